This is an optimization exercise on Yosys and OpenROAD, whose aim is small area, not a production implementation.
Where RTL was checked, it was by simulation tests only, not by an equivalence proof against the original.
Order is by start time. A run may have started before the one above it ended, and the first run may already hold edits.
Not every run is shown, and edits may drop behaviour that the tests do not exercise.
Only the layout flow was run in runs 25 to 27, 29 and 30; the RTL was not checked for function there.

==> design/flow/design.v <==
`timescale 1ns / 1ps
module line_buffer #(
    parameter DATA_WIDTH = 16,
    parameter IMG_WIDTH  = 64
)(
    input  wire                     clk,
    input  wire                     rst_n,
    input  wire [DATA_WIDTH-1:0]    pixel_in,
    input  wire                     valid_in,
    output reg  [DATA_WIDTH-1:0]    row0,   
    output reg  [DATA_WIDTH-1:0]    row1,   
    output reg  [DATA_WIDTH-1:0]    row2,   
    output reg                      valid_out
);
    (* ram_style = "block" *)
    reg [DATA_WIDTH-1:0] linebuf1 [0:IMG_WIDTH-1];
    (* ram_style = "block" *)
    reg [DATA_WIDTH-1:0] linebuf2 [0:IMG_WIDTH-1];
    reg [$clog2(IMG_WIDTH)-1:0] col;
    reg [1:0] row_cnt;
    always @(posedge clk or negedge rst_n) begin
        if (!rst_n) begin
            col       <= 0;
            row_cnt   <= 0;
            valid_out <= 0;
            row0 <= 0;
            row1 <= 0;
            row2 <= 0;
        end
        else if (valid_in) begin
            row0 <= linebuf2[col];
            row1 <= linebuf1[col];
            row2 <= pixel_in;
            linebuf2[col] <= linebuf1[col];
            linebuf1[col] <= pixel_in;
            if (col == IMG_WIDTH-1) begin
                col <= 0;
                if (row_cnt < 2)
                    row_cnt <= row_cnt + 1;
            end
            else begin
                col <= col + 1;
            end
            if (row_cnt >= 2)
                valid_out <= 1;
            else
                valid_out <= 0;
        end
        else begin
            valid_out <= 0;
        end
    end
endmodule
`timescale 1ns / 1ps
module sliding_window #(
    parameter DATA_WIDTH = 16
)(
    input  wire                     clk,
    input  wire                     rst_n,
    input  wire [DATA_WIDTH-1:0]    row0,
    input  wire [DATA_WIDTH-1:0]    row1,
    input  wire [DATA_WIDTH-1:0]    row2,
    input  wire                     valid_in,
    output reg  [DATA_WIDTH-1:0]    w00, w01, w02,
    output reg  [DATA_WIDTH-1:0]    w10, w11, w12,
    output reg  [DATA_WIDTH-1:0]    w20, w21, w22,
    output reg                      valid_out
);
    reg [1:0] col_cnt;
    reg [DATA_WIDTH-1:0] s0_0, s0_1, s0_2;
    reg [DATA_WIDTH-1:0] s1_0, s1_1, s1_2;
    reg [DATA_WIDTH-1:0] s2_0, s2_1, s2_2;
    always @(posedge clk or negedge rst_n) begin
        if (!rst_n) begin
            col_cnt   <= 0;
            valid_out <= 0;
            s0_0 <= 0; s0_1 <= 0; s0_2 <= 0;
            s1_0 <= 0; s1_1 <= 0; s1_2 <= 0;
            s2_0 <= 0; s2_1 <= 0; s2_2 <= 0;
        end
        else if (valid_in) begin
            s0_0 <= s0_1;
            s0_1 <= s0_2;
            s0_2 <= row0;
            s1_0 <= s1_1;
            s1_1 <= s1_2;
            s1_2 <= row1;
            s2_0 <= s2_1;
            s2_1 <= s2_2;
            s2_2 <= row2;
            if (col_cnt < 2)
                col_cnt <= col_cnt + 1;
            w00 <= s0_1; w01 <= s0_2; w02 <= row0;
            w10 <= s1_1; w11 <= s1_2; w12 <= row1;
            w20 <= s2_1; w21 <= s2_2; w22 <= row2;
            if (col_cnt >= 2)
                valid_out <= 1;
            else
                valid_out <= 0;
        end
        else begin
            valid_out <= 0;
        end
    end
endmodule
`timescale 1ns / 1ps
module conv_window #(
    parameter DATA_WIDTH = 16,
    parameter IMG_WIDTH  = 64
)(
    input  wire                  clk,
    input  wire                  rst_n,
    input  wire [DATA_WIDTH-1:0] pixel_in,
    input  wire                  valid_in,
    output wire [DATA_WIDTH-1:0] w00, w01, w02,
    output wire [DATA_WIDTH-1:0] w10, w11, w12,
    output wire [DATA_WIDTH-1:0] w20, w21, w22,
    output wire                  valid_out
);
    wire [DATA_WIDTH-1:0] row0, row1, row2;
    wire                  col_valid;
    line_buffer #(
        .DATA_WIDTH(DATA_WIDTH),
        .IMG_WIDTH (IMG_WIDTH)
    ) u_lb (
        .clk      (clk),
        .rst_n    (rst_n),
        .pixel_in (pixel_in),
        .valid_in (valid_in),
        .row0     (row0),
        .row1     (row1),
        .row2     (row2),
        .valid_out(col_valid)
    );
    sliding_window #(
        .DATA_WIDTH(DATA_WIDTH)
    ) u_sw (
        .clk      (clk),
        .rst_n    (rst_n),
        .row0     (row0),
        .row1     (row1),
        .row2     (row2),
        .valid_in (col_valid),
        .w00(w00), .w01(w01), .w02(w02),
        .w10(w10), .w11(w11), .w12(w12),
        .w20(w20), .w21(w21), .w22(w22),
        .valid_out(valid_out)
    );
endmodule
==> design/flow/run.sh <==
#!/bin/bash
# synth_recipe.tcl (not shown) runs the flow's synth.tcl, then flattens the netlist and writes it again
# the make line also repeats each setting of config.mk as NAME=value (left out here)
make -C /OpenROAD-flow-scripts/flow DESIGN_CONFIG=/design/flow/config.mk WORK_HOME=/design/flow/orfs CLKGATE_MAP_FILE= SYNTH_SCRIPT=/design/flow/synth_recipe.tcl finish
==> design/flow/config.mk <==
export PLATFORM = sky130hd
export DESIGN_NAME = conv_window
export DESIGN_NICKNAME = conv_window
export VERILOG_FILES = /design/flow/design.v
export SDC_FILE = /design/flow/constraint.sdc
export NUM_CORES = 8
export LEC_CHECK = 0
export CAP_MARGIN = 30
export CORE_MARGIN = 2
export CORE_UTILIZATION = 40
export SLEW_MARGIN = 30
==> design/flow/constraint.sdc <==
create_clock -name core_clock -period 7.0 [get_ports {clk}]
set_input_delay 1.4000 -clock core_clock [delete_from_list [all_inputs] [get_ports {clk}]]
set_output_delay 1.4000 -clock core_clock [all_outputs]
set_load 0.01 [all_outputs]
==> results of run 1 <==
==> worst paths after layout <==
check | to
worst max-delay path | u_lb.linebuf2[29][7]
worst min-delay path | u_lb.row2[10]
worst max register to register | u_lb.linebuf2[29][7]
worst min register to register | u_sw.w00[1]
max in group asynchronous | u_sw.s0_2[0]
min in group core_clock | u_sw.w00[1]
==> placed cells by master (no fill, tap or decap), types with 54 or more instances in the layout <==
master           instances
clkbuf_1                54
clkbuf_16              226
a221oi_1                54
nand4_1                160
and3_1                 126
a22o_1                  83
a22oi_1                639
nand3_1                171
clkdlybuf4s50_1        145
buf_4                  325
edfxtp_1              2192
nor3_2                  59
nor2_4                  60
nand2_1                121
dfrtp_1                151
mux2_2                 135
==> cell type report <==
class                           instances  area (µm²)
Inverter                                8       30.03
Timing Repair Buffer                  493        4197
Antenna cell                           22       55.05
Sequential cell                      2348       69740
Fill cell                           17820      112100
Clock inverter                        129        1181
Clock buffer                          294        6051
Tap cell                             2821        3530
Multi-Input combinational cell       2111       15830
==> per-stage QoR <==
stage	utilization	hold WS [ps]
6_report	0.4730	397.2
3_5_place_dp	0.4385	430.9
2_1_floorplan	-	421.0
3_3_place_gp	0.4378	429.2
5_1_grt	0.4727	387.6
4_1_cts	0.4724	366.2
==> logic make-up after synthesis <==
logic type	count (synthesis)
flip-flops	2348
AO/OA/AOI/OAI	1009
AND/OR/NAND/NOR	933
buffers and inverters	295
multiplexers	158
XOR/XNOR	6
adder cells (fa/ha/maj)	5
==> routing by layer <==
layer  track usage  vias to the layer above  share of wire
li1              -                    20620              -
met1        0.4204                    28510           0.34
met2        0.4532                     5855           0.41
met3        0.1295                     1375           0.17
met4        0.2070                       32          0.080
met5             0                        -        0.00079
==> summary.txt, run 1 <==
=================================================================================================
Placed insts                                                                                 7780
Sum of net half-perimeters after detailed placement                                      211.5 mm
Source of the worst register-to-register timing path                                  u_lb.col[2]
Fraction of layout instances using a drive strength above 1                                0.1863
Max-slew violations                                                                             0
XOR/XNOR Fraction of Synth Area                                                         0.0006126
Maximum number of pins on one net before global-route repair                                  145
Crit path max-delay family                                                           simple AND/OR/NAND/NOR gates
Proportion of synthesized flip-flops having asynchronous set or reset                     0.06644
Synth top area share                                                                       0.7673
Total number of placement rows                                                                169
Outcome                                                                  timing/DRC/antenna clean
Post-placement worst setup slack                                                          1922 ps
Crit path max fanout                                                                           64
Average wire per cell in the routed design                                               44.00 µm
Residual antenna-violating net count after detailed routing                                     0
Total congestion overflow after global routing                                                  0
Worst Hold Class                                                                      in -> async
H-tree levels                                                                                   4
Overall track demand over capacity in global routing                                       0.3248
Flip-flop and latch count after synthesis                                                    2348
Worst clock skew on the final layout                                                     84.11 ps
Most used DFF post-synth                                                                 edfxtp_1
Initial core utilization                                                                   0.4033
Average cell area after synthesis                                                       18.05 µm²
Kind of end point of the critical path                                                   register
Proportion of synthesized area in mux cells                                               0.02084
Count of flip-flops with a built-in enable after synthesis                                   2192
Total detailed-routing wirelength                                                        361.9 mm
Layout area overhead                                                                       17.28%
Number of vias after detailed routing                                                       56390
Placed Area                                                                             93270 µm²
Share of the synthesized area in compound gates (AO/OA/AOI/OAI)                           0.09108
Number of distinct library cell variants in the gate-level netlist after synthesis             74
Count of buffers from port buffering                                                          163
Largest regs                                                                         u_lb.linebuf1 (1024), u_lb.linebuf2 (1024)
Cell Chain, Critical Path                                                            buf_4 -> nand3b_1 -> nor2_4 -> or4_1 -> nor4b_1 -> nand4_1 -> buf_12 -> and4b_1 -> nor2_4 -> buf_4
Final setup TNS                                                                              0 ps
First-pass GRT wire length                                                               472.1 mm
Resized cells post-CTS                                                                          0
Setup repair after global routing missed its margin                                            no
Die Span X                                                                               467.1 µm
Largest incremental delay on the critical path                                             660 ps
Slowest cell on the critical path                                                         nand4_1
Cell types with the largest area share after synthesis                               edfxtp_1, a22oi_1, dfrtp_1, mux2_2, nand4_1
Full die area                                                                          218200 µm²
Final Instance Area                                                                    100600 µm²
Dominant combinational cell family by area after synthesis                           compound AO/OA/AOI/OAI gates
Most used standard cells in the synthesized netlist                                  edfxtp_1, a22oi_1, clkbuf_1, nand3_1, nand4_1
Cell with the most instances after synthesis                                             edfxtp_1
Final Worst Setup Slack                                                                   1605 ps
Arrival time of the worst setup path                                                      5970 ps
Post-synth top area cell                                                                 edfxtp_1
Relative slew slack                                                                        0.2133
Hold buffers post-CTS                                                                           0
Buf+Inv Stages, Crit Path                                                                       3
Vias in the first global route                                                              50980
Final critical-path required period                                                       5395 ps
Endpoints failing setup                                                                         0
Max Freq                                                                                185.4 MHz
Max_cap viols                                                                                   0
Mapped Cells                                                                                 4754
Syn Nets                                                                                     4778
Master cell of the clock root buffer                                                    clkbuf_16
Simple-gate share of the synthesized area                                                 0.05954
Maximum clock path buffer count                                                                 3
Worst R2R Path Depth                                                                           10
Slew at the pin with the worst max-slew slack                                             1180 ps
CTS tree                                                                                      yes
Synth Warn #                                                                                    4
Stages on worst setup path                                                                     10
Clock network latency to the later pin of the worst-skew pair                              940 ps
Clk sinks                                                                                    2348
I/O pins                                                                                      164
Mean number of vias per cell                                                                6.855
Launching element of the worst setup path                                             u_lb.col[2]
Num CTS Buffers                                                                               225
Y dimension of the die                                                                   467.1 µm
Detailed-routing iteration count for the pre-antenna-repair pass                                7
DRC violation count after routing                                                               0
CTS clk-pin slew, worst paths                                                               60 ps
Final cell count without fillers                                                             8226
Crit start category                                                                      register
Area of the core                                                                       212700 µm²
Synth Cell Area                                                                         85790 µm²
CP Data Required Time                                                                     7570 ps
Classification of the worst setup path                                                 reg -> reg
Post-CTS setup buffer count                                                                     0
Flop2flop setup slack                                                                     1610 ps
Final Hold Fails                                                                                0
Share of the clock period used by the worst path after layout                              0.7706
NumNets Final                                                                                5211
Iteration-0 DRC count of the detailed router                                                11700
Gp weighted congestion                                                                     0.9896
Adder-cell share of the synthesized area                                                0.0007293
Sequential area share after synthesis                                                      0.8128
Number of antenna violations at the first check in global routing                              34
=================================================================================================
Power of run 1 is not shown: the default activity estimate is doubtful for this run.
==> inputs of run 2 (changes only) <==
==> design/flow/design.v (replaced) <==
`timescale 1ns / 1ps
module line_buffer #(
    parameter DATA_WIDTH = 16,
    parameter IMG_WIDTH  = 64
)(
    input  wire                  clk,
    input  wire [DATA_WIDTH-1:0] pixel_in,
    input  wire                  valid_in,
    output wire [DATA_WIDTH-1:0] w01, w02,
    output wire [DATA_WIDTH-1:0] w10, w11, w12,
    output wire [DATA_WIDTH-1:0] w20, w21, w22,
    output wire [DATA_WIDTH-1:0] tap_last      
);
    localparam DEPTH = 2*IMG_WIDTH + 2;
    reg [DATA_WIDTH-1:0] sr [0:DEPTH-1];
    integer k;
    always @(posedge clk) begin
        if (valid_in) begin
            sr[0] <= pixel_in;
            for (k = 1; k < DEPTH; k = k + 1)
                sr[k] <= sr[k-1];
        end
    end
    assign w22 = sr[0];
    assign w21 = sr[1];
    assign w20 = sr[2];
    assign w12 = sr[IMG_WIDTH];
    assign w11 = sr[IMG_WIDTH+1];
    assign w10 = sr[IMG_WIDTH+2];
    assign w02 = sr[2*IMG_WIDTH];
    assign w01 = sr[2*IMG_WIDTH+1];
    assign tap_last = sr[2*IMG_WIDTH+1];
endmodule
`timescale 1ns / 1ps
module sliding_window #(
    parameter DATA_WIDTH = 16,
    parameter IMG_WIDTH  = 64
)(
    input  wire                  clk,
    input  wire                  rst_n,
    input  wire                  valid_in,
    input  wire [DATA_WIDTH-1:0] tap_last,
    output reg  [DATA_WIDTH-1:0] w00,
    output reg                   valid_out
);
    localparam FIRST = 2*IMG_WIDTH + 2;    
    reg [7:0] cnt;
    wire      full = (cnt == FIRST);
    always @(posedge clk)
        w00 <= tap_last;
    always @(posedge clk or negedge rst_n) begin
        if (!rst_n) begin
            cnt       <= 0;
            valid_out <= 0;
        end else begin
            if (valid_in && !full)
                cnt <= cnt + 1'b1;
            valid_out <= valid_in && full;
        end
    end
endmodule
`timescale 1ns / 1ps
module conv_window #(
    parameter DATA_WIDTH = 16,
    parameter IMG_WIDTH  = 64
)(
    input  wire                  clk,
    input  wire                  rst_n,
    input  wire [DATA_WIDTH-1:0] pixel_in,
    input  wire                  valid_in,
    output wire [DATA_WIDTH-1:0] w00, w01, w02,
    output wire [DATA_WIDTH-1:0] w10, w11, w12,
    output wire [DATA_WIDTH-1:0] w20, w21, w22,
    output wire                  valid_out
);
    wire [DATA_WIDTH-1:0] tap_last;
    line_buffer #(
        .DATA_WIDTH(DATA_WIDTH),
        .IMG_WIDTH (IMG_WIDTH)
    ) u_lb (
        .clk      (clk),
        .pixel_in (pixel_in),
        .valid_in (valid_in),
        .w01(w01), .w02(w02),
        .w10(w10), .w11(w11), .w12(w12),
        .w20(w20), .w21(w21), .w22(w22),
        .tap_last (tap_last)
    );
    sliding_window #(
        .DATA_WIDTH(DATA_WIDTH),
        .IMG_WIDTH (IMG_WIDTH)
    ) u_sw (
        .clk      (clk),
        .rst_n    (rst_n),
        .valid_in (valid_in),
        .tap_last (tap_last),
        .w00      (w00),
        .valid_out(valid_out)
    );
endmodule
==> run 2 against run 1 <==
Net effect:
- synthesized area is 26% lower
- setup slack better by 2100 ps
- fmax is 64% higher
- register-to-register slack better by 3600 ps
- hold slack worse by 28 ps
- final cell count is 42% lower
- synthesized cell count is 55% lower
- flip-flop and latch count is 243 lower
- via count is 63% lower
- cell area is 26% lower
- critical endpoint is now w12[9]
==> summary.txt, run 2 <==
=================================================================================================
Maximum number of pins on one net before global-route repair                                  189   +30%
Flip-flop and latch count after synthesis                                                    2105   -10%
Crit path max-delay family                                                           buffers and inverters
Count of buffers from port buffering                                                          163   unchanged
Clk sinks                                                                                    2105   -10%
Iteration-0 DRC count of the detailed router                                                 1979   -83%
Crit path max fanout                                                                            2   -97%
Gp weighted congestion                                                                     0.7214   -27%
Worst clock skew on the final layout                                                     50.59 ps   -33.53 ps
Proportion of synthesized flip-flops having asynchronous set or reset                    0.004276   -0.06216
Maximum clock path buffer count                                                                 3   unchanged
Sum of net half-perimeters after detailed placement                                      30.99 mm   -85%
Share of the clock period used by the worst path after layout                              0.4709   -0.2998
Fraction of layout instances using a drive strength above 1                                0.1244   -0.06197
Setup repair after global routing missed its margin                                            no
Leading cell type in the layout, fill and taps excluded                                  edfxtp_1
Synth Warn #                                                                                    3   -1
Met3 Use GR                                                                               0.03187   -0.09768
Fraction of met1 tracks used by global routing                                             0.1325   -0.2879
Die Span X                                                                               401.5 µm   -14%
Slew at the pin with the worst max-slew slack                                            952.5 ps   -227.5 ps
CTS clk-pin slew, worst paths                                                               60 ps   about the same
Number of vias after detailed routing                                                       21060   -63%
Initial core utilization                                                                   0.4038   +0.0004854
Worst Hold Class                                                                       reg -> reg
Number of distinct library cell variants in the gate-level netlist after synthesis             17   -77%
Average cell area after synthesis                                                       29.64 µm²   +64%
Cell with the most instances after synthesis                                             edfxtp_1
Layout area overhead                                                                       18.17%
Busiest metal layer after global routing                                                     met1
CTS tree                                                                                      yes
Average wire per cell in the routed design                                               15.53 µm   -65%
Max reg flops                                                                                2080
Total number of placement rows                                                                145   -14%
Cell types with the largest area share after synthesis                               edfxtp_1, dfxtp_1, dfrtp_1, xnor2_1, o41ai_4
Kind of end point of the critical path                                                 output pin
Post-CTS setup buffer count                                                                     0   unchanged
I/O pins                                                                                      164   unchanged
Final critical-path required period                                                       3296 ps   -2098 ps
Vias in the first global route                                                              21380   -58%
Outcome                                                                  timing/DRC/antenna clean
H-tree levels                                                                                   4   unchanged
Largest regs                                                                         u_lb.sr (2080), u_sw.w00 (16), u_sw.cnt (8)
Classification of the worst setup path                                                 reg -> out
NumNets Final                                                                                2557   -51%
Max Freq                                                                                303.4 MHz   +64%
Syn Nets                                                                                     2154   -55%
Final Hold Fails                                                                                0   unchanged
Total congestion overflow after global routing                                                  0   unchanged
Residual antenna-violating net count after detailed routing                                     0   unchanged
Routing usage on met2                                                                      0.1204   -0.3328
Multi-input combinational cell area                                                     200.2 µm²   -99%
Cell Chain, Critical Path                                                            clkdlybuf4s50_1
CP Data Required Time                                                                     5600 ps   -1970 ps
Slowest cell on the critical path                                                    clkdlybuf4s50_1
FF+latch area                                                                           63010 µm²   -9.7%
Synth Cell Area                                                                         63220 µm²   -26%
Relative slew slack                                                                        0.3650   +0.1517
Synth top area share                                                                       0.9880   +0.2207
Crit start category                                                                      register
Register bank with the most flops                                                         u_lb.sr
Max_cap viols                                                                                   0   unchanged
Fill count                                                                                  12410   -30%
Final setup TNS                                                                              0 ps   unchanged
Arrival time of the worst setup path                                                      1900 ps   -4070 ps
Sequential area share after synthesis                                                      0.9967   +0.1839
Master cell of the clock root buffer                                                    clkbuf_16
Resized cells post-CTS                                                                          0   unchanged
Overall track demand over capacity in global routing                                      0.09005   -0.2348
Clock network latency to the later pin of the worst-skew pair                              830 ps   -110 ps
Hold buffers post-CTS                                                                           0   unchanged
Total detailed-routing wirelength                                                        74.15 mm   -80%
Area of the core                                                                       156600 µm²   -26%
Endpoints failing setup                                                                         0   unchanged
Post-synth top area cell                                                                 edfxtp_1
Mean number of vias per cell                                                                4.410   -36%
Most used standard cells in the synthesized netlist                                  edfxtp_1, dfxtp_1, dfrtp_1, nand4_1, xnor2_1
Largest incremental delay on the critical path                                             770 ps   +110 ps
Mapped Cells                                                                                 2133   -55%
First-pass GRT wire length                                                               117.9 mm   -75%
DRC violation count after routing                                                               0   unchanged
Highest-count cells in the layout ignoring fill and taps                             edfxtp_1, clkbuf_16, clkdlybuf4s50_1
Num CTS Buffers                                                                               208   -7.6%
Y dimension of the die                                                                   401.5 µm   -14%
Max-slew violations                                                                             0   unchanged
Buf+Inv Stages, Crit Path                                                                       1   -2
Ant. Diodes                                                                                     0   -100%
Detailed-routing iteration count for the pre-antenna-repair pass                                5   -2
Count of flip-flops with a built-in enable after synthesis                                   2080   -5.1%
Number of antenna violations at the first check in global routing                               0   -100%
Full die area                                                                          161200 µm²   -26%
Most used DFF post-synth                                                                 edfxtp_1
=================================================================================================
[run 2: cells by family (layout without fill, tap and decap cells)]
group                      count (synthesis)  in the layout  synth area share
AOI/OAI and AO/OA                          2              2         0.0005146
xor gates and xnor gates                   6              6         0.0008313
muxes                                      1              1         0.0001583
buffers and inverters                      3            588         0.0001781
and+or+nand+nor                           14             14          0.001267
adders and majority gates                  2              2         0.0003958
DFF                                     2105           2105            0.9967
[run 2: through the flow]
stage,utilization,hold slack (ps),area [µm²],cells,setup WS (ps)
4_1_cts,0.4769,371.5,74670,4775,3547
3_3_place_gp,0.4329,351.8,67780,4383,3509
3_5_place_dp,0.4329,356.8,67780,4383,3415
5_1_grt,0.4771,382.8,74700,4776,3460
2_1_floorplan,-,400.3,63220,2133,5084
6_report,0.4771,369.5,74700,4776,3704
[run 2: final timing paths]
check	endpoint	cells after the start	slack, ps	start
max	w12[9]	1	3700	u_lb.sr[64][9]
min	u_sw.w00[5]	0	370	u_lb.sr[129][5]
max reg2reg	u_sw.cnt[1]	5	5250	u_sw.cnt[0]
min reg2reg	u_sw.w00[5]	0	370	u_lb.sr[129][5]
max in group asynchronous	u_sw.cnt[5]	1	5820	rst_n
min in group asynchronous	u_sw.cnt[4]	1	890	rst_n
[run 2: layer usage]
metal,vias up,part of all wire
li1,9554,-
met1,10890,0.49
met2,432,0.42
met3,187,0.058
met4,0,0.029
met5,-,0
[run 2: final cells by class]
cell class              count  share of cell area
multi-input cells          25            0.002680
flip-flops and latches   2105              0.8434
clock inverters           142             0.01975
well taps                2058             0.03447
inverters                   3           0.0001507
repair buffers            193             0.02708
clock buffers             250             0.07246
Power of run 2 is not shown: the default activity estimate is doubtful for this run.
==> inputs of run 3 (changes only) <==
--- a/design/flow/config.mk
+++ b/design/flow/config.mk
@@ -8,4 +8,5 @@
 export CAP_MARGIN = 30
 export CORE_MARGIN = 2
 export CORE_UTILIZATION = 40
+export CTS_BUF_LIST = sky130_fd_sc_hd__clkbuf_8
 export SLEW_MARGIN = 30
==> run 3 against run 2 <==
Net effect:
- clock skew grew 3.7 ps
- synthesized area is the same
- sequential share of layout area grew 0.87 points
- utilization shrank 0.49 points
- fmax shrank 4.5%
- count of clock-buffer cells in the layout grew 107
- critical path depth is the same
- die area is the same
- setup slack lost 150 ps
- still clean on timing, DRC and antenna
- via count grew 3.7%
==> summary.txt, run 3 <==
=================================================================================================
Outcome                                                                  timing/DRC/antenna clean
Share of the clock period used by the worst path after layout                              0.4930   +0.02210
Num CTS Buffers                                                                               347   +67%
Highest-count cells in the layout ignoring fill and taps                             edfxtp_1, clkbuf_8, clkdlybuf4s50_1
Iteration-0 DRC count of the detailed router                                                 1981   +0.10%
Slowest cell on the critical path                                                    clkdlybuf4s50_1
Classification of the worst setup path                                                 reg -> out
Hold buffers post-CTS                                                                           0   unchanged
Resized cells post-CTS                                                                          0   unchanged
Most used DFF post-synth                                                                 edfxtp_1
NumNets Final                                                                                2697   +5.5%
Final cell count without fillers                                                             4974   +4.1%
Synth Cell Area                                                                         63220 µm²   unchanged
Mean number of vias per cell                                                                4.391   -0.41%
Final Instance Area                                                                     73940 µm²   -1.0%
Die Span X                                                                               401.5 µm   unchanged
Final critical-path required period                                                       3451 ps   +154.7 ps
Most used standard cells in the synthesized netlist                                  edfxtp_1, dfxtp_1, dfrtp_1, nand4_1, xnor2_1
Average wire per cell in the routed design                                               15.63 µm   +0.67%
Residual antenna-violating net count after detailed routing                                     0   unchanged
Post-CTS setup buffer count                                                                     0   unchanged
CP Data Required Time                                                                     5600 ps   about the same
H-tree levels                                                                                   5   +1
Number of distinct library cell variants in the gate-level netlist after synthesis             17   unchanged
Busiest metal layer after global routing                                                     met1
Largest regs                                                                         u_lb.sr (2080), u_sw.w00 (16), u_sw.cnt (8)
Utilization of the core after routing                                                      0.4722   -0.004899
Slew at the pin with the worst max-slew slack                                            916.7 ps   -35.78 ps
Post-synth top area cell                                                                 edfxtp_1
Detailed-routing iteration count for the pre-antenna-repair pass                                5   unchanged
Maximum number of pins on one net before global-route repair                                  189   unchanged
Max-slew violations                                                                             0   unchanged
Flip-flop and latch count after synthesis                                                    2105   unchanged
Total detailed-routing wirelength                                                        77.74 mm   +4.8%
Worst R2R Path Depth                                                                            5   unchanged
Arrival time of the worst setup path                                                      2050 ps   +150 ps
Area of the core                                                                       156600 µm²   unchanged
Synth Warn #                                                                                    3   unchanged
Fraction of layout instances using a drive strength above 1                                0.1563   +0.03189
Placed Area                                                                             67780 µm²   unchanged
Worst clock skew on the final layout                                                     54.29 ps   +3.700 ps
Worst Hold Class                                                                       reg -> reg
Maximum clock path buffer count                                                                 4   +1
Average cell area after synthesis                                                       29.64 µm²   unchanged
Endpoints failing setup                                                                         0   unchanged
Kind of end point of the critical path                                                 output pin
Number of antenna violations at the first check in global routing                               2   +2
Cell Chain, Critical Path                                                            clkdlybuf4s50_1
Count of flip-flops with a built-in enable after synthesis                                   2080   unchanged
Sum of net half-perimeters after detailed placement                                      30.99 mm   unchanged
Register bank with the most flops                                                         u_lb.sr
Crit path max-delay family                                                           buffers and inverters
Y dimension of the die                                                                   401.5 µm   unchanged
Max reg flops                                                                                2080   unchanged
Gp weighted congestion                                                                     0.7214   unchanged
Stages on worst setup path                                                                      1   unchanged
Sequential area share after synthesis                                                      0.9967   unchanged
Crit path max fanout                                                                            2   unchanged
Overall track demand over capacity in global routing                                      0.09430   +0.004251
CTS tree                                                                                      yes
Total number of placement rows                                                                145   unchanged
Synth top area share                                                                       0.9880   unchanged
Clk sinks                                                                                    2105   unchanged
First-pass GRT wire length                                                               123.0 mm   +4.3%
Layout area overhead                                                                       16.96%
Mapped Cells                                                                                 2133   unchanged
Fraction of met1 tracks used by global routing                                             0.1335   +0.001030
Leading cell type in the layout, fill and taps excluded                                  edfxtp_1
Syn Nets                                                                                     2154   unchanged
Total congestion overflow after global routing                                                  0   unchanged
Placed insts                                                                                 4383   unchanged
I/O pins                                                                                      164   unchanged
Final Hold Fails                                                                                0   unchanged
Clock network latency to the later pin of the worst-skew pair                              960 ps   +130 ps
Setup repair after global routing missed its margin                                            no
Routing usage on met2                                                                      0.1244   +0.004030
Final setup TNS                                                                              0 ps   unchanged
CTS clk-pin slew, worst paths                                                               60 ps   about the same
Number of vias after detailed routing                                                       21840   +3.7%
Fill count                                                                                  12570   +1.3%
Proportion of synthesized flip-flops having asynchronous set or reset                    0.004276   unchanged
Crit start category                                                                      register
Max_cap viols                                                                                   0   unchanged
Largest incremental delay on the critical path                                             760 ps   about the same
Cell with the most instances after synthesis                                             edfxtp_1
Full die area                                                                          161200 µm²   unchanged
Buf+Inv Stages, Crit Path                                                                       1   unchanged
Count of buffers from port buffering                                                          163   unchanged
Number of cells on the worst hold path                                                          0   unchanged
Cell types with the largest area share after synthesis                               edfxtp_1, dfxtp_1, dfrtp_1, xnor2_1, o41ai_4
Initial core utilization                                                                   0.4038   unchanged
Max Freq                                                                                289.8 MHz   -4.5%
DRC violation count after routing                                                               0   unchanged
Master cell of the clock root buffer                                                     clkbuf_8
Relative slew slack                                                                        0.3888   +0.02385
Met3 Use GR                                                                               0.03553   +0.003665
Vias in the first global route                                                              22710   +6.2%
=================================================================================================
## run 3: cell counts after synthesis
Identical to the previous run, type by type.
## run 3: logic make-up (layout without fill, tap and decap cells)
family / count (synthesis) / after routing / synth area share
muxes: 1 / 1 / 0.0001583
xor gates and xnor gates: 6 / 6 / 0.0008313
AOI/OAI and AO/OA: 2 / 2 / 0.0005146
and+or+nand+nor: 14 / 14 / 0.001267
DFF: 2105 / 2105 / 0.9967
buffers and inverters: 3 / 782 / 0.0001781
other: 0 / 4 / 0
adders and majority gates: 2 / 2 / 0.0003958
## run 3: path summary, 6_finish.rpt
path / start / to / slack (ps)
min: u_lb.sr[16][3] / u_lb.sr[17][3] / 370
max reg2reg: u_sw.cnt[0] / u_sw.cnt[1] / 5260
min reg2reg: u_lb.sr[16][3] / u_lb.sr[17][3] / 370
min in group asynchronous: rst_n / u_sw.cnt[6] / 740
max in group asynchronous: rst_n / u_sw.cnt[4] / 5950
max: u_lb.sr[64][9] / w12[9] / 3550
## run 3: final cells by class
class / instances / area, µm² / area share
sequential: 2105 / 63010 / 0.8522
clock buffer: 357 / 4913 / 0.06646
tap: 2058 / 2575 / 0.03483
timing repair buffer: 194 / 2051 / 0.02774
clock inverter: 228 / 1170 / 0.01582
multi-input combinational: 25 / 200.2 / 0.002708
inverter: 3 / 11.26 / 0.0001523
antenna: 4 / 10.01 / 0.0001354
## run 3: metrics by stage
stage / setup slack (ps) / hold WS, ps
2_1_floorplan: 5084 / 400.3
3_3_place_gp: 3509 / 351.8
3_5_place_dp: 3415 / 356.8
4_1_cts: 3324 / 369.8
5_1_grt: 3245 / 378.1
6_report: 3549 / 367.3
## run 3: per-layer routing
layer	vias to the layer above	share of wire
li1	9876	-
met1	11140	0.48
met2	546	0.42
met3	277	0.061
met4	0	0.039
met5	-	0
Power of run 3 is not shown: the default activity estimate is doubtful for this run.
==> inputs of run 4 (changes only) <==
--- a/design/flow/config.mk
+++ b/design/flow/config.mk
@@ -9,4 +9,6 @@
 export CORE_MARGIN = 2
 export CORE_UTILIZATION = 40
 export CTS_BUF_LIST = sky130_fd_sc_hd__clkbuf_8
+export CTS_CLUSTER_DIAMETER = 60
+export CTS_CLUSTER_SIZE = 20
 export SLEW_MARGIN = 30
==> run 4 against run 3 <==
Net effect:
- count of clock-buffer cells in the layout shrank 207
- critical path depth is the same
- cell area shrank 4.0%
- sequential share of layout area grew 3.6 points
- non-clock buffer count shrank 1
- highest routed layer unchanged
- still clean
- synthesized cell count is the same
- synthesized area is the same
- setup slack gained 78 ps
- fmax grew 2.3%
- final cell count shrank 7.0%
- utilization shrank 1.9 points
- wire length shrank 6.8%
==> summary.txt, run 4 <==
=================================================================================================
Outcome                                                                  timing/DRC/antenna clean
Slew at the pin with the worst max-slew slack                                            976.7 ps   +59.94 ps
CTS tree                                                                                      yes
Kind of end point of the critical path                                                 output pin
Fraction of layout instances using a drive strength above 1                               0.09856   -0.05769
Resized cells post-CTS                                                                          0   unchanged
Crit path max fanout                                                                            2   unchanged
Num CTS Buffers                                                                               145   -58%
Largest incremental delay on the critical path                                             770 ps   about the same
Slowest cell on the critical path                                                    clkdlybuf4s50_1
Y dimension of the die                                                                   401.5 µm   unchanged
Endpoints failing setup                                                                         0   unchanged
Residual antenna-violating net count after detailed routing                                     0   unchanged
Most used standard cells in the synthesized netlist                                  edfxtp_1, dfxtp_1, dfrtp_1, nand4_1, xnor2_1
Final critical-path required period                                                       3373 ps   -77.92 ps
Average wire per cell in the routed design                                               15.66 µm   +0.22%
Flop2flop setup slack                                                                     5240 ps   -20 ps
Classification of the worst setup path                                                 reg -> out
Total congestion overflow after global routing                                                  0   unchanged
Relative slew slack                                                                        0.3489   -0.03996
Detailed-routing iteration count for the pre-antenna-repair pass                                4   -1
Setup repair after global routing missed its margin                                            no
Arrival time of the worst setup path                                                      1970 ps   -80 ps
NumNets Final                                                                                2494   -7.5%
Fill count                                                                                  12720   +1.2%
Clock network latency to the later pin of the worst-skew pair                              850 ps   -110 ps
Worst setup path end                                                                       w12[9]
Cell types with the largest area share after synthesis                               edfxtp_1, dfxtp_1, dfrtp_1, xnor2_1, o41ai_4
Max-slew violations                                                                             0   unchanged
Final setup TNS                                                                              0 ps   unchanged
Syn Nets                                                                                     2154   unchanged
Clk sinks                                                                                    2105   unchanged
Most used DFF post-synth                                                                 edfxtp_1
Master cell of the clock root buffer                                                     clkbuf_8
Gp weighted congestion                                                                     0.7214   unchanged
Average cell area after synthesis                                                       29.64 µm²   unchanged
Met3 Use GR                                                                               0.02764   -0.007887
Highest-count cells in the layout ignoring fill and taps                             edfxtp_1, clkdlybuf4s50_1, clkbuf_8
Flip-flop and latch count after synthesis                                                    2105   unchanged
Full die area                                                                          161200 µm²   unchanged
Crit path max-delay family                                                           buffers and inverters
Final Hold Fails                                                                                0   unchanged
Die Span X                                                                               401.5 µm   unchanged
Worst R2R Path Depth                                                                            5   unchanged
Post-CTS setup buffer count                                                                     0   unchanged
Max_cap viols                                                                                   0   unchanged
Stages on worst setup path                                                                      1   unchanged
Maximum number of pins on one net before global-route repair                                  189   unchanged
Maximum clock path buffer count                                                                 3   -1
CTS clk-pin slew, worst paths                                                              120 ps   +60 ps
Proportion of synthesized flip-flops having asynchronous set or reset                    0.004276   unchanged
Sum of net half-perimeters after detailed placement                                      30.99 mm   unchanged
Hold buffers post-CTS                                                                           0   unchanged
Largest regs                                                                         u_lb.sr (2080), u_sw.w00 (16), u_sw.cnt (8)
Sequential area share after synthesis                                                      0.9967   unchanged
First-pass GRT wire length                                                               114.3 mm   -7.0%
Vias in the first global route                                                              20570   -9.4%
Fraction of met1 tracks used by global routing                                             0.1300   -0.003546
Crit start category                                                                      register
Synth top area share                                                                       0.9880   unchanged
Cell Chain, Critical Path                                                            clkdlybuf4s50_1
Post-synth top area cell                                                                 edfxtp_1
Share of the clock period used by the worst path after layout                              0.4819   -0.01113
Area of the core                                                                       156600 µm²   unchanged
Busiest metal layer after global routing                                                     met1
Cell with the most instances after synthesis                                             edfxtp_1
Routing usage on met2                                                                      0.1187   -0.005666
Number of antenna violations at the first check in global routing                               2   unchanged
Leading cell type in the layout, fill and taps excluded                                  edfxtp_1
Worst Hold Class                                                                       reg -> reg
H-tree levels                                                                                   4   -1
Initial core utilization                                                                   0.4038   unchanged
Layout area overhead                                                                       12.25%
I/O pins                                                                                      164   unchanged
CP Data Required Time                                                                     5600 ps   about the same
Worst clock skew on the final layout                                                     26.61 ps   -27.67 ps
Mean number of vias per cell                                                                4.444   +1.2%
Synth Cell Area                                                                         63220 µm²   unchanged
Overall track demand over capacity in global routing                                      0.08734   -0.006955
Synth Warn #                                                                                    3   unchanged
Buf+Inv Stages, Crit Path                                                                       1   unchanged
Total number of placement rows                                                                145   unchanged
Count of flip-flops with a built-in enable after synthesis                                   2080   unchanged
Number of vias after detailed routing                                                       20560   -5.9%
Iteration-0 DRC count of the detailed router                                                 2167   +9.4%
Max Freq                                                                                296.5 MHz   +2.3%
Total detailed-routing wirelength                                                        72.47 mm   -6.8%
Source of the worst register-to-register timing path                                  u_sw.cnt[0]
Number of distinct library cell variants in the gate-level netlist after synthesis             17   unchanged
Reg2reg end                                                                           u_sw.cnt[1]
Register bank with the most flops                                                         u_lb.sr
Mapped Cells                                                                                 2133   unchanged
DRC violation count after routing                                                               0   unchanged
Max reg flops                                                                                2080   unchanged
Count of buffers from port buffering                                                          163   unchanged
Launching element of the worst setup path                                            u_lb.sr[64][9]
=================================================================================================
[run 4: cell counts after synthesis]
Identical to the previous run, type by type.
[run 4: how the worst min path moves through the flow]
stage | from | endpoint | slack [ps] | cells after the start
finish | u_lb.sr[129][3] | u_sw.w00[3] | 370 | 0
global route | u_lb.sr[129][2] | u_sw.w00[2] | 400 | 0
CTS | u_lb.sr[129][3] | u_sw.w00[3] | 380 | 0
detailed placement | u_lb.sr[129][7] | u_sw.w00[7] | 360 | 0
global placement | u_lb.sr[129][8] | u_sw.w00[8] | 350 | 0
floorplan | u_lb.sr[99][0] | u_lb.sr[100][0] | 400 | 0
[run 4: cells by family after synthesis]
family	count (synthesis)	share of synthesized area
AOI/OAI and AO/OA	2	0.0005146
xor gates and xnor gates	6	0.0008313
adders and majority gates	2	0.0003958
buffers and inverters	3	0.0001781
DFF	2105	0.9967
muxes	1	0.0001583
and+or+nand+nor	14	0.001267
[run 4: metrics by stage]
step / util / hold slack (ps) / instance area, µm² / cells / worst slack [ps]
detailed placement: 0.4329 / 356.8 / 67780 / 4383 / 3415
finish: 0.4532 / 369.3 / 70960 / 4627 / 3627
floorplan: - / 400.3 / 63220 / 2133 / 5084
global placement: 0.4329 / 351.8 / 67780 / 4383 / 3509
global route: 0.4532 / 397.7 / 70960 / 4627 / 3321
CTS: 0.4530 / 377.1 / 70930 / 4624 / 3399
[run 4: final cells by class]
| cell class | instances | area, µm² | share of cell area |
|---|---|---|---|
| Multi-Input combinational cell | 25 | 200.2 | 0.002821 |
| Clock buffer | 150 | 2064 | 0.02909 |
| Tap cell | 2058 | 2575 | 0.03629 |
| Clock inverter | 91 | 1079 | 0.01520 |
| Inverter | 3 | 11.26 | 0.0001587 |
| Antenna cell | 2 | 5.005 | 0.00007053 |
| Timing Repair Buffer | 193 | 2023 | 0.02851 |
| Sequential cell | 2105 | 63010 | 0.8879 |
[run 4: metal layers]
layer,vias to the layer above,wire [µm]
met2,378,30580
met5,-,0
met4,0,2060
met3,162,3820
li1,9312,-
met1,10710,36010
Power of run 4 is not shown: the default activity estimate is doubtful for this run.
==> inputs of run 5 (changes only) <==
--- a/design/flow/config.mk
+++ b/design/flow/config.mk
@@ -8,7 +8,7 @@
 export CAP_MARGIN = 30
 export CORE_MARGIN = 2
 export CORE_UTILIZATION = 40
-export CTS_BUF_LIST = sky130_fd_sc_hd__clkbuf_8
+export CTS_BUF_LIST = sky130_fd_sc_hd__clkbuf_16
 export CTS_CLUSTER_DIAMETER = 60
-export CTS_CLUSTER_SIZE = 20
+export CTS_CLUSTER_SIZE = 35
 export SLEW_MARGIN = 30
==> run 5 against run 4 <==
Net effect:
- still clean on timing, DRC and antenna
- setup slack improved by 87 ps
- register-to-register slack about the same
- first-iteration DRC count decreased by 6.4%
- hold slack improved by 5.9 ps
- non-clock buffer count unchanged
- die area unchanged
- flip-flop and latch count unchanged
- synthesized area unchanged
- final cell count increased by 0.17%
- count of clock-buffer cells in the layout decreased by 13
==> summary.txt, run 5 <==
=================================================================================================
Outcome                                                                  timing/DRC/antenna clean
Master cell of the clock root buffer                                                    clkbuf_16
Slowest cell on the critical path                                                    clkdlybuf4s50_1
Cell with the most instances after synthesis                                             edfxtp_1
Crit start category                                                                      register
Crit path max fanout                                                                            2   unchanged
Die Span X                                                                               401.5 µm   unchanged
Synth Warn #                                                                                    3   unchanged
Final Worst Setup Slack                                                                   3714 ps   +87.05 ps
Buf+Inv Stages, Crit Path                                                                       1   unchanged
First-pass GRT wire length                                                               113.8 mm   -0.46%
Share of the clock period used by the worst path after layout                              0.4694   -0.01244
Worst clock skew on the final layout                                                     27.67 ps   +1.063 ps
Sequential area share after synthesis                                                      0.9967   unchanged
Syn Nets                                                                                     2154   unchanged
Clock network latency to the later pin of the worst-skew pair                              760 ps   -90 ps
Crit path max-delay family                                                           buffers and inverters
CP Data Required Time                                                                     5600 ps   about the same
Max-slew violations                                                                             0   unchanged
Endpoints failing setup                                                                         0   unchanged
Total detailed-routing wirelength                                                        72.18 mm   -0.40%
Register bank with the most flops                                                         u_lb.sr
Layout area overhead                                                                       14.93%
Area of the core                                                                       156600 µm²   unchanged
Synth top area share                                                                       0.9880   unchanged
Arrival time of the worst setup path                                                      1890 ps   -80 ps
I/O pins                                                                                      164   unchanged
CTS tree                                                                                      yes
Number of antenna violations at the first check in global routing                               0   -2
DRC violation count after routing                                                               0   unchanged
Residual antenna-violating net count after detailed routing                                     0   unchanged
Count of flip-flops with a built-in enable after synthesis                                   2080   unchanged
Worst Hold Class                                                                       reg -> reg
Post-synth top area cell                                                                 edfxtp_1
Maximum number of pins on one net before global-route repair                                  189   unchanged
Number of vias after detailed routing                                                       20520   -0.22%
Classification of the worst setup path                                                 reg -> out
Y dimension of the die                                                                   401.5 µm   unchanged
Final Hold Fails                                                                                0   unchanged
Largest incremental delay on the critical path                                             770 ps   about the same
Max reg flops                                                                                2080   unchanged
Most used standard cells in the synthesized netlist                                  edfxtp_1, dfxtp_1, dfrtp_1, nand4_1, xnor2_1
Mapped Cells                                                                                 2133   unchanged
Proportion of synthesized flip-flops having asynchronous set or reset                    0.004276   unchanged
Slew at the pin with the worst max-slew slack                                             1006 ps   +29.31 ps
Total congestion overflow after global routing                                                  0   unchanged
Post-CTS setup buffer count                                                                     0   unchanged
Overall track demand over capacity in global routing                                      0.08683   -0.0005073
Most used DFF post-synth                                                                 edfxtp_1
Hold buffers post-CTS                                                                           0   unchanged
Total number of placement rows                                                                145   unchanged
Synth Cell Area                                                                         63220 µm²   unchanged
Mean number of vias per cell                                                                4.427   -0.40%
Resized cells post-CTS                                                                          0   unchanged
Initial core utilization                                                                   0.4038   unchanged
Flip-flop and latch count after synthesis                                                    2105   unchanged
Full die area                                                                          161200 µm²   unchanged
Setup repair after global routing missed its margin                                            no
Kind of end point of the critical path                                                 output pin
Ant. Diodes                                                                                     0   -2
Final critical-path required period                                                       3286 ps   -87.05 ps
H-tree levels                                                                                   4   unchanged
Average cell area after synthesis                                                       29.64 µm²   unchanged
Max_cap viols                                                                                   0   unchanged
Relative slew slack                                                                        0.3293   -0.01954
Sum of net half-perimeters after detailed placement                                      30.99 mm   unchanged
Flop2flop setup slack                                                                     5250 ps   about the same
Gp weighted congestion                                                                     0.7214   unchanged
Number of distinct library cell variants in the gate-level netlist after synthesis             17   unchanged
Cell types with the largest area share after synthesis                               edfxtp_1, dfxtp_1, dfrtp_1, xnor2_1, o41ai_4
Maximum clock path buffer count                                                                 3   unchanged
Max Freq                                                                                304.3 MHz   +2.6%
Highest-count cells in the layout ignoring fill and taps                             edfxtp_1, clkdlybuf4s50_1, clkbuf_16
Count of buffers from port buffering                                                          163   unchanged
Vias in the first global route                                                              20540   -0.14%
Leading cell type in the layout, fill and taps excluded                                  edfxtp_1
Iteration-0 DRC count of the detailed router                                                 2028   -6.4%
Final setup TNS                                                                              0 ps   unchanged
Num CTS Buffers                                                                               135   -6.9%
Average wire per cell in the routed design                                               15.57 µm   -0.57%
NumNets Final                                                                                2484   -0.40%
Detailed-routing iteration count for the pre-antenna-repair pass                                4   unchanged
Cell Chain, Critical Path                                                            clkdlybuf4s50_1
Largest regs                                                                         u_lb.sr (2080), u_sw.w00 (16), u_sw.cnt (8)
CTS clk-pin slew, worst paths                                                               90 ps   -30 ps
Post-placement worst setup slack                                                          3415 ps   unchanged
Fraction of layout instances using a drive strength above 1                                0.1044   +0.005826
Clk sinks                                                                                    2105   unchanged
=================================================================================================
[run 5: final cells by class]
cell class,instances,area [µm²]
flip-flops and latches,2105,63010
inverters,3,11.26
clock buffers,137,3428
clock inverters,114,1411
well taps,2058,2575
repair buffers,193,2023
multi-input cells,25,200.2
fillers,12570,83910
[run 5: final timing paths]
path | from | end | cells after the start
worst max-delay path | u_lb.sr[64][9] | w12[9] | 1
worst min-delay path | u_lb.sr[129][3] | u_sw.w00[3] | 0
worst max register to register | u_sw.cnt[0] | u_sw.cnt[1] | 5
max in group asynchronous | rst_n | u_sw.cnt[6] | 1
min in group asynchronous | rst_n | u_sw.cnt[7] | 1
worst min register to register | u_lb.sr[129][3] | u_sw.w00[3] | 0
[run 5: logic make-up (layout without fill, tap and decap cells)]
logic type | count (synthesis) | count (layout) | share of synthesized area
compound gates | 2 | 2 | 0.0005146
xor+xnor | 6 | 6 | 0.0008313
fa+ha+maj | 2 | 2 | 0.0003958
buf+inv | 3 | 447 | 0.0001781
flops | 2105 | 2105 | 0.9967
mux | 1 | 1 | 0.0001583
simple gates | 14 | 14 | 0.001267
[run 5: through the flow]
step	hold WS [ps]	cells	cell area (µm²)	utilization
2_1_floorplan	400.3	2133	63220	-
3_3_place_gp	351.8	4383	67780	0.4329
3_5_place_dp	356.8	4383	67780	0.4329
4_1_cts	380.3	4634	72620	0.4638
5_1_grt	395.4	4635	72650	0.4640
6_report	375.2	4635	72650	0.4640
[run 5: per-layer routing]
layer | wire (µm) | part of all wire | track usage
met1 | 36270 | 0.50 | 0.1295
met2 | 30340 | 0.42 | 0.1179
met3 | 3332 | 0.046 | 0.02621
met4 | 2238 | 0.031 | 0.03734
met5 | 0 | 0 | 0
Power of run 5 is not shown: the default activity estimate is doubtful for this run.
==> inputs of run 6 (changes only) <==
==> design/flow/config.mk (replaced) <==
export PLATFORM = sky130hd
export DESIGN_NAME = conv_window
export DESIGN_NICKNAME = conv_window
export VERILOG_FILES = /design/flow/design.v
export SDC_FILE = /design/flow/constraint.sdc
export NUM_CORES = 8
export LEC_CHECK = 0
export CAP_MARGIN = 30
export CORE_MARGIN = 2
export CORE_UTILIZATION = 70
export CTS_BUF_LIST = sky130_fd_sc_hd__clkbuf_8
export CTS_CLUSTER_DIAMETER = 40
export CTS_CLUSTER_SIZE = 20
export SLEW_MARGIN = 30
==> run 6 against run 5 <==
Net effect:
- cell area decreased by 2.6%
- critical path depth unchanged
- non-clock buffer count decreased by 7
- first-iteration DRC count decreased by 3.8%
- largest cell class unchanged
- critical endpoint is now w12[7]
- register-to-register slack improved by 20 ps
- via count increased by 0.23%
- flip-flop and latch count unchanged
- utilization increased by 32 points
- clock skew increased by 3.0 ps
- wire length decreased by 4.7%
==> summary.txt, run 6 <==
=================================================================================================
Buf+Inv Stages, Crit Path                                                                       1   unchanged
Synth top area share                                                                       0.9880   unchanged
Average cell area after synthesis                                                       29.64 µm²   unchanged
Synth Cell Area                                                                         63220 µm²   unchanged
Highest-count cells in the layout ignoring fill and taps                             edfxtp_1, clkbuf_8, clkdlybuf4s50_1
Vias in the first global route                                                              19750   -3.9%
Leading cell type in the layout, fill and taps excluded                                  edfxtp_1
Relative slew slack                                                                        0.3418   +0.01243
Die Span X                                                                               304.5 µm   -24%
Largest incremental delay on the critical path                                             790 ps   +20 ps
Detailed-routing iteration count for the pre-antenna-repair pass                                5   +1
Number of distinct library cell variants in the gate-level netlist after synthesis             17   unchanged
Area of the core                                                                        89740 µm²   -43%
Full die area                                                                           92730 µm²   -42%
Slew at the pin with the worst max-slew slack                                            987.3 ps   -18.65 ps
Max_cap viols                                                                                   0   unchanged
Layout area overhead                                                                       11.95%
Setup repair after global routing missed its margin                                            no
Maximum clock path buffer count                                                                 3   unchanged
Maximum number of pins on one net before global-route repair                                  219   +16%
Flip-flop and latch count after synthesis                                                    2105   unchanged
Classification of the worst setup path                                                 reg -> out
Syn Nets                                                                                     2154   unchanged
Count of buffers from port buffering                                                          163   unchanged
Mapped Cells                                                                                 2133   unchanged
Kind of end point of the critical path                                                 output pin
Outcome                                                                  timing/DRC/antenna clean
Initial core utilization                                                                   0.7045   +0.3007
Number of antenna violations at the first check in global routing                               1   +1
Max reg flops                                                                                2080   unchanged
Sequential area share after synthesis                                                      0.9967   unchanged
Final Hold Fails                                                                                0   unchanged
Total congestion overflow after global routing                                                  0   unchanged
Most used standard cells in the synthesized netlist                                  edfxtp_1, dfxtp_1, dfrtp_1, nand4_1, xnor2_1
Cell types with the largest area share after synthesis                               edfxtp_1, dfxtp_1, dfrtp_1, xnor2_1, o41ai_4
Crit path max-delay family                                                           buffers and inverters
Final setup TNS                                                                              0 ps   unchanged
Most used DFF post-synth                                                                 edfxtp_1
Resized cells post-CTS                                                                          0   unchanged
Cell Chain, Critical Path                                                            clkdlybuf4s50_1
Share of the clock period used by the worst path after layout                              0.4815   +0.01212
First-pass GRT wire length                                                               106.1 mm   -6.7%
Crit path max fanout                                                                            2   unchanged
Proportion of synthesized flip-flops having asynchronous set or reset                    0.004276   unchanged
Start point of the worst min-delay path                                              u_lb.sr[129][7]
Max-slew violations                                                                             0   unchanged
Fraction of layout instances using a drive strength above 1                                0.1239   +0.01953
Cell with the most instances after synthesis                                             edfxtp_1
Post-synth top area cell                                                                 edfxtp_1
Post-CTS setup buffer count                                                                     0   unchanged
Gp weighted congestion                                                                     0.7052   -2.2%
Largest regs                                                                         u_lb.sr (2080), u_sw.w00 (16), u_sw.cnt (8)
Worst clock skew on the final layout                                                     30.65 ps   +2.980 ps
Total detailed-routing wirelength                                                        68.80 mm   -4.7%
Mean number of vias per cell                                                                5.389   +22%
CTS tree                                                                                      yes
CTS clk-pin slew, worst paths                                                               90 ps   about the same
Num CTS Buffers                                                                               171   +27%
Iteration-0 DRC count of the detailed router                                                 1950   -3.8%
Count of flip-flops with a built-in enable after synthesis                                   2080   unchanged
Total number of placement rows                                                                110   -24%
Endpoints failing setup                                                                         0   unchanged
Final critical-path required period                                                       3371 ps   +84.84 ps
Max Freq                                                                                296.7 MHz   -2.5%
Slowest cell on the critical path                                                    clkdlybuf4s50_1
Synth Warn #                                                                                    3   unchanged
NumNets Final                                                                                2513   +1.2%
Number of vias after detailed routing                                                       20570   +0.23%
Overall track demand over capacity in global routing                                       0.1463   +0.05945
Launching element of the worst setup path                                            u_lb.sr[64][7]
Y dimension of the die                                                                   304.5 µm   -24%
Clock network latency to the later pin of the worst-skew pair                              850 ps   +90 ps
Crit start category                                                                      register
Hold buffers post-CTS                                                                           0   unchanged
Average wire per cell in the routed design                                               18.03 µm   +16%
Arrival time of the worst setup path                                                      1970 ps   +80 ps
Source of the worst register-to-register timing path                                  u_sw.cnt[0]
Clk sinks                                                                                    2105   unchanged
Register bank with the most flops                                                         u_lb.sr
Master cell of the clock root buffer                                                     clkbuf_8
CP Data Required Time                                                                     5600 ps   about the same
Worst Hold Class                                                                       reg -> reg
I/O pins                                                                                      164   unchanged
Sum of net half-perimeters after detailed placement                                      28.83 mm   -7.0%
DRC violation count after routing                                                               0   unchanged
Residual antenna-violating net count after detailed routing                                     0   unchanged
H-tree levels                                                                                   4   unchanged
=================================================================================================
[run 6: cell count changes in the layout (fill, tap and decap cells not counted), sizes merged]
cell,change
bufinv,+15
clkbuf,+42
clkinvlp,+18
diode,+1
buf,-7
inv,-5
clkinv,-1
[run 6: cell families (layout without fill, tap and decap cells)]
logic type / count (synthesis) / count (layout) / share of synthesized area
adders and majority gates: 2 / 2 / 0.0003958
and+or+nand+nor: 14 / 14 / 0.001267
DFF: 2105 / 2105 / 0.9967
buffers and inverters: 3 / 509 / 0.0001781
xor gates and xnor gates: 6 / 6 / 0.0008313
muxes: 1 / 1 / 0.0001583
AOI/OAI and AO/OA: 2 / 2 / 0.0005146
other: 0 / 1 / 0
[run 6: worst paths after layout]
kind                               endpoint  slack, ps  depth (start not counted)
worst max-delay path                 w12[7]       3630                          1
worst min-delay path            u_sw.w00[7]        370                          0
worst max register to register  u_sw.cnt[1]       5270                          5
worst min register to register  u_sw.w00[7]        370                          0
max in group asynchronous       u_sw.cnt[7]       5860                          1
min in group asynchronous       u_sw.cnt[5]        850                          1
[run 6: area by class of cell]
class	count	area, µm²
multi-input combinational	25	200.2
sequential	2105	63010
tap	1176	1471
timing repair buffer	186	1994
clock inverter	141	1622
clock buffer	179	2464
fill	4234	18970
inverter	3	11.26
antenna	1	2.502
[run 6: through the flow]
step	worst slack [ps]	instance area (µm²)	instances	utilization	hold WS, ps
6_report	3629	70770	3816	0.7887	374.1
5_1_grt	3444	70770	3816	0.7887	381.4
4_1_cts	3494	70710	3813	0.7880	376.2
3_5_place_dp	3427	66620	3493	0.7424	352.2
3_3_place_gp	3535	66620	3493	0.7424	349.8
2_1_floorplan	5084	63220	2133	-	400.3
[run 6: layer usage]
metal	vias up	wire [µm]	track usage	share of wire
met5	-	0	0	0
met4	0	1691	0.05906	0.025
met3	144	3216	0.03824	0.047
met2	401	29590	0.1983	0.43
met1	10590	34310	0.2354	0.50
li1	9435	-	-	-
Power of run 6 is not shown: the default activity estimate is doubtful for this run.
==> inputs of run 7 (changes only) <==
--- a/design/flow/config.mk
+++ b/design/flow/config.mk
@@ -9,6 +9,6 @@
 export CORE_MARGIN = 2
 export CORE_UTILIZATION = 70
 export CTS_BUF_LIST = sky130_fd_sc_hd__clkbuf_8
-export CTS_CLUSTER_DIAMETER = 40
-export CTS_CLUSTER_SIZE = 20
+export CTS_CLUSTER_DIAMETER = 50
+export CTS_CLUSTER_SIZE = 24
 export SLEW_MARGIN = 30
==> run 7 against run 6 <==
Net effect:
- still clean on timing, DRC and antenna
- die area stayed put
- hold slack better by 2.6 ps
- non-clock buffer count stayed put
- fmax is 1.3% higher
- register-to-register slack worse by 20 ps
- utilization is 1.1 points lower
- global-route usage is 0.36 points lower
- critical path depth stayed put
- critical path type unchanged
- largest cell class unchanged
==> summary.txt, run 7 <==
=================================================================================================
Count of buffers from port buffering                                                          163   unchanged
Average wire per cell in the routed design                                               17.82 µm   -1.2%
Final critical-path required period                                                       3328 ps   -43.05 ps
Outcome                                                                  timing/DRC/antenna clean
Gp weighted congestion                                                                     0.7052   unchanged
Cell with the most instances after synthesis                                             edfxtp_1
Synth Warn #                                                                                    3   unchanged
Largest regs                                                                         u_lb.sr (2080), u_sw.w00 (16), u_sw.cnt (8)
Slew at the pin with the worst max-slew slack                                            983.2 ps   -4.135 ps
Most used DFF post-synth                                                                 edfxtp_1
Most used standard cells in the synthesized netlist                                  edfxtp_1, dfxtp_1, dfrtp_1, nand4_1, xnor2_1
Share of the clock period used by the worst path after layout                              0.4754   -0.006150
Final Hold Fails                                                                                0   unchanged
Kind of end point of the critical path                                                 output pin
Post-synth top area cell                                                                 edfxtp_1
Simple-gate share of the synthesized area                                                0.001267   unchanged
Number of antenna violations at the first check in global routing                               1   unchanged
Flip-flop and latch count after synthesis                                                    2105   unchanged
Proportion of synthesized flip-flops having asynchronous set or reset                    0.004276   unchanged
Worst Hold Class                                                                       reg -> reg
Average cell area after synthesis                                                       29.64 µm²   unchanged
Relative slew slack                                                                        0.3445   +0.002757
Crit path max fanout                                                                            2   unchanged
Sum of net half-perimeters after detailed placement                                      28.83 mm   unchanged
Arrival time of the worst setup path                                                      1930 ps   -40 ps
Detailed-routing iteration count for the pre-antenna-repair pass                                7   +2
NumNets Final                                                                                2483   -1.2%
Slowest cell on the critical path                                                    clkdlybuf4s50_1
Sequential area share after synthesis                                                      0.9967   unchanged
Endpoints failing setup                                                                         0   unchanged
Maximum clock path buffer count                                                                 3   unchanged
Residual antenna-violating net count after detailed routing                                     0   unchanged
Max reg flops                                                                                2080   unchanged
Mapped Cells                                                                                 2133   unchanged
Max_cap viols                                                                                   0   unchanged
Max-slew violations                                                                             0   unchanged
H-tree levels                                                                                   4   unchanged
Clock network latency to the later pin of the worst-skew pair                              820 ps   -30 ps
Share of the synthesized area in compound gates (AO/OA/AOI/OAI)                         0.0005146   unchanged
Crit start category                                                                      register
Clk sinks                                                                                    2105   unchanged
Proportion of synthesized area in mux cells                                             0.0001583   unchanged
Buf+Inv Stages, Crit Path                                                                       1   unchanged
Adder-cell share of the synthesized area                                                0.0003958   unchanged
Final cell count without fillers                                                             3744   -1.9%
Crit path max-delay family                                                           buffers and inverters
Resized cells post-CTS                                                                          0   unchanged
Area of the core                                                                        89740 µm²   unchanged
Mean number of vias per cell                                                                5.409   +0.36%
Syn Nets                                                                                     2154   unchanged
Total number of placement rows                                                                110   unchanged
Flop2flop setup slack                                                                     5250 ps   -20 ps
XOR/XNOR Fraction of Synth Area                                                         0.0008313   unchanged
Cell types with the largest area share after synthesis                               edfxtp_1, dfxtp_1, dfrtp_1, xnor2_1, o41ai_4
Total congestion overflow after global routing                                                  0   unchanged
CTS tree                                                                                      yes
Classification of the worst setup path                                                 reg -> out
Num CTS Buffers                                                                               141   -18%
Overall track demand over capacity in global routing                                       0.1427   -0.003599
Max Freq                                                                                300.5 MHz   +1.3%
Highest-count cells in the layout ignoring fill and taps                             edfxtp_1, clkdlybuf4s50_1, clkbuf_8
Synth top area share                                                                       0.9880   unchanged
Fraction of layout instances using a drive strength above 1                               0.09973   -0.02418
I/O pins                                                                                      164   unchanged
Hold buffers post-CTS                                                                           0   unchanged
CP Data Required Time                                                                     5600 ps   about the same
Final setup TNS                                                                              0 ps   unchanged
Post-CTS setup buffer count                                                                     0   unchanged
Placed insts                                                                                 3493   unchanged
DRC violation count after routing                                                               0   unchanged
Y dimension of the die                                                                   304.5 µm   unchanged
First-pass GRT wire length                                                               103.8 mm   -2.2%
Number of vias after detailed routing                                                       20250   -1.5%
Die Span X                                                                               304.5 µm   unchanged
CTS clk-pin slew, worst paths                                                              110 ps   +20 ps
Number of distinct library cell variants in the gate-level netlist after synthesis             17   unchanged
Register bank with the most flops                                                         u_lb.sr
Cell Chain, Critical Path                                                            clkdlybuf4s50_1
Largest incremental delay on the critical path                                             760 ps   -30 ps
Total detailed-routing wirelength                                                        66.72 mm   -3.0%
Layout area overhead                                                                       10.45%
Count of flip-flops with a built-in enable after synthesis                                   2080   unchanged
Setup repair after global routing missed its margin                                            no
Master cell of the clock root buffer                                                     clkbuf_8
Dominant combinational cell family by area after synthesis                           simple AND/OR/NAND/NOR gates
Synth Cell Area                                                                         63220 µm²   unchanged
Hold WS                                                                                  376.7 ps   +2.608 ps
Full die area                                                                           92730 µm²   unchanged
Worst clock skew on the final layout                                                     28.62 ps   -2.039 ps
Initial core utilization                                                                   0.7045   unchanged
Leading cell type in the layout, fill and taps excluded                                  edfxtp_1
Vias in the first global route                                                              19410   -1.7%
Maximum number of pins on one net before global-route repair                                  219   unchanged
Iteration-0 DRC count of the detailed router                                                 1981   +1.6%
=================================================================================================
==> run 7: area by class of cell <==
cell class / instances / area, µm²
Sequential cell: 2105 / 63010
Fill cell: 4306 / 19910
Clock buffer: 145 / 1996
Timing Repair Buffer: 186 / 1994
Tap cell: 1176 / 1471
Clock inverter: 103 / 1145
Multi-Input combinational cell: 25 / 200.2
Inverter: 3 / 11.26
Antenna cell: 1 / 2.502
==> run 7: path summary, 6_finish.rpt <==
check | start | to | cells past startpoint
worst max-delay path | u_lb.sr[64][7] | w12[7] | 1
worst max register to register | u_sw.cnt[0] | u_sw.cnt[1] | 5
min in group asynchronous | rst_n | u_sw.cnt[3] | 1
max in group asynchronous | rst_n | u_sw.cnt[5] | 1
worst min register to register | u_lb.sr[129][13] | u_sw.w00[13] | 0
worst min-delay path | u_lb.sr[129][13] | u_sw.w00[13] | 0
==> run 7: per-layer routing <==
metal  routed length, µm  track usage  up-vias
met5                   0            0        -
met4                1379      0.05227        0
met3                3030      0.03630      110
met2               28810       0.1930      357
met1               33510       0.2334    10460
li1                    -            -     9321
==> run 7: metrics by stage <==
stage               worst slack, ps    util  area [µm²]
finish                         3672  0.7781       69830
detailed placement             3427  0.7424       66620
global route                   3435  0.7781       69830
global placement               3535  0.7424       66620
CTS                            3500  0.7774       69760
floorplan                      5084       -       63220
==> run 7: cells by family after synthesis <==
kind of cell    Yosys count
mux                       1
fa+ha+maj                 2
xor+xnor                  6
compound gates            2
simple gates             14
buf+inv                   3
flops                  2105
Power of run 7 is not shown: the default activity estimate is doubtful for this run.
==> inputs of run 8 (changes only) <==
--- a/design/flow/config.mk
+++ b/design/flow/config.mk
@@ -5,10 +5,10 @@
 export SDC_FILE = /design/flow/constraint.sdc
 export NUM_CORES = 8
 export LEC_CHECK = 0
-export CAP_MARGIN = 30
+export CAP_MARGIN = 0
 export CORE_MARGIN = 2
 export CORE_UTILIZATION = 70
 export CTS_BUF_LIST = sky130_fd_sc_hd__clkbuf_8
 export CTS_CLUSTER_DIAMETER = 50
 export CTS_CLUSTER_SIZE = 24
-export SLEW_MARGIN = 30
+export SLEW_MARGIN = 0
==> run 8 against run 7 <==
Net effect:
- still clean
- global-route usage barely moved
- final cell count about the same
- sequential share of layout area is 0.21 points higher
- count of clock-buffer cells in the layout up 3
- non-clock buffer count fell by 2
- setup slack better by 9.6 ps
- synthesized cell count stayed put
- via count shrank 0.72%
- first-iteration DRC count up 5.5%
- critical path type unchanged
- largest cell class unchanged
==> summary.txt, run 8 <==
=================================================================================================
Outcome                                                                  timing/DRC/antenna clean
Num CTS Buffers                                                                               142   +0.71%
Buf+Inv Stages, Crit Path                                                                       1   unchanged
NumNets Final                                                                                2482   -0.040%
Cell with the most instances after synthesis                                             edfxtp_1
Sum of net half-perimeters after detailed placement                                      28.69 mm   -0.50%
Number of antenna violations at the first check in global routing                               1   unchanged
Initial core utilization                                                                   0.7045   unchanged
Worst clock skew on the final layout                                                     29.30 ps   +0.6862 ps
Syn Nets                                                                                     2154   unchanged
Synth Cell Area                                                                         63220 µm²   unchanged
Most used DFF post-synth                                                                 edfxtp_1
Y dimension of the die                                                                   304.5 µm   unchanged
Clock network latency to the later pin of the worst-skew pair                              810 ps   about the same
H-tree levels                                                                                   4   unchanged
CTS tree                                                                                      yes
Overall track demand over capacity in global routing                                       0.1430   +0.0003159
Count of buffers from port buffering                                                          163   unchanged
Leading cell type in the layout, fill and taps excluded                                  edfxtp_1
Fraction of layout instances using a drive strength above 1                               0.09887   -0.0008562
Endpoints failing setup                                                                         0   unchanged
Max reg flops                                                                                2080   unchanged
Resized cells post-CTS                                                                          0   unchanged
Multi-input combinational cell area                                                     200.2 µm²   unchanged
Largest regs                                                                         u_lb.sr (2080), u_sw.w00 (16), u_sw.cnt (8)
Share of the clock period used by the worst path after layout                              0.4740   -0.001370
Total detailed-routing wirelength                                                        66.81 mm   +0.13%
Kind of end point of the critical path                                                 output pin
Total number of placement rows                                                                110   unchanged
Most used standard cells in the synthesized netlist                                  edfxtp_1, dfxtp_1, dfrtp_1, nand4_1, xnor2_1
First-pass GRT wire length                                                               104.1 mm   +0.31%
Final critical-path required period                                                       3318 ps   -9.590 ps
Number of distinct library cell variants in the gate-level netlist after synthesis             17   unchanged
Slowest cell on the critical path                                                    clkdlybuf4s50_1
Final Hold Fails                                                                                0   unchanged
Gp weighted congestion                                                                     0.7052   unchanged
FF+latch area                                                                           63010 µm²   unchanged
Largest incremental delay on the critical path                                             760 ps   about the same
Synth top area share                                                                       0.9880   unchanged
Relative slew slack                                                                        0.2526   -0.09196
Max_cap viols                                                                                   0   unchanged
DRC violation count after routing                                                               0   unchanged
Final setup TNS                                                                              0 ps   unchanged
Max-slew violations                                                                             0   unchanged
Proportion of synthesized flip-flops having asynchronous set or reset                    0.004276   unchanged
Iteration-0 DRC count of the detailed router                                                 2089   +5.5%
Maximum number of pins on one net before global-route repair                                  219   unchanged
Number of vias after detailed routing                                                       20100   -0.72%
Area of the core                                                                        89740 µm²   unchanged
Total congestion overflow after global routing                                                  0   unchanged
Full die area                                                                           92730 µm²   unchanged
Post-synth top area cell                                                                 edfxtp_1
Maximum clock path buffer count                                                                 3   unchanged
Arrival time of the worst setup path                                                      1920 ps   about the same
Crit path max fanout                                                                            2   unchanged
Highest-count cells in the layout ignoring fill and taps                             edfxtp_1, clkdlybuf4s50_1, clkbuf_8
Fill count                                                                                   4371   +1.5%
Sequential area share after synthesis                                                      0.9967   unchanged
Classification of the worst setup path                                                 reg -> out
Average cell area after synthesis                                                       29.64 µm²   unchanged
Slew at the pin with the worst max-slew slack                                             1121 ps   +137.9 ps
Count of flip-flops with a built-in enable after synthesis                                   2080   unchanged
Max Freq                                                                                301.4 MHz   +0.29%
CTS clk-pin slew, worst paths                                                              110 ps   about the same
Detailed-routing iteration count for the pre-antenna-repair pass                                5   -2
Synth Warn #                                                                                    3   unchanged
Residual antenna-violating net count after detailed routing                                     0   unchanged
Die Span X                                                                               304.5 µm   unchanged
Mean number of vias per cell                                                                5.367   -0.77%
Vias in the first global route                                                              19530   +0.61%
Setup repair after global routing missed its margin                                            no
Register bank with the most flops                                                         u_lb.sr
Worst Hold Class                                                                       reg -> reg
Crit path max-delay family                                                           buffers and inverters
Post-CTS setup buffer count                                                                     0   unchanged
I/O pins                                                                                      164   unchanged
Crit start category                                                                      register
Cell types with the largest area share after synthesis                               edfxtp_1, dfxtp_1, dfrtp_1, xnor2_1, o41ai_4
Hold buffers post-CTS                                                                           0   unchanged
CP Data Required Time                                                                     5600 ps   about the same
Flip-flop and latch count after synthesis                                                    2105   unchanged
Average wire per cell in the routed design                                               17.83 µm   about the same
Master cell of the clock root buffer                                                     clkbuf_8
Layout area overhead                                                                       10.19%
Mapped Cells                                                                                 2133   unchanged
Cell Chain, Critical Path                                                            clkdlybuf4s50_1
Clk sinks                                                                                    2105   unchanged
=================================================================================================
[run 8: cell count changes in the layout (fill, tap and decap cells not counted), sizes merged]
cell	before	now
clkbuf	145	148
buf	24	22
clkinv	38	44
bufinv	16	11
[run 8: path summary, 6_finish.rpt]
check / start / end / slack, ps / cells past startpoint
min in group asynchronous: rst_n / u_sw.valid_out / 860 / 1
setup reg to reg: u_sw.cnt[0] / u_sw.cnt[1] / 5250 / 5
max in group asynchronous: rst_n / u_sw.cnt[3] / 5860 / 1
hold reg to reg: u_lb.sr[129][3] / u_sw.w00[3] / 360 / 0
setup / recovery: u_lb.sr[64][7] / w12[7] / 3680 / 1
hold / removal: u_lb.sr[129][3] / u_sw.w00[3] / 360 / 0
[run 8: final cells by class]
type / count / area share
Tap cell: 1176 / 0.02112
Multi-Input combinational cell: 25 / 0.002874
Clock inverter: 104 / 0.01437
Clock buffer: 148 / 0.02924
Sequential cell: 2105 / 0.9045
Timing Repair Buffer: 184 / 0.02773
Antenna cell: 1 / 0.00003592
Inverter: 3 / 0.0001617
[run 8: cell families after synthesis]
| kind of cell | count (synthesis) | synth area share |
|---|---|---|
| flops | 2105 | 0.9967 |
| simple gates | 14 | 0.001267 |
| xor+xnor | 6 | 0.0008313 |
| buf+inv | 3 | 0.0001781 |
| compound gates | 2 | 0.0005146 |
| fa+ha+maj | 2 | 0.0003958 |
| mux | 1 | 0.0001583 |
[run 8: routing by layer]
| metal | GRT usage | part of all wire | vias to the layer above |
|---|---|---|---|
| met1 | 0.2344 | 0.51 | 10350 |
| li1 | - | - | 9307 |
| met3 | 0.03206 | 0.042 | 106 |
| met5 | 0 | 0 | - |
| met4 | 0.05837 | 0.023 | 0 |
| met2 | 0.1935 | 0.43 | 337 |
[run 8: through the flow]
step | util | hold slack (ps) | std cells | worst slack, ps | area, µm²
after CTS | 0.7763 | 370.3 | 3745 | 3512 | 69660
after global placement | 0.7424 | 349.8 | 3493 | 3535 | 66620
after floorplan | - | 400.3 | 2133 | 5084 | 63220
after detailed placement | 0.7424 | 352.2 | 3493 | 3426 | 66620
after global routing | 0.7763 | 369.9 | 3746 | 3466 | 69660
final | 0.7763 | 358.4 | 3746 | 3682 | 69660
Power of run 8 is not shown: the default activity estimate is doubtful for this run.
==> inputs of run 9 (changes only) <==
==> design/flow/flow/run.sh (new file) <==
#!/bin/bash
# Standard layout, with two changes: port buffers use the smallest buffer,
# and clock tree synthesis gets explicit clustering and no dummy loads.
set -euo pipefail
export BUFFER_PORTS_ARGS="-buffer_cell sky130_fd_sc_hd__buf_1"
export CTS_ARGS="-sink_clustering_enable -repair_clock_nets -sink_clustering_size 40 -sink_clustering_max_diameter 60 -buf_list sky130_fd_sc_hd__clkbuf_16 -dont_use_dummy_load"

bash standard.sh finish > standard.log 2>&1
==> design/flow/standard.sh (new file) <==
#!/bin/bash
# synth_recipe.tcl (not shown) runs the flow's synth.tcl, then flattens the netlist and writes it again
# the make line also repeats each setting of config.mk as NAME=value (left out here)
make -C /OpenROAD-flow-scripts/flow DESIGN_CONFIG=/design/flow/config.mk WORK_HOME=/design/flow/orfs CLKGATE_MAP_FILE= SYNTH_SCRIPT=/design/flow/synth_recipe.tcl "${@:-finish}"
==> design/flow/config.mk (replaced) <==
export PLATFORM = sky130hd
export DESIGN_NAME = conv_window
export DESIGN_NICKNAME = conv_window
export VERILOG_FILES = /design/flow/design.v
export SDC_FILE = /design/flow/constraint.sdc
export NUM_CORES = 8
export LEC_CHECK = 0
export CAP_MARGIN = 30
export CORE_MARGIN = 2
export CORE_UTILIZATION = 70
export SLEW_MARGIN = 30
removed: design/flow/run.sh
==> run 9 against run 8 <==
Net effect:
- via count down 1.4%
- cell area fell by 1.7%
- critical path depth grew 2
- final cell count down 3.7%
- flip-flop and latch count did not move
- utilization decreased by 1.4 points
- highest routed layer unchanged
- setup slack improved by 370 ps
- still clean
- count of clock-buffer cells in the layout decreased by 36
- die area unchanged
- clock skew increased by 34 ps
==> summary.txt, run 9 <==
=================================================================================================
Area of the core                                                                        89740 µm²   unchanged
Y dimension of the die                                                                   304.5 µm   unchanged
Cell types with the largest area share after synthesis                               edfxtp_1, dfxtp_1, dfrtp_1, xnor2_1, o41ai_4
Fraction of layout instances using a drive strength above 1                               0.05795   -0.04092
Outcome                                                                  timing/DRC/antenna clean
Number of distinct library cell variants in the gate-level netlist after synthesis             17   unchanged
Average cell area after synthesis                                                       29.64 µm²   unchanged
Number of vias after detailed routing                                                       19820   -1.4%
Crit start category                                                                    input port
Syn Nets                                                                                     2154   unchanged
Setup repair after global routing missed its margin                                            no
Final critical-path required period                                                       2948 ps   -369.8 ps
Resized cells post-CTS                                                                          0   unchanged
Slowest cell on the critical path                                                        clkbuf_4
H-tree levels                                                                                   3   -1
Crit-path most repeated cell                                                               buf_12
Layout area overhead                                                                       8.269%
Placed insts                                                                                 3497   +0.11%
Source of the worst register-to-register timing path                                  u_sw.cnt[0]
Initial core utilization                                                                   0.7045   unchanged
Hold buffers post-CTS                                                                           0   unchanged
Sequential area share after synthesis                                                      0.9967   unchanged
Iteration-0 DRC count of the detailed router                                                 1781   -15%
Clk sinks                                                                                    2105   unchanged
CTS tree                                                                                      yes
Synth Cell Area                                                                         63220 µm²   unchanged
Kind of end point of the critical path                                                   register
Highest-count cells in the layout ignoring fill and taps                             edfxtp_1, buf_1, clkbuf_16
Mapped Cells                                                                                 2133   unchanged
NumNets Final                                                                                2456   -1.0%
Total detailed-routing wirelength                                                        65.22 mm   -2.4%
Synth top area share                                                                       0.9880   unchanged
I/O pins                                                                                      164   unchanged
Crit path max-delay family                                                           buffers and inverters
Most used standard cells in the synthesized netlist                                  edfxtp_1, dfxtp_1, dfrtp_1, nand4_1, xnor2_1
Total congestion overflow after global routing                                                  0   unchanged
Relative slew slack                                                                        0.3559   +0.1034
Post-CTS setup buffer count                                                                     0   unchanged
Average wire per cell in the routed design                                               18.07 µm   +1.3%
Largest regs                                                                         u_lb.sr (2080), u_sw.w00 (16), u_sw.cnt (8)
Full die area                                                                           92730 µm²   unchanged
Start point of the worst min-delay path                                              u_lb.sr[86][8]
Slew at the pin with the worst max-slew slack                                            966.1 ps   -155.1 ps
Post-synth top area cell                                                                 edfxtp_1
Master cell of the clock root buffer                                                    clkbuf_16
Largest incremental delay on the critical path                                             590 ps   -170 ps
Count of flip-flops with a built-in enable after synthesis                                   2080   unchanged
Vias in the first global route                                                              18910   -3.2%
Arrival time of the worst setup path                                                      3240 ps   +1320 ps
Endpoints failing setup                                                                         0   unchanged
Leading cell type in the layout, fill and taps excluded                                  edfxtp_1
Overall track demand over capacity in global routing                                       0.1399   -0.003128
Final Hold Fails                                                                                0   unchanged
Max_cap viols                                                                                   0   unchanged
Launching element of the worst setup path                                                valid_in
Residual antenna-violating net count after detailed routing                                     0   unchanged
Final cell count without fillers                                                             3609   -3.7%
Num CTS Buffers                                                                               112   -21%
Count of buffers from port buffering                                                          163   unchanged
Sum of net half-perimeters after detailed placement                                      28.51 mm   -0.61%
Share of the clock period used by the worst path after layout                              0.4212   -0.05283
DRC violation count after routing                                                               0   unchanged
Number of antenna violations at the first check in global routing                               0   -1
Clock network latency to the later pin of the worst-skew pair                              710 ps   -100 ps
CTS clk-pin slew, worst paths                                                               90 ps   -20 ps
Gp weighted congestion                                                                     0.6972   -1.1%
Cell with the most instances after synthesis                                             edfxtp_1
Fill count                                                                                   4616   +5.6%
Mean number of vias per cell                                                                5.493   +2.3%
FF+latch area                                                                           63010 µm²   unchanged
Crit path max fanout                                                                          164   +162
Worst clock skew on the final layout                                                     63.77 ps   +34.47 ps
Total number of placement rows                                                                110   unchanged
CP Data Required Time                                                                     7290 ps   +1690 ps
Proportion of synthesized flip-flops having asynchronous set or reset                    0.004276   unchanged
Classification of the worst setup path                                                  in -> reg
Max reg flops                                                                                2080   unchanged
Flip-flop and latch count after synthesis                                                    2105   unchanged
Max Freq                                                                                339.2 MHz   +13%
Most used DFF post-synth                                                                 edfxtp_1
First-pass GRT wire length                                                               103.0 mm   -1.1%
Register bank with the most flops                                                         u_lb.sr
Maximum number of pins on one net before global-route repair                                  182   -17%
Multi-input combinational cell area                                                     200.2 µm²   unchanged
Synth Warn #                                                                                    3   unchanged
Worst Hold Class                                                                       reg -> reg
Ant. Diodes                                                                                     0   -1
Max-slew violations                                                                             0   unchanged
Buf+Inv Stages, Crit Path                                                                       3   +2
Maximum clock path buffer count                                                                 3   unchanged
Die Span X                                                                               304.5 µm   unchanged
Utilization of the core after routing                                                      0.7627   -0.01355
Final setup TNS                                                                              0 ps   unchanged
Detailed-routing iteration count for the pre-antenna-repair pass                                5   unchanged
Cell Chain, Critical Path                                                            clkbuf_4 -> buf_12 -> buf_12
=================================================================================================
[run 9: cell counts after synthesis]
Identical to the previous run, type by type.
[run 9: final timing paths]
path,endpoint,cells past startpoint,slack (ps)
min,u_lb.sr[87][8],0,360
max reg2reg,u_sw.cnt[2],5,5240
min in group asynchronous,u_sw.cnt[0],1,660
max,u_lb.sr[117][5],3,4050
min reg2reg,u_lb.sr[87][8],0,360
max in group asynchronous,u_sw.cnt[4],1,5990
[run 9: layer usage]
metal | up-vias | routed length (µm) | track usage
li1 | 9146 | - | -
met1 | 10230 | 33250 | 0.2349
met2 | 317 | 27690 | 0.1896
met3 | 127 | 2442 | 0.03004
met4 | 0 | 1829 | 0.04663
met5 | - | 0 | 0
[run 9: layout make-up]
| cell class | instances | area share |
|---|---|---|
| repair buffers | 188 | 0.01393 |
| inverters | 3 | 0.0001645 |
| clock buffers | 112 | 0.04095 |
| multi-input cells | 25 | 0.002925 |
| well taps | 1176 | 0.02150 |
| flip-flops and latches | 2105 | 0.9205 |
[run 9: kinds of logic after synthesis]
group,Yosys count,share of synthesized area
flip-flops,2105,0.9967
AND/OR/NAND/NOR,14,0.001267
XOR/XNOR,6,0.0008313
buffers and inverters,3,0.0001781
AO/OA/AOI/OAI,2,0.0005146
adder cells (fa/ha/maj),2,0.0003958
multiplexers,1,0.0001583
[run 9: stage by stage]
| stage | setup WS [ps] | area [µm²] | hold slack (ps) |
|---|---|---|---|
| detailed placement | 3371 | 65640 | 358.2 |
| global placement | 3438 | 65640 | 353.1 |
| floorplan | 5084 | 63220 | 400.3 |
| CTS | 3984 | 68440 | 349.5 |
| global route | 3870 | 68440 | 363.0 |
| finish | 4052 | 68440 | 355.5 |
Power of run 9 is not shown: the default activity estimate is doubtful for this run.
==> inputs of run 10 (changes only) <==
==> design/flow/flow/run.sh (replaced) <==
#!/bin/bash
# Standard layout, with two changes: port buffers use the smallest buffer,
# and clock tree synthesis gets explicit clustering and no dummy loads.
set -euo pipefail
export BUFFER_PORTS_ARGS="-buffer_cell sky130_fd_sc_hd__buf_1"
export CTS_ARGS="-sink_clustering_enable -repair_clock_nets -sink_clustering_size 32 -sink_clustering_max_diameter 50 -buf_list sky130_fd_sc_hd__clkbuf_16 -dont_use_dummy_load"

bash standard.sh finish > standard.log 2>&1
==> run 10 against run 9 <==
Net effect:
- wire length increased by 1.3%
- cell area increased by 1.2%
- global-route usage increased by 0.34 points
- clock skew decreased by 42 ps
- fmax increased by 2.1%
- first-iteration DRC count increased by 0.90%
- flip-flop and latch count unchanged
- register-to-register slack got worse by 20 ps
==> summary.txt, run 10 <==
=================================================================================================
Outcome                                                                  timing/DRC/antenna clean
Synth top area share                                                                       0.9880   unchanged
Kind of end point of the critical path                                                 output pin
Initial core utilization                                                                   0.7045   unchanged
Sequential area share after synthesis                                                      0.9967   unchanged
Hold buffers post-CTS                                                                           0   unchanged
Count of flip-flops with a built-in enable after synthesis                                   2080   unchanged
Maximum number of pins on one net before global-route repair                                  182   unchanged
Count of buffers from port buffering                                                          163   unchanged
Clk sinks                                                                                    2105   unchanged
Largest incremental delay on the critical path                                             420 ps   -170 ps
Num CTS Buffers                                                                               144   +29%
Synth Warn #                                                                                    3   unchanged
Setup repair after global routing missed its margin                                            no
CTS clk-pin slew, worst paths                                                               80 ps   about the same
Final setup TNS                                                                              0 ps   unchanged
Share of the clock period used by the worst path after layout                              0.4125   -0.008693
Die Span X                                                                               304.5 µm   unchanged
Buf+Inv Stages, Crit Path                                                                       1   -2
Flip-flop and latch count after synthesis                                                    2105   unchanged
Master cell of the clock root buffer                                                    clkbuf_16
First-pass GRT wire length                                                               104.4 mm   +1.4%
Iteration-0 DRC count of the detailed router                                                 1797   +0.90%
Layout area overhead                                                                       9.536%
Proportion of synthesized flip-flops having asynchronous set or reset                    0.004276   unchanged
Number of antenna violations at the first check in global routing                               0   unchanged
Final Hold Fails                                                                                0   unchanged
Full die area                                                                           92730 µm²   unchanged
Average cell area after synthesis                                                       29.64 µm²   unchanged
Maximum clock path buffer count                                                                 3   unchanged
Clock network latency to the later pin of the worst-skew pair                              720 ps   about the same
Arrival time of the worst setup path                                                      1490 ps   -1750 ps
Crit path max-delay family                                                           buffers and inverters
Mean number of vias per cell                                                                5.509   +0.29%
CP Data Required Time                                                                     5600 ps   -1690 ps
Post-CTS setup buffer count                                                                     0   unchanged
Synth Cell Area                                                                         63220 µm²   unchanged
Slew at the pin with the worst max-slew slack                                            925.0 ps   -41.07 ps
Residual antenna-violating net count after detailed routing                                     0   unchanged
Slowest cell on the critical path                                                           buf_1
Relative slew slack                                                                        0.3833   +0.02738
Syn Nets                                                                                     2154   unchanged
Number of distinct library cell variants in the gate-level netlist after synthesis             17   unchanged
Overall track demand over capacity in global routing                                       0.1433   +0.003400
H-tree levels                                                                                   4   +1
Area of the core                                                                        89740 µm²   unchanged
Register bank with the most flops                                                         u_lb.sr
Sum of net half-perimeters after detailed placement                                      28.51 mm   unchanged
Number of vias after detailed routing                                                       20060   +1.2%
Detailed-routing iteration count for the pre-antenna-repair pass                                7   +2
Most used standard cells in the synthesized netlist                                  edfxtp_1, dfxtp_1, dfrtp_1, nand4_1, xnor2_1
DRC violation count after routing                                                               0   unchanged
NumNets Final                                                                                2488   +1.3%
Total number of placement rows                                                                110   unchanged
Total detailed-routing wirelength                                                        66.05 mm   +1.3%
Crit path max fanout                                                                            2   -99%
Max reg flops                                                                                2080   unchanged
Max-slew violations                                                                             0   unchanged
Worst clock skew on the final layout                                                     22.14 ps   -41.63 ps
Most used DFF post-synth                                                                 edfxtp_1
Cell Chain, Critical Path                                                                   buf_1
Fraction of layout instances using a drive strength above 1                               0.07018   +0.01223
Leading cell type in the layout, fill and taps excluded                                  edfxtp_1
Crit start category                                                                      register
Post-synth top area cell                                                                 edfxtp_1
Worst Hold Class                                                                       reg -> reg
Mapped Cells                                                                                 2133   unchanged
Y dimension of the die                                                                   304.5 µm   unchanged
Highest-count cells in the layout ignoring fill and taps                             edfxtp_1, buf_1, clkbuf_16
Average wire per cell in the routed design                                               18.14 µm   +0.39%
Endpoints failing setup                                                                         0   unchanged
CTS tree                                                                                      yes
Cell types with the largest area share after synthesis                               edfxtp_1, dfxtp_1, dfrtp_1, xnor2_1, o41ai_4
Max Freq                                                                                346.3 MHz   +2.1%
I/O pins                                                                                      164   unchanged
Classification of the worst setup path                                                 reg -> out
Total congestion overflow after global routing                                                  0   unchanged
Largest regs                                                                         u_lb.sr (2080), u_sw.w00 (16), u_sw.cnt (8)
Cell with the most instances after synthesis                                             edfxtp_1
Vias in the first global route                                                              19470   +3.0%
Gp weighted congestion                                                                     0.6972   unchanged
Resized cells post-CTS                                                                          0   unchanged
Max_cap viols                                                                                   0   unchanged
Ant. Diodes                                                                                     0   unchanged
Final critical-path required period                                                       2887 ps   -60.85 ps
=================================================================================================
## run 10: changes by cell type in the layout (fill, tap and decap cells not counted)
cell	delta
clkbuf_16	+32
## run 10: final cells by class
type | count | area [µm²]
Sequential cell | 2105 | 63010
Fill cell | 4529 | 20490
Clock buffer | 144 | 3603
Tap cell | 1176 | 1471
Timing Repair Buffer | 188 | 953.4
Multi-Input combinational cell | 25 | 200.2
Inverter | 3 | 11.26
## run 10: worst paths after layout
path	slack [ps]	start	depth (start not counted)	to
setup / recovery	4110	u_lb.sr[64][7]	1	w12[7]
hold / removal	370	u_lb.sr[129][0]	0	u_sw.w00[0]
setup reg to reg	5220	u_sw.cnt[0]	5	u_sw.cnt[2]
hold reg to reg	370	u_lb.sr[129][0]	0	u_sw.w00[0]
max in group asynchronous	6030	rst_n	1	u_sw.cnt[2]
min in group asynchronous	620	rst_n	1	u_sw.cnt[1]
## run 10: layer usage
| metal | vias to the layer above | global-route usage | routed length, µm |
|---|---|---|---|
| met2 | 372 | 0.1928 | 28420 |
| met1 | 10350 | 0.2344 | 33060 |
| met5 | - | 0 | 0 |
| met4 | 0 | 0.05457 | 1538 |
| met3 | 112 | 0.03623 | 3034 |
| li1 | 9219 | - | - |
## run 10: stage by stage
stage               setup slack [ps]  utilization  cells  instance area [µm²]  hold WS (ps)
CTS                             3948       0.7717   3641                69250         372.3
floorplan                       5084            -   2133                63220         400.3
global placement                3438       0.7315   3497                65640         353.1
finish                          4113       0.7717   3641                69250         373.4
detailed placement              3371       0.7315   3497                65640         358.2
global route                    3845       0.7717   3641                69250         387.0
## run 10: kinds of logic (layout without fill, tap and decap cells)
family,Yosys count,count (layout),share of synthesized area
muxes,1,1,0.0001583
DFF,2105,2105,0.9967
buffers and inverters,3,335,0.0001781
AOI/OAI and AO/OA,2,2,0.0005146
adders and majority gates,2,2,0.0003958
and+or+nand+nor,14,14,0.001267
xor gates and xnor gates,6,6,0.0008313
Power of run 10 is not shown: the default activity estimate is doubtful for this run.
==> inputs of run 11 (changes only) <==
==> design/flow/flow/run.sh (replaced) <==
#!/bin/bash
# Standard layout, with two changes: port buffers use the smallest buffer,
# and clock tree synthesis gets explicit clustering and no dummy loads.
set -euo pipefail
export BUFFER_PORTS_ARGS="-buffer_cell sky130_fd_sc_hd__buf_1"
export CTS_ARGS="-sink_clustering_enable -repair_clock_nets -sink_clustering_size 20 -sink_clustering_max_diameter 45 -buf_list sky130_fd_sc_hd__clkbuf_8 -dont_use_dummy_load"

bash standard.sh finish > standard.log 2>&1
==> run 11 against run 10 <==
Net effect:
- global-route usage fell by 0.15 points
- first-iteration DRC count rose by 1.8%
- sequential share of layout area rose by 2.1 points
- synthesized cell count did not move
- die area did not move
- final cell count rose by 0.14%
- non-clock buffer count did not move
- hold slack improved by 2.9 ps
- synthesized area did not move
- flip-flop and latch count did not move
- fmax fell by 3.4%
==> summary.txt, run 11 <==
=================================================================================================
Slew at the pin with the worst max-slew slack                                            918.2 ps   -6.791 ps
Post-CTS setup buffer count                                                                     0   unchanged
Syn Nets                                                                                     2154   unchanged
Worst clock skew on the final layout                                                     40.06 ps   +17.92 ps
Max_cap viols                                                                                   0   unchanged
Mean number of vias per cell                                                                5.502   -0.12%
Crit start category                                                                      register
Hold WS                                                                                  376.3 ps   +2.940 ps
Max Freq                                                                                334.5 MHz   -3.4%
Synth top area share                                                                       0.9880   unchanged
Most used standard cells in the synthesized netlist                                  edfxtp_1, dfxtp_1, dfrtp_1, nand4_1, xnor2_1
Area of the core                                                                        89740 µm²   unchanged
Arrival time of the worst setup path                                                      1590 ps   +100 ps
Count of flip-flops with a built-in enable after synthesis                                   2080   unchanged
Relative slew slack                                                                        0.3879   +0.004527
Full die area                                                                           92730 µm²   unchanged
Vias in the first global route                                                              19220   -1.3%
Sequential area share after synthesis                                                      0.9967   unchanged
CP Data Required Time                                                                     5600 ps   about the same
Total congestion overflow after global routing                                                  0   unchanged
Average cell area after synthesis                                                       29.64 µm²   unchanged
Max-slew violations                                                                             0   unchanged
Iteration-0 DRC count of the detailed router                                                 1829   +1.8%
I/O pins                                                                                      164   unchanged
Total number of placement rows                                                                110   unchanged
Num CTS Buffers                                                                               148   +2.8%
Number of distinct library cell variants in the gate-level netlist after synthesis             17   unchanged
Y dimension of the die                                                                   304.5 µm   unchanged
Fill count                                                                                   4618   +2.0%
Worst min-delay path endpoint                                                        u_sw.w00[13]
Clk sinks                                                                                    2105   unchanged
Worst R2R Path Depth                                                                            5   unchanged
CTS tree                                                                                      yes
Largest incremental delay on the critical path                                             430 ps   about the same
Endpoints failing setup                                                                         0   unchanged
Synth Warn #                                                                                    3   unchanged
Average wire per cell in the routed design                                               18.04 µm   -0.56%
Die Span X                                                                               304.5 µm   unchanged
Final critical-path required period                                                       2990 ps   +102.1 ps
Cell types with the largest area share after synthesis                               edfxtp_1, dfxtp_1, dfrtp_1, xnor2_1, o41ai_4
Synth Cell Area                                                                         63220 µm²   unchanged
Sum of net half-perimeters after detailed placement                                      28.51 mm   unchanged
Register bank with the most flops                                                         u_lb.sr
Source of the worst register-to-register timing path                                  u_sw.cnt[0]
Clock network latency to the later pin of the worst-skew pair                              810 ps   +90 ps
First-pass GRT wire length                                                               103.3 mm   -1.1%
Crit path max fanout                                                                            2   unchanged
Classification of the worst setup path                                                 reg -> out
Kind of end point of the critical path                                                 output pin
Initial core utilization                                                                   0.7045   unchanged
Overall track demand over capacity in global routing                                       0.1417   -0.001533
Number of antenna violations at the first check in global routing                               1   +1
Share of the clock period used by the worst path after layout                              0.4271   +0.01459
Maximum number of pins on one net before global-route repair                                  182   unchanged
Proportion of synthesized flip-flops having asynchronous set or reset                    0.004276   unchanged
Residual antenna-violating net count after detailed routing                                     0   unchanged
Hold buffers post-CTS                                                                           0   unchanged
Final Hold Fails                                                                                0   unchanged
Flip-flop and latch count after synthesis                                                    2105   unchanged
Cell Chain, Critical Path                                                                   buf_1
Count of buffers from port buffering                                                          163   unchanged
Crit path max-delay family                                                           buffers and inverters
Reg2reg end                                                                           u_sw.cnt[2]
Gp weighted congestion                                                                     0.6972   unchanged
Final setup TNS                                                                              0 ps   unchanged
Maximum clock path buffer count                                                                 3   unchanged
Worst Hold Class                                                                       reg -> reg
Cell with the most instances after synthesis                                             edfxtp_1
Largest regs                                                                         u_lb.sr (2080), u_sw.w00 (16), u_sw.cnt (8)
Buf+Inv Stages, Crit Path                                                                       1   unchanged
FF+latch area                                                                           63010 µm²   unchanged
Detailed-routing iteration count for the pre-antenna-repair pass                                7   unchanged
Number of vias after detailed routing                                                       20060   +0.015%
Most used DFF post-synth                                                                 edfxtp_1
Fraction of layout instances using a drive strength above 1                               0.07169   +0.001506
Setup repair after global routing missed its margin                                            no
Start point of the worst min-delay path                                              u_lb.sr[129][13]
Max reg flops                                                                                2080   unchanged
Master cell of the clock root buffer                                                     clkbuf_8
Post-synth top area cell                                                                 edfxtp_1
Mapped Cells                                                                                 2133   unchanged
Total detailed-routing wirelength                                                        65.77 mm   -0.42%
Layout area overhead                                                                       7.062%
CTS clk-pin slew, worst paths                                                               90 ps   about the same
Highest-count cells in the layout ignoring fill and taps                             edfxtp_1, buf_1, clkbuf_8
H-tree levels                                                                                   4   unchanged
Resized cells post-CTS                                                                          0   unchanged
Number of cells on the worst hold path                                                          0   unchanged
Multi-input combinational cell area                                                     200.2 µm²   unchanged
Leading cell type in the layout, fill and taps excluded                                  edfxtp_1
Flop2flop setup slack                                                                     5230 ps   about the same
NumNets Final                                                                                2492   +0.16%
DRC violation count after routing                                                               0   unchanged
Outcome                                                                  timing/DRC/antenna clean
Slowest cell on the critical path                                                           buf_1
=================================================================================================
run 11: cell counts after synthesis:
Identical to the previous run, type by type.
run 11: cell families (layout without fill, tap and decap cells):
group | after synthesis | count (layout) | synth area share
AND/OR/NAND/NOR | 14 | 14 | 0.001267
adder cells (fa/ha/maj) | 2 | 2 | 0.0003958
multiplexers | 1 | 1 | 0.0001583
AO/OA/AOI/OAI | 2 | 2 | 0.0005146
buffers and inverters | 3 | 339 | 0.0001781
XOR/XNOR | 6 | 6 | 0.0008313
flip-flops | 2105 | 2105 | 0.9967
other | 0 | 1 | 0
run 11: how the worst max path moves through the flow:
| stage | from | endpoint | slack (ps) | cells after the start |
|---|---|---|---|---|
| 5_1_grt | u_lb.sr[64][7] | w12[7] | 3730 | 1 |
| 6_report | u_lb.sr[64][7] | w12[7] | 4010 | 1 |
| 3_5_place_dp | valid_in | u_lb.sr[129][10] | 3370 | 3 |
| 4_1_cts | u_lb.sr[64][7] | w12[7] | 3820 | 1 |
| 2_1_floorplan | valid_in | u_sw.cnt[2] | 5080 | 3 |
| 3_3_place_gp | valid_in | u_lb.sr[129][10] | 3440 | 3 |
run 11: metrics by stage:
stage            util  cell area (µm²)  setup WS, ps  instances
6_report       0.7542            67680          4010       3646
5_1_grt        0.7542            67680          3729       3646
2_1_floorplan       -            63220          5084       2133
4_1_cts        0.7542            67680          3822       3645
3_5_place_dp   0.7315            65640          3371       3497
3_3_place_gp   0.7315            65640          3438       3497
run 11: final cells by class:
class                      instances  share of cell area
antenna                            1          0.00003697
timing repair buffer             188             0.01409
multi-input combinational         25            0.002958
tap                             1176             0.02174
inverter                           3           0.0001664
sequential                      2105              0.9309
clock buffer                     148             0.03010
run 11: routing by layer:
metal	global-route usage	part of all wire	wire length, µm
met3	0.03623	0.044	2923
met5	0	0	0
met1	0.2318	0.50	33170
met4	0.05584	0.026	1701
met2	0.1898	0.43	27980
Power of run 11 is not shown: the default activity estimate is doubtful for this run.
==> inputs of run 12 (changes only) <==
==> design/flow/flow/run.sh (replaced) <==
#!/bin/bash
# Standard layout, with two changes: port buffers use the smallest buffer,
# and clock tree synthesis gets explicit clustering and no dummy loads.
set -euo pipefail
export BUFFER_PORTS_ARGS="-buffer_cell sky130_fd_sc_hd__buf_1"
export CTS_ARGS="-sink_clustering_enable -repair_clock_nets -sink_clustering_size 12 -sink_clustering_max_diameter 35 -buf_list sky130_fd_sc_hd__clkbuf_4 -dont_use_dummy_load"

bash standard.sh finish > standard.log 2>&1
==> run 12 against run 11 <==
Net effect:
- clock skew up 26 ps
- setup slack worse by 260 ps
- die area unchanged
- critical path type unchanged
- flip-flop and latch count unchanged
- non-clock buffer count unchanged
- utilization down 0.42 points
- critical path depth unchanged
- register-to-register slack about the same
==> summary.txt, run 12 <==
=================================================================================================
Worst R2R Path Depth                                                                            5   unchanged
Clock network latency to the later pin of the worst-skew pair                             1090 ps   +280 ps
Vias in the first global route                                                              20030   +4.2%
Average cell area after synthesis                                                       29.64 µm²   unchanged
Mean number of vias per cell                                                                5.506   about the same
Layout area overhead                                                                       6.464%
Worst clock skew on the final layout                                                     66.39 ps   +26.33 ps
Hold buffers post-CTS                                                                           0   unchanged
Relative slew slack                                                                        0.3319   -0.05596
Slew at the pin with the worst max-slew slack                                             1002 ps   +83.95 ps
Max reg flops                                                                                2080   unchanged
Max_cap viols                                                                                   0   unchanged
Classification of the worst setup path                                                 reg -> out
Cell with the most instances after synthesis                                             edfxtp_1
Fraction of layout instances using a drive strength above 1                               0.09835   +0.02666
Largest incremental delay on the critical path                                             430 ps   about the same
Final Instance Area                                                                     67300 µm²   -0.56%
Number of vias after detailed routing                                                       20480   +2.1%
Worst Hold Class                                                                      in -> async
Area of the core                                                                        89740 µm²   unchanged
Maximum number of pins on one net before global-route repair                                  182   unchanged
Number of antenna violations at the first check in global routing                               1   unchanged
Cell types with the largest area share after synthesis                               edfxtp_1, dfxtp_1, dfrtp_1, xnor2_1, o41ai_4
Buf+Inv Stages, Crit Path                                                                       1   unchanged
Total number of placement rows                                                                110   unchanged
First-pass GRT wire length                                                               106.4 mm   +2.9%
CP Data Required Time                                                                     5600 ps   about the same
Count of buffers from port buffering                                                          163   unchanged
Synth Cell Area                                                                         63220 µm²   unchanged
Max-slew violations                                                                             0   unchanged
Mapped Cells                                                                                 2133   unchanged
I/O pins                                                                                      164   unchanged
Clk sinks                                                                                    2105   unchanged
Overall track demand over capacity in global routing                                       0.1458   +0.004073
Multi-input combinational cell area                                                     200.2 µm²   unchanged
Number of distinct library cell variants in the gate-level netlist after synthesis             17   unchanged
Full die area                                                                           92730 µm²   unchanged
Total detailed-routing wirelength                                                        67.05 mm   +1.9%
H-tree levels                                                                                   4   unchanged
Die Span X                                                                               304.5 µm   unchanged
Crit path max-delay family                                                           buffers and inverters
Synth top area share                                                                       0.9880   unchanged
Initial core utilization                                                                   0.7045   unchanged
Maximum clock path buffer count                                                                 3   unchanged
Proportion of synthesized flip-flops having asynchronous set or reset                    0.004276   unchanged
NumNets Final                                                                                2565   +2.9%
Total congestion overflow after global routing                                                  0   unchanged
Setup repair after global routing missed its margin                                            no
Detailed-routing iteration count for the pre-antenna-repair pass                                5   -2
Final setup TNS                                                                              0 ps   unchanged
Stages on worst setup path                                                                      1   unchanged
Leading cell type in the layout, fill and taps excluded                                  edfxtp_1
Flip-flop and latch count after synthesis                                                    2105   unchanged
Gp weighted congestion                                                                     0.6972   unchanged
Average wire per cell in the routed design                                               18.03 µm   about the same
Fill count                                                                                   4795   +3.8%
Final Hold Fails                                                                                0   unchanged
Flop2flop setup slack                                                                     5240 ps   about the same
Max Freq                                                                                307.7 MHz   -8.0%
Share of the clock period used by the worst path after layout                              0.4643   +0.03718
Syn Nets                                                                                     2154   unchanged
CTS tree                                                                                      yes
Final critical-path required period                                                       3250 ps   +260.3 ps
Highest-count cells in the layout ignoring fill and taps                             edfxtp_1, clkbuf_4, buf_1
Iteration-0 DRC count of the detailed router                                                 1779   -2.7%
DRC violation count after routing                                                               0   unchanged
Sum of net half-perimeters after detailed placement                                      28.51 mm   unchanged
Kind of end point of the critical path                                                 output pin
Final Worst Setup Slack                                                                   3750 ps   -260.3 ps
Slowest cell on the critical path                                                           buf_1
CTS clk-pin slew, worst paths                                                              110 ps   +20 ps
Synth Warn #                                                                                    3   unchanged
Crit start category                                                                      register
Cell Chain, Critical Path                                                                   buf_1
Largest regs                                                                         u_lb.sr (2080), u_sw.w00 (16), u_sw.cnt (8)
Endpoints failing setup                                                                         0   unchanged
Post-CTS setup buffer count                                                                     0   unchanged
Most used DFF post-synth                                                                 edfxtp_1
Sequential area share after synthesis                                                      0.9967   unchanged
Post-placement worst setup slack                                                          3371 ps   unchanged
FF+latch area                                                                           63010 µm²   unchanged
Outcome                                                                  timing/DRC/antenna clean
Count of flip-flops with a built-in enable after synthesis                                   2080   unchanged
Utilization of the core after routing                                                      0.7500   -0.004211
Master cell of the clock root buffer                                                     clkbuf_4
Arrival time of the worst setup path                                                      1850 ps   +260 ps
Y dimension of the die                                                                   304.5 µm   unchanged
Post-synth top area cell                                                                 edfxtp_1
Most used standard cells in the synthesized netlist                                  edfxtp_1, dfxtp_1, dfrtp_1, nand4_1, xnor2_1
Crit path max fanout                                                                            2   unchanged
Resized cells post-CTS                                                                          0   unchanged
Placed Area                                                                             65640 µm²   unchanged
Num CTS Buffers                                                                               221   +49%
Register bank with the most flops                                                         u_lb.sr
Residual antenna-violating net count after detailed routing                                     0   unchanged
=================================================================================================
[run 12: cell counts after synthesis]
Identical to the previous run, type by type.
[run 12: final timing paths]
kind	from	end
setup reg to reg	u_sw.cnt[0]	u_sw.cnt[1]
hold reg to reg	u_lb.sr[129][7]	u_sw.w00[7]
setup / recovery	u_lb.sr[64][7]	w12[7]
max in group asynchronous	rst_n	u_sw.cnt[4]
min in group core_clock	u_lb.sr[129][7]	u_sw.w00[7]
hold / removal	rst_n	u_sw.valid_out
[run 12: logic make-up (layout without fill, tap and decap cells)]
group,after synthesis,count (layout),share of synthesized area
other cells,0,1,0
mux,1,1,0.0001583
compound gates,2,2,0.0005146
buf+inv,3,412,0.0001781
flops,2105,2105,0.9967
simple gates,14,14,0.001267
fa+ha+maj,2,2,0.0003958
xor+xnor,6,6,0.0008313
[run 12: area by class of cell]
type	count	share of cell area
Antenna cell	1	0.00003718
Timing Repair Buffer	188	0.01417
Tap cell	1176	0.02186
Multi-Input combinational cell	25	0.002974
Sequential cell	2105	0.9361
Clock buffer	221	0.02465
Inverter	3	0.0001673
[run 12: routing by layer]
metal  track usage  vias to the layer above  part of all wire
met5             0                        -                 0
met4       0.06217                        0             0.027
met3       0.04151                      165             0.051
met2        0.1886                      437              0.42
met1        0.2397                    10450              0.50
li1              -                     9425                 -
[run 12: worst register-to-register path: cells and delay by family, from the launching register on]
| kind | cells | cell delay [ps] |
|---|---|---|
| compound gates | 1 | 290 |
| simple gates | 1 | 490 |
| mux | 1 | 230 |
| buf+inv | 1 | 80 |
| fa+ha+maj | 1 | 150 |
| flops | 1 | 450 |
[run 12: metrics by stage]
step                      hold slack [ps]  instances
after floorplan                     400.3       2133
after global placement              353.1       3497
after detailed placement            358.2       3497
after CTS                           66.40       3718
after global routing                163.1       3719
final                               264.7       3719
Power of run 12 is not shown: the default activity estimate is doubtful for this run.
==> inputs of run 13 (changes only) <==
--- a/design/flow/config.mk
+++ b/design/flow/config.mk
@@ -7,5 +7,5 @@
 export LEC_CHECK = 0
 export CAP_MARGIN = 30
 export CORE_MARGIN = 2
-export CORE_UTILIZATION = 70
+export CORE_UTILIZATION = 80
 export SLEW_MARGIN = 30
==> run 13 against run 12 <==
Net effect:
- the flow now stops in detailed placement
- synthesized cell count did not move
- synthesized area unchanged
==> summary.txt, run 13 <==
=================================================================================================
Count of flip-flops with a built-in enable after synthesis                                   2080   unchanged
Mapped Cells                                                                                 2133   unchanged
Count of buffers from port buffering                                                          163   unchanged
I/O pins                                                                                      164   unchanged
Total number of placement rows                                                                103   -6.4%
Die Span X                                                                               285.1 µm   -6.4%
Cell with the most instances after synthesis                                             edfxtp_1
Sum of net half-perimeters after detailed placement                                      47.67 mm   +67%
Syn Nets                                                                                     2154   unchanged
Outcome                                                                              aborted with a tool error
Last stage the flow got to                                                           detailed placement
Most used standard cells in the synthesized netlist                                  edfxtp_1, dfxtp_1, dfrtp_1, nand4_1, xnor2_1
Synth Cell Area                                                                         63220 µm²   unchanged
Synth Warn #                                                                                    3   unchanged
First Err                                                                            [ERROR DPL-0033] detailed placement checks failed during check placement.
Gp weighted congestion                                                                     0.7369   +5.7%
Flip-flop and latch count after synthesis                                                    2105   unchanged
Sequential area share after synthesis                                                      0.9967   unchanged
Proportion of synthesized flip-flops having asynchronous set or reset                    0.004276   unchanged
Most used DFF post-synth                                                                 edfxtp_1
Synth top area share                                                                       0.9880   unchanged
Post-synth top area cell                                                                 edfxtp_1
Y dimension of the die                                                                   285.1 µm   -6.4%
Number of distinct library cell variants in the gate-level netlist after synthesis             17   unchanged
Initial core utilization                                                                   0.8042   +0.09968
Cell types with the largest area share after synthesis                               edfxtp_1, dfxtp_1, dfrtp_1, xnor2_1, o41ai_4
Average cell area after synthesis                                                       29.64 µm²   unchanged
=================================================================================================
[run 13: cells by family after synthesis]
kind of cell	share of synthesized area
AOI/OAI and AO/OA	0.0005146
DFF	0.9967
xor gates and xnor gates	0.0008313
buffers and inverters	0.0001781
adders and majority gates	0.0003958
and+or+nand+nor	0.001267
muxes	0.0001583
[run 13: per-stage QoR]
step | setup slack, ps | cells | area, µm²
after global placement | 3256 | 3370 | 65500
after floorplan | 5084 | 2133 | 63220
[run 13: worst max path at each step]
stage / startpoint / endpoint / slack (ps) / depth (start not counted)
2_1_floorplan: valid_in / u_sw.cnt[2] / 5080 / 3
3_3_place_gp: valid_in / u_lb.sr[110][2] / 3260 / 3
==> inputs of run 14 (changes only) <==
==> design/flow/design.v (replaced) <==
`timescale 1ns / 1ps
module line_buffer #(
    parameter DATA_WIDTH = 16,
    parameter IMG_WIDTH  = 64,
    parameter RING       = 8
)(
    input  wire                  clk,
    input  wire                  shift,
    input  wire [DATA_WIDTH-1:0] ring_in,
    output wire [DATA_WIDTH-1:0] w00, w01, w02,
    output wire [DATA_WIDTH-1:0] w10, w11, w12,
    output wire [DATA_WIDTH-1:0] w20, w21, w22
);
    localparam DEPTH = 2*IMG_WIDTH + 2;
    reg [DATA_WIDTH-1:0] sr [0:DEPTH-1];
    reg [DATA_WIDTH-1:0] last;     
    function integer ring_first(input integer k);
        ring_first = (k / RING) * RING;
    endfunction
    function integer ring_last(input integer k);
        ring_last = ((k / RING) * RING + RING - 1 < DEPTH - 1) ?
                    (k / RING) * RING + RING - 1 : DEPTH - 1;
    endfunction
    integer k;
    always @(posedge clk) begin
        for (k = 0; k < DEPTH; k = k + 1) begin
            if (k == ring_first(k)) begin
                if (shift)
                    sr[k] <= (k == 0) ? ring_in : sr[k-1];
                else
                    sr[k] <= sr[ring_last(k)];
            end else begin
                sr[k] <= sr[k-1];
            end
        end
        last <= sr[DEPTH-1];
    end
    assign w22 = sr[0];
    assign w21 = sr[1];
    assign w20 = sr[2];
    assign w12 = sr[IMG_WIDTH];
    assign w11 = sr[IMG_WIDTH+1];
    assign w10 = sr[IMG_WIDTH+2];
    assign w02 = sr[2*IMG_WIDTH];
    assign w01 = sr[2*IMG_WIDTH+1];
    assign w00 = last;
endmodule
`timescale 1ns / 1ps
module sliding_window #(
    parameter DATA_WIDTH = 16,
    parameter IMG_WIDTH  = 64,
    parameter RING       = 8
)(
    input  wire                  clk,
    input  wire                  rst_n,
    input  wire [DATA_WIDTH-1:0] pixel_in,
    input  wire                  valid_in,
    output wire                  shift,
    output reg  [DATA_WIDTH-1:0] ring_in,
    output reg                   valid_out
);
    localparam DLY   = RING - 1;
    localparam FIRST = 2*IMG_WIDTH + 2;       
    localparam RW    = $clog2(RING);
    reg [DATA_WIDTH-1:0] dly [0:DLY-1];
    reg [DLY-1:0]        pend;
    reg [RW-1:0]         rot;
    reg [7:0]            cnt;                  
    wire                 full = (cnt == FIRST);
    reg          any_pend;
    reg [DLY-1:0] take;                        
    integer j;
    always @(*) begin
        any_pend = 1'b0;
        take     = {DLY{1'b0}};
        ring_in  = pixel_in;
        for (j = 0; j < DLY; j = j + 1)
            if (pend[j]) begin
                any_pend = 1'b1;
                take     = {DLY{1'b0}};
                take[j]  = 1'b1;
                ring_in  = dly[j];
            end
    end
    assign shift = (rot == 0) && (any_pend || valid_in);
    wire   take_in = shift && !any_pend;       
    always @(posedge clk) begin
        dly[0] <= pixel_in;
        for (j = 1; j < DLY; j = j + 1)
            dly[j] <= dly[j-1];
    end
    always @(posedge clk or negedge rst_n) begin
        if (!rst_n) begin
            pend      <= 0;
            rot       <= 0;
            cnt       <= 0;
            valid_out <= 0;
        end else begin
            pend[0] <= valid_in && !take_in;
            for (j = 1; j < DLY; j = j + 1)
                pend[j] <= pend[j-1] && !(shift && take[j-1]);
            if (!shift)
                rot <= rot + 1'b1;
            if (shift && !full)
                cnt <= cnt + 1'b1;
            valid_out <= shift && full;
        end
    end
endmodule
`timescale 1ns / 1ps
module conv_window #(
    parameter DATA_WIDTH = 16,
    parameter IMG_WIDTH  = 64
)(
    input  wire                  clk,
    input  wire                  rst_n,
    input  wire [DATA_WIDTH-1:0] pixel_in,
    input  wire                  valid_in,
    output wire [DATA_WIDTH-1:0] w00, w01, w02,
    output wire [DATA_WIDTH-1:0] w10, w11, w12,
    output wire [DATA_WIDTH-1:0] w20, w21, w22,
    output wire                  valid_out
);
    localparam RING = 8;
    wire                  shift;
    wire [DATA_WIDTH-1:0] ring_in;
    sliding_window #(
        .DATA_WIDTH(DATA_WIDTH),
        .IMG_WIDTH (IMG_WIDTH),
        .RING      (RING)
    ) u_sw (
        .clk      (clk),
        .rst_n    (rst_n),
        .pixel_in (pixel_in),
        .valid_in (valid_in),
        .shift    (shift),
        .ring_in  (ring_in),
        .valid_out(valid_out)
    );
    line_buffer #(
        .DATA_WIDTH(DATA_WIDTH),
        .IMG_WIDTH (IMG_WIDTH),
        .RING      (RING)
    ) u_lb (
        .clk      (clk),
        .shift    (shift),
        .ring_in  (ring_in),
        .w00(w00), .w01(w01), .w02(w02),
        .w10(w10), .w11(w11), .w12(w12),
        .w20(w20), .w21(w21), .w22(w22)
    );
endmodule
--- a/design/flow/config.mk
+++ b/design/flow/config.mk
@@ -7,5 +7,5 @@
 export LEC_CHECK = 0
 export CAP_MARGIN = 30
 export CORE_MARGIN = 2
-export CORE_UTILIZATION = 80
+export CORE_UTILIZATION = 70
 export SLEW_MARGIN = 30
==> run 14 against run 13 <==
Net effect:
- now clean on timing, DRC and antenna
- synthesized area shrank 22%
- synthesized cell count is 55% higher
==> summary.txt, run 14 <==
=================================================================================================
Outcome                                                                  timing/DRC/antenna clean
Number of distinct library cell variants in the gate-level netlist after synthesis             45   +28
Die Span X                                                                               269.8 µm   -5.4%
Most used standard cells in the synthesized netlist                                  dfxtp_1, nand2_1, clkbuf_1, buf_2, inv_1
Overall track demand over capacity in global routing                                       0.1924
Proportion of synthesized flip-flops having asynchronous set or reset                    0.008532   +0.004256
Full die area                                                                           72780 µm²
H-tree levels                                                                                   4
Clk sinks                                                                                    2227
Syn Nets                                                                                     3328   +55%
Mean number of vias per cell                                                                4.736
Number of vias after detailed routing                                                       21560
Most used DFF post-synth                                                                  dfxtp_1
Endpoints failing setup                                                                         0
Max reg flops                                                                                2080
Max_cap viols                                                                                   0
Average wire per cell in the routed design                                               14.85 µm
Sum of net half-perimeters after detailed placement                                      38.93 mm   -18%
Fraction of layout instances using a drive strength above 1                               0.06624
Layout area overhead                                                                       6.434%
Post-CTS setup buffer count                                                                     0
Gp weighted congestion                                                                     0.7412   +0.58%
Share of the clock period used by the worst path after layout                              0.4614
FF+latch area                                                                           44680 µm²
Synth top area share                                                                       0.8939   -0.09414
Cell types with the largest area share after synthesis                               dfxtp_1, nand2_1, dfrtp_1, clkbuf_1, buf_2
Total detailed-routing wirelength                                                        67.62 mm
Final Hold Fails                                                                                0
Master cell of the clock root buffer                                                     clkbuf_4
Sequential area share after synthesis                                                      0.9035   -0.09316
Total number of placement rows                                                                 97   -5.8%
Synth Warn #                                                                                    4   +1
Setup repair after global routing missed its margin                                            no
Register bank with the most flops                                                         u_lb.sr
Fill count                                                                                   4551
I/O pins                                                                                      164   unchanged
Leading cell type in the layout, fill and taps excluded                                   dfxtp_1
Crit path max fanout                                                                          135
Maximum number of pins on one net before global-route repair                                  158
Worst Hold Class                                                                       reg -> reg
Kind of end point of the critical path                                                   register
Classification of the worst setup path                                                 reg -> reg
Detailed-routing iteration count for the pre-antenna-repair pass                                4
Arrival time of the worst setup path                                                      4150 ps
Count of flip-flops with a built-in enable after synthesis                                      0   -100%
Count of buffers from port buffering                                                          163   unchanged
Residual antenna-violating net count after detailed routing                                     0
Crit start category                                                                      register
Initial core utilization                                                                   0.7061   -0.09801
Multi-input combinational cell area                                                      4378 µm²
Clock network latency to the later pin of the worst-skew pair                             1080 ps
Iteration-0 DRC count of the detailed router                                                  880
Resized cells post-CTS                                                                          0
CTS clk-pin slew, worst paths                                                              110 ps
Maximum clock path buffer count                                                                 3
Area of the core                                                                        70030 µm²
CTS tree                                                                                      yes
Largest regs                                                                         u_lb.sr (2080), u_sw.dly (112), u_lb.last (16)
Post-synth top area cell                                                                  dfxtp_1
Total congestion overflow after global routing                                                  0
Number of antenna violations at the first check in global routing                               2
Mapped Cells                                                                                 3305   +55%
Y dimension of the die                                                                   269.8 µm   -5.4%
DRC violation count after routing                                                               0
Flip-flop and latch count after synthesis                                                    2227   +5.8%
Flop2flop setup slack                                                                     3770 ps
Worst clock skew on the final layout                                                     100.6 ps
Final setup TNS                                                                              0 ps
Max Freq                                                                                309.6 MHz
Average cell area after synthesis                                                       14.96 µm²   -50%
CP Data Required Time                                                                     7920 ps
First-pass GRT wire length                                                               114.1 mm
Vias in the first global route                                                              23350
Highest-count cells in the layout ignoring fill and taps                             dfxtp_1, nand2_1, clkbuf_4
Final critical-path required period                                                       3230 ps
Hold buffers post-CTS                                                                           0
Cell with the most instances after synthesis                                              dfxtp_1
Relative slew slack                                                                        0.3682
Num CTS Buffers                                                                               212
NumNets Final                                                                                3633
Synth Cell Area                                                                         49450 µm²   -22%
Slew at the pin with the worst max-slew slack                                            945.8 ps
Max-slew violations                                                                             0
=================================================================================================
## run 14: cell types whose count changed after synthesis, sizes merged, moves of 9 or more
cell and delta:
nor2 +12, o21ai +16, dfxtp +2192, mux2 +9, dfrtp +10, o22ai +9, buf +29, clkbuf +50
nand2b +11, edfxtp -2080, nand2 +791, inv +18
## run 14: path summary, 6_finish.rpt
kind | start | cells past startpoint | to
max in group asynchronous | rst_n | 1 | u_sw.pend[4]
setup reg to reg | u_sw.pend[5] | 5 | u_lb.sr[80][1]
setup / recovery | u_sw.pend[5] | 5 | u_lb.sr[80][1]
min in group asynchronous | rst_n | 1 | u_sw.pend[6]
hold reg to reg | u_lb.sr[81][15] | 0 | u_lb.sr[82][15]
hold / removal | u_lb.sr[81][15] | 0 | u_lb.sr[82][15]
## run 14: kinds of logic (layout without fill, tap and decap cells)
family / after synthesis / count (layout) / share of synthesized area
xor+xnor: 8 / 8 / 0.001417
simple gates: 852 / 852 / 0.06667
flops: 2227 / 2227 / 0.9035
mux: 16 / 16 / 0.003467
other cells: 0 / 5 / 0
compound gates: 98 / 98 / 0.01566
buf+inv: 100 / 403 / 0.008274
fa+ha+maj: 4 / 4 / 0.001012
## run 14: per-layer routing
metal | GRT usage | vias to the layer above | wire length [µm]
met5 | 0 | - | 0
met4 | 0.07968 | 0 | 1658
met3 | 0.03832 | 129 | 2168
met2 | 0.3122 | 288 | 31830
met1 | 0.2564 | 10330 | 31970
li1 | - | 10820 | -
## run 14: area by class of cell
cell class                      count  area share
Sequential cell                  2227      0.8489
Multi-Input combinational cell    978     0.08318
Clock buffer                      212     0.03024
Tap cell                          940     0.02235
Timing Repair Buffer              170     0.01360
Inverter                           21    0.001498
Antenna cell                        5   0.0002377
## run 14: per-stage QoR
| step | setup slack (ps) | hold WS, ps | util | instance area [µm²] | cells |
|---|---|---|---|---|---|
| finish | 3770 | 252.9 | 0.7516 | 52630 | 4553 |
| global route | 3607 | 230.2 | 0.7515 | 52620 | 4550 |
| CTS | 3794 | 172.3 | 0.7513 | 52610 | 4548 |
| detailed placement | 3644 | 312.1 | 0.7286 | 51020 | 4336 |
| global placement | 3377 | 309.8 | 0.7284 | 51010 | 4336 |
| floorplan | 4462 | 309.6 | - | 49450 | 3305 |
## run 14: worst max-delay path, cell delays in order (launching register included)
cell	delay, ps
dfrtp_1	680
or3_1	710
o41ai_4	780
buf_12	490
nand2_1	150
nand2_1	100
Power of run 14 is not shown: the default activity estimate is doubtful for this run.
==> inputs of run 15 (changes only) <==
--- a/design/flow/config.mk
+++ b/design/flow/config.mk
@@ -5,6 +5,7 @@
 export SDC_FILE = /design/flow/constraint.sdc
 export NUM_CORES = 8
 export LEC_CHECK = 0
+export ABC_AREA = 1
 export CAP_MARGIN = 30
 export CORE_MARGIN = 2
 export CORE_UTILIZATION = 70
==> run 15 against run 14 <==
Net effect:
- sequential share of layout area fell by 0.20 points
- non-clock buffer count decreased by 1
- flip-flop and latch count is the same
- final cell count grew 3.3%
- count of clock-buffer cells in the layout grew 1
- die area increased by 0.71%
- via count rose by 2.1%
- clock skew decreased by 29 ps
- fmax down 12%
- wire length is 0.19% higher
- critical path depth rose by 4
- cell area increased by 0.24%
- critical path type unchanged
- highest routed layer unchanged
==> summary.txt, run 15 <==
=================================================================================================
Flop2flop setup slack                                                                     3340 ps   -430 ps
Sum of net half-perimeters after detailed placement                                      39.29 mm   +0.93%
Reg2reg end                                                                           u_sw.cnt[7]
Crit path max-delay family                                                           simple AND/OR/NAND/NOR gates
Total number of placement rows                                                                 97   unchanged
Resized cells post-CTS                                                                          0   unchanged
DRC violation count after routing                                                               0   unchanged
Die Span X                                                                               270.7 µm   +0.36%
Hold buffers post-CTS                                                                           0   unchanged
Synth Warn #                                                                                    4   unchanged
Number of vias after detailed routing                                                       22010   +2.1%
Max_cap viols                                                                                   0   unchanged
Proportion of synthesized flip-flops having asynchronous set or reset                    0.008532   unchanged
Y dimension of the die                                                                   270.7 µm   +0.36%
Final Worst Setup Slack                                                                   3345 ps   -425.3 ps
Setup repair after global routing missed its margin                                            no
Most used DFF post-synth                                                                  dfxtp_1
Buf+Inv Stages, Crit Path                                                                       3   +2
Maximum number of pins on one net before global-route repair                                  161   +1.9%
Multi-input combinational cell area                                                      4472 µm²   +2.1%
Clk sinks                                                                                    2227   unchanged
Worst R2R Path Depth                                                                            9   +4
Synth top area share                                                                       0.8875   -0.006422
FF+latch area                                                                           44680 µm²   about the same
CTS clk-pin slew, worst paths                                                              100 ps   about the same
Number of antenna violations at the first check in global routing                               2   unchanged
Master cell of the clock root buffer                                                     clkbuf_4
Fraction of layout instances using a drive strength above 1                               0.06173   -0.004507
Source of the worst register-to-register timing path                                 u_sw.pend[3]
Kind of end point of the critical path                                                   register
CP Data Required Time                                                                     7850 ps   -70 ps
CTS tree                                                                                      yes
Slew at the pin with the worst max-slew slack                                            818.0 ps   -127.8 ps
Syn Nets                                                                                     3473   +4.4%
Clock network latency to the later pin of the worst-skew pair                             1040 ps   -40 ps
Share of the clock period used by the worst path after layout                              0.5222   +0.06076
Utilization of the core after routing                                                      0.7507   -0.0008340
Most used standard cells in the synthesized netlist                                  dfxtp_1, nand2_1, nor2_1, buf_2, a21oi_1
Crit start category                                                                      register
Worst setup path end                                                                  u_sw.cnt[7]
Launching element of the worst setup path                                            u_sw.pend[3]
Total congestion overflow after global routing                                                  0   unchanged
Number of distinct library cell variants in the gate-level netlist after synthesis             31   -31%
Initial core utilization                                                                   0.7088   +0.002653
Mapped Cells                                                                                 3450   +4.4%
Leading cell type in the layout, fill and taps excluded                                   dfxtp_1
Total detailed-routing wirelength                                                        67.75 mm   +0.19%
Cell with the most instances after synthesis                                              dfxtp_1
Classification of the worst setup path                                                 reg -> reg
Final setup TNS                                                                              0 ps   unchanged
Endpoints failing setup                                                                         0   unchanged
Flip-flop and latch count after synthesis                                                    2227   unchanged
Layout area overhead                                                                       5.918%
Max Freq                                                                                273.6 MHz   -12%
Residual antenna-violating net count after detailed routing                                     0   unchanged
First-pass GRT wire length                                                               113.1 mm   -0.88%
Vias in the first global route                                                              23110   -1.0%
Largest regs                                                                         u_lb.sr (2080), u_sw.dly (112), u_lb.last (16)
Average cell area after synthesis                                                       14.44 µm²   -3.5%
NumNets Final                                                                                3783   +4.1%
Worst Hold Class                                                                       reg -> reg
Post-CTS setup buffer count                                                                     0   unchanged
Highest-count cells in the layout ignoring fill and taps                             dfxtp_1, nand2_1, clkbuf_4
Sequential area share after synthesis                                                      0.8970   -0.006491
I/O pins                                                                                      164   unchanged
Num CTS Buffers                                                                               213   +0.47%
Gp weighted congestion                                                                     0.7975   +7.6%
Final critical-path required period                                                       3655 ps   +425.3 ps
Overall track demand over capacity in global routing                                       0.1909   -0.001508
Outcome                                                                  timing/DRC/antenna clean
Post-synth top area cell                                                                  dfxtp_1
Average wire per cell in the routed design                                               14.41 µm   -3.0%
Cell types with the largest area share after synthesis                               dfxtp_1, nand2_1, dfrtp_1, nor2_1, buf_6
Crit path max fanout                                                                          160   +19%
Slowest cell on the critical path                                                         dfrtp_1
H-tree levels                                                                                   4   unchanged
Area of the core                                                                        70270 µm²   +0.35%
Largest incremental delay on the critical path                                             670 ps   -110 ps
Fill count                                                                                   4475   -1.7%
Worst clock skew on the final layout                                                     71.35 ps   -29.28 ps
Relative slew slack                                                                        0.4547   +0.08650
Max-slew violations                                                                             0   unchanged
Detailed-routing iteration count for the pre-antenna-repair pass                                5   +1
Synth Cell Area                                                                         49810 µm²   +0.72%
Stages on worst setup path                                                                      9   +4
Count of flip-flops with a built-in enable after synthesis                                      0   unchanged
Count of buffers from port buffering                                                          163   unchanged
Arrival time of the worst setup path                                                      4510 ps   +360 ps
Iteration-0 DRC count of the detailed router                                                  972   +10%
Max reg flops                                                                                2080   unchanged
Final Hold Fails                                                                                0   unchanged
Maximum clock path buffer count                                                                 3   unchanged
Mean number of vias per cell                                                                4.681   -1.2%
Full die area                                                                           73300 µm²   +0.71%
Post-placement worst setup slack                                                          3145 ps   -498.9 ps
Register bank with the most flops                                                         u_lb.sr
Cell Chain, Critical Path                                                            nor2_4 -> inv_2 -> nor2_1 -> nand3_2 -> nand2_8 -> clkinv_8 -> buf_4 -> nand3_1 -> nand2_1
=================================================================================================
==> run 15: area by class of cell <==
class / instances / share of cell area
Antenna cell: 4 / 0.0001897
Timing Repair Buffer: 169 / 0.01271
Clock buffer: 213 / 0.03031
Inverter: 36 / 0.002846
Multi-Input combinational cell: 1113 / 0.08476
Tap cell: 940 / 0.02229
Sequential cell: 2227 / 0.8469
==> run 15: through the flow <==
step | cell area [µm²] | hold slack [ps] | std cells
floorplan | 49810 | 309.6 | 3450
global placement | 51140 | 309.6 | 4485
detailed placement | 51140 | 312.1 | 4485
CTS | 52740 | 214.9 | 4698
global route | 52760 | 266.9 | 4702
finish | 52760 | 273.0 | 4702
==> run 15: kinds of logic after synthesis <==
family                   Yosys count  synth area share
buffers and inverters            110           0.01344
adder cells (fa/ha/maj)            4          0.001005
AND/OR/NAND/NOR                 1037           0.08008
flip-flops                      2227            0.8970
XOR/XNOR                           7          0.001231
AO/OA/AOI/OAI                     65          0.007235
==> run 15: how the worst min path moves through the flow <==
stage	startpoint	to	slack, ps	cells past startpoint
floorplan	u_lb.sr[99][0]	u_lb.sr[100][0]	310	0
finish	u_lb.sr[83][0]	u_lb.sr[84][0]	270	0
global placement	u_lb.sr[14][9]	u_lb.sr[15][9]	310	0
global route	rst_n	u_sw.pend[1]	270	1
detailed placement	u_lb.sr[101][1]	u_lb.sr[102][1]	310	0
CTS	rst_n	u_sw.pend[1]	210	1
==> run 15: worst register-to-register path, delay by kind of cell (launching register included) <==
| kind | cells | cell delay (ps) |
|---|---|---|
| buf+inv | 3 | 1420 |
| simple gates | 6 | 1390 |
| flops | 1 | 670 |
==> run 15: layer usage <==
metal	global-route usage	vias up	routed length, µm
met2	0.3088	328	31670
met4	0.07967	0	1725
met5	0	-	0
met3	0.03825	147	2350
met1	0.2543	10420	32010
li1	-	11110	-
Power of run 15 is not shown: the default activity estimate is doubtful for this run.
==> inputs of run 16 (changes only) <==
--- a/design/flow/design.v
+++ b/design/flow/design.v
@@ -6,6 +6,7 @@
 )(
     input  wire                  clk,
     input  wire                  shift,
+    input  wire                  rotate,
     input  wire [DATA_WIDTH-1:0] ring_in,
     output wire [DATA_WIDTH-1:0] w00, w01, w02,
     output wire [DATA_WIDTH-1:0] w10, w11, w12,
@@ -25,10 +26,8 @@
     always @(posedge clk) begin
         for (k = 0; k < DEPTH; k = k + 1) begin
             if (k == ring_first(k)) begin
-                if (shift)
-                    sr[k] <= (k == 0) ? ring_in : sr[k-1];
-                else
-                    sr[k] <= sr[ring_last(k)];
+                sr[k] <= ({DATA_WIDTH{shift}}  & ((k == 0) ? ring_in : sr[k-1]))
+                       | ({DATA_WIDTH{rotate}} & sr[ring_last(k)]);
             end else begin
                 sr[k] <= sr[k-1];
             end
@@ -56,6 +55,7 @@
     input  wire [DATA_WIDTH-1:0] pixel_in,
     input  wire                  valid_in,
     output wire                  shift,
+    output wire                  rotate,
     output reg  [DATA_WIDTH-1:0] ring_in,
     output reg                   valid_out
 );
@@ -65,6 +65,7 @@
     reg [DATA_WIDTH-1:0] dly [0:DLY-1];
     reg [DLY-1:0]        pend;
     reg [RW-1:0]         rot;
+    reg [RW-1:0]         rot_b;                
     reg [7:0]            cnt;                  
     wire                 full = (cnt == FIRST);
     reg          any_pend;
@@ -82,7 +83,9 @@
                 ring_in  = dly[j];
             end
     end
-    assign shift = (rot == 0) && (any_pend || valid_in);
+    wire   avail  = any_pend || valid_in;
+    assign shift  = (rot == 0) && avail;
+    assign rotate = (rot_b != 0) || !avail;   
     wire   take_in = shift && !any_pend;       
     always @(posedge clk) begin
         dly[0] <= pixel_in;
@@ -93,6 +96,7 @@
         if (!rst_n) begin
             pend      <= 0;
             rot       <= 0;
+            rot_b     <= 0;
             cnt       <= 0;
             valid_out <= 0;
         end else begin
@@ -101,6 +105,8 @@
                 pend[j] <= pend[j-1] && !(shift && take[j-1]);
             if (!shift)
                 rot <= rot + 1'b1;
+            if (rotate)
+                rot_b <= rot_b + 1'b1;
             if (shift && !full)
                 cnt <= cnt + 1'b1;
             valid_out <= shift && full;
@@ -122,7 +128,7 @@
     output wire                  valid_out
 );
     localparam RING = 8;
-    wire                  shift;
+    wire                  shift, rotate;
     wire [DATA_WIDTH-1:0] ring_in;
     sliding_window #(
         .DATA_WIDTH(DATA_WIDTH),
@@ -134,6 +140,7 @@
         .pixel_in (pixel_in),
         .valid_in (valid_in),
         .shift    (shift),
+        .rotate   (rotate),
         .ring_in  (ring_in),
         .valid_out(valid_out)
     );
@@ -144,6 +151,7 @@
     ) u_lb (
         .clk      (clk),
         .shift    (shift),
+        .rotate   (rotate),
         .ring_in  (ring_in),
         .w00(w00), .w01(w01), .w02(w02),
         .w10(w10), .w11(w11), .w12(w12),
--- a/design/flow/config.mk
+++ b/design/flow/config.mk
@@ -5,7 +5,6 @@
 export SDC_FILE = /design/flow/constraint.sdc
 export NUM_CORES = 8
 export LEC_CHECK = 0
-export ABC_AREA = 1
 export CAP_MARGIN = 30
 export CORE_MARGIN = 2
 export CORE_UTILIZATION = 70
==> run 16 against run 15 <==
Net effect:
- utilization decreased by 0.29 points
- synthesized area decreased by 1.2%
- via count decreased by 9.8%
- clock skew increased by 39 ps
- hold slack improved by 8.3 ps
- sequential share of layout area increased by 1.1 points
- flip-flop and latch count increased by 3
- first-iteration DRC count decreased by 9.4%
- final cell count decreased by 14%
- synthesized cell count decreased by 18%
- highest routed layer unchanged
==> summary.txt, run 16 <==
=================================================================================================
Outcome                                                                  timing/DRC/antenna clean
Routing usage on met2                                                                      0.2996   -0.009260
Die Span X                                                                               269.2 µm   -0.58%
Share of the clock period used by the worst path after layout                              0.4566   -0.06559
Fraction of layout instances using a drive strength above 1                               0.07537   +0.01363
Register bank with the most flops                                                         u_lb.sr
Maximum clock path buffer count                                                                 3   unchanged
Initial core utilization                                                                   0.7053   -0.003514
Leading cell type in the layout, fill and taps excluded                                   dfxtp_1
First-pass GRT wire length                                                               107.8 mm   -4.7%
Buf+Inv Stages, Crit Path                                                                       2   -1
Fraction of met1 tracks used by global routing                                             0.2448   -0.009490
Final critical-path required period                                                       3196 ps   -459.1 ps
Overall track demand over capacity in global routing                                       0.1847   -0.006246
Endpoints failing setup                                                                         0   unchanged
Resized cells post-CTS                                                                          0   unchanged
Clk sinks                                                                                    2230   +0.13%
Share of the synthesized area in compound gates (AO/OA/AOI/OAI)                           0.06218   +0.05495
Worst Hold Class                                                                       reg -> reg
Iteration-0 DRC count of the detailed router                                                  881   -9.4%
Crit path max fanout                                                                          155   -3.1%
Average cell area after synthesis                                                       17.48 µm²   +21%
XOR/XNOR Fraction of Synth Area                                                          0.001779   +0.0005486
Busiest metal layer after global routing                                                     met2
Flop2flop setup slack                                                                     3800 ps   +460 ps
Count of flip-flops with a built-in enable after synthesis                                      0   unchanged
Vias in the first global route                                                              21010   -9.1%
Layout area overhead                                                                       6.030%
Launching element of the worst setup path                                            u_sw.pend[0]
Source of the worst register-to-register timing path                                 u_sw.pend[0]
Num CTS Buffers                                                                               212   -0.47%
Final Instance Area                                                                     52190 µm²   -1.1%
Start point of the worst min-delay path                                              u_lb.sr[86][9]
Max Freq                                                                                312.9 MHz   +14%
Proportion of synthesized area in mux cells                                              0.003203   +0.003203
Classification of the worst setup path                                                 reg -> reg
CP Data Required Time                                                                     7880 ps   +30 ps
Maximum number of pins on one net before global-route repair                                  188   +17%
Slew at the pin with the worst max-slew slack                                            937.4 ps   +119.4 ps
Hold buffers post-CTS                                                                           0   unchanged
Residual antenna-violating net count after detailed routing                                     0   unchanged
Crit start category                                                                      register
Final Hold Fails                                                                                0   unchanged
Simple-gate share of the synthesized area                                                0.008135   -0.07195
Adder-cell share of the synthesized area                                                 0.001525   +0.0005205
Average wire per cell in the routed design                                               16.09 µm   +12%
Total detailed-routing wirelength                                                        65.34 mm   -3.6%
Post-CTS setup buffer count                                                                     0   unchanged
Cell Chain, Critical Path                                                            nor2_1 -> a31oi_4 -> buf_4 -> buf_12 -> a22o_1
Max reg flops                                                                                2080   unchanged
Slowest cell on the critical path                                                         dfrtp_1
Number of cells on the worst hold path                                                          0   unchanged
Mean number of vias per cell                                                                4.889   +4.4%
Master cell of the clock root buffer                                                     clkbuf_4
Dominant combinational cell family by area after synthesis                           compound AO/OA/AOI/OAI gates
H-tree levels                                                                                   4   unchanged
Number of distinct library cell variants in the gate-level netlist after synthesis             51   +65%
Most used DFF post-synth                                                                  dfxtp_1
Synth Cell Area                                                                         49220 µm²   -1.2%
Post-synth top area cell                                                                  dfxtp_1
Final setup TNS                                                                              0 ps   unchanged
Proportion of synthesized flip-flops having asynchronous set or reset                    0.009865   +0.001334
Cell types with the largest area share after synthesis                               dfxtp_1, a22o_1, dfrtp_1, buf_6, buf_2
Setup repair after global routing missed its margin                                            no
Largest incremental delay on the critical path                                             970 ps   +300 ps
DRC violation count after routing                                                               0   unchanged
Syn Nets                                                                                     2840   -18%
Met3 Use GR                                                                               0.04061   +0.002356
Most used standard cells in the synthesized netlist                                  dfxtp_1, a22o_1, buf_2, inv_1
Area of the core                                                                        69790 µm²   -0.69%
Placed Area                                                                             50540 µm²   -1.2%
Number of vias after detailed routing                                                       19850   -9.8%
CTS clk-pin slew, worst paths                                                              110 ps   about the same
Max_cap viols                                                                                   0   unchanged
Crit path max-delay family                                                           buffers and inverters
Y dimension of the die                                                                   269.2 µm   -0.58%
Sequential area share after synthesis                                                      0.9093   +0.01227
Arrival time of the worst setup path                                                      4080 ps   -430 ps
Count of buffers from port buffering                                                          163   unchanged
Gp weighted congestion                                                                     0.7553   -5.3%
Flip-flop and latch count after synthesis                                                    2230   +0.13%
Largest regs                                                                         u_lb.sr (2080), u_sw.dly (112), u_lb.last (16)
Total congestion overflow after global routing                                                  0   unchanged
CTS tree                                                                                      yes
Worst clock skew on the final layout                                                     110.6 ps   +39.30 ps
Kind of end point of the critical path                                                   register
Highest-count cells in the layout ignoring fill and taps                             dfxtp_1, a22o_1, clkbuf_4
Relative slew slack                                                                        0.3751   -0.07962
Sum of net half-perimeters after detailed placement                                      36.71 mm   -6.6%
Clock network latency to the later pin of the worst-skew pair                             1020 ps   -20 ps
Synth Warn #                                                                                    4   unchanged
Worst R2R Path Depth                                                                            5   -4
Synth top area share                                                                       0.8981   +0.01063
Detailed-routing iteration count for the pre-antenna-repair pass                                7   +2
Hold WS                                                                                  281.3 ps   +8.270 ps
Full die area                                                                           72450 µm²   -1.2%
Stages on worst setup path                                                                      5   -4
Cell with the most instances after synthesis                                              dfxtp_1
Number of antenna violations at the first check in global routing                               1   -1
Total number of placement rows                                                                 97   unchanged
I/O pins                                                                                      164   unchanged
Mapped Cells                                                                                 2815   -18%
Max-slew violations                                                                             0   unchanged
NumNets Final                                                                                3145   -17%
=================================================================================================
run 16: changes by cell type in the layout (fill, tap and decap cells not counted), sizes merged, moves of 9 or more:
| cell | previous run | this run |
|---|---|---|
| nand2 | 910 | 26 |
| a22o | 8 | 256 |
| nor2 | 89 | 14 |
| a21oi | 31 | 4 |
| nand3 | 26 | 2 |
| o22ai | 1 | 17 |
| o21ai | 23 | 8 |
| a22oi | 1 | 12 |
| nand2b | 0 | 11 |
| mux2i | 0 | 9 |
run 16: layout make-up:
| type | count | area, µm² |
|---|---|---|
| tap | 940 | 1176 |
| sequential | 2230 | 44750 |
| inverter | 36 | 135.1 |
| antenna | 3 | 7.507 |
| multi-input combinational | 469 | 3794 |
| fill | 4267 | 17600 |
| timing repair buffer | 171 | 729.5 |
| clock buffer | 212 | 1592 |
run 16: layer usage:
layer,wire (µm),up-vias,part of all wire
met2,31030,292,0.47
li1,-,9873,-
met4,1412,0,0.022
met1,30740,9568,0.47
met3,2155,121,0.033
met5,0,-,0
run 16: kinds of logic (layout without fill, tap and decap cells):
group / count (synthesis) / after routing
mux: 15 / 15
buf+inv: 116 / 419
fa+ha+maj: 6 / 6
flops: 2230 / 2230
other cells: 0 / 3
simple gates: 78 / 78
xor+xnor: 10 / 10
compound gates: 360 / 360
run 16: through the flow:
stage | util | std cells | setup slack, ps
4_1_cts | 0.7470 | 4056 | 3862
6_report | 0.7478 | 4061 | 3804
2_1_floorplan | - | 2815 | 4468
3_3_place_gp | 0.7242 | 3844 | 3460
5_1_grt | 0.7477 | 4059 | 3652
3_5_place_dp | 0.7242 | 3844 | 3448
run 16: worst paths after layout:
path | end
max | u_lb.sr[72][6]
min | u_lb.sr[87][9]
max reg2reg | u_lb.sr[72][6]
min reg2reg | u_lb.sr[87][9]
max in group asynchronous | u_sw.cnt[6]
min in group asynchronous | u_sw.pend[5]
run 16: worst reg2reg max path: cells and delay by family, from the launching register on:
kind | cells | cell delay [ps]
buf+inv | 2 | 1140
compound gates | 2 | 730
simple gates | 1 | 250
flops | 1 | 970
Power of run 16 is not shown: the default activity estimate is doubtful for this run.
==> inputs of run 17 (changes only) <==
--- a/design/flow/config.mk
+++ b/design/flow/config.mk
@@ -7,5 +7,5 @@
 export LEC_CHECK = 0
 export CAP_MARGIN = 30
 export CORE_MARGIN = 2
-export CORE_UTILIZATION = 70
+export CORE_UTILIZATION = 88
 export SLEW_MARGIN = 30
==> run 17 against run 16 <==
Net effect:
- the run now fails in detailed placement
- synthesized cell count unchanged
- synthesized area stayed put
==> summary.txt, run 17 <==
=================================================================================================
Cell types with the largest area share after synthesis                               dfxtp_1, a22o_1, dfrtp_1, buf_6, buf_2
Mapped Cells                                                                                 2815   unchanged
Gp weighted congestion                                                                     0.8292   +9.8%
Outcome                                                                              aborted with a tool error
Proportion of synthesized flip-flops having asynchronous set or reset                    0.009865   unchanged
Syn Nets                                                                                     2840   unchanged
Synth Warn #                                                                                    4   unchanged
Count of buffers from port buffering                                                          163   unchanged
Number of distinct library cell variants in the gate-level netlist after synthesis             51   unchanged
Die Span X                                                                               240.5 µm   -11%
Last stage the flow got to                                                           detailed placement
First Err                                                                            Error: detail_place.tcl, 38 bad optional access
Post-synth top area cell                                                                  dfxtp_1
Synth top area share                                                                       0.8981   unchanged
Average cell area after synthesis                                                       17.48 µm²   unchanged
Synth Cell Area                                                                         49220 µm²   unchanged
Total number of placement rows                                                                 86   -11%
Count of flip-flops with a built-in enable after synthesis                                      0   unchanged
I/O pins                                                                                      164   unchanged
Initial core utilization                                                                   0.8916   +0.1864
Cell with the most instances after synthesis                                              dfxtp_1
Y dimension of the die                                                                   240.5 µm   -11%
Flip-flop and latch count after synthesis                                                    2230   unchanged
Most used standard cells in the synthesized netlist                                  dfxtp_1, a22o_1, buf_2, inv_1
Sequential area share after synthesis                                                      0.9093   unchanged
Most used DFF post-synth                                                                  dfxtp_1
=================================================================================================
[run 17: logic make-up after synthesis]
logic type,share of synthesized area
adders and majority gates,0.001525
AOI/OAI and AO/OA,0.06218
DFF,0.9093
and+or+nand+nor,0.008135
muxes,0.003203
xor gates and xnor gates,0.001780
buffers and inverters,0.01391
[run 17: worst max-delay path by stage]
stage | from | to | slack, ps | cells after the start
after global placement | valid_in | u_lb.sr[0][14] | 3090 | 6
after floorplan | valid_in | u_lb.sr[104][0] | 4470 | 6
[run 17: through the flow]
stage / worst slack [ps] / instances / area [µm²] / hold WS, ps
after global placement: 3089 / 3651 / 50290 / 309.6
after floorplan: 4468 / 2815 / 49220 / 309.6
==> inputs of run 18 (changes only) <==
==> design/flow/flow/run.sh (replaced) <==
#!/bin/bash
# Standard layout, with two changes: port buffers use the smallest buffer,
# and clock tree synthesis gets explicit clustering and no dummy loads.
set -euo pipefail
export BUFFER_PORTS_ARGS="-buffer_cell sky130_fd_sc_hd__buf_1"
export CTS_ARGS="-sink_clustering_enable -repair_clock_nets -sink_clustering_size 11 -sink_clustering_max_diameter 30 -buf_list sky130_fd_sc_hd__clkbuf_4 -dont_use_dummy_load"

bash standard.sh finish > standard.log 2>&1
--- a/design/flow/config.mk
+++ b/design/flow/config.mk
@@ -7,5 +7,5 @@
 export LEC_CHECK = 0
 export CAP_MARGIN = 30
 export CORE_MARGIN = 2
-export CORE_UTILIZATION = 88
+export CORE_UTILIZATION = 70
 export SLEW_MARGIN = 30
==> run 18 against run 17 <==
Net effect:
- the run now finishes clean
- synthesized cell count stayed put
- synthesized area stayed put
==> summary.txt, run 18 <==
=================================================================================================
DRC violation count after routing                                                               0
Average wire per cell in the routed design                                               16.03 µm
Slowest cell on the critical path                                                         dfrtp_1
Gp weighted congestion                                                                     0.7553   -8.9%
Highest-count cells in the layout ignoring fill and taps                             dfxtp_1, clkbuf_4, a22o_1
Full die area                                                                           72450 µm²
Count of buffers from port buffering                                                          163   unchanged
Mean number of vias per cell                                                                4.938
Max-slew violations                                                                             0
Worst Hold Class                                                                       reg -> reg
Most used standard cells in the synthesized netlist                                  dfxtp_1, a22o_1, buf_2, inv_1
Flip-flop and latch count after synthesis                                                    2230   unchanged
Final setup TNS                                                                              0 ps
Sequential area share after synthesis                                                      0.9093   unchanged
Synth Cell Area                                                                         49220 µm²   unchanged
H-tree levels                                                                                   5
Classification of the worst setup path                                                 reg -> reg
Mapped Cells                                                                                 2815   unchanged
Post-synth top area cell                                                                  dfxtp_1
Y dimension of the die                                                                   269.2 µm   +12%
Max_cap viols                                                                                   0
Clock network latency to the later pin of the worst-skew pair                             1050 ps
Number of vias after detailed routing                                                       20360
Initial core utilization                                                                   0.7053   -0.1864
Largest regs                                                                         u_lb.sr (2080), u_sw.dly (112), u_lb.last (16)
Resized cells post-CTS                                                                          0
Register bank with the most flops                                                         u_lb.sr
Maximum clock path buffer count                                                                 4
Max reg flops                                                                                2080
Kind of end point of the critical path                                                   register
Relative slew slack                                                                        0.3782
Number of distinct library cell variants in the gate-level netlist after synthesis             51   unchanged
Arrival time of the worst setup path                                                      3990 ps
Fill count                                                                                   4201
Fraction of layout instances using a drive strength above 1                               0.09397
Final Hold Fails                                                                                0
I/O pins                                                                                      164   unchanged
Leading cell type in the layout, fill and taps excluded                                   dfxtp_1
Endpoints failing setup                                                                         0
Vias in the first global route                                                              21640
Overall track demand over capacity in global routing                                       0.1876
Syn Nets                                                                                     2840   unchanged
Proportion of synthesized flip-flops having asynchronous set or reset                    0.009865   unchanged
CP Data Required Time                                                                     7890 ps
Cell types with the largest area share after synthesis                               dfxtp_1, a22o_1, dfrtp_1, buf_6, buf_2
NumNets Final                                                                                3209
Residual antenna-violating net count after detailed routing                                     0
Number of antenna violations at the first check in global routing                               1
Share of the clock period used by the worst path after layout                              0.4428
Detailed-routing iteration count for the pre-antenna-repair pass                                5
Total number of placement rows                                                                 97   +13%
Layout area overhead                                                                       6.996%
Largest incremental delay on the critical path                                             960 ps
Crit start category                                                                      register
Outcome                                                                  timing/DRC/antenna clean
Iteration-0 DRC count of the detailed router                                                  810
Total congestion overflow after global routing                                                  0
Cell with the most instances after synthesis                                              dfxtp_1
Sum of net half-perimeters after detailed placement                                      36.71 mm
CTS clk-pin slew, worst paths                                                              100 ps
Hold buffers post-CTS                                                                           0
Num CTS Buffers                                                                               276
Total detailed-routing wirelength                                                        66.09 mm
Clk sinks                                                                                    2230
Cell Chain, Critical Path                                                            nor2_1 -> a31oi_4 -> buf_4 -> buf_12 -> a22o_1
Master cell of the clock root buffer                                                     clkbuf_4
Slew at the pin with the worst max-slew slack                                            932.7 ps
CTS tree                                                                                      yes
Maximum number of pins on one net before global-route repair                                  188
Final critical-path required period                                                       3099 ps
Max Freq                                                                                322.7 MHz
Synth Warn #                                                                                    4   unchanged
Area of the core                                                                        69790 µm²
Most used DFF post-synth                                                                  dfxtp_1
Crit path max-delay family                                                           buffers and inverters
Die Span X                                                                               269.2 µm   +12%
Post-CTS setup buffer count                                                                     0
First-pass GRT wire length                                                               109.8 mm
Worst clock skew on the final layout                                                     82.98 ps
Buf+Inv Stages, Crit Path                                                                       2
Synth top area share                                                                       0.8981   unchanged
Average cell area after synthesis                                                       17.48 µm²   unchanged
Setup repair after global routing missed its margin                                            no
Count of flip-flops with a built-in enable after synthesis                                      0   unchanged
Crit path max fanout                                                                          155
=================================================================================================
## run 18: cell counts after synthesis
No cell type changed its count.
## run 18: path summary, 6_finish.rpt
kind | from | endpoint | slack (ps) | cells past startpoint
max reg2reg | u_sw.pend[0] | u_lb.sr[40][9] | 3900 | 5
max in group asynchronous | rst_n | u_sw.cnt[6] | 6340 | 2
max | u_sw.pend[0] | u_lb.sr[40][9] | 3900 | 5
min in group asynchronous | rst_n | u_sw.pend[5] | 330 | 2
min | u_lb.sr[94][4] | u_lb.sr[95][4] | 250 | 0
min reg2reg | u_lb.sr[94][4] | u_lb.sr[95][4] | 250 | 0
## run 18: cells by family after synthesis
kind of cell	after synthesis	synth area share
muxes	15	0.003203
buffers and inverters	116	0.01391
xor gates and xnor gates	10	0.001780
DFF	2230	0.9093
AOI/OAI and AO/OA	360	0.06218
and+or+nand+nor	78	0.008135
adders and majority gates	6	0.001525
## run 18: layer usage
layer,vias up,track usage,share of wire
met4,0,0.09188,0.030
met5,-,0,0
met3,171,0.04141,0.031
li1,10020,-,-
met1,9838,0.2453,0.46
met2,335,0.2994,0.47
## run 18: area by class of cell
cell class	count	area, µm²	area share
Sequential cell	2230	44750	0.8498
Antenna cell	1	2.502	0.00004752
Tap cell	940	1176	0.02233
Multi-Input combinational cell	469	3794	0.07204
Inverter	36	135.1	0.002566
Timing Repair Buffer	171	729.5	0.01385
Clock buffer	276	2072	0.03935
## run 18: worst register-to-register path, delay by kind of cell, from the launching register on
kind / cells / cell delay [ps]
compound gates: 2 / 570
buf+inv: 2 / 1210
flops: 1 / 960
simple gates: 1 / 250
## run 18: stage by stage
step	hold WS [ps]	util	setup slack [ps]	cell area, µm²	cells
6_report	252.2	0.7546	3901	52660	4123
5_1_grt	261.0	0.7546	3697	52660	4123
4_1_cts	210.9	0.7539	3857	52610	4120
3_5_place_dp	312.1	0.7242	3448	50540	3844
3_3_place_gp	309.5	0.7242	3460	50540	3844
2_1_floorplan	309.6	-	4468	49220	2815
Power of run 18 is not shown: the default activity estimate is doubtful for this run.
==> inputs of run 19 (changes only) <==
==> design/flow/flow/run.sh (replaced) <==
#!/bin/bash
# Standard layout, with two changes: port buffers use the smallest buffer,
# and clock tree synthesis gets explicit clustering and no dummy loads.
set -euo pipefail
export BUFFER_PORTS_ARGS="-buffer_cell sky130_fd_sc_hd__buf_1"
export CTS_ARGS="-sink_clustering_enable -repair_clock_nets -sink_clustering_size 20 -sink_clustering_max_diameter 45 -buf_list sky130_fd_sc_hd__clkbuf_8 -dont_use_dummy_load"

bash standard.sh finish > standard.log 2>&1
==> run 19 against run 18 <==
Net effect:
- final cell count down 3.2%
- fmax down 0.89%
- critical path depth unchanged
- critical endpoint is now u_lb.sr[64][9]
==> summary.txt, run 19 <==
=================================================================================================
Total number of placement rows                                                                 97   unchanged
Overall track demand over capacity in global routing                                       0.1831   -0.004535
Die Span X                                                                               269.2 µm   unchanged
Gp weighted congestion                                                                     0.7553   unchanged
Flip-flop and latch count after synthesis                                                    2230   unchanged
NumNets Final                                                                                3076   -4.1%
Full die area                                                                           72450 µm²   unchanged
Multi-input combinational cell area                                                      3794 µm²   unchanged
Count of flip-flops with a built-in enable after synthesis                                      0   unchanged
Arrival time of the worst setup path                                                      3820 ps   -170 ps
Residual antenna-violating net count after detailed routing                                     0   unchanged
Vias in the first global route                                                              20410   -5.6%
Maximum clock path buffer count                                                                 3   -1
Layout area overhead                                                                       6.780%
Final Hold Fails                                                                                0   unchanged
Final critical-path required period                                                       3127 ps   +27.94 ps
Initial core utilization                                                                   0.7053   unchanged
Slew at the pin with the worst max-slew slack                                            916.9 ps   -15.81 ps
Synth top area share                                                                       0.8981   unchanged
Average cell area after synthesis                                                       17.48 µm²   unchanged
Placed insts                                                                                 3844   unchanged
Routing usage on met2                                                                      0.2969   -0.002509
Count of buffers from port buffering                                                          163   unchanged
Detailed-routing iteration count for the pre-antenna-repair pass                                5   unchanged
Slowest cell on the critical path                                                          nor2_1
Syn Nets                                                                                     2840   unchanged
Busiest metal layer after global routing                                                     met2
Maximum number of pins on one net before global-route repair                                  188   unchanged
Iteration-0 DRC count of the detailed router                                                  942   +16%
Post-synth top area cell                                                                  dfxtp_1
Number of vias after detailed routing                                                       19570   -3.9%
CTS tree                                                                                      yes
First-pass GRT wire length                                                               106.7 mm   -2.8%
Fraction of met1 tracks used by global routing                                             0.2463   +0.0009965
Cell Chain, Critical Path                                                            nor2_1 -> a311o_2 -> buf_12 -> buf_16 -> a22o_1
Final setup TNS                                                                              0 ps   unchanged
Crit start category                                                                      register
Most used standard cells in the synthesized netlist                                  dfxtp_1, a22o_1, buf_2, inv_1
Area of the core                                                                        69790 µm²   unchanged
Register bank with the most flops                                                         u_lb.sr
Max Freq                                                                                319.8 MHz   -0.89%
Largest regs                                                                         u_lb.sr (2080), u_sw.dly (112), u_lb.last (16)
Fill count                                                                                   4167   -0.81%
Post-CTS setup buffer count                                                                     0   unchanged
I/O pins                                                                                      164   unchanged
Endpoints failing setup                                                                         0   unchanged
Flop2flop setup slack                                                                     3870 ps   -30 ps
Mapped Cells                                                                                 2815   unchanged
Kind of end point of the critical path                                                   register
H-tree levels                                                                                   4   -1
Synth Warn #                                                                                    4   unchanged
FF+latch area                                                                           44750 µm²   unchanged
Met3 Use GR                                                                               0.03616   -0.005254
Max-slew violations                                                                             0   unchanged
Outcome                                                                  timing/DRC/antenna clean
Cell types with the largest area share after synthesis                               dfxtp_1, a22o_1, dfrtp_1, buf_6, buf_2
Mean number of vias per cell                                                                4.905   -0.67%
Largest incremental delay on the critical path                                             770 ps   -190 ps
Y dimension of the die                                                                   269.2 µm   unchanged
Clk sinks                                                                                    2230   unchanged
Proportion of synthesized flip-flops having asynchronous set or reset                    0.009865   unchanged
Setup repair after global routing missed its margin                                            no
Highest-count cells in the layout ignoring fill and taps                             dfxtp_1, a22o_1, buf_1
Final cell count without fillers                                                             3990   -3.2%
Classification of the worst setup path                                                 reg -> reg
Max reg flops                                                                                2080   unchanged
Fraction of layout instances using a drive strength above 1                               0.05444   -0.03952
Cell with the most instances after synthesis                                              dfxtp_1
Worst Hold Class                                                                       reg -> reg
Total congestion overflow after global routing                                                  0   unchanged
Master cell of the clock root buffer                                                     clkbuf_8
CTS clk-pin slew, worst paths                                                              100 ps   about the same
Relative slew slack                                                                        0.3887   +0.01054
Share of the clock period used by the worst path after layout                              0.4467   +0.003991
Num CTS Buffers                                                                               144   -48%
Sequential area share after synthesis                                                      0.9093   unchanged
Leading cell type in the layout, fill and taps excluded                                   dfxtp_1
Number of antenna violations at the first check in global routing                               1   unchanged
Max_cap viols                                                                                   0   unchanged
Clock network latency to the later pin of the worst-skew pair                              800 ps   -250 ps
Most used DFF post-synth                                                                  dfxtp_1
CP Data Required Time                                                                     7690 ps   -200 ps
Average wire per cell in the routed design                                               16.31 µm   +1.8%
Sum of net half-perimeters after detailed placement                                      36.71 mm   unchanged
Worst clock skew on the final layout                                                     58.54 ps   -24.44 ps
Hold buffers post-CTS                                                                           0   unchanged
DRC violation count after routing                                                               0   unchanged
Number of distinct library cell variants in the gate-level netlist after synthesis             51   unchanged
Total detailed-routing wirelength                                                        65.09 mm   -1.5%
Crit path max fanout                                                                          107   -31%
Synth Cell Area                                                                         49220 µm²   unchanged
Resized cells post-CTS                                                                          0   unchanged
=================================================================================================
[run 19: worst paths after layout]
check                                      from         endpoint  cells after the start
worst max-delay path               u_sw.pend[2]   u_lb.sr[64][9]                      5
worst min-delay path            u_lb.sr[13][13]  u_lb.sr[14][13]                      0
worst max register to register     u_sw.pend[2]   u_lb.sr[64][9]                      5
worst min register to register  u_lb.sr[13][13]  u_lb.sr[14][13]                      0
max in group asynchronous                 rst_n      u_sw.cnt[6]                      2
min in group asynchronous                 rst_n    u_sw.rot_b[1]                      2
[run 19: metrics by stage]
step / setup WS, ps / hold slack, ps / instance area, µm² / util
finish: 3873 / 271.5 / 52560 / 0.7531
global route: 3691 / 270.3 / 52560 / 0.7531
CTS: 3901 / 274.4 / 52520 / 0.7526
detailed placement: 3448 / 312.1 / 50540 / 0.7242
global placement: 3460 / 309.5 / 50540 / 0.7242
floorplan: 4468 / 309.6 / 49220 / -
[run 19: metal layers]
layer,share of wire,vias up,routed length (µm)
met5,0,-,0
met4,0.028,0,1794
met3,0.032,148,2101
met2,0.47,288,30560
met1,0.47,9476,30630
li1,-,9658,-
[run 19: area by class of cell]
class                           count  share of cell area
Antenna cell                        1          0.00004761
Clock buffer                      144             0.03771
Inverter                           36            0.002571
Multi-Input combinational cell    469             0.07218
Sequential cell                  2230              0.8515
Tap cell                          940             0.02238
Timing Repair Buffer              170             0.01357
[run 19: cells by family (layout without fill, tap and decap cells)]
family          after synthesis  count (layout)  share of synthesized area
compound gates              360             360                    0.06218
flops                      2230            2230                     0.9093
other cells                   0               1                          0
mux                          15              15                   0.003203
fa+ha+maj                     6               6                   0.001525
simple gates                 78              78                   0.008135
xor+xnor                     10              10                   0.001780
buf+inv                     116             350                    0.01391
[run 19: critical path: cells and delay by family, from the launching register on]
| family | cells | cell delay (ps) |
|---|---|---|
| buffers and inverters | 2 | 800 |
| AND/OR/NAND/NOR | 1 | 770 |
| AO/OA/AOI/OAI | 2 | 740 |
| flip-flops | 1 | 620 |
Power of run 19 is not shown: the default activity estimate is doubtful for this run.
==> inputs of run 20 (changes only) <==
==> design/flow/flow/run.sh (replaced) <==
#!/bin/bash
# Standard layout, with two changes: port buffers use the smallest buffer,
# and clock tree synthesis gets explicit clustering and no dummy loads.
set -euo pipefail
export BUFFER_PORTS_ARGS="-buffer_cell sky130_fd_sc_hd__buf_1"
export CTS_ARGS="-sink_clustering_enable -repair_clock_nets -sink_clustering_size 32 -sink_clustering_max_diameter 55 -buf_list sky130_fd_sc_hd__clkbuf_16 -dont_use_dummy_load"

bash standard.sh finish > standard.log 2>&1
==> run 20 against run 19 <==
Net effect:
- still clean
- clock skew is 8.5 ps lower
- hold slack improved by 15 ps
- via count shrank 0.94%
- cell area up 1.3%
- count of clock-buffer cells in the layout fell by 38
- first-iteration DRC count grew 9.2%
- final cell count decreased by 0.98%
- synthesized cell count unchanged
- fmax up 0.68%
- die area unchanged
- sequential share of layout area down 1.1 points
- wire length increased by 2.1%
- largest cell class unchanged
- highest routed layer unchanged
==> summary.txt, run 20 <==
=================================================================================================
Outcome                                                                  timing/DRC/antenna clean
Master cell of the clock root buffer                                                    clkbuf_16
DRC violation count after routing                                                               0   unchanged
Crit path max fanout                                                                          102   -4.7%
Final Instance Area                                                                     53220 µm²   +1.3%
Register bank with the most flops                                                         u_lb.sr
Share of the clock period used by the worst path after layout                              0.4437   -0.003029
Fill count                                                                                   4006   -3.9%
Number of distinct library cell variants in the gate-level netlist after synthesis             51   unchanged
Clock network latency to the later pin of the worst-skew pair                              680 ps   -120 ps
Detailed-routing iteration count for the pre-antenna-repair pass                                5   unchanged
Count of flip-flops with a built-in enable after synthesis                                      0   unchanged
Most used standard cells in the synthesized netlist                                  dfxtp_1, a22o_1, buf_2, inv_1
Flip-flop and latch count after synthesis                                                    2230   unchanged
Vias in the first global route                                                              20110   -1.5%
NumNets Final                                                                                3038   -1.2%
Residual antenna-violating net count after detailed routing                                     0   unchanged
Post-synth top area cell                                                                  dfxtp_1
Die Span X                                                                               269.2 µm   unchanged
CP Data Required Time                                                                     7580 ps   -110 ps
I/O pins                                                                                      164   unchanged
Most used DFF post-synth                                                                  dfxtp_1
Maximum clock path buffer count                                                                 3   unchanged
Initial core utilization                                                                   0.7053   unchanged
Clk sinks                                                                                    2230   unchanged
Classification of the worst setup path                                                 reg -> reg
Proportion of synthesized flip-flops having asynchronous set or reset                    0.009865   unchanged
Max Freq                                                                                322.0 MHz   +0.68%
CTS clk-pin slew, worst paths                                                              100 ps   about the same
Final setup TNS                                                                              0 ps   unchanged
Total congestion overflow after global routing                                                  0   unchanged
Flop2flop setup slack                                                                     3890 ps   +20 ps
Average cell area after synthesis                                                       17.48 µm²   unchanged
Resized cells post-CTS                                                                          0   unchanged
Gp weighted congestion                                                                     0.7553   unchanged
Maximum number of pins on one net before global-route repair                                  188   unchanged
Endpoints failing setup                                                                         0   unchanged
Slew at the pin with the worst max-slew slack                                            877.4 ps   -39.49 ps
Worst Hold Class                                                                       reg -> reg
Post-CTS setup buffer count                                                                     0   unchanged
Number of antenna violations at the first check in global routing                               0   -1
H-tree levels                                                                                   3   -1
Final critical-path required period                                                       3106 ps   -21.20 ps
Mean number of vias per cell                                                                4.907   about the same
Iteration-0 DRC count of the detailed router                                                 1029   +9.2%
Cell types with the largest area share after synthesis                               dfxtp_1, a22o_1, dfrtp_1, buf_6, buf_2
Setup repair after global routing missed its margin                                            no
Hold buffers post-CTS                                                                           0   unchanged
Area of the core                                                                        69790 µm²   unchanged
Leading cell type in the layout, fill and taps excluded                                   dfxtp_1
Sequential area share after synthesis                                                      0.9093   unchanged
Multi-input combinational cell area                                                      3794 µm²   unchanged
Sum of net half-perimeters after detailed placement                                      36.71 mm   unchanged
Y dimension of the die                                                                   269.2 µm   unchanged
Worst clock skew on the final layout                                                     50.03 ps   -8.507 ps
Final Hold Fails                                                                                0   unchanged
Synth top area share                                                                       0.8981   unchanged
Kind of end point of the critical path                                                   register
Highest-count cells in the layout ignoring fill and taps                             dfxtp_1, a22o_1, buf_1
Cell with the most instances after synthesis                                              dfxtp_1
Count of buffers from port buffering                                                          163   unchanged
Average wire per cell in the routed design                                               16.82 µm   +3.1%
Layout area overhead                                                                       8.140%
Relative slew slack                                                                        0.4150   +0.02633
Placed Area                                                                             50540 µm²   unchanged
FF+latch area                                                                           44750 µm²   about the same
Number of vias after detailed routing                                                       19390   -0.94%
Mapped Cells                                                                                 2815   unchanged
Total number of placement rows                                                                 97   unchanged
Syn Nets                                                                                     2840   unchanged
Crit start category                                                                      register
Arrival time of the worst setup path                                                      3680 ps   -140 ps
First-pass GRT wire length                                                               107.9 mm   +1.2%
Largest regs                                                                         u_lb.sr (2080), u_sw.dly (112), u_lb.last (16)
Max_cap viols                                                                                   0   unchanged
Ant. Diodes                                                                                     0   -1
Fraction of layout instances using a drive strength above 1                               0.04284   -0.01160
Max reg flops                                                                                2080   unchanged
Synth Cell Area                                                                         49220 µm²   unchanged
Synth Warn #                                                                                    4   unchanged
Overall track demand over capacity in global routing                                       0.1843   +0.001236
Num CTS Buffers                                                                               106   -26%
Total detailed-routing wirelength                                                        66.46 mm   +2.1%
Max-slew violations                                                                             0   unchanged
Full die area                                                                           72450 µm²   unchanged
CTS tree                                                                                      yes
=================================================================================================
[run 20: cell type report]
| class | instances | share of cell area |
|---|---|---|
| flip-flops and latches | 2230 | 0.8409 |
| multi-input cells | 469 | 0.07128 |
| repair buffers | 170 | 0.01340 |
| clock buffers | 106 | 0.04984 |
| inverters | 36 | 0.002539 |
| well taps | 940 | 0.02210 |
[run 20: kinds of logic (layout without fill, tap and decap cells)]
logic type / after synthesis / count (layout) / share of synthesized area
compound gates: 360 / 360 / 0.06218
fa+ha+maj: 6 / 6 / 0.001525
xor+xnor: 10 / 10 / 0.001780
simple gates: 78 / 78 / 0.008135
buf+inv: 116 / 312 / 0.01391
flops: 2230 / 2230 / 0.9093
mux: 15 / 15 / 0.003203
[run 20: metal layers]
| metal | share of wire | track usage | up-vias |
|---|---|---|---|
| li1 | - | - | 9598 |
| met2 | 0.48 | 0.3026 | 242 |
| met3 | 0.027 | 0.03019 | 124 |
| met5 | 0 | 0 | - |
| met1 | 0.47 | 0.2546 | 9423 |
| met4 | 0.026 | 0.05690 | 0 |
[run 20: worst paths after layout]
kind	startpoint	to	cells after the start
setup / recovery	u_sw.pend[2]	u_lb.sr[64][9]	5
min in group asynchronous	rst_n	u_sw.rot_b[1]	2
max in group asynchronous	rst_n	u_sw.valid_out	2
setup reg to reg	u_sw.pend[2]	u_lb.sr[64][9]	5
hold / removal	u_lb.sr[76][7]	u_lb.sr[77][7]	0
hold reg to reg	u_lb.sr[76][7]	u_lb.sr[77][7]	0
[run 20: metrics by stage]
step | hold slack, ps | cells | utilization | setup WS (ps)
after floorplan | 309.6 | 2815 | - | 4468
after global placement | 309.5 | 3844 | 0.7242 | 3460
after detailed placement | 312.1 | 3844 | 0.7242 | 3448
after CTS | 289.0 | 3950 | 0.7622 | 3867
after global routing | 290.4 | 3951 | 0.7627 | 3668
final | 286.6 | 3951 | 0.7627 | 3894
[run 20: critical path, cell delays in order (launching register included)]
cell and delay, ps:
dfrtp_1 610, nor2_1 750, a311o_2 490, buf_12 430
buf_16 370, a22o_1 220
Power of run 20 is not shown: the default activity estimate is doubtful for this run.
==> inputs of run 21 (changes only) <==
==> design/flow/flow/run.sh (replaced) <==
#!/bin/bash
# Standard layout, with two changes: port buffers use the smallest buffer,
# and clock tree synthesis gets explicit clustering and no dummy loads.
set -euo pipefail
export BUFFER_PORTS_ARGS="-buffer_cell sky130_fd_sc_hd__buf_1"
export CTS_ARGS="-sink_clustering_enable -repair_clock_nets -sink_clustering_size 12 -sink_clustering_max_diameter 40 -buf_list sky130_fd_sc_hd__clkbuf_4 -dont_use_dummy_load"

bash standard.sh finish > standard.log 2>&1
==> run 21 against run 20 <==
Net effect:
- cell area fell by 2.0%
- critical path depth did not move
- first-iteration DRC count fell by 9.3%
- flip-flop and latch count did not move
- final cell count rose by 2.6%
- die area did not move
- global-route usage rose by 0.15 points
- hold slack got worse by 10 ps
- fmax fell by 1.6%
- sequential share of layout area rose by 1.7 points
- highest routed layer unchanged
- critical path type unchanged
- setup slack got worse by 50 ps
==> summary.txt, run 21 <==
=================================================================================================
Outcome                                                                  timing/DRC/antenna clean
Fill count                                                                                   4272   +6.6%
Endpoints failing setup                                                                         0   unchanged
Master cell of the clock root buffer                                                     clkbuf_4
Synth Cell Area                                                                         49220 µm²   unchanged
Share of the clock period used by the worst path after layout                              0.4509   +0.007140
Arrival time of the worst setup path                                                      4040 ps   +360 ps
Final Hold Fails                                                                                0   unchanged
Total number of placement rows                                                                 97   unchanged
Count of buffers from port buffering                                                          163   unchanged
Maximum number of pins on one net before global-route repair                                  188   unchanged
Register bank with the most flops                                                         u_lb.sr
Utilization of the core after routing                                                      0.7472   -0.01553
Post-synth top area cell                                                                  dfxtp_1
Vias in the first global route                                                              21000   +4.4%
Clk sinks                                                                                    2230   unchanged
Detailed-routing iteration count for the pre-antenna-repair pass                                6   +1
Mapped Cells                                                                                 2815   unchanged
Slew at the pin with the worst max-slew slack                                            933.2 ps   +55.80 ps
Resized cells post-CTS                                                                          0   unchanged
Fraction of layout instances using a drive strength above 1                               0.07359   +0.03074
H-tree levels                                                                                   4   +1
Gp weighted congestion                                                                     0.7553   unchanged
Worst clock skew on the final layout                                                     85.27 ps   +35.24 ps
Synth Warn #                                                                                    4   unchanged
Setup repair after global routing missed its margin                                            no
CTS tree                                                                                      yes
Initial core utilization                                                                   0.7053   unchanged
Cell types with the largest area share after synthesis                               dfxtp_1, a22o_1, dfrtp_1, buf_6, buf_2
Hold buffers post-CTS                                                                           0   unchanged
CTS clk-pin slew, worst paths                                                              110 ps   about the same
Flip-flop and latch count after synthesis                                                    2230   unchanged
Layout area overhead                                                                       5.939%
Largest incremental delay on the critical path                                             970 ps   +220 ps
Number of distinct library cell variants in the gate-level netlist after synthesis             51   unchanged
Most used DFF post-synth                                                                  dfxtp_1
Syn Nets                                                                                     2840   unchanged
Average cell area after synthesis                                                       17.48 µm²   unchanged
Residual antenna-violating net count after detailed routing                                     0   unchanged
Sequential area share after synthesis                                                      0.9093   unchanged
Max reg flops                                                                                2080   unchanged
Final critical-path required period                                                       3156 ps   +49.98 ps
Buf+Inv Stages, Crit Path                                                                       2   unchanged
Maximum clock path buffer count                                                                 3   unchanged
FF+latch area                                                                           44750 µm²   about the same
Highest-count cells in the layout ignoring fill and taps                             dfxtp_1, a22o_1, clkbuf_4
Number of vias after detailed routing                                                       20010   +3.2%
Number of antenna violations at the first check in global routing                               1   +1
Synth top area share                                                                       0.8981   unchanged
Crit path max fanout                                                                          155   +52%
Crit start category                                                                      register
NumNets Final                                                                                3139   +3.3%
Die Span X                                                                               269.2 µm   unchanged
Max_cap viols                                                                                   0   unchanged
Post-CTS setup buffer count                                                                     0   unchanged
Kind of end point of the critical path                                                   register
Overall track demand over capacity in global routing                                       0.1858   +0.001516
Max Freq                                                                                316.9 MHz   -1.6%
Leading cell type in the layout, fill and taps excluded                                   dfxtp_1
Total congestion overflow after global routing                                                  0   unchanged
Final setup TNS                                                                              0 ps   unchanged
Cell Chain, Critical Path                                                            nor2_1 -> a31oi_4 -> buf_4 -> buf_12 -> a22o_1
CP Data Required Time                                                                     7890 ps   +310 ps
Num CTS Buffers                                                                               206   +94%
Mean number of vias per cell                                                                4.934   +0.56%
Clock network latency to the later pin of the worst-skew pair                             1010 ps   +330 ps
Count of flip-flops with a built-in enable after synthesis                                      0   unchanged
Cell with the most instances after synthesis                                              dfxtp_1
DRC violation count after routing                                                               0   unchanged
I/O pins                                                                                      164   unchanged
Slowest cell on the critical path                                                         dfrtp_1
Iteration-0 DRC count of the detailed router                                                  933   -9.3%
Proportion of synthesized flip-flops having asynchronous set or reset                    0.009865   unchanged
Crit path max-delay family                                                           buffers and inverters
Full die area                                                                           72450 µm²   unchanged
Largest regs                                                                         u_lb.sr (2080), u_sw.dly (112), u_lb.last (16)
Sum of net half-perimeters after detailed placement                                      36.71 mm   unchanged
First-pass GRT wire length                                                               108.5 mm   +0.54%
Total detailed-routing wirelength                                                        65.67 mm   -1.2%
Area of the core                                                                        69790 µm²   unchanged
Worst Hold Class                                                                       reg -> reg
Classification of the worst setup path                                                 reg -> reg
Average wire per cell in the routed design                                               16.20 µm   -3.7%
Most used standard cells in the synthesized netlist                                  dfxtp_1, a22o_1, buf_2, inv_1
Y dimension of the die                                                                   269.2 µm   unchanged
Relative slew slack                                                                        0.3778   -0.03720
Multi-input combinational cell area                                                      3794 µm²   unchanged
Max-slew violations                                                                             0   unchanged
=================================================================================================
==> run 21: cell counts after synthesis <==
No cell type changed its count.
==> run 21: cells by family (layout without fill, tap and decap cells) <==
family / Yosys count / after routing / share of synthesized area
DFF: 2230 / 2230 / 0.9093
and+or+nand+nor: 78 / 78 / 0.008135
muxes: 15 / 15 / 0.003203
xor gates and xnor gates: 10 / 10 / 0.001780
other: 0 / 3 / 0
AOI/OAI and AO/OA: 360 / 360 / 0.06218
adders and majority gates: 6 / 6 / 0.001525
buffers and inverters: 116 / 413 / 0.01391
==> run 21: routing by layer <==
metal	wire (µm)	share of wire	global-route usage	vias to the layer above
li1	-	-	-	9852
met3	2446	0.037	0.04132	141
met1	30570	0.47	0.2472	9678
met2	31170	0.47	0.3004	337
met4	1484	0.023	0.07218	0
met5	0	0	0	-
==> run 21: worst paths after layout <==
path / start / endpoint / slack [ps] / cells after the start
hold reg to reg: u_lb.sr[85][6] / u_lb.sr[86][6] / 280 / 0
hold / removal: u_lb.sr[85][6] / u_lb.sr[86][6] / 280 / 0
min in group asynchronous: rst_n / u_sw.pend[5] / 330 / 2
setup / recovery: u_sw.pend[0] / u_lb.sr[96][8] / 3840 / 5
max in group asynchronous: rst_n / u_sw.cnt[0] / 6350 / 2
setup reg to reg: u_sw.pend[0] / u_lb.sr[96][8] / 3840 / 5
==> run 21: cell type report <==
class / count / share of cell area
Antenna cell: 3 / 0.0001440
Sequential cell: 2230 / 0.8583
Timing Repair Buffer: 171 / 0.01399
Clock buffer: 206 / 0.02966
Multi-Input combinational cell: 469 / 0.07276
Inverter: 36 / 0.002592
Tap cell: 940 / 0.02256
==> run 21: metrics by stage <==
step           instances  worst slack (ps)  hold slack, ps  cell area [µm²]
2_1_floorplan       2815              4468           309.6            49220
3_3_place_gp        3844              3460           309.5            50540
3_5_place_dp        3844              3448           312.1            50540
4_1_cts             4050              3853           216.1            52080
5_1_grt             4053              3652           277.9            52140
6_report            4055              3844           276.2            52140
Power of run 21 is not shown: the default activity estimate is doubtful for this run.
==> inputs of run 22 (changes only) <==
==> design/flow/flow/run.sh (replaced) <==
#!/bin/bash
# Standard layout, with two changes: port buffers use the smallest buffer,
# and clock tree synthesis gets explicit clustering and no dummy loads.
set -euo pipefail
export BUFFER_PORTS_ARGS="-buffer_cell sky130_fd_sc_hd__buf_1"
export CTS_ARGS="-sink_clustering_enable -repair_clock_nets -sink_clustering_size 12 -sink_clustering_max_diameter 35 -buf_list sky130_fd_sc_hd__clkbuf_4 -dont_use_dummy_load"

bash standard.sh finish > standard.log 2>&1
--- a/design/flow/config.mk
+++ b/design/flow/config.mk
@@ -7,5 +7,5 @@
 export LEC_CHECK = 0
 export CAP_MARGIN = 30
 export CORE_MARGIN = 2
-export CORE_UTILIZATION = 70
+export CORE_UTILIZATION = 75
 export SLEW_MARGIN = 30
==> run 22 against run 21 <==
Net effect:
- still clean
- register-to-register slack lost 470 ps
- global-route usage grew 2.2 points
- largest cell class unchanged
- highest routed layer unchanged
- final cell count shrank 2.0%
- synthesized cell count is the same
==> summary.txt, run 22 <==
=================================================================================================
Outcome                                                                  timing/DRC/antenna clean
Total detailed-routing wirelength                                                        68.25 mm   +3.9%
Synth Cell Area                                                                         49220 µm²   unchanged
Max_cap viols                                                                                   0   unchanged
Overall track demand over capacity in global routing                                       0.2075   +0.02165
Proportion of synthesized flip-flops having asynchronous set or reset                    0.009865   unchanged
CTS tree                                                                                      yes
Syn Nets                                                                                     2840   unchanged
Number of distinct library cell variants in the gate-level netlist after synthesis             51   unchanged
Max reg flops                                                                                2080   unchanged
DRC violation count after routing                                                               0   unchanged
Endpoints failing setup                                                                         0   unchanged
Cell types with the largest area share after synthesis                               dfxtp_1, a22o_1, dfrtp_1, buf_6, buf_2
Final cell count without fillers                                                             3973   -2.0%
Flop2flop setup slack                                                                     3370 ps   -470 ps
Max Freq                                                                                275.8 MHz   -13%
Final setup TNS                                                                              0 ps   unchanged
Hold WS                                                                                  290.8 ps   +14.55 ps
Count of buffers from port buffering                                                          163   unchanged
Largest regs                                                                         u_lb.sr (2080), u_sw.dly (112), u_lb.last (16)
Hold buffers post-CTS                                                                           0   unchanged
Full die area                                                                           67690 µm²   -6.6%
Post-CTS setup buffer count                                                                     0   unchanged
Synth top area share                                                                       0.8981   unchanged
Flip-flop and latch count after synthesis                                                    2230   unchanged
Worst clock skew on the final layout                                                     70.72 ps   -14.55 ps
Share of the clock period used by the worst path after layout                              0.5181   +0.06720
Post-placement worst setup slack                                                          3103 ps   -344.2 ps
CP Data Required Time                                                                     7900 ps   about the same
Final Hold Fails                                                                                0   unchanged
Number of vias after detailed routing                                                       19950   -0.28%
Detailed-routing iteration count for the pre-antenna-repair pass                                6   unchanged
Setup repair after global routing missed its margin                                            no
Crit start category                                                                      register
Mapped Cells                                                                                 2815   unchanged
Register bank with the most flops                                                         u_lb.sr
Final Worst Setup Slack                                                                   3374 ps   -470.4 ps
Worst R2R Path Depth                                                                            5   unchanged
Clk sinks                                                                                    2230   unchanged
Classification of the worst setup path                                                 reg -> reg
H-tree levels                                                                                   4   unchanged
Total congestion overflow after global routing                                                  0   unchanged
Kind of end point of the critical path                                                   register
Fraction of layout instances using a drive strength above 1                               0.07478   +0.001189
Num CTS Buffers                                                                               210   +1.9%
Average cell area after synthesis                                                       17.48 µm²   unchanged
Vias in the first global route                                                              21120   +0.56%
Total number of placement rows                                                                 93   -4.1%
Resized cells post-CTS                                                                          0   unchanged
Post-synth top area cell                                                                  dfxtp_1
Residual antenna-violating net count after detailed routing                                     0   unchanged
Crit path max fanout                                                                          161   +3.9%
Leading cell type in the layout, fill and taps excluded                                   dfxtp_1
Initial core utilization                                                                   0.7608   +0.05547
Maximum clock path buffer count                                                                 3   unchanged
Cell with the most instances after synthesis                                              dfxtp_1
Placed insts                                                                                 3761   -2.2%
Slew at the pin with the worst max-slew slack                                            960.9 ps   +27.61 ps
Arrival time of the worst setup path                                                      4530 ps   +490 ps
Iteration-0 DRC count of the detailed router                                                  973   +4.3%
Synth Warn #                                                                                    4   unchanged
I/O pins                                                                                      164   unchanged
Highest-count cells in the layout ignoring fill and taps                             dfxtp_1, a22o_1, clkbuf_4
Sum of net half-perimeters after detailed placement                                      40.17 mm   +9.4%
Worst Hold Class                                                                       reg -> reg
NumNets Final                                                                                3143   +0.13%
Relative slew slack                                                                        0.3571   -0.02077
Average wire per cell in the routed design                                               17.18 µm   +6.1%
Sequential area share after synthesis                                                      0.9093   unchanged
Number of antenna violations at the first check in global routing                               1   unchanged
Die Span X                                                                               260.2 µm   -3.3%
CTS clk-pin slew, worst paths                                                              110 ps   about the same
Y dimension of the die                                                                   260.2 µm   -3.3%
Layout area overhead                                                                       5.778%
Most used DFF post-synth                                                                  dfxtp_1
Gp weighted congestion                                                                     0.8070   +6.8%
Number of cells on the worst hold path                                                          0   unchanged
Fill count                                                                                   3397   -20%
First-pass GRT wire length                                                               110.3 mm   +1.6%
Max-slew violations                                                                             0   unchanged
Master cell of the clock root buffer                                                     clkbuf_4
Final critical-path required period                                                       3626 ps   +470.4 ps
Most used standard cells in the synthesized netlist                                  dfxtp_1, a22o_1, buf_2, inv_1
Mean number of vias per cell                                                                5.022   +1.8%
Maximum number of pins on one net before global-route repair                                  162   -14%
Clock network latency to the later pin of the worst-skew pair                             1020 ps   about the same
Count of flip-flops with a built-in enable after synthesis                                      0   unchanged
Area of the core                                                                        64700 µm²   -7.3%
=================================================================================================
[run 22: path summary, 6_finish.rpt]
path | startpoint | endpoint
worst min register to register | u_lb.sr[70][8] | u_lb.sr[71][8]
worst max register to register | u_sw.pend[2] | u_lb.sr[80][1]
max in group asynchronous | rst_n | u_sw.cnt[1]
min in group asynchronous | rst_n | u_sw.pend[4]
worst min-delay path | u_lb.sr[70][8] | u_lb.sr[71][8]
worst max-delay path | u_sw.pend[2] | u_lb.sr[80][1]
[run 22: cells by family (layout without fill, tap and decap cells)]
group | Yosys count | after routing | synth area share
fa+ha+maj | 6 | 6 | 0.001525
mux | 15 | 15 | 0.003203
xor+xnor | 10 | 10 | 0.001780
other cells | 0 | 2 | 0
simple gates | 78 | 78 | 0.008135
flops | 2230 | 2230 | 0.9093
buf+inv | 116 | 417 | 0.01391
compound gates | 360 | 360 | 0.06218
[run 22: final cells by class]
cell class                 instances  area, µm²  area share
multi-input combinational        469       3794     0.07287
tap                              855       1070     0.02055
timing repair buffer             171      729.5     0.01401
clock buffer                     210       1577     0.03028
inverter                          36      135.1    0.002596
antenna                            2      5.005  0.00009613
sequential                      2230      44750      0.8596
[run 22: critical path, cell delays in order (launching register included)]
cell	delay, ps
dfrtp_1	610
nor2_1	830
a311o_2	470
buf_12	590
buf_4	670
a22o_1	260
[run 22: layer usage]
metal | GRT usage | up-vias | part of all wire | routed length (µm)
met1 | 0.2759 | 9644 | 0.46 | 31300
met2 | 0.3397 | 323 | 0.49 | 33250
met4 | 0.07238 | 0 | 0.019 | 1278
li1 | - | 9873 | - | -
met3 | 0.04688 | 112 | 0.035 | 2420
met5 | 0 | - | 0 | 0
[run 22: stage by stage]
stage | util | instance area (µm²)
CTS | 0.8046 | 52050
global placement | 0.7798 | 50450
detailed placement | 0.7802 | 50480
global route | 0.8047 | 52060
floorplan | - | 49220
finish | 0.8047 | 52060
Power of run 22 is not shown: the default activity estimate is doubtful for this run.
==> inputs of run 23 (changes only) <==
--- a/design/flow/config.mk
+++ b/design/flow/config.mk
@@ -7,5 +7,6 @@
 export LEC_CHECK = 0
 export CAP_MARGIN = 30
 export CORE_MARGIN = 2
-export CORE_UTILIZATION = 75
+export CORE_UTILIZATION = 70
+export GPL_TIMING_DRIVEN = 0
 export SLEW_MARGIN = 30
==> run 23 against run 22 <==
Net effect:
- cell area up 1.1%
- critical endpoint is now w22[1]
- die area is 7.0% higher
- utilization decreased by 5.1 points
- critical path depth decreased by 4
- final cell count increased by 4.2%
- non-clock buffer count is 72 higher
- synthesized cell count did not move
- count of clock-buffer cells in the layout increased by 3
- flip-flop and latch count is the same
- register-to-register slack improved by 860 ps
==> summary.txt, run 23 <==
=================================================================================================
CP Data Required Time                                                                     5600 ps   -2300 ps
Share of the clock period used by the worst path after layout                              0.4296   -0.08844
Num CTS Buffers                                                                               213   +1.4%
Syn Nets                                                                                     2840   unchanged
Worst R2R Path Depth                                                                            6   +1
Kind of end point of the critical path                                                 output pin
Highest-count cells in the layout ignoring fill and taps                             dfxtp_1, a22o_1, clkbuf_4
Post-placement worst setup slack                                                          3330 ps   +226.5 ps
Crit path max fanout                                                                            2   -99%
I/O pins                                                                                      164   unchanged
Crit start category                                                                      register
First-pass GRT wire length                                                               111.0 mm   +0.69%
Leading cell type in the layout, fill and taps excluded                                   dfxtp_1
H-tree levels                                                                                   4   unchanged
Buf+Inv Stages, Crit Path                                                                       1   -1
Cell with the most instances after synthesis                                              dfxtp_1
Outcome                                                                  timing/DRC/antenna clean
Final Hold Fails                                                                                0   unchanged
Final Worst Setup Slack                                                                   3993 ps   +619.1 ps
Reg2reg end                                                                          u_lb.sr[32][2]
Synth top area share                                                                       0.8981   unchanged
Setup repair after global routing missed its margin                                            no
Most used DFF post-synth                                                                  dfxtp_1
Mean number of vias per cell                                                                4.911   -2.2%
Residual antenna-violating net count after detailed routing                                     0   unchanged
Vias in the first global route                                                              21410   +1.4%
Arrival time of the worst setup path                                                      1610 ps   -2920 ps
Sum of net half-perimeters after detailed placement                                      43.11 mm   +7.3%
Endpoints failing setup                                                                         0   unchanged
Max-slew violations                                                                             0   unchanged
Worst Hold Class                                                                       reg -> reg
Y dimension of the die                                                                   269.2 µm   +3.5%
Crit path max-delay family                                                             flip-flops
Synth Warn #                                                                                    4   unchanged
Average cell area after synthesis                                                       17.48 µm²   unchanged
Post-CTS setup buffer count                                                                     0   unchanged
Cell types with the largest area share after synthesis                               dfxtp_1, a22o_1, dfrtp_1, buf_6, buf_2
Final critical-path required period                                                       3007 ps   -619.1 ps
Synth Cell Area                                                                         49220 µm²   unchanged
Max Freq                                                                                332.5 MHz   +21%
Stages on worst setup path                                                                      1   -4
Total number of placement rows                                                                 97   +4.3%
Hold buffers post-CTS                                                                           0   unchanged
Max reg flops                                                                                2080   unchanged
Worst setup path end                                                                       w22[1]
Resized cells post-CTS                                                                          0   unchanged
Detailed-routing iteration count for the pre-antenna-repair pass                                5   -1
Final cell count without fillers                                                             4138   +4.2%
Largest regs                                                                         u_lb.sr (2080), u_sw.dly (112), u_lb.last (16)
Layout area overhead                                                                       6.920%
Clock network latency to the later pin of the worst-skew pair                             1050 ps   +30 ps
Flop2flop setup slack                                                                     4230 ps   +860 ps
Relative slew slack                                                                        0.4438   +0.08678
Register bank with the most flops                                                         u_lb.sr
Die Span X                                                                               269.2 µm   +3.5%
Number of antenna violations at the first check in global routing                               2   +1
Sequential area share after synthesis                                                      0.9093   unchanged
Area of the core                                                                        69790 µm²   +7.9%
Iteration-0 DRC count of the detailed router                                                  877   -9.9%
Placed insts                                                                                 3918   +4.2%
Mapped Cells                                                                                 2815   unchanged
Source of the worst register-to-register timing path                                 u_sw.pend[1]
Total detailed-routing wirelength                                                        68.73 mm   +0.71%
Worst clock skew on the final layout                                                     108.8 ps   +38.06 ps
Maximum clock path buffer count                                                                 3   unchanged
Total congestion overflow after global routing                                                  0   unchanged
Number of distinct library cell variants in the gate-level netlist after synthesis             51   unchanged
Initial core utilization                                                                   0.7053   -0.05547
Full die area                                                                           72450 µm²   +7.0%
Fraction of layout instances using a drive strength above 1                               0.09151   +0.01673
Flip-flop and latch count after synthesis                                                    2230   unchanged
Average wire per cell in the routed design                                               16.61 µm   -3.3%
Final setup TNS                                                                              0 ps   unchanged
Overall track demand over capacity in global routing                                       0.1934   -0.01402
CTS tree                                                                                      yes
Max_cap viols                                                                                   0   unchanged
Classification of the worst setup path                                                 reg -> out
Master cell of the clock root buffer                                                     clkbuf_4
Count of flip-flops with a built-in enable after synthesis                                      0   unchanged
DRC violation count after routing                                                               0   unchanged
Maximum number of pins on one net before global-route repair                                   23   -86%
NumNets Final                                                                                3218   +2.4%
Gp weighted congestion                                                                     0.8258   +2.3%
Proportion of synthesized flip-flops having asynchronous set or reset                    0.009865   unchanged
Cell Chain, Critical Path                                                                   buf_1
Launching element of the worst setup path                                            u_lb.sr[0][1]
CTS clk-pin slew, worst paths                                                              130 ps   +20 ps
Count of buffers from port buffering                                                          163   unchanged
Slowest cell on the critical path                                                         dfxtp_1
Number of vias after detailed routing                                                       20320   +1.9%
Slew at the pin with the worst max-slew slack                                            831.6 ps   -129.3 ps
Largest incremental delay on the critical path                                             370 ps   -460 ps
Post-synth top area cell                                                                  dfxtp_1
Most used standard cells in the synthesized netlist                                  dfxtp_1, a22o_1, buf_2, inv_1
Clk sinks                                                                                    2230   unchanged
Utilization of the core after routing                                                      0.7541   -0.05063
=================================================================================================
[run 23: layout make-up]
cell class	count	area, µm²
buffer	80	549.3
tap	940	1176
inverter	36	135.1
timing repair buffer	163	613.1
antenna	7	17.52
clock buffer	213	1599
fill	4254	17160
sequential	2230	44750
multi-input combinational	469	3781
[run 23: logic make-up (layout without fill, tap and decap cells)]
| family | count (synthesis) | in the layout | synth area share |
|---|---|---|---|
| mux | 15 | 15 | 0.003203 |
| flops | 2230 | 2230 | 0.9093 |
| xor+xnor | 10 | 10 | 0.001780 |
| simple gates | 78 | 78 | 0.008135 |
| compound gates | 360 | 360 | 0.06218 |
| fa+ha+maj | 6 | 6 | 0.001525 |
| buf+inv | 116 | 492 | 0.01391 |
| other cells | 0 | 7 | 0 |
[run 23: how the worst min path moves through the flow]
stage	startpoint	endpoint	slack (ps)	cells past startpoint
after floorplan	u_lb.sr[99][0]	u_lb.sr[100][0]	310	0
after global placement	u_lb.sr[73][9]	u_lb.sr[74][9]	310	0
after detailed placement	u_lb.sr[101][9]	u_lb.sr[102][9]	310	0
after CTS	rst_n	u_sw.pend[0]	170	1
after global routing	rst_n	u_sw.pend[0]	200	1
final	u_lb.sr[8][11]	u_lb.sr[9][11]	250	0
[run 23: through the flow]
step                      hold WS (ps)  instance area [µm²]
after floorplan                  309.6                49220
after global placement           309.8                51010
after detailed placement         312.1                51010
after CTS                        169.8                52610
after global routing             203.6                52620
final                            247.9                52620
[run 23: per-layer routing]
layer	global-route usage	wire, µm	vias to the layer above
li1	-	-	10050
met1	0.2652	32620	9748
met2	0.3051	31700	366
met3	0.04177	2637	164
met4	0.07557	1782	0
met5	0	0	-
Power of run 23 is not shown: the default activity estimate is doubtful for this run.
==> inputs of run 24 (changes only) <==
==> design/flow/run.sh (new file) <==
#!/bin/bash
# synth_recipe.tcl (not shown) runs the flow's synth.tcl, then flattens the netlist and writes it again
# the make line also repeats each setting of config.mk as NAME=value (left out here)
make -C /OpenROAD-flow-scripts/flow DESIGN_CONFIG=/design/flow/config.mk WORK_HOME=/design/flow/orfs CLKGATE_MAP_FILE= SYNTH_SCRIPT=/design/flow/synth_recipe.tcl finish
--- a/design/flow/config.mk
+++ b/design/flow/config.mk
@@ -8,5 +8,7 @@
 export CAP_MARGIN = 30
 export CORE_MARGIN = 2
 export CORE_UTILIZATION = 70
-export GPL_TIMING_DRIVEN = 0
+export CTS_BUF_LIST = sky130_fd_sc_hd__clkbuf_4
+export CTS_CLUSTER_DIAMETER = 35
+export CTS_CLUSTER_SIZE = 12
 export SLEW_MARGIN = 30
removed: design/flow/flow/run.sh
removed: design/flow/standard.sh
==> run 24 against run 23 <==
Net effect:
- critical endpoint is now w22[12]
- die area unchanged
- count of clock-buffer cells in the layout increased by 29
- synthesized area stayed put
==> summary.txt, run 24 <==
=================================================================================================
Outcome                                                                  timing/DRC/antenna clean
Sum of net half-perimeters after detailed placement                                      38.18 mm   -11%
Detailed-routing iteration count for the pre-antenna-repair pass                                6   +1
Number of antenna violations at the first check in global routing                               2   unchanged
Mean number of vias per cell                                                                4.884   -0.56%
Classification of the worst setup path                                                 reg -> out
Share of the clock period used by the worst path after layout                              0.4922   +0.06262
Relative slew slack                                                                        0.3481   -0.09573
Cell Chain, Critical Path                                                            clkdlybuf4s50_1
Max Freq                                                                                290.2 MHz   -13%
Total detailed-routing wirelength                                                        67.92 mm   -1.2%
Area of the core                                                                        69790 µm²   unchanged
Largest incremental delay on the critical path                                             560 ps   +190 ps
Mapped Cells                                                                                 2815   unchanged
Layout area overhead                                                                       9.182%
Maximum number of pins on one net before global-route repair                                  200   +770%
Most used DFF post-synth                                                                  dfxtp_1
Gp weighted congestion                                                                     0.7901   -4.3%
Average wire per cell in the routed design                                               16.44 µm   -1.0%
Count of buffers from port buffering                                                          163   unchanged
Reg2reg end                                                                          u_lb.sr[40][11]
Average cell area after synthesis                                                       17.48 µm²   unchanged
Flop2flop setup slack                                                                     3880 ps   -350 ps
Source of the worst register-to-register timing path                                 u_sw.pend[2]
Slew at the pin with the worst max-slew slack                                            977.8 ps   +146.2 ps
Syn Nets                                                                                     2840   unchanged
CTS clk-pin slew, worst paths                                                              110 ps   -20 ps
Synth Warn #                                                                                    4   unchanged
Final Hold Fails                                                                                0   unchanged
Number of cells on the worst hold path                                                          0   unchanged
Largest regs                                                                         u_lb.sr (2080), u_sw.dly (112), u_lb.last (16)
Vias in the first global route                                                              21230   -0.84%
Worst clock skew on the final layout                                                     74.50 ps   -34.27 ps
Register bank with the most flops                                                         u_lb.sr
Max-slew violations                                                                             0   unchanged
Worst Hold Class                                                                       reg -> reg
Hold buffers post-CTS                                                                           0   unchanged
Fill count                                                                                   4105   -3.5%
Cell with the most instances after synthesis                                              dfxtp_1
Overall track demand over capacity in global routing                                       0.1908   -0.002594
Total congestion overflow after global routing                                                  0   unchanged
Fraction of layout instances using a drive strength above 1                               0.09105   -0.0004556
Buf+Inv Stages, Crit Path                                                                       1   unchanged
Worst min-delay path endpoint                                                        u_lb.sr[115][0]
Final setup TNS                                                                              0 ps   unchanged
Start point of the worst min-delay path                                              u_lb.sr[114][0]
Y dimension of the die                                                                   269.2 µm   unchanged
Synth top area share                                                                       0.8981   unchanged
Proportion of synthesized flip-flops having asynchronous set or reset                    0.009865   unchanged
Synth Cell Area                                                                         49220 µm²   unchanged
Post-CTS setup buffer count                                                                     0   unchanged
Final cell count without fillers                                                             4131   -0.17%
Num CTS Buffers                                                                               212   -0.47%
Initial core utilization                                                                   0.7053   unchanged
Sequential area share after synthesis                                                      0.9093   unchanged
Kind of end point of the critical path                                                 output pin
Worst R2R Path Depth                                                                            4   -2
First-pass GRT wire length                                                               111.0 mm   about the same
Slowest cell on the critical path                                                    clkdlybuf4s50_1
Full die area                                                                           72450 µm²   unchanged
Clock network latency to the later pin of the worst-skew pair                             1080 ps   +30 ps
Launching element of the worst setup path                                            u_lb.sr[0][12]
Crit path max fanout                                                                            2   unchanged
I/O pins                                                                                      164   unchanged
Number of vias after detailed routing                                                       20180   -0.73%
Endpoints failing setup                                                                         0   unchanged
Highest-count cells in the layout ignoring fill and taps                             dfxtp_1, a22o_1, clkbuf_4
Count of flip-flops with a built-in enable after synthesis                                      0   unchanged
Final critical-path required period                                                       3446 ps   +438.3 ps
Max reg flops                                                                                2080   unchanged
NumNets Final                                                                                3144   -2.3%
Placed insts                                                                                 3843   -1.9%
Most used standard cells in the synthesized netlist                                  dfxtp_1, a22o_1, buf_2, inv_1
H-tree levels                                                                                   4   unchanged
Cell types with the largest area share after synthesis                               dfxtp_1, a22o_1, dfrtp_1, buf_6, buf_2
DRC violation count after routing                                                               0   unchanged
Clk sinks                                                                                    2230   unchanged
Number of distinct library cell variants in the gate-level netlist after synthesis             51   unchanged
Total number of placement rows                                                                 97   unchanged
Maximum clock path buffer count                                                                 3   unchanged
Crit start category                                                                      register
Arrival time of the worst setup path                                                      2050 ps   +440 ps
CP Data Required Time                                                                     5600 ps   about the same
Setup repair after global routing missed its margin                                            no
Crit path max-delay family                                                           buffers and inverters
Master cell of the clock root buffer                                                     clkbuf_4
Flip-flop and latch count after synthesis                                                    2230   unchanged
Post-synth top area cell                                                                  dfxtp_1
Iteration-0 DRC count of the detailed router                                                 1026   +17%
Max_cap viols                                                                                   0   unchanged
Leading cell type in the layout, fill and taps excluded                                   dfxtp_1
CTS tree                                                                                      yes
Die Span X                                                                               269.2 µm   unchanged
Resized cells post-CTS                                                                          0   unchanged
Residual antenna-violating net count after detailed routing                                     0   unchanged
=================================================================================================
## run 24: area by class of cell
type | instances | area, µm² | share of cell area
Antenna cell | 6 | 15.01 | 0.0002794
Clock buffer | 242 | 1817 | 0.03381
Clock inverter | 38 | 311.5 | 0.005798
Inverter | 36 | 135.1 | 0.002515
Multi-Input combinational cell | 469 | 3794 | 0.07060
Sequential cell | 2230 | 44750 | 0.8328
Tap cell | 940 | 1176 | 0.02189
Timing Repair Buffer | 170 | 1737 | 0.03232
## run 24: worst max path at each step
stage | end | slack (ps) | depth (start not counted)
3_3_place_gp | u_sw.cnt[7] | 3140 | 6
5_1_grt | w20[2] | 3420 | 1
3_5_place_dp | u_sw.cnt[5] | 3120 | 6
4_1_cts | w22[12] | 3400 | 1
6_report | w22[12] | 3550 | 1
2_1_floorplan | u_lb.sr[104][0] | 4470 | 6
## run 24: layer usage
metal | vias up | GRT usage | share of wire | routed length, µm
met2 | 339 | 0.3051 | 0.48 | 32430
met3 | 136 | 0.04382 | 0.036 | 2464
met4 | 0 | 0.07836 | 0.024 | 1612
met1 | 9736 | 0.2544 | 0.46 | 31420
met5 | - | 0 | 0 | 0
li1 | 9964 | - | - | -
## run 24: cells by family (layout without fill, tap and decap cells)
family                     Yosys count  count (layout)  share of synthesized area
xor gates and xnor gates            10              10                   0.001780
DFF                               2230            2230                     0.9093
other                                0               6                          0
and+or+nand+nor                     78              78                   0.008135
AOI/OAI and AO/OA                  360             360                    0.06218
adders and majority gates            6               6                   0.001525
muxes                               15              15                   0.003203
buffers and inverters              116             486                    0.01391
## run 24: through the flow
| stage | util | worst slack [ps] | area (µm²) | hold WS [ps] |
|---|---|---|---|---|
| 3_3_place_gp | 0.7387 | 3140 | 51550 | 309.7 |
| 5_1_grt | 0.7700 | 3423 | 53740 | 237.2 |
| 4_1_cts | 0.7691 | 3403 | 53670 | 171.4 |
| 6_report | 0.7700 | 3554 | 53740 | 295.9 |
| 3_5_place_dp | 0.7386 | 3120 | 51540 | 312.1 |
| 2_1_floorplan | - | 4468 | 49220 | 309.6 |
Power of run 24 is not shown: the default activity estimate is doubtful for this run.
==> inputs of run 25 (changes only) <==
--- a/design/flow/design.v
+++ b/design/flow/design.v
@@ -13,35 +13,57 @@
     output wire [DATA_WIDTH-1:0] w20, w21, w22
 );
     localparam DEPTH = 2*IMG_WIDTH + 2;
-    reg [DATA_WIDTH-1:0] sr [0:DEPTH-1];
     reg [DATA_WIDTH-1:0] last;     
-    function integer ring_first(input integer k);
-        ring_first = (k / RING) * RING;
+    function automatic integer ring_len(input integer start);
+        integer d;
+        begin
+            ring_len = 1;
+            for (d = 1; d <= RING; d = d + 1)
+                if (RING % d == 0 && d <= DEPTH - start)
+                    ring_len = d;
+        end
     endfunction
-    function integer ring_last(input integer k);
-        ring_last = ((k / RING) * RING + RING - 1 < DEPTH - 1) ?
-                    (k / RING) * RING + RING - 1 : DEPTH - 1;
+    function automatic integer ring_first(input integer k);
+        integer s;
+        begin
+            ring_first = 0;
+            for (s = 0; s <= k; s = s + ring_len(s))
+                ring_first = s;
+        end
     endfunction
-    integer k;
-    always @(posedge clk) begin
-        for (k = 0; k < DEPTH; k = k + 1) begin
-            if (k == ring_first(k)) begin
-                sr[k] <= ({DATA_WIDTH{shift}}  & ((k == 0) ? ring_in : sr[k-1]))
-                       | ({DATA_WIDTH{rotate}} & sr[ring_last(k)]);
-            end else begin
-                sr[k] <= sr[k-1];
+    function automatic integer ring_last(input integer k);
+        ring_last = ring_first(k) + ring_len(ring_first(k)) - 1;
+    endfunction
+    genvar k;
+    generate
+        for (k = 0; k < DEPTH; k = k + 1) begin : pos
+            localparam integer FIRST = ring_first(k);
+            localparam integer LAST  = ring_last(k);
+            reg [DATA_WIDTH-1:0] sr;
+            if (k == 0) begin : head0
+                always @(posedge clk)
+                    sr <= ({DATA_WIDTH{shift}}  & ring_in)
+                        | ({DATA_WIDTH{rotate}} & pos[LAST].sr);
+            end else if (k == FIRST) begin : head
+                always @(posedge clk)
+                    sr <= ({DATA_WIDTH{shift}}  & pos[k-1].sr)
+                        | ({DATA_WIDTH{rotate}} & pos[LAST].sr);
+            end else begin : body
+                always @(posedge clk)
+                    sr <= pos[k-1].sr;
             end
         end
-        last <= sr[DEPTH-1];
-    end
-    assign w22 = sr[0];
-    assign w21 = sr[1];
-    assign w20 = sr[2];
-    assign w12 = sr[IMG_WIDTH];
-    assign w11 = sr[IMG_WIDTH+1];
-    assign w10 = sr[IMG_WIDTH+2];
-    assign w02 = sr[2*IMG_WIDTH];
-    assign w01 = sr[2*IMG_WIDTH+1];
+    endgenerate
+    always @(posedge clk)
+        last <= pos[DEPTH-1].sr;
+    assign w22 = pos[0].sr;
+    assign w21 = pos[1].sr;
+    assign w20 = pos[2].sr;
+    assign w12 = pos[IMG_WIDTH].sr;
+    assign w11 = pos[IMG_WIDTH+1].sr;
+    assign w10 = pos[IMG_WIDTH+2].sr;
+    assign w02 = pos[2*IMG_WIDTH].sr;
+    assign w01 = pos[2*IMG_WIDTH+1].sr;
     assign w00 = last;
 endmodule
 `timescale 1ns / 1ps
@@ -104,9 +126,9 @@
             for (j = 1; j < DLY; j = j + 1)
                 pend[j] <= pend[j-1] && !(shift && take[j-1]);
             if (!shift)
-                rot <= rot + 1'b1;
+                rot <= (rot == RING-1) ? {RW{1'b0}} : rot + 1'b1;
             if (rotate)
-                rot_b <= rot_b + 1'b1;
+                rot_b <= (rot_b == RING-1) ? {RW{1'b0}} : rot_b + 1'b1;
             if (shift && !full)
                 cnt <= cnt + 1'b1;
             valid_out <= shift && full;
==> design/flow/flow/run.sh (new file) <==
#!/bin/bash
# Standard layout, with two changes: port buffers use the smallest buffer,
# and clock tree synthesis gets explicit clustering and no dummy loads.
set -euo pipefail
export BUFFER_PORTS_ARGS="-buffer_cell sky130_fd_sc_hd__buf_1"
export CTS_ARGS="-sink_clustering_enable -repair_clock_nets -sink_clustering_size 12 -sink_clustering_max_diameter 35 -buf_list sky130_fd_sc_hd__clkbuf_4 -dont_use_dummy_load"

bash standard.sh finish > standard.log 2>&1
==> design/flow/standard.sh (new file) <==
#!/bin/bash
# synth_recipe.tcl (not shown) runs the flow's synth.tcl, then flattens the netlist and writes it again
# the make line also repeats each setting of config.mk as NAME=value (left out here)
make -C /OpenROAD-flow-scripts/flow DESIGN_CONFIG=/design/flow/config.mk WORK_HOME=/design/flow/orfs CLKGATE_MAP_FILE= SYNTH_SCRIPT=/design/flow/synth_recipe.tcl "${@:-finish}"
--- a/design/flow/config.mk
+++ b/design/flow/config.mk
@@ -8,7 +8,4 @@
 export CAP_MARGIN = 30
 export CORE_MARGIN = 2
 export CORE_UTILIZATION = 70
-export CTS_BUF_LIST = sky130_fd_sc_hd__clkbuf_4
-export CTS_CLUSTER_DIAMETER = 35
-export CTS_CLUSTER_SIZE = 12
 export SLEW_MARGIN = 30
removed: design/flow/run.sh
==> run 25 against run 24 <==
Net effect:
- clock skew is 23 ps higher
- cell area fell by 3.0%
- setup slack better by 240 ps
- wire length fell by 0.20%
- die area decreased by 0.20%
- utilization shrank 2.3 points
- still clean on timing, DRC and antenna
==> summary.txt, run 25 <==
=================================================================================================
Overall track demand over capacity in global routing                                       0.1895   -0.001343
Count of flip-flops with a built-in enable after synthesis                                      0   unchanged
Max reg flops                                                                                2080   unchanged
Vias in the first global route                                                              20320   -4.3%
Largest regs                                                                         u_lb.pos.sr (2080), u_sw.dly (112), u_lb.last (16)
Cell types with the largest area share after synthesis                               dfxtp_1, a22o_1, dfrtp_1, buf_6, nand2b_1
Worst Hold Class                                                                       reg -> reg
Detailed-routing iteration count for the pre-antenna-repair pass                                5   -1
Resized cells post-CTS                                                                          0   unchanged
Max Freq                                                                                312.0 MHz   +7.5%
Mapped Cells                                                                                 2792   -0.82%
Proportion of synthesized flip-flops having asynchronous set or reset                    0.009865   unchanged
Average cell area after synthesis                                                       17.59 µm²   +0.62%
Synth top area share                                                                       0.8999   +0.001784
Layout area overhead                                                                       6.128%
Mean number of vias per cell                                                                4.890   +0.13%
DRC violation count after routing                                                               0   unchanged
Syn Nets                                                                                     2819   -0.74%
Synth Cell Area                                                                         49120 µm²   -0.20%
Total number of placement rows                                                                 97   unchanged
Number of vias after detailed routing                                                       19760   -2.1%
Hold WS                                                                                  259.7 ps   -36.14 ps
Average wire per cell in the routed design                                               16.77 µm   +2.0%
NumNets Final                                                                                3122   -0.70%
Crit path max fanout                                                                          144   +142
Post-CTS setup buffer count                                                                     0   unchanged
Relative slew slack                                                                        0.3544   +0.006247
Num CTS Buffers                                                                               211   -0.47%
Worst R2R Path Depth                                                                            4   unchanged
Final Hold Fails                                                                                0   unchanged
H-tree levels                                                                                   4   unchanged
Max_cap viols                                                                                   0   unchanged
Max-slew violations                                                                             0   unchanged
CTS tree                                                                                      yes
Flip-flop and latch count after synthesis                                                    2230   unchanged
Clk sinks                                                                                    2230   unchanged
Final critical-path required period                                                       3205 ps   -240.2 ps
Outcome                                                                  timing/DRC/antenna clean
Sequential area share after synthesis                                                      0.9111   +0.001807
I/O pins                                                                                      164   unchanged
Clock network latency to the later pin of the worst-skew pair                             1070 ps   about the same
Area of the core                                                                        69790 µm²   unchanged
Post-synth top area cell                                                                  dfxtp_1
Arrival time of the worst setup path                                                      4140 ps   +2090 ps
Worst clock skew on the final layout                                                     97.85 ps   +23.34 ps
Y dimension of the die                                                                   268.9 µm   about the same
Share of the clock period used by the worst path after layout                              0.4579   -0.03431
Die Span X                                                                               268.9 µm   about the same
Number of cells on the worst hold path                                                          0   unchanged
Endpoints failing setup                                                                         0   unchanged
Number of distinct library cell variants in the gate-level netlist after synthesis             46   -9.8%
Total congestion overflow after global routing                                                  0   unchanged
Initial core utilization                                                                   0.7039   -0.001398
Synth Warn #                                                                                    3   -1
CP Data Required Time                                                                     7930 ps   +2330 ps
Crit start category                                                                      register
Fill count                                                                                   4303   +4.8%
Final Worst Setup Slack                                                                   3795 ps   +240.2 ps
Post-placement worst setup slack                                                          3389 ps   +268.9 ps
Classification of the worst setup path                                                 reg -> reg
Sum of net half-perimeters after detailed placement                                      38.14 mm   -0.11%
Maximum number of pins on one net before global-route repair                                  145   -28%
Register bank with the most flops                                                     u_lb.pos.sr
Highest-count cells in the layout ignoring fill and taps                             dfxtp_1, a22o_1, clkbuf_4
Count of buffers from port buffering                                                          163   unchanged
First-pass GRT wire length                                                               106.9 mm   -3.7%
Most used standard cells in the synthesized netlist                                  dfxtp_1, a22o_1, nand2_1, buf_2, clkbuf_1
Setup repair after global routing missed its margin                                            no
Iteration-0 DRC count of the detailed router                                                  980   -4.5%
Hold buffers post-CTS                                                                           0   unchanged
Fraction of layout instances using a drive strength above 1                               0.07662   -0.01443
Number of antenna violations at the first check in global routing                               3   +1
Leading cell type in the layout, fill and taps excluded                                   dfxtp_1
Kind of end point of the critical path                                                   register
Final cell count without fillers                                                             4041   -2.2%
Total detailed-routing wirelength                                                        67.78 mm   -0.20%
CTS clk-pin slew, worst paths                                                              100 ps   about the same
Residual antenna-violating net count after detailed routing                                     0   unchanged
Full die area                                                                           72310 µm²   -0.20%
Maximum clock path buffer count                                                                 3   unchanged
Master cell of the clock root buffer                                                     clkbuf_4
Final setup TNS                                                                              0 ps   unchanged
Cell with the most instances after synthesis                                              dfxtp_1
Placed insts                                                                                 3822   -0.55%
Gp weighted congestion                                                                     0.7834   -0.85%
Most used DFF post-synth                                                                  dfxtp_1
Slew at the pin with the worst max-slew slack                                            968.5 ps   -9.372 ps
=================================================================================================
## run 25: changes by cell type in the layout (fill, tap and decap cells not counted), sizes merged, moves of 12 or more
cell	change
buf	+162
clkdlybuf4s50	-162
inv	-33
clkbuf	-31
clkinv	-23
o21ai	+17
a221o	+12
## run 25: final timing paths
path                                     start                   to  slack, ps
min in group asynchronous                rst_n          u_sw.cnt[1]        310
max reg2reg                       u_sw.pend[0]   u_lb.pos[96].sr[4]       3790
min                        u_lb.pos[102].sr[8]  u_lb.pos[103].sr[8]        260
max                               u_sw.pend[0]   u_lb.pos[96].sr[4]       3790
min reg2reg                u_lb.pos[102].sr[8]  u_lb.pos[103].sr[8]        260
max in group asynchronous                rst_n        u_sw.rot_b[0]       6290
## run 25: layout make-up
type                            instances  area, µm²  area share
Antenna cell                            8      20.02   0.0003840
Clock buffer                          211       1584     0.03039
Inverter                                7      26.28   0.0005040
Multi-Input combinational cell        475       3846     0.07378
Sequential cell                      2230      44760      0.8585
Tap cell                              940       1176     0.02256
Timing Repair Buffer                  170      723.2     0.01387
## run 25: critical path: stages, from the launching register on
cell and delay, ps:
dfrtp_1 740, or4_1 790, o21ai_4 580, buf_12 580, a22o_1 240
## run 25: kinds of logic after synthesis
family,share of synthesized area
fa+ha+maj,0.002038
xor+xnor,0.001070
compound gates,0.06205
flops,0.9111
simple gates,0.009170
buf+inv,0.01108
mux,0.003515
## run 25: through the flow
step                  util  cell area (µm²)
finish              0.7470            52130
global route        0.7468            52120
CTS                 0.7467            52110
detailed placement  0.7240            50520
global placement    0.7234            50480
floorplan                -            49120
## run 25: metal layers
layer	global-route usage	wire, µm	part of all wire
met4	0.07703	1632	0.024
met1	0.2622	32710	0.48
met2	0.2930	31130	0.46
met3	0.04292	2315	0.034
met5	0	0	0
Power of run 25 is not shown: the default activity estimate is doubtful for this run.
==> inputs of run 26 (changes only) <==
--- a/design/flow/design.v
+++ b/design/flow/design.v
@@ -149,7 +149,7 @@
     output wire [DATA_WIDTH-1:0] w20, w21, w22,
     output wire                  valid_out
 );
-    localparam RING = 8;
+    localparam RING = 7;
     wire                  shift, rotate;
     wire [DATA_WIDTH-1:0] ring_in;
     sliding_window #(
==> run 26 against run 25 <==
Net effect:
- non-clock buffer count down 2
- sequential share of layout area down 0.69 points
- cell area about the same
- largest cell class unchanged
- die area up 0.64%
==> summary.txt, run 26 <==
=================================================================================================
Slew at the pin with the worst max-slew slack                                             1043 ps   +74.12 ps
CTS tree                                                                                      yes
Fraction of layout instances using a drive strength above 1                               0.07744   +0.0008175
Max reg flops                                                                                2080   unchanged
Hold WS                                                                                  269.0 ps   +9.270 ps
Y dimension of the die                                                                   269.8 µm   +0.32%
DRC violation count after routing                                                               0   unchanged
Post-CTS setup buffer count                                                                     0   unchanged
Resized cells post-CTS                                                                          0   unchanged
I/O pins                                                                                      164   unchanged
Crit path max-delay family                                                           compound AO/OA/AOI/OAI gates
Count of flip-flops with a built-in enable after synthesis                                      0   unchanged
Outcome                                                                  timing/DRC/antenna clean
Number of distinct library cell variants in the gate-level netlist after synthesis             41   -11%
Worst clock skew on the final layout                                                     72.17 ps   -25.68 ps
CTS clk-pin slew, worst paths                                                              110 ps   about the same
Area of the core                                                                        70030 µm²   +0.35%
Classification of the worst setup path                                                 reg -> reg
Iteration-0 DRC count of the detailed router                                                  885   -9.7%
Proportion of synthesized flip-flops having asynchronous set or reset                    0.009489   -0.0003761
Flop2flop setup slack                                                                     3700 ps   -100 ps
Die Span X                                                                               269.8 µm   +0.32%
Max-slew violations                                                                             0   unchanged
Largest incremental delay on the critical path                                             820 ps   +30 ps
Synth top area share                                                                       0.8876   -0.01231
Total congestion overflow after global routing                                                  0   unchanged
Largest regs                                                                         u_lb.pos.sr (2080), u_sw.dly (96), u_lb.last (16)
Arrival time of the worst setup path                                                      4230 ps   +90 ps
Final setup TNS                                                                              0 ps   unchanged
Cell Chain, Critical Path                                                            or2_2 -> o31a_4 -> buf_12 -> a22o_1
Final Hold Fails                                                                                0   unchanged
Highest-count cells in the layout ignoring fill and taps                             dfxtp_1, a22o_1, clkbuf_4
Buf+Inv Stages, Crit Path                                                                       1   unchanged
Residual antenna-violating net count after detailed routing                                     0   unchanged
Total number of placement rows                                                                 97   unchanged
Crit start category                                                                      register
Total detailed-routing wirelength                                                        67.82 mm   about the same
Leading cell type in the layout, fill and taps excluded                                   dfxtp_1
NumNets Final                                                                                3135   +0.42%
Mean number of vias per cell                                                                4.992   +2.1%
Post-synth top area cell                                                                  dfxtp_1
Most used standard cells in the synthesized netlist                                  dfxtp_1, a22o_1, buf_6, buf_2, dfrtp_1
Initial core utilization                                                                   0.7060   +0.002134
Number of antenna violations at the first check in global routing                               2   -1
Overall track demand over capacity in global routing                                       0.1919   +0.002386
Sequential area share after synthesis                                                      0.8982   -0.01289
Cell types with the largest area share after synthesis                               dfxtp_1, a22o_1, buf_6, dfrtp_1, mux2_2
Synth Cell Area                                                                         49440 µm²   +0.65%
Syn Nets                                                                                     2849   +1.1%
Final critical-path required period                                                       3303 ps   +97.85 ps
Clk sinks                                                                                    2213   -0.76%
H-tree levels                                                                                   4   unchanged
Sum of net half-perimeters after detailed placement                                      37.41 mm   -1.9%
Flip-flop and latch count after synthesis                                                    2213   -0.76%
Cell with the most instances after synthesis                                              dfxtp_1
Most used DFF post-synth                                                                  dfxtp_1
Synth Warn #                                                                                    3   unchanged
Worst Hold Class                                                                       reg -> reg
Register bank with the most flops                                                     u_lb.pos.sr
Number of vias after detailed routing                                                       20250   +2.5%
Vias in the first global route                                                              21640   +6.5%
Full die area                                                                           72770 µm²   +0.64%
Max_cap viols                                                                                   0   unchanged
Average wire per cell in the routed design                                               16.72 µm   -0.31%
Detailed-routing iteration count for the pre-antenna-repair pass                                5   unchanged
Master cell of the clock root buffer                                                     clkbuf_4
CP Data Required Time                                                                     7930 ps   about the same
First-pass GRT wire length                                                               112.3 mm   +5.0%
Layout area overhead                                                                       5.476%
Num CTS Buffers                                                                               210   -0.47%
Crit path max fanout                                                                          173   +20%
Hold buffers post-CTS                                                                           0   unchanged
Average cell area after synthesis                                                       17.48 µm²   -0.63%
Maximum number of pins on one net before global-route repair                                  187   +29%
Maximum clock path buffer count                                                                 3   unchanged
Endpoints failing setup                                                                         0   unchanged
Share of the clock period used by the worst path after layout                              0.4719   +0.01398
Slowest cell on the critical path                                                         dfrtp_1
Relative slew slack                                                                        0.3049   -0.04941
Setup repair after global routing missed its margin                                            no
Clock network latency to the later pin of the worst-skew pair                             1050 ps   -20 ps
Max Freq                                                                                302.7 MHz   -3.0%
Gp weighted congestion                                                                     0.7782   -0.66%
Kind of end point of the critical path                                                   register
Count of buffers from port buffering                                                          163   unchanged
Mapped Cells                                                                                 2828   +1.3%
=================================================================================================
run 26: changes by cell type after synthesis, sizes merged, moves of 14 or more:
cell	change
buf	+25
a22o	+81
dfxtp	-16
nand2	-27
nand2b	-19
a21oi	+14
run 26: area by class of cell:
class	count	area [µm²]
Tap cell	940	1176
Inverter	19	71.32
Timing Repair Buffer	168	688.2
Multi-Input combinational cell	502	4218
Clock buffer	210	1577
Sequential cell	2213	44410
Fill cell	4381	17880
Antenna cell	4	10.01
run 26: cell families after synthesis:
family,after synthesis,share of synthesized area
AOI/OAI and AO/OA,415,0.07121
adders and majority gates,2,0.0005061
muxes,35,0.007516
DFF,2213,0.8982
xor gates and xnor gates,6,0.001063
and+or+nand+nor,44,0.004505
buffers and inverters,113,0.01701
run 26: path summary, 6_finish.rpt:
path	startpoint	end	cells past startpoint
max in group asynchronous	rst_n	u_sw.pend[1]	1
setup reg to reg	u_sw.pend[5]	u_lb.pos[84].sr[5]	4
hold reg to reg	u_lb.pos[121].sr[3]	u_lb.pos[122].sr[3]	0
setup / recovery	u_sw.pend[5]	u_lb.pos[84].sr[5]	4
hold / removal	u_lb.pos[121].sr[3]	u_lb.pos[122].sr[3]	0
min in group asynchronous	rst_n	u_sw.pend[0]	1
run 26: metrics by stage:
step / setup slack (ps) / instance area [µm²] / utilization / instances
after global placement: 3177 / 50550 / 0.7218 / 3842
after CTS: 3447 / 52140 / 0.7445 / 4052
final: 3697 / 52150 / 0.7447 / 4056
after floorplan: 4240 / 49440 / - / 2828
after detailed placement: 3478 / 50560 / 0.7220 / 3842
after global routing: 3505 / 52150 / 0.7447 / 4056
run 26: metal layers:
metal  GRT usage  part of all wire  wire length, µm
met1      0.2595              0.47            32010
met2      0.3064              0.47            31830
met3     0.03740             0.031             2124
met4     0.08143             0.027             1859
met5           0                 0                0
Power of run 26 is not shown: the default activity estimate is doubtful for this run.
==> inputs of run 27 (changes only) <==
--- a/design/flow/design.v
+++ b/design/flow/design.v
@@ -149,7 +149,7 @@
     output wire [DATA_WIDTH-1:0] w20, w21, w22,
     output wire                  valid_out
 );
-    localparam RING = 7;
+    localparam RING = 4;
     wire                  shift, rotate;
     wire [DATA_WIDTH-1:0] ring_in;
     sliding_window #(
==> run 27 against run 26 <==
Net effect:
- still clean on timing, DRC and antenna
- fmax is 1.3% higher
- utilization is 0.25 points higher
- die area is 0.22% higher
- synthesized cell count is 4.2% higher
- flip-flop and latch count is 53 lower
- sequential share of layout area is 2.4 points lower
- first-iteration DRC count is 19% higher
- critical path type unchanged
==> summary.txt, run 27 <==
=================================================================================================
DRC violation count after routing                                                               0   unchanged
Mapped Cells                                                                                 2948   +4.2%
Kind of end point of the critical path                                                   register
Number of distinct library cell variants in the gate-level netlist after synthesis             31   -24%
Iteration-0 DRC count of the detailed router                                                 1055   +19%
Relative slew slack                                                                        0.3856   +0.08069
Total detailed-routing wirelength                                                        69.65 mm   +2.7%
Most used standard cells in the synthesized netlist                                  dfxtp_1, a22o_1, buf_2, buf_6, nand2_1
Setup repair after global routing missed its margin                                            no
Largest regs                                                                         u_lb.pos.sr (2080), u_sw.dly (48), u_lb.last (16)
Overall track demand over capacity in global routing                                       0.1941   +0.002254
Register bank with the most flops                                                     u_lb.pos.sr
NumNets Final                                                                                3233   +3.1%
Proportion of synthesized flip-flops having asynchronous set or reset                    0.007407   -0.002082
Post-CTS setup buffer count                                                                     0   unchanged
Average cell area after synthesis                                                       16.81 µm²   -3.9%
Crit start category                                                                      register
Worst Hold Class                                                                       reg -> reg
Cell with the most instances after synthesis                                              dfxtp_1
I/O pins                                                                                      164   unchanged
CP Data Required Time                                                                     7900 ps   -30 ps
Worst R2R Path Depth                                                                            4   unchanged
Total number of placement rows                                                                 97   unchanged
Worst clock skew on the final layout                                                     94.48 ps   +22.31 ps
Max_cap viols                                                                                   0   unchanged
Slew at the pin with the worst max-slew slack                                            921.5 ps   -121.0 ps
Syn Nets                                                                                     2973   +4.4%
Gp weighted congestion                                                                     0.7787   about the same
Final critical-path required period                                                       3261 ps   -41.98 ps
Final Hold Fails                                                                                0   unchanged
Flop2flop setup slack                                                                     3740 ps   +40 ps
Cell types with the largest area share after synthesis                               dfxtp_1, a22o_1, buf_2, dfrtp_1, buf_6
Most used DFF post-synth                                                                  dfxtp_1
Resized cells post-CTS                                                                          0   unchanged
Count of flip-flops with a built-in enable after synthesis                                      0   unchanged
Share of the clock period used by the worst path after layout                              0.4659   -0.005997
Max Freq                                                                                306.6 MHz   +1.3%
Y dimension of the die                                                                   270.1 µm   +0.11%
Crit path max fanout                                                                          174   +0.58%
Max reg flops                                                                                2080   unchanged
Flip-flop and latch count after synthesis                                                    2160   -2.4%
Worst min-delay path endpoint                                                        u_lb.pos[11].sr[12]
Max-slew violations                                                                             0   unchanged
Leading cell type in the layout, fill and taps excluded                                   dfxtp_1
Total congestion overflow after global routing                                                  0   unchanged
Post-synth top area cell                                                                  dfxtp_1
Sum of net half-perimeters after detailed placement                                      38.02 mm   +1.6%
Clk sinks                                                                                    2160   -2.4%
Source of the worst register-to-register timing path                                 u_sw.pend[0]
Launching element of the worst setup path                                            u_sw.pend[0]
Synth Warn #                                                                                    3   unchanged
Master cell of the clock root buffer                                                     clkbuf_4
Maximum clock path buffer count                                                                 3   unchanged
Outcome                                                                  timing/DRC/antenna clean
Initial core utilization                                                                   0.7076   +0.001572
Hold buffers post-CTS                                                                           0   unchanged
Mean number of vias per cell                                                                5.153   +3.2%
CTS clk-pin slew, worst paths                                                              110 ps   about the same
Number of vias after detailed routing                                                       21380   +5.6%
Start point of the worst min-delay path                                              u_lb.pos[10].sr[12]
Highest-count cells in the layout ignoring fill and taps                             dfxtp_1, a22o_1, clkbuf_4
Number of cells on the worst hold path                                                          0   unchanged
Residual antenna-violating net count after detailed routing                                     0   unchanged
First-pass GRT wire length                                                               116.4 mm   +3.7%
Vias in the first global route                                                              22640   +4.6%
H-tree levels                                                                                   4   unchanged
Final setup TNS                                                                              0 ps   unchanged
Classification of the worst setup path                                                 reg -> reg
Die Span X                                                                               270.1 µm   +0.11%
Average wire per cell in the routed design                                               16.78 µm   +0.36%
Layout area overhead                                                                       5.598%
Fraction of layout instances using a drive strength above 1                               0.07143   -0.006014
Number of antenna violations at the first check in global routing                               2   unchanged
Endpoints failing setup                                                                         0   unchanged
Arrival time of the worst setup path                                                      4160 ps   -70 ps
Detailed-routing iteration count for the pre-antenna-repair pass                                5   unchanged
Full die area                                                                           72930 µm²   +0.22%
Count of buffers from port buffering                                                          163   unchanged
Maximum number of pins on one net before global-route repair                                  175   -6.4%
Reg2reg end                                                                          u_lb.pos[8].sr[5]
Sequential area share after synthesis                                                      0.8743   -0.02391
Area of the core                                                                        70030 µm²   unchanged
Fill count                                                                                   4309   -1.6%
CTS tree                                                                                      yes
Num CTS Buffers                                                                               207   -1.4%
Synth Cell Area                                                                         49550 µm²   +0.22%
Clock network latency to the later pin of the worst-skew pair                             1040 ps   about the same
Synth top area share                                                                       0.8662   -0.02136
=================================================================================================
## run 27: cell count changes after synthesis, sizes merged, moves of 4 or more
cell | previous run | this run
a221oi | 16 | 0
dfrtp | 21 | 16
nor2b | 1 | 16
a32o | 15 | 0
dfxtp | 2192 | 2144
buf | 78 | 113
inv | 19 | 7
mux2 | 17 | 1
nand2 | 3 | 22
nor2 | 20 | 3
a22o | 337 | 528
ha | 2 | 6
## run 27: critical path: stages (launching register included)
cell and delay, ps:
dfrtp_2 670, o41ai_2 590, buf_12 600, buf_4 780, a22o_1 250
## run 27: cell families (layout without fill, tap and decap cells)
logic type      count (synthesis)  in the layout  share of synthesized area
compound gates                571            571                    0.09843
xor+xnor                        6              6                   0.001061
fa+ha+maj                       6              6                   0.001515
buf+inv                       134            392                    0.01566
flops                        2160           2160                     0.8743
mux                            18             18                   0.003661
other cells                     0              4                          0
simple gates                   53             53                   0.005404
## run 27: metrics by stage
step,util,area (µm²),cells,setup slack [ps],hold WS (ps)
finish,0.7472,52330,4150,3739,253.2
global route,0.7472,52320,4149,3595,231.0
CTS,0.7470,52310,4146,3808,225.8
detailed placement,0.7248,50760,3939,3141,312.1
global placement,0.7245,50730,3937,3211,309.6
floorplan,-,49550,2948,4482,309.6
## run 27: worst max path at each step
stage                               end
CTS                   u_lb.pos[8].sr[5]
global route         u_lb.pos[16].sr[9]
global placement    u_lb.pos[64].sr[15]
floorplan            u_lb.pos[12].sr[0]
finish                u_lb.pos[8].sr[5]
detailed placement    u_lb.pos[8].sr[3]
## run 27: area by class of cell
cell class	instances	area, µm²	area share
Sequential cell	2160	43320	0.8280
Multi-Input combinational cell	654	5465	0.1044
Clock buffer	207	1554	0.02970
Tap cell	940	1176	0.02248
Timing Repair Buffer	178	770.7	0.01473
Inverter	7	26.28	0.0005022
Antenna cell	4	10.01	0.0001913
## run 27: metal layers
metal,vias to the layer above,global-route usage,share of wire
met5,-,0,0
met4,0,0.07076,0.021
met3,130,0.04063,0.031
met2,294,0.3079,0.47
met1,10440,0.2670,0.48
li1,10520,-,-
Power of run 27 is not shown: the default activity estimate is doubtful for this run.
==> inputs of run 28 (changes only) <==
--- a/design/flow/design.v
+++ b/design/flow/design.v
@@ -149,7 +149,7 @@
     output wire [DATA_WIDTH-1:0] w20, w21, w22,
     output wire                  valid_out
 );
-    localparam RING = 4;
+    localparam RING = 6;
     wire                  shift, rotate;
     wire [DATA_WIDTH-1:0] ring_in;
     sliding_window #(
==> run 28 against run 27 <==
Net effect:
- still clean on timing, DRC and antenna
- first-iteration DRC count decreased by 21%
- non-clock buffer count fell by 6
- final cell count is 2.8% lower
- count of clock-buffer cells in the layout is 2 higher
- setup slack gained 180 ps
- cell area fell by 1.1%
- clock skew is 1.5 ps lower
- global-route usage fell by 0.17 points
- via count down 5.6%
- critical endpoint is now w11[11]
- highest routed layer unchanged
==> summary.txt, run 28 <==
=================================================================================================
Outcome                                                                  timing/DRC/antenna clean
Hold buffers post-CTS                                                                           0   unchanged
Detailed-routing iteration count for the pre-antenna-repair pass                                4   -1
Share of the clock period used by the worst path after layout                              0.4408   -0.02509
Number of vias after detailed routing                                                       20180   -5.6%
Initial core utilization                                                                   0.7082   about the same
Average wire per cell in the routed design                                               16.69 µm   -0.57%
Slowest cell on the critical path                                                         dfxtp_1
Proportion of synthesized flip-flops having asynchronous set or reset                    0.009107   +0.001700
Number of antenna violations at the first check in global routing                               2   unchanged
Max Freq                                                                                324.1 MHz   +5.7%
Total detailed-routing wirelength                                                        67.32 mm   -3.3%
Vias in the first global route                                                              21580   -4.7%
First-pass GRT wire length                                                               110.0 mm   -5.5%
Mapped Cells                                                                                 2812   -4.6%
Classification of the worst setup path                                                 reg -> out
CTS clk-pin slew, worst paths                                                              110 ps   about the same
Crit path max fanout                                                                            3   -98%
Synth Cell Area                                                                         48750 µm²   -1.6%
CTS tree                                                                                      yes
Largest incremental delay on the critical path                                             470 ps   -310 ps
Crit path max-delay family                                                             flip-flops
Synth Warn #                                                                                    3   unchanged
Most used standard cells in the synthesized netlist                                  dfxtp_1, a22o_1, buf_2, nand2_1, clkbuf_1
Full die area                                                                           71760 µm²   -1.6%
Average cell area after synthesis                                                       17.33 µm²   +3.1%
Sequential area share after synthesis                                                      0.9039   +0.02965
Most used DFF post-synth                                                                  dfxtp_1
Overall track demand over capacity in global routing                                       0.1925   -0.001652
Post-synth top area cell                                                                  dfxtp_1
Layout area overhead                                                                       6.196%
Setup repair after global routing missed its margin                                            no
Residual antenna-violating net count after detailed routing                                     0   unchanged
Synth top area share                                                                       0.8937   +0.02746
Total number of placement rows                                                                 96   -1.0%
Slew at the pin with the worst max-slew slack                                            892.1 ps   -29.44 ps
Placed Area                                                                             50180 µm²   -1.1%
Leading cell type in the layout, fill and taps excluded                                   dfxtp_1
NumNets Final                                                                                3121   -3.5%
Endpoints failing setup                                                                         0   unchanged
Max_cap viols                                                                                   0   unchanged
CP Data Required Time                                                                     5600 ps   -2300 ps
Clock network latency to the later pin of the worst-skew pair                             1050 ps   about the same
H-tree levels                                                                                   4   unchanged
Final Hold Fails                                                                                0   unchanged
DRC violation count after routing                                                               0   unchanged
I/O pins                                                                                      164   unchanged
Register bank with the most flops                                                     u_lb.pos.sr
Max-slew violations                                                                             0   unchanged
Sum of net half-perimeters after detailed placement                                      37.00 mm   -2.7%
Fraction of layout instances using a drive strength above 1                               0.07456   +0.003136
Post-CTS setup buffer count                                                                     0   unchanged
Final critical-path required period                                                       3086 ps   -175.6 ps
Relative slew slack                                                                        0.4053   +0.01962
Master cell of the clock root buffer                                                     clkbuf_4
Crit start category                                                                      register
Buf+Inv Stages, Crit Path                                                                       1   -1
Worst clock skew on the final layout                                                     92.99 ps   -1.483 ps
Final setup TNS                                                                              0 ps   unchanged
Iteration-0 DRC count of the detailed router                                                  833   -21%
Maximum clock path buffer count                                                                 3   unchanged
Count of flip-flops with a built-in enable after synthesis                                      0   unchanged
Cell types with the largest area share after synthesis                               dfxtp_1, a22o_1, dfrtp_1, buf_2, mux2i_1
Resized cells post-CTS                                                                          0   unchanged
Die Span X                                                                               267.9 µm   -0.81%
Mean number of vias per cell                                                                5.003   -2.9%
Cell with the most instances after synthesis                                              dfxtp_1
Area of the core                                                                        68830 µm²   -1.7%
Syn Nets                                                                                     2833   -4.7%
Y dimension of the die                                                                   267.9 µm   -0.81%
Final Instance Area                                                                     51770 µm²   -1.1%
Count of buffers from port buffering                                                          163   unchanged
Arrival time of the worst setup path                                                      1690 ps   -2470 ps
Max reg flops                                                                                2080   unchanged
Cell Chain, Critical Path                                                                   buf_1
Highest-count cells in the layout ignoring fill and taps                             dfxtp_1, a22o_1, clkbuf_4
Kind of end point of the critical path                                                 output pin
Flip-flop and latch count after synthesis                                                    2196   +1.7%
Largest regs                                                                         u_lb.pos.sr (2080), u_sw.dly (80), u_lb.last (16)
Gp weighted congestion                                                                     0.7577   -2.7%
Total congestion overflow after global routing                                                  0   unchanged
Maximum number of pins on one net before global-route repair                                  152   -13%
Number of distinct library cell variants in the gate-level netlist after synthesis             42   +35%
Clk sinks                                                                                    2196   +1.7%
Num CTS Buffers                                                                               209   +0.97%
Worst Hold Class                                                                       reg -> reg
=================================================================================================
run 28: routing by layer:
layer / track usage / part of all wire / up-vias / routed length, µm
met5: 0 / 0 / - / 0
met4: 0.08546 / 0.024 / 0 / 1625
met3: 0.04197 / 0.036 / 132 / 2420
met2: 0.3143 / 0.48 / 286 / 32200
met1: 0.2494 / 0.46 / 9857 / 31070
li1: - / - / 9908 / -
run 28: worst paths after layout:
path                                      from                 end  slack [ps]  depth (start not counted)
min in group asynchronous                rst_n      u_sw.valid_out         290                          1
max reg2reg                       u_sw.pend[0]  u_lb.pos[12].sr[6]        4040                          5
max in group asynchronous                rst_n         u_sw.cnt[0]        6340                          1
max                        u_lb.pos[65].sr[11]             w11[11]        3910                          1
min                         u_lb.pos[12].sr[2]  u_lb.pos[13].sr[2]         260                          0
min reg2reg                 u_lb.pos[12].sr[2]  u_lb.pos[13].sr[2]         260                          0
run 28: stage by stage:
step	setup slack (ps)	instances	util	hold WS, ps
after CTS	3754	4029	0.7519	135.2
after detailed placement	3360	3820	0.7291	312.1
after global placement	3331	3819	0.7286	309.8
after floorplan	4358	2812	-	309.6
final	3914	4034	0.7521	261.0
after global routing	3763	4032	0.7521	190.6
run 28: area by class of cell:
class                           instances  area, µm²
Inverter                                5      18.77
Fill cell                            4263      17060
Sequential cell                      2196      44060
Multi-Input combinational cell        516       4194
Antenna cell                            5      12.51
Clock buffer                          209       1569
Timing Repair Buffer                  172      742.0
Tap cell                              931       1165
run 28: cells by family (layout without fill, tap and decap cells):
family / after synthesis / count (layout) / share of synthesized area
AO/OA/AOI/OAI: 425 / 425 / 0.07400
XOR/XNOR: 7 / 7 / 0.001258
adder cells (fa/ha/maj): 2 / 2 / 0.0005133
buffers and inverters: 100 / 386 / 0.01040
flip-flops: 2196 / 2196 / 0.9039
multiplexers: 19 / 19 / 0.003927
other: 0 / 5 / 0
AND/OR/NAND/NOR: 63 / 63 / 0.005981
Power of run 28 is not shown: the default activity estimate is doubtful for this run.
==> inputs of run 29 (changes only) <==
--- a/design/flow/design.v
+++ b/design/flow/design.v
@@ -83,11 +83,13 @@
 );
     localparam DLY   = RING - 1;
     localparam FIRST = 2*IMG_WIDTH + 2;       
-    localparam RW    = $clog2(RING);
+    localparam JW    = RING / 2;              
     reg [DATA_WIDTH-1:0] dly [0:DLY-1];
     reg [DLY-1:0]        pend;
-    reg [RW-1:0]         rot;
-    reg [RW-1:0]         rot_b;                
+    reg [JW-1:0]         rot;
+    reg [JW-1:0]         rot_b;                
+    wire                 rot_0   = !rot[JW-1]   && !rot[0];
+    wire                 rot_b_0 = !rot_b[JW-1] && !rot_b[0];
     reg [7:0]            cnt;                  
     wire                 full = (cnt == FIRST);
     reg          any_pend;
@@ -106,8 +108,8 @@
             end
     end
     wire   avail  = any_pend || valid_in;
-    assign shift  = (rot == 0) && avail;
-    assign rotate = (rot_b != 0) || !avail;   
+    assign shift  = rot_0 && avail;
+    assign rotate = !rot_b_0 || !avail;       
     wire   take_in = shift && !any_pend;       
     always @(posedge clk) begin
         dly[0] <= pixel_in;
@@ -126,9 +128,9 @@
             for (j = 1; j < DLY; j = j + 1)
                 pend[j] <= pend[j-1] && !(shift && take[j-1]);
             if (!shift)
-                rot <= (rot == RING-1) ? {RW{1'b0}} : rot + 1'b1;
+                rot <= {rot[JW-2:0], !rot[JW-1]};
             if (rotate)
-                rot_b <= (rot_b == RING-1) ? {RW{1'b0}} : rot_b + 1'b1;
+                rot_b <= {rot_b[JW-2:0], !rot_b[JW-1]};
             if (shift && !full)
                 cnt <= cnt + 1'b1;
             valid_out <= shift && full;
==> run 29 against run 28 <==
Net effect:
- register-to-register slack worse by 440 ps
- synthesized area grew 0.95%
- utilization down 0.94 points
- global-route usage shrank 0.46 points
- setup slack worse by 310 ps
- critical path depth is 5 higher
- fmax fell by 9.1%
- first-iteration DRC count grew 7.8%
- flip-flop and latch count is the same
- hold slack improved by 2.0 ps
- sequential share of layout area down 0.11 points
- non-clock buffer count rose by 1
- critical endpoint is now u_lb.pos[36].sr[7]
- largest cell class unchanged
==> summary.txt, run 29 <==
=================================================================================================
Crit path max-delay family                                                           simple AND/OR/NAND/NOR gates
Layout area overhead                                                                       5.329%
Clk sinks                                                                                    2196   unchanged
Register bank with the most flops                                                     u_lb.pos.sr
Syn Nets                                                                                     2809   -0.85%
Highest-count cells in the layout ignoring fill and taps                             dfxtp_1, a22o_1, clkbuf_4
Outcome                                                                  timing/DRC/antenna clean
Setup repair after global routing missed its margin                                            no
DRC violation count after routing                                                               0   unchanged
Leading cell type in the layout, fill and taps excluded                                   dfxtp_1
Mean number of vias per cell                                                                4.971   -0.64%
Full die area                                                                           72430 µm²   +0.94%
First-pass GRT wire length                                                               110.5 mm   +0.43%
Residual antenna-violating net count after detailed routing                                     0   unchanged
Placed Area                                                                             50210 µm²   about the same
Source of the worst register-to-register timing path                                 u_sw.pend[0]
Kind of end point of the critical path                                                   register
Post-synth top area cell                                                                  dfxtp_1
Count of flip-flops with a built-in enable after synthesis                                      0   unchanged
Total congestion overflow after global routing                                                  0   unchanged
Endpoints failing setup                                                                         0   unchanged
Number of cells on the worst hold path                                                          0   unchanged
Final cell count without fillers                                                             4018   -0.40%
Vias in the first global route                                                              21440   -0.66%
Worst Hold Class                                                                       reg -> reg
Largest incremental delay on the critical path                                             710 ps   +240 ps
Maximum clock path buffer count                                                                 3   unchanged
Worst R2R Path Depth                                                                            6   +1
Flop2flop setup slack                                                                     3600 ps   -440 ps
Fraction of layout instances using a drive strength above 1                               0.07935   +0.004785
Slew at the pin with the worst max-slew slack                                            829.8 ps   -62.34 ps
Most used DFF post-synth                                                                  dfxtp_1
Post-CTS setup buffer count                                                                     0   unchanged
Flip-flop and latch count after synthesis                                                    2196   unchanged
Cell types with the largest area share after synthesis                               dfxtp_1, a22o_1, buf_6, dfrtp_1, mux2_2
Largest regs                                                                         u_lb.pos.sr (2080), u_sw.dly (80), u_lb.last (16)
Synth Warn #                                                                                    3   unchanged
Max reg flops                                                                                2080   unchanged
Synth top area share                                                                       0.8853   -0.008407
Overall track demand over capacity in global routing                                       0.1879   -0.004598
Initial core utilization                                                                   0.7051   -0.003106
Iteration-0 DRC count of the detailed router                                                  898   +7.8%
Mapped Cells                                                                                 2788   -0.85%
Synth Cell Area                                                                         49210 µm²   +0.95%
CTS clk-pin slew, worst paths                                                              110 ps   about the same
Worst clock skew on the final layout                                                     75.49 ps   -17.50 ps
Total number of placement rows                                                                 97   +1.0%
Total detailed-routing wirelength                                                        66.74 mm   -0.86%
CP Data Required Time                                                                     7910 ps   +2310 ps
Proportion of synthesized flip-flops having asynchronous set or reset                    0.009107   unchanged
Average wire per cell in the routed design                                               16.61 µm   -0.46%
Reg2reg end                                                                          u_lb.pos[36].sr[7]
Buf+Inv Stages, Crit Path                                                                       2   +1
Final Instance Area                                                                     51830 µm²   +0.13%
Final critical-path required period                                                       3396 ps   +310.2 ps
NumNets Final                                                                                3098   -0.74%
Crit start category                                                                      register
Crit path max fanout                                                                           71   +68
Master cell of the clock root buffer                                                     clkbuf_4
Resized cells post-CTS                                                                          0   unchanged
Sum of net half-perimeters after detailed placement                                      36.29 mm   -1.9%
Cell with the most instances after synthesis                                              dfxtp_1
Number of antenna violations at the first check in global routing                               2   unchanged
Start point of the worst min-delay path                                              u_lb.pos[99].sr[9]
Cell Chain, Critical Path                                                            or4_4 -> nor3_4 -> or3_4 -> buf_16 -> buf_4 -> a22o_1
Final Hold Fails                                                                                0   unchanged
Number of vias after detailed routing                                                       19970   -1.0%
Num CTS Buffers                                                                               211   +0.96%
Max Freq                                                                                294.5 MHz   -9.1%
I/O pins                                                                                      164   unchanged
Hold buffers post-CTS                                                                           0   unchanged
Max-slew violations                                                                             0   unchanged
Arrival time of the worst setup path                                                      4310 ps   +2620 ps
Hold WS                                                                                  263.0 ps   +2.007 ps
Sequential area share after synthesis                                                      0.8954   -0.008504
Count of buffers from port buffering                                                          163   unchanged
Maximum number of pins on one net before global-route repair                                  148   -2.6%
Detailed-routing iteration count for the pre-antenna-repair pass                                4   unchanged
Max_cap viols                                                                                   0   unchanged
Most used standard cells in the synthesized netlist                                  dfxtp_1, a22o_1, buf_6, dfrtp_1
Relative slew slack                                                                        0.4468   +0.04156
Number of distinct library cell variants in the gate-level netlist after synthesis             36   -14%
H-tree levels                                                                                   4   unchanged
CTS tree                                                                                      yes
Gp weighted congestion                                                                     0.7358   -2.9%
Classification of the worst setup path                                                 reg -> reg
Clock network latency to the later pin of the worst-skew pair                             1040 ps   about the same
Average cell area after synthesis                                                       17.65 µm²   +1.8%
Placed insts                                                                                 3803   -0.45%
Slowest cell on the critical path                                                           buf_4
Final setup TNS                                                                              0 ps   unchanged
Y dimension of the die                                                                   269.1 µm   +0.47%
Worst min-delay path endpoint                                                        u_lb.pos[100].sr[9]
Share of the clock period used by the worst path after layout                              0.4851   +0.04432
Area of the core                                                                        69790 µm²   +1.4%
Die Span X                                                                               269.1 µm   +0.47%
=================================================================================================
==> run 29: per-stage QoR <==
stage,util,setup WS (ps)
6_report,0.7427,3604
5_1_grt,0.7427,3414
3_3_place_gp,0.7195,3149
3_5_place_dp,0.7195,3133
4_1_cts,0.7422,3227
2_1_floorplan,-,4504
==> run 29: area by class of cell <==
cell class	count	area, µm²
multi-input cells	492	4230
diodes	3	7.507
flip-flops and latches	2196	44060
well taps	940	1176
clock buffers	211	1584
repair buffers	173	758.2
fillers	4331	17950
inverters	3	11.26
==> run 29: worst max-delay path by stage <==
| stage | startpoint | endpoint | slack (ps) | cells after the start |
|---|---|---|---|---|
| finish | u_sw.pend[0] | u_lb.pos[36].sr[7] | 3600 | 6 |
| global route | u_sw.pend[0] | u_lb.pos[54].sr[7] | 3410 | 6 |
| CTS | u_sw.pend[1] | u_lb.pos[36].sr[7] | 3230 | 5 |
| detailed placement | valid_in | u_lb.pos[90].sr[5] | 3130 | 5 |
| global placement | valid_in | u_lb.pos[78].sr[4] | 3150 | 5 |
| floorplan | valid_in | u_lb.pos[42].sr[0] | 4500 | 6 |
==> run 29: logic make-up (layout without fill, tap and decap cells) <==
kind of cell,Yosys count,in the layout,share of synthesized area
xor gates and xnor gates,7,7,0.001246
and+or+nand+nor,42,42,0.005187
DFF,2196,2196,0.8954
adders and majority gates,2,2,0.0005084
muxes,33,33,0.007119
buffers and inverters,100,387,0.01874
other,0,3,0
AOI/OAI and AO/OA,408,408,0.07178
==> run 29: layer usage <==
| metal | global-route usage | up-vias | routed length (µm) |
|---|---|---|---|
| li1 | - | 9851 | - |
| met1 | 0.2481 | 9708 | 31030 |
| met2 | 0.3023 | 278 | 31580 |
| met3 | 0.03981 | 137 | 2260 |
| met4 | 0.08350 | 0 | 1867 |
| met5 | 0 | - | 0 |
Power of run 29 is not shown: the default activity estimate is doubtful for this run.
==> inputs of run 30 (changes only) <==
--- a/design/flow/design.v
+++ b/design/flow/design.v
@@ -83,13 +83,11 @@
 );
     localparam DLY   = RING - 1;
     localparam FIRST = 2*IMG_WIDTH + 2;       
-    localparam JW    = RING / 2;              
+    localparam RW    = $clog2(RING);
     reg [DATA_WIDTH-1:0] dly [0:DLY-1];
     reg [DLY-1:0]        pend;
-    reg [JW-1:0]         rot;
-    reg [JW-1:0]         rot_b;                
-    wire                 rot_0   = !rot[JW-1]   && !rot[0];
-    wire                 rot_b_0 = !rot_b[JW-1] && !rot_b[0];
+    reg [RW-1:0]         rot;
+    reg [RW-1:0]         rot_b;                
     reg [7:0]            cnt;                  
     wire                 full = (cnt == FIRST);
     reg          any_pend;
@@ -108,8 +106,8 @@
             end
     end
     wire   avail  = any_pend || valid_in;
-    assign shift  = rot_0 && avail;
-    assign rotate = !rot_b_0 || !avail;       
+    assign shift  = (rot == 0) && avail;
+    assign rotate = (rot_b != 0) || !avail;   
     wire   take_in = shift && !any_pend;       
     always @(posedge clk) begin
         dly[0] <= pixel_in;
@@ -128,9 +126,9 @@
             for (j = 1; j < DLY; j = j + 1)
                 pend[j] <= pend[j-1] && !(shift && take[j-1]);
             if (!shift)
-                rot <= {rot[JW-2:0], !rot[JW-1]};
+                rot <= (rot == RING-1) ? {RW{1'b0}} : rot + 1'b1;
             if (rotate)
-                rot_b <= {rot_b[JW-2:0], !rot_b[JW-1]};
+                rot_b <= (rot_b == RING-1) ? {RW{1'b0}} : rot_b + 1'b1;
             if (shift && !full)
                 cnt <= cnt + 1'b1;
             valid_out <= shift && full;
@@ -151,7 +149,7 @@
     output wire [DATA_WIDTH-1:0] w20, w21, w22,
     output wire                  valid_out
 );
-    localparam RING = 6;
+    localparam RING = 5;
     wire                  shift, rotate;
     wire [DATA_WIDTH-1:0] ring_in;
     sliding_window #(
==> run 30 against run 29 <==
Net effect:
- synthesized cell count grew 2.1%
- die area shrank 0.24%
- critical endpoint is now u_lb.pos[35].sr[0]
- highest routed layer unchanged
- global-route usage grew 0.37 points
- first-iteration DRC count shrank 0.89%
- critical path type unchanged
==> summary.txt, run 30 <==
=================================================================================================
Number of vias after detailed routing                                                       20530   +2.8%
Crit start category                                                                      register
XOR/XNOR Fraction of Synth Area                                                          0.001071   -0.0001754
Max-slew violations                                                                             0   unchanged
Gp weighted congestion                                                                     0.7313   -0.61%
Final setup TNS                                                                              0 ps   unchanged
Simple-gate share of the synthesized area                                                0.004843   -0.0003443
Total congestion overflow after global routing                                                  0   unchanged
Final Instance Area                                                                     51940 µm²   +0.21%
Adder-cell share of the synthesized area                                                 0.001529   +0.001021
CTS clk-pin slew, worst paths                                                              120 ps   about the same
Fill count                                                                                   4381   +1.2%
Flop2flop setup slack                                                                     3550 ps   -60 ps
Vias in the first global route                                                              21530   +0.40%
Sequential area share after synthesis                                                      0.8906   -0.004867
Largest incremental delay on the critical path                                             740 ps   +30 ps
Full die area                                                                           72260 µm²   -0.24%
Outcome                                                                  timing/DRC/antenna clean
Final Hold Fails                                                                                0   unchanged
Sum of net half-perimeters after detailed placement                                      36.73 mm   +1.2%
Initial core utilization                                                                   0.7034   -0.001703
Worst Hold Class                                                                       reg -> reg
Number of distinct library cell variants in the gate-level netlist after synthesis             38   +5.6%
Cell with the most instances after synthesis                                              dfxtp_1
Post-synth top area cell                                                                  dfxtp_1
Mean number of vias per cell                                                                5.049   +1.6%
Most used standard cells in the synthesized netlist                                  dfxtp_1, a22o_1, buf_2, o21ai_0, buf_6
Proportion of synthesized area in mux cells                                              0.006933   -0.0001867
Final critical-path required period                                                       3453 ps   +57.11 ps
CTS tree                                                                                      yes
Leading cell type in the layout, fill and taps excluded                                   dfxtp_1
Average wire per cell in the routed design                                               16.69 µm   +0.46%
Master cell of the clock root buffer                                                     clkbuf_4
Placed Area                                                                             50330 µm²   +0.23%
Syn Nets                                                                                     2871   +2.2%
Proportion of synthesized flip-flops having asynchronous set or reset                    0.008720   -0.0003879
Layout area overhead                                                                       5.801%
Post-CTS setup buffer count                                                                     0   unchanged
Number of antenna violations at the first check in global routing                               2   unchanged
Count of flip-flops with a built-in enable after synthesis                                      0   unchanged
Worst clock skew on the final layout                                                     95.33 ps   +19.83 ps
Largest regs                                                                         u_lb.pos.sr (2080), u_sw.dly (64), u_lb.last (16)
Detailed-routed wire length on met2                                                      32.30 mm   +2.3%
Fraction of layout instances using a drive strength above 1                               0.07722   -0.002131
DRC violation count after routing                                                               0   unchanged
Max Freq                                                                                289.6 MHz   -1.7%
Resized cells post-CTS                                                                          0   unchanged
Reg2reg end                                                                          u_lb.pos[35].sr[0]
Max reg flops                                                                                2080   unchanged
Maximum clock path buffer count                                                                 3   unchanged
Total detailed-routing wirelength                                                        67.85 mm   +1.7%
Arrival time of the worst setup path                                                      4350 ps   +40 ps
Slowest cell on the critical path                                                         dfrtp_1
Register bank with the most flops                                                     u_lb.pos.sr
Hold buffers post-CTS                                                                           0   unchanged
I/O pins                                                                                      164   unchanged
Synth top area share                                                                       0.8809   -0.004381
FF+latch area                                                                           43720 µm²   -0.78%
Routed wire length on met3                                                               2.042 mm   -9.6%
Iteration-0 DRC count of the detailed router                                                  890   -0.89%
Endpoints failing setup                                                                         0   unchanged
DRT met1 WL                                                                              32.12 mm   +3.5%
Detailed-routing iteration count for the pre-antenna-repair pass                                4   unchanged
Area of the core                                                                        69790 µm²   unchanged
Overall track demand over capacity in global routing                                       0.1916   +0.003748
Cell types with the largest area share after synthesis                               dfxtp_1, a22o_1, dfrtp_1, buf_2, buf_6
Worst R2R Path Depth                                                                            6   unchanged
Worst min-delay path endpoint                                                        u_lb.pos[12].sr[8]
Crit path max fanout                                                                          120   +69%
Highest routed layer                                                                         met4
Synth Warn #                                                                                    3   unchanged
Setup repair after global routing missed its margin                                            no
Maximum number of pins on one net before global-route repair                                  210   +42%
Die Span X                                                                               268.8 µm   -0.12%
Source of the worst register-to-register timing path                                 u_sw.pend[0]
Share of the clock period used by the worst path after layout                              0.4933   +0.008159
Dominant combinational cell family by area after synthesis                           compound AO/OA/AOI/OAI gates
Number of cells on the worst hold path                                                          0   unchanged
Most used DFF post-synth                                                                  dfxtp_1
Post-placement worst setup slack                                                          2967 ps   -166.0 ps
Num CTS Buffers                                                                               209   -0.95%
Y dimension of the die                                                                   268.8 µm   -0.12%
H-tree levels                                                                                   4   unchanged
Share of the synthesized area in compound gates (AO/OA/AOI/OAI)                           0.08059   +0.008814
NumNets Final                                                                                3148   +1.6%
Slew at the pin with the worst max-slew slack                                            941.2 ps   +111.4 ps
Highest-count cells in the layout ignoring fill and taps                             dfxtp_1, a22o_1, clkbuf_4
Total number of placement rows                                                                 97   unchanged
Average cell area after synthesis                                                       17.25 µm²   -2.3%
Synth Cell Area                                                                         49090 µm²   -0.24%
Clk sinks                                                                                    2179   -0.77%
Max_cap viols                                                                                   0   unchanged
Residual antenna-violating net count after detailed routing                                     0   unchanged
Cell Chain, Critical Path                                                            or4_4 -> o21ai_2 -> or2_4 -> buf_12 -> buf_12 -> a22o_1
Final Worst Setup Slack                                                                   3547 ps   -57.11 ps
Relative slew slack                                                                        0.3725   -0.07428
Mapped Cells                                                                                 2846   +2.1%
Count of buffers from port buffering                                                          163   unchanged
Clock network latency to the later pin of the worst-skew pair                             1040 ps   about the same
First-pass GRT wire length                                                               110.8 mm   +0.29%
Multi-input combinational cell area                                                      4671 µm²   +10%
Classification of the worst setup path                                                 reg -> reg
Start point of the worst min-delay path                                              u_lb.pos[11].sr[8]
Crit-path most repeated cell                                                               buf_12
Flip-flop and latch count after synthesis                                                    2179   -0.77%
CP Data Required Time                                                                     7890 ps   -20 ps
Kind of end point of the critical path                                                   register
=================================================================================================
run 30: cell types whose count changed after synthesis, sizes merged, moves of 3 or more:
cell	change
buf	+5
dfxtp	-16
o31a	-3
inv	+3
a221oi	-16
a22o	+48
xnor2	-3
clkbuf	+4
ha	+4
a21oi	+18
nand2	+6
o21ai	+8
run 30: kinds of logic (layout without fill, tap and decap cells):
| logic type | after synthesis | count (layout) |
|---|---|---|
| flops | 2179 | 2179 |
| compound gates | 468 | 468 |
| mux | 32 | 32 |
| buf+inv | 112 | 387 |
| fa+ha+maj | 6 | 6 |
| simple gates | 43 | 43 |
| other cells | 0 | 5 |
| xor+xnor | 6 | 6 |
run 30: how the worst max path moves through the flow:
stage / slack, ps / cells past startpoint / from / end
3_5_place_dp: 2970 / 7 / valid_in / u_lb.pos[65].sr[2]
3_3_place_gp: 2840 / 6 / valid_in / u_lb.pos[50].sr[13]
2_1_floorplan: 4060 / 6 / valid_in / u_lb.pos[10].sr[0]
5_1_grt: 3370 / 6 / u_sw.pend[0] / u_lb.pos[35].sr[0]
4_1_cts: 3550 / 6 / u_sw.pend[0] / u_lb.pos[35].sr[0]
6_report: 3550 / 6 / u_sw.pend[0] / u_lb.pos[35].sr[0]
run 30: area by class of cell:
cell class | count | share of cell area
Sequential cell | 2179 | 0.8418
Multi-Input combinational cell | 555 | 0.08993
Clock buffer | 209 | 0.03021
Tap cell | 940 | 0.02265
Timing Repair Buffer | 172 | 0.01477
Inverter | 6 | 0.0004336
Antenna cell | 5 | 0.0002409
run 30: critical path, delay by kind of cell, from the launching register on:
family / cells / cell delay [ps]
compound gates: 2 / 440
buf+inv: 2 / 780
flops: 1 / 740
simple gates: 2 / 1250
run 30: routing by layer:
| metal | vias up | track usage |
|---|---|---|
| li1 | 10090 | - |
| met1 | 10040 | 0.2581 |
| met2 | 268 | 0.3101 |
| met3 | 131 | 0.04046 |
| met4 | 0 | 0.06982 |
| met5 | - | 0 |
run 30: stage by stage:
| stage | hold slack [ps] | util | instances |
|---|---|---|---|
| 6_report | 247.1 | 0.7442 | 4066 |
| 5_1_grt | 202.0 | 0.7442 | 4064 |
| 4_1_cts | 258.3 | 0.7436 | 4060 |
| 3_5_place_dp | 312.1 | 0.7212 | 3851 |
| 3_3_place_gp | 309.7 | 0.7208 | 3850 |
| 2_1_floorplan | 309.6 | - | 2846 |
Power of run 30 is not shown: the default activity estimate is doubtful for this run.
==> inputs of run 31 (changes only) <==
--- a/design/flow/design.v
+++ b/design/flow/design.v
@@ -149,7 +149,7 @@
     output wire [DATA_WIDTH-1:0] w20, w21, w22,
     output wire                  valid_out
 );
-    localparam RING = 5;
+    localparam RING = 6;
     wire                  shift, rotate;
     wire [DATA_WIDTH-1:0] ring_in;
     sliding_window #(
==> design/flow/flow/run.sh (replaced) <==
#!/bin/bash
# Standard layout, with two changes: port buffers use the smallest buffer,
# and clock tree synthesis gets explicit clustering and no dummy loads.
set -euo pipefail
export BUFFER_PORTS_ARGS="-buffer_cell sky130_fd_sc_hd__buf_1"
export CTS_ARGS="-sink_clustering_enable -repair_clock_nets -sink_clustering_size 11 -sink_clustering_max_diameter 35 -buf_list sky130_fd_sc_hd__clkbuf_4 -dont_use_dummy_load"

bash standard.sh finish > standard.log 2>&1
==> run 31 against run 30 <==
Net effect:
- utilization is 0.92 points higher
- critical path type is now reg -> out
- critical endpoint is now w11[3]
- synthesized area is 0.70% lower
- die area is 0.69% lower
- cell area is 0.16% lower
- largest cell class unchanged
==> summary.txt, run 31 <==
=================================================================================================
Sum of net half-perimeters after detailed placement                                      37.00 mm   +0.72%
NumNets Final                                                                                3134   -0.44%
Count of buffers from port buffering                                                          163   unchanged
Max reg flops                                                                                2080   unchanged
Hold buffers post-CTS                                                                           0   unchanged
Relative slew slack                                                                        0.3966   +0.02409
Total number of placement rows                                                                 96   -1.0%
Synth Cell Area                                                                         48750 µm²   -0.70%
Average wire per cell in the routed design                                               16.74 µm   +0.30%
H-tree levels                                                                                   4   unchanged
Worst Hold Class                                                                       reg -> reg
Slew at the pin with the worst max-slew slack                                            905.0 ps   -36.14 ps
Post-synth top area cell                                                                  dfxtp_1
Number of cells on the worst hold path                                                          0   unchanged
Proportion of synthesized flip-flops having asynchronous set or reset                    0.009107   +0.0003879
CP Data Required Time                                                                     5600 ps   -2290 ps
Buf+Inv Stages, Crit Path                                                                       1   -1
Placed insts                                                                                 3820   -0.80%
Worst R2R Path Depth                                                                            5   -1
Crit start category                                                                      register
Mean number of vias per cell                                                                4.989   -1.2%
Dominant combinational cell family by area after synthesis                           compound AO/OA/AOI/OAI gates
Clk sinks                                                                                    2196   +0.78%
Simple-gate share of the synthesized area                                                0.005981   +0.001138
Largest regs                                                                         u_lb.pos.sr (2080), u_sw.dly (80), u_lb.last (16)
Syn Nets                                                                                     2833   -1.3%
Source of the worst register-to-register timing path                                 u_sw.pend[0]
Residual antenna-violating net count after detailed routing                                     0   unchanged
Y dimension of the die                                                                   267.9 µm   -0.35%
Post-CTS setup buffer count                                                                     0   unchanged
Layout area overhead                                                                       6.381%
Mapped Cells                                                                                 2812   -1.2%
Slowest cell on the critical path                                                         dfxtp_1
Overall track demand over capacity in global routing                                       0.1932   +0.001616
Reg2reg end                                                                          u_lb.pos[24].sr[8]
Final setup TNS                                                                              0 ps   unchanged
Die Span X                                                                               267.9 µm   -0.35%
Number of vias after detailed routing                                                       20180   -1.7%
Iteration-0 DRC count of the detailed router                                                  799   -10%
Share of the clock period used by the worst path after layout                              0.4396   -0.05369
Share of the synthesized area in compound gates (AO/OA/AOI/OAI)                           0.07400   -0.006592
Cell types with the largest area share after synthesis                               dfxtp_1, a22o_1, dfrtp_1, buf_2, mux2i_1
Largest incremental delay on the critical path                                             460 ps   -280 ps
Area of the core                                                                        68830 µm²   -1.4%
Fill count                                                                                   4252   -2.9%
Crit path max fanout                                                                            3   -98%
Cell Chain, Critical Path                                                                   buf_1
Detailed-routing iteration count for the pre-antenna-repair pass                                5   +1
Flop2flop setup slack                                                                     4050 ps   +500 ps
CTS tree                                                                                      yes
Resized cells post-CTS                                                                          0   unchanged
Final cell count without fillers                                                             4044   -0.54%
Crit path max-delay family                                                             flip-flops
Final Hold Fails                                                                                0   unchanged
Total congestion overflow after global routing                                                  0   unchanged
Arrival time of the worst setup path                                                      1680 ps   -2670 ps
Hold WS                                                                                  261.2 ps   +14.10 ps
Sequential area share after synthesis                                                      0.9039   +0.01337
Worst min-delay path endpoint                                                        u_lb.pos[28].sr[9]
Number of antenna violations at the first check in global routing                               2   unchanged
XOR/XNOR Fraction of Synth Area                                                          0.001258   +0.0001872
Highest-count cells in the layout ignoring fill and taps                             dfxtp_1, a22o_1, clkbuf_4
Leading cell type in the layout, fill and taps excluded                                   dfxtp_1
Cell with the most instances after synthesis                                              dfxtp_1
Synth Warn #                                                                                    3   unchanged
Initial core utilization                                                                   0.7082   +0.004809
Number of distinct library cell variants in the gate-level netlist after synthesis             42   +11%
Max_cap viols                                                                                   0   unchanged
DRC violation count after routing                                                               0   unchanged
Total detailed-routing wirelength                                                        67.69 mm   -0.24%
Most used standard cells in the synthesized netlist                                  dfxtp_1, a22o_1, buf_2, nand2_1, clkbuf_1
Most used DFF post-synth                                                                  dfxtp_1
Clock network latency to the later pin of the worst-skew pair                             1000 ps   -40 ps
Num CTS Buffers                                                                               222   +6.2%
Final Instance Area                                                                     51860 µm²   -0.16%
Vias in the first global route                                                              21650   +0.57%
Adder-cell share of the synthesized area                                                0.0005134   -0.001016
Endpoints failing setup                                                                         0   unchanged
Worst clock skew on the final layout                                                     78.31 ps   -17.02 ps
CTS clk-pin slew, worst paths                                                              100 ps   -20 ps
Setup repair after global routing missed its margin                                            no
Count of flip-flops with a built-in enable after synthesis                                      0   unchanged
Max-slew violations                                                                             0   unchanged
Master cell of the clock root buffer                                                     clkbuf_4
Start point of the worst min-delay path                                              u_lb.pos[27].sr[9]
Placed Area                                                                             50180 µm²   -0.28%
Full die area                                                                           71760 µm²   -0.69%
Fraction of layout instances using a drive strength above 1                               0.07843   +0.001213
Average cell area after synthesis                                                       17.33 µm²   +0.50%
Gp weighted congestion                                                                     0.7577   +3.6%
Classification of the worst setup path                                                 reg -> out
Max Freq                                                                                325.0 MHz   +12%
Register bank with the most flops                                                     u_lb.pos.sr
Outcome                                                                  timing/DRC/antenna clean
Maximum clock path buffer count                                                                 3   unchanged
Final critical-path required period                                                       3077 ps   -375.8 ps
Synth top area share                                                                       0.8937   +0.01279
Proportion of synthesized area in mux cells                                              0.003927   -0.003006
Flip-flop and latch count after synthesis                                                    2196   +0.78%
Maximum number of pins on one net before global-route repair                                  152   -28%
Kind of end point of the critical path                                                 output pin
I/O pins                                                                                      164   unchanged
First-pass GRT wire length                                                               110.6 mm   -0.21%
=================================================================================================
run 31: changes by cell type after synthesis, sizes merged, moves of 14 or more:
cell and delta:
buf -20, dfxtp +16, a22o -33, a32o -16
nand2 +27, o22ai +14, mux2 -15, a31o +15
a21oi -16
run 31: worst reg2reg max path: stages, from the launching register on:
cell,delay [ps]
dfrtp_2,760
nor3_2,170
a21boi_4,250
buf_4,550
buf_4,820
a22o_1,300
run 31: layer usage:
metal | up-vias | wire, µm | global-route usage
met5 | - | 0 | 0
met2 | 264 | 32160 | 0.3156
li1 | 9932 | - | -
met4 | 0 | 1802 | 0.08757
met3 | 130 | 2033 | 0.04059
met1 | 9850 | 31690 | 0.2507
run 31: final cells by class:
cell class,count,area (µm²),area share
sequential,2196,44060,0.8498
clock buffer,222,1667,0.03214
tap,931,1165,0.02246
antenna,2,5.005,0.00009651
timing repair buffer,172,742.0,0.01431
inverter,5,18.77,0.0003619
multi-input combinational,516,4194,0.08088
run 31: kinds of logic after synthesis:
logic type      count (synthesis)
simple gates                   63
flops                        2196
xor+xnor                        7
fa+ha+maj                       2
mux                            19
compound gates                425
buf+inv                       100
run 31: through the flow:
stage / utilization / worst slack [ps]
after floorplan: - / 4358
after global placement: 0.7286 / 3331
after detailed placement: 0.7291 / 3360
after CTS: 0.7534 / 3767
after global routing: 0.7534 / 3779
final: 0.7534 / 3923
run 31: worst max path at each step:
stage | startpoint | end | slack (ps) | cells past startpoint
after floorplan | valid_in | u_lb.pos[102].sr[0] | 4360 | 6
after global placement | valid_in | u_lb.pos[42].sr[12] | 3330 | 6
after detailed placement | valid_in | u_lb.pos[12].sr[6] | 3360 | 6
after CTS | u_lb.pos[65].sr[3] | w11[3] | 3770 | 1
after global routing | u_lb.pos[65].sr[11] | w11[11] | 3780 | 1
final | u_lb.pos[65].sr[3] | w11[3] | 3920 | 1
Power of run 31 is not shown: the default activity estimate is doubtful for this run.
==> inputs of run 32 (changes only) <==
==> design/flow/flow/run.sh (replaced) <==
#!/bin/bash
# Standard layout, with two changes: port buffers use the smallest buffer,
# and clock tree synthesis gets explicit clustering and no dummy loads.
set -euo pipefail
export BUFFER_PORTS_ARGS="-buffer_cell sky130_fd_sc_hd__buf_1"
export CTS_ARGS="-sink_clustering_enable -repair_clock_nets -sink_clustering_size 12 -sink_clustering_max_diameter 35 -buf_list sky130_fd_sc_hd__clkbuf_4 -dont_use_dummy_load"

bash standard.sh finish > standard.log 2>&1
--- a/design/flow/config.mk
+++ b/design/flow/config.mk
@@ -7,5 +7,5 @@
 export LEC_CHECK = 0
 export CAP_MARGIN = 30
 export CORE_MARGIN = 2
-export CORE_UTILIZATION = 70
+export CORE_UTILIZATION = 75
 export SLEW_MARGIN = 30
==> run 32 against run 31 <==
Net effect:
- die area fell by 6.6%
- cell area fell by 0.43%
- final cell count fell by 2.2%
- flip-flop and latch count did not move
- critical path type is now reg -> reg
==> summary.txt, run 32 <==
=================================================================================================
Outcome                                                                  timing/DRC/antenna clean
CP Data Required Time                                                                     7920 ps   +2320 ps
Reg2reg end                                                                          u_lb.pos[96].sr[5]
Worst clock skew on the final layout                                                     75.33 ps   -2.980 ps
Number of distinct library cell variants in the gate-level netlist after synthesis             42   unchanged
Proportion of synthesized flip-flops having asynchronous set or reset                    0.009107   unchanged
Most used DFF post-synth                                                                  dfxtp_1
I/O pins                                                                                      164   unchanged
Setup repair after global routing missed its margin                                            no
Synth top area share                                                                       0.8937   unchanged
Vias in the first global route                                                              21640   -0.055%
Worst Hold Class                                                                       reg -> reg
Iteration-0 DRC count of the detailed router                                                  851   +6.5%
Residual antenna-violating net count after detailed routing                                     0   unchanged
Cell Chain, Critical Path                                                            nor3_4 -> a2111o_2 -> buf_4 -> a22o_1
Final setup TNS                                                                              0 ps   unchanged
NumNets Final                                                                                3119   -0.48%
Count of flip-flops with a built-in enable after synthesis                                      0   unchanged
Max-slew violations                                                                             0   unchanged
Crit start category                                                                      register
CTS tree                                                                                      yes
Max_cap viols                                                                                   0   unchanged
Resized cells post-CTS                                                                          0   unchanged
Post-CTS setup buffer count                                                                     0   unchanged
Crit path max fanout                                                                           74   +71
Num CTS Buffers                                                                               208   -6.3%
Fraction of layout instances using a drive strength above 1                               0.07429   -0.004142
Relative slew slack                                                                        0.3304   -0.06620
Fill count                                                                                   3422   -20%
Synth Cell Area                                                                         48750 µm²   unchanged
Multi-input combinational cell area                                                      4204 µm²   +0.24%
Cell with the most instances after synthesis                                              dfxtp_1
CTS clk-pin slew, worst paths                                                              110 ps   about the same
DRC violation count after routing                                                               0   unchanged
FF+latch area                                                                           44060 µm²   unchanged
Leading cell type in the layout, fill and taps excluded                                   dfxtp_1
Endpoints failing setup                                                                         0   unchanged
Layout area overhead                                                                       5.922%
Worst min-delay path endpoint                                                        u_lb.pos[124].sr[14]
Start point of the worst min-delay path                                              u_lb.pos[123].sr[14]
Register bank with the most flops                                                     u_lb.pos.sr
Area of the core                                                                        64350 µm²   -6.5%
H-tree levels                                                                                   4   unchanged
Total number of placement rows                                                                 93   -3.1%
Master cell of the clock root buffer                                                     clkbuf_4
Source of the worst register-to-register timing path                                 u_sw.pend[3]
Kind of end point of the critical path                                                   register
Average wire per cell in the routed design                                               17.20 µm   +2.8%
Count of buffers from port buffering                                                          163   unchanged
Gp weighted congestion                                                                     0.7859   +3.7%
Largest regs                                                                         u_lb.pos.sr (2080), u_sw.dly (80), u_lb.last (16)
Hold buffers post-CTS                                                                           0   unchanged
Max reg flops                                                                                2080   unchanged
Average cell area after synthesis                                                       17.33 µm²   unchanged
Number of vias after detailed routing                                                       20220   +0.23%
Slew at the pin with the worst max-slew slack                                             1001 ps   +96.05 ps
Y dimension of the die                                                                   258.9 µm   -3.3%
Most used standard cells in the synthesized netlist                                  dfxtp_1, a22o_1, buf_2, nand2_1, clkbuf_1
Synth Warn #                                                                                    3   unchanged
Total detailed-routing wirelength                                                        68.08 mm   +0.58%
Worst R2R Path Depth                                                                            4   -1
Cell types with the largest area share after synthesis                               dfxtp_1, a22o_1, dfrtp_1, buf_2, mux2i_1
Number of cells on the worst hold path                                                          0   unchanged
Flop2flop setup slack                                                                     3440 ps   -610 ps
Sequential area share after synthesis                                                      0.9039   unchanged
Share of the clock period used by the worst path after layout                              0.5091   +0.06945
Max Freq                                                                                280.6 MHz   -14%
Clock network latency to the later pin of the worst-skew pair                             1020 ps   +20 ps
Overall track demand over capacity in global routing                                       0.2089   +0.01566
Largest incremental delay on the critical path                                             860 ps   +400 ps
Clk sinks                                                                                    2196   unchanged
Highest-count cells in the layout ignoring fill and taps                             dfxtp_1, a22o_1, clkbuf_4
Flip-flop and latch count after synthesis                                                    2196   unchanged
Post-synth top area cell                                                                  dfxtp_1
Classification of the worst setup path                                                 reg -> reg
Crit path max-delay family                                                           compound AO/OA/AOI/OAI gates
First-pass GRT wire length                                                               111.4 mm   +0.69%
Arrival time of the worst setup path                                                      4480 ps   +2800 ps
Sum of net half-perimeters after detailed placement                                      38.66 mm   +4.5%
Die Span X                                                                               258.9 µm   -3.3%
Number of antenna violations at the first check in global routing                               2   unchanged
Buf+Inv Stages, Crit Path                                                                       1   unchanged
Final critical-path required period                                                       3563 ps   +486.2 ps
Full die area                                                                           67050 µm²   -6.6%
Mapped Cells                                                                                 2812   unchanged
Final Hold Fails                                                                                0   unchanged
Maximum number of pins on one net before global-route repair                                  177   +16%
Syn Nets                                                                                     2833   unchanged
Total congestion overflow after global routing                                                  0   unchanged
Maximum clock path buffer count                                                                 3   unchanged
Detailed-routing iteration count for the pre-antenna-repair pass                                5   unchanged
Slowest cell on the critical path                                                          nor3_4
Mean number of vias per cell                                                                5.110   +2.4%
Initial core utilization                                                                   0.7575   +0.04929
=================================================================================================
==> run 32: cell counts after synthesis <==
Identical to the previous run, type by type.
==> run 32: worst max path at each step <==
stage               slack (ps)             endpoint         start  cells past startpoint
finish                    3440   u_lb.pos[96].sr[5]  u_sw.pend[3]                      4
global route              3250   u_lb.pos[96].sr[5]  u_sw.pend[3]                      4
CTS                       3460   u_lb.pos[96].sr[5]  u_sw.pend[3]                      4
detailed placement        3150   u_lb.pos[96].sr[5]      valid_in                      5
global placement          2910   u_lb.pos[84].sr[9]  u_sw.pend[3]                      4
floorplan                 4360  u_lb.pos[102].sr[0]      valid_in                      6
==> run 32: area by class of cell <==
class / instances / share of cell area
Antenna cell: 6 / 0.0002908
Clock buffer: 208 / 0.03024
Inverter: 5 / 0.0003635
Multi-Input combinational cell: 516 / 0.08142
Sequential cell: 2196 / 0.8534
Tap cell: 855 / 0.02072
Timing Repair Buffer: 171 / 0.01352
==> run 32: cell families (layout without fill, tap and decap cells) <==
logic type	count (synthesis)	count (layout)	share of synthesized area
flops	2196	2196	0.9039
compound gates	425	425	0.07400
buf+inv	100	384	0.01040
simple gates	63	63	0.005981
mux	19	19	0.003927
xor+xnor	7	7	0.001258
fa+ha+maj	2	2	0.0005133
other cells	0	6	0
==> run 32: through the flow <==
step                utilization  instance area (µm²)  std cells  hold slack, ps  setup WS (ps)
detailed placement       0.7779                50060       3743           312.1           3151
CTS                      0.8022                51620       3951           201.1           3465
global route             0.8023                51630       3956           217.2           3253
finish                   0.8024                51630       3957           287.5           3437
global placement         0.7777                50040       3743           309.6           2913
floorplan                     -                48750       2812           309.6           4358
==> run 32: worst reg2reg max path, cell delays in order (launching register included) <==
cell and delay, ps:
dfrtp_2 640, nor3_4 870, a2111o_2 820, buf_4 820
a22o_1 340
==> run 32: layer usage <==
layer / share of wire / vias to the layer above / global-route usage
met5: 0 / - / 0
met4: 0.029 / 0 / 0.08960
met3: 0.033 / 168 / 0.04579
met2: 0.48 / 315 / 0.3433
met1: 0.46 / 9808 / 0.2707
li1: - / 9931 / -
Power of run 32 is not shown: the default activity estimate is doubtful for this run.
==> inputs of run 33 (changes only) <==
==> design/flow/config.mk (replaced) <==
export PLATFORM = sky130hd
export DESIGN_NAME = conv_window
export DESIGN_NICKNAME = conv_window
export VERILOG_FILES = /design/flow/design.v
export SDC_FILE = /design/flow/constraint.sdc
export NUM_CORES = 8
export LEC_CHECK = 0
export CAP_MARGIN = 10
export CORE_MARGIN = 2
export CORE_UTILIZATION = 70
export SLEW_MARGIN = 10
==> run 33 against run 32 <==
Net effect:
- still clean on timing, DRC and antenna
- register-to-register slack improved by 290 ps
- count of clock-buffer cells in the layout increased by 3
- wire length decreased by 1.1%
==> summary.txt, run 33 <==
=================================================================================================
Outcome                                                                  timing/DRC/antenna clean
Max reg flops                                                                                2080   unchanged
Die Span X                                                                               267.9 µm   +3.5%
Worst Hold Class                                                                       reg -> reg
Final cell count without fillers                                                             4033   +1.9%
Buf+Inv Stages, Crit Path                                                                       2   +1
Syn Nets                                                                                     2833   unchanged
Y dimension of the die                                                                   267.9 µm   +3.5%
Kind of end point of the critical path                                                   register
Resized cells post-CTS                                                                          0   unchanged
Layout area overhead                                                                       6.145%
Crit-path most repeated cell                                                                buf_4
Final critical-path required period                                                       3276 ps   -287.2 ps
Total congestion overflow after global routing                                                  0   unchanged
Endpoints failing setup                                                                         0   unchanged
Most used standard cells in the synthesized netlist                                  dfxtp_1, a22o_1, buf_2, nand2_1, clkbuf_1
I/O pins                                                                                      164   unchanged
Average wire per cell in the routed design                                               16.69 µm   -3.0%
Classification of the worst setup path                                                 reg -> reg
Number of cells on the worst hold path                                                          0   unchanged
Slew at the pin with the worst max-slew slack                                             1200 ps   +198.8 ps
Post-CTS setup buffer count                                                                     0   unchanged
FF+latch area                                                                           44060 µm²   about the same
Slowest cell on the critical path                                                         dfrtp_1
Final Instance Area                                                                     51740 µm²   +0.21%
Average cell area after synthesis                                                       17.33 µm²   unchanged
Cell Chain, Critical Path                                                            nor3_2 -> a21boi_4 -> buf_4 -> buf_4 -> a22o_1
Residual antenna-violating net count after detailed routing                                     0   unchanged
Flop2flop setup slack                                                                     3720 ps   +290 ps
Gp weighted congestion                                                                     0.7577   -3.6%
Utilization of the core after routing                                                      0.7518   -0.05063
First-pass GRT wire length                                                               110.1 mm   -1.1%
Clock network latency to the later pin of the worst-skew pair                             1040 ps   +20 ps
Initial core utilization                                                                   0.7082   -0.04929
Synth top area share                                                                       0.8937   unchanged
Crit start category                                                                      register
Worst min-delay path endpoint                                                        u_lb.pos[21].sr[5]
Num CTS Buffers                                                                               211   +1.4%
CTS tree                                                                                      yes
Relative slew slack                                                                        0.2001   -0.1304
Sum of net half-perimeters after detailed placement                                      36.81 mm   -4.8%
Iteration-0 DRC count of the detailed router                                                  801   -5.9%
Fraction of layout instances using a drive strength above 1                               0.07389   -0.0003946
Crit path max-delay family                                                           buffers and inverters
Highest-count cells in the layout ignoring fill and taps                             dfxtp_1, a22o_1, clkbuf_4
Register bank with the most flops                                                     u_lb.pos.sr
Vias in the first global route                                                              21460   -0.83%
Max-slew violations                                                                             0   unchanged
Synth Cell Area                                                                         48750 µm²   unchanged
Number of antenna violations at the first check in global routing                               2   unchanged
Max Freq                                                                                305.2 MHz   +8.8%
Share of the clock period used by the worst path after layout                              0.4680   -0.04103
Synth Warn #                                                                                    3   unchanged
Fill count                                                                                   4236   +24%
Largest regs                                                                         u_lb.pos.sr (2080), u_sw.dly (80), u_lb.last (16)
Area of the core                                                                        68830 µm²   +7.0%
Mapped Cells                                                                                 2812   unchanged
DRC violation count after routing                                                               0   unchanged
Leading cell type in the layout, fill and taps excluded                                   dfxtp_1
Multi-input combinational cell area                                                      4194 µm²   -0.24%
Hold buffers post-CTS                                                                           0   unchanged
Count of buffers from port buffering                                                          163   unchanged
Crit path max fanout                                                                           77   +4.1%
H-tree levels                                                                                   4   unchanged
Total detailed-routing wirelength                                                        67.32 mm   -1.1%
Flip-flop and latch count after synthesis                                                    2196   unchanged
Count of flip-flops with a built-in enable after synthesis                                      0   unchanged
Proportion of synthesized flip-flops having asynchronous set or reset                    0.009107   unchanged
Overall track demand over capacity in global routing                                       0.1926   -0.01634
Detailed-routing iteration count for the pre-antenna-repair pass                                4   -1
Largest incremental delay on the critical path                                            1140 ps   +280 ps
Full die area                                                                           71760 µm²   +7.0%
Start point of the worst min-delay path                                              u_lb.pos[20].sr[5]
CTS clk-pin slew, worst paths                                                              120 ps   about the same
Worst clock skew on the final layout                                                     74.57 ps   -0.7556 ps
Total number of placement rows                                                                 96   +3.2%
Placed insts                                                                                 3819   +2.0%
Final setup TNS                                                                              0 ps   unchanged
Maximum number of pins on one net before global-route repair                                  216   +22%
Cell types with the largest area share after synthesis                               dfxtp_1, a22o_1, dfrtp_1, buf_2, mux2i_1
CP Data Required Time                                                                     7930 ps   about the same
Reg2reg end                                                                          u_lb.pos[12].sr[6]
Sequential area share after synthesis                                                      0.9039   unchanged
Final Hold Fails                                                                                0   unchanged
NumNets Final                                                                                3122   +0.096%
Clk sinks                                                                                    2196   unchanged
Post-synth top area cell                                                                  dfxtp_1
Most used DFF post-synth                                                                  dfxtp_1
Number of vias after detailed routing                                                       20020   -0.99%
Number of distinct library cell variants in the gate-level netlist after synthesis             42   unchanged
Arrival time of the worst setup path                                                      4210 ps   -270 ps
Mean number of vias per cell                                                                4.965   -2.9%
Worst R2R Path Depth                                                                            5   +1
Cell with the most instances after synthesis                                              dfxtp_1
Placed Area                                                                             50150 µm²   +0.19%
Setup repair after global routing missed its margin                                            no
Max_cap viols                                                                                   0   unchanged
Master cell of the clock root buffer                                                     clkbuf_4
Maximum clock path buffer count                                                                 3   unchanged
Source of the worst register-to-register timing path                                 u_sw.pend[3]
=================================================================================================
==> run 33: per-stage QoR <==
stage / worst slack, ps / hold WS (ps)
floorplan: 4358 / 309.6
global placement: 3331 / 309.8
global route: 3505 / 278.2
detailed placement: 3355 / 312.1
CTS: 3688 / 257.5
finish: 3724 / 279.7
==> run 33: cell type report <==
cell class	count	area share
sequential	2196	0.8516
multi-input combinational	516	0.08106
timing repair buffer	171	0.01371
antenna	3	0.0001451
tap	931	0.02251
clock buffer	211	0.03061
inverter	5	0.0003627
==> run 33: routing by layer <==
layer / vias to the layer above / GRT usage / share of wire
met5: - / 0 / 0
li1: 9946 / - / -
met2: 277 / 0.3155 / 0.48
met4: 0 / 0.08063 / 0.023
met1: 9667 / 0.2526 / 0.47
met3: 132 / 0.03913 / 0.031
==> run 33: kinds of logic (layout without fill, tap and decap cells) <==
logic type	count (synthesis)	after routing	synth area share
AOI/OAI and AO/OA	425	425	0.07400
other	0	3	0
xor gates and xnor gates	7	7	0.001258
DFF	2196	2196	0.9039
and+or+nand+nor	63	63	0.005981
muxes	19	19	0.003927
buffers and inverters	100	387	0.01040
adders and majority gates	2	2	0.0005133
==> run 33: how the worst max path moves through the flow <==
stage	start	slack (ps)	cells past startpoint	to
finish	u_sw.pend[3]	3720	5	u_lb.pos[12].sr[6]
detailed placement	valid_in	3350	6	u_lb.pos[12].sr[8]
CTS	u_sw.pend[0]	3690	5	u_lb.pos[12].sr[6]
global route	u_sw.pend[3]	3510	5	u_lb.pos[12].sr[8]
floorplan	valid_in	4360	6	u_lb.pos[102].sr[0]
global placement	valid_in	3330	6	u_lb.pos[42].sr[12]
Power of run 33 is not shown: the default activity estimate is doubtful for this run.
==> inputs of run 34 (changes only) <==
--- a/design/flow/design.v
+++ b/design/flow/design.v
@@ -90,25 +90,31 @@
     reg [RW-1:0]         rot_b;                
     reg [7:0]            cnt;                  
     wire                 full = (cnt == FIRST);
-    reg          any_pend;
-    reg [DLY-1:0] take;                        
+    reg  [DLY-1:0] sel;
+    reg            none;
+    wire           any_pend = !none;
     integer j;
     always @(*) begin
-        any_pend = 1'b0;
-        take     = {DLY{1'b0}};
-        ring_in  = pixel_in;
+        ring_in = {DATA_WIDTH{none}} & pixel_in;
         for (j = 0; j < DLY; j = j + 1)
-            if (pend[j]) begin
-                any_pend = 1'b1;
-                take     = {DLY{1'b0}};
-                take[j]  = 1'b1;
-                ring_in  = dly[j];
-            end
+            ring_in = ring_in | ({DATA_WIDTH{sel[j]}} & dly[j]);
     end
     wire   avail  = any_pend || valid_in;
     assign shift  = (rot == 0) && avail;
     assign rotate = (rot_b != 0) || !avail;   
     wire   take_in = shift && !any_pend;       
+    reg [DLY-1:0] pend_nx, sel_nx;
+    always @(*) begin
+        pend_nx[0] = valid_in && !take_in;
+        for (j = 1; j < DLY; j = j + 1)
+            pend_nx[j] = pend[j-1] && !(shift && sel[j-1]);
+        sel_nx = {DLY{1'b0}};
+        for (j = 0; j < DLY; j = j + 1)
+            if (pend_nx[j]) begin
+                sel_nx    = {DLY{1'b0}};
+                sel_nx[j] = 1'b1;
+            end
+    end
     always @(posedge clk) begin
         dly[0] <= pixel_in;
         for (j = 1; j < DLY; j = j + 1)
@@ -117,14 +123,16 @@
     always @(posedge clk or negedge rst_n) begin
         if (!rst_n) begin
             pend      <= 0;
+            sel       <= 0;
+            none      <= 1'b1;
             rot       <= 0;
             rot_b     <= 0;
             cnt       <= 0;
             valid_out <= 0;
         end else begin
-            pend[0] <= valid_in && !take_in;
-            for (j = 1; j < DLY; j = j + 1)
-                pend[j] <= pend[j-1] && !(shift && take[j-1]);
+            pend <= pend_nx;
+            sel  <= sel_nx;
+            none <= !(|pend_nx);
             if (!shift)
                 rot <= (rot == RING-1) ? {RW{1'b0}} : rot + 1'b1;
             if (rotate)
--- a/design/flow/config.mk
+++ b/design/flow/config.mk
@@ -5,7 +5,7 @@
 export SDC_FILE = /design/flow/constraint.sdc
 export NUM_CORES = 8
 export LEC_CHECK = 0
-export CAP_MARGIN = 10
+export CAP_MARGIN = 30
 export CORE_MARGIN = 2
 export CORE_UTILIZATION = 70
-export SLEW_MARGIN = 10
+export SLEW_MARGIN = 30
==> run 34 against run 33 <==
Net effect:
- still clean
- clock skew grew 15 ps
- via count is essentially flat
- first-iteration DRC count grew 28%
- final cell count shrank 0.60%
- fmax grew 1.9%
- setup slack gained 62 ps
- critical path depth grew 1
- register-to-register slack gained 60 ps
- count of clock-buffer cells in the layout is the same
- hold slack lost 31 ps
- synthesized area shrank 0.11%
- non-clock buffer count shrank 2
- critical endpoint is now u_lb.pos[12].sr[8]
==> summary.txt, run 34 <==
=================================================================================================
H-tree levels                                                                                   4   unchanged
Total number of placement rows                                                                 96   unchanged
Final setup TNS                                                                              0 ps   unchanged
Buf+Inv Stages, Crit Path                                                                       2   unchanged
Highest-count cells in the layout ignoring fill and taps                             dfxtp_1, a22o_1, clkbuf_4
Classification of the worst setup path                                                 reg -> reg
Number of distinct library cell variants in the gate-level netlist after synthesis             33   -21%
Sum of net half-perimeters after detailed placement                                      37.12 mm   +0.83%
Register bank with the most flops                                                     u_lb.pos.sr
Relative slew slack                                                                        0.3453   +0.1452
Count of buffers from port buffering                                                          163   unchanged
Flip-flop and latch count after synthesis                                                    2201   +0.23%
Full die area                                                                           71690 µm²   -0.10%
Detailed-routing iteration count for the pre-antenna-repair pass                                5   +1
Most used DFF post-synth                                                                  dfxtp_1
Synth Cell Area                                                                         48690 µm²   -0.11%
Crit path max-delay family                                                           simple AND/OR/NAND/NOR gates
Y dimension of the die                                                                   267.7 µm   about the same
Die Span X                                                                               267.7 µm   about the same
Master cell of the clock root buffer                                                     clkbuf_4
Largest incremental delay on the critical path                                             800 ps   -340 ps
Mapped Cells                                                                                 2787   -0.89%
Worst clock skew on the final layout                                                     89.65 ps   +15.08 ps
Syn Nets                                                                                     2808   -0.88%
Sequential area share after synthesis                                                      0.9075   +0.003571
Number of vias after detailed routing                                                       20040   +0.090%
Kind of end point of the critical path                                                   register
Worst Hold Class                                                                       reg -> reg
I/O pins                                                                                      164   unchanged
CP Data Required Time                                                                     7930 ps   about the same
Layout area overhead                                                                       6.247%   about the same
CTS tree                                                                                      yes
Average wire per cell in the routed design                                               17.09 µm   +2.4%
Cell with the most instances after synthesis                                              dfxtp_1
Residual antenna-violating net count after detailed routing                                     0   unchanged
Maximum number of pins on one net before global-route repair                                  172   -20%
Crit start category                                                                      register
Setup repair after global routing missed its margin                                            no
Slowest cell on the critical path                                                         dfstp_2
Number of antenna violations at the first check in global routing                               2   unchanged
Final Hold Fails                                                                                0   unchanged
Clock network latency to the later pin of the worst-skew pair                             1060 ps   +20 ps
Max_cap viols                                                                                   0   unchanged
Max Freq                                                                                311.2 MHz   +1.9%
Total congestion overflow after global routing                                                  0   unchanged
DRC violation count after routing                                                               0   unchanged
Cell types with the largest area share after synthesis                               dfxtp_1, a22o_1, dfrtp_1, buf_2, a22oi_1
Overall track demand over capacity in global routing                                       0.1951   +0.002485
Most used standard cells in the synthesized netlist                                  dfxtp_1, a22o_1, buf_2, a22oi_1, dfrtp_1
Leading cell type in the layout, fill and taps excluded                                   dfxtp_1
Arrival time of the worst setup path                                                      4150 ps   -60 ps
Max-slew violations                                                                             0   unchanged
Area of the core                                                                        68710 µm²   -0.17%
Hold buffers post-CTS                                                                           0   unchanged
Synth top area share                                                                       0.8946   +0.0009645
Crit path max fanout                                                                          149   +94%
Post-synth top area cell                                                                  dfxtp_1
CTS clk-pin slew, worst paths                                                              120 ps   about the same
Total detailed-routing wirelength                                                        68.51 mm   +1.8%
Outcome                                                                  timing/DRC/antenna clean
Vias in the first global route                                                              20980   -2.2%
Largest regs                                                                         u_lb.pos.sr (2080), u_sw.dly (80), u_lb.last (16)
Slew at the pin with the worst max-slew slack                                            982.0 ps   -217.9 ps
Initial core utilization                                                                   0.7087   about the same
Post-CTS setup buffer count                                                                     0   unchanged
Num CTS Buffers                                                                               211   unchanged
Final Instance Area                                                                     51730 µm²   about the same
Fill count                                                                                   4242   +0.14%
Hold WS                                                                                  248.5 ps   -31.17 ps
Endpoints failing setup                                                                         0   unchanged
Cell Chain, Critical Path                                                            nor2b_1 -> nor3_2 -> nand2b_4 -> buf_16 -> buf_12 -> a22o_1
Clk sinks                                                                                    2201   +0.23%
Flop2flop setup slack                                                                     3790 ps   +60 ps
Synth Warn #                                                                                    3   unchanged
Share of the clock period used by the worst path after layout                              0.4591   -0.008923
Fraction of layout instances using a drive strength above 1                               0.07296   -0.0009306
Resized cells post-CTS                                                                          0   unchanged
Iteration-0 DRC count of the detailed router                                                 1024   +28%
Maximum clock path buffer count                                                                 3   unchanged
Count of flip-flops with a built-in enable after synthesis                                      0   unchanged
NumNets Final                                                                                3093   -0.93%
Max reg flops                                                                                2080   unchanged
Mean number of vias per cell                                                                4.999   +0.69%
Proportion of synthesized flip-flops having asynchronous set or reset                     0.01136   +0.002251
Gp weighted congestion                                                                     0.7619   +0.55%
Average cell area after synthesis                                                       17.47 µm²   +0.79%
First-pass GRT wire length                                                               110.7 mm   +0.52%
Placed Area                                                                             50100 µm²   about the same
Final critical-path required period                                                       3214 ps   -62.46 ps
=================================================================================================
-- run 34: cell types whose count changed after synthesis, moves of 11 or more --
cell	delta
o22ai_1	-15
o21ai_0	-16
buf_4	-13
a31o_1	-11
nand2_1	-32
nand3_1	+18
a22oi_1	+48
buf_2	+37
mux2i_1	-16
-- run 34: layout make-up --
type	instances	area, µm²	area share
multi-input cells	483	4026	0.07783
flip-flops and latches	2201	44190	0.8541
inverters	6	22.52	0.0004353
clock buffers	211	1584	0.03062
well taps	931	1165	0.02252
repair buffers	169	728.2	0.01408
diodes	8	20.02	0.0003870
-- run 34: final timing paths --
kind / from / depth (start not counted) / to
max: u_sw.none / 6 / u_lb.pos[12].sr[8]
min: u_lb.pos[58].sr[8] / 0 / u_lb.pos[59].sr[8]
max reg2reg: u_sw.none / 6 / u_lb.pos[12].sr[8]
min reg2reg: u_lb.pos[58].sr[8] / 0 / u_lb.pos[59].sr[8]
max in group asynchronous: rst_n / 1 / u_sw.rot_b[0]
min in group asynchronous: rst_n / 1 / u_sw.rot_b[2]
-- run 34: routing by layer --
metal | vias up | part of all wire | global-route usage
met5 | - | 0 | 0
met2 | 329 | 0.47 | 0.3003
met3 | 138 | 0.034 | 0.04179
met4 | 0 | 0.025 | 0.08335
li1 | 9868 | - | -
met1 | 9705 | 0.48 | 0.2713
-- run 34: cell families (layout without fill, tap and decap cells) --
| kind of cell | count (synthesis) | in the layout | synth area share |
|---|---|---|---|
| multiplexers | 3 | 3 | 0.0006424 |
| adder cells (fa/ha/maj) | 2 | 2 | 0.0005138 |
| XOR/XNOR | 7 | 7 | 0.001259 |
| flip-flops | 2201 | 2201 | 0.9075 |
| buffers and inverters | 103 | 386 | 0.009970 |
| AND/OR/NAND/NOR | 47 | 47 | 0.005371 |
| other | 0 | 8 | 0 |
| AO/OA/AOI/OAI | 424 | 424 | 0.07475 |
-- run 34: per-stage QoR --
stage / std cells / util / setup WS (ps)
floorplan: 2787 / - / 4484
global placement: 3789 / 0.7292 / 3104
detailed placement: 3789 / 0.7292 / 3072
CTS: 4000 / 0.7523 / 3669
global route: 4009 / 0.7530 / 3558
finish: 4009 / 0.7530 / 3786
Power of run 34 is not shown: the default activity estimate is doubtful for this run.

re-timing with driven ports:
In the flow no input, the clock included, has a driving cell. The finished layouts below were timed again as built, in two steps.
Step 1, drivers: a clkbuf_16 drives clk and a buf_2 each remaining input, both assumed.
Step 2, shift: input delay + t, output delay - t, t = (earliest + latest rising clock arrival at the registers) / 2. This alone moves slack from input paths to output paths.
a / b / c = no drivers / after step 1 / after step 2; a / b = the first two.
run	shift t [ns]	setup WS [ns]	worst hold slack (ns)	worst data-port slew with drivers (ns)	cell pins on the clock port's net
run 1	0.978	1.605 / 1.605 / 1.605	0.397 / 0.352 / 0.441	0.05	1
run 2	0.865	3.704 / 3.632 / 3.354	0.369 / 0.369 / 0.369	0.08	1
run 3	1.017	3.549 / 3.482 / 3.267	0.367 / 0.367 / 0.367	0.08	1
run 4	0.911	3.627 / 3.559 / 3.316	0.369 / 0.369 / 0.369	0.08	1
run 5	0.826	3.714 / 3.644 / 3.309	0.375 / 0.375 / 0.375	0.08	1
run 6	0.895	3.629 / 3.565 / 3.335	0.374 / 0.374 / 0.374	0.08	1
run 7	0.869	3.672 / 3.608 / 3.343	0.377 / 0.377 / 0.377	0.08	1
run 8	0.867	3.682 / 3.614 / 3.334	0.358 / 0.358 / 0.358	0.08	1
run 9	0.746	4.052 / 4.065 / 3.345	0.356 / 0.356 / 0.356	0.06	1
run 10	0.772	4.113 / 4.045 / 3.389	0.373 / 0.373 / 0.373	0.05	1
run 11	0.855	4.010 / 3.949 / 3.380	0.376 / 0.376 / 0.376	0.06	1
run 12	1.115	3.750 / 3.683 / 3.393	0.265 / 0.255 / 0.375	0.05	1
run 14	1.073	3.770 / 3.770 / 3.539	0.253 / 0.253 / 0.253	0.05	1
run 15	1.067	3.345 / 3.345 / 3.065	0.273 / 0.273 / 0.273	0.05	1
run 16	1.022	3.804 / 3.804 / 3.361	0.281 / 0.281 / 0.281	0.04	1
run 18	1.056	3.901 / 3.901 / 3.425	0.252 / 0.252 / 0.252	0.04	1
run 19	0.816	3.873 / 3.873 / 3.423	0.272 / 0.272 / 0.272	0.04	1
run 20	0.713	3.894 / 3.894 / 3.449	0.287 / 0.287 / 0.287	0.04	1
run 21	1.032	3.844 / 3.844 / 3.402	0.276 / 0.276 / 0.276	0.04	1
run 22	1.041	3.374 / 3.374 / 3.100	0.291 / 0.291 / 0.291	0.03	1
run 23	1.058	3.993 / 3.932 / 3.450	0.248 / 0.248 / 0.248	0.04	1
run 24	1.103	3.554 / 3.492 / 3.146	0.296 / 0.274 / 0.296	0.04	1
run 25	1.084	3.795 / 3.783 / 3.331	0.260 / 0.260 / 0.260	0.07	1
run 26	1.078	3.697 / 3.697 / 3.441	0.269 / 0.266 / 0.269	0.04	1
run 27	1.057	3.739 / 3.739 / 2.986	0.253 / 0.253 / 0.253	0.07	1
run 28	1.073	3.914 / 3.850 / 3.340	0.261 / 0.246 / 0.261	0.04	1
run 29	1.058	3.604 / 3.604 / 3.383	0.263 / 0.263 / 0.263	0.05	1
run 30	1.053	3.547 / 3.547 / 2.907	0.247 / 0.247 / 0.247	0.06	1
run 31	1.046	3.923 / 3.859 / 3.326	0.261 / 0.261 / 0.261	0.04	1
run 32	1.049	3.437 / 3.437 / 3.082	0.288 / 0.278 / 0.288	0.07	1
run 33	1.056	3.724 / 3.724 / 3.370	0.280 / 0.280 / 0.280	0.04	1
run 34	1.075	3.786 / 3.786 / 3.163	0.249 / 0.249 / 0.249	0.06	1
After both steps every run listed still meets setup and hold. The setup slack of run 27, which loses most, moves by 0.000 ns with the drivers and by -0.753 ns with both steps.
